This is an optimization exercise on Yosys and OpenROAD, whose aim is small area and a short achievable clock period, not a production implementation.
At most, simulation tests tie the RTL to the original design; equivalence was not proved.
Order is by start time. A run may have started before the one above it ended, and the first run may already hold edits.
Not every run is shown, and edits may drop behaviour that the tests do not exercise.
The RTL of runs 2 to 7, 9, 16 to 20, 22, 23, 26 to 29, 35 and 36 was laid out without a check of its function.

[flow/constraint.sdc]
create_clock -name core_clock -period 11.0 [get_ports {Clock}]
set_input_delay 2.2000 -clock core_clock [delete_from_list [all_inputs] [get_ports {Clock}]]
set_output_delay 2.2000 -clock core_clock [all_outputs]
set_load 0.01 [all_outputs]
[flow/run.sh]
#!/bin/bash
# synth_recipe.tcl (not shown) runs the flow's synth.tcl, then flattens the netlist and writes it again
# the make line also repeats each setting of config.mk as NAME=value (left out here)
make -C /OpenROAD-flow-scripts/flow DESIGN_CONFIG=/design/flow/config.mk WORK_HOME=/design/flow/orfs CLKGATE_MAP_FILE= SYNTH_SCRIPT=/design/flow/synth_recipe.tcl finish
[flow/design.v]
module FIRLPF(
       input                     Clock,
       input                     Rst_n,
       input      signed  [31:0] InputData1,
       output reg signed  [31:0] OutputData    
);
parameter COEFF_00 = 13'sd5;
parameter COEFF_01 = 13'sd5;
parameter COEFF_02 = 13'sd5;
parameter COEFF_03 = 13'sd2;
parameter COEFF_04 = -13'sd2;
parameter COEFF_05 = -13'sd9;
parameter COEFF_06 = -13'sd15;
parameter COEFF_07 = -13'sd12;
parameter COEFF_08 =  13'sd10;
parameter COEFF_09 =  13'sd67;
parameter COEFF_10 =  13'sd178;
parameter COEFF_11 =  13'sd359;
parameter COEFF_12 =  13'sd621;
parameter COEFF_13 =  13'sd964;
parameter COEFF_14 =  13'sd1374;
parameter COEFF_15 =  13'sd1823;
parameter COEFF_16 =  13'sd2269;
parameter COEFF_17 =  13'sd2664;
parameter COEFF_18 =  13'sd2959;
parameter COEFF_19 =  13'sd3117;
parameter COEFF_20 =  13'sd3117;
parameter COEFF_21 =  13'sd2959;
parameter COEFF_22 =  13'sd2664;
parameter COEFF_23 =  13'sd2269;
parameter COEFF_24 =  13'sd1823;
parameter COEFF_25 =  13'sd1374;
parameter COEFF_26 =  13'sd964;
parameter COEFF_27 =  13'sd621;
parameter COEFF_28 =  13'sd359;
parameter COEFF_29 =  13'sd178;
parameter COEFF_30 =  13'sd67;
parameter COEFF_31 =  13'sd10;
parameter COEFF_32 = -13'sd12;
parameter COEFF_33 = -13'sd15;
parameter COEFF_34 = -13'sd9;
parameter COEFF_35 = -13'sd2;
parameter COEFF_36 = 13'sd2;
parameter COEFF_37 = 13'sd5;
parameter COEFF_38 = 13'sd5;
parameter COEFF_39 = 13'sd5;
wire signed[31:0] InputData;
assign InputData = InputData1;
reg [5:0]	Count;
always @(posedge Clock or negedge Rst_n)
begin
  if(Rst_n==1'b0)
    Count<=6'd0;
  else if(Count<6'd39)
    Count<=Count+6'd1;
  else
    Count<=6'd0;      
end	 
reg signed [39:0] FIRSum;
always @(posedge Clock or negedge Rst_n)
begin
  if(Rst_n==1'b0)
    FIRSum<=40'sd0;
  else 
    case(Count)
    	6'd0:FIRSum<=InputData*COEFF_00;
    	6'd1:FIRSum<=FIRSum+InputData*COEFF_01;
    	6'd2:FIRSum<=FIRSum+InputData*COEFF_02;
    	6'd3:FIRSum<=FIRSum+InputData*COEFF_03;
    	6'd4:FIRSum<=FIRSum+InputData*COEFF_04;
    	6'd5:FIRSum<=FIRSum+InputData*COEFF_05;
    	6'd6:FIRSum<=FIRSum+InputData*COEFF_06;
    	6'd7:FIRSum<=FIRSum+InputData*COEFF_07;
    	6'd8:FIRSum<=FIRSum+InputData*COEFF_08;   
    	6'd9:FIRSum<=FIRSum+InputData*COEFF_09; 
     6'd10:FIRSum<=FIRSum+InputData*COEFF_10; 
     6'd11:FIRSum<=FIRSum+InputData*COEFF_11;
     6'd12:FIRSum<=FIRSum+InputData*COEFF_12;
     6'd13:FIRSum<=FIRSum+InputData*COEFF_13;
     6'd14:FIRSum<=FIRSum+InputData*COEFF_14;
     6'd15:FIRSum<=FIRSum+InputData*COEFF_15;
     6'd16:FIRSum<=FIRSum+InputData*COEFF_16;
     6'd17:FIRSum<=FIRSum+InputData*COEFF_17;
     6'd18:FIRSum<=FIRSum+InputData*COEFF_18;   
     6'd19:FIRSum<=FIRSum+InputData*COEFF_19; 
     6'd20:FIRSum<=FIRSum+InputData*COEFF_20; 
     6'd21:FIRSum<=FIRSum+InputData*COEFF_21;
     6'd22:FIRSum<=FIRSum+InputData*COEFF_22;
     6'd23:FIRSum<=FIRSum+InputData*COEFF_23;
     6'd24:FIRSum<=FIRSum+InputData*COEFF_24;
     6'd25:FIRSum<=FIRSum+InputData*COEFF_25;
     6'd26:FIRSum<=FIRSum+InputData*COEFF_26;
     6'd27:FIRSum<=FIRSum+InputData*COEFF_27;
     6'd28:FIRSum<=FIRSum+InputData*COEFF_28;   
     6'd29:FIRSum<=FIRSum+InputData*COEFF_29; 
     6'd30:FIRSum<=FIRSum+InputData*COEFF_30; 
     6'd31:FIRSum<=FIRSum+InputData*COEFF_31;
     6'd32:FIRSum<=FIRSum+InputData*COEFF_32;
     6'd33:FIRSum<=FIRSum+InputData*COEFF_33;
     6'd34:FIRSum<=FIRSum+InputData*COEFF_34;
     6'd35:FIRSum<=FIRSum+InputData*COEFF_35;
     6'd36:FIRSum<=FIRSum+InputData*COEFF_36;
     6'd37:FIRSum<=FIRSum+InputData*COEFF_37;
     6'd38:FIRSum<=FIRSum+InputData*COEFF_38;   
     6'd39:FIRSum<=FIRSum+InputData*COEFF_39;
     default:FIRSum<=FIRSum;                	    	  	    	
    endcase	    
end	 
reg signed [24:0] FIRSum_Reg0;
reg signed [24:0] FIRSum_Reg1;
reg signed [24:0] FIRSum_Reg2;
reg signed [24:0] FIRSum_Reg3;
reg signed [24:0] FIRSum_Reg4;
reg signed [24:0] FIRSum_Reg5;
reg signed [24:0] FIRSum_Reg6;
reg signed [24:0] FIRSum_Reg7;
reg signed [27:0] FIRSum_RegSum;
always @(posedge Clock or negedge Rst_n)
begin
  if(Rst_n==1'b0)
    begin
    FIRSum_Reg0<=25'sd0;
    FIRSum_Reg1<=25'sd0;
    FIRSum_Reg2<=25'sd0;
    FIRSum_Reg3<=25'sd0;
    FIRSum_Reg4<=25'sd0;
    FIRSum_Reg5<=25'sd0;
    FIRSum_Reg6<=25'sd0;
    FIRSum_Reg7<=25'sd0;
    FIRSum_RegSum<=28'sd0;
    OutputData<=32'sd0;
    end
  else 
    case(Count)
    	6'd0:
		    begin
		    FIRSum_Reg0<=FIRSum[39:15];
		    FIRSum_Reg1<=FIRSum_Reg0;
		    FIRSum_Reg2<=FIRSum_Reg1;
		    FIRSum_Reg3<=FIRSum_Reg2;
		    FIRSum_Reg4<=FIRSum_Reg3;
		    FIRSum_Reg5<=FIRSum_Reg4;
		    FIRSum_Reg6<=FIRSum_Reg5;
		    FIRSum_Reg7<=FIRSum_Reg6;
		    OutputData<={{7{FIRSum_RegSum[27]}},FIRSum_RegSum[27:3]};
		    end
    	6'd1:FIRSum_RegSum<={{3{FIRSum_Reg0[24]}},FIRSum_Reg0};
    	6'd2:FIRSum_RegSum<=FIRSum_RegSum+{{3{FIRSum_Reg1[24]}},FIRSum_Reg1};
    	6'd3:FIRSum_RegSum<=FIRSum_RegSum+{{3{FIRSum_Reg2[24]}},FIRSum_Reg2};
    	6'd4:FIRSum_RegSum<=FIRSum_RegSum+{{3{FIRSum_Reg3[24]}},FIRSum_Reg3};
    	6'd5:FIRSum_RegSum<=FIRSum_RegSum+{{3{FIRSum_Reg4[24]}},FIRSum_Reg4};
    	6'd6:FIRSum_RegSum<=FIRSum_RegSum+{{3{FIRSum_Reg5[24]}},FIRSum_Reg5};
    	6'd7:FIRSum_RegSum<=FIRSum_RegSum+{{3{FIRSum_Reg6[24]}},FIRSum_Reg6};
    	6'd8:FIRSum_RegSum<=FIRSum_RegSum+{{3{FIRSum_Reg7[24]}},FIRSum_Reg7};
		default:FIRSum_RegSum<=FIRSum_RegSum;
    endcase
end
endmodule 
[flow/config.mk]
export PLATFORM = sky130hd
export DESIGN_NAME = FIRLPF
export DESIGN_NICKNAME = FIRLPF
export VERILOG_FILES = /design/flow/design.v
export SDC_FILE = /design/flow/constraint.sdc
export NUM_CORES = 4
export LEC_CHECK = 0
export CAP_MARGIN = 20
export CORE_MARGIN = 2
export CORE_UTILIZATION = 40
export SLEW_MARGIN = 20
==> impl_metrics.tcl, run 1 <==
set metrics [dict create \
    crit_path_end_kind "flip-flop" \
    clock-skew-final_ns 0.02295 \
    synth_seq_cells 299 \
    groute.usage.overall_pct 37.10 \
    crit_type "in2reg" \
    crit_slowest_cell "sky130_fd_sc_hd__fa_1" \
    synth_seq_area_share_pct 7.421 \
    synth.top_cells.by_area "sky130_fd_sc_hd__fa_1 (30%), sky130_fd_sc_hd__ha_1 (19%), sky130_fd_sc_hd__inv_1 (9.3%), sky130_fd_sc_hd__dfrtp_1 (7.4%), sky130_fd_sc_hd__nand2_1 (3.9%)" \
    period_minus_slack_ns 10.76 \
    via_count 92120 \
    grt_setup_unrepaired "no" \
    cts.reportedPaths.clkPinSlew_ns 0.06 \
    synthFlopType "sky130_fd_sc_hd__dfrtp_1" \
    synth_async_sr_flop_share_pct 100.0 \
    synthDominantCellAreaShare_pct 29.60 \
    drc_errors 0 \
    yosys.area.top_type "sky130_fd_sc_hd__fa_1" \
    yosysWarnings 1 \
    worst-slew-pin-transition_ns 1.254 \
    postLayoutCoreUtil_pct 44.78 \
    detail_route.iter0.violations 10650 \
    finalMaxSlewViolations 0 \
    syn_to_final_growth_pct 11.46 \
    cp_slowest_stage_delay_ns 0.51 \
    layout-drive-gt1-share_pct 8.438 \
    cts-buffers-inserted 38 \
    clock_tree.root_cell "sky130_fd_sc_hd__clkbuf_16" \
    post_synth_instance_area_um2 100800 \
    io_pins 66 \
    synth.most_common_cell "sky130_fd_sc_hd__inv_1" \
    timing.final.setup_violations 0 \
    cts_tree "built" \
    synth.distinct_cells 93 \
    netlist_instances 11660 \
    route.detailed.wl_per_inst_um 30.53 \
    cts.hold.buffers_added 0 \
    die-height_um 506.1 \
    synth_top_cells_by_count "sky130_fd_sc_hd__inv_1 (2487), sky130_fd_sc_hd__ha_1 (1536), sky130_fd_sc_hd__fa_1 (1491)" \
    clock_sink_count 299 \
    finalWirelength_mm 480.4 \
    edff_count_synth 0 \
    final_cell_area_um2 112400 \
    drt_pass1_iterations 7 \
    port_buffers 65 \
    drv.max_cap_violation_count 0 \
    place_hpwl_mm 406.4 \
    syn-num-nets 14720 \
    worst-r2r-setup-slack_ns 3.08 \
    core-area_um2 250900 \
    fp-row-count 184 \
    die_width_um 506.1 \
    nets 15410 \
    ant_nets 0 \
    via_count_of_the_first_global_routing_pass 91240 \
    hold_violations 0 \
    start_kind "input pin" \
    dpl-instance-area_um2 111000 \
    finalWeightedCongestion 1.088 \
    critPathArrivalTime_ns 11.21 \
    largest_net_degree_at_the_start_of_global_routing 139 \
    critical_path.max_fanout 6 \
    slew_headroom_pct 15.49 \
    vias_per_cell 5.855 \
    crit_required_ns 11.45 \
    run_status "finished clean" \
    fin_crit_sh_pct 97.80 \
    ctsLongestPathBuffers 3 \
    syn-mean-instance-area_um2 8.645 \
    die_area_um2 256100 \
    initial_utilization_pct 40.18 \
    clock.fmax_mhz 92.96 \
    overflow 0 \
    clock_insertion_delay_worst_skew_ns 0.58 \
    first_pass_grt_wire_length_mm 675.9 \
    min-delay-path-class "reg2reg" \
    antenna_found_initial 40 \
    cts-htree-levels 2 \
]
logic make-up after synthesis:
kind of cell / Yosys count / synth area share (%)
mux: 61 / 0.6106
compound gates: 2554 / 16.74
flops: 299 / 7.421
simple gates: 2316 / 10.50
buf+inv: 2733 / 10.22
xor+xnor: 673 / 5.846
fa+ha+maj: 3027 / 48.67
sequential cells by signal, indices dropped and copies added (netlist names):
| name | cells |
|---|---|
| FIRSum_Reg3 | 25 |
| FIRSum | 40 |
| FIRSum_Reg1 | 25 |
| FIRSum_Reg5 | 25 |
| FIRSum_RegSum | 28 |
| FIRSum_Reg7 | 25 |
| FIRSum_Reg6 | 25 |
| FIRSum_Reg2 | 25 |
| Count | 6 |
| OutputData | 25 |
| FIRSum_Reg4 | 25 |
| FIRSum_Reg0 | 25 |
cells in the final DEF (no fill, tap or decap), types with 44 or more instances in the layout:
master and instances:
sky130_fd_sc_hd__a31oi_1 84, sky130_fd_sc_hd__nand2_1 1042, sky130_fd_sc_hd__mux2i_1 57, sky130_fd_sc_hd__ha_1 1536, sky130_fd_sc_hd__nand2b_1 118, sky130_fd_sc_hd__nor2_1 432, sky130_fd_sc_hd__o21bai_1 96, sky130_fd_sc_hd__a21o_1 340
sky130_fd_sc_hd__xor2_1 280, sky130_fd_sc_hd__nand3_1 153, sky130_fd_sc_hd__a21oi_1 683, sky130_fd_sc_hd__o22ai_1 80, sky130_fd_sc_hd__xnor2_1 391, sky130_fd_sc_hd__nor2b_1 71, sky130_fd_sc_hd__a22oi_1 102, sky130_fd_sc_hd__o21ai_0 423
sky130_fd_sc_hd__inv_1 2486, sky130_fd_sc_hd__nor3_1 117, sky130_fd_sc_hd__o31ai_1 44, sky130_fd_sc_hd__and2_1 56, sky130_fd_sc_hd__o221ai_1 46, sky130_fd_sc_hd__buf_4 812, sky130_fd_sc_hd__o211ai_1 44, sky130_fd_sc_hd__fa_1 1491
sky130_fd_sc_hd__and3_1 86, sky130_fd_sc_hd__a211oi_1 83, sky130_fd_sc_hd__dfrtp_1 299, sky130_fd_sc_hd__nand4_1 59, sky130_fd_sc_hd__a221oi_1 59, sky130_fd_sc_hd__o21a_1 93
critical path: cells and delay by family:
family / cells / cell delay [ns]
fa+ha+maj: 7 / 2.82
compound gates: 17 / 4.22
xor+xnor: 1 / 0.25
buf+inv: 8 / 1.16
simple gates: 4 / 0.55
through the flow:
step | hold WS, ns | setup TNS (ns) | std cells | setup slack (ns)
floorplan | 0.4462 | 0 | 11660 | 0.7147
detailed placement | 0.4657 | -1.058 | 15650 | -0.3565
CTS | 0.4832 | 0 | 15720 | 0.2216
global route | 0.4990 | 0 | 15720 | 0.007423
finish | 0.4763 | 0 | 15730 | 0.2424
global placement | 0.4578 | -0.5856 | 15650 | -0.3258
what timing repair did:
| item | in CTS | in global routing |
|---|---|---|
| setup endpoints to repair | 0 | 8 |
| buffers inserted | 0 | 2 |
| gates resized for setup | 0 | 20 |
layer usage:
| layer | part of all wire, % | routed length [um] | track usage, % | up-vias |
|---|---|---|---|---|
| li1 | - | - | - | 39890 |
| met1 | 38 | 181400 | 46.57 | 45180 |
| met2 | 41 | 196600 | 54.03 | 5444 |
| met3 | 11 | 52420 | 9.104 | 1570 |
| met4 | 10 | 49820 | 30.23 | 32 |
| met5 | 0.040 | 194 | 0 | - |
area by class of cell:
type | count | area (um2)
fill | 25350 | 138600
multi-input combinational | 8631 | 83290
inverter | 2487 | 9339
sequential | 299 | 7482
timing repair buffer | 887 | 6812
tap | 3348 | 4189
clock buffer | 51 | 1081
clock inverter | 17 | 151.4
antenna | 13 | 32.53
final timing paths:
path / start / endpoint / depth (start not counted)
worst min register to register: OutputData[21] / OutputData[21] / 2
worst min-delay path: OutputData[21] / OutputData[21] / 2
worst max register to register: Count[4] / FIRSum[25] / 21
min in group asynchronous: Rst_n / FIRSum_Reg5[21] / 1
worst max-delay path: InputData1[13] / FIRSum[37] / 37
max in group asynchronous: Rst_n / FIRSum[5] / 2
Power of run 1 is not shown: default switching activity piles up to over one toggle a cycle in this logic, so the estimate is an artifact.
==> run 2, diff against run 1 <==
==> flow/design.v (replaced) <==
module FIRLPF(
       input                     Clock,
       input                     Rst_n,
       input      signed  [31:0] InputData1,
       output     signed  [31:0] OutputData
);
reg [5:0] Count;
always @(posedge Clock or negedge Rst_n)
  if (!Rst_n)            Count <= 6'd0;
  else if (Count < 6'd39) Count <= Count + 6'd1;
  else                   Count <= 6'd0;
wire first = (Count == 6'd0);
reg signed [12:0] coef;
always @* begin
  case (Count)
    6'd0,  6'd39: coef = 13'sd5;
    6'd1,  6'd38: coef = 13'sd5;
    6'd2,  6'd37: coef = 13'sd5;
    6'd3,  6'd36: coef = 13'sd2;
    6'd4,  6'd35: coef = -13'sd2;
    6'd5,  6'd34: coef = -13'sd9;
    6'd6,  6'd33: coef = -13'sd15;
    6'd7,  6'd32: coef = -13'sd12;
    6'd8,  6'd31: coef = 13'sd10;
    6'd9,  6'd30: coef = 13'sd67;
    6'd10, 6'd29: coef = 13'sd178;
    6'd11, 6'd28: coef = 13'sd359;
    6'd12, 6'd27: coef = 13'sd621;
    6'd13, 6'd26: coef = 13'sd964;
    6'd14, 6'd25: coef = 13'sd1374;
    6'd15, 6'd24: coef = 13'sd1823;
    6'd16, 6'd23: coef = 13'sd2269;
    6'd17, 6'd22: coef = 13'sd2664;
    6'd18, 6'd21: coef = 13'sd2959;
    default:      coef = 13'sd3117;
  endcase
end
reg  signed [39:0] S;
wire signed [39:0] prod = InputData1 * coef;
always @(posedge Clock)
  S <= (first ? 40'sd0 : S) + prod;
reg [3:0] nb;
always @(posedge Clock or negedge Rst_n)
  if (!Rst_n)                 nb <= 4'd0;
  else if (first && nb != 4'd9) nb <= nb + 4'd1;
reg [27:0] R0, R1, R2, R3, R4, R5, R6, R7, R8;
wire [27:0] newest = R3;
wire [27:0] oldest = (nb == 4'd9) ? R8 : 28'd0;
wire [27:0] ins    = (nb == 4'd0) ? 28'd0 : newest + {{3{S[39]}}, S[39:15]};
always @(posedge Clock) begin
  R0 <= first ? ins : R8;
  R1 <= R0; R2 <= R1; R3 <= R2; R4 <= R3;
  R5 <= R4; R6 <= R5; R7 <= R6; R8 <= R7;
end
wire [27:0] diff = newest - oldest;
reg [24:0] Out;
always @(posedge Clock or negedge Rst_n)
  if (!Rst_n)     Out <= 25'd0;
  else if (first) Out <= (nb == 4'd0) ? 25'd0 : diff[27:3];
assign OutputData = {{7{Out[24]}}, Out};
endmodule
==> run 2 against run 1 <==
Still clean. Area after synthesis shrank 75%. Maximum frequency grew 23%. Critical path depth shrank 12. Sequential cell count grew 28. Utilization is essentially flat. Final area shrank 75%. Wire length shrank 88%. Critical path type is now reg2reg. Critical endpoint is now S[37]. Highest routed layer unchanged.
==> impl_metrics.tcl, run 2 <==
set metrics [dict create \
    critical_path.startpoint "Count[3]" \
    via_count_of_the_first_global_routing_pass 17740 \
    synthDominantCellAreaShare_pct 30.08 \
    groute.usage.overall_pct 18.20 \
    cp_slowest_stage_delay_ns 0.86 \
    finalSetupTns_ns 0 \
    finalWirelength_mm 56.15 \
    port_buffers 65 \
    crit_slowest_cell "sky130_fd_sc_hd__dfrtp_1" \
    start_kind "flip-flop" \
    ctsLongestPathBuffers 3 \
    drt_pass1_iterations 7 \
    cts-buffers-inserted 31 \
    most-common-layout-cells "sky130_fd_sc_hd__inv_1 (457), sky130_fd_sc_hd__fa_1 (377), sky130_fd_sc_hd__dfxtp_1 (292)" \
    timing.final.setup_violations 0 \
    synth.top_cells.by_area "sky130_fd_sc_hd__fa_1 (30%), sky130_fd_sc_hd__dfxtp_1 (23%), sky130_fd_sc_hd__ha_1 (8.7%), sky130_fd_sc_hd__inv_1 (6.8%), sky130_fd_sc_hd__and2_1 (5.0%)" \
    cts_tree "built" \
    crit_type "reg2reg" \
    route.detailed.wl_per_inst_um 16.46 \
    period_minus_slack_ns 8.776 \
    holdPathStages 0 \
    die_area_um2 64730 \
    post_synth_instance_area_um2 25090 \
    flip_flop_count_of_the_largest_register_all_copies_and_words_added 40 \
    yosysWarnings 1 \
    ant_nets 0 \
    place_hpwl_mm 43.92 \
    worstReg2RegStart "Count[3]" \
    initial_utilization_pct 40.58 \
    worst-r2r-setup-slack_ns 2.22 \
    clock-skew-final_ns 0.02343 \
    layout-drive-gt1-share_pct 4.312 \
    placedCellCount 3353 \
    hold_violations 0 \
    antenna_found_initial 2 \
    io_pins 66 \
    layout_commonest_cell "sky130_fd_sc_hd__inv_1" \
    worstHoldStart "R4[11]" \
    synth_top_cells_by_count "sky130_fd_sc_hd__inv_1 (457), sky130_fd_sc_hd__fa_1 (377), sky130_fd_sc_hd__dfxtp_1 (292)" \
    clock.fmax_mhz 113.9 \
    die-height_um 254.4 \
    clock_insertion_delay_worst_skew_ns 0.57 \
    overflow 0 \
    synth.distinct_cells 67 \
    synth_async_sr_flop_share_pct 10.70 \
    run_status "finished clean" \
    netlist_instances 2543 \
    grt_setup_unrepaired "no" \
    syn_to_final_growth_pct 10.39 \
    cts_resized 0 \
    drv.max_cap_violation_count 0 \
    synth.most_common_cell "sky130_fd_sc_hd__inv_1" \
    hold_ws_ns 0.3088 \
    synth_seq_area_share_pct 26.79 \
    regMostFlops "S" \
    final.fill_count 5863 \
    syn-mean-instance-area_um2 9.865 \
    syn-num-nets 3129 \
    core-area_um2 61830 \
    first_pass_grt_wire_length_mm 93.77 \
    cts.repair_timing.setup_buffer_count 0 \
    vias_per_cell 4.836 \
    finalMaxSlewViolations 0 \
    fin_ws_ns 2.224 \
    die_width_um 254.4 \
    fp-row-count 91 \
    clock_sink_count 327 \
    crit_path_end_kind "flip-flop" \
    via_count 16500 \
    timing.hold.worst_endpoint "R5[11]" \
    largest_net_degree_at_the_start_of_global_routing 63 \
    clock_tree.root_cell "sky130_fd_sc_hd__clkbuf_16" \
    edff_count_synth 0 \
    detail_route.iter0.violations 790 \
    worst-slew-pin-transition_ns 0.9769 \
    yosys.area.top_type "sky130_fd_sc_hd__fa_1" \
    synthFlopType "sky130_fd_sc_hd__dfxtp_1" \
    rr_endpoint "S[37]" \
    finalWeightedCongestion 0.8418 \
    crit_required_ns 11.46 \
    fin_crit_sh_pct 79.79 \
    cts-htree-levels 1 \
    drc_errors 0 \
    min-delay-path-class "reg2reg" \
    synth_seq_cells 327 \
    worst-r2r-cell-count 25 \
    nets 3135 \
    cts.hold.buffers_added 0 \
    cts.reportedPaths.clkPinSlew_ns 0.06 \
    critPathMostFrequentCell "sky130_fd_sc_hd__fa_1" \
    final_cells 3412 \
    critical_path.max_fanout 26 \
    dp_worst_setup_slack_ns 2.069 \
    critPathArrivalTime_ns 9.23 \
    slew_headroom_pct 34.87 \
]
-- run 2: final cells by class --
class	instances	area, um2	area share, %
multi-input combinational	1649	16310	58.88
sequential	327	6721	24.27
inverter	457	1715	6.194
tap	837	1047	3.782
clock buffer	42	973.4	3.515
timing repair buffer	83	780.7	2.819
clock inverter	16	145.1	0.5241
antenna	1	2.502	0.009036
-- run 2: worst max path at each step --
stage	end	slack, ns	depth (start not counted)
floorplan	S[37]	3.20	24
finish	S[37]	2.22	25
global route	S[37]	1.76	25
detailed placement	S[37]	2.07	23
global placement	S[37]	2.20	23
CTS	S[37]	2.33	25
-- run 2: per-stage QoR --
step,cell area [um2],utilization [%]
detailed placement,26570,42.98
global route,27690,44.79
finish,27690,44.79
floorplan,25090,-
CTS,27690,44.79
global placement,26560,42.97
-- run 2: critical path: cells and delay by family, from the launching register on --
kind	cells	cell delay (ns)
compound gates	8	2.61
simple gates	4	0.65
flops	1	0.86
buf+inv	5	1.05
xor+xnor	1	0.12
fa+ha+maj	7	3.30
-- run 2: logic make-up after synthesis --
family / after synthesis / synth area share, %
DFF: 327 / 26.79
buffers and inverters: 567 / 8.628
muxes: 8 / 0.4688
AOI/OAI and AO/OA: 309 / 8.414
xor gates and xnor gates: 105 / 3.666
adders and majority gates: 552 / 38.81
and+or+nand+nor: 675 / 13.22
-- run 2: routing by layer --
metal | GRT usage, % | share of wire (%) | vias up
met5 | 0 | 0.021 | -
met4 | 3.697 | 1.7 | 2
met3 | 2.358 | 4.9 | 71
met2 | 29.05 | 44 | 387
met1 | 26.52 | 49 | 8190
li1 | - | - | 7850
Power of run 2 is not shown: the default activity estimate is doubtful for this run.
==> run 3, diff against run 2 <==
==> flow/design.v (replaced) <==
module FIRLPF(
       input                     Clock,
       input                     Rst_n,
       input      signed  [31:0] InputData1,
       output     signed  [31:0] OutputData
);
reg [5:0] Count;
always @(posedge Clock or negedge Rst_n)
  if (!Rst_n)             Count <= 6'd0;
  else if (Count < 6'd39) Count <= Count + 6'd1;
  else                    Count <= 6'd0;
reg [19:0] rom;
always @* begin
  case (Count)
    6'd0: rom = 20'b00000000001001000000;
    6'd1: rom = 20'b00000000001001000000;
    6'd2: rom = 20'b00000000001001000000;
    6'd3: rom = 20'b00010000000000000000;
    6'd4: rom = 20'b10010000000000000000;
    6'd5: rom = 20'b00001001000000000101;
    6'd6: rom = 20'b00000001000000000110;
    6'd7: rom = 20'b10100000101000000000;
    6'd8: rom = 20'b00010000000000000001;
    6'd9: rom = 20'b00001001001000010000;
    6'd10: rom = 20'b00010000010000001010;
    6'd11: rom = 20'b10100010010101000110;
    6'd12: rom = 20'b10010100010101000110;
    6'd13: rom = 20'b00000000001010110000;
    6'd14: rom = 20'b10010010010010101000;
    6'd15: rom = 20'b01001010000101001000;
    6'd16: rom = 20'b01000010101001101000;
    6'd17: rom = 20'b01000100010000101001;
    6'd18: rom = 20'b01001001110010000010;
    6'd19: rom = 20'b01000001101010001010;
    6'd20: rom = 20'b01000001101010001010;
    6'd21: rom = 20'b01001001110010000010;
    6'd22: rom = 20'b01000100010000101001;
    6'd23: rom = 20'b01000010101001101000;
    6'd24: rom = 20'b01001010000101001000;
    6'd25: rom = 20'b10010010010010101000;
    6'd26: rom = 20'b00000000001010110000;
    6'd27: rom = 20'b10010100010101000110;
    6'd28: rom = 20'b10100010010101000110;
    6'd29: rom = 20'b00010000010000001010;
    6'd30: rom = 20'b00001001001000010000;
    6'd31: rom = 20'b00010000000000000001;
    6'd32: rom = 20'b10100000101000000000;
    6'd33: rom = 20'b00000001000000000110;
    6'd34: rom = 20'b00001001000000000101;
    6'd35: rom = 20'b10010000000000000000;
    6'd36: rom = 20'b00010000000000000000;
    6'd37: rom = 20'b00000000001001000000;
    6'd38: rom = 20'b00000000001001000000;
    6'd39: rom = 20'b00000000001001000000;
    default: rom = 20'b0;
  endcase
end
reg [31:0] xr;
reg [19:0] ctl;
always @(posedge Clock) begin
  xr  <= InputData1;
  ctl <= rom;
end
wire [31:0] xo = {~xr[31], xr[30:0]};
wire [1:0] sel0 = ctl[1:0];
wire neg0 = ctl[2];
wire [31:0] v0 = xo ^ {32{neg0}};
wire [39:0] row0 = ({40{sel0[0]}} & {5'd0, v0, 3'd0})
                   | ({40{sel0[1]}} & {4'd0, v0, 4'd0});
wire [1:0] sel1 = ctl[4:3];
wire neg1 = ctl[5];
wire [31:0] v1 = xo ^ {32{neg1}};
wire [39:0] row1 = ({40{sel1[0]}} & {3'd0, v1, 5'd0})
                   | ({40{sel1[1]}} & {2'd0, v1, 6'd0});
wire [1:0] sel2 = ctl[7:6];
wire neg2 = ctl[8];
wire [31:0] v2 = xo ^ {32{neg2}};
wire [39:0] row2 = ({40{sel2[0]}} & {8'd0, v2})
                   | ({40{sel2[1]}} & {v2[29:0], 10'd0});
wire [1:0] sel3 = ctl[10:9];
wire neg3 = ctl[11];
wire [31:0] v3 = xo ^ {32{neg3}};
wire [39:0] row3 = ({40{sel3[0]}} & {6'd0, v3, 2'd0})
                   | ({40{sel3[1]}} & {1'd0, v3, 7'd0});
wire [2:0] sel4 = ctl[14:12];
wire neg4 = ctl[15];
wire [31:0] v4 = xo ^ {32{neg4}};
wire [39:0] row4 = ({40{sel4[0]}} & {8'd0, v4})
                   | ({40{sel4[1]}} & {v4, 8'd0})
                   | ({40{sel4[2]}} & {v4[30:0], 9'd0});
wire [2:0] sel5 = ctl[18:16];
wire neg5 = ctl[19];
wire [31:0] v5 = xo ^ {32{neg5}};
wire [39:0] row5 = ({40{sel5[0]}} & {7'd0, v5, 1'd0})
                   | ({40{sel5[1]}} & {5'd0, v5, 3'd0})
                   | ({40{sel5[2]}} & {v5[28:0], 11'd0});
wire restart = (Count == 6'd1);
localparam [39:0] K = 40'h0000000500;
reg [39:0] S;
always @(posedge Clock)
  S <= (restart ? K : S) + row0 + row1 + row2 + row3 + row4 + row5;
wire [24:0] Stop = S[39:15];
reg [3:0] nins;
always @(posedge Clock or negedge Rst_n)
  if (!Rst_n)                      nins <= 4'd0;
  else if (restart && nins != 4'd9) nins <= nins + 4'd1;
reg [27:0] R0, R1, R2, R3, R4, R5, R6, R7, R8;
wire [27:0] ins = (nins == 4'd0) ? 28'd0 : R3 + {{3{Stop[24]}}, Stop};
always @(posedge Clock) begin
  R0 <= restart ? ins : R8;
  R1 <= R0; R2 <= R1; R3 <= R2; R4 <= R3;
  R5 <= R4; R6 <= R5; R7 <= R6; R8 <= R7;
end
wire [27:0] newest = (nins == 4'd0) ? 28'd0 : R2;
wire [27:0] oldest = (nins == 4'd9) ? R7 : 28'd0;
wire [27:0] diff   = newest - oldest;
reg  [24:0] Out;
always @(posedge Clock or negedge Rst_n)
  if (!Rst_n)              Out <= 25'd0;
  else if (Count == 6'd0)  Out <= diff[27:3];
assign OutputData = {{7{Out[24]}}, Out};
endmodule
==> run 3 against run 2 <==
Still clean on timing, DRC and antenna. Die area is 8.1% lower. Count of clock-buffer cells in the layout is 11 higher. First-iteration DRC count is 76% higher. Utilization is 0.31 points higher. Maximum frequency is 27% higher.
==> impl_metrics.tcl, run 3 <==
set metrics [dict create \
    detail_route.iter0.violations 1393 \
    yosys.area.top_type "sky130_fd_sc_hd__dfxtp_1" \
    worst-r2r-cell-count 22 \
    syn-num-nets 2660 \
    finalMaxSlewViolations 0 \
    synth_top_cells_by_count "sky130_fd_sc_hd__dfxtp_1 (344), sky130_fd_sc_hd__inv_1 (219), sky130_fd_sc_hd__fa_1 (181)" \
    crit_type "reg2reg" \
    die_area_um2 59500 \
    critical_path.max_fanout 77 \
    critPathCapture "S[38]" \
    final.fill_count 5329 \
    cts_tree "built" \
    worstHoldStart "R6[27]" \
    largest_net_degree_at_the_start_of_global_routing 78 \
    layout-drive-gt1-share_pct 6.350 \
    clock_tree.root_cell "sky130_fd_sc_hd__clkbuf_16" \
    via_count_of_the_first_global_routing_pass 16650 \
    slew_headroom_pct 27.28 \
    grt_setup_unrepaired "no" \
    min-delay-path-class "reg2reg" \
    ant_nets 0 \
    fp-row-count 87 \
    netlist_instances 2335 \
    drc_errors 0 \
    critPathMostFrequentCell "sky130_fd_sc_hd__fa_1" \
    clock_insertion_delay_worst_skew_ns 0.59 \
    finalWeightedCongestion 0.9683 \
    finalWirelength_mm 58.95 \
    syn-mean-instance-area_um2 9.862 \
    crit_required_ns 11.51 \
    antenna_found_initial 0 \
    reg.largest.list "S x40, xr x32" \
    core-area_um2 56600 \
    dp_worst_setup_slack_ns 4.117 \
    syn_to_final_growth_pct 10.87 \
    first_pass_grt_wire_length_mm 94.32 \
    die_width_um 243.9 \
    clock-skew-final_ns 0.04528 \
    critical_path_depth 22 \
    antennaDiodeCount 0 \
    yosysWarnings 1 \
    most-common-layout-cells "sky130_fd_sc_hd__dfxtp_1 (337), sky130_fd_sc_hd__inv_1 (219), sky130_fd_sc_hd__fa_1 (181)" \
    cts.repair_timing.setup_buffer_count 0 \
    via_count 16710 \
    worst-slew-pin-transition_ns 1.090 \
    post_synth_instance_area_um2 23030 \
    worstReg2RegStart "Count[4]" \
    synth.most_common_cell "sky130_fd_sc_hd__dfxtp_1" \
    drv.max_cap_violation_count 0 \
    flip_flop_count_of_the_largest_register_all_copies_and_words_added 40 \
    cts_resized 0 \
    clock.fmax_mhz 144.5 \
    vias_per_cell 5.442 \
    finalSetupTns_ns 0 \
    die-height_um 243.9 \
    groute.usage.overall_pct 19.90 \
    cp_top_family "adder cells" \
    route.detailed.wl_per_inst_um 19.20 \
    synth_seq_cells 379 \
    crit_path_end_kind "flip-flop" \
    overflow 0 \
    period_minus_slack_ns 6.920 \
    run_status "finished clean" \
    fin_crit_sh_pct 62.91 \
    rr_endpoint "S[38]" \
    io_pins 66 \
    cts.reportedPaths.clkPinSlew_ns 0.06 \
    hold_violations 0 \
    critPathArrivalTime_ns 7.43 \
    cts-buffers-inserted 41 \
    synth.distinct_cells 82 \
    hold_ws_ns 0.2903 \
    ctsLongestPathBuffers 3 \
    clock_sink_count 379 \
    crit_slowest_cell "sky130_fd_sc_hd__dfrtp_1" \
    synth.top_cells.by_area "sky130_fd_sc_hd__dfxtp_1 (30%), sky130_fd_sc_hd__fa_1 (16%), sky130_fd_sc_hd__xor2_1 (6.5%), sky130_fd_sc_hd__ha_1 (6.0%), sky130_fd_sc_hd__dfrtp_1 (3.8%)" \
    initial_utilization_pct 40.68 \
    path_buf_inv 4 \
    timing.final.setup_violations 0 \
    critical_path.startpoint "Count[4]" \
    synth_async_sr_flop_share_pct 9.235 \
    postLayoutCoreUtil_pct 45.10 \
    nets 2608 \
    timing.critical_path.cells "nor2_1 -> nand3b_1 -> buf_4 -> nand2_1 -> fa_1 -> inv_1 -> fa_1 -> inv_1 -> fa_1 -> inv_1 -> ha_1 -> ha_1 -> fa_1 -> a21oi_1 -> o21a_1 -> o41ai_2 -> a31oi_1 -> nand2_1 -> nand4_1 -> nand3_1 -> o41ai_1 -> xnor2_1" \
    regMostFlops "S" \
    cts.hold.buffers_added 0 \
    cp_slowest_stage_delay_ns 0.97 \
    synthDominantCellAreaShare_pct 29.91 \
    cts-htree-levels 2 \
    place_hpwl_mm 43.44 \
    worst-r2r-setup-slack_ns 4.08 \
    synthFlopType "sky130_fd_sc_hd__dfxtp_1" \
    layout_commonest_cell "sky130_fd_sc_hd__dfxtp_1" \
    port_buffers 65 \
    edff_count_synth 0 \
    start_kind "flip-flop" \
    drt_pass1_iterations 12 \
    fin_ws_ns 4.080 \
    synth_seq_area_share_pct 33.71 \
]
run 3: how the worst min path moves through the flow:
| stage | cells past startpoint | end | slack (ns) |
|---|---|---|---|
| 2_1_floorplan | 0 | R1[0] | 0.31 |
| 3_3_place_gp | 0 | R6[24] | 0.31 |
| 3_5_place_dp | 0 | R2[15] | 0.31 |
| 4_1_cts | 0 | R7[27] | 0.29 |
| 5_1_grt | 0 | R7[27] | 0.29 |
| 6_report | 0 | R7[27] | 0.29 |
run 3: stage by stage:
step	instances	cell area, um2
after CTS	3071	25530
after detailed placement	2996	24080
after global placement	2996	24080
after global routing	3071	25530
final	3071	25530
after floorplan	2335	23030
run 3: per-layer routing:
metal  vias up  share of wire (%)  track usage (%)
met3        92                8.1            4.851
met1      8071                 47            28.55
met2       648                 43            29.76
met5         -                  0                0
li1       7901                  -                -
met4         0                2.1            5.434
run 3: logic make-up after synthesis:
logic type	synth area share, %
buffers and inverters	6.678
AND/OR/NAND/NOR	9.156
adder cells (fa/ha/maj)	21.71
XOR/XNOR	9.128
AO/OA/AOI/OAI	19.21
multiplexers	0.4021
flip-flops	33.71
run 3: area by class of cell:
cell class | count | area [um2] | share of cell area [%]
multi-input cells | 1554 | 13730 | 53.77
flip-flops and latches | 379 | 7771 | 30.44
clock buffers | 53 | 1141 | 4.470
well taps | 756 | 945.9 | 3.705
inverters | 220 | 827.0 | 3.240
repair buffers | 87 | 810.8 | 3.176
clock inverters | 22 | 306.5 | 1.201
Power of run 3 is not shown: the default activity estimate is doubtful for this run.
==> run 4, diff against run 3 <==
==> flow/design.v (replaced) <==
module FIRLPF(
       input                     Clock,
       input                     Rst_n,
       input      signed  [31:0] InputData1,
       output     signed  [31:0] OutputData
);
reg [5:0] Count;
always @(posedge Clock or negedge Rst_n)
  if (!Rst_n)             Count <= 6'd0;
  else if (Count < 6'd39) Count <= Count + 6'd1;
  else                    Count <= 6'd0;
reg [22:0] rom;
always @* begin
  case (Count)
    6'd0: rom = 23'b00000001000000100000000;
    6'd1: rom = 23'b00000001000000100000000;
    6'd2: rom = 23'b00000001000000100000000;
    6'd3: rom = 23'b00000000100000000000000;
    6'd4: rom = 23'b00000000000000000000001;
    6'd5: rom = 23'b00000010000000010000000;
    6'd6: rom = 23'b00100000000000100000000;
    6'd7: rom = 23'b00100001000000000000000;
    6'd8: rom = 23'b00000000100000000000010;
    6'd9: rom = 23'b01000001000010000000000;
    6'd10: rom = 23'b00100000100001000000100;
    6'd11: rom = 23'b01001000000011000000010;
    6'd12: rom = 23'b00100000001000010100001;
    6'd13: rom = 23'b00000001010000000000100;
    6'd14: rom = 23'b01001000010001000000001;
    6'd15: rom = 23'b00001000000100010001000;
    6'd16: rom = 23'b00000100000011001000001;
    6'd17: rom = 23'b00100010001000000101000;
    6'd18: rom = 23'b10000000010000010011000;
    6'd19: rom = 23'b00110000010000011000001;
    6'd20: rom = 23'b00110000010000011000001;
    6'd21: rom = 23'b10000000010000010011000;
    6'd22: rom = 23'b00100010001000000101000;
    6'd23: rom = 23'b00000100000011001000001;
    6'd24: rom = 23'b00001000000100010001000;
    6'd25: rom = 23'b01001000010001000000001;
    6'd26: rom = 23'b00000001010000000000100;
    6'd27: rom = 23'b00100000001000010100001;
    6'd28: rom = 23'b01001000000011000000010;
    6'd29: rom = 23'b00100000100001000000100;
    6'd30: rom = 23'b01000001000010000000000;
    6'd31: rom = 23'b00000000100000000000010;
    6'd32: rom = 23'b00100001000000000000000;
    6'd33: rom = 23'b00100000000000100000000;
    6'd34: rom = 23'b00000010000000010000000;
    6'd35: rom = 23'b00000000000000000000001;
    6'd36: rom = 23'b00000000100000000000000;
    6'd37: rom = 23'b00000001000000100000000;
    6'd38: rom = 23'b00000001000000100000000;
    6'd39: rom = 23'b00000001000000100000000;
    default: rom = 23'b0;
  endcase
end
reg [31:0] xr;
reg [22:0] ctl;
always @(posedge Clock) begin
  xr  <= InputData1;
  ctl <= rom;
end
wire [31:0] xo = {~xr[31], xr[30:0]};
wire [3:0] sel0 = ctl[3:0];
wire [2:0] sel1 = ctl[6:4];
wire [2:0] sel2 = ctl[9:7];
wire [3:0] sel3 = ctl[13:10];
wire [5:0] sel4 = ctl[19:14];
wire [2:0] sel5 = ctl[22:20];
wire [31:0] n0_0 = ~xo;
wire [31:0] n0_2 = ~xo;
wire [39:0] row0 = ({40{sel0[0]}} & {7'd0, n0_0, 1'd0})
                   | ({40{sel0[1]}} & {5'd0, xo, 3'd0})
                   | ({40{sel0[2]}} & {2'd0, n0_2, 6'd0})
                   | ({40{sel0[3]}} & {xo[28:0], 11'd0});
wire [39:0] row1 = ({40{sel1[0]}} & {4'd0, xo, 4'd0})
                   | ({40{sel1[1]}} & {1'd0, xo, 7'd0})
                   | ({40{sel1[2]}} & {xo[28:0], 11'd0});
wire [31:0] n2_0 = ~xo;
wire [39:0] row2 = ({40{sel2[0]}} & {8'd0, n2_0})
                   | ({40{sel2[1]}} & {8'd0, xo})
                   | ({40{sel2[2]}} & {xo, 8'd0});
wire [31:0] n3_0 = ~xo;
wire [31:0] n3_1 = ~xo;
wire [39:0] row3 = ({40{sel3[0]}} & {8'd0, n3_0})
                   | ({40{sel3[1]}} & {n3_1, 8'd0})
                   | ({40{sel3[2]}} & {xo[30:0], 9'd0})
                   | ({40{sel3[3]}} & {xo[29:0], 10'd0});
wire [31:0] n4_2 = ~xo;
wire [31:0] n4_3 = ~xo;
wire [39:0] row4 = ({40{sel4[0]}} & {7'd0, xo, 1'd0})
                   | ({40{sel4[1]}} & {6'd0, xo, 2'd0})
                   | ({40{sel4[2]}} & {5'd0, n4_2, 3'd0})
                   | ({40{sel4[3]}} & {3'd0, n4_3, 5'd0})
                   | ({40{sel4[4]}} & {3'd0, xo, 5'd0})
                   | ({40{sel4[5]}} & {2'd0, xo, 6'd0});
wire [31:0] n5_0 = ~xo;
wire [31:0] n5_2 = ~xo;
wire [39:0] row5 = ({40{sel5[0]}} & {4'd0, n5_0, 4'd0})
                   | ({40{sel5[1]}} & {2'd0, xo, 6'd0})
                   | ({40{sel5[2]}} & {1'd0, n5_2, 7'd0});
reg restart;
always @(posedge Clock or negedge Rst_n)
  if (!Rst_n) restart <= 1'b0;
  else        restart <= (Count == 6'd0);
localparam [39:0] K = 40'hbc00000544;
reg [39:0] Ss, Sc;
wire [39:0] ss = restart ? K : Ss;
wire [39:0] sc = restart ? 40'd0 : Sc;
wire f0s = ss[0] ^ row2[0] ^ row3[0];
wire f0c = (ss[0] & row2[0]) | (ss[0] & row3[0]) | (row2[0] & row3[0]);
wire f1s = ss[1] ^ sc[1] ^ row0[1];
wire f1c = (ss[1] & sc[1]) | (ss[1] & row0[1]) | (sc[1] & row0[1]);
wire f2s = row2[1] ^ row3[1] ^ row4[1];
wire f2c = (row2[1] & row3[1]) | (row2[1] & row4[1]) | (row3[1] & row4[1]);
wire f3s = f0c ^ f1s ^ f2s;
wire f3c = (f0c & f1s) | (f0c & f2s) | (f1s & f2s);
wire f4s = ss[2] ^ sc[2] ^ row0[2];
wire f4c = (ss[2] & sc[2]) | (ss[2] & row0[2]) | (sc[2] & row0[2]);
wire f5s = row2[2] ^ row3[2] ^ row4[2];
wire f5c = (row2[2] & row3[2]) | (row2[2] & row4[2]) | (row3[2] & row4[2]);
wire f6s = f1c ^ f2c ^ f4s;
wire f6c = (f1c & f2c) | (f1c & f4s) | (f2c & f4s);
wire f7s = f5s ^ f3c ^ f6s;
wire f7c = (f5s & f3c) | (f5s & f6s) | (f3c & f6s);
wire f8s = ss[3] ^ sc[3] ^ row0[3];
wire f8c = (ss[3] & sc[3]) | (ss[3] & row0[3]) | (sc[3] & row0[3]);
wire f9s = row2[3] ^ row3[3] ^ row4[3];
wire f9c = (row2[3] & row3[3]) | (row2[3] & row4[3]) | (row3[3] & row4[3]);
wire f10s = f4c ^ f5c ^ f8s;
wire f10c = (f4c & f5c) | (f4c & f8s) | (f5c & f8s);
wire f11s = f9s ^ f6c ^ f10s;
wire f11c = (f9s & f6c) | (f9s & f10s) | (f6c & f10s);
wire f12s = ss[4] ^ sc[4] ^ row0[4];
wire f12c = (ss[4] & sc[4]) | (ss[4] & row0[4]) | (sc[4] & row0[4]);
wire f13s = row1[4] ^ row2[4] ^ row3[4];
wire f13c = (row1[4] & row2[4]) | (row1[4] & row3[4]) | (row2[4] & row3[4]);
wire f14s = row4[4] ^ row5[4] ^ f8c;
wire f14c = (row4[4] & row5[4]) | (row4[4] & f8c) | (row5[4] & f8c);
wire f15s = f9c ^ f12s ^ f13s;
wire f15c = (f9c & f12s) | (f9c & f13s) | (f12s & f13s);
wire f16s = f10c ^ f14s ^ f15s;
wire f16c = (f10c & f14s) | (f10c & f15s) | (f14s & f15s);
wire f17s = ss[5] ^ sc[5] ^ row0[5];
wire f17c = (ss[5] & sc[5]) | (ss[5] & row0[5]) | (sc[5] & row0[5]);
wire f18s = row1[5] ^ row2[5] ^ row3[5];
wire f18c = (row1[5] & row2[5]) | (row1[5] & row3[5]) | (row2[5] & row3[5]);
wire f19s = row4[5] ^ row5[5] ^ f12c;
wire f19c = (row4[5] & row5[5]) | (row4[5] & f12c) | (row5[5] & f12c);
wire f20s = f13c ^ f17s ^ f18s;
wire f20c = (f13c & f17s) | (f13c & f18s) | (f17s & f18s);
wire f21s = f14c ^ f15c ^ f19s;
wire f21c = (f14c & f15c) | (f14c & f19s) | (f15c & f19s);
wire f22s = f20s ^ f16c ^ f21s;
wire f22c = (f20s & f16c) | (f20s & f21s) | (f16c & f21s);
wire f23s = ss[6] ^ sc[6] ^ row0[6];
wire f23c = (ss[6] & sc[6]) | (ss[6] & row0[6]) | (sc[6] & row0[6]);
wire f24s = row1[6] ^ row2[6] ^ row3[6];
wire f24c = (row1[6] & row2[6]) | (row1[6] & row3[6]) | (row2[6] & row3[6]);
wire f25s = row4[6] ^ row5[6] ^ f17c;
wire f25c = (row4[6] & row5[6]) | (row4[6] & f17c) | (row5[6] & f17c);
wire f26s = f18c ^ f23s ^ f24s;
wire f26c = (f18c & f23s) | (f18c & f24s) | (f23s & f24s);
wire f27s = f19c ^ f20c ^ f25s;
wire f27c = (f19c & f20c) | (f19c & f25s) | (f20c & f25s);
wire f28s = f26s ^ f21c ^ f27s;
wire f28c = (f26s & f21c) | (f26s & f27s) | (f21c & f27s);
wire f29s = ss[7] ^ sc[7] ^ row0[7];
wire f29c = (ss[7] & sc[7]) | (ss[7] & row0[7]) | (sc[7] & row0[7]);
wire f30s = row1[7] ^ row2[7] ^ row3[7];
wire f30c = (row1[7] & row2[7]) | (row1[7] & row3[7]) | (row2[7] & row3[7]);
wire f31s = row4[7] ^ row5[7] ^ f23c;
wire f31c = (row4[7] & row5[7]) | (row4[7] & f23c) | (row5[7] & f23c);
wire f32s = f24c ^ f29s ^ f30s;
wire f32c = (f24c & f29s) | (f24c & f30s) | (f29s & f30s);
wire f33s = f25c ^ f26c ^ f31s;
wire f33c = (f25c & f26c) | (f25c & f31s) | (f26c & f31s);
wire f34s = f32s ^ f27c ^ f33s;
wire f34c = (f32s & f27c) | (f32s & f33s) | (f27c & f33s);
wire f35s = ss[8] ^ sc[8] ^ row0[8];
wire f35c = (ss[8] & sc[8]) | (ss[8] & row0[8]) | (sc[8] & row0[8]);
wire f36s = row1[8] ^ row2[8] ^ row3[8];
wire f36c = (row1[8] & row2[8]) | (row1[8] & row3[8]) | (row2[8] & row3[8]);
wire f37s = row4[8] ^ row5[8] ^ f29c;
wire f37c = (row4[8] & row5[8]) | (row4[8] & f29c) | (row5[8] & f29c);
wire f38s = f30c ^ f35s ^ f36s;
wire f38c = (f30c & f35s) | (f30c & f36s) | (f35s & f36s);
wire f39s = f31c ^ f32c ^ f37s;
wire f39c = (f31c & f32c) | (f31c & f37s) | (f32c & f37s);
wire f40s = f38s ^ f33c ^ f39s;
wire f40c = (f38s & f33c) | (f38s & f39s) | (f33c & f39s);
wire f41s = ss[9] ^ sc[9] ^ row0[9];
wire f41c = (ss[9] & sc[9]) | (ss[9] & row0[9]) | (sc[9] & row0[9]);
wire f42s = row1[9] ^ row2[9] ^ row3[9];
wire f42c = (row1[9] & row2[9]) | (row1[9] & row3[9]) | (row2[9] & row3[9]);
wire f43s = row4[9] ^ row5[9] ^ f35c;
wire f43c = (row4[9] & row5[9]) | (row4[9] & f35c) | (row5[9] & f35c);
wire f44s = f36c ^ f41s ^ f42s;
wire f44c = (f36c & f41s) | (f36c & f42s) | (f41s & f42s);
wire f45s = f37c ^ f38c ^ f43s;
wire f45c = (f37c & f38c) | (f37c & f43s) | (f38c & f43s);
wire f46s = f44s ^ f39c ^ f45s;
wire f46c = (f44s & f39c) | (f44s & f45s) | (f39c & f45s);
wire f47s = ss[10] ^ sc[10] ^ row0[10];
wire f47c = (ss[10] & sc[10]) | (ss[10] & row0[10]) | (sc[10] & row0[10]);
wire f48s = row1[10] ^ row2[10] ^ row3[10];
wire f48c = (row1[10] & row2[10]) | (row1[10] & row3[10]) | (row2[10] & row3[10]);
wire f49s = row4[10] ^ row5[10] ^ f41c;
wire f49c = (row4[10] & row5[10]) | (row4[10] & f41c) | (row5[10] & f41c);
wire f50s = f42c ^ f47s ^ f48s;
wire f50c = (f42c & f47s) | (f42c & f48s) | (f47s & f48s);
wire f51s = f43c ^ f44c ^ f49s;
wire f51c = (f43c & f44c) | (f43c & f49s) | (f44c & f49s);
wire f52s = f50s ^ f45c ^ f51s;
wire f52c = (f50s & f45c) | (f50s & f51s) | (f45c & f51s);
wire f53s = ss[11] ^ sc[11] ^ row0[11];
wire f53c = (ss[11] & sc[11]) | (ss[11] & row0[11]) | (sc[11] & row0[11]);
wire f54s = row1[11] ^ row2[11] ^ row3[11];
wire f54c = (row1[11] & row2[11]) | (row1[11] & row3[11]) | (row2[11] & row3[11]);
wire f55s = row4[11] ^ row5[11] ^ f47c;
wire f55c = (row4[11] & row5[11]) | (row4[11] & f47c) | (row5[11] & f47c);
wire f56s = f48c ^ f53s ^ f54s;
wire f56c = (f48c & f53s) | (f48c & f54s) | (f53s & f54s);
wire f57s = f49c ^ f50c ^ f55s;
wire f57c = (f49c & f50c) | (f49c & f55s) | (f50c & f55s);
wire f58s = f56s ^ f51c ^ f57s;
wire f58c = (f56s & f51c) | (f56s & f57s) | (f51c & f57s);
wire f59s = ss[12] ^ sc[12] ^ row0[12];
wire f59c = (ss[12] & sc[12]) | (ss[12] & row0[12]) | (sc[12] & row0[12]);
wire f60s = row1[12] ^ row2[12] ^ row3[12];
wire f60c = (row1[12] & row2[12]) | (row1[12] & row3[12]) | (row2[12] & row3[12]);
wire f61s = row4[12] ^ row5[12] ^ f53c;
wire f61c = (row4[12] & row5[12]) | (row4[12] & f53c) | (row5[12] & f53c);
wire f62s = f54c ^ f59s ^ f60s;
wire f62c = (f54c & f59s) | (f54c & f60s) | (f59s & f60s);
wire f63s = f55c ^ f56c ^ f61s;
wire f63c = (f55c & f56c) | (f55c & f61s) | (f56c & f61s);
wire f64s = f62s ^ f57c ^ f63s;
wire f64c = (f62s & f57c) | (f62s & f63s) | (f57c & f63s);
wire f65s = ss[13] ^ sc[13] ^ row0[13];
wire f65c = (ss[13] & sc[13]) | (ss[13] & row0[13]) | (sc[13] & row0[13]);
wire f66s = row1[13] ^ row2[13] ^ row3[13];
wire f66c = (row1[13] & row2[13]) | (row1[13] & row3[13]) | (row2[13] & row3[13]);
wire f67s = row4[13] ^ row5[13] ^ f59c;
wire f67c = (row4[13] & row5[13]) | (row4[13] & f59c) | (row5[13] & f59c);
wire f68s = f60c ^ f65s ^ f66s;
wire f68c = (f60c & f65s) | (f60c & f66s) | (f65s & f66s);
wire f69s = f61c ^ f62c ^ f67s;
wire f69c = (f61c & f62c) | (f61c & f67s) | (f62c & f67s);
wire f70s = f68s ^ f63c ^ f69s;
wire f70c = (f68s & f63c) | (f68s & f69s) | (f63c & f69s);
wire f71s = ss[14] ^ sc[14] ^ row0[14];
wire f71c = (ss[14] & sc[14]) | (ss[14] & row0[14]) | (sc[14] & row0[14]);
wire f72s = row1[14] ^ row2[14] ^ row3[14];
wire f72c = (row1[14] & row2[14]) | (row1[14] & row3[14]) | (row2[14] & row3[14]);
wire f73s = row4[14] ^ row5[14] ^ f65c;
wire f73c = (row4[14] & row5[14]) | (row4[14] & f65c) | (row5[14] & f65c);
wire f74s = f66c ^ f71s ^ f72s;
wire f74c = (f66c & f71s) | (f66c & f72s) | (f71s & f72s);
wire f75s = f67c ^ f68c ^ f73s;
wire f75c = (f67c & f68c) | (f67c & f73s) | (f68c & f73s);
wire f76s = f74s ^ f69c ^ f75s;
wire f76c = (f74s & f69c) | (f74s & f75s) | (f69c & f75s);
wire f77s = ss[15] ^ sc[15] ^ row0[15];
wire f77c = (ss[15] & sc[15]) | (ss[15] & row0[15]) | (sc[15] & row0[15]);
wire f78s = row1[15] ^ row2[15] ^ row3[15];
wire f78c = (row1[15] & row2[15]) | (row1[15] & row3[15]) | (row2[15] & row3[15]);
wire f79s = row4[15] ^ row5[15] ^ f71c;
wire f79c = (row4[15] & row5[15]) | (row4[15] & f71c) | (row5[15] & f71c);
wire f80s = f72c ^ f77s ^ f78s;
wire f80c = (f72c & f77s) | (f72c & f78s) | (f77s & f78s);
wire f81s = f73c ^ f74c ^ f79s;
wire f81c = (f73c & f74c) | (f73c & f79s) | (f74c & f79s);
wire f82s = f80s ^ f75c ^ f81s;
wire f82c = (f80s & f75c) | (f80s & f81s) | (f75c & f81s);
wire f83s = ss[16] ^ sc[16] ^ row0[16];
wire f83c = (ss[16] & sc[16]) | (ss[16] & row0[16]) | (sc[16] & row0[16]);
wire f84s = row1[16] ^ row2[16] ^ row3[16];
wire f84c = (row1[16] & row2[16]) | (row1[16] & row3[16]) | (row2[16] & row3[16]);
wire f85s = row4[16] ^ row5[16] ^ f77c;
wire f85c = (row4[16] & row5[16]) | (row4[16] & f77c) | (row5[16] & f77c);
wire f86s = f78c ^ f83s ^ f84s;
wire f86c = (f78c & f83s) | (f78c & f84s) | (f83s & f84s);
wire f87s = f79c ^ f80c ^ f85s;
wire f87c = (f79c & f80c) | (f79c & f85s) | (f80c & f85s);
wire f88s = f86s ^ f81c ^ f87s;
wire f88c = (f86s & f81c) | (f86s & f87s) | (f81c & f87s);
wire f89s = ss[17] ^ sc[17] ^ row0[17];
wire f89c = (ss[17] & sc[17]) | (ss[17] & row0[17]) | (sc[17] & row0[17]);
wire f90s = row1[17] ^ row2[17] ^ row3[17];
wire f90c = (row1[17] & row2[17]) | (row1[17] & row3[17]) | (row2[17] & row3[17]);
wire f91s = row4[17] ^ row5[17] ^ f83c;
wire f91c = (row4[17] & row5[17]) | (row4[17] & f83c) | (row5[17] & f83c);
wire f92s = f84c ^ f89s ^ f90s;
wire f92c = (f84c & f89s) | (f84c & f90s) | (f89s & f90s);
wire f93s = f85c ^ f86c ^ f91s;
wire f93c = (f85c & f86c) | (f85c & f91s) | (f86c & f91s);
wire f94s = f92s ^ f87c ^ f93s;
wire f94c = (f92s & f87c) | (f92s & f93s) | (f87c & f93s);
wire f95s = ss[18] ^ sc[18] ^ row0[18];
wire f95c = (ss[18] & sc[18]) | (ss[18] & row0[18]) | (sc[18] & row0[18]);
wire f96s = row1[18] ^ row2[18] ^ row3[18];
wire f96c = (row1[18] & row2[18]) | (row1[18] & row3[18]) | (row2[18] & row3[18]);
wire f97s = row4[18] ^ row5[18] ^ f89c;
wire f97c = (row4[18] & row5[18]) | (row4[18] & f89c) | (row5[18] & f89c);
wire f98s = f90c ^ f95s ^ f96s;
wire f98c = (f90c & f95s) | (f90c & f96s) | (f95s & f96s);
wire f99s = f91c ^ f92c ^ f97s;
wire f99c = (f91c & f92c) | (f91c & f97s) | (f92c & f97s);
wire f100s = f98s ^ f93c ^ f99s;
wire f100c = (f98s & f93c) | (f98s & f99s) | (f93c & f99s);
wire f101s = ss[19] ^ sc[19] ^ row0[19];
wire f101c = (ss[19] & sc[19]) | (ss[19] & row0[19]) | (sc[19] & row0[19]);
wire f102s = row1[19] ^ row2[19] ^ row3[19];
wire f102c = (row1[19] & row2[19]) | (row1[19] & row3[19]) | (row2[19] & row3[19]);
wire f103s = row4[19] ^ row5[19] ^ f95c;
wire f103c = (row4[19] & row5[19]) | (row4[19] & f95c) | (row5[19] & f95c);
wire f104s = f96c ^ f101s ^ f102s;
wire f104c = (f96c & f101s) | (f96c & f102s) | (f101s & f102s);
wire f105s = f97c ^ f98c ^ f103s;
wire f105c = (f97c & f98c) | (f97c & f103s) | (f98c & f103s);
wire f106s = f104s ^ f99c ^ f105s;
wire f106c = (f104s & f99c) | (f104s & f105s) | (f99c & f105s);
wire f107s = ss[20] ^ sc[20] ^ row0[20];
wire f107c = (ss[20] & sc[20]) | (ss[20] & row0[20]) | (sc[20] & row0[20]);
wire f108s = row1[20] ^ row2[20] ^ row3[20];
wire f108c = (row1[20] & row2[20]) | (row1[20] & row3[20]) | (row2[20] & row3[20]);
wire f109s = row4[20] ^ row5[20] ^ f101c;
wire f109c = (row4[20] & row5[20]) | (row4[20] & f101c) | (row5[20] & f101c);
wire f110s = f102c ^ f107s ^ f108s;
wire f110c = (f102c & f107s) | (f102c & f108s) | (f107s & f108s);
wire f111s = f103c ^ f104c ^ f109s;
wire f111c = (f103c & f104c) | (f103c & f109s) | (f104c & f109s);
wire f112s = f110s ^ f105c ^ f111s;
wire f112c = (f110s & f105c) | (f110s & f111s) | (f105c & f111s);
wire f113s = ss[21] ^ sc[21] ^ row0[21];
wire f113c = (ss[21] & sc[21]) | (ss[21] & row0[21]) | (sc[21] & row0[21]);
wire f114s = row1[21] ^ row2[21] ^ row3[21];
wire f114c = (row1[21] & row2[21]) | (row1[21] & row3[21]) | (row2[21] & row3[21]);
wire f115s = row4[21] ^ row5[21] ^ f107c;
wire f115c = (row4[21] & row5[21]) | (row4[21] & f107c) | (row5[21] & f107c);
wire f116s = f108c ^ f113s ^ f114s;
wire f116c = (f108c & f113s) | (f108c & f114s) | (f113s & f114s);
wire f117s = f109c ^ f110c ^ f115s;
wire f117c = (f109c & f110c) | (f109c & f115s) | (f110c & f115s);
wire f118s = f116s ^ f111c ^ f117s;
wire f118c = (f116s & f111c) | (f116s & f117s) | (f111c & f117s);
wire f119s = ss[22] ^ sc[22] ^ row0[22];
wire f119c = (ss[22] & sc[22]) | (ss[22] & row0[22]) | (sc[22] & row0[22]);
wire f120s = row1[22] ^ row2[22] ^ row3[22];
wire f120c = (row1[22] & row2[22]) | (row1[22] & row3[22]) | (row2[22] & row3[22]);
wire f121s = row4[22] ^ row5[22] ^ f113c;
wire f121c = (row4[22] & row5[22]) | (row4[22] & f113c) | (row5[22] & f113c);
wire f122s = f114c ^ f119s ^ f120s;
wire f122c = (f114c & f119s) | (f114c & f120s) | (f119s & f120s);
wire f123s = f115c ^ f116c ^ f121s;
wire f123c = (f115c & f116c) | (f115c & f121s) | (f116c & f121s);
wire f124s = f122s ^ f117c ^ f123s;
wire f124c = (f122s & f117c) | (f122s & f123s) | (f117c & f123s);
wire f125s = ss[23] ^ sc[23] ^ row0[23];
wire f125c = (ss[23] & sc[23]) | (ss[23] & row0[23]) | (sc[23] & row0[23]);
wire f126s = row1[23] ^ row2[23] ^ row3[23];
wire f126c = (row1[23] & row2[23]) | (row1[23] & row3[23]) | (row2[23] & row3[23]);
wire f127s = row4[23] ^ row5[23] ^ f119c;
wire f127c = (row4[23] & row5[23]) | (row4[23] & f119c) | (row5[23] & f119c);
wire f128s = f120c ^ f125s ^ f126s;
wire f128c = (f120c & f125s) | (f120c & f126s) | (f125s & f126s);
wire f129s = f121c ^ f122c ^ f127s;
wire f129c = (f121c & f122c) | (f121c & f127s) | (f122c & f127s);
wire f130s = f128s ^ f123c ^ f129s;
wire f130c = (f128s & f123c) | (f128s & f129s) | (f123c & f129s);
wire f131s = ss[24] ^ sc[24] ^ row0[24];
wire f131c = (ss[24] & sc[24]) | (ss[24] & row0[24]) | (sc[24] & row0[24]);
wire f132s = row1[24] ^ row2[24] ^ row3[24];
wire f132c = (row1[24] & row2[24]) | (row1[24] & row3[24]) | (row2[24] & row3[24]);
wire f133s = row4[24] ^ row5[24] ^ f125c;
wire f133c = (row4[24] & row5[24]) | (row4[24] & f125c) | (row5[24] & f125c);
wire f134s = f126c ^ f131s ^ f132s;
wire f134c = (f126c & f131s) | (f126c & f132s) | (f131s & f132s);
wire f135s = f127c ^ f128c ^ f133s;
wire f135c = (f127c & f128c) | (f127c & f133s) | (f128c & f133s);
wire f136s = f134s ^ f129c ^ f135s;
wire f136c = (f134s & f129c) | (f134s & f135s) | (f129c & f135s);
wire f137s = ss[25] ^ sc[25] ^ row0[25];
wire f137c = (ss[25] & sc[25]) | (ss[25] & row0[25]) | (sc[25] & row0[25]);
wire f138s = row1[25] ^ row2[25] ^ row3[25];
wire f138c = (row1[25] & row2[25]) | (row1[25] & row3[25]) | (row2[25] & row3[25]);
wire f139s = row4[25] ^ row5[25] ^ f131c;
wire f139c = (row4[25] & row5[25]) | (row4[25] & f131c) | (row5[25] & f131c);
wire f140s = f132c ^ f137s ^ f138s;
wire f140c = (f132c & f137s) | (f132c & f138s) | (f137s & f138s);
wire f141s = f133c ^ f134c ^ f139s;
wire f141c = (f133c & f134c) | (f133c & f139s) | (f134c & f139s);
wire f142s = f140s ^ f135c ^ f141s;
wire f142c = (f140s & f135c) | (f140s & f141s) | (f135c & f141s);
wire f143s = ss[26] ^ sc[26] ^ row0[26];
wire f143c = (ss[26] & sc[26]) | (ss[26] & row0[26]) | (sc[26] & row0[26]);
wire f144s = row1[26] ^ row2[26] ^ row3[26];
wire f144c = (row1[26] & row2[26]) | (row1[26] & row3[26]) | (row2[26] & row3[26]);
wire f145s = row4[26] ^ row5[26] ^ f137c;
wire f145c = (row4[26] & row5[26]) | (row4[26] & f137c) | (row5[26] & f137c);
wire f146s = f138c ^ f143s ^ f144s;
wire f146c = (f138c & f143s) | (f138c & f144s) | (f143s & f144s);
wire f147s = f139c ^ f140c ^ f145s;
wire f147c = (f139c & f140c) | (f139c & f145s) | (f140c & f145s);
wire f148s = f146s ^ f141c ^ f147s;
wire f148c = (f146s & f141c) | (f146s & f147s) | (f141c & f147s);
wire f149s = ss[27] ^ sc[27] ^ row0[27];
wire f149c = (ss[27] & sc[27]) | (ss[27] & row0[27]) | (sc[27] & row0[27]);
wire f150s = row1[27] ^ row2[27] ^ row3[27];
wire f150c = (row1[27] & row2[27]) | (row1[27] & row3[27]) | (row2[27] & row3[27]);
wire f151s = row4[27] ^ row5[27] ^ f143c;
wire f151c = (row4[27] & row5[27]) | (row4[27] & f143c) | (row5[27] & f143c);
wire f152s = f144c ^ f149s ^ f150s;
wire f152c = (f144c & f149s) | (f144c & f150s) | (f149s & f150s);
wire f153s = f145c ^ f146c ^ f151s;
wire f153c = (f145c & f146c) | (f145c & f151s) | (f146c & f151s);
wire f154s = f152s ^ f147c ^ f153s;
wire f154c = (f152s & f147c) | (f152s & f153s) | (f147c & f153s);
wire f155s = ss[28] ^ sc[28] ^ row0[28];
wire f155c = (ss[28] & sc[28]) | (ss[28] & row0[28]) | (sc[28] & row0[28]);
wire f156s = row1[28] ^ row2[28] ^ row3[28];
wire f156c = (row1[28] & row2[28]) | (row1[28] & row3[28]) | (row2[28] & row3[28]);
wire f157s = row4[28] ^ row5[28] ^ f149c;
wire f157c = (row4[28] & row5[28]) | (row4[28] & f149c) | (row5[28] & f149c);
wire f158s = f150c ^ f155s ^ f156s;
wire f158c = (f150c & f155s) | (f150c & f156s) | (f155s & f156s);
wire f159s = f151c ^ f152c ^ f157s;
wire f159c = (f151c & f152c) | (f151c & f157s) | (f152c & f157s);
wire f160s = f158s ^ f153c ^ f159s;
wire f160c = (f158s & f153c) | (f158s & f159s) | (f153c & f159s);
wire f161s = ss[29] ^ sc[29] ^ row0[29];
wire f161c = (ss[29] & sc[29]) | (ss[29] & row0[29]) | (sc[29] & row0[29]);
wire f162s = row1[29] ^ row2[29] ^ row3[29];
wire f162c = (row1[29] & row2[29]) | (row1[29] & row3[29]) | (row2[29] & row3[29]);
wire f163s = row4[29] ^ row5[29] ^ f155c;
wire f163c = (row4[29] & row5[29]) | (row4[29] & f155c) | (row5[29] & f155c);
wire f164s = f156c ^ f161s ^ f162s;
wire f164c = (f156c & f161s) | (f156c & f162s) | (f161s & f162s);
wire f165s = f157c ^ f158c ^ f163s;
wire f165c = (f157c & f158c) | (f157c & f163s) | (f158c & f163s);
wire f166s = f164s ^ f159c ^ f165s;
wire f166c = (f164s & f159c) | (f164s & f165s) | (f159c & f165s);
wire f167s = ss[30] ^ sc[30] ^ row0[30];
wire f167c = (ss[30] & sc[30]) | (ss[30] & row0[30]) | (sc[30] & row0[30]);
wire f168s = row1[30] ^ row2[30] ^ row3[30];
wire f168c = (row1[30] & row2[30]) | (row1[30] & row3[30]) | (row2[30] & row3[30]);
wire f169s = row4[30] ^ row5[30] ^ f161c;
wire f169c = (row4[30] & row5[30]) | (row4[30] & f161c) | (row5[30] & f161c);
wire f170s = f162c ^ f167s ^ f168s;
wire f170c = (f162c & f167s) | (f162c & f168s) | (f167s & f168s);
wire f171s = f163c ^ f164c ^ f169s;
wire f171c = (f163c & f164c) | (f163c & f169s) | (f164c & f169s);
wire f172s = f170s ^ f165c ^ f171s;
wire f172c = (f170s & f165c) | (f170s & f171s) | (f165c & f171s);
wire f173s = ss[31] ^ sc[31] ^ row0[31];
wire f173c = (ss[31] & sc[31]) | (ss[31] & row0[31]) | (sc[31] & row0[31]);
wire f174s = row1[31] ^ row2[31] ^ row3[31];
wire f174c = (row1[31] & row2[31]) | (row1[31] & row3[31]) | (row2[31] & row3[31]);
wire f175s = row4[31] ^ row5[31] ^ f167c;
wire f175c = (row4[31] & row5[31]) | (row4[31] & f167c) | (row5[31] & f167c);
wire f176s = f168c ^ f173s ^ f174s;
wire f176c = (f168c & f173s) | (f168c & f174s) | (f173s & f174s);
wire f177s = f169c ^ f170c ^ f175s;
wire f177c = (f169c & f170c) | (f169c & f175s) | (f170c & f175s);
wire f178s = f176s ^ f171c ^ f177s;
wire f178c = (f176s & f171c) | (f176s & f177s) | (f171c & f177s);
wire f179s = ss[32] ^ sc[32] ^ row0[32];
wire f179c = (ss[32] & sc[32]) | (ss[32] & row0[32]) | (sc[32] & row0[32]);
wire f180s = row1[32] ^ row2[32] ^ row3[32];
wire f180c = (row1[32] & row2[32]) | (row1[32] & row3[32]) | (row2[32] & row3[32]);
wire f181s = row4[32] ^ row5[32] ^ f173c;
wire f181c = (row4[32] & row5[32]) | (row4[32] & f173c) | (row5[32] & f173c);
wire f182s = f174c ^ f179s ^ f180s;
wire f182c = (f174c & f179s) | (f174c & f180s) | (f179s & f180s);
wire f183s = f175c ^ f176c ^ f181s;
wire f183c = (f175c & f176c) | (f175c & f181s) | (f176c & f181s);
wire f184s = f182s ^ f177c ^ f183s;
wire f184c = (f182s & f177c) | (f182s & f183s) | (f177c & f183s);
wire f185s = ss[33] ^ sc[33] ^ row0[33];
wire f185c = (ss[33] & sc[33]) | (ss[33] & row0[33]) | (sc[33] & row0[33]);
wire f186s = row1[33] ^ row2[33] ^ row3[33];
wire f186c = (row1[33] & row2[33]) | (row1[33] & row3[33]) | (row2[33] & row3[33]);
wire f187s = row4[33] ^ row5[33] ^ f179c;
wire f187c = (row4[33] & row5[33]) | (row4[33] & f179c) | (row5[33] & f179c);
wire f188s = f180c ^ f185s ^ f186s;
wire f188c = (f180c & f185s) | (f180c & f186s) | (f185s & f186s);
wire f189s = f181c ^ f182c ^ f187s;
wire f189c = (f181c & f182c) | (f181c & f187s) | (f182c & f187s);
wire f190s = f188s ^ f183c ^ f189s;
wire f190c = (f188s & f183c) | (f188s & f189s) | (f183c & f189s);
wire f191s = ss[34] ^ sc[34] ^ row0[34];
wire f191c = (ss[34] & sc[34]) | (ss[34] & row0[34]) | (sc[34] & row0[34]);
wire f192s = row1[34] ^ row2[34] ^ row3[34];
wire f192c = (row1[34] & row2[34]) | (row1[34] & row3[34]) | (row2[34] & row3[34]);
wire f193s = row4[34] ^ row5[34] ^ f185c;
wire f193c = (row4[34] & row5[34]) | (row4[34] & f185c) | (row5[34] & f185c);
wire f194s = f186c ^ f191s ^ f192s;
wire f194c = (f186c & f191s) | (f186c & f192s) | (f191s & f192s);
wire f195s = f187c ^ f188c ^ f193s;
wire f195c = (f187c & f188c) | (f187c & f193s) | (f188c & f193s);
wire f196s = f194s ^ f189c ^ f195s;
wire f196c = (f194s & f189c) | (f194s & f195s) | (f189c & f195s);
wire f197s = ss[35] ^ sc[35] ^ row0[35];
wire f197c = (ss[35] & sc[35]) | (ss[35] & row0[35]) | (sc[35] & row0[35]);
wire f198s = row1[35] ^ row2[35] ^ row3[35];
wire f198c = (row1[35] & row2[35]) | (row1[35] & row3[35]) | (row2[35] & row3[35]);
wire f199s = row4[35] ^ row5[35] ^ f191c;
wire f199c = (row4[35] & row5[35]) | (row4[35] & f191c) | (row5[35] & f191c);
wire f200s = f192c ^ f197s ^ f198s;
wire f200c = (f192c & f197s) | (f192c & f198s) | (f197s & f198s);
wire f201s = f193c ^ f194c ^ f199s;
wire f201c = (f193c & f194c) | (f193c & f199s) | (f194c & f199s);
wire f202s = f200s ^ f195c ^ f201s;
wire f202c = (f200s & f195c) | (f200s & f201s) | (f195c & f201s);
wire f203s = ss[36] ^ sc[36] ^ row0[36];
wire f203c = (ss[36] & sc[36]) | (ss[36] & row0[36]) | (sc[36] & row0[36]);
wire f204s = row1[36] ^ row2[36] ^ row3[36];
wire f204c = (row1[36] & row2[36]) | (row1[36] & row3[36]) | (row2[36] & row3[36]);
wire f205s = row4[36] ^ row5[36] ^ f197c;
wire f205c = (row4[36] & row5[36]) | (row4[36] & f197c) | (row5[36] & f197c);
wire f206s = f198c ^ f203s ^ f204s;
wire f206c = (f198c & f203s) | (f198c & f204s) | (f203s & f204s);
wire f207s = f199c ^ f200c ^ f205s;
wire f207c = (f199c & f200c) | (f199c & f205s) | (f200c & f205s);
wire f208s = f206s ^ f201c ^ f207s;
wire f208c = (f206s & f201c) | (f206s & f207s) | (f201c & f207s);
wire f209s = ss[37] ^ sc[37] ^ row0[37];
wire f209c = (ss[37] & sc[37]) | (ss[37] & row0[37]) | (sc[37] & row0[37]);
wire f210s = row1[37] ^ row2[37] ^ row3[37];
wire f210c = (row1[37] & row2[37]) | (row1[37] & row3[37]) | (row2[37] & row3[37]);
wire f211s = row4[37] ^ row5[37] ^ f203c;
wire f211c = (row4[37] & row5[37]) | (row4[37] & f203c) | (row5[37] & f203c);
wire f212s = f204c ^ f209s ^ f210s;
wire f212c = (f204c & f209s) | (f204c & f210s) | (f209s & f210s);
wire f213s = f205c ^ f206c ^ f211s;
wire f213c = (f205c & f206c) | (f205c & f211s) | (f206c & f211s);
wire f214s = f212s ^ f207c ^ f213s;
wire f214c = (f212s & f207c) | (f212s & f213s) | (f207c & f213s);
wire f215s = ss[38] ^ sc[38] ^ row0[38];
wire f215c = (ss[38] & sc[38]) | (ss[38] & row0[38]) | (sc[38] & row0[38]);
wire f216s = row1[38] ^ row2[38] ^ row3[38];
wire f216c = (row1[38] & row2[38]) | (row1[38] & row3[38]) | (row2[38] & row3[38]);
wire f217s = row5[38] ^ f209c ^ f210c;
wire f217c = (row5[38] & f209c) | (row5[38] & f210c) | (f209c & f210c);
wire f218s = f215s ^ f216s ^ f211c;
wire f218c = (f215s & f216s) | (f215s & f211c) | (f216s & f211c);
wire f219s = f212c ^ f217s ^ f213c;
wire f219c = (f212c & f217s) | (f212c & f213c) | (f217s & f213c);
wire f220s = f218s ^ f214c ^ f219s;
wire f220c = (f218s & f214c) | (f218s & f219s) | (f214c & f219s);
wire f221s = ss[39] ^ sc[39] ^ row0[39];
wire f221c = (ss[39] & sc[39]) | (ss[39] & row0[39]) | (sc[39] & row0[39]);
wire f222s = row1[39] ^ row2[39] ^ row3[39];
wire f222c = (row1[39] & row2[39]) | (row1[39] & row3[39]) | (row2[39] & row3[39]);
wire f223s = f215c ^ f216c ^ f221s;
wire f223c = (f215c & f216c) | (f215c & f221s) | (f216c & f221s);
wire f224s = f222s ^ f217c ^ f223s;
wire f224c = (f222s & f217c) | (f222s & f223s) | (f217c & f223s);
wire f225s = f218c ^ f224s ^ f219c;
wire f225c = (f218c & f224s) | (f218c & f219c) | (f224s & f219c);
always @(posedge Clock) begin
  Ss <= {f220c, f220s, f208c, f202c, f196c, f190c, f184c, f178c, f172c, f166c, f160c, f154c, f148c, f142c, f136c, f130c, f124c, f118c, f112c, f106c, f100c, f94c, f88c, f82c, f76c, f70c, f64c, f58c, f52c, f46c, f40c, f34c, f28c, f22c, f22s, f11c, f7c, f7s, f3s, f0s};
  Sc <= {f225s, 1'b0, f214s, f208s, f202s, f196s, f190s, f184s, f178s, f172s, f166s, f160s, f154s, f148s, f142s, f136s, f130s, f124s, f118s, f112s, f106s, f100s, f94s, f88s, f82s, f76s, f70s, f64s, f58s, f52s, f46s, f40s, f34s, f28s, 1'b0, f16s, f11s, 1'b0, 1'b0, 1'b0};
end
wire [39:0] Ssum = Ss + Sc;
wire [24:0] Sfin = Ssum[39:15];
reg [3:0] nins;
always @(posedge Clock or negedge Rst_n)
  if (!Rst_n)                        nins <= 4'd0;
  else if (restart && nins != 4'd10) nins <= nins + 4'd1;
reg [24:0] R0, R1, R2, R3, R4, R5, R6, R7, R8;
always @(posedge Clock) begin
  R0 <= restart ? Sfin : R8;
  R1 <= R0; R2 <= R1; R3 <= R2; R4 <= R3;
  R5 <= R4; R6 <= R5; R7 <= R6; R8 <= R7;
end
reg upd;
always @(posedge Clock or negedge Rst_n)
  if (!Rst_n) upd <= 1'b0;
  else        upd <= (Count == 6'd39);
wire [24:0] add = (nins >= 4'd2)  ? R2 : 25'd0;
wire [24:0] sub = (nins == 4'd10) ? R7 : 25'd0;
reg  [27:0] U;
always @(posedge Clock or negedge Rst_n)
  if (!Rst_n)   U <= 28'd0;
  else if (upd) U <= U + {{3{add[24]}}, add} - {{3{sub[24]}}, sub};
assign OutputData = {{7{U[27]}}, U[27:3]};
endmodule
--- a/flow/config.mk
+++ b/flow/config.mk
@@ -5,6 +5,7 @@
 export SDC_FILE = /design/flow/constraint.sdc
 export NUM_CORES = 4
 export LEC_CHECK = 0
+export ABC_CLOCK_PERIOD_IN_PS = 3000
 export CAP_MARGIN = 20
 export CORE_MARGIN = 2
 export CORE_UTILIZATION = 40
==> run 4 against run 3 <==
Count of clock-buffer cells in the layout increased by 4. Hold slack improved by 0.026 ns. Utilization is 0.40 points lower. Critical path depth shrank 7. Global-route usage about the same. Final area shrank 0.89%. Sequential cell count is 14 higher. Non-clock buffer count is 1 lower. First-iteration DRC count is 51% higher. Die area decreased by 0.20%. Via count fell by 1.5%. Synthesized cell count fell by 4.1%. Largest cell class unchanged. Highest routed layer unchanged.
==> impl_metrics.tcl, run 4 <==
set metrics [dict create \
    final.fill_count 5403 \
    synthDominantCellAreaShare_pct 30.75 \
    overflow 0 \
    ff_latch_area_um2 8071 \
    synth_async_sr_flop_share_pct 10.18 \
    worst-r2r-cell-count 15 \
    layout-drive-gt1-share_pct 6.412 \
    worst-slew-pin-transition_ns 1.159 \
    drc_errors 0 \
    rr_endpoint "U[22]" \
    most-common-layout-cells "sky130_fd_sc_hd__dfxtp_1 (351), sky130_fd_sc_hd__inv_1 (277), sky130_fd_sc_hd__fa_1 (244)" \
    cts-buffers-inserted 43 \
    crit_type "reg2reg" \
    cts_resized 0 \
    port_buffers 65 \
    layout_commonest_cell "sky130_fd_sc_hd__dfxtp_1" \
    route.detailed.wl_per_inst_um 19.84 \
    netlist_instances 2240 \
    groute.usage.overall_pct 19.90 \
    grt_setup_unrepaired "no" \
    run_status "finished clean" \
    fin_crit_sh_pct 44.09 \
    synth.most_common_cell "sky130_fd_sc_hd__dfxtp_1" \
    cts.repair_timing.setup_buffer_count 0 \
    ant_nets 0 \
    cts_tree "built" \
    clock-skew-final_ns 0.02944 \
    critPathArrivalTime_ns 5.28 \
    via_count_of_the_first_global_routing_pass 16960 \
    crit_path_end_kind "flip-flop" \
    cts.hold.buffers_added 0 \
    synthFlopType "sky130_fd_sc_hd__dfxtp_1" \
    clock_insertion_delay_worst_skew_ns 0.59 \
    start_kind "flip-flop" \
    synth_seq_cells 393 \
    die-height_um 243.7 \
    clock_sink_count 393 \
    finalWirelength_mm 58.62 \
    syn-num-nets 2599 \
    clock_tree.root_cell "sky130_fd_sc_hd__clkbuf_16" \
    critical_path.startpoint "nins[0]" \
    clock.fmax_mhz 206.2 \
    synth_top_cells_by_count "sky130_fd_sc_hd__dfxtp_1 (353), sky130_fd_sc_hd__inv_1 (277), sky130_fd_sc_hd__fa_1 (244)" \
    post_synth_instance_area_um2 22980 \
    syn-mean-instance-area_um2 10.26 \
    vias_per_cell 5.572 \
    cts.reportedPaths.clkPinSlew_ns 0.06 \
    worst-r2r-setup-slack_ns 6.15 \
    finalSetupTns_ns 0 \
    drv.max_cap_violation_count 0 \
    yosys.area.top_type "sky130_fd_sc_hd__dfxtp_1" \
    drt_pass1_iterations 10 \
    period_minus_slack_ns 4.850 \
    die_area_um2 59380 \
    critical_path.max_fanout 25 \
    fp-row-count 87 \
    timing.hold.worst_endpoint "R2[11]" \
    die_width_um 243.7 \
    initial_utilization_pct 40.60 \
    reg.largest.list "Ss x40, Sc x35, xr x32" \
    ctsLongestPathBuffers 3 \
    synth_seq_area_share_pct 35.11 \
    worstReg2RegStart "nins[0]" \
    synth.distinct_cells 77 \
    flip_flop_count_of_the_largest_register_all_copies_and_words_added 40 \
    core-area_um2 56600 \
    hold_violations 0 \
    crit_required_ns 11.43 \
    antennaDiodeCount 0 \
    nets 2527 \
    via_count 16470 \
    place_hpwl_mm 40.81 \
    finalWeightedCongestion 0.8677 \
    detail_route.iter0.violations 2107 \
    timing.final.setup_violations 0 \
    largest_net_degree_at_the_start_of_global_routing 65 \
    edff_count_synth 0 \
    cts-htree-levels 2 \
    slew_headroom_pct 22.65 \
    min-delay-path-class "reg2reg" \
    combined_area_of_the_multi_input_logic_cells_um2 12980 \
    holdPathStages 0 \
    antenna_found_initial 1 \
    finalMaxSlewViolations 0 \
    worstHoldStart "R1[11]" \
    synth.top_cells.by_area "sky130_fd_sc_hd__dfxtp_1 (31%), sky130_fd_sc_hd__fa_1 (21%), sky130_fd_sc_hd__inv_1 (4.5%), sky130_fd_sc_hd__ha_1 (4.4%), sky130_fd_sc_hd__dfrtp_1 (4.4%)" \
    yosysWarnings 1 \
    regMostFlops "Ss" \
    io_pins 66 \
    first_pass_grt_wire_length_mm 94.79 \
    syn_to_final_growth_pct 10.11 \
]
## run 4: cell types whose count changed after synthesis, moves of 40 or more
| cell | delta |
|---|---|
| sky130_fd_sc_hd__a22o_1 | -92 |
| sky130_fd_sc_hd__fa_1 | +63 |
| sky130_fd_sc_hd__xor2_1 | -156 |
| sky130_fd_sc_hd__mux2i_1 | +40 |
| sky130_fd_sc_hd__inv_1 | +58 |
| sky130_fd_sc_hd__o22ai_1 | +43 |
| sky130_fd_sc_hd__a221oi_1 | +45 |
| sky130_fd_sc_hd__nand2_1 | -45 |
## run 4: metrics by stage
stage               hold WS, ns  instance area (um2)  std cells  util [%]  setup slack, ns
detailed placement       0.3121                23850       2879     42.13            6.142
global placement         0.3098                23850       2879     42.13            6.249
CTS                      0.3170                25300       2955     44.70            6.140
global route             0.3214                25300       2955     44.70            5.898
floorplan                0.3096                22980       2240         -            6.918
finish                   0.3162                25300       2955     44.70            6.150
## run 4: worst max path at each step
stage | endpoint
floorplan | U[22]
global placement | U[22]
detailed placement | U[22]
CTS | U[22]
global route | U[22]
finish | U[22]
## run 4: per-layer routing
metal | routed length [um] | global-route usage, %
met1 | 26440 | 28.57
met2 | 25180 | 29.42
met3 | 5158 | 4.076
met4 | 1848 | 7.532
met5 | 0 | 0
## run 4: layout make-up
type / count / area share (%)
Clock buffer: 57 / 4.747
Clock inverter: 19 / 1.004
Inverter: 280 / 4.154
Multi-Input combinational cell: 1364 / 51.28
Sequential cell: 393 / 31.90
Tap cell: 756 / 3.738
Timing Repair Buffer: 86 / 3.175
## run 4: logic make-up (layout without fill, tap and decap cells)
kind of cell    Yosys count  count (layout)  synth area share (%)
flops                   393             393                 35.11
mux                      78              78                 3.566
simple gates            416             416                 9.082
fa+ha+maj               325             325                 25.67
buf+inv                 483             442                 8.423
xor+xnor                 55              55                 2.096
compound gates          490             490                 16.06
## run 4: worst max-delay path: stages, from the launching register on
cell and delay (ns):
sky130_fd_sc_hd__dfrtp_1 0.41, sky130_fd_sc_hd__inv_1 0.08, sky130_fd_sc_hd__ha_1 0.21, sky130_fd_sc_hd__or4_1 0.82
sky130_fd_sc_hd__and2_1 0.36, sky130_fd_sc_hd__fa_1 0.49, sky130_fd_sc_hd__inv_1 0.09, sky130_fd_sc_hd__fa_1 0.16
sky130_fd_sc_hd__nand2b_1 0.16, sky130_fd_sc_hd__a21oi_1 0.12, sky130_fd_sc_hd__o311a_1 0.37, sky130_fd_sc_hd__or4b_1 0.58
sky130_fd_sc_hd__a31o_1 0.28, sky130_fd_sc_hd__a221oi_4 0.31, sky130_fd_sc_hd__xor2_1 0.17, sky130_fd_sc_hd__mux2i_1 0.09
Power of run 4 is not shown: the default activity estimate is doubtful for this run.
==> run 5: too many edits to list; what changed since run 4 <==
flow/design.v: 590 -> 601 lines; modules unchanged: 0
  FIRLPF: edited, 590 -> 601 lines, shown in part
==> module FIRLPF as of run 5, first 44 of 601 lines <==
module FIRLPF(
       input                     Clock,
       input                     Rst_n,
       input      signed  [31:0] InputData1,
       output     signed  [31:0] OutputData
);
reg [5:0] Count;
always @(posedge Clock or negedge Rst_n)
  if (!Rst_n)             Count <= 6'd0;
  else if (Count < 6'd39) Count <= Count + 6'd1;
  else                    Count <= 6'd0;
reg [22:0] rom;
always @* begin
  case (Count)
    6'd0: rom = 23'b00000001000000100000000;
    6'd1: rom = 23'b00000001000000100000000;
    6'd2: rom = 23'b00000001000000100000000;
    6'd3: rom = 23'b00000000100000000000000;
    6'd4: rom = 23'b00000000000000000000001;
    6'd5: rom = 23'b00000010000000010000000;
    6'd6: rom = 23'b00100000000000100000000;
    6'd7: rom = 23'b00100001000000000000000;
    6'd8: rom = 23'b00000000100000000000010;
    6'd9: rom = 23'b01000001000010000000000;
    6'd10: rom = 23'b00100000100001000000100;
    6'd11: rom = 23'b01001000000011000000010;
    6'd12: rom = 23'b00100000001000010100001;
    6'd13: rom = 23'b00000001010000000000100;
    6'd14: rom = 23'b01001000010001000000001;
    6'd15: rom = 23'b00001000000100010001000;
    6'd16: rom = 23'b00000100000011001000001;
    6'd17: rom = 23'b00100010001000000101000;
    6'd18: rom = 23'b10000000010000010011000;
    6'd19: rom = 23'b00110000010000011000001;
    6'd20: rom = 23'b00110000010000011000001;
    6'd21: rom = 23'b10000000010000010011000;
    6'd22: rom = 23'b00100010001000000101000;
    6'd23: rom = 23'b00000100000011001000001;
    6'd24: rom = 23'b00001000000100010001000;
    6'd25: rom = 23'b01001000010001000000001;
    6'd26: rom = 23'b00000001010000000000100;
    6'd27: rom = 23'b00100000001000010100001;
    6'd28: rom = 23'b01001000000011000000010;
    6'd29: rom = 23'b00100000100001000000100;
--- a/flow/config.mk
+++ b/flow/config.mk
@@ -7,6 +7,8 @@
 export LEC_CHECK = 0
 export ABC_CLOCK_PERIOD_IN_PS = 3000
 export CAP_MARGIN = 20
+export CELL_PAD_IN_SITES_DETAIL_PLACEMENT = 1
 export CORE_MARGIN = 2
-export CORE_UTILIZATION = 40
+export CORE_UTILIZATION = 30
+export PLACE_DENSITY = 0.5
 export SLEW_MARGIN = 20
==> run 5 against run 4 <==
Register-to-register slack improved by 0.64 ns. Utilization is 11 points lower. Cell count increased by 16%. Largest cell class unchanged. Still clean. Via count rose by 3.5%. Critical path type unchanged.
==> impl_metrics.tcl, run 5 <==
set metrics [dict create \
    start_kind "flip-flop" \
    cts.reportedPaths.clkPinSlew_ns 0.06 \
    reg.largest.list "Sc x40, Ss x40, xr x32" \
    worst-r2r-setup-slack_ns 6.79 \
    min-delay-path-class "reg2reg" \
    io_pins 66 \
    finalSetupTns_ns 0 \
    layout-drive-gt1-share_pct 6.653 \
    nets 2703 \
    cp_slowest_stage_delay_ns 0.85 \
    worstReg2RegStart "addv" \
    run_status "finished clean" \
    finalMaxSlewViolations 0 \
    synth.distinct_cells 70 \
    final_cells 3415 \
    drt_pass1_iterations 14 \
    synth_seq_area_share_pct 34.73 \
    combined_area_of_the_multi_input_logic_cells_um2 13240 \
    dpl-instance-area_um2 24880 \
    timing.critical_path.cells "nand2_1 -> fa_1 -> inv_1 -> ha_1 -> a2111oi_2 -> o21ai_1 -> or3b_1 -> o21ai_2 -> o41a_1 -> a21oi_2 -> o21bai_1 -> or4b_1 -> nand4_1" \
    overflow 0 \
    final.fill_count 8729 \
    ff_latch_area_um2 8229 \
    syn-mean-instance-area_um2 9.838 \
    drc_errors 0 \
    cts_resized 0 \
    synth_seq_cells 400 \
    crit_path_end_kind "flip-flop" \
    critPathArrivalTime_ns 4.73 \
    cts-buffers-inserted 46 \
    ctsLongestPathBuffers 3 \
    antennaDiodeCount 0 \
    clock.fmax_mhz 237.5 \
    crit_type "reg2reg" \
    most-common-layout-cells "sky130_fd_sc_hd__dfxtp_1 (351), sky130_fd_sc_hd__inv_1 (351), sky130_fd_sc_hd__fa_1 (244)" \
    placedCellCount 3330 \
    ant_nets 0 \
    clock_tree.root_cell "sky130_fd_sc_hd__clkbuf_16" \
    groute.usage.overall_pct 16.15 \
    clock_insertion_delay_worst_skew_ns 0.60 \
    synthFlopType "sky130_fd_sc_hd__dfxtp_1" \
    crit_required_ns 11.52 \
    fin_crit_sh_pct 38.28 \
    first_pass_grt_wire_length_mm 106.3 \
    worst-slew-pin-transition_ns 0.9884 \
    synth_top_cells_by_count "sky130_fd_sc_hd__dfxtp_1 (358), sky130_fd_sc_hd__inv_1 (351), sky130_fd_sc_hd__fa_1 (244)" \
    detail_route.iter0.violations 1329 \
    synthDominantCellAreaShare_pct 30.29 \
    final_cell_area_um2 26510 \
    finalWeightedCongestion 0.8824 \
    grt_setup_unrepaired "no" \
    port_buffers 65 \
    yosysWarnings 1 \
    syn_to_final_growth_pct 12.05 \
    cts_tree "built" \
    drv.max_cap_violation_count 0 \
    cts.hold.buffers_added 0 \
    cts.repair_timing.setup_buffer_count 0 \
    largest_net_degree_at_the_start_of_global_routing 113 \
    vias_per_cell 4.992 \
    worst-r2r-cell-count 13 \
    clock-skew-final_ns 0.02790 \
    period_minus_slack_ns 4.211 \
    via_count 17050 \
    die_width_um 284.8 \
    critical_path.startpoint "addv" \
    initial_utilization_pct 30.44 \
    crit_slowest_cell "sky130_fd_sc_hd__dfrtp_1" \
    synth.top_cells.by_area "sky130_fd_sc_hd__dfxtp_1 (30%), sky130_fd_sc_hd__fa_1 (21%), sky130_fd_sc_hd__inv_1 (5.6%), sky130_fd_sc_hd__ha_1 (4.6%), sky130_fd_sc_hd__dfrtp_1 (4.4%)" \
    die-height_um 284.8 \
    route.detailed.wl_per_inst_um 19.04 \
    post_synth_instance_area_um2 23660 \
    via_count_of_the_first_global_routing_pass 18700 \
    hold_violations 0 \
    clock_sink_count 400 \
    synth.most_common_cell "sky130_fd_sc_hd__dfxtp_1" \
    fp-row-count 102 \
    slew_headroom_pct 34.11 \
    finalWirelength_mm 65.03 \
    place_hpwl_mm 47.55 \
    die_area_um2 81130 \
    timing.final.setup_violations 0 \
    critPathCapture "U[27]" \
    critical_path.max_fanout 25 \
    yosys.area.top_type "sky130_fd_sc_hd__dfxtp_1" \
    netlist_instances 2405 \
    synth_async_sr_flop_share_pct 10.50 \
    edff_count_synth 0 \
    cts-htree-levels 2 \
    rr_endpoint "U[27]" \
    antenna_found_initial 1 \
    core-area_um2 77720 \
    syn-num-nets 2770 \
]
## run 5: cell types whose count changed in the layout (fill, tap and decap cells not counted), moves of 8 or more
cell / delta
sky130_fd_sc_hd__o21ai_1: -16
sky130_fd_sc_hd__a221o_1: +25
sky130_fd_sc_hd__mux2i_1: -8
sky130_fd_sc_hd__nor2_1: +11
sky130_fd_sc_hd__inv_1: +74
sky130_fd_sc_hd__a221oi_1: -46
sky130_fd_sc_hd__o22ai_1: -39
sky130_fd_sc_hd__o21ai_0: +58
sky130_fd_sc_hd__o211ai_1: +9
sky130_fd_sc_hd__nand4_1: +11
sky130_fd_sc_hd__a22oi_1: +11
sky130_fd_sc_hd__nand2_1: +73
## run 5: how the worst min path moves through the flow
stage | from | endpoint | slack (ns) | cells after the start
final | R6[14] | R7[14] | 0.32 | 0
after global routing | R5[12] | R6[12] | 0.32 | 0
after CTS | R5[10] | R6[10] | 0.32 | 0
after detailed placement | R0[14] | R1[14] | 0.31 | 0
after global placement | R4[8] | R5[8] | 0.31 | 0
after floorplan | R0[0] | R1[0] | 0.31 | 0
## run 5: area by class of cell
type                    count  share of cell area [%]
inverters                 356                   5.040
clock inverters            31                   1.496
well taps                1040                   4.908
clock buffers              54                   4.648
flip-flops and latches    400                   31.04
repair buffers             82                   2.931
multi-input cells        1452                   49.94
## run 5: metrics by stage
stage | hold slack [ns] | utilization, % | setup slack (ns)
final | 0.3199 | 34.11 | 6.789
after global routing | 0.3217 | 34.11 | 6.457
after detailed placement | 0.3132 | 32.01 | 6.705
after global placement | 0.3098 | 32.00 | 6.877
after CTS | 0.3220 | 34.10 | 6.722
after floorplan | 0.3096 | - | 7.271
## run 5: layer usage
layer,wire length (um),track usage (%),share of wire (%)
met1,30020,22.58,46
met3,4492,3.008,6.9
met5,0,0,0
met4,2059,5.382,3.2
met2,28470,25.07,44
## run 5: worst max-delay path: cells and delay by family (launching register included)
| family | cells | cell delay (ns) |
|---|---|---|
| AOI/OAI and AO/OA | 6 | 1.27 |
| adders and majority gates | 2 | 0.94 |
| DFF | 1 | 0.85 |
| and+or+nand+nor | 4 | 1.03 |
| buffers and inverters | 1 | 0.04 |
## run 5: kinds of logic (layout without fill, tap and decap cells)
family	count (synthesis)	after routing	share of synthesized area, %
flip-flops	400	400	34.73
AO/OA/AOI/OAI	470	470	14.61
buffers and inverters	553	523	9.312
multiplexers	72	72	3.220
AND/OR/NAND/NOR	521	521	10.74
XOR/XNOR	58	58	2.147
adder cells (fa/ha/maj)	331	331	25.24
Power of run 5 is not shown: the default activity estimate is doubtful for this run.
--- run 6: outline of the changes from run 5 ---
flow/design.v: 601 -> 603 lines; modules unchanged: 0
  FIRLPF: edited, 601 -> 595 lines, shown in part
  FIRLPF_fa: new, 4 lines
  FIRLPF_ha: new, 4 lines
==> module FIRLPF, changes in run 6, first 39 of 970 lines <==
@@ -100,481 +100,486 @@
 wire [39:0] row5 = ({40{sel5[0]}} & {4'd0, n5_0, 4'd0})
                    | ({40{sel5[1]}} & {2'd0, xo, 6'd0})
                    | ({40{sel5[2]}} & {1'd0, n5_2, 7'd0});
-reg restart;
+reg restart, restart_n, restart_s;
 always @(posedge Clock or negedge Rst_n)
   if (!Rst_n) restart <= 1'b0;
   else        restart <= (Count == 6'd0);
+always @(posedge Clock)
+  restart_n <= (Count == 6'd0);
+always @(posedge Clock or negedge Rst_n)
+  if (!Rst_n) restart_s <= 1'b1;
+  else        restart_s <= (Count == 6'd0);
 localparam [39:0] K = 40'hbc00000544;
 reg [39:0] Ss, Sc;
-wire [39:0] ss = restart ? K : Ss;
-wire [39:0] sc = restart ? 40'd0 : Sc;
-wire f0s = ss[4] ^ sc[4] ^ row0[4];
-wire f0c = (ss[4] & sc[4]) | (ss[4] & row0[4]) | (sc[4] & row0[4]);
-wire f1s = ss[5] ^ sc[5] ^ row0[5];
-wire f1c = (ss[5] & sc[5]) | (ss[5] & row0[5]) | (sc[5] & row0[5]);
-wire h2s = row1[5] ^ row2[5];
-wire h2c = row1[5] & row2[5];
-wire f3s = ss[6] ^ sc[6] ^ row0[6];
-wire f3c = (ss[6] & sc[6]) | (ss[6] & row0[6]) | (sc[6] & row0[6]);
-wire f4s = row1[6] ^ row2[6] ^ row3[6];
-wire f4c = (row1[6] & row2[6]) | (row1[6] & row3[6]) | (row2[6] & row3[6]);
-wire f5s = ss[7] ^ sc[7] ^ row0[7];
-wire f5c = (ss[7] & sc[7]) | (ss[7] & row0[7]) | (sc[7] & row0[7]);
-wire f6s = row1[7] ^ row2[7] ^ row3[7];
-wire f6c = (row1[7] & row2[7]) | (row1[7] & row3[7]) | (row2[7] & row3[7]);
-wire f7s = ss[8] ^ sc[8] ^ row0[8];
-wire f7c = (ss[8] & sc[8]) | (ss[8] & row0[8]) | (sc[8] & row0[8]);
-wire f8s = row1[8] ^ row2[8] ^ row3[8];
-wire f8c = (row1[8] & row2[8]) | (row1[8] & row3[8]) | (row2[8] & row3[8]);
-wire f9s = ss[9] ^ sc[9] ^ row0[9];
-wire f9c = (ss[9] & sc[9]) | (ss[9] & row0[9]) | (sc[9] & row0[9]);
-wire f10s = row1[9] ^ row2[9] ^ row3[9];
==> module FIRLPF_fa as of run 6 <==
module FIRLPF_fa(input a, input b, input c, output s, output co);
assign s  = a ^ b ^ c;
assign co = (a & b) | (a & c) | (b & c);
endmodule
==> module FIRLPF_ha as of run 6 <==
module FIRLPF_ha(input a, input b, output s, output co);
assign s  = a ^ b;
assign co = a & b;
endmodule
--- a/flow/config.mk
+++ b/flow/config.mk
@@ -5,10 +5,11 @@
 export SDC_FILE = /design/flow/constraint.sdc
 export NUM_CORES = 4
 export LEC_CHECK = 0
-export ABC_CLOCK_PERIOD_IN_PS = 3000
 export CAP_MARGIN = 20
 export CELL_PAD_IN_SITES_DETAIL_PLACEMENT = 1
 export CORE_MARGIN = 2
 export CORE_UTILIZATION = 30
 export PLACE_DENSITY = 0.5
 export SLEW_MARGIN = 20
+export SYNTH_HIERARCHICAL = 1
+export SYNTH_MINIMUM_KEEP_SIZE = 0
==> run 6 against run 5 <==
Final area decreased by 3.1%. Synthesized cell count decreased by 5.4%. Sequential share of layout area increased by 0.78 points. Sequential cell count decreased by 2. Clock skew decreased by 0.0091 ns. Critical path depth decreased by 7. Area after synthesis decreased by 3.5%. Utilization decreased by 0.18 points. Highest routed layer unchanged.
==> impl_metrics.tcl, run 6 <==
set metrics [dict create \
    run_status "finished clean" \
    drc_errors 0 \
    die_width_um 279.9 \
    place_hpwl_mm 46.22 \
    slew_headroom_pct 26.87 \
    cts-htree-levels 2 \
    min-delay-path-class "reg2reg" \
    cts_tree "built" \
    route.detailed.wl_per_inst_um 20.23 \
    synth.most_common_cell "sky130_fd_sc_hd__dfxtp_1" \
    clock_tree.root_cell "sky130_fd_sc_hd__clkbuf_16" \
    die_area_um2 78340 \
    yosys.area.top_type "sky130_fd_sc_hd__dfxtp_1" \
    cts.hold.buffers_added 0 \
    synthDominantCellAreaShare_pct 31.47 \
    reg.largest.list "Sc x40, Ss x40, xr x32" \
    initial_utilization_pct 30.17 \
    overflow 0 \
    worst-slew-pin-transition_ns 1.097 \
    netlist_instances 2274 \
    cts_resized 0 \
    finalWeightedCongestion 0.8944 \
    synth.top_cells.by_area "sky130_fd_sc_hd__dfxtp_1 (31%), sky130_fd_sc_hd__fa_1 (22%), sky130_fd_sc_hd__ha_1 (4.8%), sky130_fd_sc_hd__nand2_1 (4.7%), sky130_fd_sc_hd__dfrtp_1 (4.2%)" \
    cts.reportedPaths.clkPinSlew_ns 0.06 \
    via_count 16570 \
    critPathArrivalTime_ns 4.82 \
    holdPathStages 0 \
    die-height_um 279.9 \
    detail_route.iter0.violations 1362 \
    cts.repair_timing.setup_buffer_count 0 \
    syn-num-nets 2644 \
    most-common-layout-cells "sky130_fd_sc_hd__dfxtp_1 (355), sky130_fd_sc_hd__nand2_1 (288), sky130_fd_sc_hd__fa_1 (249)" \
    drt_pass1_iterations 6 \
    layout-drive-gt1-share_pct 6.147 \
    start_kind "flip-flop" \
    fp-row-count 101 \
    crit_path_end_kind "flip-flop" \
    antennaDiodeCount 0 \
    layout_commonest_cell "sky130_fd_sc_hd__dfxtp_1" \
    hold_ws_ns 0.3191 \
    synth_top_cells_by_count "sky130_fd_sc_hd__dfxtp_1 (359), sky130_fd_sc_hd__nand2_1 (288), sky130_fd_sc_hd__fa_1 (249)" \
    finalMaxSlewViolations 0 \
    hold_violations 0 \
    synth.distinct_cells 70 \
    timing.final.setup_violations 0 \
    vias_per_cell 5.140 \
    clock-skew-final_ns 0.01878 \
    synth_seq_area_share_pct 35.75 \
    critical_path.max_fanout 19 \
    syn_to_final_growth_pct 12.46 \
    finalSetupTns_ns 0 \
    finalWirelength_mm 65.20 \
    groute.usage.overall_pct 16.77 \
    grt_setup_unrepaired "no" \
    largest_net_degree_at_the_start_of_global_routing 54 \
    via_count_of_the_first_global_routing_pass 18060 \
    drv.max_cap_violation_count 0 \
    post_synth_instance_area_um2 22840 \
    port_buffers 65 \
    worst-r2r-cell-count 6 \
    clock_insertion_delay_worst_skew_ns 0.59 \
    synth_async_sr_flop_share_pct 9.799 \
    ctsLongestPathBuffers 3 \
    ant_nets 0 \
    syn-mean-instance-area_um2 10.04 \
    cts-buffers-inserted 45 \
    synthFlopType "sky130_fd_sc_hd__dfxtp_1" \
    nets 2579 \
    first_pass_grt_wire_length_mm 104.2 \
    antenna_found_initial 0 \
    io_pins 66 \
    yosysWarnings 7 \
    crit_type "reg2reg" \
    fin_crit_sh_pct 39.69 \
    clock_sink_count 398 \
    edff_count_synth 0 \
    synth_seq_cells 398 \
    period_minus_slack_ns 4.366 \
    crit_required_ns 11.46 \
    core-area_um2 75700 \
    clock.fmax_mhz 229.0 \
]
## run 6: cell type report
class	count	area, um2
repair buffers	88	818.3
clock inverters	25	411.6
clock buffers	58	1255
fillers	8381	50010
flip-flops and latches	398	8172
well taps	978	1224
multi-input cells	1508	13170
inverters	168	630.6
## run 6: worst paths after layout
check / startpoint / to / slack [ns]
min in group asynchronous: Rst_n / Count[2] / 1.70
setup / recovery: ctl[1] / Sc[33] / 6.63
hold / removal: R6[12] / R7[12] / 0.32
max in group asynchronous: Rst_n / upd / 8.76
hold reg to reg: R6[12] / R7[12] / 0.32
setup reg to reg: ctl[1] / Sc[33] / 6.63
## run 6: critical path: stages, from the launching register on
cell,delay [ns]
sky130_fd_sc_hd__dfxtp_1,0.91
sky130_fd_sc_hd__clkinv_1,0.82
sky130_fd_sc_hd__o221ai_1,0.60
sky130_fd_sc_hd__fa_1,0.52
sky130_fd_sc_hd__fa_1,0.43
sky130_fd_sc_hd__fa_1,0.53
sky130_fd_sc_hd__fa_1,0.40
## run 6: layer usage
layer	global-route usage (%)	vias up	part of all wire, %
met4	5.430	0	2.7
met2	26.70	602	45
met5	0	-	0
li1	-	7559	-
met3	3.236	129	6.5
met1	22.89	8277	46
## run 6: per-module statistics from Yosys (local to each module, per instance)
module | flops+latches | cells inside | times used
FIRLPF | 398 | 2047 | 1
FIRLPF_ha | 0 | 1 | 5
FIRLPF_fa | 0 | 1 | 222
## run 6: per-stage QoR
step / instances / worst slack, ns / cell area [um2] / utilization [%]
2_1_floorplan: 2274 / 7.757 / 22840 / -
3_3_place_gp: 3140 / 6.847 / 24010 / 31.72
3_5_place_dp: 3140 / 6.742 / 24010 / 31.72
4_1_cts: 3223 / 6.725 / 25680 / 33.92
5_1_grt: 3223 / 6.579 / 25680 / 33.93
6_report: 3223 / 6.634 / 25680 / 33.93
## run 6: kinds of logic after synthesis
| family | share of synthesized area (%) |
|---|---|
| compound gates | 16.55 |
| xor+xnor | 1.841 |
| fa+ha+maj | 26.60 |
| buf+inv | 6.580 |
| flops | 35.75 |
| mux | 2.082 |
| simple gates | 10.60 |
Power of run 6 is not shown: the default activity estimate is doubtful for this run.
==> run 7, diff against run 6 <==
==> flow/flow/run.sh (new file) <==
#!/bin/bash
# The standard layout (standard.sh), with two changes to how it is made:
# - the port buffers that global placement inserts use buf_4 instead of the
#   flow's default pick, a slow delay buffer;
# - repair_design also keeps each net's fanout at most 10 (pre_resize.tcl), so
#   high-fanout nets are buffered.
# Everything else, including synthesis, is the standard flow's. Each tool's
# full output goes to standard.log in the work folder (and the ORFS logs).
set -euo pipefail
here=$(cd "$(dirname "$0")" && pwd)
export BUFFER_PORTS_ARGS="-buffer_cell sky130_fd_sc_hd__buf_4"
export PRE_RESIZE_TCL="$here/pre_resize.tcl"
bash standard.sh > standard.log 2>&1
==> flow/flow/pre_resize.tcl (new file) <==
# Sourced by ORFS before repair_design (placement resizing step).
set_max_fanout 10 [current_design]
==> flow/standard.sh (new file) <==
#!/bin/bash
# synth_recipe.tcl (not shown) runs the flow's synth.tcl, then flattens the netlist and writes it again
# the make line also repeats each setting of config.mk as NAME=value (left out here)
make -C /OpenROAD-flow-scripts/flow DESIGN_CONFIG=/design/flow/config.mk WORK_HOME=/design/flow/orfs CLKGATE_MAP_FILE= SYNTH_SCRIPT=/design/flow/synth_recipe.tcl "${@:-finish}"
removed: flow/run.sh
==> run 7 against run 6 <==
Utilization is 2.2 points higher. Setup slack worse by 1.4 ns. Cell count grew 5.9%. Sequential share of layout area shrank 2.0 points. First-iteration DRC count increased by 21%. Critical path depth increased by 4. Via count up 8.5%. Critical path type unchanged. Largest cell class unchanged. Final area increased by 6.6%.
==> impl_metrics.tcl, run 7 <==
set metrics [dict create \
    cts_tree "built" \
    via_count_of_the_first_global_routing_pass 19490 \
    synth_top_cells_by_count "sky130_fd_sc_hd__dfxtp_1 (359), sky130_fd_sc_hd__nand2_1 (288), sky130_fd_sc_hd__fa_1 (249)" \
    crit_slowest_cell "sky130_fd_sc_hd__clkdlybuf4s50_1" \
    hold_violations 0 \
    antennaDiodeCount 0 \
    largest_net_degree_at_the_start_of_global_routing 16 \
    clock_tree.root_cell "sky130_fd_sc_hd__clkbuf_16" \
    crit_type "reg2reg" \
    synth_seq_area_share_pct 35.75 \
    core-area_um2 75700 \
    most-common-layout-cells "sky130_fd_sc_hd__dfxtp_1 (357), sky130_fd_sc_hd__nand2_1 (288), sky130_fd_sc_hd__fa_1 (249)" \
    post_synth_instance_area_um2 22840 \
    clock_sink_count 398 \
    critPathArrivalTime_ns 6.21 \
    netlist_instances 2274 \
    synth.distinct_cells 70 \
    port_buffers 65 \
    groute.usage.overall_pct 18.99 \
    cts.repair_timing.setup_buffer_count 0 \
    drv.max_cap_violation_count 0 \
    synth_seq_cells 398 \
    layout_commonest_cell "sky130_fd_sc_hd__dfxtp_1" \
    vias_per_cell 5.269 \
    synth_async_sr_flop_share_pct 9.799 \
    layout-drive-gt1-share_pct 8.217 \
    syn-num-nets 2644 \
    timing.critical_path.cells "buf_4 -> clkdlybuf4s50_1 -> clkdlybuf4s50_1 -> inv_1 -> clkdlybuf4s50_1 -> o211ai_1 -> fa_1 -> fa_1 -> fa_1 -> fa_1" \
    cts.reportedPaths.clkPinSlew_ns 0.06 \
    finalWeightedCongestion 0.8930 \
    min-delay-path-class "reg2reg" \
    yosysWarnings 7 \
    edff_count_synth 0 \
    slew_headroom_pct 40.20 \
    cts-htree-levels 2 \
    timing.final.setup_violations 0 \
    combined_area_of_the_multi_input_logic_cells_um2 13170 \
    io_pins 66 \
    ant_nets 0 \
    critPathMostFrequentCell "sky130_fd_sc_hd__fa_1" \
    drt_pass1_iterations 7 \
    place_hpwl_mm 58.38 \
    initial_utilization_pct 30.17 \
    synthFlopType "sky130_fd_sc_hd__dfxtp_1" \
    ff_latch_area_um2 8168 \
    drc_errors 0 \
    start_kind "flip-flop" \
    route.detailed.wl_per_inst_um 21.74 \
    reg.largest.list "Sc x40, Ss x40, xr x32" \
    clock-skew-final_ns 0.03145 \
    syn-mean-instance-area_um2 10.04 \
    clock_insertion_delay_worst_skew_ns 0.61 \
    worst-slew-pin-transition_ns 0.8911 \
    fin_crit_sh_pct 52.18 \
    yosys.area.top_type "sky130_fd_sc_hd__dfxtp_1" \
    detail_route.iter0.violations 1646 \
    critical_path.max_fanout 10 \
    die_width_um 279.9 \
    cts.hold.buffers_added 0 \
    cts-buffers-inserted 45 \
    final.fill_count 8419 \
    crit_required_ns 11.47 \
    nets 2768 \
    via_count 17980 \
    hold_ws_ns 0.3127 \
    synthDominantCellAreaShare_pct 31.47 \
    synth.top_cells.by_area "sky130_fd_sc_hd__dfxtp_1 (31%), sky130_fd_sc_hd__fa_1 (22%), sky130_fd_sc_hd__ha_1 (4.8%), sky130_fd_sc_hd__nand2_1 (4.7%), sky130_fd_sc_hd__dfrtp_1 (4.2%)" \
    run_status "finished clean" \
    finalSetupTns_ns 0 \
    period_minus_slack_ns 5.740 \
    antenna_found_initial 1 \
    finalMaxSlewViolations 0 \
    finalWirelength_mm 74.16 \
    fp-row-count 101 \
    overflow 0 \
    cp_slowest_stage_delay_ns 0.93 \
    cts_resized 0 \
    syn_to_final_growth_pct 19.89 \
    clock.fmax_mhz 174.2 \
    ctsLongestPathBuffers 3 \
    synth.most_common_cell "sky130_fd_sc_hd__dfxtp_1" \
    first_pass_grt_wire_length_mm 115.7 \
    die_area_um2 78340 \
    die-height_um 279.9 \
    crit_path_end_kind "flip-flop" \
    grt_setup_unrepaired "no" \
]
## run 7: cell counts after synthesis
Identical to the previous run, type by type.
## run 7: layout make-up
cell class / instances / area share, %
multi-input combinational: 1508 / 48.11
sequential: 398 / 29.83
timing repair buffer: 277 / 9.305
clock buffer: 58 / 4.625
inverter: 168 / 2.303
tap: 978 / 4.470
clock inverter: 25 / 1.353
## run 7: Yosys stat by module (local to each module, per instance)
module	cells inside	area (um2)
FIRLPF_fa	1	20.02
FIRLPF	2047	18330
FIRLPF_ha	1	12.51
## run 7: kinds of logic (layout without fill, tap and decap cells)
group	count (synthesis)	after routing	synth area share [%]
compound gates	547	547	16.55
fa+ha+maj	336	336	26.60
simple gates	530	530	10.60
buf+inv	368	528	6.580
xor+xnor	48	48	1.841
flops	398	398	35.75
mux	47	47	2.082
## run 7: final timing paths
kind                               from  endpoint  slack, ns  depth (start not counted)
worst max-delay path            ctl[10]    Sc[11]       5.26                         10
worst min-delay path             R0[11]    R1[11]       0.31                          0
worst max register to register  ctl[10]    Sc[11]       5.26                         10
worst min register to register   R0[11]    R1[11]       0.31                          0
max in group asynchronous         Rst_n     U[14]       6.42                          4
min in group asynchronous         Rst_n  Count[0]       2.12                          2
## run 7: metrics by stage
step                worst slack, ns  std cells  area (um2)  util [%]
floorplan                     7.757       2274       22840         -
global placement              6.868       3142       23870     31.53
CTS                           5.352       3412       27380     36.17
detailed placement            5.405       3329       25740     34.01
global route                  5.246       3412       27380     36.17
finish                        5.260       3412       27380     36.17
## run 7: layer usage
metal,vias up,track usage (%),part of all wire (%)
li1,7971,-,-
met1,8943,24.95,43
met2,827,29.85,44
met3,235,3.862,8.0
met4,2,9.201,5.3
met5,-,0,0.013
## run 7: worst max-delay path: cells and delay by family (launching register included)
kind | cells | cell delay, ns
DFF | 1 | 0.31
adders and majority gates | 4 | 1.91
buffers and inverters | 5 | 2.96
AOI/OAI and AO/OA | 1 | 0.41
Power of run 7 is not shown: the default activity estimate is doubtful for this run.
==> run 8: too many edits to list; what changed since run 7 <==
flow/design.v: 603 -> 595 lines; modules unchanged: 0
  FIRLPF: edited, 595 -> 595 lines, shown in part
  removed: FIRLPF_fa, FIRLPF_ha
==> module FIRLPF as of run 8, first 44 of 595 lines <==
module FIRLPF(
       input                     Clock,
       input                     Rst_n,
       input      signed  [31:0] InputData1,
       output     signed  [31:0] OutputData
);
reg [5:0] Count;
always @(posedge Clock or negedge Rst_n)
  if (!Rst_n)             Count <= 6'd0;
  else if (Count < 6'd39) Count <= Count + 6'd1;
  else                    Count <= 6'd0;
reg [22:0] rom;
always @* begin
  case (Count)
    6'd0: rom = 23'b00000001000000100000000;
    6'd1: rom = 23'b00000001000000100000000;
    6'd2: rom = 23'b00000001000000100000000;
    6'd3: rom = 23'b00000000100000000000000;
    6'd4: rom = 23'b00000000000000000000001;
    6'd5: rom = 23'b00000010000000010000000;
    6'd6: rom = 23'b00100000000000100000000;
    6'd7: rom = 23'b00100001000000000000000;
    6'd8: rom = 23'b00000000100000000000010;
    6'd9: rom = 23'b01000001000010000000000;
    6'd10: rom = 23'b00100000100001000000100;
    6'd11: rom = 23'b01001000000011000000010;
    6'd12: rom = 23'b00100000001000010100001;
    6'd13: rom = 23'b00000001010000000000100;
    6'd14: rom = 23'b01001000010001000000001;
    6'd15: rom = 23'b00001000000100010001000;
    6'd16: rom = 23'b00000100000011001000001;
    6'd17: rom = 23'b00100010001000000101000;
    6'd18: rom = 23'b10000000010000010011000;
    6'd19: rom = 23'b00110000010000011000001;
    6'd20: rom = 23'b00110000010000011000001;
    6'd21: rom = 23'b10000000010000010011000;
    6'd22: rom = 23'b00100010001000000101000;
    6'd23: rom = 23'b00000100000011001000001;
    6'd24: rom = 23'b00001000000100010001000;
    6'd25: rom = 23'b01001000010001000000001;
    6'd26: rom = 23'b00000001010000000000100;
    6'd27: rom = 23'b00100000001000010100001;
    6'd28: rom = 23'b01001000000011000000010;
    6'd29: rom = 23'b00100000100001000000100;
removed: flow/flow/run.sh
removed: flow/flow/pre_resize.tcl
removed: flow/standard.sh
==> flow/run.sh (new file) <==
#!/bin/bash
# synth_recipe.tcl (not shown) runs the flow's synth.tcl, then flattens the netlist and writes it again
# the make line also repeats each setting of config.mk as NAME=value (left out here)
make -C /OpenROAD-flow-scripts/flow DESIGN_CONFIG=/design/flow/config.mk WORK_HOME=/design/flow/orfs CLKGATE_MAP_FILE= SYNTH_SCRIPT=/design/flow/synth_recipe.tcl finish
==> flow/config.mk (replaced) <==
export PLATFORM = sky130hd
export DESIGN_NAME = FIRLPF
export DESIGN_NICKNAME = FIRLPF
export VERILOG_FILES = /design/flow/design.v
export SDC_FILE = /design/flow/constraint.sdc
export NUM_CORES = 4
export LEC_CHECK = 0
export ABC_CLOCK_PERIOD_IN_PS = 3000
export CAP_MARGIN = 20
export CELL_PAD_IN_SITES_DETAIL_PLACEMENT = 1
export CORE_MARGIN = 2
export CORE_UTILIZATION = 30
export PLACE_DENSITY = 0.5
export SLEW_MARGIN = 20
==> run 8 against run 7 <==
Still clean. Die area is 3.0% higher. Sequential share of layout area is 1.2 points higher. Critical path depth is 1 lower. Clock skew shrank 0.0082 ns. Hold slack improved by 0.0080 ns. Register-to-register slack improved by 1.7 ns. Via count fell by 3.7%. Highest routed layer is now met4.
==> impl_metrics.tcl, run 8 <==
set metrics [dict create \
    clock_sink_count 398 \
    crit_path_end_kind "flip-flop" \
    syn-mean-instance-area_um2 9.746 \
    dp_worst_setup_slack_ns 7.060 \
    cp_top_family "adder cells" \
    initial_utilization_pct 30.32 \
    clock.fmax_mhz 249.8 \
    synth_async_sr_flop_share_pct 9.799 \
    cts_tree "built" \
    cts-htree-levels 2 \
    yosys.area.top_type "sky130_fd_sc_hd__dfxtp_1" \
    route.detailed.wl_per_inst_um 20.18 \
    crit_slowest_cell "sky130_fd_sc_hd__dfxtp_1" \
    cts.repair_timing.setup_buffer_count 0 \
    post_synth_instance_area_um2 23530 \
    fin_ws_ns 6.998 \
    synth_top_cells_by_count "sky130_fd_sc_hd__inv_1 (380), sky130_fd_sc_hd__dfxtp_1 (359), sky130_fd_sc_hd__fa_1 (244)" \
    synth_xor_xnor_area_share_pct 1.973 \
    synthDominantCellAreaShare_pct 30.55 \
    post_synth_mux_area_share_pct 2.335 \
    worst-slew-pin-transition_ns 1.051 \
    syn_to_final_growth_pct 11.98 \
    layout_commonest_cell "sky130_fd_sc_hd__inv_1" \
    synth.top_cells.by_area "sky130_fd_sc_hd__dfxtp_1 (31%), sky130_fd_sc_hd__fa_1 (21%), sky130_fd_sc_hd__inv_1 (6.1%), sky130_fd_sc_hd__ha_1 (4.6%), sky130_fd_sc_hd__dfrtp_1 (4.0%)" \
    crit_required_ns 11.47 \
    timing.hold.worst_endpoint "R5[8]" \
    main_combinational_cell_family_by_area_after_synthesis "adder cells" \
    cts.hold.buffers_added 0 \
    min-delay-path-class "reg2reg" \
    holdPathStages 0 \
    antenna_found_initial 1 \
    ctsLongestPathBuffers 3 \
    via_count_of_the_first_global_routing_pass 19220 \
    detail_route.iter0.violations 1555 \
    overflow 0 \
    yosysWarnings 1 \
    finalWeightedCongestion 0.8489 \
    first_pass_grt_wire_length_mm 110.7 \
    syn-num-nets 2779 \
    die_width_um 284.0 \
    nets 2714 \
    die_area_um2 80680 \
    path_buf_inv 3 \
    worst-r2r-cell-count 9 \
    fp-row-count 102 \
    critPathMostFrequentCell "sky130_fd_sc_hd__fa_1" \
    timing.critical_path.cells "inv_1 -> nand2_1 -> o211ai_1 -> fa_1 -> inv_1 -> fa_1 -> fa_1 -> inv_1 -> fa_1" \
    synth_seq_cells 398 \
    synth.most_common_cell "sky130_fd_sc_hd__inv_1" \
    clock_insertion_delay_worst_skew_ns 0.60 \
    vias_per_cell 5.055 \
    finalSetupTns_ns 0 \
    cts_resized 0 \
    worstHoldStart "R4[8]" \
    rr_endpoint "Sc[18]" \
    edff_count_synth 0 \
    die-height_um 284.0 \
    netlist_instances 2414 \
    most-common-layout-cells "sky130_fd_sc_hd__inv_1 (380), sky130_fd_sc_hd__dfxtp_1 (356), sky130_fd_sc_hd__fa_1 (244)" \
    place_hpwl_mm 50.22 \
    drc_errors 0 \
    period_minus_slack_ns 4.002 \
    cts-buffers-inserted 46 \
    io_pins 66 \
    core-area_um2 77590 \
    reg.largest.list "Sc x40, Ss x40, xr x32" \
    run_status "finished clean" \
    drv.max_cap_violation_count 0 \
    fin_crit_sh_pct 36.39 \
    clock_tree.root_cell "sky130_fd_sc_hd__clkbuf_16" \
    finalWirelength_mm 69.14 \
    timing.final.setup_violations 0 \
    synth_compound_area_share_pct 15.31 \
    finalMaxSlewViolations 0 \
    start_kind "flip-flop" \
    slew_headroom_pct 29.94 \
    crit_type "reg2reg" \
    final.fill_count 8889 \
    largest_net_degree_at_the_start_of_global_routing 60 \
    synth-adder-area-share_pct 25.39 \
    groute.usage.overall_pct 17.14 \
    synthFlopType "sky130_fd_sc_hd__dfxtp_1" \
    worst-r2r-setup-slack_ns 7.00 \
    via_count 17320 \
    cts.reportedPaths.clkPinSlew_ns 0.06 \
    synth_seq_area_share_pct 34.70 \
    clock-skew-final_ns 0.02325 \
    cp_slowest_stage_delay_ns 0.93 \
    drt_pass1_iterations 7 \
    port_buffers 65 \
    synth_simple_gate_area_share_pct 10.44 \
    layout-drive-gt1-share_pct 5.535 \
    hold_violations 0 \
    grt_setup_unrepaired "no" \
    critical_path.max_fanout 18 \
    worstReg2RegStart "xr[9]" \
    ant_nets 0 \
    synth.distinct_cells 77 \
    critPathArrivalTime_ns 4.47 \
]
run 8: cell count changes after synthesis, moves of 16 or more:
cell and change:
sky130_fd_sc_hd__inv_1 +215, sky130_fd_sc_hd__nand2_1 -81, sky130_fd_sc_hd__nand2b_1 +64, sky130_fd_sc_hd__o21ai_0 -61, sky130_fd_sc_hd__a222oi_1 +55, sky130_fd_sc_hd__nor2b_1 -37
sky130_fd_sc_hd__o221ai_1 -34, sky130_fd_sc_hd__a221oi_1 +22, sky130_fd_sc_hd__o22ai_1 -18, sky130_fd_sc_hd__a221o_1 -16
run 8: layer usage:
layer,vias up,GRT usage [%],part of all wire (%)
li1,7865,-,-
met1,8712,23.70,46
met2,621,26.66,44
met3,120,3.746,7.2
met4,0,5.355,2.8
met5,-,0,0
run 8: worst max-delay path by stage:
stage,startpoint,to,depth (start not counted)
after global placement,xr[9],Sc[11],7
after CTS,U[27],OutputData[29],1
after global routing,ctl[0],Sc[18],8
final,xr[9],Sc[18],9
after detailed placement,ctl[0],Sc[19],8
after floorplan,xr[12],Sc[13],10
run 8: cell type report:
type	instances	area, um2	share of cell area, %
clock buffer	61	1289	4.892
sequential	398	8169	31.01
clock inverter	23	271.5	1.031
multi-input combinational	1430	13050	49.52
antenna	1	2.502	0.009498
timing repair buffer	89	825.8	3.134
inverter	384	1441	5.471
tap	1040	1301	4.939
run 8: stage by stage:
stage          area [um2]  hold WS [ns]  util, %  std cells
3_3_place_gp        24780        0.3095    31.94       3341
2_1_floorplan       23530        0.3096        -       2414
4_1_cts             26340        0.3201    33.95       3425
5_1_grt             26340        0.3287    33.95       3425
6_report            26350        0.3207    33.95       3426
3_5_place_dp        24780        0.3132    31.94       3341
run 8: cells by family (layout without fill, tap and decap cells):
group,Yosys count,count (layout)
buffers and inverters,586,557
and+or+nand+nor,502,502
AOI/OAI and AO/OA,492,492
DFF,398,398
adders and majority gates,331,331
xor gates and xnor gates,53,53
muxes,52,52
other,0,1
Power of run 8 is not shown: the default activity estimate is doubtful for this run.
==> run 9, diff against run 8 <==
==> flow/design.v: back to that of run 6 <==
==> flow/flow/run.sh (new file) <==
#!/bin/bash
# The standard layout (standard.sh), with two changes to how it is made:
# - the port buffers that global placement inserts use buf_2 instead of the
#   flow's default pick, a slow delay buffer;
# - repair_design also keeps each net's fanout at most 16, with real buffers rather than delay cells (pre_resize.tcl), so
#   high-fanout nets are buffered.
# Everything else, including synthesis, is the standard flow's. Each tool's
# full output goes to standard.log in the work folder (and the ORFS logs).
set -euo pipefail
here=$(cd "$(dirname "$0")" && pwd)
export BUFFER_PORTS_ARGS="-buffer_cell sky130_fd_sc_hd__buf_2"
export PRE_RESIZE_TCL="$here/pre_resize.tcl"
bash standard.sh > standard.log 2>&1
==> flow/flow/pre_resize.tcl (new file) <==
# Sourced by ORFS before repair_design (placement resizing step): buffer
# high-fanout nets, and do it with ordinary buffers, not delay cells.
set_dont_use [get_lib_cells {sky130_fd_sc_hd__clkdlybuf4s* sky130_fd_sc_hd__dlygate* sky130_fd_sc_hd__dlymetal* sky130_fd_sc_hd__buf_1 sky130_fd_sc_hd__clkbuf_1}]
set_max_fanout 16 [current_design]
==> flow/standard.sh (new file) <==
#!/bin/bash
# synth_recipe.tcl (not shown) runs the flow's synth.tcl, then flattens the netlist and writes it again
# the make line also repeats each setting of config.mk as NAME=value (left out here)
make -C /OpenROAD-flow-scripts/flow DESIGN_CONFIG=/design/flow/config.mk WORK_HOME=/design/flow/orfs CLKGATE_MAP_FILE= SYNTH_SCRIPT=/design/flow/synth_recipe.tcl "${@:-finish}"
--- a/flow/config.mk
+++ b/flow/config.mk
@@ -5,10 +5,11 @@
 export SDC_FILE = /design/flow/constraint.sdc
 export NUM_CORES = 4
 export LEC_CHECK = 0
-export ABC_CLOCK_PERIOD_IN_PS = 3000
 export CAP_MARGIN = 20
 export CELL_PAD_IN_SITES_DETAIL_PLACEMENT = 1
 export CORE_MARGIN = 2
 export CORE_UTILIZATION = 30
 export PLACE_DENSITY = 0.5
 export SLEW_MARGIN = 20
+export SYNTH_HIERARCHICAL = 1
+export SYNTH_MINIMUM_KEEP_SIZE = 0
removed: flow/run.sh
==> run 9 against run 8 <==
Maximum frequency down 0.51%. Sequential cell count unchanged. Area after synthesis down 2.9%. Highest routed layer unchanged.
==> impl_metrics.tcl, run 9 <==
set metrics [dict create \
    hold_violations 0 \
    most-common-layout-cells "sky130_fd_sc_hd__dfxtp_1 (357), sky130_fd_sc_hd__nand2_1 (288), sky130_fd_sc_hd__fa_1 (249)" \
    yosys.area.top_type "sky130_fd_sc_hd__dfxtp_1" \
    critPathArrivalTime_ns 4.48 \
    first_pass_grt_wire_length_mm 111.1 \
    period_minus_slack_ns 4.023 \
    synth.top_cells.by_area "sky130_fd_sc_hd__dfxtp_1 (31%), sky130_fd_sc_hd__fa_1 (22%), sky130_fd_sc_hd__ha_1 (4.8%), sky130_fd_sc_hd__nand2_1 (4.7%), sky130_fd_sc_hd__dfrtp_1 (4.2%)" \
    synth_seq_area_share_pct 35.75 \
    ant_nets 0 \
    slew_headroom_pct 39.72 \
    critical_path.max_fanout 16 \
    drv.max_cap_violation_count 0 \
    post_synth_instance_area_um2 22840 \
    initial_utilization_pct 30.17 \
    cts_resized 0 \
    synthDominantCellAreaShare_pct 31.47 \
    vias_per_cell 5.200 \
    crit_type "reg2reg" \
    nets 2676 \
    min-delay-path-class "reg2reg" \
    synth.most_common_cell "sky130_fd_sc_hd__dfxtp_1" \
    synth_top_cells_by_count "sky130_fd_sc_hd__dfxtp_1 (359), sky130_fd_sc_hd__nand2_1 (288), sky130_fd_sc_hd__fa_1 (249)" \
    clock_sink_count 398 \
    cts-htree-levels 2 \
    detail_route.iter0.violations 1582 \
    finalSetupTns_ns 0 \
    reg.largest.list "Sc x40, Ss x40, xr x32" \
    clock_tree.root_cell "sky130_fd_sc_hd__clkbuf_16" \
    run_status "finished clean" \
    syn_to_final_growth_pct 12.74 \
    clock.fmax_mhz 248.6 \
    cts.repair_timing.setup_buffer_count 0 \
    groute.usage.overall_pct 18.07 \
    worst-slew-pin-transition_ns 0.8948 \
    via_count 17250 \
    drt_pass1_iterations 6 \
    crit_path_end_kind "flip-flop" \
    cts_tree "built" \
    crit_required_ns 11.46 \
    synthFlopType "sky130_fd_sc_hd__dfxtp_1" \
    layout-drive-gt1-share_pct 12.56 \
    netlist_instances 2274 \
    ctsLongestPathBuffers 3 \
    finalMaxSlewViolations 0 \
    cts.hold.buffers_added 0 \
    synth.distinct_cells 70 \
    cts-buffers-inserted 45 \
    largest_net_degree_at_the_start_of_global_routing 17 \
    edff_count_synth 0 \
    yosysWarnings 7 \
    core-area_um2 75700 \
    synth_async_sr_flop_share_pct 9.799 \
    via_count_of_the_first_global_routing_pass 18860 \
    antenna_found_initial 1 \
    die_width_um 279.9 \
    fp-row-count 101 \
    place_hpwl_mm 53.57 \
    die_area_um2 78340 \
    io_pins 66 \
    fin_crit_sh_pct 36.57 \
    finalWirelength_mm 70.06 \
    layout_commonest_cell "sky130_fd_sc_hd__dfxtp_1" \
    die-height_um 279.9 \
    final_cells 3318 \
    port_buffers 65 \
    start_kind "flip-flop" \
    antennaDiodeCount 0 \
    cts.reportedPaths.clkPinSlew_ns 0.06 \
    route.detailed.wl_per_inst_um 21.12 \
    syn-mean-instance-area_um2 10.04 \
    overflow 0 \
    placedCellCount 3237 \
    drc_errors 0 \
    grt_setup_unrepaired "no" \
    finalWeightedCongestion 0.9053 \
    synth_seq_cells 398 \
    syn-num-nets 2644 \
    timing.final.setup_violations 0 \
    clock_insertion_delay_worst_skew_ns 0.60 \
    clock-skew-final_ns 0.03367 \
]
## run 9: cell families (layout without fill, tap and decap cells)
logic type               Yosys count  count (layout)  synth area share, %
AO/OA/AOI/OAI                    547             547                16.55
XOR/XNOR                          48              48                1.841
adder cells (fa/ha/maj)          336             336                26.60
buffers and inverters            368             434                6.580
flip-flops                       398             398                35.75
multiplexers                      47              47                2.082
AND/OR/NAND/NOR                  530             530                10.60
## run 9: metal layers
layer	global-route usage, %	wire [um]	vias up
met5	0	0	-
met4	7.788	3162	0
met3	3.870	5436	184
met2	28.22	30710	732
met1	24.12	30750	8571
li1	-	-	7765
## run 9: worst paths after layout
| check | start | end | slack [ns] | cells past startpoint |
|---|---|---|---|---|
| max | ctl[1] | Sc[20] | 6.98 | 8 |
| min | R0[7] | R1[7] | 0.32 | 0 |
| max reg2reg | ctl[1] | Sc[20] | 6.98 | 8 |
| min reg2reg | R0[7] | R1[7] | 0.32 | 0 |
| max in group asynchronous | Rst_n | upd | 7.96 | 5 |
| min in group asynchronous | Rst_n | Count[2] | 1.70 | 3 |
## run 9: stage by stage
step | utilization [%] | instance area (um2) | hold WS, ns | worst slack [ns]
detailed placement | 31.95 | 24180 | 0.3132 | 7.052
global route | 34.01 | 25740 | 0.3276 | 6.897
global placement | 31.33 | 23710 | 0.3097 | 6.878
finish | 34.01 | 25740 | 0.3216 | 6.977
CTS | 34.01 | 25740 | 0.3220 | 7.043
floorplan | - | 22840 | 0.3096 | 7.757
## run 9: final cells by class
class / count / area (um2)
fill: 8506 / 49950
clock buffer: 61 / 1329
sequential: 398 / 8168
timing repair buffer: 185 / 991.0
clock inverter: 20 / 231.5
inverter: 168 / 630.6
tap: 978 / 1224
multi-input combinational: 1508 / 13170
## run 9: modules after synthesis (local to each module, per instance)
| module | area [um2] | times used |
|---|---|---|
| FIRLPF | 18330 | 1 |
| FIRLPF_fa | 20.02 | 222 |
| FIRLPF_ha | 12.51 | 5 |
## run 9: worst max-delay path, stage by stage, from the launching register on
cell	delay (ns)
sky130_fd_sc_hd__dfxtp_1	0.86
sky130_fd_sc_hd__clkinv_1	0.41
sky130_fd_sc_hd__buf_2	0.35
sky130_fd_sc_hd__o22ai_1	0.20
sky130_fd_sc_hd__a221o_1	0.24
sky130_fd_sc_hd__fa_1	0.47
sky130_fd_sc_hd__fa_1	0.43
sky130_fd_sc_hd__fa_1	0.53
sky130_fd_sc_hd__fa_1	0.40
Power of run 9 is not shown: the default activity estimate is doubtful for this run.
==> run 10, diff against run 9 <==
==> flow/design.v (replaced) <==
module FIRLPF(
       input                     Clock,
       input                     Rst_n,
       input      signed  [31:0] InputData1,
       output     signed  [31:0] OutputData
);
reg [5:0] Count;
always @(posedge Clock or negedge Rst_n)
  if (!Rst_n)             Count <= 6'd0;
  else if (Count < 6'd39) Count <= Count + 6'd1;
  else                    Count <= 6'd0;
reg [21:0] rom;
always @* begin
  case (Count)
    6'd0: rom = 22'b0000100010000000000000;
    6'd1: rom = 22'b0000100010000000000000;
    6'd2: rom = 22'b0000100010000000000000;
    6'd3: rom = 22'b0001000000000000000000;
    6'd4: rom = 22'b0000000000100000000000;
    6'd5: rom = 22'b0000010100000000000000;
    6'd6: rom = 22'b0000100000000000000001;
    6'd7: rom = 22'b0000000010000000000001;
    6'd8: rom = 22'b0001001000000000000000;
    6'd9: rom = 22'b0000010010000100000000;
    6'd10: rom = 22'b0001000000000010100001;
    6'd11: rom = 22'b0000011000000100101000;
    6'd12: rom = 22'b0010100001010000000001;
    6'd13: rom = 22'b0100000010000010000000;
    6'd14: rom = 22'b0100000000100100101000;
    6'd15: rom = 22'b1000010000000000011000;
    6'd16: rom = 22'b1000100001000000100100;
    6'd17: rom = 22'b0010001000000101001000;
    6'd18: rom = 22'b0100010000001001000010;
    6'd19: rom = 22'b0100010000100101000001;
    6'd20: rom = 22'b0100010000100101000001;
    6'd21: rom = 22'b0100010000001001000010;
    6'd22: rom = 22'b0010001000000101001000;
    6'd23: rom = 22'b1000100001000000100100;
    6'd24: rom = 22'b1000010000000000011000;
    6'd25: rom = 22'b0100000000100100101000;
    6'd26: rom = 22'b0100000010000010000000;
    6'd27: rom = 22'b0010100001010000000001;
    6'd28: rom = 22'b0000011000000100101000;
    6'd29: rom = 22'b0001000000000010100001;
    6'd30: rom = 22'b0000010010000100000000;
    6'd31: rom = 22'b0001001000000000000000;
    6'd32: rom = 22'b0000000010000000000001;
    6'd33: rom = 22'b0000100000000000000001;
    6'd34: rom = 22'b0000010100000000000000;
    6'd35: rom = 22'b0000000000100000000000;
    6'd36: rom = 22'b0001000000000000000000;
    6'd37: rom = 22'b0000100010000000000000;
    6'd38: rom = 22'b0000100010000000000000;
    6'd39: rom = 22'b0000100010000000000000;
    default: rom = 22'b0;
  endcase
end
reg [31:0] xr;
reg [21:0] ctl;
always @(posedge Clock) begin
  xr  <= InputData1;
  ctl <= rom;
end
wire [31:0] xo = {~xr[31], xr[30:0]};
wire [3:0] sel0 = ctl[3:0];
wire [2:0] sel1 = ctl[6:4];
wire [3:0] sel2 = ctl[10:7];
wire [4:0] sel3 = ctl[15:11];
wire [2:0] sel4 = ctl[18:16];
wire [2:0] sel5 = ctl[21:19];
wire [31:0] n0_0 = ~xo;
wire [31:0] n0_2 = ~xo;
wire [39:0] row0 = ({40{sel0[0]}} & {4'd0, n0_0, 4'd0})
                   | ({40{sel0[1]}} & {4'd0, xo, 4'd0})
                   | ({40{sel0[2]}} & {3'd0, n0_2, 5'd0})
                   | ({40{sel0[3]}} & {3'd0, xo, 5'd0});
wire [31:0] n1_0 = ~xo;
wire [39:0] row1 = ({40{sel1[0]}} & {n1_0, 8'd0})
                   | ({40{sel1[1]}} & {xo, 8'd0})
                   | ({40{sel1[2]}} & {xo[28:0], 11'd0});
wire [31:0] n2_0 = ~xo;
wire [31:0] n2_2 = ~xo;
wire [39:0] row2 = ({40{sel2[0]}} & {2'd0, n2_0, 6'd0})
                   | ({40{sel2[1]}} & {2'd0, xo, 6'd0})
                   | ({40{sel2[2]}} & {1'd0, n2_2, 7'd0})
                   | ({40{sel2[3]}} & {1'd0, xo, 7'd0});
wire [31:0] n3_0 = ~xo;
wire [31:0] n3_1 = ~xo;
wire [31:0] n3_3 = ~xo;
wire [39:0] row3 = ({40{sel3[0]}} & {7'd0, n3_0, 1'd0})
                   | ({40{sel3[1]}} & {6'd0, n3_1, 2'd0})
                   | ({40{sel3[2]}} & {6'd0, xo, 2'd0})
                   | ({40{sel3[3]}} & {5'd0, n3_3, 3'd0})
                   | ({40{sel3[4]}} & {5'd0, xo, 3'd0});
wire [31:0] n4_0 = ~xo;
wire [39:0] row4 = ({40{sel4[0]}} & {8'd0, n4_0})
                   | ({40{sel4[1]}} & {8'd0, xo})
                   | ({40{sel4[2]}} & {7'd0, xo, 1'd0});
wire [39:0] row5 = ({40{sel5[0]}} & {xo[30:0], 9'd0})
                   | ({40{sel5[1]}} & {xo[29:0], 10'd0})
                   | ({40{sel5[2]}} & {xo[28:0], 11'd0});
reg restart, restart_n, restart_s;
always @(posedge Clock or negedge Rst_n)
  if (!Rst_n) restart <= 1'b0;
  else        restart <= (Count == 6'd0);
always @(posedge Clock)
  restart_n <= (Count == 6'd0);
always @(posedge Clock or negedge Rst_n)
  if (!Rst_n) restart_s <= 1'b1;
  else        restart_s <= (Count == 6'd0);
localparam [39:0] K = 40'he800000518;
reg [39:0] Ss, Sc;
wire [39:0] ss = restart_s ? K : Ss;
wire [39:0] sc = restart_n ? 40'd0 : Sc;
wire h0s, h0c;
FIRLPF_ha uh0 (.a(ss[8]), .b(sc[8]), .s(h0s), .co(h0c));
wire f1s, f1c;
FIRLPF_fa uf1 (.a(ss[9]), .b(sc[9]), .c(row0[9]), .s(f1s), .co(f1c));
wire h2s, h2c;
FIRLPF_ha uh2 (.a(row1[9]), .b(row2[9]), .s(h2s), .co(h2c));
wire f3s, f3c;
FIRLPF_fa uf3 (.a(ss[10]), .b(sc[10]), .c(row0[10]), .s(f3s), .co(f3c));
wire f4s, f4c;
FIRLPF_fa uf4 (.a(row1[10]), .b(row2[10]), .c(row3[10]), .s(f4s), .co(f4c));
wire f5s, f5c;
FIRLPF_fa uf5 (.a(ss[11]), .b(sc[11]), .c(row0[11]), .s(f5s), .co(f5c));
wire f6s, f6c;
FIRLPF_fa uf6 (.a(row1[11]), .b(row2[11]), .c(row3[11]), .s(f6s), .co(f6c));
wire f7s, f7c;
FIRLPF_fa uf7 (.a(ss[12]), .b(sc[12]), .c(row0[12]), .s(f7s), .co(f7c));
wire f8s, f8c;
FIRLPF_fa uf8 (.a(row1[12]), .b(row2[12]), .c(row3[12]), .s(f8s), .co(f8c));
wire f9s, f9c;
FIRLPF_fa uf9 (.a(ss[13]), .b(sc[13]), .c(row0[13]), .s(f9s), .co(f9c));
wire f10s, f10c;
FIRLPF_fa uf10 (.a(row1[13]), .b(row2[13]), .c(row3[13]), .s(f10s), .co(f10c));
wire f11s, f11c;
FIRLPF_fa uf11 (.a(ss[14]), .b(sc[14]), .c(row0[14]), .s(f11s), .co(f11c));
wire f12s, f12c;
FIRLPF_fa uf12 (.a(row1[14]), .b(row2[14]), .c(row3[14]), .s(f12s), .co(f12c));
wire f13s, f13c;
FIRLPF_fa uf13 (.a(ss[15]), .b(sc[15]), .c(row0[15]), .s(f13s), .co(f13c));
wire f14s, f14c;
FIRLPF_fa uf14 (.a(row1[15]), .b(row2[15]), .c(row3[15]), .s(f14s), .co(f14c));
wire f15s, f15c;
FIRLPF_fa uf15 (.a(ss[16]), .b(sc[16]), .c(row0[16]), .s(f15s), .co(f15c));
wire f16s, f16c;
FIRLPF_fa uf16 (.a(row1[16]), .b(row2[16]), .c(row3[16]), .s(f16s), .co(f16c));
wire f17s, f17c;
FIRLPF_fa uf17 (.a(ss[17]), .b(sc[17]), .c(row0[17]), .s(f17s), .co(f17c));
wire f18s, f18c;
FIRLPF_fa uf18 (.a(row1[17]), .b(row2[17]), .c(row3[17]), .s(f18s), .co(f18c));
wire f19s, f19c;
FIRLPF_fa uf19 (.a(ss[18]), .b(sc[18]), .c(row0[18]), .s(f19s), .co(f19c));
wire f20s, f20c;
FIRLPF_fa uf20 (.a(row1[18]), .b(row2[18]), .c(row3[18]), .s(f20s), .co(f20c));
wire f21s, f21c;
FIRLPF_fa uf21 (.a(ss[19]), .b(sc[19]), .c(row0[19]), .s(f21s), .co(f21c));
wire f22s, f22c;
FIRLPF_fa uf22 (.a(row1[19]), .b(row2[19]), .c(row3[19]), .s(f22s), .co(f22c));
wire f23s, f23c;
FIRLPF_fa uf23 (.a(ss[20]), .b(sc[20]), .c(row0[20]), .s(f23s), .co(f23c));
wire f24s, f24c;
FIRLPF_fa uf24 (.a(row1[20]), .b(row2[20]), .c(row3[20]), .s(f24s), .co(f24c));
wire f25s, f25c;
FIRLPF_fa uf25 (.a(ss[21]), .b(sc[21]), .c(row0[21]), .s(f25s), .co(f25c));
wire f26s, f26c;
FIRLPF_fa uf26 (.a(row1[21]), .b(row2[21]), .c(row3[21]), .s(f26s), .co(f26c));
wire f27s, f27c;
FIRLPF_fa uf27 (.a(ss[22]), .b(sc[22]), .c(row0[22]), .s(f27s), .co(f27c));
wire f28s, f28c;
FIRLPF_fa uf28 (.a(row1[22]), .b(row2[22]), .c(row3[22]), .s(f28s), .co(f28c));
wire f29s, f29c;
FIRLPF_fa uf29 (.a(ss[23]), .b(sc[23]), .c(row0[23]), .s(f29s), .co(f29c));
wire f30s, f30c;
FIRLPF_fa uf30 (.a(row1[23]), .b(row2[23]), .c(row3[23]), .s(f30s), .co(f30c));
wire f31s, f31c;
FIRLPF_fa uf31 (.a(ss[24]), .b(sc[24]), .c(row0[24]), .s(f31s), .co(f31c));
wire f32s, f32c;
FIRLPF_fa uf32 (.a(row1[24]), .b(row2[24]), .c(row3[24]), .s(f32s), .co(f32c));
wire f33s, f33c;
FIRLPF_fa uf33 (.a(ss[25]), .b(sc[25]), .c(row0[25]), .s(f33s), .co(f33c));
wire f34s, f34c;
FIRLPF_fa uf34 (.a(row1[25]), .b(row2[25]), .c(row3[25]), .s(f34s), .co(f34c));
wire f35s, f35c;
FIRLPF_fa uf35 (.a(ss[26]), .b(sc[26]), .c(row0[26]), .s(f35s), .co(f35c));
wire f36s, f36c;
FIRLPF_fa uf36 (.a(row1[26]), .b(row2[26]), .c(row3[26]), .s(f36s), .co(f36c));
wire f37s, f37c;
FIRLPF_fa uf37 (.a(ss[27]), .b(sc[27]), .c(row0[27]), .s(f37s), .co(f37c));
wire f38s, f38c;
FIRLPF_fa uf38 (.a(row1[27]), .b(row2[27]), .c(row3[27]), .s(f38s), .co(f38c));
wire f39s, f39c;
FIRLPF_fa uf39 (.a(ss[28]), .b(sc[28]), .c(row0[28]), .s(f39s), .co(f39c));
wire f40s, f40c;
FIRLPF_fa uf40 (.a(row1[28]), .b(row2[28]), .c(row3[28]), .s(f40s), .co(f40c));
wire f41s, f41c;
FIRLPF_fa uf41 (.a(ss[29]), .b(sc[29]), .c(row0[29]), .s(f41s), .co(f41c));
wire f42s, f42c;
FIRLPF_fa uf42 (.a(row1[29]), .b(row2[29]), .c(row3[29]), .s(f42s), .co(f42c));
wire f43s, f43c;
FIRLPF_fa uf43 (.a(ss[30]), .b(sc[30]), .c(row0[30]), .s(f43s), .co(f43c));
wire f44s, f44c;
FIRLPF_fa uf44 (.a(row1[30]), .b(row2[30]), .c(row3[30]), .s(f44s), .co(f44c));
wire f45s, f45c;
FIRLPF_fa uf45 (.a(ss[31]), .b(sc[31]), .c(row0[31]), .s(f45s), .co(f45c));
wire f46s, f46c;
FIRLPF_fa uf46 (.a(row1[31]), .b(row2[31]), .c(row3[31]), .s(f46s), .co(f46c));
wire f47s, f47c;
FIRLPF_fa uf47 (.a(ss[32]), .b(sc[32]), .c(row0[32]), .s(f47s), .co(f47c));
wire f48s, f48c;
FIRLPF_fa uf48 (.a(row1[32]), .b(row2[32]), .c(row3[32]), .s(f48s), .co(f48c));
wire f49s, f49c;
FIRLPF_fa uf49 (.a(ss[33]), .b(sc[33]), .c(row0[33]), .s(f49s), .co(f49c));
wire h50s, h50c;
FIRLPF_ha uh50 (.a(row1[33]), .b(row2[33]), .s(h50s), .co(h50c));
wire f51s, f51c;
FIRLPF_fa uf51 (.a(ss[34]), .b(sc[34]), .c(row0[34]), .s(f51s), .co(f51c));
wire h52s, h52c;
FIRLPF_ha uh52 (.a(row1[34]), .b(row2[34]), .s(h52s), .co(h52c));
wire f53s, f53c;
FIRLPF_fa uf53 (.a(ss[35]), .b(sc[35]), .c(row0[35]), .s(f53s), .co(f53c));
wire h54s, h54c;
FIRLPF_ha uh54 (.a(ss[36]), .b(sc[36]), .s(h54s), .co(h54c));
wire h55s, h55c;
FIRLPF_ha uh55 (.a(ss[4]), .b(sc[4]), .s(h55s), .co(h55c));
wire f56s, f56c;
FIRLPF_fa uf56 (.a(ss[5]), .b(sc[5]), .c(row0[5]), .s(f56s), .co(f56c));
wire f57s, f57c;
FIRLPF_fa uf57 (.a(ss[6]), .b(sc[6]), .c(row0[6]), .s(f57s), .co(f57c));
wire h58s, h58c;
FIRLPF_ha uh58 (.a(row2[6]), .b(row3[6]), .s(h58s), .co(h58c));
wire f59s, f59c;
FIRLPF_fa uf59 (.a(ss[7]), .b(sc[7]), .c(row0[7]), .s(f59s), .co(f59c));
wire f60s, f60c;
FIRLPF_fa uf60 (.a(row2[7]), .b(row3[7]), .c(row4[7]), .s(f60s), .co(f60c));
wire f61s, f61c;
FIRLPF_fa uf61 (.a(h0s), .b(row0[8]), .c(row1[8]), .s(f61s), .co(f61c));
wire f62s, f62c;
FIRLPF_fa uf62 (.a(row2[8]), .b(row3[8]), .c(row4[8]), .s(f62s), .co(f62c));
wire f63s, f63c;
FIRLPF_fa uf63 (.a(h0c), .b(row3[9]), .c(row4[9]), .s(f63s), .co(f63c));
wire f64s, f64c;
FIRLPF_fa uf64 (.a(row5[9]), .b(h2s), .c(f1s), .s(f64s), .co(f64c));
wire f65s, f65c;
FIRLPF_fa uf65 (.a(row4[10]), .b(row5[10]), .c(h2c), .s(f65s), .co(f65c));
wire f66s, f66c;
FIRLPF_fa uf66 (.a(f1c), .b(f3s), .c(f4s), .s(f66s), .co(f66c));
wire f67s, f67c;
FIRLPF_fa uf67 (.a(row4[11]), .b(row5[11]), .c(f3c), .s(f67s), .co(f67c));
wire f68s, f68c;
FIRLPF_fa uf68 (.a(f4c), .b(f5s), .c(f6s), .s(f68s), .co(f68c));
wire f69s, f69c;
FIRLPF_fa uf69 (.a(row4[12]), .b(row5[12]), .c(f5c), .s(f69s), .co(f69c));
wire f70s, f70c;
FIRLPF_fa uf70 (.a(f6c), .b(f7s), .c(f8s), .s(f70s), .co(f70c));
wire f71s, f71c;
FIRLPF_fa uf71 (.a(row4[13]), .b(row5[13]), .c(f7c), .s(f71s), .co(f71c));
wire f72s, f72c;
FIRLPF_fa uf72 (.a(f8c), .b(f9s), .c(f10s), .s(f72s), .co(f72c));
wire f73s, f73c;
FIRLPF_fa uf73 (.a(row4[14]), .b(row5[14]), .c(f9c), .s(f73s), .co(f73c));
wire f74s, f74c;
FIRLPF_fa uf74 (.a(f10c), .b(f11s), .c(f12s), .s(f74s), .co(f74c));
wire f75s, f75c;
FIRLPF_fa uf75 (.a(row4[15]), .b(row5[15]), .c(f11c), .s(f75s), .co(f75c));
wire f76s, f76c;
FIRLPF_fa uf76 (.a(f12c), .b(f13s), .c(f14s), .s(f76s), .co(f76c));
wire f77s, f77c;
FIRLPF_fa uf77 (.a(row4[16]), .b(row5[16]), .c(f13c), .s(f77s), .co(f77c));
wire f78s, f78c;
FIRLPF_fa uf78 (.a(f14c), .b(f15s), .c(f16s), .s(f78s), .co(f78c));
wire f79s, f79c;
FIRLPF_fa uf79 (.a(row4[17]), .b(row5[17]), .c(f15c), .s(f79s), .co(f79c));
wire f80s, f80c;
FIRLPF_fa uf80 (.a(f16c), .b(f17s), .c(f18s), .s(f80s), .co(f80c));
wire f81s, f81c;
FIRLPF_fa uf81 (.a(row4[18]), .b(row5[18]), .c(f17c), .s(f81s), .co(f81c));
wire f82s, f82c;
FIRLPF_fa uf82 (.a(f18c), .b(f19s), .c(f20s), .s(f82s), .co(f82c));
wire f83s, f83c;
FIRLPF_fa uf83 (.a(row4[19]), .b(row5[19]), .c(f19c), .s(f83s), .co(f83c));
wire f84s, f84c;
FIRLPF_fa uf84 (.a(f20c), .b(f21s), .c(f22s), .s(f84s), .co(f84c));
wire f85s, f85c;
FIRLPF_fa uf85 (.a(row4[20]), .b(row5[20]), .c(f21c), .s(f85s), .co(f85c));
wire f86s, f86c;
FIRLPF_fa uf86 (.a(f22c), .b(f23s), .c(f24s), .s(f86s), .co(f86c));
wire f87s, f87c;
FIRLPF_fa uf87 (.a(row4[21]), .b(row5[21]), .c(f23c), .s(f87s), .co(f87c));
wire f88s, f88c;
FIRLPF_fa uf88 (.a(f24c), .b(f25s), .c(f26s), .s(f88s), .co(f88c));
wire f89s, f89c;
FIRLPF_fa uf89 (.a(row4[22]), .b(row5[22]), .c(f25c), .s(f89s), .co(f89c));
wire f90s, f90c;
FIRLPF_fa uf90 (.a(f26c), .b(f27s), .c(f28s), .s(f90s), .co(f90c));
wire f91s, f91c;
FIRLPF_fa uf91 (.a(row4[23]), .b(row5[23]), .c(f27c), .s(f91s), .co(f91c));
wire f92s, f92c;
FIRLPF_fa uf92 (.a(f28c), .b(f29s), .c(f30s), .s(f92s), .co(f92c));
wire f93s, f93c;
FIRLPF_fa uf93 (.a(row4[24]), .b(row5[24]), .c(f29c), .s(f93s), .co(f93c));
wire f94s, f94c;
FIRLPF_fa uf94 (.a(f30c), .b(f31s), .c(f32s), .s(f94s), .co(f94c));
wire f95s, f95c;
FIRLPF_fa uf95 (.a(row4[25]), .b(row5[25]), .c(f31c), .s(f95s), .co(f95c));
wire f96s, f96c;
FIRLPF_fa uf96 (.a(f32c), .b(f33s), .c(f34s), .s(f96s), .co(f96c));
wire f97s, f97c;
FIRLPF_fa uf97 (.a(row4[26]), .b(row5[26]), .c(f33c), .s(f97s), .co(f97c));
wire f98s, f98c;
FIRLPF_fa uf98 (.a(f34c), .b(f35s), .c(f36s), .s(f98s), .co(f98c));
wire f99s, f99c;
FIRLPF_fa uf99 (.a(row4[27]), .b(row5[27]), .c(f35c), .s(f99s), .co(f99c));
wire f100s, f100c;
FIRLPF_fa uf100 (.a(f36c), .b(f37s), .c(f38s), .s(f100s), .co(f100c));
wire f101s, f101c;
FIRLPF_fa uf101 (.a(row4[28]), .b(row5[28]), .c(f37c), .s(f101s), .co(f101c));
wire f102s, f102c;
FIRLPF_fa uf102 (.a(f38c), .b(f39s), .c(f40s), .s(f102s), .co(f102c));
wire f103s, f103c;
FIRLPF_fa uf103 (.a(row4[29]), .b(row5[29]), .c(f39c), .s(f103s), .co(f103c));
wire f104s, f104c;
FIRLPF_fa uf104 (.a(f40c), .b(f41s), .c(f42s), .s(f104s), .co(f104c));
wire f105s, f105c;
FIRLPF_fa uf105 (.a(row4[30]), .b(row5[30]), .c(f41c), .s(f105s), .co(f105c));
wire f106s, f106c;
FIRLPF_fa uf106 (.a(f42c), .b(f43s), .c(f44s), .s(f106s), .co(f106c));
wire f107s, f107c;
FIRLPF_fa uf107 (.a(row4[31]), .b(row5[31]), .c(f43c), .s(f107s), .co(f107c));
wire f108s, f108c;
FIRLPF_fa uf108 (.a(f44c), .b(f45s), .c(f46s), .s(f108s), .co(f108c));
wire f109s, f109c;
FIRLPF_fa uf109 (.a(row4[32]), .b(row5[32]), .c(f45c), .s(f109s), .co(f109c));
wire f110s, f110c;
FIRLPF_fa uf110 (.a(f46c), .b(f47s), .c(f48s), .s(f110s), .co(f110c));
wire f111s, f111c;
FIRLPF_fa uf111 (.a(row3[33]), .b(row5[33]), .c(h50s), .s(f111s), .co(f111c));
wire f112s, f112c;
FIRLPF_fa uf112 (.a(f47c), .b(f48c), .c(f49s), .s(f112s), .co(f112c));
wire f113s, f113c;
FIRLPF_fa uf113 (.a(row3[34]), .b(row5[34]), .c(h50c), .s(f113s), .co(f113c));
wire f114s, f114c;
FIRLPF_fa uf114 (.a(h52s), .b(f49c), .c(f51s), .s(f114s), .co(f114c));
wire f115s, f115c;
FIRLPF_fa uf115 (.a(row1[35]), .b(row2[35]), .c(row5[35]), .s(f115s), .co(f115c));
wire f116s, f116c;
FIRLPF_fa uf116 (.a(h52c), .b(f51c), .c(f53s), .s(f116s), .co(f116c));
wire f117s, f117c;
FIRLPF_fa uf117 (.a(h54s), .b(row0[36]), .c(row1[36]), .s(f117s), .co(f117c));
wire f118s, f118c;
FIRLPF_fa uf118 (.a(row2[36]), .b(row5[36]), .c(f53c), .s(f118s), .co(f118c));
wire f119s, f119c;
FIRLPF_fa uf119 (.a(ss[37]), .b(sc[37]), .c(h54c), .s(f119s), .co(f119c));
wire f120s, f120c;
FIRLPF_fa uf120 (.a(row1[37]), .b(row2[37]), .c(row5[37]), .s(f120s), .co(f120c));
wire f121s, f121c;
FIRLPF_fa uf121 (.a(ss[38]), .b(sc[38]), .c(row1[38]), .s(f121s), .co(f121c));
wire h122s, h122c;
FIRLPF_ha uh122 (.a(row2[38]), .b(row5[38]), .s(h122s), .co(h122c));
wire f123s, f123c;
FIRLPF_fa uf123 (.a(ss[39]), .b(sc[39]), .c(row1[39]), .s(f123s), .co(f123c));
wire h124s, h124c;
FIRLPF_ha uh124 (.a(ss[1]), .b(sc[1]), .s(h124s), .co(h124c));
wire f125s, f125c;
FIRLPF_fa uf125 (.a(ss[2]), .b(sc[2]), .c(row3[2]), .s(f125s), .co(f125c));
wire f126s, f126c;
FIRLPF_fa uf126 (.a(ss[3]), .b(sc[3]), .c(row3[3]), .s(f126s), .co(f126c));
wire f127s, f127c;
FIRLPF_fa uf127 (.a(h55s), .b(row0[4]), .c(row3[4]), .s(f127s), .co(f127c));
wire f128s, f128c;
FIRLPF_fa uf128 (.a(h55c), .b(row3[5]), .c(row4[5]), .s(f128s), .co(f128c));
wire f129s, f129c;
FIRLPF_fa uf129 (.a(row4[6]), .b(h58s), .c(f56c), .s(f129s), .co(f129c));
wire f130s, f130c;
FIRLPF_fa uf130 (.a(h58c), .b(f57c), .c(f59s), .s(f130s), .co(f130c));
wire f131s, f131c;
FIRLPF_fa uf131 (.a(f59c), .b(f60c), .c(f61s), .s(f131s), .co(f131c));
wire f132s, f132c;
FIRLPF_fa uf132 (.a(f61c), .b(f62c), .c(f63s), .s(f132s), .co(f132c));
wire f133s, f133c;
FIRLPF_fa uf133 (.a(f63c), .b(f65s), .c(f64c), .s(f133s), .co(f133c));
wire f134s, f134c;
FIRLPF_fa uf134 (.a(f65c), .b(f66c), .c(f67s), .s(f134s), .co(f134c));
wire f135s, f135c;
FIRLPF_fa uf135 (.a(f67c), .b(f68c), .c(f69s), .s(f135s), .co(f135c));
wire f136s, f136c;
FIRLPF_fa uf136 (.a(f69c), .b(f70c), .c(f71s), .s(f136s), .co(f136c));
wire f137s, f137c;
FIRLPF_fa uf137 (.a(f71c), .b(f72c), .c(f73s), .s(f137s), .co(f137c));
wire f138s, f138c;
FIRLPF_fa uf138 (.a(f73c), .b(f74c), .c(f75s), .s(f138s), .co(f138c));
wire f139s, f139c;
FIRLPF_fa uf139 (.a(f75c), .b(f76c), .c(f77s), .s(f139s), .co(f139c));
wire f140s, f140c;
FIRLPF_fa uf140 (.a(f77c), .b(f78c), .c(f79s), .s(f140s), .co(f140c));
wire f141s, f141c;
FIRLPF_fa uf141 (.a(f79c), .b(f80c), .c(f81s), .s(f141s), .co(f141c));
wire f142s, f142c;
FIRLPF_fa uf142 (.a(f81c), .b(f82c), .c(f83s), .s(f142s), .co(f142c));
wire f143s, f143c;
FIRLPF_fa uf143 (.a(f83c), .b(f84c), .c(f85s), .s(f143s), .co(f143c));
wire f144s, f144c;
FIRLPF_fa uf144 (.a(f85c), .b(f86c), .c(f87s), .s(f144s), .co(f144c));
wire f145s, f145c;
FIRLPF_fa uf145 (.a(f87c), .b(f88c), .c(f89s), .s(f145s), .co(f145c));
wire f146s, f146c;
FIRLPF_fa uf146 (.a(f89c), .b(f90c), .c(f91s), .s(f146s), .co(f146c));
wire f147s, f147c;
FIRLPF_fa uf147 (.a(f91c), .b(f92c), .c(f93s), .s(f147s), .co(f147c));
wire f148s, f148c;
FIRLPF_fa uf148 (.a(f93c), .b(f94c), .c(f95s), .s(f148s), .co(f148c));
wire f149s, f149c;
FIRLPF_fa uf149 (.a(f95c), .b(f96c), .c(f97s), .s(f149s), .co(f149c));
wire f150s, f150c;
FIRLPF_fa uf150 (.a(f97c), .b(f98c), .c(f99s), .s(f150s), .co(f150c));
wire f151s, f151c;
FIRLPF_fa uf151 (.a(f99c), .b(f100c), .c(f101s), .s(f151s), .co(f151c));
wire f152s, f152c;
FIRLPF_fa uf152 (.a(f101c), .b(f102c), .c(f103s), .s(f152s), .co(f152c));
wire f153s, f153c;
FIRLPF_fa uf153 (.a(f103c), .b(f104c), .c(f105s), .s(f153s), .co(f153c));
wire f154s, f154c;
FIRLPF_fa uf154 (.a(f105c), .b(f106c), .c(f107s), .s(f154s), .co(f154c));
wire f155s, f155c;
FIRLPF_fa uf155 (.a(f107c), .b(f108c), .c(f109s), .s(f155s), .co(f155c));
wire f156s, f156c;
FIRLPF_fa uf156 (.a(f111s), .b(f109c), .c(f110c), .s(f156s), .co(f156c));
wire f157s, f157c;
FIRLPF_fa uf157 (.a(f113s), .b(f111c), .c(f112c), .s(f157s), .co(f157c));
wire f158s, f158c;
FIRLPF_fa uf158 (.a(f115s), .b(f113c), .c(f114c), .s(f158s), .co(f158c));
wire f159s, f159c;
FIRLPF_fa uf159 (.a(f115c), .b(f117s), .c(f116c), .s(f159s), .co(f159c));
wire f160s, f160c;
FIRLPF_fa uf160 (.a(f119s), .b(f117c), .c(f120s), .s(f160s), .co(f160c));
wire f161s, f161c;
FIRLPF_fa uf161 (.a(f119c), .b(h122s), .c(f120c), .s(f161s), .co(f161c));
wire f162s, f162c;
FIRLPF_fa uf162 (.a(row5[39]), .b(h122c), .c(f121c), .s(f162s), .co(f162c));
wire h163s, h163c;
FIRLPF_ha uh163 (.a(ss[0]), .b(sc[0]), .s(h163s), .co(h163c));
wire f164s, f164c;
FIRLPF_fa uf164 (.a(h124s), .b(row3[1]), .c(row4[1]), .s(f164s), .co(f164c));
wire f165s, f165c;
FIRLPF_fa uf165 (.a(h124c), .b(row4[2]), .c(f125s), .s(f165s), .co(f165c));
wire f166s, f166c;
FIRLPF_fa uf166 (.a(row4[3]), .b(f125c), .c(f126s), .s(f166s), .co(f166c));
wire f167s, f167c;
FIRLPF_fa uf167 (.a(row4[4]), .b(f126c), .c(f127s), .s(f167s), .co(f167c));
wire f168s, f168c;
FIRLPF_fa uf168 (.a(f127c), .b(f56s), .c(f128s), .s(f168s), .co(f168c));
wire f169s, f169c;
FIRLPF_fa uf169 (.a(f128c), .b(f57s), .c(f129s), .s(f169s), .co(f169c));
wire f170s, f170c;
FIRLPF_fa uf170 (.a(f60s), .b(f129c), .c(f130s), .s(f170s), .co(f170c));
wire f171s, f171c;
FIRLPF_fa uf171 (.a(f62s), .b(f130c), .c(f131s), .s(f171s), .co(f171c));
wire f172s, f172c;
FIRLPF_fa uf172 (.a(f131c), .b(f64s), .c(f132s), .s(f172s), .co(f172c));
wire f173s, f173c;
FIRLPF_fa uf173 (.a(f132c), .b(f66s), .c(f133s), .s(f173s), .co(f173c));
wire f174s, f174c;
FIRLPF_fa uf174 (.a(f68s), .b(f133c), .c(f134s), .s(f174s), .co(f174c));
wire f175s, f175c;
FIRLPF_fa uf175 (.a(f70s), .b(f134c), .c(f135s), .s(f175s), .co(f175c));
wire f176s, f176c;
FIRLPF_fa uf176 (.a(f72s), .b(f135c), .c(f136s), .s(f176s), .co(f176c));
wire f177s, f177c;
FIRLPF_fa uf177 (.a(f74s), .b(f136c), .c(f137s), .s(f177s), .co(f177c));
wire f178s, f178c;
FIRLPF_fa uf178 (.a(f76s), .b(f137c), .c(f138s), .s(f178s), .co(f178c));
wire f179s, f179c;
FIRLPF_fa uf179 (.a(f78s), .b(f138c), .c(f139s), .s(f179s), .co(f179c));
wire f180s, f180c;
FIRLPF_fa uf180 (.a(f80s), .b(f139c), .c(f140s), .s(f180s), .co(f180c));
wire f181s, f181c;
FIRLPF_fa uf181 (.a(f82s), .b(f140c), .c(f141s), .s(f181s), .co(f181c));
wire f182s, f182c;
FIRLPF_fa uf182 (.a(f84s), .b(f141c), .c(f142s), .s(f182s), .co(f182c));
wire f183s, f183c;
FIRLPF_fa uf183 (.a(f86s), .b(f142c), .c(f143s), .s(f183s), .co(f183c));
wire f184s, f184c;
FIRLPF_fa uf184 (.a(f88s), .b(f143c), .c(f144s), .s(f184s), .co(f184c));
wire f185s, f185c;
FIRLPF_fa uf185 (.a(f90s), .b(f144c), .c(f145s), .s(f185s), .co(f185c));
wire f186s, f186c;
FIRLPF_fa uf186 (.a(f92s), .b(f145c), .c(f146s), .s(f186s), .co(f186c));
wire f187s, f187c;
FIRLPF_fa uf187 (.a(f94s), .b(f146c), .c(f147s), .s(f187s), .co(f187c));
wire f188s, f188c;
FIRLPF_fa uf188 (.a(f96s), .b(f147c), .c(f148s), .s(f188s), .co(f188c));
wire f189s, f189c;
FIRLPF_fa uf189 (.a(f98s), .b(f148c), .c(f149s), .s(f189s), .co(f189c));
wire f190s, f190c;
FIRLPF_fa uf190 (.a(f100s), .b(f149c), .c(f150s), .s(f190s), .co(f190c));
wire f191s, f191c;
FIRLPF_fa uf191 (.a(f102s), .b(f150c), .c(f151s), .s(f191s), .co(f191c));
wire f192s, f192c;
FIRLPF_fa uf192 (.a(f104s), .b(f151c), .c(f152s), .s(f192s), .co(f192c));
wire f193s, f193c;
FIRLPF_fa uf193 (.a(f106s), .b(f152c), .c(f153s), .s(f193s), .co(f193c));
wire f194s, f194c;
FIRLPF_fa uf194 (.a(f108s), .b(f153c), .c(f154s), .s(f194s), .co(f194c));
wire f195s, f195c;
FIRLPF_fa uf195 (.a(f110s), .b(f154c), .c(f155s), .s(f195s), .co(f195c));
wire f196s, f196c;
FIRLPF_fa uf196 (.a(f112s), .b(f155c), .c(f156s), .s(f196s), .co(f196c));
wire f197s, f197c;
FIRLPF_fa uf197 (.a(f114s), .b(f156c), .c(f157s), .s(f197s), .co(f197c));
wire f198s, f198c;
FIRLPF_fa uf198 (.a(f116s), .b(f157c), .c(f158s), .s(f198s), .co(f198c));
wire f199s, f199c;
FIRLPF_fa uf199 (.a(f118s), .b(f158c), .c(f159s), .s(f199s), .co(f199c));
wire f200s, f200c;
FIRLPF_fa uf200 (.a(f118c), .b(f160s), .c(f159c), .s(f200s), .co(f200c));
wire f201s, f201c;
FIRLPF_fa uf201 (.a(f121s), .b(f160c), .c(f161s), .s(f201s), .co(f201c));
wire f202s, f202c;
FIRLPF_fa uf202 (.a(f123s), .b(f161c), .c(f162s), .s(f202s), .co(f202c));
always @(posedge Clock) begin
  Ss <= {f201c, f200c, f199c, f198c, f197c, f196c, f195c, f194c, f193c, f192c, f191c, f190c, f189c, f188c, f187c, f186c, f185c, f184c, f183c, f182c, f181c, f180c, f179c, f178c, f177c, f176c, f175c, f174c, f173c, f172c, f171c, f170c, f169c, f168c, f167c, f166c, f165c, f164c, h163c, row4[0]};
  Sc <= {f202s, f201s, f200s, f199s, f198s, f197s, f196s, f195s, f194s, f193s, f192s, f191s, f190s, f189s, f188s, f187s, f186s, f185s, f184s, f183s, f182s, f181s, f180s, f179s, f178s, f177s, f176s, f175s, f174s, f173s, f172s, f171s, f170s, f169s, f168s, f167s, f166s, f165s, f164s, h163s};
end
wire [39:0] Ssum = Ss + Sc;
wire [24:0] Sfin = Ssum[39:15];
reg [1:0] nins;
always @(posedge Clock or negedge Rst_n)
  if (!Rst_n)                       nins <= 2'd0;
  else if (restart && nins != 2'd2) nins <= nins + 2'd1;
reg [24:0] R0, R1, R2, R3, R4, R5, R6, R7, R8;
always @(posedge Clock) begin
  R0 <= restart ? (nins == 2'd0 ? 25'd0 : Sfin) : (nins == 2'd2 ? R8 : 25'd0);
  R1 <= R0; R2 <= R1; R3 <= R2; R4 <= R3;
  R5 <= R4; R6 <= R5; R7 <= R6; R8 <= R7;
end
reg upd;
always @(posedge Clock or negedge Rst_n)
  if (!Rst_n) upd <= 1'b0;
  else        upd <= (Count == 6'd39);
reg  [27:0] U;
always @(posedge Clock or negedge Rst_n)
  if (!Rst_n)   U <= 28'd0;
  else if (upd) U <= U + {{3{R2[24]}}, R2} - {{3{R7[24]}}, R7};
assign OutputData = {{7{U[27]}}, U[27:3]};
endmodule
module FIRLPF_fa(input a, input b, input c, output s, output co);
assign s  = a ^ b ^ c;
assign co = (a & b) | (a & c) | (b & c);
endmodule
module FIRLPF_ha(input a, input b, output s, output co);
assign s  = a ^ b;
assign co = a & b;
endmodule
==> flow/flow/pre_resize.tcl (replaced) <==
# Sourced by ORFS before repair_design (placement resizing step): buffer
# high-fanout nets and keep transitions short, with ordinary buffers rather
# than delay cells.
set_dont_use [get_lib_cells {sky130_fd_sc_hd__clkdlybuf4s* sky130_fd_sc_hd__dlygate* sky130_fd_sc_hd__dlymetal* sky130_fd_sc_hd__buf_1 sky130_fd_sc_hd__clkbuf_1}]
set_max_fanout 10 [current_design]
set_max_transition 0.3 [current_design]
==> run 10 against run 9 <==
Area after synthesis is 2.4% lower. Hold slack worse by 0.0028 ns. Non-clock buffer count is 409 higher. Maximum frequency is 1.2% higher. Count of clock-buffer cells in the layout is 1 higher. Global-route usage is 0.66 points higher. Critical endpoint is now R0[24]. Critical path depth is 13 higher. Setup slack better by 0.047 ns. Register-to-register slack better by 0.05 ns. Die area is 2.4% lower. Via count is 0.74% higher.
==> impl_metrics.tcl, run 10 <==
set metrics [dict create \
    run_status "finished clean" \
    cts.reportedPaths.clkPinSlew_ns 0.06 \
    port_buffers 65 \
    grt_setup_unrepaired "no" \
    clock.fmax_mhz 251.5 \
    synth.most_common_cell "sky130_fd_sc_hd__dfxtp_1" \
    synthDominantCellAreaShare_pct 32.26 \
    edff_count_synth 0 \
    final.fill_count 8059 \
    groute.usage.overall_pct 18.72 \
    cts_resized 0 \
    drv.max_cap_violation_count 0 \
    drc_errors 0 \
    critical_path.max_fanout 3 \
    final_cell_area_um2 28560 \
    synth_top_cells_by_count "sky130_fd_sc_hd__dfxtp_1 (359), sky130_fd_sc_hd__fa_1 (220), sky130_fd_sc_hd__mux2i_1 (197)" \
    crit_path_end_kind "flip-flop" \
    detail_route.iter0.violations 1032 \
    place_hpwl_mm 57.81 \
    synth_async_sr_flop_share_pct 9.799 \
    cts.repair_timing.setup_buffer_count 0 \
    netlist_instances 2057 \
    finalWeightedCongestion 0.8086 \
    synth_seq_cells 398 \
    via_count 17380 \
    reg.largest.list "Sc x40, Ss x40, xr x32" \
    yosysWarnings 7 \
    holdPathStages 0 \
    die-height_um 276.5 \
    clock-skew-final_ns 0.04305 \
    min-delay-path-class "reg2reg" \
    die_width_um 276.5 \
    most-common-layout-cells "sky130_fd_sc_hd__buf_2 (385), sky130_fd_sc_hd__dfxtp_1 (349), sky130_fd_sc_hd__fa_1 (220)" \
    first_pass_grt_wire_length_mm 112.8 \
    io_pins 66 \
    route.detailed.wl_per_inst_um 20.41 \
    critPathCapture "R0[24]" \
    synth.top_cells.by_area "sky130_fd_sc_hd__dfxtp_1 (32%), sky130_fd_sc_hd__fa_1 (20%), sky130_fd_sc_hd__mux2i_1 (8.9%), sky130_fd_sc_hd__ha_1 (5.0%), sky130_fd_sc_hd__dfrtp_1 (4.3%)" \
    fp-row-count 99 \
    cts-htree-levels 2 \
    synth.distinct_cells 77 \
    yosys.area.top_type "sky130_fd_sc_hd__dfxtp_1" \
    finalWirelength_mm 71.46 \
    slew_headroom_pct 76.61 \
    clock_tree.root_cell "sky130_fd_sc_hd__clkbuf_16" \
    nets 2846 \
    period_minus_slack_ns 3.976 \
    critPathArrivalTime_ns 4.46 \
    post_synth_instance_area_um2 22280 \
    timing.final.setup_violations 0 \
    syn_to_final_growth_pct 28.19 \
    start_kind "flip-flop" \
    worstReg2RegStart "Ss[7]" \
    drt_pass1_iterations 9 \
    cts_tree "built" \
    finalMaxSlewViolations 0 \
    layout_commonest_cell "sky130_fd_sc_hd__buf_2" \
    die_area_um2 76460 \
    cts-buffers-inserted 47 \
    layout-drive-gt1-share_pct 31.47 \
    synthFlopType "sky130_fd_sc_hd__dfxtp_1" \
    largest_net_degree_at_the_start_of_global_routing 15 \
    synth_seq_area_share_pct 36.65 \
    cts.hold.buffers_added 0 \
    clock_sink_count 398 \
    antenna_found_initial 5 \
    critical_path.startpoint "Ss[7]" \
    worst-r2r-cell-count 21 \
    ctsLongestPathBuffers 3 \
    crit_type "reg2reg" \
    worst-slew-pin-transition_ns 0.3508 \
    initial_utilization_pct 30.43 \
    rr_endpoint "R0[24]" \
    syn-mean-instance-area_um2 10.83 \
    via_count_of_the_first_global_routing_pass 19220 \
    hold_violations 0 \
    worst-r2r-setup-slack_ns 7.02 \
    vias_per_cell 4.964 \
    finalSetupTns_ns 0 \
    ant_nets 0 \
    dpl-instance-area_um2 26880 \
    clock_insertion_delay_worst_skew_ns 0.62 \
    antennaDiodeCount 0 \
    syn-num-nets 2400 \
    fin_crit_sh_pct 36.14 \
    core-area_um2 73210 \
    overflow 0 \
    crit_required_ns 11.48 \
]
## run 10: cell count changes after synthesis, moves of 29 or more
cell	change
sky130_fd_sc_hd__a221oi_1	-29
sky130_fd_sc_hd__nor2_1	-32
sky130_fd_sc_hd__nand2_1	-166
sky130_fd_sc_hd__fa_1	-29
sky130_fd_sc_hd__o21ai_0	-53
sky130_fd_sc_hd__a221o_1	-38
sky130_fd_sc_hd__mux2i_1	+154
sky130_fd_sc_hd__o221ai_1	-36
## run 10: worst max-delay path, stage by stage, from the launching register on
cell and delay (ns):
sky130_fd_sc_hd__dfxtp_1 0.34, sky130_fd_sc_hd__ha_1 0.37, sky130_fd_sc_hd__a2111oi_4 0.36, sky130_fd_sc_hd__o21a_1 0.21, sky130_fd_sc_hd__o32ai_4 0.09, sky130_fd_sc_hd__buf_2 0.14, sky130_fd_sc_hd__buf_2 0.13, sky130_fd_sc_hd__a21boi_4 0.24
sky130_fd_sc_hd__o21ai_4 0.07, sky130_fd_sc_hd__buf_4 0.16, sky130_fd_sc_hd__buf_2 0.15, sky130_fd_sc_hd__a22oi_2 0.16, sky130_fd_sc_hd__buf_2 0.15, sky130_fd_sc_hd__buf_2 0.13, sky130_fd_sc_hd__o311ai_4 0.09, sky130_fd_sc_hd__buf_2 0.14
sky130_fd_sc_hd__buf_2 0.12, sky130_fd_sc_hd__buf_2 0.13, sky130_fd_sc_hd__o31ai_4 0.22, sky130_fd_sc_hd__xnor2_2 0.10, sky130_fd_sc_hd__buf_2 0.15, sky130_fd_sc_hd__a22o_1 0.19
## run 10: metrics by stage
step	hold slack (ns)	std cells	worst slack [ns]	utilization, %
6_report	0.3188	3501	7.024	39.01
5_1_grt	0.3244	3501	6.869	39.01
4_1_cts	0.3207	3501	6.975	39.01
3_5_place_dp	0.3132	3413	7.045	36.72
3_3_place_gp	0.3097	2905	7.343	31.57
2_1_floorplan	0.3096	2057	7.721	-
## run 10: logic make-up after synthesis
family	Yosys count	synth area share [%]
compound gates	423	13.59
buf+inv	358	6.571
xor+xnor	56	2.202
flops	398	36.65
fa+ha+maj	309	24.77
simple gates	306	6.852
mux	207	9.374
## run 10: worst min path at each step
stage               startpoint      to
floorplan                R0[0]   R1[0]
global placement        R1[17]  R2[17]
detailed placement      R5[12]  R6[12]
CTS                      R6[3]   R7[3]
global route            R3[12]  R4[12]
finish                  R3[11]  R4[11]
## run 10: routing by layer
metal	routed length, um	vias up	global-route usage [%]
li1	-	7859	-
met1	30380	8769	23.90
met2	34030	578	31.42
met3	4295	173	3.312
met4	2755	0	7.356
met5	0	-	0
## run 10: modules after synthesis (local to each module, per instance)
module / flops+latches / area, um2
FIRLPF_fa: 0 / 20.02
FIRLPF: 398 / 18290
FIRLPF_ha: 0 / 12.51
## run 10: layout make-up
cell class	instances	area, um2	share of cell area, %
inverter	161	605.6	2.120
clock buffer	62	1314	4.600
tap	959	1200	4.202
multi-input combinational	1301	13100	45.86
clock inverter	26	362.8	1.271
timing repair buffer	594	3797	13.30
sequential	398	8182	28.65
Power of run 10 is not shown: the default activity estimate is doubtful for this run.
==> run 11, diff against run 10 <==
==> flow/flow/pre_resize.tcl (replaced) <==
# Sourced by ORFS before repair_design (placement resizing step): buffer
# high-fanout nets and keep transitions short, with ordinary buffers rather
# than delay cells.
set_dont_use [get_lib_cells {sky130_fd_sc_hd__clkdlybuf4s* sky130_fd_sc_hd__dlygate* sky130_fd_sc_hd__dlymetal* sky130_fd_sc_hd__buf_1 sky130_fd_sc_hd__clkbuf_1}]
set_max_fanout 16 [current_design]
set_max_transition 0.2 [current_design]
==> run 11 against run 10 <==
Still clean on timing, DRC and antenna. Hold slack lost 0.0046 ns. Clock skew decreased by 0.011 ns. Global-route usage is 0.086 points higher. Sequential share of layout area decreased by 2.5 points. Non-clock buffer count up 11. Count of clock-buffer cells in the layout grew 1. Critical path type unchanged. Highest routed layer unchanged.
==> impl_metrics.tcl, run 11 <==
set metrics [dict create \
    hold_violations 0 \
    cts-buffers-inserted 45 \
    first_pass_grt_wire_length_mm 114.6 \
    synth.distinct_cells 77 \
    synth_seq_cells 398 \
    syn_to_final_growth_pct 42.51 \
    yosys.area.top_type "sky130_fd_sc_hd__dfxtp_1" \
    synth_seq_area_share_pct 36.65 \
    synth_async_sr_flop_share_pct 9.799 \
    netlist_instances 2057 \
    drv.max_cap_violation_count 0 \
    syn-num-nets 2400 \
    clock_sink_count 398 \
    run_status "finished clean" \
    antennaDiodeCount 0 \
    critical_path.startpoint "U[4]" \
    cts.reportedPaths.clkPinSlew_ns 0.06 \
    synthFlopType "sky130_fd_sc_hd__dfxtp_1" \
    groute.usage.overall_pct 18.81 \
    layout_commonest_cell "sky130_fd_sc_hd__buf_2" \
    overflow 0 \
    critPathArrivalTime_ns 5.74 \
    period_minus_slack_ns 5.259 \
    drt_pass1_iterations 6 \
    crit_type "reg2reg" \
    route.detailed.wl_per_inst_um 20.21 \
    synth-adder-area-share_pct 24.77 \
    worst-r2r-setup-slack_ns 5.74 \
    crit_slowest_cell "sky130_fd_sc_hd__fa_1" \
    cp_slowest_stage_delay_ns 0.54 \
    start_kind "flip-flop" \
    synth_compound_area_share_pct 13.59 \
    io_pins 66 \
    critPathCapture "U[26]" \
    most-common-layout-cells "sky130_fd_sc_hd__buf_2 (336), sky130_fd_sc_hd__dfxtp_1 (317), sky130_fd_sc_hd__fa_1 (214)" \
    fp-row-count 99 \
    synth.top_cells.by_area "sky130_fd_sc_hd__dfxtp_1 (32%), sky130_fd_sc_hd__fa_1 (20%), sky130_fd_sc_hd__mux2i_1 (8.9%), sky130_fd_sc_hd__ha_1 (5.0%), sky130_fd_sc_hd__dfrtp_1 (4.3%)" \
    clock_tree.root_cell "sky130_fd_sc_hd__clkbuf_16" \
    crit_required_ns 11.48 \
    synth_xor_xnor_area_share_pct 2.202 \
    finalWirelength_mm 70.89 \
    cts_resized 0 \
    cts_tree "built" \
    synth_simple_gate_area_share_pct 6.852 \
    nets 2855 \
    clock-skew-final_ns 0.03200 \
    cts.repair_timing.setup_buffer_count 0 \
    rr_endpoint "U[26]" \
    die_area_um2 76460 \
    layout-drive-gt1-share_pct 44.06 \
    critical_path.max_fanout 3 \
    detail_route.iter0.violations 911 \
    clock.fmax_mhz 190.2 \
    reg.largest.list "Sc x40, Ss x40, xr x32" \
    place_hpwl_mm 57.15 \
    post_synth_instance_area_um2 22280 \
    port_buffers 65 \
    worst-slew-pin-transition_ns 0.5823 \
    cts-htree-levels 2 \
    finalMaxSlewViolations 0 \
    edff_count_synth 0 \
    die-height_um 276.5 \
    grt_setup_unrepaired "no" \
    main_combinational_cell_family_by_area_after_synthesis "adder cells" \
    critPathMostFrequentCell "sky130_fd_sc_hd__buf_2" \
    drc_errors 0 \
    worstReg2RegStart "U[4]" \
    die_width_um 276.5 \
    syn-mean-instance-area_um2 10.83 \
    yosysWarnings 7 \
    via_count 17210 \
    cts.hold.buffers_added 0 \
    synthDominantCellAreaShare_pct 32.26 \
    fin_crit_sh_pct 47.81 \
    synth.most_common_cell "sky130_fd_sc_hd__dfxtp_1" \
    finalSetupTns_ns 0 \
    crit_path_end_kind "flip-flop" \
    vias_per_cell 4.905 \
    worst-r2r-cell-count 32 \
    largest_net_degree_at_the_start_of_global_routing 17 \
    slew_headroom_pct 60.86 \
    ant_nets 0 \
    clock_insertion_delay_worst_skew_ns 0.62 \
    via_count_of_the_first_global_routing_pass 19870 \
    min-delay-path-class "reg2reg" \
    synth_top_cells_by_count "sky130_fd_sc_hd__dfxtp_1 (359), sky130_fd_sc_hd__fa_1 (220), sky130_fd_sc_hd__mux2i_1 (197)" \
    finalWeightedCongestion 0.8086 \
    post_synth_mux_area_share_pct 9.374 \
    initial_utilization_pct 30.43 \
    timing.final.setup_violations 0 \
    antenna_found_initial 4 \
    core-area_um2 73210 \
    ctsLongestPathBuffers 3 \
]
==> run 11: layout make-up <==
type	count	area (um2)
multi-input combinational	1301	14730
sequential	398	8314
tap	959	1200
fill	7756	41460
timing repair buffer	605	5261
clock buffer	63	1326
clock inverter	21	306.5
inverter	161	611.8
==> run 11: kinds of logic (layout without fill, tap and decap cells) <==
logic type | after synthesis | after routing
AOI/OAI and AO/OA | 423 | 423
xor gates and xnor gates | 56 | 56
adders and majority gates | 309 | 309
buffers and inverters | 358 | 850
DFF | 398 | 398
muxes | 207 | 207
and+or+nand+nor | 306 | 306
==> run 11: worst max-delay path, delay by kind of cell, from the launching register on <==
kind / cells / cell delay (ns)
adder cells (fa/ha/maj): 2 / 0.83
AO/OA/AOI/OAI: 7 / 1.01
flip-flops: 1 / 0.35
AND/OR/NAND/NOR: 3 / 0.61
buffers and inverters: 20 / 2.33
==> run 11: stage by stage <==
| stage | util, % | std cells | hold slack [ns] | setup WS [ns] | cell area (um2) |
|---|---|---|---|---|---|
| 2_1_floorplan | - | 2057 | 0.3096 | 7.721 | 22280 |
| 6_report | 43.37 | 3508 | 0.3142 | 5.741 | 31750 |
| 3_5_place_dp | 41.14 | 3424 | 0.3132 | 5.707 | 30120 |
| 4_1_cts | 43.37 | 3508 | 0.3155 | 5.713 | 31750 |
| 5_1_grt | 43.37 | 3508 | 0.3229 | 5.478 | 31750 |
| 3_3_place_gp | 31.57 | 2905 | 0.3097 | 7.343 | 23110 |
==> run 11: worst min-delay path by stage <==
stage / cells after the start / from / to / slack (ns)
floorplan: 0 / R0[0] / R1[0] / 0.31
global placement: 0 / R1[17] / R2[17] / 0.31
detailed placement: 0 / R3[15] / R4[15] / 0.31
CTS: 0 / R1[8] / R2[8] / 0.32
global route: 0 / R5[3] / R6[3] / 0.32
finish: 0 / R1[8] / R2[8] / 0.31
==> run 11: Yosys stat by module (local to each module, per instance) <==
module | area, um2 | times used
FIRLPF_ha | 12.51 | 10
FIRLPF | 18290 | 1
FIRLPF_fa | 20.02 | 193
==> run 11: per-layer routing <==
metal | GRT usage [%] | part of all wire (%) | vias up
li1 | - | - | 7872
met1 | 23.38 | 43 | 8794
met2 | 33.25 | 50 | 417
met3 | 2.586 | 4.0 | 123
met4 | 6.613 | 3.2 | 0
met5 | 0 | 0 | -
Power of run 11 is not shown: the default activity estimate is doubtful for this run.
==> run 12, diff against run 11 <==
--- a/flow/flow/run.sh
+++ b/flow/flow/run.sh
@@ -2,7 +2,7 @@
 # The standard layout (standard.sh), with two changes to how it is made:
 # - the port buffers that global placement inserts use buf_2 instead of the
 #   flow's default pick, a slow delay buffer;
-# - repair_design also keeps each net's fanout at most 16, with real buffers rather than delay cells (pre_resize.tcl), so
+# - repair_design also keeps each net's fanout at most 6, with real buffers rather than delay cells (pre_resize.tcl), so
 #   high-fanout nets are buffered.
 # Everything else, including synthesis, is the standard flow's. Each tool's
 # full output goes to standard.log in the work folder (and the ORFS logs).
==> flow/flow/pre_resize.tcl (replaced) <==
# Sourced by ORFS before repair_design (placement resizing step): buffer
# high-fanout nets, and do it with ordinary buffers, not delay cells.
set_dont_use [get_lib_cells {sky130_fd_sc_hd__clkdlybuf4s* sky130_fd_sc_hd__dlygate* sky130_fd_sc_hd__dlymetal* sky130_fd_sc_hd__buf_1 sky130_fd_sc_hd__clkbuf_1}]
set_max_fanout 6 [current_design]
--- a/flow/config.mk
+++ b/flow/config.mk
@@ -9,6 +9,8 @@
 export CELL_PAD_IN_SITES_DETAIL_PLACEMENT = 1
 export CORE_MARGIN = 2
 export CORE_UTILIZATION = 30
+export CTS_CLUSTER_DIAMETER = 60
+export CTS_CLUSTER_SIZE = 30
 export PLACE_DENSITY = 0.5
 export SLEW_MARGIN = 20
 export SYNTH_HIERARCHICAL = 1
==> run 12 against run 11 <==
Area after synthesis unchanged. Count of clock-buffer cells in the layout decreased by 27. Final area decreased by 17%. Die area unchanged. Clock skew increased by 0.023 ns. Highest routed layer unchanged. Critical path depth decreased by 18. First-iteration DRC count increased by 22%. Still clean on timing, DRC and antenna. Utilization decreased by 7.5 points. Non-clock buffer count decreased by 147. Sequential share of layout area increased by 4.9 points. Maximum frequency increased by 42%. Synthesized cell count unchanged.
==> impl_metrics.tcl, run 12 <==
set metrics [dict create \
    overflow 0 \
    cts_resized 0 \
    synthFlopType "sky130_fd_sc_hd__dfxtp_1" \
    clock.fmax_mhz 270.5 \
    start_kind "flip-flop" \
    cts_tree "built" \
    clock_insertion_delay_worst_skew_ns 0.59 \
    synth_top_cells_by_count "sky130_fd_sc_hd__dfxtp_1 (359), sky130_fd_sc_hd__fa_1 (220), sky130_fd_sc_hd__mux2i_1 (197)" \
    slew_headroom_pct 23.27 \
    drv.max_cap_violation_count 0 \
    timing.final.setup_violations 0 \
    detail_route.iter0.violations 1112 \
    yosysWarnings 7 \
    cts.hold.buffers_added 0 \
    post_synth_instance_area_um2 22280 \
    synth_async_sr_flop_share_pct 9.799 \
    clock_sink_count 398 \
    synth_seq_cells 398 \
    synth-adder-area-share_pct 24.77 \
    synth.most_common_cell "sky130_fd_sc_hd__dfxtp_1" \
    worst-slew-pin-transition_ns 1.140 \
    final.fill_count 8222 \
    critical_path.max_fanout 4 \
    edff_count_synth 0 \
    syn-mean-instance-area_um2 10.83 \
    vias_per_cell 5.007 \
    min-delay-path-class "reg2reg" \
    yosys.area.top_type "sky130_fd_sc_hd__dfxtp_1" \
    cts.repair_timing.setup_buffer_count 0 \
    worstHoldStart "R0[2]" \
    fin_crit_sh_pct 33.60 \
    layout_commonest_cell "sky130_fd_sc_hd__buf_2" \
    most-common-layout-cells "sky130_fd_sc_hd__buf_2 (437), sky130_fd_sc_hd__dfxtp_1 (355), sky130_fd_sc_hd__fa_1 (220)" \
    drt_pass1_iterations 7 \
    critical_path.startpoint "U[1]" \
    core-area_um2 73210 \
    die_width_um 276.5 \
    cp_slowest_stage_delay_ns 0.54 \
    reg.largest.list "Sc x40, Ss x40, xr x32" \
    post_synth_mux_area_share_pct 9.374 \
    finalWirelength_mm 70.03 \
    placedCellCount 3277 \
    grt_setup_unrepaired "no" \
    io_pins 66 \
    clock_tree.root_cell "sky130_fd_sc_hd__clkbuf_16" \
    nets 2698 \
    clock-skew-final_ns 0.05509 \
    finalSetupTns_ns 0 \
    first_pass_grt_wire_length_mm 110.4 \
    layout-drive-gt1-share_pct 24.27 \
    die-height_um 276.5 \
    hold_violations 0 \
    place_hpwl_mm 57.94 \
    syn_to_final_growth_pct 17.86 \
    groute.usage.overall_pct 18.43 \
    ctsLongestPathBuffers 3 \
    critPathArrivalTime_ns 4.16 \
    crit_required_ns 11.46 \
    via_count_of_the_first_global_routing_pass 18710 \
    initial_utilization_pct 30.43 \
    cts.reportedPaths.clkPinSlew_ns 0.10 \
    synth_compound_area_share_pct 13.59 \
    synth.distinct_cells 77 \
    postLayoutCoreUtil_pct 35.87 \
    run_status "finished clean" \
    route.detailed.wl_per_inst_um 20.95 \
    finalMaxSlewViolations 0 \
    worstReg2RegStart "U[1]" \
    largest_net_degree_at_the_start_of_global_routing 31 \
    period_minus_slack_ns 3.696 \
    hold_ws_ns 0.3288 \
    synth_seq_area_share_pct 36.65 \
    synthDominantCellAreaShare_pct 32.26 \
    synth_xor_xnor_area_share_pct 2.202 \
    finalWeightedCongestion 0.8086 \
    timing.critical_path.cells "inv_1 -> fa_1 -> inv_1 -> fa_1 -> a21oi_1 -> o31ai_1 -> a21oi_1 -> nand2b_1 -> o21ai_2 -> o41ai_4 -> o22ai_2 -> a221oi_2 -> nor4bb_1 -> or3_1" \
    ant_nets 0 \
    via_count 16730 \
    main_combinational_cell_family_by_area_after_synthesis "adder cells" \
    netlist_instances 2057 \
    synth_simple_gate_area_share_pct 6.852 \
    cts-htree-levels 2 \
    cts-buffers-inserted 35 \
    synth.top_cells.by_area "sky130_fd_sc_hd__dfxtp_1 (32%), sky130_fd_sc_hd__fa_1 (20%), sky130_fd_sc_hd__mux2i_1 (8.9%), sky130_fd_sc_hd__ha_1 (5.0%), sky130_fd_sc_hd__dfrtp_1 (4.3%)" \
    port_buffers 65 \
    syn-num-nets 2400 \
    antenna_found_initial 3 \
    crit_path_end_kind "flip-flop" \
    final_cells 3342 \
    die_area_um2 76460 \
    crit_type "reg2reg" \
    fp-row-count 99 \
    crit_slowest_cell "sky130_fd_sc_hd__fa_1" \
    drc_errors 0 \
]
run 12: cell types whose count changed in the layout (fill, tap and decap cells not counted), sizes merged:
cell,before,now
inv,163,174
bufinv,5,1
buf,605,458
clkbuf,63,36
diode,0,1
run 12: path summary, 6_finish.rpt:
path | end | slack (ns) | cells past startpoint
worst max register to register | U[26] | 7.30 | 14
worst min register to register | R1[2] | 0.33 | 0
max in group asynchronous | U[17] | 8.19 | 7
worst max-delay path | U[26] | 7.30 | 14
worst min-delay path | R1[2] | 0.33 | 0
min in group asynchronous | restart_s | 2.02 | 3
run 12: stage by stage:
step           area (um2)  setup slack [ns]
2_1_floorplan       22280             7.721
3_3_place_gp        23110             7.343
3_5_place_dp        24970             7.334
4_1_cts             26250             7.292
5_1_grt             26250             7.044
6_report            26260             7.304
run 12: cell families (layout without fill, tap and decap cells):
family,Yosys count,after routing
AOI/OAI and AO/OA,423,423
muxes,207,207
xor gates and xnor gates,56,56
other,0,1
DFF,398,398
adders and majority gates,309,309
buffers and inverters,358,683
and+or+nand+nor,306,306
run 12: cell type report:
class | instances | area, um2 | share of cell area [%]
antenna | 1 | 2.502 | 0.009531
clock buffer | 36 | 900.9 | 3.431
clock inverter | 28 | 379.1 | 1.444
inverter | 161 | 604.3 | 2.302
multi-input combinational | 1301 | 12650 | 48.20
sequential | 398 | 8170 | 31.12
tap | 959 | 1200 | 4.570
timing repair buffer | 458 | 2345 | 8.930
run 12: per-module statistics from Yosys (local to each module, per instance):
| module | area [um2] | cells |
|---|---|---|
| FIRLPF_fa | 20.02 | 1 |
| FIRLPF_ha | 12.51 | 1 |
| FIRLPF | 18290 | 1854 |
run 12: worst max-delay path: cells and delay by family (launching register included):
family                   cells  cell delay [ns]
adder cells (fa/ha/maj)      2             0.95
AO/OA/AOI/OAI                7             1.53
buffers and inverters        2             0.13
AND/OR/NAND/NOR              3             0.65
flip-flops                   1             0.34
run 12: routing by layer:
layer | global-route usage [%] | up-vias | wire [um]
li1 | - | 7556 | -
met1 | 23.39 | 8387 | 29760
met4 | 8.813 | 0 | 3449
met3 | 3.549 | 197 | 4447
met5 | 0 | - | 0
met2 | 30.14 | 592 | 32380
Power of run 12 is not shown: the default activity estimate is doubtful for this run.
==> run 13, diff against run 12 <==
==> flow/run.sh (new file) <==
#!/bin/bash
# synth_recipe.tcl (not shown) runs the flow's synth.tcl, then flattens the netlist and writes it again
# the make line also repeats each setting of config.mk as NAME=value (left out here)
make -C /OpenROAD-flow-scripts/flow DESIGN_CONFIG=/design/flow/config.mk WORK_HOME=/design/flow/orfs CLKGATE_MAP_FILE= SYNTH_SCRIPT=/design/flow/synth_recipe.tcl finish
--- a/flow/config.mk
+++ b/flow/config.mk
@@ -9,8 +9,6 @@
 export CELL_PAD_IN_SITES_DETAIL_PLACEMENT = 1
 export CORE_MARGIN = 2
 export CORE_UTILIZATION = 30
-export CTS_CLUSTER_DIAMETER = 60
-export CTS_CLUSTER_SIZE = 30
 export PLACE_DENSITY = 0.5
 export SLEW_MARGIN = 20
 export SYNTH_HIERARCHICAL = 1
removed: flow/flow/run.sh
removed: flow/flow/pre_resize.tcl
removed: flow/standard.sh
==> run 13 against run 12 <==
Hold slack lost 0.026 ns. Global-route usage decreased by 2.7 points. Maximum frequency fell by 3.4%. Wire length shrank 15%. Via count down 12%. Count of clock-buffer cells in the layout rose by 25. Setup slack worse by 0.13 ns. Register-to-register slack got worse by 0.08 ns. Utilization fell by 1.8 points. Clock skew shrank 0.0060 ns. Critical path depth shrank 13. Area after synthesis stayed put.
==> impl_metrics.tcl, run 13 <==
set metrics [dict create \
    run_status "finished clean" \
    finalMaxSlewViolations 0 \
    synth_simple_gate_area_share_pct 6.852 \
    synthFlopType "sky130_fd_sc_hd__dfxtp_1" \
    drt_pass1_iterations 5 \
    synthDominantCellAreaShare_pct 32.26 \
    main_combinational_cell_family_by_area_after_synthesis "adder cells" \
    layout_commonest_cell "sky130_fd_sc_hd__dfxtp_1" \
    ctsLongestPathBuffers 3 \
    die_width_um 276.5 \
    io_pins 66 \
    worst-r2r-cell-count 14 \
    syn_to_final_growth_pct 11.95 \
    cts.repair_timing.setup_buffer_count 0 \
    synth_seq_cells 398 \
    port_buffers 65 \
    via_count 14730 \
    edff_count_synth 0 \
    period_minus_slack_ns 3.828 \
    layout-drive-gt1-share_pct 7.495 \
    finalSetupTns_ns 0 \
    initial_utilization_pct 30.43 \
    clock_sink_count 398 \
    synth_compound_area_share_pct 13.59 \
    crit_slowest_cell "sky130_fd_sc_hd__clkdlybuf4s50_1" \
    worst-slew-pin-transition_ns 1.076 \
    synth_xor_xnor_area_share_pct 2.202 \
    syn-mean-instance-area_um2 10.83 \
    min-delay-path-class "reg2reg" \
    ant_nets 0 \
    synth_seq_area_share_pct 36.65 \
    die_area_um2 76460 \
    finalWirelength_mm 59.34 \
    critPathArrivalTime_ns 1.63 \
    critical_path_depth 1 \
    critPathCapture "OutputData[31]" \
    synth.distinct_cells 77 \
    antennaDiodeCount 0 \
    timing.final.setup_violations 0 \
    crit_path_end_kind "output pin" \
    start_kind "flip-flop" \
    slew_headroom_pct 28.30 \
    clock.fmax_mhz 261.2 \
    cts.reportedPaths.clkPinSlew_ns 0.06 \
    most-common-layout-cells "sky130_fd_sc_hd__dfxtp_1 (353), sky130_fd_sc_hd__fa_1 (220), sky130_fd_sc_hd__mux2i_1 (197)" \
    ff_latch_area_um2 8173 \
    combined_area_of_the_multi_input_logic_cells_um2 12650 \
    antenna_found_initial 1 \
    synth.top_cells.by_area "sky130_fd_sc_hd__dfxtp_1 (32%), sky130_fd_sc_hd__fa_1 (20%), sky130_fd_sc_hd__mux2i_1 (8.9%), sky130_fd_sc_hd__ha_1 (5.0%), sky130_fd_sc_hd__dfrtp_1 (4.3%)" \
    netlist_instances 2057 \
    path_buf_inv 1 \
    nets 2335 \
    cp_top_family "buffers and inverters" \
    yosysWarnings 7 \
    post_synth_mux_area_share_pct 9.374 \
    post_synth_instance_area_um2 22280 \
    hold_ws_ns 0.3026 \
    worstReg2RegStart "U[1]" \
    cts.hold.buffers_added 0 \
    core-area_um2 73210 \
    overflow 0 \
    crit_type "reg2out" \
    grt_setup_unrepaired "no" \
    die-height_um 276.5 \
    clock_tree.root_cell "sky130_fd_sc_hd__clkbuf_16" \
    groute.usage.overall_pct 15.73 \
    hold_violations 0 \
    synth-adder-area-share_pct 24.77 \
    route.detailed.wl_per_inst_um 19.87 \
    drv.max_cap_violation_count 0 \
    cts-htree-levels 2 \
    critical_path.startpoint "U[27]" \
    vias_per_cell 4.930 \
    timing.critical_path.cells "clkdlybuf4s50_1" \
    yosys.area.top_type "sky130_fd_sc_hd__dfxtp_1" \
    synth_async_sr_flop_share_pct 9.799 \
    first_pass_grt_wire_length_mm 95.75 \
    fp-row-count 99 \
    finalWeightedCongestion 0.8045 \
    cts-buffers-inserted 44 \
    via_count_of_the_first_global_routing_pass 16720 \
    synth.most_common_cell "sky130_fd_sc_hd__dfxtp_1" \
    cts_resized 0 \
    detail_route.iter0.violations 907 \
    critical_path.max_fanout 9 \
    final.fill_count 7944 \
    cts_tree "built" \
    worst-r2r-setup-slack_ns 7.22 \
    fin_crit_sh_pct 34.80 \
    cp_slowest_stage_delay_ns 0.59 \
    synth_top_cells_by_count "sky130_fd_sc_hd__dfxtp_1 (359), sky130_fd_sc_hd__fa_1 (220), sky130_fd_sc_hd__mux2i_1 (197)" \
    clock_insertion_delay_worst_skew_ns 0.61 \
    syn-num-nets 2400 \
    rr_endpoint "U[26]" \
    largest_net_degree_at_the_start_of_global_routing 65 \
    clock-skew-final_ns 0.04910 \
    crit_required_ns 8.80 \
    drc_errors 0 \
    place_hpwl_mm 40.71 \
    reg.largest.list "Sc x40, Ss x40, xr x32" \
]
run 13: cell counts after synthesis:
No cell type changed its count.
run 13: cells by family (layout without fill, tap and decap cells):
logic type / count (synthesis) / count (layout)
adder cells (fa/ha/maj): 309 / 309
flip-flops: 398 / 398
AO/OA/AOI/OAI: 423 / 423
XOR/XNOR: 56 / 56
buffers and inverters: 358 / 329
multiplexers: 207 / 207
AND/OR/NAND/NOR: 306 / 306
run 13: final cells by class:
| class | count | area share, % |
|---|---|---|
| Tap cell | 959 | 4.811 |
| Clock buffer | 61 | 4.997 |
| Multi-Input combinational cell | 1301 | 50.74 |
| Clock inverter | 21 | 1.038 |
| Inverter | 161 | 2.423 |
| Timing Repair Buffer | 86 | 3.221 |
| Sequential cell | 398 | 32.77 |
run 13: worst min path at each step:
stage                start     end  slack [ns]  cells after the start
finish              R1[12]  R2[12]        0.30                      0
global route        R1[12]  R2[12]        0.31                      0
CTS                 R1[12]  R2[12]        0.32                      0
detailed placement  R0[13]  R1[13]        0.31                      0
global placement    R1[21]  R2[21]        0.31                      0
floorplan            R0[0]   R1[0]        0.31                      0
run 13: layer usage:
layer  up-vias  GRT usage (%)  wire, um
met4         2          4.722      1393
met3       100          2.772      2868
met2       324          26.20     27750
met5         -              0        16
met1      7488          20.80     27310
li1       6813              -         -
run 13: modules after synthesis (local to each module, per instance):
module     times used  cell area (um2)  flops+latches  cells
FIRLPF              1            18290            398   1854
FIRLPF_ha          10            12.51              0      1
FIRLPF_fa         193            20.02              0      1
run 13: stage by stage:
step / std cells / instance area [um2] / util, % / worst slack [ns]
5_1_grt: 2987 / 24940 / 34.07 / 6.925
3_5_place_dp: 2905 / 23430 / 32.01 / 7.257
6_report: 2987 / 24940 / 34.07 / 7.172
3_3_place_gp: 2905 / 23430 / 32.01 / 7.333
2_1_floorplan: 2057 / 22280 / - / 7.721
4_1_cts: 2987 / 24940 / 34.07 / 7.108
Power of run 13 is not shown: the default activity estimate is doubtful for this run.
==> run 14, diff against run 13 <==
==> flow/flow/run.sh (new file) <==
#!/bin/bash
# The standard layout (standard.sh), with two changes to how it is made:
# - the port buffers that global placement inserts use buf_2 instead of the
#   flow's default pick, a slow delay buffer;
# - repair_design also keeps each net's fanout at most 6, with real buffers rather than delay cells (pre_resize.tcl), so
#   high-fanout nets are buffered.
# Everything else, including synthesis, is the standard flow's. Each tool's
# full output goes to standard.log in the work folder (and the ORFS logs).
set -euo pipefail
here=$(cd "$(dirname "$0")" && pwd)
export BUFFER_PORTS_ARGS="-buffer_cell sky130_fd_sc_hd__buf_2"
export PRE_RESIZE_TCL="$here/pre_resize.tcl"
bash standard.sh > standard.log 2>&1
==> flow/flow/pre_resize.tcl (new file) <==
# Sourced by ORFS before repair_design (placement resizing step): buffer
# high-fanout nets, and do it with ordinary buffers, not delay cells.
set_dont_use [get_lib_cells {sky130_fd_sc_hd__clkdlybuf4s* sky130_fd_sc_hd__dlygate* sky130_fd_sc_hd__dlymetal* sky130_fd_sc_hd__buf_1 sky130_fd_sc_hd__clkbuf_1}]
set_max_fanout 6 [current_design]
==> flow/standard.sh (new file) <==
#!/bin/bash
# synth_recipe.tcl (not shown) runs the flow's synth.tcl, then flattens the netlist and writes it again
# the make line also repeats each setting of config.mk as NAME=value (left out here)
make -C /OpenROAD-flow-scripts/flow DESIGN_CONFIG=/design/flow/config.mk WORK_HOME=/design/flow/orfs CLKGATE_MAP_FILE= SYNTH_SCRIPT=/design/flow/synth_recipe.tcl "${@:-finish}"
removed: flow/run.sh
==> run 14 against run 13 <==
Final area rose by 6.3%. Global-route usage up 2.8 points. Non-clock buffer count up 372. Via count is 14% higher. Hold slack gained 0.0053 ns. Wire length up 19%. Utilization increased by 2.1 points. Clock skew shrank 0.014 ns. Sequential share of layout area fell by 1.9 points. Count of clock-buffer cells in the layout is 8 lower.
==> impl_metrics.tcl, run 14 <==
set metrics [dict create \
    syn-mean-instance-area_um2 10.83 \
    critical_path.startpoint "U[1]" \
    fp-row-count 99 \
    port_buffers 65 \
    vias_per_cell 4.987 \
    yosys.area.top_type "sky130_fd_sc_hd__dfxtp_1" \
    ant_nets 0 \
    finalWeightedCongestion 0.8086 \
    die-height_um 276.5 \
    clock_insertion_delay_worst_skew_ns 0.60 \
    yosysWarnings 7 \
    die_width_um 276.5 \
    first_pass_grt_wire_length_mm 111.0 \
    drv.max_cap_violation_count 0 \
    cts_tree "built" \
    finalSetupTns_ns 0 \
    fin_crit_sh_pct 33.52 \
    clock_tree.root_cell "sky130_fd_sc_hd__clkbuf_16" \
    run_status "finished clean" \
    clock.fmax_mhz 271.2 \
    critical_path.max_fanout 4 \
    syn-num-nets 2400 \
    min-delay-path-class "reg2reg" \
    cts.reportedPaths.clkPinSlew_ns 0.06 \
    drt_pass1_iterations 6 \
    synthDominantCellAreaShare_pct 32.26 \
    clock_sink_count 398 \
    synth.most_common_cell "sky130_fd_sc_hd__dfxtp_1" \
    slew_headroom_pct 27.66 \
    detail_route.iter0.violations 954 \
    synth_top_cells_by_count "sky130_fd_sc_hd__dfxtp_1 (359), sky130_fd_sc_hd__fa_1 (220), sky130_fd_sc_hd__mux2i_1 (197)" \
    io_pins 66 \
    synth.distinct_cells 77 \
    groute.usage.overall_pct 18.57 \
    synthFlopType "sky130_fd_sc_hd__dfxtp_1" \
    cts.repair_timing.setup_buffer_count 0 \
    antenna_found_initial 3 \
    ctsLongestPathBuffers 3 \
    crit_type "reg2reg" \
    synth.top_cells.by_area "sky130_fd_sc_hd__dfxtp_1 (32%), sky130_fd_sc_hd__fa_1 (20%), sky130_fd_sc_hd__mux2i_1 (8.9%), sky130_fd_sc_hd__ha_1 (5.0%), sky130_fd_sc_hd__dfrtp_1 (4.3%)" \
    worstHoldStart "R1[3]" \
    crit_path_end_kind "flip-flop" \
    via_count_of_the_first_global_routing_pass 18750 \
    most-common-layout-cells "sky130_fd_sc_hd__buf_2 (437), sky130_fd_sc_hd__dfxtp_1 (355), sky130_fd_sc_hd__fa_1 (220)" \
    initial_utilization_pct 30.43 \
    finalWirelength_mm 70.83 \
    timing.final.setup_violations 0 \
    largest_net_degree_at_the_start_of_global_routing 15 \
    syn_to_final_growth_pct 18.99 \
    finalMaxSlewViolations 0 \
    worstReg2RegStart "U[1]" \
    layout-drive-gt1-share_pct 24.74 \
    core-area_um2 73210 \
    via_count 16770 \
    synth_seq_cells 398 \
    overflow 0 \
    start_kind "flip-flop" \
    hold_violations 0 \
    synth_async_sr_flop_share_pct 9.799 \
    netlist_instances 2057 \
    critPathArrivalTime_ns 4.14 \
    post_synth_instance_area_um2 22280 \
    cts.hold.buffers_added 0 \
    drc_errors 0 \
    die_area_um2 76460 \
    grt_setup_unrepaired "no" \
    final.fill_count 8197 \
    cts_resized 0 \
    reg.largest.list "Sc x40, Ss x40, xr x32" \
    edff_count_synth 0 \
    route.detailed.wl_per_inst_um 21.06 \
    synth_seq_area_share_pct 36.65 \
    crit_required_ns 11.45 \
    place_hpwl_mm 57.94 \
    clock-skew-final_ns 0.03482 \
    cts-buffers-inserted 45 \
    period_minus_slack_ns 3.687 \
    layout_commonest_cell "sky130_fd_sc_hd__buf_2" \
    worst-slew-pin-transition_ns 1.075 \
    nets 2708 \
    cts-htree-levels 2 \
]
[run 14: cell counts after synthesis]
No cell type changed its count.
[run 14: layout make-up]
cell class / count / area (um2) / area share (%)
Antenna cell: 3 / 7.507 / 0.02832
Tap cell: 959 / 1200 / 4.527
Clock inverter: 30 / 320.3 / 1.208
Clock buffer: 53 / 1206 / 4.550
Timing Repair Buffer: 458 / 2345 / 8.845
Inverter: 161 / 604.3 / 2.280
Multi-Input combinational cell: 1301 / 12650 / 47.74
Sequential cell: 398 / 8170 / 30.82
[run 14: worst max-delay path, cell delays in order (launching register included)]
cell and delay, ns:
sky130_fd_sc_hd__dfrtp_1 0.32, sky130_fd_sc_hd__inv_1 0.06, sky130_fd_sc_hd__fa_1 0.54, sky130_fd_sc_hd__inv_1 0.07, sky130_fd_sc_hd__fa_1 0.41, sky130_fd_sc_hd__a21oi_1 0.20, sky130_fd_sc_hd__o31ai_1 0.09, sky130_fd_sc_hd__a21oi_1 0.31
sky130_fd_sc_hd__nand2b_1 0.20, sky130_fd_sc_hd__o21ai_2 0.12, sky130_fd_sc_hd__o41ai_4 0.31, sky130_fd_sc_hd__o22ai_2 0.20, sky130_fd_sc_hd__a221oi_2 0.30, sky130_fd_sc_hd__nor4bb_1 0.09, sky130_fd_sc_hd__or3_1 0.36
[run 14: stage by stage]
step	setup WS [ns]	util [%]	instance area (um2)	cells	hold slack, ns
2_1_floorplan	7.721	-	22280	2057	0.3096
3_3_place_gp	7.343	31.57	23110	2905	0.3097
3_5_place_dp	7.334	34.11	24970	3277	0.3132
4_1_cts	7.301	36.20	26500	3360	0.3034
5_1_grt	7.076	36.20	26500	3360	0.3249
6_report	7.313	36.21	26510	3363	0.3078
[run 14: final timing paths]
kind | end | depth (start not counted) | slack (ns)
min in group asynchronous | restart_s | 3 | 1.96
hold reg to reg | R2[3] | 0 | 0.31
hold / removal | R2[3] | 0 | 0.31
max in group asynchronous | U[15] | 7 | 8.21
setup / recovery | U[26] | 14 | 7.31
setup reg to reg | U[26] | 14 | 7.31
[run 14: logic make-up after synthesis]
kind of cell             share of synthesized area, %
adder cells (fa/ha/maj)                         24.77
AND/OR/NAND/NOR                                 6.852
multiplexers                                    9.374
flip-flops                                      36.65
AO/OA/AOI/OAI                                   13.59
XOR/XNOR                                        2.202
buffers and inverters                           6.571
[run 14: Yosys stat by module (local to each module, per instance)]
| module | cells inside | flops+latches | times used |
|---|---|---|---|
| FIRLPF | 1854 | 398 | 1 |
| FIRLPF_fa | 1 | 0 | 193 |
| FIRLPF_ha | 1 | 0 | 10 |
[run 14: layer usage]
metal  global-route usage [%]  up-vias  share of wire [%]
met5                        0        -                  0
met4                    8.505        0                4.5
met3                    3.777      182                6.6
met2                    30.53      638                 47
met1                    23.44     8362                 42
li1                         -     7590                  -
Power of run 14 is not shown: the default activity estimate is doubtful for this run.
==> run 15, diff against run 14 <==
==> flow/flow/run.sh (replaced) <==
#!/bin/bash
# The standard layout (standard.sh) with one change to how it is made:
# the port buffers that global placement inserts use buf_2 instead of the
# flow's default pick, a slow delay buffer. Everything else, including
# synthesis, is the standard flow's. The tools' full output goes to
# standard.log in the work folder (and to the ORFS logs under orfs/logs).
set -euo pipefail
export BUFFER_PORTS_ARGS="-buffer_cell sky130_fd_sc_hd__buf_2"
bash standard.sh > standard.log 2>&1
removed: flow/flow/pre_resize.tcl
==> run 15 against run 14 <==
Cell count shrank 11%. Wire length decreased by 17%. Register-to-register slack gained 0.02 ns. Non-clock buffer count decreased by 372. Die area unchanged. Clock skew decreased by 0.012 ns. Global-route usage fell by 3.1 points. Final area shrank 6.9%. Sequential cell count stayed put. Setup slack gained 0.020 ns. Utilization is 2.5 points lower. Synthesized cell count did not move.
==> impl_metrics.tcl, run 15 <==
set metrics [dict create \
    run_status "finished clean" \
    synth.distinct_cells 77 \
    cts_tree "built" \
    cts_resized 0 \
    crit_type "reg2reg" \
    die-height_um 276.5 \
    grt_setup_unrepaired "no" \
    vias_per_cell 4.940 \
    clock_insertion_delay_worst_skew_ns 0.60 \
    worst-r2r-setup-slack_ns 7.33 \
    nets 2336 \
    critical_path.max_fanout 4 \
    reg.largest.list "Sc x40, Ss x40, xr x32" \
    edff_count_synth 0 \
    yosys.area.top_type "sky130_fd_sc_hd__dfxtp_1" \
    syn-num-nets 2400 \
    timing.final.setup_violations 0 \
    ctsLongestPathBuffers 3 \
    netlist_instances 2057 \
    first_pass_grt_wire_length_mm 94.80 \
    start_kind "flip-flop" \
    finalSetupTns_ns 0 \
    synth.most_common_cell "sky130_fd_sc_hd__dfxtp_1" \
    finalWirelength_mm 58.86 \
    min-delay-path-class "reg2reg" \
    detail_route.iter0.violations 914 \
    via_count 14760 \
    ant_nets 0 \
    finalMaxSlewViolations 0 \
    synth_seq_cells 398 \
    route.detailed.wl_per_inst_um 19.70 \
    synth_seq_area_share_pct 36.65 \
    fin_crit_sh_pct 33.34 \
    overflow 0 \
    crit_path_end_kind "flip-flop" \
    yosysWarnings 7 \
    fp-row-count 99 \
    dpl-instance-area_um2 23110 \
    synth_top_cells_by_count "sky130_fd_sc_hd__dfxtp_1 (359), sky130_fd_sc_hd__fa_1 (220), sky130_fd_sc_hd__mux2i_1 (197)" \
    groute.usage.overall_pct 15.49 \
    cts-buffers-inserted 45 \
    die_area_um2 76460 \
    critPathArrivalTime_ns 4.14 \
    period_minus_slack_ns 3.668 \
    hold_violations 0 \
    cts.repair_timing.setup_buffer_count 0 \
    place_hpwl_mm 40.59 \
    synth_async_sr_flop_share_pct 9.799 \
    drv.max_cap_violation_count 0 \
    synthFlopType "sky130_fd_sc_hd__dfxtp_1" \
    cts.hold.buffers_added 0 \
    largest_net_degree_at_the_start_of_global_routing 65 \
    post_synth_instance_area_um2 22280 \
    slew_headroom_pct 30.17 \
    synthDominantCellAreaShare_pct 32.26 \
    worst-slew-pin-transition_ns 1.047 \
    crit_required_ns 11.47 \
    antennaDiodeCount 0 \
    syn_to_final_growth_pct 10.73 \
    synth.top_cells.by_area "sky130_fd_sc_hd__dfxtp_1 (32%), sky130_fd_sc_hd__fa_1 (20%), sky130_fd_sc_hd__mux2i_1 (8.9%), sky130_fd_sc_hd__ha_1 (5.0%), sky130_fd_sc_hd__dfrtp_1 (4.3%)" \
    port_buffers 65 \
    most-common-layout-cells "sky130_fd_sc_hd__dfxtp_1 (353), sky130_fd_sc_hd__fa_1 (220), sky130_fd_sc_hd__mux2i_1 (197)" \
    clock_tree.root_cell "sky130_fd_sc_hd__clkbuf_16" \
    cts-htree-levels 2 \
    syn-mean-instance-area_um2 10.83 \
    cts.reportedPaths.clkPinSlew_ns 0.06 \
    drc_errors 0 \
    layout_commonest_cell "sky130_fd_sc_hd__dfxtp_1" \
    die_width_um 276.5 \
    layout-drive-gt1-share_pct 10.84 \
    initial_utilization_pct 30.43 \
    clock-skew-final_ns 0.02287 \
    clock_sink_count 398 \
    drt_pass1_iterations 6 \
    antenna_found_initial 1 \
    via_count_of_the_first_global_routing_pass 16430 \
    core-area_um2 73210 \
    io_pins 66 \
    final_cell_area_um2 24670 \
    clock.fmax_mhz 272.7 \
    finalWeightedCongestion 0.8086 \
]
[run 15: cell count changes in the layout (fill, tap and decap cells not counted), sizes merged]
cell	before	now
clkinv	16	14
inv	166	165
buf	458	86
clkbuf	53	56
diode	3	0
[run 15: final cells by class]
type / count / area (um2)
tap: 959 / 1200
timing repair buffer: 86 / 483.0
clock inverter: 27 / 335.3
sequential: 398 / 8173
clock buffer: 56 / 1219
inverter: 161 / 604.3
fill: 8031 / 48540
multi-input combinational: 1301 / 12650
[run 15: stage by stage]
step	setup slack, ns	utilization [%]	cells	hold slack (ns)
after global routing	7.062	33.70	2988	0.3230
final	7.332	33.70	2988	0.3220
after global placement	7.343	31.57	2905	0.3097
after CTS	7.337	33.70	2988	0.3220
after floorplan	7.721	-	2057	0.3096
after detailed placement	7.350	31.57	2905	0.3132
[run 15: logic make-up (layout without fill, tap and decap cells)]
group                      count (synthesis)  after routing  share of synthesized area, %
adders and majority gates                309            309                         24.77
AOI/OAI and AO/OA                        423            423                         13.59
buffers and inverters                    358            330                         6.571
xor gates and xnor gates                  56             56                         2.202
DFF                                      398            398                         36.65
and+or+nand+nor                          306            306                         6.852
muxes                                    207            207                         9.374
[run 15: Yosys stat by module (local to each module, per instance)]
module | times used | cells
FIRLPF | 1 | 1854
FIRLPF_ha | 10 | 1
FIRLPF_fa | 193 | 1
[run 15: critical path: stages, from the launching register on]
cell and delay, ns:
sky130_fd_sc_hd__dfrtp_1 0.32, sky130_fd_sc_hd__inv_1 0.06, sky130_fd_sc_hd__fa_1 0.53, sky130_fd_sc_hd__inv_1 0.07
sky130_fd_sc_hd__fa_1 0.41, sky130_fd_sc_hd__a21oi_1 0.20, sky130_fd_sc_hd__o31ai_1 0.09, sky130_fd_sc_hd__a21oi_1 0.34
sky130_fd_sc_hd__nand2b_1 0.20, sky130_fd_sc_hd__o21ai_2 0.11, sky130_fd_sc_hd__o41ai_4 0.29, sky130_fd_sc_hd__o22ai_2 0.19
sky130_fd_sc_hd__a221oi_2 0.30, sky130_fd_sc_hd__nor4bb_1 0.09, sky130_fd_sc_hd__or3_1 0.36
[run 15: final timing paths]
check	from	to	cells past startpoint
max	U[1]	U[26]	14
min in group asynchronous	Rst_n	U[8]	2
max in group asynchronous	Rst_n	upd	2
min reg2reg	R6[17]	R7[17]	0
min	R6[17]	R7[17]	0
max reg2reg	U[1]	U[26]	14
[run 15: routing by layer]
layer	global-route usage, %	share of wire (%)	up-vias
met5	0	0	-
met2	25.73	47	347
met4	4.554	2.2	0
met1	20.62	46	7502
met3	2.687	4.7	92
li1	-	-	6819
Power of run 15 is not shown: the default activity estimate is doubtful for this run.
## Run 16: large edit since run 15, in outline
flow/design.v: 554 -> 1148 lines; modules unchanged: 2
  FIRLPF: edited, 546 -> 1136 lines, shown in part
  FIRLPF_gp: new, 4 lines
==> module FIRLPF, changes in run 16, first 33 of 611 lines <==
@@ -522,8 +522,326 @@
   Ss <= {f201c, f200c, f199c, f198c, f197c, f196c, f195c, f194c, f193c, f192c, f191c, f190c, f189c, f188c, f187c, f186c, f185c, f184c, f183c, f182c, f181c, f180c, f179c, f178c, f177c, f176c, f175c, f174c, f173c, f172c, f171c, f170c, f169c, f168c, f167c, f166c, f165c, f164c, h163c, row4[0]};
   Sc <= {f202s, f201s, f200s, f199s, f198s, f197s, f196s, f195s, f194s, f193s, f192s, f191s, f190s, f189s, f188s, f187s, f186s, f185s, f184s, f183s, f182s, f181s, f180s, f179s, f178s, f177s, f176s, f175s, f174s, f173s, f172s, f171s, f170s, f169s, f168s, f167s, f166s, f165s, f164s, h163s};
 end
-wire [39:0] Ssum = Ss + Sc;
-wire [24:0] Sfin = Ssum[39:15];
+wire sap0, sag0;
+FIRLPF_ha usah0 (.a(Ss[0]), .b(Sc[0]), .s(sap0), .co(sag0));
+wire sap1, sag1;
+FIRLPF_ha usah1 (.a(Ss[1]), .b(Sc[1]), .s(sap1), .co(sag1));
+wire sap2, sag2;
+FIRLPF_ha usah2 (.a(Ss[2]), .b(Sc[2]), .s(sap2), .co(sag2));
+wire sap3, sag3;
+FIRLPF_ha usah3 (.a(Ss[3]), .b(Sc[3]), .s(sap3), .co(sag3));
+wire sap4, sag4;
+FIRLPF_ha usah4 (.a(Ss[4]), .b(Sc[4]), .s(sap4), .co(sag4));
+wire sap5, sag5;
+FIRLPF_ha usah5 (.a(Ss[5]), .b(Sc[5]), .s(sap5), .co(sag5));
+wire sap6, sag6;
+FIRLPF_ha usah6 (.a(Ss[6]), .b(Sc[6]), .s(sap6), .co(sag6));
+wire sap7, sag7;
+FIRLPF_ha usah7 (.a(Ss[7]), .b(Sc[7]), .s(sap7), .co(sag7));
+wire sap8, sag8;
+FIRLPF_ha usah8 (.a(Ss[8]), .b(Sc[8]), .s(sap8), .co(sag8));
+wire sap9, sag9;
+FIRLPF_ha usah9 (.a(Ss[9]), .b(Sc[9]), .s(sap9), .co(sag9));
+wire sap10, sag10;
+FIRLPF_ha usah10 (.a(Ss[10]), .b(Sc[10]), .s(sap10), .co(sag10));
+wire sap11, sag11;
+FIRLPF_ha usah11 (.a(Ss[11]), .b(Sc[11]), .s(sap11), .co(sag11));
+wire sap12, sag12;
+FIRLPF_ha usah12 (.a(Ss[12]), .b(Sc[12]), .s(sap12), .co(sag12));
+wire sap13, sag13;
==> module FIRLPF_gp as of run 16 <==
module FIRLPF_gp(input gh, input ph, input gl, input pl, output g, output p);
assign g = gh | (ph & gl);
assign p = ph & pl;
endmodule
==> run 16 against run 15 <==
First-iteration DRC count fell by 14%. Critical endpoint is now OutputData[31]. Global-route usage shrank 0.88 points. Register-to-register slack better by 0.16 ns. Wire length fell by 5.8%. Highest routed layer is now met5. Count of clock-buffer cells in the layout increased by 6. Die area decreased by 0.14%. Still clean on timing, DRC and antenna. Final area down 0.78%. Hold slack got worse by 0.0045 ns. Non-clock buffer count stayed put. Clock skew up 0.0046 ns. Synthesized cell count shrank 4.0%.
==> impl_metrics.tcl, run 16 <==
set metrics [dict create \
    run_status "finished clean" \
    post_synth_instance_area_um2 22250 \
    cts.repair_timing.setup_buffer_count 0 \
    critPathArrivalTime_ns 1.36 \
    slew_headroom_pct 29.33 \
    cts.reportedPaths.clkPinSlew_ns 0.06 \
    largest_net_degree_at_the_start_of_global_routing 56 \
    place_hpwl_mm 38.83 \
    timing.critical_path.cells "buf_2" \
    start_kind "flip-flop" \
    worst-r2r-cell-count 7 \
    most-common-layout-cells "sky130_fd_sc_hd__dfxtp_1 (353), sky130_fd_sc_hd__fa_1 (221), sky130_fd_sc_hd__mux2i_1 (189)" \
    fp-row-count 99 \
    syn-num-nets 2322 \
    cts-buffers-inserted 45 \
    combined_area_of_the_multi_input_logic_cells_um2 12850 \
    ff_latch_area_um2 8173 \
    cts-htree-levels 2 \
    worst-slew-pin-transition_ns 1.059 \
    yosysWarnings 7 \
    finalWirelength_mm 55.47 \
    initial_utilization_pct 30.39 \
    finalMaxSlewViolations 0 \
    drc_errors 0 \
    timing.hold.worst_endpoint "R7[17]" \
    finalSetupTns_ns 0 \
    cp_top_family "flip-flops" \
    worstReg2RegStart "ctl[9]" \
    crit_type "reg2out" \
    layout-drive-gt1-share_pct 10.01 \
    clock-skew-final_ns 0.02748 \
    core-area_um2 73210 \
    overflow 0 \
    cts_resized 0 \
    reg.largest.list "Sc x40, Ss x40, xr x32" \
    grt_setup_unrepaired "no" \
    route.detailed.wl_per_inst_um 19.07 \
    ant_nets 0 \
    clock_sink_count 398 \
    first_pass_grt_wire_length_mm 89.82 \
    detail_route.iter0.violations 784 \
    worstHoldStart "R6[17]" \
    cts_tree "built" \
    min-delay-path-class "reg2reg" \
    timing.final.setup_violations 0 \
    dp_worst_setup_slack_ns 7.488 \
    critical_path.max_fanout 10 \
    clock_tree.root_cell "sky130_fd_sc_hd__clkbuf_16" \
    crit_path_end_kind "output pin" \
    worst-r2r-setup-slack_ns 7.49 \
    fin_ws_ns 7.445 \
    io_pins 66 \
    cp_slowest_stage_delay_ns 0.57 \
    ctsLongestPathBuffers 3 \
    fin_crit_sh_pct 32.32 \
    via_count_of_the_first_global_routing_pass 15770 \
    die_width_um 276.3 \
    clock.fmax_mhz 281.3 \
    syn-mean-instance-area_um2 11.26 \
    netlist_instances 1975 \
    cts.hold.buffers_added 0 \
    holdPathStages 0 \
    nets 2262 \
    path_buf_inv 1 \
    groute.usage.overall_pct 14.61 \
    die_area_um2 76340 \
    syn_to_final_growth_pct 10.03 \
    port_buffers 65 \
    antenna_found_initial 4 \
    crit_required_ns 8.80 \
    finalWeightedCongestion 0.7632 \
    vias_per_cell 4.875 \
    hold_violations 0 \
    drv.max_cap_violation_count 0 \
    period_minus_slack_ns 3.555 \
    crit_slowest_cell "sky130_fd_sc_hd__dfrtp_1" \
    via_count 14180 \
    clock_insertion_delay_worst_skew_ns 0.59 \
    drt_pass1_iterations 8 \
    rr_endpoint "Sc[15]" \
    final.fill_count 7919 \
    die-height_um 276.3 \
    layout_commonest_cell "sky130_fd_sc_hd__dfxtp_1" \
]
==> run 16: worst max path at each step <==
stage	to	start	cells after the start
after CTS	OutputData[31]	U[27]	1
final	OutputData[31]	U[27]	1
after global routing	OutputData[29]	U[27]	1
after floorplan	Sc[12]	restart_s	6
after detailed placement	Sc[19]	ctl[15]	6
after global placement	Sc[20]	ctl[3]	7
==> run 16: metal layers <==
layer / track usage [%] / vias up / wire length (um)
li1: - / 6573 / -
met1: 19.63 / 7256 / 25750
met2: 24.41 / 276 / 26570
met3: 2.425 / 74 / 2217
met4: 3.685 / 2 / 919
met5: 0 / - / 11
==> run 16: final cells by class <==
type,count,share of cell area [%]
Sequential cell,398,33.39
Timing Repair Buffer,86,1.973
Tap cell,959,4.902
Clock inverter,19,0.8179
Multi-Input combinational cell,1321,52.49
Clock buffer,62,5.439
Inverter,63,0.9763
Antenna cell,1,0.01022
==> run 16: metrics by stage <==
step	util [%]	cell area (um2)	cells	hold WS (ns)
3_5_place_dp	31.34	22940	2827	0.3132
5_1_grt	33.43	24470	2908	0.3292
6_report	33.44	24480	2909	0.3175
4_1_cts	33.43	24470	2908	0.3186
2_1_floorplan	-	22250	1975	0.3096
3_3_place_gp	31.33	22940	2827	0.3102
Power of run 16 is not shown: the default activity estimate is doubtful for this run.
==> run 17, diff against run 16 <==
==> flow/flow/run.sh (replaced) <==
#!/bin/bash
# The standard layout (standard.sh) with two changes to how it is made:
# - the port buffers that global placement inserts use buf_2 instead of the
#   flow's default pick, a slow delay buffer;
# - after placement resizing (repair_design), flip-flops that drive many
#   loads get their strongest drive strength of the same cell type
#   (post_resize.tcl); detailed placement then legalizes them as usual.
# Everything else, including synthesis, is the standard flow's. The tools'
# full output goes to standard.log in the work folder (and to the ORFS logs
# under orfs/logs).
set -euo pipefail
here=$(cd "$(dirname "$0")" && pwd)
export BUFFER_PORTS_ARGS="-buffer_cell sky130_fd_sc_hd__buf_2"
export POST_RESIZE_TCL="$here/post_resize.tcl"
bash standard.sh > standard.log 2>&1
==> flow/flow/post_resize.tcl (new file) <==
# Sourced by ORFS after repair_design in the placement resizing step.
# Upsize flip-flops whose output drives more than 6 pins to the _4 drive
# strength of the same cell (same function, same type of flip-flop).
set n_up 0
foreach inst [get_cells *] {
  set master [get_property $inst ref_name]
  if {![regexp {^(sky130_fd_sc_hd__(dfxtp|dfrtp|dfstp))_[12]$} $master -> base]} { continue }
  set fo 0
  foreach pin [get_pins -of_objects $inst -filter "direction == output"] {
    set net [get_nets -of_objects $pin]
    if {$net eq ""} { continue }
    incr fo [llength [get_pins -of_objects $net -filter "direction == input"]]
  }
  if {$fo > 6} {
    replace_cell $inst ${base}_4
    incr n_up
  }
}
puts "post_resize.tcl: upsized $n_up flip-flops"
==> run 17 against run 16 <==
Wire length is 0.38% higher. Register-to-register slack hardly changed. Setup slack better by 0.051 ns. Cell count hardly changed. Highest routed layer is now met4. Die area stayed put. Largest cell class unchanged. Hold slack better by 0.0040 ns. Count of clock-buffer cells in the layout is 5 lower. Still clean on timing, DRC and antenna. Non-clock buffer count stayed put. Global-route usage is 0.14 points higher. Utilization is 0.22 points higher. Sequential cell count stayed put.
==> impl_metrics.tcl, run 17 <==
set metrics [dict create \
    start_kind "flip-flop" \
    timing.final.setup_violations 0 \
    final_cell_area_um2 24640 \
    clock_tree.root_cell "sky130_fd_sc_hd__clkbuf_16" \
    clock_insertion_delay_worst_skew_ns 0.59 \
    drv.max_cap_violation_count 0 \
    fp-row-count 99 \
    die_area_um2 76340 \
    antenna_found_initial 2 \
    most-common-layout-cells "sky130_fd_sc_hd__dfxtp_1 (318), sky130_fd_sc_hd__fa_1 (221), sky130_fd_sc_hd__mux2i_1 (189)" \
    antennaDiodeCount 0 \
    largest_net_degree_at_the_start_of_global_routing 56 \
    ctsLongestPathBuffers 3 \
    dpl-instance-area_um2 23120 \
    clock.fmax_mhz 285.4 \
    crit_required_ns 11.45 \
    cts_resized 0 \
    die-height_um 276.3 \
    finalSetupTns_ns 0 \
    die_width_um 276.3 \
    grt_setup_unrepaired "no" \
    netlist_instances 1975 \
    via_count_of_the_first_global_routing_pass 15830 \
    syn_to_final_growth_pct 10.76 \
    detail_route.iter0.violations 738 \
    ant_nets 0 \
    min-delay-path-class "reg2reg" \
    fin_crit_sh_pct 31.86 \
    nets 2261 \
    critPathArrivalTime_ns 3.95 \
    crit_type "reg2reg" \
    finalWirelength_mm 55.68 \
    post_synth_instance_area_um2 22250 \
    place_hpwl_mm 38.89 \
    slew_headroom_pct 29.94 \
    drt_pass1_iterations 5 \
    initial_utilization_pct 30.39 \
    via_count 14170 \
    route.detailed.wl_per_inst_um 19.15 \
    core-area_um2 73210 \
    yosysWarnings 7 \
    syn-mean-instance-area_um2 11.26 \
    crit_path_end_kind "flip-flop" \
    critical_path.max_fanout 31 \
    period_minus_slack_ns 3.504 \
    port_buffers 65 \
    finalWeightedCongestion 0.7632 \
    cts.reportedPaths.clkPinSlew_ns 0.07 \
    cts-buffers-inserted 44 \
    postLayoutCoreUtil_pct 33.66 \
    io_pins 66 \
    groute.usage.overall_pct 14.76 \
    drc_errors 0 \
    clock-skew-final_ns 0.02637 \
    run_status "finished clean" \
    cts.repair_timing.setup_buffer_count 0 \
    cts-htree-levels 2 \
    vias_per_cell 4.874 \
    finalMaxSlewViolations 0 \
    hold_violations 0 \
    worst-r2r-setup-slack_ns 7.50 \
    overflow 0 \
    cts_tree "built" \
    clock_sink_count 398 \
    worst-slew-pin-transition_ns 1.050 \
    reg.largest.list "Sc x40, Ss x40, xr x32" \
    layout-drive-gt1-share_pct 12.11 \
    layout_commonest_cell "sky130_fd_sc_hd__dfxtp_1" \
    cts.hold.buffers_added 0 \
    first_pass_grt_wire_length_mm 90.67 \
    syn-num-nets 2322 \
]
run 17: per-layer routing:
| metal | wire length (um) | part of all wire, % | GRT usage (%) |
|---|---|---|---|
| met1 | 25880 | 46 | 19.89 |
| met2 | 26580 | 48 | 24.78 |
| met3 | 2217 | 4.0 | 2.197 |
| met4 | 998 | 1.8 | 3.699 |
| met5 | 0 | 0 | 0 |
run 17: critical path, cell delays in order, from the launching register on:
cell,delay (ns)
sky130_fd_sc_hd__dfxtp_1,0.31
sky130_fd_sc_hd__inv_1,0.74
sky130_fd_sc_hd__o21ai_0,0.29
sky130_fd_sc_hd__fa_1,0.58
sky130_fd_sc_hd__fa_1,0.48
sky130_fd_sc_hd__fa_1,0.54
sky130_fd_sc_hd__fa_1,0.41
run 17: worst paths after layout:
kind / startpoint / endpoint / cells after the start
max reg2reg: ctl[4] / Sc[24] / 6
max: ctl[4] / Sc[24] / 6
max in group asynchronous: Rst_n / U[27] / 2
min in group asynchronous: Rst_n / Count[2] / 2
min: R6[15] / R7[15] / 0
min reg2reg: R6[15] / R7[15] / 0
run 17: layout make-up:
class | count | area, um2
inverter | 63 | 239.0
sequential | 398 | 8349
clock buffer | 57 | 1275
fill | 7933 | 48570
timing repair buffer | 86 | 483.0
multi-input combinational | 1321 | 12850
clock inverter | 24 | 244.0
tap | 959 | 1200
run 17: per-stage QoR:
stage | instances | worst slack (ns) | hold WS, ns
2_1_floorplan | 1975 | 8.141 | 0.3096
3_3_place_gp | 2827 | 7.480 | 0.3102
3_5_place_dp | 2827 | 7.556 | 0.3132
4_1_cts | 2908 | 7.462 | 0.3239
5_1_grt | 2908 | 7.352 | 0.3283
6_report | 2908 | 7.496 | 0.3215
Power of run 17 is not shown: the default activity estimate is doubtful for this run.
==> run 18, diff against run 17 <==
--- a/flow/design.v
+++ b/flow/design.v
@@ -522,86 +522,114 @@
   Ss <= {f201c, f200c, f199c, f198c, f197c, f196c, f195c, f194c, f193c, f192c, f191c, f190c, f189c, f188c, f187c, f186c, f185c, f184c, f183c, f182c, f181c, f180c, f179c, f178c, f177c, f176c, f175c, f174c, f173c, f172c, f171c, f170c, f169c, f168c, f167c, f166c, f165c, f164c, h163c, row4[0]};
   Sc <= {f202s, f201s, f200s, f199s, f198s, f197s, f196s, f195s, f194s, f193s, f192s, f191s, f190s, f189s, f188s, f187s, f186s, f185s, f184s, f183s, f182s, f181s, f180s, f179s, f178s, f177s, f176s, f175s, f174s, f173s, f172s, f171s, f170s, f169s, f168s, f167s, f166s, f165s, f164s, h163s};
 end
+wire lp0, lg0;
+FIRLPF_ha ulh0 (.a(Ss[0]), .b(Sc[0]), .s(lp0), .co(lg0));
+wire lp1, lg1;
+FIRLPF_ha ulh1 (.a(Ss[1]), .b(Sc[1]), .s(lp1), .co(lg1));
+wire lp2, lg2;
+FIRLPF_ha ulh2 (.a(Ss[2]), .b(Sc[2]), .s(lp2), .co(lg2));
+wire lp3, lg3;
+FIRLPF_ha ulh3 (.a(Ss[3]), .b(Sc[3]), .s(lp3), .co(lg3));
+wire lp4, lg4;
+FIRLPF_ha ulh4 (.a(Ss[4]), .b(Sc[4]), .s(lp4), .co(lg4));
+wire lp5, lg5;
+FIRLPF_ha ulh5 (.a(Ss[5]), .b(Sc[5]), .s(lp5), .co(lg5));
+wire lp6, lg6;
+FIRLPF_ha ulh6 (.a(Ss[6]), .b(Sc[6]), .s(lp6), .co(lg6));
+wire lp7, lg7;
+FIRLPF_ha ulh7 (.a(Ss[7]), .b(Sc[7]), .s(lp7), .co(lg7));
+wire lp8, lg8;
+FIRLPF_ha ulh8 (.a(Ss[8]), .b(Sc[8]), .s(lp8), .co(lg8));
+wire lp9, lg9;
+FIRLPF_ha ulh9 (.a(Ss[9]), .b(Sc[9]), .s(lp9), .co(lg9));
+wire lp10, lg10;
+FIRLPF_ha ulh10 (.a(Ss[10]), .b(Sc[10]), .s(lp10), .co(lg10));
+wire lp11, lg11;
+FIRLPF_ha ulh11 (.a(Ss[11]), .b(Sc[11]), .s(lp11), .co(lg11));
+wire lp12, lg12;
+FIRLPF_ha ulh12 (.a(Ss[12]), .b(Sc[12]), .s(lp12), .co(lg12));
+wire lp13, lg13;
+FIRLPF_ha ulh13 (.a(Ss[13]), .b(Sc[13]), .s(lp13), .co(lg13));
+wire lp14, lg14;
+FIRLPF_ha ulh14 (.a(Ss[14]), .b(Sc[14]), .s(lp14), .co(lg14));
+wire lt0g, lt0p;
+FIRLPF_gp ult0 (.gh(lg1), .ph(lp1), .gl(lg0), .pl(lp0), .g(lt0g), .p(lt0p));
+wire lt1g, lt1p;
+FIRLPF_gp ult1 (.gh(lg3), .ph(lp3), .gl(lg2), .pl(lp2), .g(lt1g), .p(lt1p));
+wire lt2g, lt2p;
+FIRLPF_gp ult2 (.gh(lg5), .ph(lp5), .gl(lg4), .pl(lp4), .g(lt2g), .p(lt2p));
+wire lt3g, lt3p;
+FIRLPF_gp ult3 (.gh(lg7), .ph(lp7), .gl(lg6), .pl(lp6), .g(lt3g), .p(lt3p));
+wire lt4g, lt4p;
+FIRLPF_gp ult4 (.gh(lg9), .ph(lp9), .gl(lg8), .pl(lp8), .g(lt4g), .p(lt4p));
+wire lt5g, lt5p;
+FIRLPF_gp ult5 (.gh(lg11), .ph(lp11), .gl(lg10), .pl(lp10), .g(lt5g), .p(lt5p));
+wire lt6g, lt6p;
+FIRLPF_gp ult6 (.gh(lg13), .ph(lp13), .gl(lg12), .pl(lp12), .g(lt6g), .p(lt6p));
+wire lt7g, lt7p;
+FIRLPF_gp ult7 (.gh(lt1g), .ph(lt1p), .gl(lt0g), .pl(lt0p), .g(lt7g), .p(lt7p));
+wire lt8g, lt8p;
+FIRLPF_gp ult8 (.gh(lt3g), .ph(lt3p), .gl(lt2g), .pl(lt2p), .g(lt8g), .p(lt8p));
+wire lt9g, lt9p;
+FIRLPF_gp ult9 (.gh(lt5g), .ph(lt5p), .gl(lt4g), .pl(lt4p), .g(lt9g), .p(lt9p));
+wire lt10g, lt10p;
+FIRLPF_gp ult10 (.gh(lg14), .ph(lp14), .gl(lt6g), .pl(lt6p), .g(lt10g), .p(lt10p));
+wire lt11g, lt11p;
+FIRLPF_gp ult11 (.gh(lt8g), .ph(lt8p), .gl(lt7g), .pl(lt7p), .g(lt11g), .p(lt11p));
+wire lt12g, lt12p;
+FIRLPF_gp ult12 (.gh(lt10g), .ph(lt10p), .gl(lt9g), .pl(lt9p), .g(lt12g), .p(lt12p));
+wire lt13g, lt13p;
+FIRLPF_gp ult13 (.gh(lt12g), .ph(lt12p), .gl(lt11g), .pl(lt11p), .g(lt13g), .p(lt13p));
 wire sap0, sag0;
-FIRLPF_ha usah0 (.a(Ss[0]), .b(Sc[0]), .s(sap0), .co(sag0));
+FIRLPF_ha usah0 (.a(Ss[15]), .b(Sc[15]), .s(sap0), .co(sag0));
 wire sap1, sag1;
-FIRLPF_ha usah1 (.a(Ss[1]), .b(Sc[1]), .s(sap1), .co(sag1));
+FIRLPF_ha usah1 (.a(Ss[16]), .b(Sc[16]), .s(sap1), .co(sag1));
 wire sap2, sag2;
-FIRLPF_ha usah2 (.a(Ss[2]), .b(Sc[2]), .s(sap2), .co(sag2));
+FIRLPF_ha usah2 (.a(Ss[17]), .b(Sc[17]), .s(sap2), .co(sag2));
 wire sap3, sag3;
-FIRLPF_ha usah3 (.a(Ss[3]), .b(Sc[3]), .s(sap3), .co(sag3));
+FIRLPF_ha usah3 (.a(Ss[18]), .b(Sc[18]), .s(sap3), .co(sag3));
 wire sap4, sag4;
-FIRLPF_ha usah4 (.a(Ss[4]), .b(Sc[4]), .s(sap4), .co(sag4));
+FIRLPF_ha usah4 (.a(Ss[19]), .b(Sc[19]), .s(sap4), .co(sag4));
 wire sap5, sag5;
-FIRLPF_ha usah5 (.a(Ss[5]), .b(Sc[5]), .s(sap5), .co(sag5));
+FIRLPF_ha usah5 (.a(Ss[20]), .b(Sc[20]), .s(sap5), .co(sag5));
 wire sap6, sag6;
-FIRLPF_ha usah6 (.a(Ss[6]), .b(Sc[6]), .s(sap6), .co(sag6));
+FIRLPF_ha usah6 (.a(Ss[21]), .b(Sc[21]), .s(sap6), .co(sag6));
 wire sap7, sag7;
-FIRLPF_ha usah7 (.a(Ss[7]), .b(Sc[7]), .s(sap7), .co(sag7));
+FIRLPF_ha usah7 (.a(Ss[22]), .b(Sc[22]), .s(sap7), .co(sag7));
 wire sap8, sag8;
-FIRLPF_ha usah8 (.a(Ss[8]), .b(Sc[8]), .s(sap8), .co(sag8));
+FIRLPF_ha usah8 (.a(Ss[23]), .b(Sc[23]), .s(sap8), .co(sag8));
 wire sap9, sag9;
-FIRLPF_ha usah9 (.a(Ss[9]), .b(Sc[9]), .s(sap9), .co(sag9));
+FIRLPF_ha usah9 (.a(Ss[24]), .b(Sc[24]), .s(sap9), .co(sag9));
 wire sap10, sag10;
-FIRLPF_ha usah10 (.a(Ss[10]), .b(Sc[10]), .s(sap10), .co(sag10));
+FIRLPF_ha usah10 (.a(Ss[25]), .b(Sc[25]), .s(sap10), .co(sag10));
 wire sap11, sag11;
-FIRLPF_ha usah11 (.a(Ss[11]), .b(Sc[11]), .s(sap11), .co(sag11));
+FIRLPF_ha usah11 (.a(Ss[26]), .b(Sc[26]), .s(sap11), .co(sag11));
 wire sap12, sag12;
-FIRLPF_ha usah12 (.a(Ss[12]), .b(Sc[12]), .s(sap12), .co(sag12));
+FIRLPF_ha usah12 (.a(Ss[27]), .b(Sc[27]), .s(sap12), .co(sag12));
 wire sap13, sag13;
-FIRLPF_ha usah13 (.a(Ss[13]), .b(Sc[13]), .s(sap13), .co(sag13));
+FIRLPF_ha usah13 (.a(Ss[28]), .b(Sc[28]), .s(sap13), .co(sag13));
 wire sap14, sag14;
-FIRLPF_ha usah14 (.a(Ss[14]), .b(Sc[14]), .s(sap14), .co(sag14));
+FIRLPF_ha usah14 (.a(Ss[29]), .b(Sc[29]), .s(sap14), .co(sag14));
 wire sap15, sag15;
-FIRLPF_ha usah15 (.a(Ss[15]), .b(Sc[15]), .s(sap15), .co(sag15));
+FIRLPF_ha usah15 (.a(Ss[30]), .b(Sc[30]), .s(sap15), .co(sag15));
 wire sap16, sag16;
-FIRLPF_ha usah16 (.a(Ss[16]), .b(Sc[16]), .s(sap16), .co(sag16));
+FIRLPF_ha usah16 (.a(Ss[31]), .b(Sc[31]), .s(sap16), .co(sag16));
 wire sap17, sag17;
-FIRLPF_ha usah17 (.a(Ss[17]), .b(Sc[17]), .s(sap17), .co(sag17));
+FIRLPF_ha usah17 (.a(Ss[32]), .b(Sc[32]), .s(sap17), .co(sag17));
 wire sap18, sag18;
-FIRLPF_ha usah18 (.a(Ss[18]), .b(Sc[18]), .s(sap18), .co(sag18));
+FIRLPF_ha usah18 (.a(Ss[33]), .b(Sc[33]), .s(sap18), .co(sag18));
 wire sap19, sag19;
-FIRLPF_ha usah19 (.a(Ss[19]), .b(Sc[19]), .s(sap19), .co(sag19));
+FIRLPF_ha usah19 (.a(Ss[34]), .b(Sc[34]), .s(sap19), .co(sag19));
 wire sap20, sag20;
-FIRLPF_ha usah20 (.a(Ss[20]), .b(Sc[20]), .s(sap20), .co(sag20));
+FIRLPF_ha usah20 (.a(Ss[35]), .b(Sc[35]), .s(sap20), .co(sag20));
 wire sap21, sag21;
-FIRLPF_ha usah21 (.a(Ss[21]), .b(Sc[21]), .s(sap21), .co(sag21));
+FIRLPF_ha usah21 (.a(Ss[36]), .b(Sc[36]), .s(sap21), .co(sag21));
 wire sap22, sag22;
-FIRLPF_ha usah22 (.a(Ss[22]), .b(Sc[22]), .s(sap22), .co(sag22));
+FIRLPF_ha usah22 (.a(Ss[37]), .b(Sc[37]), .s(sap22), .co(sag22));
 wire sap23, sag23;
-FIRLPF_ha usah23 (.a(Ss[23]), .b(Sc[23]), .s(sap23), .co(sag23));
+FIRLPF_ha usah23 (.a(Ss[38]), .b(Sc[38]), .s(sap23), .co(sag23));
 wire sap24, sag24;
-FIRLPF_ha usah24 (.a(Ss[24]), .b(Sc[24]), .s(sap24), .co(sag24));
-wire sap25, sag25;
-FIRLPF_ha usah25 (.a(Ss[25]), .b(Sc[25]), .s(sap25), .co(sag25));
-wire sap26, sag26;
-FIRLPF_ha usah26 (.a(Ss[26]), .b(Sc[26]), .s(sap26), .co(sag26));
-wire sap27, sag27;
-FIRLPF_ha usah27 (.a(Ss[27]), .b(Sc[27]), .s(sap27), .co(sag27));
-wire sap28, sag28;
-FIRLPF_ha usah28 (.a(Ss[28]), .b(Sc[28]), .s(sap28), .co(sag28));
-wire sap29, sag29;
-FIRLPF_ha usah29 (.a(Ss[29]), .b(Sc[29]), .s(sap29), .co(sag29));
-wire sap30, sag30;
-FIRLPF_ha usah30 (.a(Ss[30]), .b(Sc[30]), .s(sap30), .co(sag30));
-wire sap31, sag31;
-FIRLPF_ha usah31 (.a(Ss[31]), .b(Sc[31]), .s(sap31), .co(sag31));
-wire sap32, sag32;
-FIRLPF_ha usah32 (.a(Ss[32]), .b(Sc[32]), .s(sap32), .co(sag32));
-wire sap33, sag33;
-FIRLPF_ha usah33 (.a(Ss[33]), .b(Sc[33]), .s(sap33), .co(sag33));
-wire sap34, sag34;
-FIRLPF_ha usah34 (.a(Ss[34]), .b(Sc[34]), .s(sap34), .co(sag34));
-wire sap35, sag35;
-FIRLPF_ha usah35 (.a(Ss[35]), .b(Sc[35]), .s(sap35), .co(sag35));
-wire sap36, sag36;
-FIRLPF_ha usah36 (.a(Ss[36]), .b(Sc[36]), .s(sap36), .co(sag36));
-wire sap37, sag37;
-FIRLPF_ha usah37 (.a(Ss[37]), .b(Sc[37]), .s(sap37), .co(sag37));
-wire sap38, sag38;
-FIRLPF_ha usah38 (.a(Ss[38]), .b(Sc[38]), .s(sap38), .co(sag38));
-wire sap39, sag39;
-FIRLPF_ha usah39 (.a(Ss[39]), .b(Sc[39]), .s(sap39), .co(sag39));
+FIRLPF_ha usah24 (.a(Ss[39]), .b(Sc[39]), .s(sap24), .co(sag24));
 wire saG0_1g, saG0_1p;
 FIRLPF_gp usaG0_1 (.gh(sag1), .ph(sap1), .gl(sag0), .pl(sap0), .g(saG0_1g), .p(saG0_1p));
 wire saG0_3g, saG0_3p;
@@ -626,22 +654,6 @@
 FIRLPF_gp usaG0_21 (.gh(sag21), .ph(sap21), .gl(sag20), .pl(sap20), .g(saG0_21g), .p(saG0_21p));
 wire saG0_23g, saG0_23p;
 FIRLPF_gp usaG0_23 (.gh(sag23), .ph(sap23), .gl(sag22), .pl(sap22), .g(saG0_23g), .p(saG0_23p));
-wire saG0_25g, saG0_25p;
-FIRLPF_gp usaG0_25 (.gh(sag25), .ph(sap25), .gl(sag24), .pl(sap24), .g(saG0_25g), .p(saG0_25p));
-wire saG0_27g, saG0_27p;
-FIRLPF_gp usaG0_27 (.gh(sag27), .ph(sap27), .gl(sag26), .pl(sap26), .g(saG0_27g), .p(saG0_27p));
-wire saG0_29g, saG0_29p;
-FIRLPF_gp usaG0_29 (.gh(sag29), .ph(sap29), .gl(sag28), .pl(sap28), .g(saG0_29g), .p(saG0_29p));
-wire saG0_31g, saG0_31p;
-FIRLPF_gp usaG0_31 (.gh(sag31), .ph(sap31), .gl(sag30), .pl(sap30), .g(saG0_31g), .p(saG0_31p));
-wire saG0_33g, saG0_33p;
-FIRLPF_gp usaG0_33 (.gh(sag33), .ph(sap33), .gl(sag32), .pl(sap32), .g(saG0_33g), .p(saG0_33p));
-wire saG0_35g, saG0_35p;
-FIRLPF_gp usaG0_35 (.gh(sag35), .ph(sap35), .gl(sag34), .pl(sap34), .g(saG0_35g), .p(saG0_35p));
-wire saG0_37g, saG0_37p;
-FIRLPF_gp usaG0_37 (.gh(sag37), .ph(sap37), .gl(sag36), .pl(sap36), .g(saG0_37g), .p(saG0_37p));
-wire saG0_39g, saG0_39p;
-FIRLPF_gp usaG0_39 (.gh(sag39), .ph(sap39), .gl(sag38), .pl(sap38), .g(saG0_39g), .p(saG0_39p));
 wire saG1_2g, saG1_2p;
 FIRLPF_gp usaG1_2 (.gh(sag2), .ph(sap2), .gl(saG0_1g), .pl(saG0_1p), .g(saG1_2g), .p(saG1_2p));
 wire saG1_3g, saG1_3p;
@@ -666,22 +678,6 @@
 FIRLPF_gp usaG1_22 (.gh(sag22), .ph(sap22), .gl(saG0_21g), .pl(saG0_21p), .g(saG1_22g), .p(saG1_22p));
 wire saG1_23g, saG1_23p;
 FIRLPF_gp usaG1_23 (.gh(saG0_23g), .ph(saG0_23p), .gl(saG0_21g), .pl(saG0_21p), .g(saG1_23g), .p(saG1_23p));
-wire saG1_26g, saG1_26p;
-FIRLPF_gp usaG1_26 (.gh(sag26), .ph(sap26), .gl(saG0_25g), .pl(saG0_25p), .g(saG1_26g), .p(saG1_26p));
-wire saG1_27g, saG1_27p;
-FIRLPF_gp usaG1_27 (.gh(saG0_27g), .ph(saG0_27p), .gl(saG0_25g), .pl(saG0_25p), .g(saG1_27g), .p(saG1_27p));
-wire saG1_30g, saG1_30p;
-FIRLPF_gp usaG1_30 (.gh(sag30), .ph(sap30), .gl(saG0_29g), .pl(saG0_29p), .g(saG1_30g), .p(saG1_30p));
-wire saG1_31g, saG1_31p;
-FIRLPF_gp usaG1_31 (.gh(saG0_31g), .ph(saG0_31p), .gl(saG0_29g), .pl(saG0_29p), .g(saG1_31g), .p(saG1_31p));
-wire saG1_34g, saG1_34p;
-FIRLPF_gp usaG1_34 (.gh(sag34), .ph(sap34), .gl(saG0_33g), .pl(saG0_33p), .g(saG1_34g), .p(saG1_34p));
-wire saG1_35g, saG1_35p;
-FIRLPF_gp usaG1_35 (.gh(saG0_35g), .ph(saG0_35p), .gl(saG0_33g), .pl(saG0_33p), .g(saG1_35g), .p(saG1_35p));
-wire saG1_38g, saG1_38p;
-FIRLPF_gp usaG1_38 (.gh(sag38), .ph(sap38), .gl(saG0_37g), .pl(saG0_37p), .g(saG1_38g), .p(saG1_38p));
-wire saG1_39g, saG1_39p;
-FIRLPF_gp usaG1_39 (.gh(saG0_39g), .ph(saG0_39p), .gl(saG0_37g), .pl(saG0_37p), .g(saG1_39g), .p(saG1_39p));
 wire saG2_4g, saG2_4p;
 FIRLPF_gp usaG2_4 (.gh(sag4), .ph(sap4), .gl(saG1_3g), .pl(saG1_3p), .g(saG2_4g), .p(saG2_4p));
 wire saG2_5g, saG2_5p;
@@ -706,22 +702,6 @@
 FIRLPF_gp usaG2_22 (.gh(saG1_22g), .ph(saG1_22p), .gl(saG1_19g), .pl(saG1_19p), .g(saG2_22g), .p(saG2_22p));
 wire saG2_23g, saG2_23p;
 FIRLPF_gp usaG2_23 (.gh(saG1_23g), .ph(saG1_23p), .gl(saG1_19g), .pl(saG1_19p), .g(saG2_23g), .p(saG2_23p));
-wire saG2_28g, saG2_28p;
-FIRLPF_gp usaG2_28 (.gh(sag28), .ph(sap28), .gl(saG1_27g), .pl(saG1_27p), .g(saG2_28g), .p(saG2_28p));
-wire saG2_29g, saG2_29p;
-FIRLPF_gp usaG2_29 (.gh(saG0_29g), .ph(saG0_29p), .gl(saG1_27g), .pl(saG1_27p), .g(saG2_29g), .p(saG2_29p));
-wire saG2_30g, saG2_30p;
-FIRLPF_gp usaG2_30 (.gh(saG1_30g), .ph(saG1_30p), .gl(saG1_27g), .pl(saG1_27p), .g(saG2_30g), .p(saG2_30p));
-wire saG2_31g, saG2_31p;
-FIRLPF_gp usaG2_31 (.gh(saG1_31g), .ph(saG1_31p), .gl(saG1_27g), .pl(saG1_27p), .g(saG2_31g), .p(saG2_31p));
-wire saG2_36g, saG2_36p;
-FIRLPF_gp usaG2_36 (.gh(sag36), .ph(sap36), .gl(saG1_35g), .pl(saG1_35p), .g(saG2_36g), .p(saG2_36p));
-wire saG2_37g, saG2_37p;
-FIRLPF_gp usaG2_37 (.gh(saG0_37g), .ph(saG0_37p), .gl(saG1_35g), .pl(saG1_35p), .g(saG2_37g), .p(saG2_37p));
-wire saG2_38g, saG2_38p;
-FIRLPF_gp usaG2_38 (.gh(saG1_38g), .ph(saG1_38p), .gl(saG1_35g), .pl(saG1_35p), .g(saG2_38g), .p(saG2_38p));
-wire saG2_39g, saG2_39p;
-FIRLPF_gp usaG2_39 (.gh(saG1_39g), .ph(saG1_39p), .gl(saG1_35g), .pl(saG1_35p), .g(saG2_39g), .p(saG2_39p));
 wire saG3_8g, saG3_8p;
 FIRLPF_gp usaG3_8 (.gh(sag8), .ph(sap8), .gl(saG2_7g), .pl(saG2_7p), .g(saG3_8g), .p(saG3_8p));
 wire saG3_9g, saG3_9p;
@@ -740,20 +720,6 @@
 FIRLPF_gp usaG3_15 (.gh(saG2_15g), .ph(saG2_15p), .gl(saG2_7g), .pl(saG2_7p), .g(saG3_15g), .p(saG3_15p));
 wire saG3_24g, saG3_24p;
 FIRLPF_gp usaG3_24 (.gh(sag24), .ph(sap24), .gl(saG2_23g), .pl(saG2_23p), .g(saG3_24g), .p(saG3_24p));
-wire saG3_25g, saG3_25p;
-FIRLPF_gp usaG3_25 (.gh(saG0_25g), .ph(saG0_25p), .gl(saG2_23g), .pl(saG2_23p), .g(saG3_25g), .p(saG3_25p));
-wire saG3_26g, saG3_26p;
-FIRLPF_gp usaG3_26 (.gh(saG1_26g), .ph(saG1_26p), .gl(saG2_23g), .pl(saG2_23p), .g(saG3_26g), .p(saG3_26p));
-wire saG3_27g, saG3_27p;
-FIRLPF_gp usaG3_27 (.gh(saG1_27g), .ph(saG1_27p), .gl(saG2_23g), .pl(saG2_23p), .g(saG3_27g), .p(saG3_27p));
-wire saG3_28g, saG3_28p;
-FIRLPF_gp usaG3_28 (.gh(saG2_28g), .ph(saG2_28p), .gl(saG2_23g), .pl(saG2_23p), .g(saG3_28g), .p(saG3_28p));
-wire saG3_29g, saG3_29p;
-FIRLPF_gp usaG3_29 (.gh(saG2_29g), .ph(saG2_29p), .gl(saG2_23g), .pl(saG2_23p), .g(saG3_29g), .p(saG3_29p));
-wire saG3_30g, saG3_30p;
-FIRLPF_gp usaG3_30 (.gh(saG2_30g), .ph(saG2_30p), .gl(saG2_23g), .pl(saG2_23p), .g(saG3_30g), .p(saG3_30p));
-wire saG3_31g, saG3_31p;
-FIRLPF_gp usaG3_31 (.gh(saG2_31g), .ph(saG2_31p), .gl(saG2_23g), .pl(saG2_23p), .g(saG3_31g), .p(saG3_31p));
 wire saG4_16g, saG4_16p;
 FIRLPF_gp usaG4_16 (.gh(sag16), .ph(sap16), .gl(saG3_15g), .pl(saG3_15p), .g(saG4_16g), .p(saG4_16p));
 wire saG4_17g, saG4_17p;
@@ -772,76 +738,57 @@
 FIRLPF_gp usaG4_23 (.gh(saG2_23g), .ph(saG2_23p), .gl(saG3_15g), .pl(saG3_15p), .g(saG4_23g), .p(saG4_23p));
 wire saG4_24g, saG4_24p;
 FIRLPF_gp usaG4_24 (.gh(saG3_24g), .ph(saG3_24p), .gl(saG3_15g), .pl(saG3_15p), .g(saG4_24g), .p(saG4_24p));
-wire saG4_25g, saG4_25p;
-FIRLPF_gp usaG4_25 (.gh(saG3_25g), .ph(saG3_25p), .gl(saG3_15g), .pl(saG3_15p), .g(saG4_25g), .p(saG4_25p));
-wire saG4_26g, saG4_26p;
-FIRLPF_gp usaG4_26 (.gh(saG3_26g), .ph(saG3_26p), .gl(saG3_15g), .pl(saG3_15p), .g(saG4_26g), .p(saG4_26p));
-wire saG4_27g, saG4_27p;
-FIRLPF_gp usaG4_27 (.gh(saG3_27g), .ph(saG3_27p), .gl(saG3_15g), .pl(saG3_15p), .g(saG4_27g), .p(saG4_27p));
-wire saG4_28g, saG4_28p;
-FIRLPF_gp usaG4_28 (.gh(saG3_28g), .ph(saG3_28p), .gl(saG3_15g), .pl(saG3_15p), .g(saG4_28g), .p(saG4_28p));
-wire saG4_29g, saG4_29p;
-FIRLPF_gp usaG4_29 (.gh(saG3_29g), .ph(saG3_29p), .gl(saG3_15g), .pl(saG3_15p), .g(saG4_29g), .p(saG4_29p));
-wire saG4_30g, saG4_30p;
-FIRLPF_gp usaG4_30 (.gh(saG3_30g), .ph(saG3_30p), .gl(saG3_15g), .pl(saG3_15p), .g(saG4_30g), .p(saG4_30p));
-wire saG4_31g, saG4_31p;
-FIRLPF_gp usaG4_31 (.gh(saG3_31g), .ph(saG3_31p), .gl(saG3_15g), .pl(saG3_15p), .g(saG4_31g), .p(saG4_31p));
-wire saG5_32g, saG5_32p;
-FIRLPF_gp usaG5_32 (.gh(sag32), .ph(sap32), .gl(saG4_31g), .pl(saG4_31p), .g(saG5_32g), .p(saG5_32p));
-wire saG5_33g, saG5_33p;
-FIRLPF_gp usaG5_33 (.gh(saG0_33g), .ph(saG0_33p), .gl(saG4_31g), .pl(saG4_31p), .g(saG5_33g), .p(saG5_33p));
-wire saG5_34g, saG5_34p;
-FIRLPF_gp usaG5_34 (.gh(saG1_34g), .ph(saG1_34p), .gl(saG4_31g), .pl(saG4_31p), .g(saG5_34g), .p(saG5_34p));
-wire saG5_35g, saG5_35p;
-FIRLPF_gp usaG5_35 (.gh(saG1_35g), .ph(saG1_35p), .gl(saG4_31g), .pl(saG4_31p), .g(saG5_35g), .p(saG5_35p));
-wire saG5_36g, saG5_36p;
-FIRLPF_gp usaG5_36 (.gh(saG2_36g), .ph(saG2_36p), .gl(saG4_31g), .pl(saG4_31p), .g(saG5_36g), .p(saG5_36p));
-wire saG5_37g, saG5_37p;
-FIRLPF_gp usaG5_37 (.gh(saG2_37g), .ph(saG2_37p), .gl(saG4_31g), .pl(saG4_31p), .g(saG5_37g), .p(saG5_37p));
-wire saG5_38g, saG5_38p;
-FIRLPF_gp usaG5_38 (.gh(saG2_38g), .ph(saG2_38p), .gl(saG4_31g), .pl(saG4_31p), .g(saG5_38g), .p(saG5_38p));
-wire saG5_39g, saG5_39p;
-FIRLPF_gp usaG5_39 (.gh(saG2_39g), .ph(saG2_39p), .gl(saG4_31g), .pl(saG4_31p), .g(saG5_39g), .p(saG5_39p));
-wire sas1 = sap1 ^ sag0;
-wire sas2 = sap2 ^ saG0_1g;
-wire sas3 = sap3 ^ saG1_2g;
-wire sas4 = sap4 ^ saG1_3g;
-wire sas5 = sap5 ^ saG2_4g;
-wire sas6 = sap6 ^ saG2_5g;
-wire sas7 = sap7 ^ saG2_6g;
-wire sas8 = sap8 ^ saG2_7g;
-wire sas9 = sap9 ^ saG3_8g;
-wire sas10 = sap10 ^ saG3_9g;
-wire sas11 = sap11 ^ saG3_10g;
-wire sas12 = sap12 ^ saG3_11g;
-wire sas13 = sap13 ^ saG3_12g;
-wire sas14 = sap14 ^ saG3_13g;
-wire sas15 = sap15 ^ saG3_14g;
-wire sas16 = sap16 ^ saG3_15g;
-wire sas17 = sap17 ^ saG4_16g;
-wire sas18 = sap18 ^ saG4_17g;
-wire sas19 = sap19 ^ saG4_18g;
-wire sas20 = sap20 ^ saG4_19g;
-wire sas21 = sap21 ^ saG4_20g;
-wire sas22 = sap22 ^ saG4_21g;
-wire sas23 = sap23 ^ saG4_22g;
-wire sas24 = sap24 ^ saG4_23g;
-wire sas25 = sap25 ^ saG4_24g;
-wire sas26 = sap26 ^ saG4_25g;
-wire sas27 = sap27 ^ saG4_26g;
-wire sas28 = sap28 ^ saG4_27g;
-wire sas29 = sap29 ^ saG4_28g;
-wire sas30 = sap30 ^ saG4_29g;
-wire sas31 = sap31 ^ saG4_30g;
-wire sas32 = sap32 ^ saG4_31g;
-wire sas33 = sap33 ^ saG5_32g;
-wire sas34 = sap34 ^ saG5_33g;
-wire sas35 = sap35 ^ saG5_34g;
-wire sas36 = sap36 ^ saG5_35g;
-wire sas37 = sap37 ^ saG5_36g;
-wire sas38 = sap38 ^ saG5_37g;
-wire sas39 = sap39 ^ saG5_38g;
-wire [24:0] Sfin = {sas39, sas38, sas37, sas36, sas35, sas34, sas33, sas32, sas31, sas30, sas29, sas28, sas27, sas26, sas25, sas24, sas23, sas22, sas21, sas20, sas19, sas18, sas17, sas16, sas15};
+wire sac0 = sag0 | (sap0 & lt13g);
+wire sac1 = saG0_1g | (saG0_1p & lt13g);
+wire sac2 = saG1_2g | (saG1_2p & lt13g);
+wire sac3 = saG1_3g | (saG1_3p & lt13g);
+wire sac4 = saG2_4g | (saG2_4p & lt13g);
+wire sac5 = saG2_5g | (saG2_5p & lt13g);
+wire sac6 = saG2_6g | (saG2_6p & lt13g);
+wire sac7 = saG2_7g | (saG2_7p & lt13g);
+wire sac8 = saG3_8g | (saG3_8p & lt13g);
+wire sac9 = saG3_9g | (saG3_9p & lt13g);
+wire sac10 = saG3_10g | (saG3_10p & lt13g);
+wire sac11 = saG3_11g | (saG3_11p & lt13g);
+wire sac12 = saG3_12g | (saG3_12p & lt13g);
+wire sac13 = saG3_13g | (saG3_13p & lt13g);
+wire sac14 = saG3_14g | (saG3_14p & lt13g);
+wire sac15 = saG3_15g | (saG3_15p & lt13g);
+wire sac16 = saG4_16g | (saG4_16p & lt13g);
+wire sac17 = saG4_17g | (saG4_17p & lt13g);
+wire sac18 = saG4_18g | (saG4_18p & lt13g);
+wire sac19 = saG4_19g | (saG4_19p & lt13g);
+wire sac20 = saG4_20g | (saG4_20p & lt13g);
+wire sac21 = saG4_21g | (saG4_21p & lt13g);
+wire sac22 = saG4_22g | (saG4_22p & lt13g);
+wire sac23 = saG4_23g | (saG4_23p & lt13g);
+wire sac24 = saG4_24g | (saG4_24p & lt13g);
+wire sas0 = sap0 ^ lt13g;
+wire sas1 = sap1 ^ sac0;
+wire sas2 = sap2 ^ sac1;
+wire sas3 = sap3 ^ sac2;
+wire sas4 = sap4 ^ sac3;
+wire sas5 = sap5 ^ sac4;
+wire sas6 = sap6 ^ sac5;
+wire sas7 = sap7 ^ sac6;
+wire sas8 = sap8 ^ sac7;
+wire sas9 = sap9 ^ sac8;
+wire sas10 = sap10 ^ sac9;
+wire sas11 = sap11 ^ sac10;
+wire sas12 = sap12 ^ sac11;
+wire sas13 = sap13 ^ sac12;
+wire sas14 = sap14 ^ sac13;
+wire sas15 = sap15 ^ sac14;
+wire sas16 = sap16 ^ sac15;
+wire sas17 = sap17 ^ sac16;
+wire sas18 = sap18 ^ sac17;
+wire sas19 = sap19 ^ sac18;
+wire sas20 = sap20 ^ sac19;
+wire sas21 = sap21 ^ sac20;
+wire sas22 = sap22 ^ sac21;
+wire sas23 = sap23 ^ sac22;
+wire sas24 = sap24 ^ sac23;
+wire [24:0] Sfin = {sas24, sas23, sas22, sas21, sas20, sas19, sas18, sas17, sas16, sas15, sas14, sas13, sas12, sas11, sas10, sas9, sas8, sas7, sas6, sas5, sas4, sas3, sas2, sas1, sas0};
 reg [1:0] nins;
 always @(posedge Clock or negedge Rst_n)
   if (!Rst_n)                       nins <= 2'd0;
==> flow/flow/run.sh (replaced) <==
#!/bin/bash
# The standard layout (standard.sh) with two changes to how it is made:
# - the port buffers that global placement inserts use buf_2 instead of the
#   flow's default pick, a slow delay buffer;
# - after placement resizing (repair_design), cells that drive many loads
#   get a stronger drive strength of the same cell (post_resize.tcl);
#   detailed placement then legalizes them as usual.
# Everything else, including synthesis, is the standard flow's. The tools'
# full output goes to standard.log in the work folder (and to the ORFS logs
# under orfs/logs).
set -euo pipefail
here=$(cd "$(dirname "$0")" && pwd)
export BUFFER_PORTS_ARGS="-buffer_cell sky130_fd_sc_hd__buf_2"
export POST_RESIZE_TCL="$here/post_resize.tcl"
bash standard.sh > standard.log 2>&1
==> flow/flow/post_resize.tcl (replaced) <==
# Sourced by ORFS after repair_design in the placement resizing step.
# Cells whose output drives more than 6 pins get the _4 drive strength of the
# same cell, more than 3 pins the _2 one, where the library has it (same
# function; flip-flops stay the same type of flip-flop).
set n_up 0
foreach inst [get_cells *] {
  set master [get_property $inst ref_name]
  if {![regexp {^(sky130_fd_sc_hd__[a-z0-9]+)_([0-9]+)$} $master -> base drive]} { continue }
  if {[string match "*clkbuf*" $base] || [string match "*dly*" $base] || [string match "*tap*" $base]} { continue }
  set fo 0
  foreach pin [get_pins -of_objects $inst -filter "direction == output"] {
    set net [get_nets -of_objects $pin]
    if {$net eq ""} { continue }
    incr fo [llength [get_pins -of_objects $net -filter "direction == input"]]
  }
  if {$fo > 6} { set want 4 } elseif {$fo > 3} { set want 2 } else { continue }
  if {$drive >= $want} { continue }
  if {[llength [get_lib_cells -quiet ${base}_$want]] == 0} { continue }
  replace_cell $inst ${base}_$want
  incr n_up
}
puts "post_resize.tcl: upsized $n_up cells"
==> run 18 against run 17 <==
Still clean on timing, DRC and antenna. Sequential cell count stayed put. Maximum frequency is 1.8% higher. Cell count is 0.62% higher. Final area is 1.2% higher. Die area is 0.18% higher. Count of clock-buffer cells in the layout is 6 higher. Critical path type is now reg2out. Critical endpoint is now OutputData[27]. Highest routed layer unchanged.
==> impl_metrics.tcl, run 18 <==
set metrics [dict create \
    drv.max_cap_violation_count 0 \
    syn-mean-instance-area_um2 11.17 \
    netlist_instances 1995 \
    ant_nets 0 \
    most-common-layout-cells "sky130_fd_sc_hd__dfxtp_1 (316), sky130_fd_sc_hd__fa_1 (221), sky130_fd_sc_hd__mux2i_1 (188)" \
    grt_setup_unrepaired "no" \
    via_count_of_the_first_global_routing_pass 15880 \
    critical_path.max_fanout 10 \
    layout-drive-gt1-share_pct 16.68 \
    cts-buffers-inserted 44 \
    initial_utilization_pct 30.44 \
    route.detailed.wl_per_inst_um 19.03 \
    clock_sink_count 398 \
    core-area_um2 73210 \
    clock_tree.root_cell "sky130_fd_sc_hd__clkbuf_16" \
    largest_net_degree_at_the_start_of_global_routing 65 \
    finalWeightedCongestion 0.7800 \
    layout_commonest_cell "sky130_fd_sc_hd__dfxtp_1" \
    via_count 14220 \
    crit_required_ns 8.80 \
    first_pass_grt_wire_length_mm 91.58 \
    antenna_found_initial 2 \
    hold_violations 0 \
    run_status "finished clean" \
    drc_errors 0 \
    post_synth_instance_area_um2 22290 \
    clock.fmax_mhz 290.6 \
    cts_tree "built" \
    syn-num-nets 2343 \
    finalSetupTns_ns 0 \
    timing.final.setup_violations 0 \
    die_width_um 276.6 \
    place_hpwl_mm 39.04 \
    cts-htree-levels 2 \
    finalWirelength_mm 55.69 \
    cts.reportedPaths.clkPinSlew_ns 0.06 \
    worst-slew-pin-transition_ns 0.9935 \
    crit_type "reg2out" \
    hold_ws_ns 0.3201 \
    path_buf_inv 1 \
    groute.usage.overall_pct 14.79 \
    drt_pass1_iterations 6 \
    period_minus_slack_ns 3.441 \
    vias_per_cell 4.861 \
    cts_resized 0 \
    timing.critical_path.cells "buf_2" \
    io_pins 66 \
    clock-skew-final_ns 0.02174 \
    die_area_um2 76480 \
    nets 2281 \
    port_buffers 65 \
    fin_crit_sh_pct 31.28 \
    reg.largest.list "Sc x40, Ss x40, xr x32" \
    cp_slowest_stage_delay_ns 0.52 \
    finalMaxSlewViolations 0 \
    min-delay-path-class "reg2reg" \
    die-height_um 276.6 \
    slew_headroom_pct 33.16 \
    yosysWarnings 7 \
    cp_top_family "flip-flops" \
    fp-row-count 99 \
    cts.hold.buffers_added 0 \
    syn_to_final_growth_pct 11.89 \
    crit_slowest_cell "sky130_fd_sc_hd__dfrtp_4" \
    clock_insertion_delay_worst_skew_ns 0.59 \
    ctsLongestPathBuffers 3 \
    crit_path_end_kind "output pin" \
    cts.repair_timing.setup_buffer_count 0 \
    critPathArrivalTime_ns 1.24 \
    start_kind "flip-flop" \
    overflow 0 \
    detail_route.iter0.violations 812 \
]
[run 18: per-layer routing]
| layer | up-vias | part of all wire, % | track usage, % |
|---|---|---|---|
| met5 | - | 0 | 0 |
| met4 | 0 | 1.9 | 3.601 |
| met3 | 65 | 4.0 | 2.087 |
| met2 | 302 | 47 | 24.55 |
| met1 | 7214 | 47 | 20.27 |
| li1 | 6643 | - | - |
[run 18: final cells by class]
class / count / area (um2)
Sequential cell: 398 / 8349
Clock buffer: 63 / 1339
Clock inverter: 16 / 173.9
Fill cell: 7887 / 48270
Inverter: 64 / 252.7
Antenna cell: 1 / 2.502
Multi-Input combinational cell: 1339 / 13130
Timing Repair Buffer: 86 / 483.0
Tap cell: 959 / 1200
[run 18: final timing paths]
path / from / end / slack, ns / cells after the start
min in group asynchronous: Rst_n / Count[4] / 1.72 / 2
setup / recovery: U[27] / OutputData[27] / 7.56 / 1
hold / removal: R3[19] / R4[19] / 0.32 / 0
setup reg to reg: ctl[9] / Sc[27] / 7.75 / 7
max in group asynchronous: Rst_n / U[27] / 8.73 / 2
hold reg to reg: R3[19] / R4[19] / 0.32 / 0
[run 18: stage by stage]
stage	util [%]	instance area, um2	setup slack, ns	std cells
after global placement	31.41	22990	7.454	2846
after floorplan	-	22290	8.141	1995
after global routing	34.06	24930	7.498	2925
final	34.06	24930	7.559	2926
after CTS	34.06	24930	7.508	2925
after detailed placement	31.99	23420	7.741	2846
Power of run 18 is not shown: the default activity estimate is doubtful for this run.
==> run 19, diff against run 18 <==
--- a/flow/config.mk
+++ b/flow/config.mk
@@ -9,6 +9,7 @@
 export CELL_PAD_IN_SITES_DETAIL_PLACEMENT = 1
 export CORE_MARGIN = 2
 export CORE_UTILIZATION = 30
+export CTS_BUF_LIST = sky130_fd_sc_hd__clkbuf_8
 export PLACE_DENSITY = 0.5
 export SLEW_MARGIN = 20
 export SYNTH_HIERARCHICAL = 1
==> run 19 against run 18 <==
Maximum frequency decreased by 2.1%. Critical path type unchanged. Critical path depth did not move. Non-clock buffer count unchanged. First-iteration DRC count unchanged. Die area unchanged. Global-route usage grew 0.21 points. Hold slack lost 0.015 ns. Count of clock-buffer cells in the layout grew 23. Sequential share of layout area up 0.077 points.
==> impl_metrics.tcl, run 19 <==
set metrics [dict create \
    ff_latch_area_um2 8349 \
    finalMaxSlewViolations 0 \
    overflow 0 \
    reg.largest.list "Sc x40, Ss x40, xr x32" \
    dp_worst_setup_slack_ns 7.741 \
    antenna_found_initial 3 \
    drt_pass1_iterations 7 \
    final.fill_count 7918 \
    die_area_um2 76480 \
    io_pins 66 \
    vias_per_cell 4.852 \
    yosysWarnings 7 \
    cp_top_family "flip-flops" \
    netlist_instances 1995 \
    detail_route.iter0.violations 812 \
    critPathArrivalTime_ns 1.32 \
    run_status "finished clean" \
    die-height_um 276.6 \
    groute.usage.overall_pct 15.00 \
    port_buffers 65 \
    timing.critical_path.cells "buf_2" \
    cts_tree "built" \
    timing.final.setup_violations 0 \
    syn-mean-instance-area_um2 11.17 \
    clock_insertion_delay_worst_skew_ns 0.66 \
    layout-drive-gt1-share_pct 17.74 \
    finalWirelength_mm 55.98 \
    min-delay-path-class "reg2reg" \
    place_hpwl_mm 39.04 \
    grt_setup_unrepaired "no" \
    combined_area_of_the_multi_input_logic_cells_um2 13130 \
    crit_required_ns 8.80 \
    via_count_of_the_first_global_routing_pass 16120 \
    fp-row-count 99 \
    path_buf_inv 1 \
    ant_nets 0 \
    period_minus_slack_ns 3.516 \
    hold_violations 0 \
    via_count 14420 \
    first_pass_grt_wire_length_mm 92.65 \
    start_kind "flip-flop" \
    finalWeightedCongestion 0.7800 \
    nets 2307 \
    slew_headroom_pct 34.42 \
    dpl-instance-area_um2 23420 \
    layout_commonest_cell "sky130_fd_sc_hd__dfxtp_1" \
    die_width_um 276.6 \
    finalSetupTns_ns 0 \
    clock_tree.root_cell "sky130_fd_sc_hd__clkbuf_8" \
    post_synth_instance_area_um2 22290 \
    worst-slew-pin-transition_ns 0.9748 \
    crit_type "reg2out" \
    cts.reportedPaths.clkPinSlew_ns 0.05 \
    cts.hold.buffers_added 0 \
    cts-buffers-inserted 70 \
    clock_sink_count 398 \
    grt.met2_usage_pct 24.41 \
    fin_ws_ns 7.484 \
    cts-htree-levels 3 \
    crit_slowest_cell "sky130_fd_sc_hd__dfrtp_4" \
    final_cell_area_um2 24880 \
    grt_util_met1_pct 20.40 \
    core-area_um2 73210 \
    cts.repair_timing.setup_buffer_count 0 \
    groute.layer.met3.usage_pct 2.298 \
    ctsLongestPathBuffers 3 \
    crit_path_end_kind "output pin" \
    initial_utilization_pct 30.44 \
    syn_to_final_growth_pct 11.63 \
    drc_errors 0 \
    route.detailed.wl_per_inst_um 18.83 \
    most-common-layout-cells "sky130_fd_sc_hd__dfxtp_1 (316), sky130_fd_sc_hd__fa_1 (221), sky130_fd_sc_hd__mux2i_1 (188)" \
    syn-num-nets 2343 \
    gr-max-usage-layer "met2" \
    cts_resized 0 \
    cp_slowest_stage_delay_ns 0.52 \
    largest_net_degree_at_the_start_of_global_routing 65 \
    drv.max_cap_violation_count 0 \
    fin_crit_sh_pct 31.97 \
    clock.fmax_mhz 284.4 \
    critical_path.max_fanout 10 \
    clock-skew-final_ns 0.03906 \
]
-- run 19: cell count changes in the layout (fill, tap and decap cells not counted), moves of 2 or more --
cell	before	now
sky130_fd_sc_hd__clkbuf_16	49	0
sky130_fd_sc_hd__inv_16	2	0
sky130_fd_sc_hd__clkbuf_1	8	0
sky130_fd_sc_hd__inv_1	57	81
sky130_fd_sc_hd__clkbuf_8	6	86
sky130_fd_sc_hd__clkinv_2	7	5
-- run 19: path summary, 6_finish.rpt --
kind                         from              to  slack, ns  cells after the start
max                         U[27]  OutputData[27]       7.48                      1
min                         R1[0]           R2[0]       0.30                      0
max reg2reg                ctl[9]          Sc[24]       7.75                      7
min reg2reg                 R1[0]           R2[0]       0.30                      0
max in group asynchronous   Rst_n           U[27]       8.80                      2
min in group asynchronous   Rst_n        Count[4]       1.66                      2
-- run 19: cell type report --
class	instances	area share, %
repair buffers	86	1.941
flip-flops and latches	398	33.56
diodes	2	0.02012
clock buffers	86	4.758
multi-input cells	1339	52.80
clock inverters	39	1.081
well taps	959	4.823
inverters	64	1.016
-- run 19: worst register-to-register path, cell delays in order (launching register included) --
cell	delay [ns]
sky130_fd_sc_hd__dfxtp_2	0.31
sky130_fd_sc_hd__buf_4	0.60
sky130_fd_sc_hd__mux2i_1	0.22
sky130_fd_sc_hd__nand2_1	0.14
sky130_fd_sc_hd__fa_1	0.45
sky130_fd_sc_hd__fa_1	0.45
sky130_fd_sc_hd__fa_1	0.53
sky130_fd_sc_hd__fa_1	0.41
-- run 19: metal layers --
| metal | wire length (um) | vias up |
|---|---|---|
| li1 | - | 6711 |
| met1 | 25990 | 7295 |
| met2 | 26400 | 332 |
| met3 | 2433 | 86 |
| met4 | 1160 | 0 |
| met5 | 0 | - |
-- run 19: through the flow --
step	instances	hold WS, ns	util (%)
2_1_floorplan	1995	0.3096	-
3_5_place_dp	2846	0.3132	31.99
4_1_cts	2971	0.3083	33.97
6_report	2973	0.3049	33.98
5_1_grt	2972	0.3153	33.98
3_3_place_gp	2846	0.3098	31.41
Power of run 19 is not shown: the default activity estimate is doubtful for this run.
==> run 20, diff against run 19 <==
--- a/flow/design.v
+++ b/flow/design.v
@@ -803,11 +803,11 @@
 always @(posedge Clock or negedge Rst_n)
   if (!Rst_n) upd <= 1'b0;
   else        upd <= (Count == 6'd39);
-reg  [27:0] U;
-wire [27:0] Unext;
-wire [27:0] ua = U;
-wire [27:0] ub = {{3{R2[24]}}, R2};
-wire [27:0] uc = ~{{3{R7[24]}}, R7};
+reg  [29:0] U;
+wire [29:0] Unext;
+wire [29:0] ua = U;
+wire [29:0] ub = {{5{R2[24]}}, R2};
+wire [29:0] uc = ~{{5{R7[24]}}, R7};
 wire us0, uk0;
 FIRLPF_fa uu0 (.a(ua[0]), .b(ub[0]), .c(uc[0]), .s(us0), .co(uk0));
 wire us1, uk1;
@@ -864,6 +864,10 @@
 FIRLPF_fa uu26 (.a(ua[26]), .b(ub[26]), .c(uc[26]), .s(us26), .co(uk26));
 wire us27, uk27;
 FIRLPF_fa uu27 (.a(ua[27]), .b(ub[27]), .c(uc[27]), .s(us27), .co(uk27));
+wire us28, uk28;
+FIRLPF_fa uu28 (.a(ua[28]), .b(ub[28]), .c(uc[28]), .s(us28), .co(uk28));
+wire us29, uk29;
+FIRLPF_fa uu29 (.a(ua[29]), .b(ub[29]), .c(uc[29]), .s(us29), .co(uk29));
 wire uap0, uag0;
 FIRLPF_ha uuah0 (.a(us0), .b(1'b1), .s(uap0), .co(uag0));
 wire uap1, uag1;
@@ -920,6 +924,10 @@
 FIRLPF_ha uuah26 (.a(us26), .b(uk25), .s(uap26), .co(uag26));
 wire uap27, uag27;
 FIRLPF_ha uuah27 (.a(us27), .b(uk26), .s(uap27), .co(uag27));
+wire uap28, uag28;
+FIRLPF_ha uuah28 (.a(us28), .b(uk27), .s(uap28), .co(uag28));
+wire uap29, uag29;
+FIRLPF_ha uuah29 (.a(us29), .b(uk28), .s(uap29), .co(uag29));
 wire uaG0_1g, uaG0_1p;
 FIRLPF_gp uuaG0_1 (.gh(uag1), .ph(uap1), .gl(uag0), .pl(uap0), .g(uaG0_1g), .p(uaG0_1p));
 wire uaG0_3g, uaG0_3p;
@@ -948,6 +956,8 @@
 FIRLPF_gp uuaG0_25 (.gh(uag25), .ph(uap25), .gl(uag24), .pl(uap24), .g(uaG0_25g), .p(uaG0_25p));
 wire uaG0_27g, uaG0_27p;
 FIRLPF_gp uuaG0_27 (.gh(uag27), .ph(uap27), .gl(uag26), .pl(uap26), .g(uaG0_27g), .p(uaG0_27p));
+wire uaG0_29g, uaG0_29p;
+FIRLPF_gp uuaG0_29 (.gh(uag29), .ph(uap29), .gl(uag28), .pl(uap28), .g(uaG0_29g), .p(uaG0_29p));
 wire uaG1_2g, uaG1_2p;
 FIRLPF_gp uuaG1_2 (.gh(uag2), .ph(uap2), .gl(uaG0_1g), .pl(uaG0_1p), .g(uaG1_2g), .p(uaG1_2p));
 wire uaG1_3g, uaG1_3p;
@@ -1000,6 +1010,10 @@
 FIRLPF_gp uuaG2_22 (.gh(uaG1_22g), .ph(uaG1_22p), .gl(uaG1_19g), .pl(uaG1_19p), .g(uaG2_22g), .p(uaG2_22p));
 wire uaG2_23g, uaG2_23p;
 FIRLPF_gp uuaG2_23 (.gh(uaG1_23g), .ph(uaG1_23p), .gl(uaG1_19g), .pl(uaG1_19p), .g(uaG2_23g), .p(uaG2_23p));
+wire uaG2_28g, uaG2_28p;
+FIRLPF_gp uuaG2_28 (.gh(uag28), .ph(uap28), .gl(uaG1_27g), .pl(uaG1_27p), .g(uaG2_28g), .p(uaG2_28p));
+wire uaG2_29g, uaG2_29p;
+FIRLPF_gp uuaG2_29 (.gh(uaG0_29g), .ph(uaG0_29p), .gl(uaG1_27g), .pl(uaG1_27p), .g(uaG2_29g), .p(uaG2_29p));
 wire uaG3_8g, uaG3_8p;
 FIRLPF_gp uuaG3_8 (.gh(uag8), .ph(uap8), .gl(uaG2_7g), .pl(uaG2_7p), .g(uaG3_8g), .p(uaG3_8p));
 wire uaG3_9g, uaG3_9p;
@@ -1024,6 +1038,10 @@
 FIRLPF_gp uuaG3_26 (.gh(uaG1_26g), .ph(uaG1_26p), .gl(uaG2_23g), .pl(uaG2_23p), .g(uaG3_26g), .p(uaG3_26p));
 wire uaG3_27g, uaG3_27p;
 FIRLPF_gp uuaG3_27 (.gh(uaG1_27g), .ph(uaG1_27p), .gl(uaG2_23g), .pl(uaG2_23p), .g(uaG3_27g), .p(uaG3_27p));
+wire uaG3_28g, uaG3_28p;
+FIRLPF_gp uuaG3_28 (.gh(uaG2_28g), .ph(uaG2_28p), .gl(uaG2_23g), .pl(uaG2_23p), .g(uaG3_28g), .p(uaG3_28p));
+wire uaG3_29g, uaG3_29p;
+FIRLPF_gp uuaG3_29 (.gh(uaG2_29g), .ph(uaG2_29p), .gl(uaG2_23g), .pl(uaG2_23p), .g(uaG3_29g), .p(uaG3_29p));
 wire uaG4_16g, uaG4_16p;
 FIRLPF_gp uuaG4_16 (.gh(uag16), .ph(uap16), .gl(uaG3_15g), .pl(uaG3_15p), .g(uaG4_16g), .p(uaG4_16p));
 wire uaG4_17g, uaG4_17p;
@@ -1048,6 +1066,10 @@
 FIRLPF_gp uuaG4_26 (.gh(uaG3_26g), .ph(uaG3_26p), .gl(uaG3_15g), .pl(uaG3_15p), .g(uaG4_26g), .p(uaG4_26p));
 wire uaG4_27g, uaG4_27p;
 FIRLPF_gp uuaG4_27 (.gh(uaG3_27g), .ph(uaG3_27p), .gl(uaG3_15g), .pl(uaG3_15p), .g(uaG4_27g), .p(uaG4_27p));
+wire uaG4_28g, uaG4_28p;
+FIRLPF_gp uuaG4_28 (.gh(uaG3_28g), .ph(uaG3_28p), .gl(uaG3_15g), .pl(uaG3_15p), .g(uaG4_28g), .p(uaG4_28p));
+wire uaG4_29g, uaG4_29p;
+FIRLPF_gp uuaG4_29 (.gh(uaG3_29g), .ph(uaG3_29p), .gl(uaG3_15g), .pl(uaG3_15p), .g(uaG4_29g), .p(uaG4_29p));
 wire uas1 = uap1 ^ uag0;
 wire uas2 = uap2 ^ uaG0_1g;
 wire uas3 = uap3 ^ uaG1_2g;
@@ -1075,11 +1097,13 @@
 wire uas25 = uap25 ^ uaG4_24g;
 wire uas26 = uap26 ^ uaG4_25g;
 wire uas27 = uap27 ^ uaG4_26g;
-assign Unext = {uas27, uas26, uas25, uas24, uas23, uas22, uas21, uas20, uas19, uas18, uas17, uas16, uas15, uas14, uas13, uas12, uas11, uas10, uas9, uas8, uas7, uas6, uas5, uas4, uas3, uas2, uas1, uap0};
+wire uas28 = uap28 ^ uaG4_27g;
+wire uas29 = uap29 ^ uaG4_28g;
+assign Unext = {uas29, uas28, uas27, uas26, uas25, uas24, uas23, uas22, uas21, uas20, uas19, uas18, uas17, uas16, uas15, uas14, uas13, uas12, uas11, uas10, uas9, uas8, uas7, uas6, uas5, uas4, uas3, uas2, uas1, uap0};
 always @(posedge Clock or negedge Rst_n)
-  if (!Rst_n)   U <= 28'd0;
+  if (!Rst_n)   U <= 30'd0;
   else if (upd) U <= Unext;
-assign OutputData = {{7{U[27]}}, U[27:3]};
+assign OutputData = {U[29], U[29], U[28], U[28], U[28], U[27], U[27], U[27], U[26:3]};
 endmodule
 module FIRLPF_fa(input a, input b, input c, output s, output co);
 assign s  = a ^ b ^ c;
--- a/flow/config.mk
+++ b/flow/config.mk
@@ -9,7 +9,6 @@
 export CELL_PAD_IN_SITES_DETAIL_PLACEMENT = 1
 export CORE_MARGIN = 2
 export CORE_UTILIZATION = 30
-export CTS_BUF_LIST = sky130_fd_sc_hd__clkbuf_8
 export PLACE_DENSITY = 0.5
 export SLEW_MARGIN = 20
 export SYNTH_HIERARCHICAL = 1
==> run 20 against run 19 <==
Still clean on timing, DRC and antenna. Maximum frequency grew 3.3%. Global-route usage decreased by 0.23 points. Wire length increased by 0.28%. Setup slack better by 0.11 ns. Area after synthesis rose by 0.85%.
==> impl_metrics.tcl, run 20 <==
set metrics [dict create \
    run_status "finished clean" \
    detail_route.iter0.violations 861 \
    finalSetupTns_ns 0 \
    post_synth_instance_area_um2 22480 \
    worst-r2r-setup-slack_ns 7.78 \
    critPathArrivalTime_ns 1.20 \
    layout-drive-gt1-share_pct 17.01 \
    postLayoutCoreUtil_pct 34.01 \
    via_count 14470 \
    cts.reportedPaths.clkPinSlew_ns 0.06 \
    finalMaxSlewViolations 0 \
    period_minus_slack_ns 3.402 \
    port_buffers 65 \
    clock_sink_count 400 \
    cp_slowest_stage_delay_ns 0.46 \
    critPathCapture "OutputData[13]" \
    core-area_um2 74320 \
    fp-row-count 100 \
    clock-skew-final_ns 0.02980 \
    place_hpwl_mm 39.47 \
    clock_insertion_delay_worst_skew_ns 0.58 \
    critical_path.startpoint "U[16]" \
    route.detailed.wl_per_inst_um 18.95 \
    start_kind "flip-flop" \
    syn-num-nets 2368 \
    drv.max_cap_violation_count 0 \
    overflow 0 \
    antenna_found_initial 2 \
    reg.largest.list "Sc x40, Ss x40, xr x32" \
    crit_type "reg2out" \
    syn_to_final_growth_pct 12.46 \
    initial_utilization_pct 30.24 \
    finalWirelength_mm 56.14 \
    die_width_um 277.7 \
    cts.repair_timing.setup_buffer_count 0 \
    largest_net_degree_at_the_start_of_global_routing 65 \
    crit_slowest_cell "sky130_fd_sc_hd__dfrtp_1" \
    worst-slew-pin-transition_ns 0.7931 \
    critical_path.max_fanout 3 \
    critical_path_depth 1 \
    crit_path_end_kind "output pin" \
    cts-htree-levels 2 \
    most-common-layout-cells "sky130_fd_sc_hd__dfxtp_1 (317), sky130_fd_sc_hd__fa_1 (223), sky130_fd_sc_hd__mux2i_1 (189)" \
    io_pins 66 \
    crit_required_ns 8.80 \
    fin_crit_sh_pct 30.93 \
    timing.critical_path.cells "buf_2" \
    ctsLongestPathBuffers 3 \
    dp_worst_setup_slack_ns 7.799 \
    cts.hold.buffers_added 0 \
    first_pass_grt_wire_length_mm 91.69 \
    yosysWarnings 7 \
    hold_violations 0 \
    placedCellCount 2876 \
    layout_commonest_cell "sky130_fd_sc_hd__dfxtp_1" \
    cts_tree "built" \
    grt_setup_unrepaired "no" \
    die-height_um 277.7 \
    vias_per_cell 4.885 \
    drt_pass1_iterations 9 \
    final_cells 2962 \
    timing.final.setup_violations 0 \
    netlist_instances 2016 \
    worst-r2r-cell-count 7 \
    nets 2308 \
    clock_tree.root_cell "sky130_fd_sc_hd__clkbuf_16" \
    clock.fmax_mhz 293.9 \
    groute.usage.overall_pct 14.77 \
    drc_errors 0 \
    slew_headroom_pct 47.13 \
    cts_resized 0 \
    rr_endpoint "Sc[24]" \
    finalWeightedCongestion 0.7643 \
    syn-mean-instance-area_um2 11.15 \
    min-delay-path-class "reg2reg" \
    worstReg2RegStart "ctl[9]" \
    path_buf_inv 1 \
    cp_top_family "flip-flops" \
    ant_nets 0 \
    cts-buffers-inserted 47 \
    die_area_um2 77120 \
    antennaDiodeCount 0 \
    via_count_of_the_first_global_routing_pass 15930 \
    fin_ws_ns 7.598 \
]
## run 20: worst min path at each step
stage	startpoint	to	slack, ns	cells past startpoint
2_1_floorplan	R0[0]	R1[0]	0.31	0
3_5_place_dp	R0[18]	R1[18]	0.31	0
5_1_grt	R1[20]	R2[20]	0.32	0
4_1_cts	R1[20]	R2[20]	0.31	0
3_3_place_gp	R1[2]	R2[2]	0.31	0
6_report	R0[5]	R1[5]	0.30	0
## run 20: cell type report
type                            instances  area [um2]
Tap cell                              969        1212
Fill cell                            8110       49050
Clock buffer                           70        1425
Multi-Input combinational cell       1359       13340
Sequential cell                       400        8398
Inverter                               63       244.0
Timing Repair Buffer                   85       475.5
Clock inverter                         16       176.4
## run 20: metal layers
metal / track usage, % / wire length, um / up-vias
met1: 20.33 / 26290 / 7401
met3: 2.392 / 2407 / 64
met2: 24.30 / 26590 / 286
met4: 3.354 / 851 / 0
li1: - / - / 6718
met5: 0 / 0 / -
## run 20: through the flow
stage | area [um2] | hold WS (ns)
global route | 25280 | 0.3158
floorplan | 22480 | 0.3096
global placement | 23250 | 0.3097
finish | 25280 | 0.2999
CTS | 25280 | 0.3132
detailed placement | 23670 | 0.3132
Power of run 20 is not shown: the default activity estimate is doubtful for this run.
==> run 21, diff against run 20 <==
--- a/flow/design.v
+++ b/flow/design.v
@@ -803,11 +803,11 @@
 always @(posedge Clock or negedge Rst_n)
   if (!Rst_n) upd <= 1'b0;
   else        upd <= (Count == 6'd39);
-reg  [29:0] U;
-wire [29:0] Unext;
-wire [29:0] ua = U;
-wire [29:0] ub = {{5{R2[24]}}, R2};
-wire [29:0] uc = ~{{5{R7[24]}}, R7};
+reg  [27:0] U;
+wire [27:0] Unext;
+wire [27:0] ua = U;
+wire [27:0] ub = {{3{R2[24]}}, R2};
+wire [27:0] uc = ~{{3{R7[24]}}, R7};
 wire us0, uk0;
 FIRLPF_fa uu0 (.a(ua[0]), .b(ub[0]), .c(uc[0]), .s(us0), .co(uk0));
 wire us1, uk1;
@@ -864,10 +864,6 @@
 FIRLPF_fa uu26 (.a(ua[26]), .b(ub[26]), .c(uc[26]), .s(us26), .co(uk26));
 wire us27, uk27;
 FIRLPF_fa uu27 (.a(ua[27]), .b(ub[27]), .c(uc[27]), .s(us27), .co(uk27));
-wire us28, uk28;
-FIRLPF_fa uu28 (.a(ua[28]), .b(ub[28]), .c(uc[28]), .s(us28), .co(uk28));
-wire us29, uk29;
-FIRLPF_fa uu29 (.a(ua[29]), .b(ub[29]), .c(uc[29]), .s(us29), .co(uk29));
 wire uap0, uag0;
 FIRLPF_ha uuah0 (.a(us0), .b(1'b1), .s(uap0), .co(uag0));
 wire uap1, uag1;
@@ -924,10 +920,6 @@
 FIRLPF_ha uuah26 (.a(us26), .b(uk25), .s(uap26), .co(uag26));
 wire uap27, uag27;
 FIRLPF_ha uuah27 (.a(us27), .b(uk26), .s(uap27), .co(uag27));
-wire uap28, uag28;
-FIRLPF_ha uuah28 (.a(us28), .b(uk27), .s(uap28), .co(uag28));
-wire uap29, uag29;
-FIRLPF_ha uuah29 (.a(us29), .b(uk28), .s(uap29), .co(uag29));
 wire uaG0_1g, uaG0_1p;
 FIRLPF_gp uuaG0_1 (.gh(uag1), .ph(uap1), .gl(uag0), .pl(uap0), .g(uaG0_1g), .p(uaG0_1p));
 wire uaG0_3g, uaG0_3p;
@@ -956,8 +948,6 @@
 FIRLPF_gp uuaG0_25 (.gh(uag25), .ph(uap25), .gl(uag24), .pl(uap24), .g(uaG0_25g), .p(uaG0_25p));
 wire uaG0_27g, uaG0_27p;
 FIRLPF_gp uuaG0_27 (.gh(uag27), .ph(uap27), .gl(uag26), .pl(uap26), .g(uaG0_27g), .p(uaG0_27p));
-wire uaG0_29g, uaG0_29p;
-FIRLPF_gp uuaG0_29 (.gh(uag29), .ph(uap29), .gl(uag28), .pl(uap28), .g(uaG0_29g), .p(uaG0_29p));
 wire uaG1_2g, uaG1_2p;
 FIRLPF_gp uuaG1_2 (.gh(uag2), .ph(uap2), .gl(uaG0_1g), .pl(uaG0_1p), .g(uaG1_2g), .p(uaG1_2p));
 wire uaG1_3g, uaG1_3p;
@@ -1010,10 +1000,6 @@
 FIRLPF_gp uuaG2_22 (.gh(uaG1_22g), .ph(uaG1_22p), .gl(uaG1_19g), .pl(uaG1_19p), .g(uaG2_22g), .p(uaG2_22p));
 wire uaG2_23g, uaG2_23p;
 FIRLPF_gp uuaG2_23 (.gh(uaG1_23g), .ph(uaG1_23p), .gl(uaG1_19g), .pl(uaG1_19p), .g(uaG2_23g), .p(uaG2_23p));
-wire uaG2_28g, uaG2_28p;
-FIRLPF_gp uuaG2_28 (.gh(uag28), .ph(uap28), .gl(uaG1_27g), .pl(uaG1_27p), .g(uaG2_28g), .p(uaG2_28p));
-wire uaG2_29g, uaG2_29p;
-FIRLPF_gp uuaG2_29 (.gh(uaG0_29g), .ph(uaG0_29p), .gl(uaG1_27g), .pl(uaG1_27p), .g(uaG2_29g), .p(uaG2_29p));
 wire uaG3_8g, uaG3_8p;
 FIRLPF_gp uuaG3_8 (.gh(uag8), .ph(uap8), .gl(uaG2_7g), .pl(uaG2_7p), .g(uaG3_8g), .p(uaG3_8p));
 wire uaG3_9g, uaG3_9p;
@@ -1038,10 +1024,6 @@
 FIRLPF_gp uuaG3_26 (.gh(uaG1_26g), .ph(uaG1_26p), .gl(uaG2_23g), .pl(uaG2_23p), .g(uaG3_26g), .p(uaG3_26p));
 wire uaG3_27g, uaG3_27p;
 FIRLPF_gp uuaG3_27 (.gh(uaG1_27g), .ph(uaG1_27p), .gl(uaG2_23g), .pl(uaG2_23p), .g(uaG3_27g), .p(uaG3_27p));
-wire uaG3_28g, uaG3_28p;
-FIRLPF_gp uuaG3_28 (.gh(uaG2_28g), .ph(uaG2_28p), .gl(uaG2_23g), .pl(uaG2_23p), .g(uaG3_28g), .p(uaG3_28p));
-wire uaG3_29g, uaG3_29p;
-FIRLPF_gp uuaG3_29 (.gh(uaG2_29g), .ph(uaG2_29p), .gl(uaG2_23g), .pl(uaG2_23p), .g(uaG3_29g), .p(uaG3_29p));
 wire uaG4_16g, uaG4_16p;
 FIRLPF_gp uuaG4_16 (.gh(uag16), .ph(uap16), .gl(uaG3_15g), .pl(uaG3_15p), .g(uaG4_16g), .p(uaG4_16p));
 wire uaG4_17g, uaG4_17p;
@@ -1066,10 +1048,6 @@
 FIRLPF_gp uuaG4_26 (.gh(uaG3_26g), .ph(uaG3_26p), .gl(uaG3_15g), .pl(uaG3_15p), .g(uaG4_26g), .p(uaG4_26p));
 wire uaG4_27g, uaG4_27p;
 FIRLPF_gp uuaG4_27 (.gh(uaG3_27g), .ph(uaG3_27p), .gl(uaG3_15g), .pl(uaG3_15p), .g(uaG4_27g), .p(uaG4_27p));
-wire uaG4_28g, uaG4_28p;
-FIRLPF_gp uuaG4_28 (.gh(uaG3_28g), .ph(uaG3_28p), .gl(uaG3_15g), .pl(uaG3_15p), .g(uaG4_28g), .p(uaG4_28p));
-wire uaG4_29g, uaG4_29p;
-FIRLPF_gp uuaG4_29 (.gh(uaG3_29g), .ph(uaG3_29p), .gl(uaG3_15g), .pl(uaG3_15p), .g(uaG4_29g), .p(uaG4_29p));
 wire uas1 = uap1 ^ uag0;
 wire uas2 = uap2 ^ uaG0_1g;
 wire uas3 = uap3 ^ uaG1_2g;
@@ -1097,13 +1075,11 @@
 wire uas25 = uap25 ^ uaG4_24g;
 wire uas26 = uap26 ^ uaG4_25g;
 wire uas27 = uap27 ^ uaG4_26g;
-wire uas28 = uap28 ^ uaG4_27g;
-wire uas29 = uap29 ^ uaG4_28g;
-assign Unext = {uas29, uas28, uas27, uas26, uas25, uas24, uas23, uas22, uas21, uas20, uas19, uas18, uas17, uas16, uas15, uas14, uas13, uas12, uas11, uas10, uas9, uas8, uas7, uas6, uas5, uas4, uas3, uas2, uas1, uap0};
+assign Unext = {uas27, uas26, uas25, uas24, uas23, uas22, uas21, uas20, uas19, uas18, uas17, uas16, uas15, uas14, uas13, uas12, uas11, uas10, uas9, uas8, uas7, uas6, uas5, uas4, uas3, uas2, uas1, uap0};
 always @(posedge Clock or negedge Rst_n)
-  if (!Rst_n)   U <= 30'd0;
+  if (!Rst_n)   U <= 28'd0;
   else if (upd) U <= Unext;
-assign OutputData = {U[29], U[29], U[28], U[28], U[28], U[27], U[27], U[27], U[26:3]};
+assign OutputData = {U[27], U[27], U[27], U[27], U[27], U[27], U[27], U[27], U[26:3]};
 endmodule
 module FIRLPF_fa(input a, input b, input c, output s, output co);
 assign s  = a ^ b ^ c;
==> run 21 against run 20 <==
Still clean. Critical path depth stayed put. Die area is 0.83% lower. Final area is 1.4% lower. Global-route usage hardly changed. Sequential cell count is 2 lower. Critical path type unchanged. Critical endpoint is now OutputData[27].
==> impl_metrics.tcl, run 21 <==
set metrics [dict create \
    rr_endpoint "Sc[27]" \
    grt_setup_unrepaired "no" \
    timing.final.setup_violations 0 \
    via_count 14220 \
    via_count_of_the_first_global_routing_pass 15880 \
    detail_route.iter0.violations 812 \
    groute.usage.overall_pct 14.79 \
    critical_path.startpoint "U[27]" \
    antenna_found_initial 2 \
    syn-num-nets 2343 \
    overflow 0 \
    syn-mean-instance-area_um2 11.17 \
    slew_headroom_pct 33.16 \
    worst-r2r-cell-count 7 \
    drv.max_cap_violation_count 0 \
    largest_net_degree_at_the_start_of_global_routing 65 \
    cp_slowest_stage_delay_ns 0.52 \
    drt_pass1_iterations 6 \
    finalWirelength_mm 55.69 \
    critical_path.max_fanout 10 \
    layout_commonest_cell "sky130_fd_sc_hd__dfxtp_1" \
    worst-r2r-setup-slack_ns 7.75 \
    critPathCapture "OutputData[27]" \
    core-area_um2 73210 \
    worst-slew-pin-transition_ns 0.9935 \
    min-delay-path-class "reg2reg" \
    critical_path_depth 1 \
    ant_nets 0 \
    route.detailed.wl_per_inst_um 19.03 \
    timing.critical_path.cells "buf_2" \
    post_synth_instance_area_um2 22290 \
    worstReg2RegStart "ctl[9]" \
    fp-row-count 99 \
    crit_slowest_cell "sky130_fd_sc_hd__dfrtp_4" \
    fin_crit_sh_pct 31.28 \
    dpl-instance-area_um2 23420 \
    die-height_um 276.6 \
    clock.fmax_mhz 290.6 \
    first_pass_grt_wire_length_mm 91.58 \
    drc_errors 0 \
    layout-drive-gt1-share_pct 16.68 \
    crit_required_ns 8.80 \
    cts.repair_timing.setup_buffer_count 0 \
    yosysWarnings 7 \
    initial_utilization_pct 30.44 \
    path_buf_inv 1 \
    cts-buffers-inserted 44 \
    critPathArrivalTime_ns 1.24 \
    die_area_um2 76480 \
    syn_to_final_growth_pct 11.89 \
    cts_tree "built" \
    cts.reportedPaths.clkPinSlew_ns 0.06 \
    clock_insertion_delay_worst_skew_ns 0.59 \
    clock_sink_count 398 \
    cts-htree-levels 2 \
    clock_tree.root_cell "sky130_fd_sc_hd__clkbuf_16" \
    ctsLongestPathBuffers 3 \
    run_status "finished clean" \
    final_cell_area_um2 24930 \
    io_pins 66 \
    finalSetupTns_ns 0 \
    vias_per_cell 4.861 \
    port_buffers 65 \
    hold_violations 0 \
    die_width_um 276.6 \
    finalMaxSlewViolations 0 \
    nets 2281 \
    cts.hold.buffers_added 0 \
    period_minus_slack_ns 3.441 \
    cp_top_family "flip-flops" \
    most-common-layout-cells "sky130_fd_sc_hd__dfxtp_1 (316), sky130_fd_sc_hd__fa_1 (221), sky130_fd_sc_hd__mux2i_1 (188)" \
    clock-skew-final_ns 0.02174 \
    netlist_instances 1995 \
    place_hpwl_mm 39.04 \
    crit_type "reg2out" \
    reg.largest.list "Sc x40, Ss x40, xr x32" \
    final.fill_count 7887 \
    start_kind "flip-flop" \
    cts_resized 0 \
    finalWeightedCongestion 0.7800 \
    crit_path_end_kind "output pin" \
    postLayoutCoreUtil_pct 34.06 \
]
## run 21: through the flow
| stage | hold slack [ns] | setup WS (ns) | std cells |
|---|---|---|---|
| 2_1_floorplan | 0.3096 | 8.141 | 1995 |
| 3_3_place_gp | 0.3098 | 7.454 | 2846 |
| 3_5_place_dp | 0.3132 | 7.741 | 2846 |
| 4_1_cts | 0.3200 | 7.508 | 2925 |
| 5_1_grt | 0.3240 | 7.498 | 2925 |
| 6_report | 0.3201 | 7.559 | 2926 |
## run 21: area by class of cell
| class | count | area, um2 | share of cell area (%) |
|---|---|---|---|
| Tap cell | 959 | 1200 | 4.812 |
| Clock inverter | 16 | 173.9 | 0.6975 |
| Antenna cell | 1 | 2.502 | 0.01004 |
| Timing Repair Buffer | 86 | 483.0 | 1.937 |
| Sequential cell | 398 | 8349 | 33.49 |
| Multi-Input combinational cell | 1339 | 13130 | 52.67 |
| Clock buffer | 63 | 1339 | 5.369 |
| Inverter | 64 | 252.7 | 1.014 |
## run 21: metal layers
metal	track usage [%]	vias up	share of wire (%)
li1	-	6643	-
met1	20.27	7214	47
met4	3.601	0	1.9
met2	24.55	302	47
met5	0	-	0
met3	2.087	65	4.0
## run 21: worst min-delay path by stage
stage	from	end	cells after the start
floorplan	R0[0]	R1[0]	0
global placement	R3[7]	R4[7]	0
detailed placement	R0[1]	R1[1]	0
CTS	R0[2]	R1[2]	0
global route	R0[2]	R1[2]	0
finish	R3[19]	R4[19]	0
Power of run 21 is not shown: the default activity estimate is doubtful for this run.
## Run 22: large edit since run 21, in outline
flow/design.v: 1095 -> 1113 lines; modules unchanged: 3
  FIRLPF: edited, 1083 -> 1101 lines, shown in part
==> module FIRLPF as of run 22, first 33 of 1101 lines <==
module FIRLPF(
       input                     Clock,
       input                     Rst_n,
       input      signed  [31:0] InputData1,
       output     signed  [31:0] OutputData
);
reg [5:0] Count;
always @(posedge Clock or negedge Rst_n)
  if (!Rst_n)             Count <= 6'd0;
  else if (Count < 6'd39) Count <= Count + 6'd1;
  else                    Count <= 6'd0;
reg [20:0] rom;
always @* begin
  case (Count)
    6'd0: rom = 21'b100100000000000000000;
    6'd1: rom = 21'b100100000000000000000;
    6'd2: rom = 21'b100100000000000000000;
    6'd3: rom = 21'b000010000000000000000;
    6'd4: rom = 21'b000001000000000000000;
    6'd5: rom = 21'b011000000000000000000;
    6'd6: rom = 21'b100000000001000000000;
    6'd7: rom = 21'b000100000001000000000;
    6'd8: rom = 21'b000010000000000000001;
    6'd9: rom = 21'b010100000000000000100;
    6'd10: rom = 21'b000010000001100000100;
    6'd11: rom = 21'b011000010001100000000;
    6'd12: rom = 21'b010001000001100001000;
    6'd13: rom = 21'b000100000100001000000;
    6'd14: rom = 21'b000001010100000100100;
    6'd15: rom = 21'b010000100010000100000;
    6'd16: rom = 21'b010001011000000010000;
    6'd17: rom = 21'b001000100001100001000;
    6'd18: rom = 21'b010000100100010000010;
--- a/flow/flow/run.sh
+++ b/flow/flow/run.sh
@@ -3,7 +3,8 @@
 # - the port buffers that global placement inserts use buf_2 instead of the
 #   flow's default pick, a slow delay buffer;
 # - after placement resizing (repair_design), cells that drive many loads
-#   get a stronger drive strength of the same cell (post_resize.tcl);
+#   and flip-flops that feed output ports get a stronger drive strength of
+#   the same cell (post_resize.tcl);
 #   detailed placement then legalizes them as usual.
 # Everything else, including synthesis, is the standard flow's. The tools'
 # full output goes to standard.log in the work folder (and to the ORFS logs
--- a/flow/flow/post_resize.tcl
+++ b/flow/flow/post_resize.tcl
@@ -1,6 +1,7 @@
 # Sourced by ORFS after repair_design in the placement resizing step.
-# Cells whose output drives more than 6 pins get the _4 drive strength of the
-# same cell, more than 3 pins the _2 one, where the library has it (same
+# Cells whose output drives more than 6 pins, and flip-flops that drive an
+# output port's buffer, get the _4 drive strength of the same cell; cells
+# driving more than 3 pins the _2 one, where the library has it (same
 # function; flip-flops stay the same type of flip-flop).
 set n_up 0
 foreach inst [get_cells *] {
@@ -13,7 +14,18 @@
     if {$net eq ""} { continue }
     incr fo [llength [get_pins -of_objects $net -filter "direction == input"]]
   }
-  if {$fo > 6} { set want 4 } elseif {$fo > 3} { set want 2 } else { continue }
+  # flip-flops that feed an output port's buffer get the strongest drive
+  set to_port 0
+  if {[regexp {^sky130_fd_sc_hd__df} $base]} {
+    foreach pin [get_pins -of_objects $inst -filter "direction == output"] {
+      set net [get_nets -of_objects $pin]
+      if {$net eq ""} { continue }
+      foreach ld [get_pins -of_objects $net -filter "direction == input"] {
+        if {[string match "output*" [get_name [get_cells -of_objects $ld]]]} { set to_port 1 }
+      }
+    }
+  }
+  if {$fo > 6 || $to_port} { set want 4 } elseif {$fo > 3} { set want 2 } else { continue }
   if {$drive >= $want} { continue }
   if {[llength [get_lib_cells -quiet ${base}_$want]] == 0} { continue }
   replace_cell $inst ${base}_$want
==> run 22 against run 21 <==
Utilization up 0.41 points. First-iteration DRC count up 16%. Maximum frequency down 3.4%. Critical endpoint is now Sc[18]. Sequential cell count down 2. Area after synthesis down 2.1%. Die area down 2.1%. Largest cell class unchanged. Count of clock-buffer cells in the layout down 3. Cell count down 0.75%. Hold slack worse by 0.0047 ns. Global-route usage up 0.79 points. Wire length up 2.3%. Still clean.
==> impl_metrics.tcl, run 22 <==
set metrics [dict create \
    cts_resized 0 \
    critPathMostFrequentCell "sky130_fd_sc_hd__fa_1" \
    clock-skew-final_ns 0.02600 \
    syn_to_final_growth_pct 13.36 \
    slew_headroom_pct 59.08 \
    drt_pass1_iterations 5 \
    core-area_um2 71730 \
    hold_violations 0 \
    drc_errors 0 \
    cts.repair_timing.setup_buffer_count 0 \
    port_buffers 65 \
    cts-buffers-inserted 45 \
    dp_worst_setup_slack_ns 7.443 \
    place_hpwl_mm 40.70 \
    route.detailed.wl_per_inst_um 19.61 \
    first_pass_grt_wire_length_mm 92.75 \
    vias_per_cell 5.064 \
    finalMaxSlewViolations 0 \
    timing.critical_path.cells "inv_4 -> buf_4 -> o21ai_0 -> a221oi_1 -> o21ai_0 -> fa_1 -> fa_1 -> fa_1 -> fa_1" \
    cts-htree-levels 2 \
    overflow 0 \
    largest_net_degree_at_the_start_of_global_routing 56 \
    crit_slowest_cell "sky130_fd_sc_hd__fa_1" \
    most-common-layout-cells "sky130_fd_sc_hd__dfxtp_1 (320), sky130_fd_sc_hd__fa_1 (229), sky130_fd_sc_hd__a21o_1 (114)" \
    run_status "finished clean" \
    via_count 14710 \
    layout-drive-gt1-share_pct 21.24 \
    clock.fmax_mhz 280.7 \
    antennaDiodeCount 0 \
    cts.hold.buffers_added 0 \
    yosysWarnings 7 \
    post_synth_instance_area_um2 21810 \
    critical_path.max_fanout 30 \
    period_minus_slack_ns 3.562 \
    timing.final.setup_violations 0 \
    cp_slowest_stage_delay_ns 0.54 \
    crit_required_ns 11.44 \
    cts_tree "built" \
    syn-num-nets 2319 \
    initial_utilization_pct 30.41 \
    cts.reportedPaths.clkPinSlew_ns 0.06 \
    nets 2282 \
    finalWirelength_mm 56.94 \
    ctsLongestPathBuffers 3 \
    finalSetupTns_ns 0 \
    dpl-instance-area_um2 23210 \
    finalWeightedCongestion 0.8185 \
    fin_crit_sh_pct 32.38 \
    clock_sink_count 396 \
    io_pins 66 \
    start_kind "flip-flop" \
    worst-slew-pin-transition_ns 0.6138 \
    groute.usage.overall_pct 15.58 \
    die_width_um 273.7 \
    clock_tree.root_cell "sky130_fd_sc_hd__clkbuf_16" \
    die-height_um 273.7 \
    critPathArrivalTime_ns 4.00 \
    drv.max_cap_violation_count 0 \
    clock_insertion_delay_worst_skew_ns 0.59 \
    postLayoutCoreUtil_pct 34.47 \
    syn-mean-instance-area_um2 11.15 \
    reg.largest.list "Sc x40, Ss x40, xr x32" \
    via_count_of_the_first_global_routing_pass 16020 \
    detail_route.iter0.violations 940 \
    final_cell_area_um2 24730 \
    fin_ws_ns 7.438 \
    min-delay-path-class "reg2reg" \
    ant_nets 0 \
    die_area_um2 74890 \
    antenna_found_initial 1 \
    netlist_instances 1956 \
    crit_type "reg2reg" \
    grt_setup_unrepaired "no" \
    layout_commonest_cell "sky130_fd_sc_hd__dfxtp_1" \
    fp-row-count 98 \
    crit_path_end_kind "flip-flop" \
]
[run 22: critical path, delay by kind of cell, from the launching register on]
kind                       cells  cell delay, ns
AOI/OAI and AO/OA              3            0.51
buffers and inverters          2            0.60
DFF                            1            0.38
adders and majority gates      4            1.91
[run 22: final cells by class]
| class | count | area [um2] |
|---|---|---|
| Sequential cell | 396 | 8379 |
| Fill cell | 7798 | 47000 |
| Timing Repair Buffer | 83 | 460.4 |
| Multi-Input combinational cell | 1317 | 12870 |
| Clock buffer | 60 | 1284 |
| Tap cell | 950 | 1189 |
| Clock inverter | 22 | 230.2 |
| Inverter | 76 | 315.3 |
[run 22: stage by stage]
step	hold slack [ns]	cells
floorplan	0.3096	1956
global placement	0.3096	2822
detailed placement	0.3131	2822
CTS	0.3168	2904
global route	0.3276	2904
finish	0.3154	2904
[run 22: worst paths after layout]
kind | start | end | slack [ns] | depth (start not counted)
worst max-delay path | ctl[7] | Sc[18] | 7.44 | 9
worst min-delay path | R0[19] | R1[19] | 0.32 | 0
worst max register to register | ctl[7] | Sc[18] | 7.44 | 9
worst min register to register | R0[19] | R1[19] | 0.32 | 0
max in group asynchronous | Rst_n | U[4] | 8.80 | 2
min in group asynchronous | Rst_n | U[24] | 1.72 | 2
[run 22: routing by layer]
metal | part of all wire [%] | up-vias | GRT usage (%) | wire [um]
li1 | - | 6688 | - | -
met1 | 47 | 7503 | 22.08 | 26700
met2 | 45 | 425 | 24.01 | 25540
met3 | 6.1 | 90 | 2.974 | 3463
met4 | 2.2 | 0 | 4.616 | 1240
met5 | 0 | - | 0 | 0
Power of run 22 is not shown: the default activity estimate is doubtful for this run.
==> run 23, diff against run 22 <==
--- a/flow/design.v
+++ b/flow/design.v
@@ -821,11 +821,11 @@
 always @(posedge Clock or negedge Rst_n)
   if (!Rst_n) upd <= 1'b0;
   else        upd <= (Count == 6'd39);
-reg  [27:0] U;
-wire [27:0] Unext;
-wire [27:0] ua = U;
-wire [27:0] ub = {{3{R2[24]}}, R2};
-wire [27:0] uc = ~{{3{R7[24]}}, R7};
+reg  [29:0] U;
+wire [29:0] Unext;
+wire [29:0] ua = U;
+wire [29:0] ub = {{5{R2[24]}}, R2};
+wire [29:0] uc = ~{{5{R7[24]}}, R7};
 wire us0, uk0;
 FIRLPF_fa uu0 (.a(ua[0]), .b(ub[0]), .c(uc[0]), .s(us0), .co(uk0));
 wire us1, uk1;
@@ -882,6 +882,10 @@
 FIRLPF_fa uu26 (.a(ua[26]), .b(ub[26]), .c(uc[26]), .s(us26), .co(uk26));
 wire us27, uk27;
 FIRLPF_fa uu27 (.a(ua[27]), .b(ub[27]), .c(uc[27]), .s(us27), .co(uk27));
+wire us28, uk28;
+FIRLPF_fa uu28 (.a(ua[28]), .b(ub[28]), .c(uc[28]), .s(us28), .co(uk28));
+wire us29, uk29;
+FIRLPF_fa uu29 (.a(ua[29]), .b(ub[29]), .c(uc[29]), .s(us29), .co(uk29));
 wire uap0, uag0;
 FIRLPF_ha uuah0 (.a(us0), .b(1'b1), .s(uap0), .co(uag0));
 wire uap1, uag1;
@@ -938,6 +942,10 @@
 FIRLPF_ha uuah26 (.a(us26), .b(uk25), .s(uap26), .co(uag26));
 wire uap27, uag27;
 FIRLPF_ha uuah27 (.a(us27), .b(uk26), .s(uap27), .co(uag27));
+wire uap28, uag28;
+FIRLPF_ha uuah28 (.a(us28), .b(uk27), .s(uap28), .co(uag28));
+wire uap29, uag29;
+FIRLPF_ha uuah29 (.a(us29), .b(uk28), .s(uap29), .co(uag29));
 wire uaG0_1g, uaG0_1p;
 FIRLPF_gp uuaG0_1 (.gh(uag1), .ph(uap1), .gl(uag0), .pl(uap0), .g(uaG0_1g), .p(uaG0_1p));
 wire uaG0_3g, uaG0_3p;
@@ -966,6 +974,8 @@
 FIRLPF_gp uuaG0_25 (.gh(uag25), .ph(uap25), .gl(uag24), .pl(uap24), .g(uaG0_25g), .p(uaG0_25p));
 wire uaG0_27g, uaG0_27p;
 FIRLPF_gp uuaG0_27 (.gh(uag27), .ph(uap27), .gl(uag26), .pl(uap26), .g(uaG0_27g), .p(uaG0_27p));
+wire uaG0_29g, uaG0_29p;
+FIRLPF_gp uuaG0_29 (.gh(uag29), .ph(uap29), .gl(uag28), .pl(uap28), .g(uaG0_29g), .p(uaG0_29p));
 wire uaG1_2g, uaG1_2p;
 FIRLPF_gp uuaG1_2 (.gh(uag2), .ph(uap2), .gl(uaG0_1g), .pl(uaG0_1p), .g(uaG1_2g), .p(uaG1_2p));
 wire uaG1_3g, uaG1_3p;
@@ -1018,6 +1028,10 @@
 FIRLPF_gp uuaG2_22 (.gh(uaG1_22g), .ph(uaG1_22p), .gl(uaG1_19g), .pl(uaG1_19p), .g(uaG2_22g), .p(uaG2_22p));
 wire uaG2_23g, uaG2_23p;
 FIRLPF_gp uuaG2_23 (.gh(uaG1_23g), .ph(uaG1_23p), .gl(uaG1_19g), .pl(uaG1_19p), .g(uaG2_23g), .p(uaG2_23p));
+wire uaG2_28g, uaG2_28p;
+FIRLPF_gp uuaG2_28 (.gh(uag28), .ph(uap28), .gl(uaG1_27g), .pl(uaG1_27p), .g(uaG2_28g), .p(uaG2_28p));
+wire uaG2_29g, uaG2_29p;
+FIRLPF_gp uuaG2_29 (.gh(uaG0_29g), .ph(uaG0_29p), .gl(uaG1_27g), .pl(uaG1_27p), .g(uaG2_29g), .p(uaG2_29p));
 wire uaG3_8g, uaG3_8p;
 FIRLPF_gp uuaG3_8 (.gh(uag8), .ph(uap8), .gl(uaG2_7g), .pl(uaG2_7p), .g(uaG3_8g), .p(uaG3_8p));
 wire uaG3_9g, uaG3_9p;
@@ -1042,6 +1056,10 @@
 FIRLPF_gp uuaG3_26 (.gh(uaG1_26g), .ph(uaG1_26p), .gl(uaG2_23g), .pl(uaG2_23p), .g(uaG3_26g), .p(uaG3_26p));
 wire uaG3_27g, uaG3_27p;
 FIRLPF_gp uuaG3_27 (.gh(uaG1_27g), .ph(uaG1_27p), .gl(uaG2_23g), .pl(uaG2_23p), .g(uaG3_27g), .p(uaG3_27p));
+wire uaG3_28g, uaG3_28p;
+FIRLPF_gp uuaG3_28 (.gh(uaG2_28g), .ph(uaG2_28p), .gl(uaG2_23g), .pl(uaG2_23p), .g(uaG3_28g), .p(uaG3_28p));
+wire uaG3_29g, uaG3_29p;
+FIRLPF_gp uuaG3_29 (.gh(uaG2_29g), .ph(uaG2_29p), .gl(uaG2_23g), .pl(uaG2_23p), .g(uaG3_29g), .p(uaG3_29p));
 wire uaG4_16g, uaG4_16p;
 FIRLPF_gp uuaG4_16 (.gh(uag16), .ph(uap16), .gl(uaG3_15g), .pl(uaG3_15p), .g(uaG4_16g), .p(uaG4_16p));
 wire uaG4_17g, uaG4_17p;
@@ -1066,6 +1084,10 @@
 FIRLPF_gp uuaG4_26 (.gh(uaG3_26g), .ph(uaG3_26p), .gl(uaG3_15g), .pl(uaG3_15p), .g(uaG4_26g), .p(uaG4_26p));
 wire uaG4_27g, uaG4_27p;
 FIRLPF_gp uuaG4_27 (.gh(uaG3_27g), .ph(uaG3_27p), .gl(uaG3_15g), .pl(uaG3_15p), .g(uaG4_27g), .p(uaG4_27p));
+wire uaG4_28g, uaG4_28p;
+FIRLPF_gp uuaG4_28 (.gh(uaG3_28g), .ph(uaG3_28p), .gl(uaG3_15g), .pl(uaG3_15p), .g(uaG4_28g), .p(uaG4_28p));
+wire uaG4_29g, uaG4_29p;
+FIRLPF_gp uuaG4_29 (.gh(uaG3_29g), .ph(uaG3_29p), .gl(uaG3_15g), .pl(uaG3_15p), .g(uaG4_29g), .p(uaG4_29p));
 wire uas1 = uap1 ^ uag0;
 wire uas2 = uap2 ^ uaG0_1g;
 wire uas3 = uap3 ^ uaG1_2g;
@@ -1093,11 +1115,13 @@
 wire uas25 = uap25 ^ uaG4_24g;
 wire uas26 = uap26 ^ uaG4_25g;
 wire uas27 = uap27 ^ uaG4_26g;
-assign Unext = {uas27, uas26, uas25, uas24, uas23, uas22, uas21, uas20, uas19, uas18, uas17, uas16, uas15, uas14, uas13, uas12, uas11, uas10, uas9, uas8, uas7, uas6, uas5, uas4, uas3, uas2, uas1, uap0};
+wire uas28 = uap28 ^ uaG4_27g;
+wire uas29 = uap29 ^ uaG4_28g;
+assign Unext = {uas29, uas28, uas27, uas26, uas25, uas24, uas23, uas22, uas21, uas20, uas19, uas18, uas17, uas16, uas15, uas14, uas13, uas12, uas11, uas10, uas9, uas8, uas7, uas6, uas5, uas4, uas3, uas2, uas1, uap0};
 always @(posedge Clock or negedge Rst_n)
-  if (!Rst_n)   U <= 28'd0;
+  if (!Rst_n)   U <= 30'd0;
   else if (upd) U <= Unext;
-assign OutputData = {U[27], U[27], U[27], U[27], U[27], U[27], U[27], U[27], U[26:3]};
+assign OutputData = {U[29], U[29], U[28], U[28], U[28], U[27], U[27], U[27], U[26:3]};
 endmodule
 module FIRLPF_fa(input a, input b, input c, output s, output co);
 assign s  = a ^ b ^ c;
==> run 23 against run 22 <==
First-iteration DRC count is 2.4% lower. Via count up 1.4%. Sequential share of layout area is 0.12 points lower. Clock skew is 0.00071 ns lower. Utilization decreased by 0.24 points. Critical path depth is the same. Area after synthesis up 1.2%. Wire length grew 1.6%. Register-to-register slack lost 0.02 ns. Setup slack worse by 0.024 ns. Hold slack better by 0.0030 ns. Maximum frequency is 0.67% lower.
==> impl_metrics.tcl, run 23 <==
set metrics [dict create \
    cts_tree "built" \
    cts_resized 0 \
    crit_type "reg2reg" \
    hold_violations 0 \
    via_count 14910 \
    crit_path_end_kind "flip-flop" \
    antenna_found_initial 1 \
    port_buffers 65 \
    period_minus_slack_ns 3.586 \
    syn_to_final_growth_pct 13.14 \
    cts.repair_timing.setup_buffer_count 0 \
    worstReg2RegStart "ctl[12]" \
    groute.usage.overall_pct 15.55 \
    finalMaxSlewViolations 0 \
    fin_crit_sh_pct 32.60 \
    critical_path_depth 9 \
    run_status "finished clean" \
    io_pins 66 \
    antennaDiodeCount 0 \
    clock-skew-final_ns 0.02530 \
    critPathArrivalTime_ns 4.04 \
    syn-mean-instance-area_um2 11.19 \
    finalWirelength_mm 57.88 \
    cp_slowest_stage_delay_ns 0.55 \
    worst-slew-pin-transition_ns 0.6360 \
    combined_area_of_the_multi_input_logic_cells_um2 13070 \
    grt_setup_unrepaired "no" \
    layout-drive-gt1-share_pct 21.36 \
    yosysWarnings 7 \
    initial_utilization_pct 30.26 \
    crit_slowest_cell "sky130_fd_sc_hd__fa_1" \
    critPathMostFrequentCell "sky130_fd_sc_hd__fa_1" \
    ff_latch_area_um2 8436 \
    cts.reportedPaths.clkPinSlew_ns 0.06 \
    final.fill_count 7881 \
    largest_net_degree_at_the_start_of_global_routing 60 \
    die_width_um 275.3 \
    drc_errors 0 \
    drt_pass1_iterations 5 \
    netlist_instances 1973 \
    crit_required_ns 11.46 \
    timing.critical_path.cells "buf_4 -> inv_4 -> o21ai_0 -> a221oi_1 -> o21ai_0 -> fa_1 -> fa_1 -> fa_1 -> fa_1" \
    place_hpwl_mm 41.11 \
    clock.fmax_mhz 278.9 \
    layout_commonest_cell "sky130_fd_sc_hd__dfxtp_1" \
    clock_sink_count 398 \
    worst-r2r-setup-slack_ns 7.41 \
    cts-buffers-inserted 43 \
    via_count_of_the_first_global_routing_pass 16500 \
    route.detailed.wl_per_inst_um 19.79 \
    cts.hold.buffers_added 0 \
    die_area_um2 75780 \
    nets 2300 \
    most-common-layout-cells "sky130_fd_sc_hd__dfxtp_1 (321), sky130_fd_sc_hd__fa_1 (231), sky130_fd_sc_hd__a21o_1 (123)" \
    min-delay-path-class "reg2reg" \
    syn-num-nets 2340 \
    critical_path.max_fanout 41 \
    cp_top_family "adder cells" \
    overflow 0 \
    critical_path.startpoint "ctl[12]" \
    timing.final.setup_violations 0 \
    detail_route.iter0.violations 917 \
    core-area_um2 72960 \
    cts-htree-levels 2 \
    path_buf_inv 2 \
    vias_per_cell 5.097 \
    ctsLongestPathBuffers 3 \
    start_kind "flip-flop" \
    clock_tree.root_cell "sky130_fd_sc_hd__clkbuf_16" \
    reg.largest.list "Sc x40, Ss x40, xr x32" \
    fp-row-count 99 \
    post_synth_instance_area_um2 22080 \
    die-height_um 275.3 \
    finalWeightedCongestion 0.8112 \
    drv.max_cap_violation_count 0 \
    ant_nets 0 \
    holdPathStages 0 \
    worst-r2r-cell-count 9 \
    first_pass_grt_wire_length_mm 93.59 \
    finalSetupTns_ns 0 \
    rr_endpoint "Sc[22]" \
    slew_headroom_pct 57.60 \
    clock_insertion_delay_worst_skew_ns 0.58 \
    critPathCapture "Sc[22]" \
]
## run 23: final cells by class
class	instances	area share, %
Multi-Input combinational cell	1332	52.32
Sequential cell	398	33.77
Clock buffer	54	4.843
Tap cell	959	4.803
Timing Repair Buffer	82	1.813
Inverter	76	1.262
Clock inverter	24	1.192
## run 23: worst min-delay path by stage
stage | from | end | slack, ns
after floorplan | R0[0] | R1[0] | 0.31
after global placement | R1[5] | R2[5] | 0.31
after detailed placement | R0[18] | R1[18] | 0.31
after CTS | R6[19] | R7[19] | 0.32
after global routing | R5[22] | R6[22] | 0.33
final | R6[14] | R7[14] | 0.32
## run 23: per-layer routing
layer	part of all wire, %	track usage, %	up-vias
met5	0	0	-
met4	2.0	4.765	0
met3	5.9	2.793	100
met2	46	24.65	461
met1	46	21.58	7614
li1	-	-	6734
## run 23: through the flow
stage | util, % | cell area [um2] | setup WS, ns | std cells | hold WS, ns
after floorplan | - | 22080 | 7.844 | 1973 | 0.3096
after global placement | 31.45 | 22940 | 7.148 | 2847 | 0.3096
after detailed placement | 32.17 | 23470 | 7.416 | 2847 | 0.3132
after CTS | 34.24 | 24980 | 7.404 | 2925 | 0.3246
after global routing | 34.24 | 24980 | 7.210 | 2925 | 0.3262
final | 34.24 | 24980 | 7.414 | 2925 | 0.3184
Power of run 23 is not shown: the default activity estimate is doubtful for this run.
==> run 24, diff against run 23 <==
==> flow/design.v: back to that of run 21 <==
==> run 24 against run 23 <==
Still clean on timing, DRC and antenna. Count of clock-buffer cells in the layout rose by 4. Wire length fell by 2.9%. Area after synthesis rose by 0.93%. Die area rose by 0.92%. Non-clock buffer count rose by 4. Utilization barely moved. Sequential share of layout area fell by 0.13 points. Cell count rose by 0.24%. Largest cell class unchanged. Highest routed layer unchanged.
==> impl_metrics.tcl, run 24 <==
set metrics [dict create \
    run_status "finished clean" \
    syn-num-nets 2343 \
    vias_per_cell 4.906 \
    drv.max_cap_violation_count 0 \
    finalSetupTns_ns 0 \
    final_cells 2932 \
    route.detailed.wl_per_inst_um 19.17 \
    die_width_um 276.6 \
    finalWirelength_mm 56.19 \
    cts-buffers-inserted 45 \
    post_synth_instance_area_um2 22290 \
    grt_setup_unrepaired "no" \
    core-area_um2 73210 \
    worst-slew-pin-transition_ns 0.9800 \
    yosysWarnings 7 \
    period_minus_slack_ns 3.455 \
    antenna_found_initial 1 \
    die-height_um 276.6 \
    most-common-layout-cells "sky130_fd_sc_hd__dfxtp_1 (316), sky130_fd_sc_hd__fa_1 (221), sky130_fd_sc_hd__mux2i_1 (188)" \
    finalMaxSlewViolations 0 \
    crit_path_end_kind "output pin" \
    timing.final.setup_violations 0 \
    fp-row-count 99 \
    cp_top_family "flip-flops" \
    groute.usage.overall_pct 14.85 \
    clock_tree.root_cell "sky130_fd_sc_hd__clkbuf_16" \
    drt_pass1_iterations 5 \
    cp_slowest_stage_delay_ns 0.52 \
    cts.reportedPaths.clkPinSlew_ns 0.06 \
    ant_nets 0 \
    path_buf_inv 1 \
    slew_headroom_pct 34.07 \
    clock.fmax_mhz 289.4 \
    syn_to_final_growth_pct 12.58 \
    initial_utilization_pct 30.44 \
    nets 2282 \
    critPathArrivalTime_ns 1.26 \
    cts_tree "built" \
    overflow 0 \
    critical_path.max_fanout 10 \
    clock_sink_count 398 \
    placedCellCount 2846 \
    port_buffers 65 \
    final_cell_area_um2 25090 \
    clock_insertion_delay_worst_skew_ns 0.59 \
    layout_commonest_cell "sky130_fd_sc_hd__dfxtp_1" \
    netlist_instances 1995 \
    detail_route.iter0.violations 898 \
    min-delay-path-class "reg2reg" \
    largest_net_degree_at_the_start_of_global_routing 65 \
    via_count_of_the_first_global_routing_pass 15960 \
    clock-skew-final_ns 0.02187 \
    timing.critical_path.cells "buf_2" \
    io_pins 66 \
    cts.repair_timing.setup_buffer_count 0 \
    drc_errors 0 \
    layout-drive-gt1-share_pct 18.22 \
    crit_required_ns 8.80 \
    first_pass_grt_wire_length_mm 91.94 \
    fin_crit_sh_pct 31.41 \
    cts_resized 0 \
    reg.largest.list "Sc x40, Ss x40, xr x32" \
    cts.hold.buffers_added 0 \
    place_hpwl_mm 39.24 \
    ctsLongestPathBuffers 3 \
    crit_slowest_cell "sky130_fd_sc_hd__dfrtp_4" \
    finalWeightedCongestion 0.7800 \
    cts-htree-levels 2 \
    dpl-instance-area_um2 23510 \
    die_area_um2 76480 \
    syn-mean-instance-area_um2 11.17 \
    crit_type "reg2out" \
    start_kind "flip-flop" \
    hold_violations 0 \
    via_count 14380 \
]
[run 24: through the flow]
stage,hold slack [ns],worst slack [ns],util (%)
after floorplan,0.3096,8.141,-
after global placement,0.3098,7.454,31.41
after detailed placement,0.3132,7.744,32.11
after CTS,0.3212,7.508,34.26
after global routing,0.3260,7.494,34.26
final,0.3235,7.545,34.27
[run 24: cell type report]
cell class              count  area, um2
fillers                  7826      48120
multi-input cells        1339      13130
flip-flops and latches    398       8439
clock buffers              58       1287
well taps                 959       1200
repair buffers             86      483.0
clock inverters            25      284.0
inverters                  64      252.7
diodes                      3      7.507
[run 24: layer usage]
layer	GRT usage, %	vias to the layer above	wire, um
met5	0	-	0
met4	3.867	0	1132
met3	2.121	85	2269
met2	24.48	303	26550
met1	20.38	7352	26240
li1	-	6643	-
[run 24: final timing paths]
path | from | cells after the start | end | slack (ns)
setup / recovery | U[27] | 1 | OutputData[27] | 7.54
hold / removal | R0[2] | 0 | R1[2] | 0.32
setup reg to reg | ctl[9] | 7 | Sc[25] | 7.75
hold reg to reg | R0[2] | 0 | R1[2] | 0.32
max in group asynchronous | Rst_n | 2 | U[6] | 8.71
min in group asynchronous | Rst_n | 2 | Count[2] | 1.71
Power of run 24 is not shown: the default activity estimate is doubtful for this run.
==> run 25, diff against run 24 <==
--- a/flow/config.mk
+++ b/flow/config.mk
@@ -9,6 +9,8 @@
 export CELL_PAD_IN_SITES_DETAIL_PLACEMENT = 1
 export CORE_MARGIN = 2
 export CORE_UTILIZATION = 30
+export CTS_CLUSTER_DIAMETER = 60
+export CTS_CLUSTER_SIZE = 30
 export PLACE_DENSITY = 0.5
 export SLEW_MARGIN = 20
 export SYNTH_HIERARCHICAL = 1
==> run 25 against run 24 <==
Still clean on timing, DRC and antenna. Die area stayed put. First-iteration DRC count increased by 9.6%. Non-clock buffer count unchanged. Global-route usage is 0.081 points lower. Count of clock-buffer cells in the layout decreased by 19. Critical endpoint unchanged.
==> impl_metrics.tcl, run 25 <==
set metrics [dict create \
    core-area_um2 73210 \
    clock.fmax_mhz 288.6 \
    clock-skew-final_ns 0.03782 \
    most-common-layout-cells "sky130_fd_sc_hd__dfxtp_1 (316), sky130_fd_sc_hd__fa_1 (221), sky130_fd_sc_hd__mux2i_1 (188)" \
    groute.usage.overall_pct 14.77 \
    largest_net_degree_at_the_start_of_global_routing 65 \
    syn-mean-instance-area_um2 11.17 \
    dp_worst_setup_slack_ns 7.744 \
    hold_ws_ns 0.3147 \
    crit_slowest_cell "sky130_fd_sc_hd__dfrtp_4" \
    netlist_instances 1995 \
    ff_latch_area_um2 8439 \
    critPathArrivalTime_ns 1.26 \
    via_count 14330 \
    syn_to_final_growth_pct 11.56 \
    crit_required_ns 8.80 \
    grt_setup_unrepaired "no" \
    layout_commonest_cell "sky130_fd_sc_hd__dfxtp_1" \
    die-height_um 276.6 \
    final.fill_count 7862 \
    fp-row-count 99 \
    clock_sink_count 398 \
    first_pass_grt_wire_length_mm 91.25 \
    period_minus_slack_ns 3.465 \
    cts.repair_timing.setup_buffer_count 0 \
    cts_resized 0 \
    path_buf_inv 1 \
    cts.reportedPaths.clkPinSlew_ns 0.10 \
    cts-buffers-inserted 35 \
    cts.hold.buffers_added 0 \
    run_status "finished clean" \
    port_buffers 65 \
    combined_area_of_the_multi_input_logic_cells_um2 13130 \
    cts-htree-levels 2 \
    timing.critical_path.cells "buf_2" \
    finalSetupTns_ns 0 \
    timing.final.setup_violations 0 \
    clock_tree.root_cell "sky130_fd_sc_hd__clkbuf_16" \
    slew_headroom_pct 34.19 \
    io_pins 66 \
    start_kind "flip-flop" \
    detail_route.iter0.violations 984 \
    place_hpwl_mm 39.24 \
    route.detailed.wl_per_inst_um 19.16 \
    post_synth_instance_area_um2 22290 \
    drv.max_cap_violation_count 0 \
    syn-num-nets 2343 \
    min-delay-path-class "reg2reg" \
    gr-max-usage-layer "met2" \
    reg.largest.list "Sc x40, Ss x40, xr x32" \
    overflow 0 \
    worst-slew-pin-transition_ns 0.9781 \
    critical_path.max_fanout 10 \
    antenna_found_initial 1 \
    crit_type "reg2out" \
    cp_slowest_stage_delay_ns 0.53 \
    die_width_um 276.6 \
    nets 2272 \
    ant_nets 0 \
    groute.layer.met3.usage_pct 2.113 \
    yosysWarnings 7 \
    hold_violations 0 \
    ctsLongestPathBuffers 3 \
    layout-drive-gt1-share_pct 17.58 \
    grt.met2_usage_pct 24.34 \
    drc_errors 0 \
    via_count_of_the_first_global_routing_pass 15880 \
    initial_utilization_pct 30.44 \
    grt_util_met1_pct 20.31 \
    finalWeightedCongestion 0.7800 \
    fin_crit_sh_pct 31.50 \
    vias_per_cell 4.921 \
    drt_pass1_iterations 7 \
    fin_ws_ns 7.535 \
    crit_path_end_kind "output pin" \
    cp_top_family "flip-flops" \
    finalMaxSlewViolations 0 \
    cts_tree "built" \
    finalWirelength_mm 55.79 \
    clock_insertion_delay_worst_skew_ns 0.59 \
    die_area_um2 76480 \
]
-- run 25: worst paths after layout --
| check | startpoint | end | cells past startpoint | slack, ns |
|---|---|---|---|---|
| setup / recovery | U[27] | OutputData[27] | 1 | 7.54 |
| hold / removal | R6[17] | R7[17] | 0 | 0.31 |
| setup reg to reg | ctl[9] | Sc[11] | 7 | 7.73 |
| hold reg to reg | R6[17] | R7[17] | 0 | 0.31 |
| max in group asynchronous | Rst_n | U[8] | 2 | 8.72 |
| min in group asynchronous | Rst_n | Count[5] | 2 | 1.73 |
-- run 25: final cells by class --
| class | count | share of cell area, % |
|---|---|---|
| clock inverters | 25 | 1.590 |
| inverters | 64 | 1.017 |
| repair buffers | 86 | 1.943 |
| well taps | 959 | 4.826 |
| diodes | 1 | 0.01007 |
| flip-flops and latches | 398 | 33.95 |
| clock buffers | 39 | 3.840 |
| multi-input cells | 1339 | 52.83 |
-- run 25: metrics by stage --
| stage | instances | util, % | instance area [um2] |
|---|---|---|---|
| 3_3_place_gp | 2846 | 31.41 | 22990 |
| 2_1_floorplan | 1995 | - | 22290 |
| 5_1_grt | 2910 | 33.96 | 24860 |
| 3_5_place_dp | 2846 | 32.11 | 23510 |
| 4_1_cts | 2910 | 33.96 | 24860 |
| 6_report | 2911 | 33.96 | 24860 |
-- run 25: layer usage --
layer  part of all wire, %  vias to the layer above
met2                    47                      323
met3                   4.2                       69
met1                    47                     7309
li1                      -                     6625
met4                   1.8                        0
met5                     0                        -
Power of run 25 is not shown: the default activity estimate is doubtful for this run.
==> run 26, diff against run 25 <==
==> flow/design.v: back to that of run 20 <==
--- a/flow/config.mk
+++ b/flow/config.mk
@@ -9,8 +9,6 @@
 export CELL_PAD_IN_SITES_DETAIL_PLACEMENT = 1
 export CORE_MARGIN = 2
 export CORE_UTILIZATION = 30
-export CTS_CLUSTER_DIAMETER = 60
-export CTS_CLUSTER_SIZE = 30
 export PLACE_DENSITY = 0.5
 export SLEW_MARGIN = 20
 export SYNTH_HIERARCHICAL = 1
==> run 26 against run 25 <==
Highest routed layer unchanged. Wire length rose by 0.69%. Cell count rose by 1.6%. Non-clock buffer count fell by 1. Setup slack improved by 0.017 ns. Maximum frequency rose by 0.48%. Sequential cell count rose by 2. Final area rose by 2.0%. Still clean. Clock skew fell by 0.020 ns. Synthesized cell count rose by 1.1%.
==> impl_metrics.tcl, run 26 <==
set metrics [dict create \
    critical_path.startpoint "U[16]" \
    period_minus_slack_ns 3.448 \
    clock_insertion_delay_worst_skew_ns 0.58 \
    fp-row-count 100 \
    die_area_um2 77120 \
    finalWeightedCongestion 0.7643 \
    antennaDiodeCount 0 \
    cp_top_family "flip-flops" \
    combined_area_of_the_multi_input_logic_cells_um2 13340 \
    netlist_instances 2016 \
    antenna_found_initial 2 \
    clock_tree.root_cell "sky130_fd_sc_hd__clkbuf_16" \
    fin_crit_sh_pct 31.35 \
    cts.reportedPaths.clkPinSlew_ns 0.06 \
    via_count_of_the_first_global_routing_pass 16030 \
    die_width_um 277.7 \
    ctsLongestPathBuffers 3 \
    yosysWarnings 7 \
    most-common-layout-cells "sky130_fd_sc_hd__dfxtp_1 (317), sky130_fd_sc_hd__fa_1 (223), sky130_fd_sc_hd__mux2i_1 (189)" \
    die-height_um 277.7 \
    final.fill_count 8098 \
    slew_headroom_pct 47.53 \
    worst-r2r-setup-slack_ns 7.79 \
    syn-num-nets 2368 \
    finalMaxSlewViolations 0 \
    min-delay-path-class "reg2reg" \
    timing.critical_path.cells "buf_2" \
    clock_sink_count 400 \
    layout-drive-gt1-share_pct 17.89 \
    grt_setup_unrepaired "no" \
    cts-buffers-inserted 45 \
    drc_errors 0 \
    rr_endpoint "Sc[14]" \
    cts_tree "built" \
    post_synth_instance_area_um2 22480 \
    overflow 0 \
    crit_required_ns 8.80 \
    worstReg2RegStart "ctl[9]" \
    run_status "finished clean" \
    timing.final.setup_violations 0 \
    ff_latch_area_um2 8496 \
    critical_path.max_fanout 3 \
    detail_route.iter0.violations 909 \
    finalWirelength_mm 56.17 \
    worst-slew-pin-transition_ns 0.7870 \
    worst-r2r-cell-count 7 \
    start_kind "flip-flop" \
    via_count 14490 \
    finalSetupTns_ns 0 \
    crit_type "reg2out" \
    drt_pass1_iterations 7 \
    cts_resized 0 \
    critPathArrivalTime_ns 1.25 \
    clock-skew-final_ns 0.01829 \
    nets 2306 \
    crit_slowest_cell "sky130_fd_sc_hd__dfrtp_4" \
    cts.hold.buffers_added 0 \
    port_buffers 65 \
    drv.max_cap_violation_count 0 \
    cts-htree-levels 2 \
    syn_to_final_growth_pct 12.83 \
    place_hpwl_mm 39.45 \
    syn-mean-instance-area_um2 11.15 \
    groute.usage.overall_pct 14.75 \
    critical_path_depth 1 \
    vias_per_cell 4.898 \
    cts.repair_timing.setup_buffer_count 0 \
    cp_slowest_stage_delay_ns 0.52 \
    layout_commonest_cell "sky130_fd_sc_hd__dfxtp_1" \
    core-area_um2 74320 \
    ant_nets 0 \
    crit_path_end_kind "output pin" \
    initial_utilization_pct 30.24 \
    largest_net_degree_at_the_start_of_global_routing 65 \
    reg.largest.list "Sc x40, Ss x40, xr x32" \
    clock.fmax_mhz 290.0 \
    first_pass_grt_wire_length_mm 91.76 \
    critPathCapture "OutputData[13]" \
    route.detailed.wl_per_inst_um 18.98 \
    hold_violations 0 \
    path_buf_inv 1 \
    io_pins 66 \
]
run 26: cell count changes in the layout (fill, tap and decap cells not counted), sizes merged, moves of 3 or more:
cell / delta
clkbuf: +26
nor3: +3
and2: +6
bufinv: +5
a21o: +7
clkinv: +3
inv: -16
nand2: -5
o22ai: -4
run 26: routing by layer:
layer	global-route usage (%)	part of all wire, %	vias to the layer above
li1	-	-	6721
met1	20.36	47	7384
met2	23.88	47	313
met3	2.131	4.3	76
met4	4.435	2.1	0
met5	0	0	-
run 26: worst min path at each step:
| stage | startpoint | cells after the start | end | slack [ns] |
|---|---|---|---|---|
| detailed placement | R0[18] | 0 | R1[18] | 0.31 |
| finish | R1[6] | 0 | R2[6] | 0.32 |
| CTS | R1[20] | 0 | R2[20] | 0.32 |
| global route | R1[20] | 0 | R2[20] | 0.32 |
| global placement | R1[2] | 0 | R2[2] | 0.31 |
| floorplan | R0[0] | 0 | R1[0] | 0.31 |
run 26: area by class of cell:
type,count,share of cell area [%]
Clock buffer,65,5.141
Timing Repair Buffer,85,1.875
Multi-Input combinational cell,1359,52.62
Sequential cell,400,33.50
Tap cell,969,4.781
Inverter,63,0.9622
Clock inverter,18,1.115
run 26: through the flow:
stage / hold slack, ns / util (%) / instances / setup slack [ns] / area (um2)
after global routing: 0.3221 / 34.12 / 2959 / 7.504 / 25360
after floorplan: 0.3096 / - / 2016 / 8.041 / 22480
final: 0.3230 / 34.12 / 2959 / 7.552 / 25360
after global placement: 0.3097 / 31.28 / 2876 / 7.574 / 23250
after CTS: 0.3185 / 34.12 / 2959 / 7.505 / 25360
after detailed placement: 0.3132 / 31.98 / 2876 / 7.801 / 23770
Power of run 26 is not shown: the default activity estimate is doubtful for this run.
==> run 27, diff against run 26 <==
--- a/flow/config.mk
+++ b/flow/config.mk
@@ -8,8 +8,8 @@
 export CAP_MARGIN = 20
 export CELL_PAD_IN_SITES_DETAIL_PLACEMENT = 1
 export CORE_MARGIN = 2
-export CORE_UTILIZATION = 30
-export PLACE_DENSITY = 0.5
+export CORE_UTILIZATION = 45
+export PLACE_DENSITY = 0.65
 export SLEW_MARGIN = 20
 export SYNTH_HIERARCHICAL = 1
 export SYNTH_MINIMUM_KEEP_SIZE = 0
==> run 27 against run 26 <==
Cell count down 11%. Wire length rose by 3.1%. Non-clock buffer count is 5 lower. Maximum frequency is 0.37% higher. Hold slack got worse by 0.0099 ns. Final area shrank 2.0%. Setup slack better by 0.013 ns.
==> impl_metrics.tcl, run 27 <==
set metrics [dict create \
    ctsLongestPathBuffers 3 \
    hold_ws_ns 0.3131 \
    first_pass_grt_wire_length_mm 94.44 \
    clock_insertion_delay_worst_skew_ns 0.59 \
    place_hpwl_mm 39.17 \
    drc_errors 0 \
    cts.reportedPaths.clkPinSlew_ns 0.06 \
    die_width_um 227.5 \
    period_minus_slack_ns 3.435 \
    io_pins 66 \
    rr_endpoint "Sc[26]" \
    finalSetupTns_ns 0 \
    detail_route.iter0.violations 996 \
    route.detailed.wl_per_inst_um 21.91 \
    drv.max_cap_violation_count 0 \
    crit_slowest_cell "sky130_fd_sc_hd__dfrtp_4" \
    path_buf_inv 1 \
    core-area_um2 49150 \
    clock_sink_count 400 \
    timing.hold.worst_endpoint "R2[8]" \
    die-height_um 227.5 \
    port_buffers 65 \
    clock.fmax_mhz 291.1 \
    cts-buffers-inserted 42 \
    syn-mean-instance-area_um2 11.15 \
    slew_headroom_pct 50.55 \
    critical_path.max_fanout 3 \
    hold_violations 0 \
    critical_path_depth 1 \
    cts.hold.buffers_added 0 \
    cp_slowest_stage_delay_ns 0.51 \
    ant_nets 0 \
    cts.repair_timing.setup_buffer_count 0 \
    die_area_um2 51750 \
    via_count 14810 \
    grt_setup_unrepaired "no" \
    start_kind "flip-flop" \
    nets 2298 \
    cp_top_family "flip-flops" \
    run_status "finished clean" \
    worst-slew-pin-transition_ns 0.7350 \
    timing.critical_path.cells "buf_2" \
    cts-htree-levels 2 \
    critPathArrivalTime_ns 1.24 \
    crit_path_end_kind "output pin" \
    largest_net_degree_at_the_start_of_global_routing 60 \
    worst-r2r-setup-slack_ns 7.69 \
    worstHoldStart "R1[8]" \
    finalMaxSlewViolations 0 \
    antennaDiodeCount 0 \
    post_synth_instance_area_um2 22480 \
    worst-r2r-cell-count 7 \
    layout-drive-gt1-share_pct 18.03 \
    timing.final.setup_violations 0 \
    fin_crit_sh_pct 31.23 \
    syn-num-nets 2368 \
    antenna_found_initial 0 \
    overflow 0 \
    clock-skew-final_ns 0.03577 \
    yosysWarnings 7 \
    finalWirelength_mm 57.94 \
    fp-row-count 81 \
    reg.largest.list "Sc x40, Ss x40, xr x32" \
    cts_resized 0 \
    layout_commonest_cell "sky130_fd_sc_hd__dfxtp_1" \
    crit_type "reg2out" \
    clock_tree.root_cell "sky130_fd_sc_hd__clkbuf_16" \
    crit_required_ns 8.80 \
    min-delay-path-class "reg2reg" \
    via_count_of_the_first_global_routing_pass 16700 \
    initial_utilization_pct 45.72 \
    cts_tree "built" \
    netlist_instances 2016 \
    holdPathStages 0 \
    worstReg2RegStart "ctl[9]" \
    most-common-layout-cells "sky130_fd_sc_hd__dfxtp_1 (314), sky130_fd_sc_hd__fa_1 (223), sky130_fd_sc_hd__mux2i_1 (189)" \
    vias_per_cell 5.602 \
    finalWeightedCongestion 0.8393 \
    groute.usage.overall_pct 23.24 \
    critical_path.startpoint "U[18]" \
    drt_pass1_iterations 10 \
    syn_to_final_growth_pct 10.55 \
]
-- run 27: cell count changes in the layout (fill, tap and decap cells not counted), moves of 2 or more --
cell                         previous run  this run
sky130_fd_sc_hd__bufinv_16              6         4
sky130_fd_sc_hd__dfxtp_2                2         0
sky130_fd_sc_hd__dfxtp_4               40        45
sky130_fd_sc_hd__nor2b_4                0         2
sky130_fd_sc_hd__nor2b_2                4         2
sky130_fd_sc_hd__clkbuf_8               6         9
sky130_fd_sc_hd__dfxtp_1              317       314
sky130_fd_sc_hd__clkbuf_1              12         6
sky130_fd_sc_hd__buf_4                 20        15
sky130_fd_sc_hd__clkinvlp_4             0         5
sky130_fd_sc_hd__clkinv_2               4         6
sky130_fd_sc_hd__clkinv_4               3         1
sky130_fd_sc_hd__clkbuf_16             47        42
-- run 27: layer usage --
metal / up-vias / track usage [%] / routed length [um]
met5: - / 0 / 0
met4: 0 / 7.000 / 1227
met3: 85 / 3.549 / 2897
met2: 398 / 39.58 / 28650
met1: 7619 / 30.55 / 25160
li1: 6710 / - / -
-- run 27: layout make-up --
cell class	instances	area [um2]
clock buffers	57	1197
multi-input cells	1359	13350
well taps	664	830.8
flip-flops and latches	400	8512
inverters	63	246.5
fillers	5088	24310
repair buffers	80	437.9
clock inverters	21	267.8
-- run 27: worst max-delay path by stage --
stage                           to
CTS                 OutputData[15]
finish              OutputData[15]
detailed placement          Sc[26]
global placement            Sc[21]
global route        OutputData[15]
floorplan                   Sc[11]
-- run 27: metrics by stage --
step | setup WS (ns) | util, % | std cells | cell area (um2)
floorplan | 8.041 | - | 2016 | 22480
global placement | 7.511 | 46.45 | 2566 | 22830
detailed placement | 7.715 | 47.57 | 2566 | 23380
CTS | 7.533 | 50.55 | 2644 | 24850
global route | 7.530 | 50.55 | 2644 | 24850
finish | 7.565 | 50.55 | 2644 | 24850
Power of run 27 is not shown: the default activity estimate is doubtful for this run.
==> run 28: too many edits to list; what changed since run 27 <==
flow/design.v: 1119 -> 1095 lines; modules unchanged: 3
  FIRLPF: edited, 1107 -> 1083 lines, shown in part
==> module FIRLPF, changes in run 28, first 27 of 630 lines <==
@@ -9,54 +9,54 @@
   if (!Rst_n)             Count <= 6'd0;
   else if (Count < 6'd39) Count <= Count + 6'd1;
   else                    Count <= 6'd0;
-reg [21:0] rom;
+reg [20:0] rom;
 always @* begin
   case (Count)
-    6'd0: rom = 22'b0000100010000000000000;
-    6'd1: rom = 22'b0000100010000000000000;
-    6'd2: rom = 22'b0000100010000000000000;
-    6'd3: rom = 22'b0001000000000000000000;
-    6'd4: rom = 22'b0000000000100000000000;
-    6'd5: rom = 22'b0000010100000000000000;
-    6'd6: rom = 22'b0000100000000000000001;
-    6'd7: rom = 22'b0000000010000000000001;
-    6'd8: rom = 22'b0001001000000000000000;
-    6'd9: rom = 22'b0000010010000100000000;
-    6'd10: rom = 22'b0001000000000010100001;
-    6'd11: rom = 22'b0000011000000100101000;
-    6'd12: rom = 22'b0010100001010000000001;
-    6'd13: rom = 22'b0100000010000010000000;
-    6'd14: rom = 22'b0100000000100100101000;
-    6'd15: rom = 22'b1000010000000000011000;
-    6'd16: rom = 22'b1000100001000000100100;
-    6'd17: rom = 22'b0010001000000101001000;
-    6'd18: rom = 22'b0100010000001001000010;
--- a/flow/flow/run.sh
+++ b/flow/flow/run.sh
@@ -3,8 +3,7 @@
 # - the port buffers that global placement inserts use buf_2 instead of the
 #   flow's default pick, a slow delay buffer;
 # - after placement resizing (repair_design), cells that drive many loads
-#   and flip-flops that feed output ports get a stronger drive strength of
-#   the same cell (post_resize.tcl);
+#   get a stronger drive strength of the same cell (post_resize.tcl);
 #   detailed placement then legalizes them as usual.
 # Everything else, including synthesis, is the standard flow's. The tools'
 # full output goes to standard.log in the work folder (and to the ORFS logs
==> flow/flow/post_resize.tcl (replaced) <==
# Sourced by ORFS after repair_design in the placement resizing step.
# Cells whose output drives more than 6 pins get the _4 drive strength of the
# same cell, more than 3 pins the _2 one, where the library has it (same
# function; flip-flops stay the same type of flip-flop).
set n_up 0
foreach inst [get_cells *] {
  set master [get_property $inst ref_name]
  if {![regexp {^(sky130_fd_sc_hd__[a-z0-9]+)_([0-9]+)$} $master -> base drive]} { continue }
  if {[string match "*clkbuf*" $base] || [string match "*dly*" $base] || [string match "*tap*" $base]} { continue }
  set fo 0
  foreach pin [get_pins -of_objects $inst -filter "direction == output"] {
    set net [get_nets -of_objects $pin]
    if {$net eq ""} { continue }
    incr fo [llength [get_pins -of_objects $net -filter "direction == input"]]
  }
  if {$fo > 6} { set want 4 } elseif {$fo > 3} { set want 2 } else { continue }
  if {$drive >= $want} { continue }
  if {[llength [get_lib_cells -quiet ${base}_$want]] == 0} { continue }
  replace_cell $inst ${base}_$want
  incr n_up
}
puts "post_resize.tcl: upsized $n_up cells"
--- a/flow/config.mk
+++ b/flow/config.mk
@@ -8,8 +8,10 @@
 export CAP_MARGIN = 20
 export CELL_PAD_IN_SITES_DETAIL_PLACEMENT = 1
 export CORE_MARGIN = 2
-export CORE_UTILIZATION = 45
-export PLACE_DENSITY = 0.65
+export CORE_UTILIZATION = 30
+export CTS_CLUSTER_DIAMETER = 60
+export CTS_CLUSTER_SIZE = 30
+export PLACE_DENSITY = 0.5
 export SLEW_MARGIN = 20
 export SYNTH_HIERARCHICAL = 1
 export SYNTH_MINIMUM_KEEP_SIZE = 0
==> run 28 against run 27 <==
Still clean on timing, DRC and antenna. Sequential cell count fell by 3. Wire length fell by 5.2%. Hold slack improved by 0.0064 ns. Register-to-register slack improved by 0.04 ns. Maximum frequency fell by 1.4%. Cell count rose by 9.1%. Count of clock-buffer cells in the layout fell by 19. Utilization fell by 17 points. Via count fell by 3.8%. Area after synthesis fell by 2.7%. Setup slack got worse by 0.048 ns. Critical path type unchanged. Largest cell class unchanged.
==> impl_metrics.tcl, run 28 <==
set metrics [dict create \
    reg.largest.list "Sc x40, Ss x40, xr x32" \
    detail_route.iter0.violations 996 \
    clock.fmax_mhz 287.1 \
    cts-buffers-inserted 37 \
    crit_type "reg2out" \
    cts.repair_timing.setup_buffer_count 0 \
    worstReg2RegStart "ctl[1]" \
    worst-slew-pin-transition_ns 0.7079 \
    clock_tree.root_cell "sky130_fd_sc_hd__clkbuf_16" \
    syn-num-nets 2289 \
    crit_required_ns 8.80 \
    period_minus_slack_ns 3.484 \
    grt_setup_unrepaired "no" \
    route.detailed.wl_per_inst_um 19.04 \
    die_area_um2 75080 \
    cts-htree-levels 2 \
    fp-row-count 99 \
    die_width_um 274 \
    worst-r2r-setup-slack_ns 7.73 \
    first_pass_grt_wire_length_mm 90.95 \
    clock_sink_count 397 \
    worstHoldStart "R1[20]" \
    finalSetupTns_ns 0 \
    critPathArrivalTime_ns 1.28 \
    finalWirelength_mm 54.94 \
    yosysWarnings 7 \
    cts.reportedPaths.clkPinSlew_ns 0.10 \
    overflow 0 \
    post_synth_instance_area_um2 21870 \
    drc_errors 0 \
    finalMaxSlewViolations 0 \
    timing.hold.worst_endpoint "R2[20]" \
    run_status "finished clean" \
    layout_commonest_cell "sky130_fd_sc_hd__dfxtp_1" \
    most-common-layout-cells "sky130_fd_sc_hd__dfxtp_1 (317), sky130_fd_sc_hd__fa_1 (221), sky130_fd_sc_hd__mux2i_1 (128)" \
    io_pins 66 \
    hold_violations 0 \
    min-delay-path-class "reg2reg" \
    netlist_instances 1937 \
    ctsLongestPathBuffers 3 \
    start_kind "flip-flop" \
    via_count_of_the_first_global_routing_pass 16030 \
    finalWeightedCongestion 0.8026 \
    nets 2248 \
    cts.hold.buffers_added 0 \
    worst-r2r-cell-count 7 \
    largest_net_degree_at_the_start_of_global_routing 62 \
    cp_top_family "flip-flops" \
    fin_crit_sh_pct 31.67 \
    initial_utilization_pct 30.13 \
    antenna_found_initial 1 \
    crit_path_end_kind "output pin" \
    clock-skew-final_ns 0.05593 \
    syn-mean-instance-area_um2 11.29 \
    groute.usage.overall_pct 15.12 \
    place_hpwl_mm 39.80 \
    drt_pass1_iterations 10 \
    timing.critical_path.cells "buf_2" \
    via_count 14250 \
    critical_path.max_fanout 10 \
    core-area_um2 72590 \
    syn_to_final_growth_pct 12.37 \
    rr_endpoint "Sc[36]" \
    slew_headroom_pct 52.81 \
    crit_slowest_cell "sky130_fd_sc_hd__dfrtp_4" \
    cts_tree "built" \
    clock_insertion_delay_worst_skew_ns 0.60 \
    timing.final.setup_violations 0 \
    cts_resized 0 \
    cp_slowest_stage_delay_ns 0.54 \
    vias_per_cell 4.938 \
    drv.max_cap_violation_count 0 \
    path_buf_inv 1 \
    layout-drive-gt1-share_pct 16.52 \
    ant_nets 0 \
    die-height_um 274 \
    holdPathStages 0 \
    port_buffers 65 \
]
-- run 28: cell type report --
cell class / count / area (um2)
fill: 7947 / 48010
multi-input combinational: 1280 / 12760
sequential: 397 / 8324
tap: 959 / 1200
clock buffer: 38 / 950.9
clock inverter: 30 / 506.7
timing repair buffer: 83 / 460.4
inverter: 97 / 374.1
antenna: 1 / 2.502
-- run 28: worst max path at each step --
stage | from | to | slack (ns) | cells after the start
2_1_floorplan | restart_s | Sc[12] | 8.14 | 6
3_3_place_gp | restart_n | Sc[14] | 7.49 | 6
3_5_place_dp | ctl[1] | Sc[36] | 7.72 | 7
4_1_cts | U[27] | OutputData[29] | 7.45 | 1
5_1_grt | U[27] | OutputData[29] | 7.45 | 1
6_report | U[27] | OutputData[29] | 7.52 | 1
-- run 28: worst reg2reg max path, delay by kind of cell (launching register included) --
kind                     cells  cell delay [ns]
AO/OA/AOI/OAI                1             0.31
adder cells (fa/ha/maj)      4             1.82
flip-flops                   1             0.31
buffers and inverters        2             0.70
-- run 28: through the flow --
step,worst slack [ns],utilization (%),area [um2],cells,hold slack [ns]
after CTS,7.452,33.85,24570,2884,0.3211
after global placement,7.492,31.26,22690,2816,0.3097
after detailed placement,7.723,31.84,23110,2816,0.3132
after global routing,7.447,33.85,24570,2884,0.3252
after floorplan,8.141,-,21870,1937,0.3096
final,7.516,33.86,24570,2885,0.3195
-- run 28: per-layer routing --
metal  up-vias  track usage, %  routed length [um]
met1      7253           20.83               25770
met4         0           4.891                1319
met5         -               0                   0
met3        82           1.997                2274
met2       348           24.53               25580
li1       6563               -                   -
Power of run 28 is not shown: the default activity estimate is doubtful for this run.
--- run 29: outline of the changes from run 28 ---
flow/design.v: 1095 -> 830 lines; modules unchanged: 3
  FIRLPF: edited, 1083 -> 818 lines, shown in part
==> module FIRLPF as of run 29, first 44 of 818 lines <==
module FIRLPF(
       input                     Clock,
       input                     Rst_n,
       input      signed  [31:0] InputData1,
       output     signed  [31:0] OutputData
);
reg [5:0] Count;
always @(posedge Clock or negedge Rst_n)
  if (!Rst_n)             Count <= 6'd0;
  else if (Count < 6'd39) Count <= Count + 6'd1;
  else                    Count <= 6'd0;
reg [21:0] rom;
always @* begin
  case (Count)
    6'd0: rom = 22'b0000100010000000000000;
    6'd1: rom = 22'b0000100010000000000000;
    6'd2: rom = 22'b0000100010000000000000;
    6'd3: rom = 22'b0001000000000000000000;
    6'd4: rom = 22'b0000000000100000000000;
    6'd5: rom = 22'b0000010100000000000000;
    6'd6: rom = 22'b0000100000000000000001;
    6'd7: rom = 22'b0000000010000000000001;
    6'd8: rom = 22'b0001001000000000000000;
    6'd9: rom = 22'b0000010010000100000000;
    6'd10: rom = 22'b0001000000000010100001;
    6'd11: rom = 22'b0000011000000100101000;
    6'd12: rom = 22'b0010100001010000000001;
    6'd13: rom = 22'b0100000010000010000000;
    6'd14: rom = 22'b0100000000100100101000;
    6'd15: rom = 22'b1000010000000000011000;
    6'd16: rom = 22'b1000100001000000100100;
    6'd17: rom = 22'b0010001000000101001000;
    6'd18: rom = 22'b0100010000001001000010;
    6'd19: rom = 22'b0100010000100101000001;
    6'd20: rom = 22'b0100010000100101000001;
    6'd21: rom = 22'b0100010000001001000010;
    6'd22: rom = 22'b0010001000000101001000;
    6'd23: rom = 22'b1000100001000000100100;
    6'd24: rom = 22'b1000010000000000011000;
    6'd25: rom = 22'b0100000000100100101000;
    6'd26: rom = 22'b0100000010000010000000;
    6'd27: rom = 22'b0010100001010000000001;
    6'd28: rom = 22'b0000011000000100101000;
    6'd29: rom = 22'b0001000000000010100001;
==> run 29 against run 28 <==
Count of clock-buffer cells in the layout is 4 higher. Via count grew 4.9%. Final area rose by 2.7%.
==> impl_metrics.tcl, run 29 <==
set metrics [dict create \
    holdPathStages 0 \
    first_pass_grt_wire_length_mm 97.33 \
    syn-mean-instance-area_um2 10.79 \
    netlist_instances 2056 \
    cts.reportedPaths.clkPinSlew_ns 0.09 \
    worstHoldStart "R0[9]" \
    cts_tree "built" \
    rr_endpoint "Sc[22]" \
    nets 2320 \
    port_buffers 65 \
    finalMaxSlewViolations 0 \
    cp_slowest_stage_delay_ns 0.53 \
    place_hpwl_mm 42.38 \
    via_count_of_the_first_global_routing_pass 16820 \
    critical_path.max_fanout 10 \
    crit_type "reg2out" \
    cts.repair_timing.setup_buffer_count 0 \
    combined_area_of_the_multi_input_logic_cells_um2 13420 \
    placedCellCount 2894 \
    ff_latch_area_um2 8349 \
    post_synth_instance_area_um2 22180 \
    worstReg2RegStart "ctl[9]" \
    overflow 0 \
    antenna_found_initial 7 \
    layout-drive-gt1-share_pct 15.94 \
    most-common-layout-cells "sky130_fd_sc_hd__dfxtp_1 (317), sky130_fd_sc_hd__fa_1 (221), sky130_fd_sc_hd__mux2i_1 (189)" \
    syn_to_final_growth_pct 13.73 \
    die-height_um 275.9 \
    timing.critical_path.cells "buf_2" \
    hold_ws_ns 0.3150 \
    clock-skew-final_ns 0.04631 \
    cts-htree-levels 2 \
    clock.fmax_mhz 287.4 \
    cp_top_family "flip-flops" \
    slew_headroom_pct 39.86 \
    reg.largest.list "Sc x40, Ss x40, xr x32" \
    period_minus_slack_ns 3.479 \
    cts-buffers-inserted 39 \
    timing.final.setup_violations 0 \
    worst-slew-pin-transition_ns 0.8939 \
    path_buf_inv 1 \
    drc_errors 0 \
    finalWirelength_mm 61.02 \
    worst-r2r-cell-count 7 \
    vias_per_cell 5.037 \
    run_status "finished clean" \
    crit_slowest_cell "sky130_fd_sc_hd__dfrtp_4" \
    clock_sink_count 398 \
    cts_resized 0 \
    hold_violations 0 \
    yosysWarnings 7 \
    cts.hold.buffers_added 0 \
    layout_commonest_cell "sky130_fd_sc_hd__dfxtp_1" \
    die_width_um 275.9 \
    clock_tree.root_cell "sky130_fd_sc_hd__clkbuf_16" \
    min-delay-path-class "reg2reg" \
    syn-num-nets 2400 \
    clock_insertion_delay_worst_skew_ns 0.61 \
    route.detailed.wl_per_inst_um 20.57 \
    largest_net_degree_at_the_start_of_global_routing 65 \
    groute.usage.overall_pct 16.30 \
    finalWeightedCongestion 0.8008 \
    crit_path_end_kind "output pin" \
    finalSetupTns_ns 0 \
    via_count 14950 \
    worst-r2r-setup-slack_ns 7.68 \
    drt_pass1_iterations 18 \
    timing.hold.worst_endpoint "R1[9]" \
    fp-row-count 99 \
    critPathArrivalTime_ns 1.28 \
    drv.max_cap_violation_count 0 \
    grt_setup_unrepaired "no" \
    detail_route.iter0.violations 892 \
    start_kind "flip-flop" \
    io_pins 66 \
    ctsLongestPathBuffers 3 \
    final.fill_count 7970 \
    crit_required_ns 8.80 \
    initial_utilization_pct 30.35 \
    fin_crit_sh_pct 31.63 \
    final_cells 2967 \
    ant_nets 0 \
    core-area_um2 73080 \
    postLayoutCoreUtil_pct 34.52 \
    die_area_um2 76130 \
]
-- run 29: cell count changes in the layout (fill, tap and decap cells not counted), moves of 29 or more --
cell	before	now
sky130_fd_sc_hd__o211ai_1	4	34
sky130_fd_sc_hd__o21ai_0	46	89
sky130_fd_sc_hd__and2_1	83	31
sky130_fd_sc_hd__nand2_1	79	132
sky130_fd_sc_hd__ha_4	1	33
sky130_fd_sc_hd__a21o_1	116	71
sky130_fd_sc_hd__o221ai_1	30	1
sky130_fd_sc_hd__mux2i_1	128	189
sky130_fd_sc_hd__a22o_1	54	1
-- run 29: stage by stage --
stage	worst slack, ns	area [um2]
floorplan	7.920	22180
global placement	7.498	22950
detailed placement	7.695	23700
CTS	7.471	25230
global route	7.463	25230
finish	7.521	25230
-- run 29: per-layer routing --
metal  part of all wire (%)  wire length (um)  vias up  global-route usage [%]
met5                   0.11                70        -                       0
met4                    2.4              1481       12                   5.122
met2                     48             29150      353                   27.18
met1                     44             27010     7647                   21.09
li1                       -                 -     6832                       -
met3                    5.4              3305      102                   3.494
-- run 29: final cells by class --
| cell class | instances | area share, % |
|---|---|---|
| Antenna cell | 1 | 0.009919 |
| Clock buffer | 42 | 3.992 |
| Clock inverter | 30 | 2.073 |
| Inverter | 74 | 1.161 |
| Multi-Input combinational cell | 1383 | 53.18 |
| Sequential cell | 398 | 33.10 |
| Tap cell | 959 | 4.756 |
| Timing Repair Buffer | 80 | 1.736 |
-- run 29: how the worst max path moves through the flow --
stage	to	startpoint	cells after the start	slack, ns
after global routing	OutputData[29]	U[27]	1	7.46
after CTS	OutputData[25]	U[27]	1	7.47
after global placement	Sc[12]	ctl[14]	6	7.50
after detailed placement	Sc[22]	ctl[9]	7	7.69
final	OutputData[25]	U[27]	1	7.52
after floorplan	Sc[13]	xr[7]	8	7.92
Power of run 29 is not shown: the default activity estimate is doubtful for this run.
==> run 30, diff against run 29 <==
==> flow/design.v: back to that of run 21 <==
==> run 30 against run 29 <==
Die area increased by 0.46%. Hold slack got worse by 0.0088 ns. Sequential share of layout area increased by 0.72 points. Count of clock-buffer cells in the layout decreased by 5. Global-route usage decreased by 1.7 points. Sequential cell count unchanged.
==> impl_metrics.tcl, run 30 <==
set metrics [dict create \
    finalMaxSlewViolations 0 \
    path_buf_inv 1 \
    rr_endpoint "Sc[11]" \
    run_status "finished clean" \
    clock_sink_count 398 \
    finalWeightedCongestion 0.7800 \
    cts_tree "built" \
    drt_pass1_iterations 6 \
    cts-htree-levels 2 \
    crit_required_ns 8.80 \
    critPathArrivalTime_ns 1.25 \
    most-common-layout-cells "sky130_fd_sc_hd__dfxtp_1 (316), sky130_fd_sc_hd__fa_1 (221), sky130_fd_sc_hd__mux2i_1 (188)" \
    layout_commonest_cell "sky130_fd_sc_hd__dfxtp_1" \
    route.detailed.wl_per_inst_um 18.90 \
    ant_nets 0 \
    final_cell_area_um2 24690 \
    clock.fmax_mhz 290.1 \
    fp-row-count 99 \
    worstReg2RegStart "ctl[9]" \
    dpl-instance-area_um2 23420 \
    worst-slew-pin-transition_ns 0.9540 \
    clock_tree.root_cell "sky130_fd_sc_hd__clkbuf_16" \
    overflow 0 \
    cp_slowest_stage_delay_ns 0.52 \
    layout-drive-gt1-share_pct 16.37 \
    clock-skew-final_ns 0.03426 \
    cts-buffers-inserted 34 \
    grt_setup_unrepaired "no" \
    cts.reportedPaths.clkPinSlew_ns 0.08 \
    timing.final.setup_violations 0 \
    crit_slowest_cell "sky130_fd_sc_hd__dfrtp_4" \
    die_area_um2 76480 \
    cp_top_family "flip-flops" \
    ctsLongestPathBuffers 3 \
    detail_route.iter0.violations 767 \
    drv.max_cap_violation_count 0 \
    post_synth_instance_area_um2 22290 \
    place_hpwl_mm 39.04 \
    syn-num-nets 2343 \
    period_minus_slack_ns 3.447 \
    finalSetupTns_ns 0 \
    crit_type "reg2out" \
    initial_utilization_pct 30.44 \
    cts.hold.buffers_added 0 \
    cts_resized 0 \
    via_count_of_the_first_global_routing_pass 15700 \
    cts.repair_timing.setup_buffer_count 0 \
    hold_violations 0 \
    io_pins 66 \
    crit_path_end_kind "output pin" \
    antenna_found_initial 2 \
    timing.hold.worst_endpoint "R7[17]" \
    vias_per_cell 4.879 \
    first_pass_grt_wire_length_mm 90.65 \
    start_kind "flip-flop" \
    placedCellCount 2846 \
    core-area_um2 73210 \
    die_width_um 276.6 \
    syn_to_final_growth_pct 10.79 \
    syn-mean-instance-area_um2 11.17 \
    final.fill_count 7889 \
    fin_crit_sh_pct 31.34 \
    slew_headroom_pct 35.81 \
    largest_net_degree_at_the_start_of_global_routing 65 \
    timing.critical_path.cells "buf_2" \
    groute.usage.overall_pct 14.64 \
    drc_errors 0 \
    worst-r2r-setup-slack_ns 7.75 \
    port_buffers 65 \
    reg.largest.list "Sc x40, Ss x40, xr x32" \
    clock_insertion_delay_worst_skew_ns 0.58 \
    netlist_instances 1995 \
    nets 2271 \
    die-height_um 276.6 \
    worst-r2r-cell-count 7 \
    worstHoldStart "R6[17]" \
    postLayoutCoreUtil_pct 33.72 \
    final_cells 2909 \
    holdPathStages 0 \
    yosysWarnings 7 \
    via_count 14190 \
    critical_path.max_fanout 10 \
    finalWirelength_mm 54.99 \
    min-delay-path-class "reg2reg" \
]
run 30: area by class of cell:
class	count	area [um2]	area share (%)
timing repair buffer	86	483.0	1.956
antenna	1	2.502	0.01014
clock buffer	37	914.6	3.705
sequential	398	8349	33.82
inverter	64	252.7	1.024
tap	959	1200	4.860
clock inverter	25	352.8	1.429
multi-input combinational	1339	13130	53.20
run 30: routing by layer:
layer  up-vias  wire length (um)  GRT usage (%)
met5         -                 0              0
met4         0               986          3.489
met3        60              2259          2.053
met2       279             26150          24.11
li1       6633                 -              -
met1      7221             25600          20.25
run 30: worst max-delay path by stage:
stage	startpoint	depth (start not counted)	endpoint	slack, ns
global route	U[27]	1	OutputData[27]	7.49
global placement	restart_n	6	Sc[14]	7.45
CTS	U[27]	1	OutputData[27]	7.50
detailed placement	ctl[9]	7	Sc[18]	7.74
finish	U[27]	1	OutputData[27]	7.55
floorplan	restart_s	6	Sc[12]	8.14
run 30: per-stage QoR:
step	hold slack, ns	worst slack (ns)
2_1_floorplan	0.3096	8.141
3_3_place_gp	0.3098	7.454
3_5_place_dp	0.3132	7.741
4_1_cts	0.3053	7.500
5_1_grt	0.3187	7.495
6_report	0.3062	7.553
Power of run 30 is not shown: the default activity estimate is doubtful for this run.
==> run 31, diff against run 30 <==
==> flow/flow/post_resize.tcl (replaced) <==
set n_up 0
foreach inst [get_cells *] {
  set master [get_property $inst ref_name]
  if {![regexp {^(sky130_fd_sc_hd__[a-z0-9]+)_([0-9]+)$} $master -> base drive]} { continue }
  if {[string match "*clkbuf*" $base] || [string match "*dly*" $base] || [string match "*tap*" $base]} { continue }
  set fo 0
  foreach pin [get_pins -of_objects $inst -filter "direction == output"] {
    set net [get_nets -of_objects $pin]
    if {$net eq ""} { continue }
    incr fo [llength [get_pins -of_objects $net -filter "direction == input"]]
  }
  if {$fo > 8} { set want 4 } elseif {$fo > 4} { set want 2 } else { continue }
  if {$drive >= $want} { continue }
  if {[llength [get_lib_cells -quiet ${base}_$want]] == 0} { continue }
  replace_cell $inst ${base}_$want
  incr n_up
}
puts "post_resize.tcl: upsized $n_up cells"
==> run 31 against run 30 <==
Critical path depth is the same. Via count is 0.42% higher. Wire length rose by 0.67%. Non-clock buffer count unchanged. Register-to-register slack lost 0.02 ns. Critical endpoint unchanged. Largest cell class unchanged.
==> impl_metrics.tcl, run 31 <==
set metrics [dict create \
    drv.max_cap_violation_count 0 \
    layout_commonest_cell "sky130_fd_sc_hd__dfxtp_1" \
    largest_net_degree_at_the_start_of_global_routing 65 \
    netlist_instances 1995 \
    worst-r2r-cell-count 7 \
    clock_insertion_delay_worst_skew_ns 0.60 \
    critical_path.max_fanout 10 \
    worst-r2r-setup-slack_ns 7.73 \
    grt_setup_unrepaired "no" \
    die_width_um 276.6 \
    die-height_um 276.6 \
    cts-htree-levels 2 \
    timing.critical_path.cells "buf_2" \
    drc_errors 0 \
    io_pins 66 \
    groute.usage.overall_pct 14.73 \
    start_kind "flip-flop" \
    via_count_of_the_first_global_routing_pass 15830 \
    most-common-layout-cells "sky130_fd_sc_hd__dfxtp_1 (316), sky130_fd_sc_hd__fa_1 (221), sky130_fd_sc_hd__mux2i_1 (188)" \
    cts_resized 0 \
    crit_path_end_kind "output pin" \
    first_pass_grt_wire_length_mm 91.16 \
    run_status "finished clean" \
    ant_nets 0 \
    clock-skew-final_ns 0.04354 \
    clock.fmax_mhz 288.8 \
    syn_to_final_growth_pct 11.17 \
    period_minus_slack_ns 3.463 \
    clock_sink_count 398 \
    worst-slew-pin-transition_ns 0.9439 \
    clock_tree.root_cell "sky130_fd_sc_hd__clkbuf_16" \
    ctsLongestPathBuffers 3 \
    crit_slowest_cell "sky130_fd_sc_hd__dfrtp_4" \
    layout-drive-gt1-share_pct 14.43 \
    cts_tree "built" \
    path_buf_inv 1 \
    port_buffers 65 \
    crit_required_ns 8.80 \
    die_area_um2 76480 \
    finalWeightedCongestion 0.7800 \
    yosysWarnings 7 \
    post_synth_instance_area_um2 22290 \
    fp-row-count 99 \
    cts.repair_timing.setup_buffer_count 0 \
    timing.final.setup_violations 0 \
    finalSetupTns_ns 0 \
    nets 2274 \
    initial_utilization_pct 30.44 \
    finalMaxSlewViolations 0 \
    reg.largest.list "Sc x40, Ss x40, xr x32" \
    syn-num-nets 2343 \
    cp_slowest_stage_delay_ns 0.53 \
    final.fill_count 7868 \
    critical_path_depth 1 \
    drt_pass1_iterations 6 \
    slew_headroom_pct 36.49 \
    core-area_um2 73210 \
    cts.hold.buffers_added 0 \
    vias_per_cell 4.893 \
    antenna_found_initial 4 \
    holdPathStages 0 \
    fin_crit_sh_pct 31.48 \
    hold_violations 0 \
    cts.reportedPaths.clkPinSlew_ns 0.11 \
    finalWirelength_mm 55.36 \
    cts-buffers-inserted 37 \
    cp_top_family "flip-flops" \
    via_count 14250 \
    syn-mean-instance-area_um2 11.17 \
    critPathArrivalTime_ns 1.26 \
    overflow 0 \
    route.detailed.wl_per_inst_um 19.00 \
    min-delay-path-class "reg2reg" \
    detail_route.iter0.violations 811 \
    place_hpwl_mm 39.20 \
    crit_type "reg2out" \
    antennaDiodeCount 0 \
]
run 31: cell type report:
cell class / instances / area [um2] / share of cell area, %
multi-input combinational: 1339 / 13050 / 52.66
sequential: 398 / 8347 / 33.69
tap: 959 / 1200 / 4.843
clock buffer: 38 / 950.9 / 3.838
clock inverter: 29 / 500.5 / 2.020
timing repair buffer: 86 / 483.0 / 1.949
inverter: 64 / 247.7 / 1.000
run 31: stage by stage:
step                      area (um2)  util [%]  setup slack [ns]  hold slack [ns]  std cells
final                          24780     33.84             7.537           0.3073       2913
after global placement         22990     31.41             7.454           0.3098       2846
after CTS                      24780     33.84             7.491           0.3081       2913
after global routing           24780     33.84             7.483           0.3120       2913
after floorplan                22290         -             8.141           0.3096       1995
after detailed placement       23320     31.86             7.721           0.3132       2846
run 31: path summary, 6_finish.rpt:
check / from / to
max: U[27] / OutputData[27]
min: R0[1] / R1[1]
max reg2reg: ctl[9] / Sc[25]
min reg2reg: R0[1] / R1[1]
max in group asynchronous: Rst_n / U[27]
min in group asynchronous: Rst_n / Count[5]
run 31: layer usage:
layer / track usage (%) / share of wire, % / up-vias
li1: - / - / 6631
met1: 20.19 / 47 / 7281
met2: 24.31 / 48 / 270
met3: 2.163 / 3.8 / 69
met4: 3.755 / 1.9 / 2
met5: 0 / 0.018 / -
run 31: worst register-to-register path: stages, from the launching register on:
cell and delay [ns]:
sky130_fd_sc_hd__dfxtp_2 0.32, sky130_fd_sc_hd__buf_4 0.63, sky130_fd_sc_hd__mux2i_1 0.19, sky130_fd_sc_hd__nand2_1 0.15
sky130_fd_sc_hd__fa_1 0.46, sky130_fd_sc_hd__fa_1 0.44, sky130_fd_sc_hd__fa_1 0.55, sky130_fd_sc_hd__fa_1 0.42
Power of run 31 is not shown: the default activity estimate is doubtful for this run.
==> run 32, diff against run 31 <==
==> flow/flow/post_resize.tcl (replaced) <==
# Sourced by ORFS after repair_design in the placement resizing step.
# Cells whose output drives more than 6 pins get the _4 drive strength of the
# same cell, more than 3 pins the _2 one, where the library has it (same
# function; flip-flops stay the same type of flip-flop). Adder cells are
# left alone.
set n_up 0
foreach inst [get_cells *] {
  set master [get_property $inst ref_name]
  if {![regexp {^(sky130_fd_sc_hd__[a-z0-9]+)_([0-9]+)$} $master -> base drive]} { continue }
  if {[string match "*clkbuf*" $base] || [string match "*dly*" $base] || [string match "*tap*" $base]} { continue }
  # the adders' cells (half adders and prefix cells) are left as they are
  if {[regexp {__(ha|fa|a21o)$} $base]} { continue }
  set fo 0
  foreach pin [get_pins -of_objects $inst -filter "direction == output"] {
    set net [get_nets -of_objects $pin]
    if {$net eq ""} { continue }
    incr fo [llength [get_pins -of_objects $net -filter "direction == input"]]
  }
  if {$fo > 6} { set want 4 } elseif {$fo > 3} { set want 2 } else { continue }
  if {$drive >= $want} { continue }
  if {[llength [get_lib_cells -quiet ${base}_$want]] == 0} { continue }
  replace_cell $inst ${base}_$want
  incr n_up
}
puts "post_resize.tcl: upsized $n_up cells"
==> run 32 against run 31 <==
Largest cell class unchanged. Clock skew is 0.0026 ns lower. Wire length is 0.55% lower. Still clean on timing, DRC and antenna. Hold slack is essentially flat. Area after synthesis unchanged. Critical path type unchanged. Cell count decreased by 0.10%.
==> impl_metrics.tcl, run 32 <==
set metrics [dict create \
    finalMaxSlewViolations 0 \
    drc_errors 0 \
    vias_per_cell 4.900 \
    crit_required_ns 8.80 \
    hold_violations 0 \
    drt_pass1_iterations 9 \
    syn_to_final_growth_pct 10.02 \
    overflow 0 \
    cts-buffers-inserted 35 \
    run_status "finished clean" \
    groute.usage.overall_pct 14.60 \
    antenna_found_initial 2 \
    antennaDiodeCount 0 \
    clock_insertion_delay_worst_skew_ns 0.58 \
    cp_slowest_stage_delay_ns 0.52 \
    netlist_instances 1995 \
    place_hpwl_mm 38.86 \
    grt_setup_unrepaired "no" \
    largest_net_degree_at_the_start_of_global_routing 65 \
    cts.repair_timing.setup_buffer_count 0 \
    layout_commonest_cell "sky130_fd_sc_hd__dfxtp_1" \
    min-delay-path-class "reg2reg" \
    most-common-layout-cells "sky130_fd_sc_hd__dfxtp_1 (316), sky130_fd_sc_hd__fa_1 (221), sky130_fd_sc_hd__mux2i_1 (188)" \
    drv.max_cap_violation_count 0 \
    cts.hold.buffers_added 0 \
    period_minus_slack_ns 3.450 \
    fp-row-count 99 \
    clock.fmax_mhz 289.8 \
    yosysWarnings 7 \
    finalWirelength_mm 55.05 \
    clock_sink_count 398 \
    first_pass_grt_wire_length_mm 90.12 \
    slew_headroom_pct 25.18 \
    final.fill_count 7887 \
    cp_top_family "flip-flops" \
    finalSetupTns_ns 0 \
    core-area_um2 73210 \
    syn-num-nets 2343 \
    post_synth_instance_area_um2 22290 \
    cts_resized 0 \
    critical_path.max_fanout 10 \
    die_width_um 276.6 \
    holdPathStages 0 \
    fin_crit_sh_pct 31.37 \
    crit_path_end_kind "output pin" \
    via_count 14260 \
    postLayoutCoreUtil_pct 33.49 \
    via_count_of_the_first_global_routing_pass 15660 \
    nets 2272 \
    critical_path_depth 1 \
    finalWeightedCongestion 0.7800 \
    worst-slew-pin-transition_ns 1.122 \
    start_kind "flip-flop" \
    path_buf_inv 1 \
    ant_nets 0 \
    clock-skew-final_ns 0.04089 \
    critPathArrivalTime_ns 1.25 \
    cts_tree "built" \
    ctsLongestPathBuffers 3 \
    detail_route.iter0.violations 905 \
    timing.final.setup_violations 0 \
    clock_tree.root_cell "sky130_fd_sc_hd__clkbuf_16" \
    crit_type "reg2out" \
    cts-htree-levels 2 \
    die_area_um2 76480 \
    die-height_um 276.6 \
    initial_utilization_pct 30.44 \
    syn-mean-instance-area_um2 11.17 \
    reg.largest.list "Sc x40, Ss x40, xr x32" \
    io_pins 66 \
    cts.reportedPaths.clkPinSlew_ns 0.09 \
    layout-drive-gt1-share_pct 12.97 \
    worst-r2r-cell-count 7 \
    crit_slowest_cell "sky130_fd_sc_hd__dfrtp_4" \
    port_buffers 65 \
    timing.critical_path.cells "buf_2" \
    route.detailed.wl_per_inst_um 18.92 \
]
-- run 32: worst register-to-register path: stages (launching register included) --
cell and delay (ns):
sky130_fd_sc_hd__dfxtp_2 0.32, sky130_fd_sc_hd__buf_4 0.62, sky130_fd_sc_hd__mux2i_1 0.19, sky130_fd_sc_hd__nand2_1 0.13, sky130_fd_sc_hd__fa_1 0.45, sky130_fd_sc_hd__fa_1 0.45, sky130_fd_sc_hd__fa_1 0.55, sky130_fd_sc_hd__fa_1 0.42
-- run 32: routing by layer --
layer,up-vias,track usage (%),wire length (um)
li1,6630,-,-
met1,7288,19.91,25610
met2,262,24.23,26150
met3,78,2.146,2174
met4,0,3.699,1120
met5,-,0,0
-- run 32: area by class of cell --
class | instances | area (um2) | area share (%)
clock inverters | 23 | 319.1 | 1.301
repair buffers | 86 | 483.0 | 1.970
inverters | 64 | 252.7 | 1.031
well taps | 959 | 1200 | 4.894
flip-flops and latches | 398 | 8349 | 34.05
clock buffers | 41 | 960.9 | 3.919
multi-input cells | 1339 | 12950 | 52.83
-- run 32: path summary, 6_finish.rpt --
path / end / slack (ns) / from
setup / recovery: OutputData[27] / 7.55 / U[27]
min in group asynchronous: nins[0] / 1.75 / Rst_n
hold reg to reg: R6[18] / 0.31 / R5[18]
setup reg to reg: Sc[11] / 7.75 / ctl[9]
max in group asynchronous: U[27] / 8.73 / Rst_n
hold / removal: R6[18] / 0.31 / R5[18]
-- run 32: stage by stage --
| step | setup WS (ns) | hold WS [ns] | instances | cell area, um2 |
|---|---|---|---|---|
| after CTS | 7.494 | 0.3117 | 2910 | 24520 |
| final | 7.550 | 0.3073 | 2910 | 24520 |
| after detailed placement | 7.741 | 0.3132 | 2846 | 23240 |
| after global placement | 7.454 | 0.3098 | 2846 | 22990 |
| after global routing | 7.490 | 0.3260 | 2910 | 24520 |
| after floorplan | 8.141 | 0.3096 | 1995 | 22290 |
Power of run 32 is not shown: the default activity estimate is doubtful for this run.
==> run 33, diff against run 32 <==
--- a/flow/flow/run.sh
+++ b/flow/flow/run.sh
@@ -3,7 +3,8 @@
 # - the port buffers that global placement inserts use buf_2 instead of the
 #   flow's default pick, a slow delay buffer;
 # - after placement resizing (repair_design), cells that drive many loads
-#   get a stronger drive strength of the same cell (post_resize.tcl);
+#   get a stronger drive strength of the same cell, adder cells excepted
+#   (post_resize.tcl);
 #   detailed placement then legalizes them as usual.
 # Everything else, including synthesis, is the standard flow's. The tools'
 # full output goes to standard.log in the work folder (and to the ORFS logs
==> run 33 against run 32 <==
Still clean on timing, DRC and antenna. Die area is the same. Final area is the same. Sequential cell count is the same. Sequential share of layout area is the same. Critical path type unchanged. Largest cell class unchanged.
==> impl_metrics.tcl, run 33 <==
set metrics [dict create \
    run_status "finished clean" \
    period_minus_slack_ns 3.450 \
    overflow 0 \
    first_pass_grt_wire_length_mm 90.12 \
    antennaDiodeCount 0 \
    nets 2272 \
    syn-mean-instance-area_um2 11.17 \
    fin_crit_sh_pct 31.37 \
    drc_errors 0 \
    cp_slowest_stage_delay_ns 0.52 \
    cp_top_family "flip-flops" \
    critPathArrivalTime_ns 1.25 \
    drt_pass1_iterations 9 \
    min-delay-path-class "reg2reg" \
    finalSetupTns_ns 0 \
    crit_type "reg2out" \
    cts_tree "built" \
    largest_net_degree_at_the_start_of_global_routing 65 \
    port_buffers 65 \
    antenna_found_initial 2 \
    clock_sink_count 398 \
    syn-num-nets 2343 \
    die_width_um 276.6 \
    groute.usage.overall_pct 14.60 \
    reg.largest.list "Sc x40, Ss x40, xr x32" \
    crit_slowest_cell "sky130_fd_sc_hd__dfrtp_4" \
    via_count_of_the_first_global_routing_pass 15660 \
    detail_route.iter0.violations 905 \
    yosysWarnings 7 \
    cts.reportedPaths.clkPinSlew_ns 0.09 \
    hold_violations 0 \
    initial_utilization_pct 30.44 \
    drv.max_cap_violation_count 0 \
    vias_per_cell 4.900 \
    core-area_um2 73210 \
    io_pins 66 \
    layout-drive-gt1-share_pct 12.97 \
    crit_required_ns 8.80 \
    clock_insertion_delay_worst_skew_ns 0.58 \
    finalWirelength_mm 55.05 \
    slew_headroom_pct 25.18 \
    cts_resized 0 \
    wl_met2_mm 26.15 \
    detailroute.wirelength.met3_mm 2.174 \
    finalMaxSlewViolations 0 \
    crit_path_end_kind "output pin" \
    finalWeightedCongestion 0.7800 \
    post_synth_instance_area_um2 22290 \
    netlist_instances 1995 \
    die-height_um 276.6 \
    critical_path.max_fanout 10 \
    worst-slew-pin-transition_ns 1.122 \
    layout_commonest_cell "sky130_fd_sc_hd__dfxtp_1" \
    timing.final.setup_violations 0 \
    die_area_um2 76480 \
    timing.critical_path.cells "buf_2" \
    wl_met1_mm 25.61 \
    fp-row-count 99 \
    most-common-layout-cells "sky130_fd_sc_hd__dfxtp_1 (316), sky130_fd_sc_hd__fa_1 (221), sky130_fd_sc_hd__mux2i_1 (188)" \
    place_hpwl_mm 38.86 \
    grt_setup_unrepaired "no" \
    ctsLongestPathBuffers 3 \
    cts.hold.buffers_added 0 \
    path_buf_inv 1 \
    start_kind "flip-flop" \
    clock-skew-final_ns 0.04089 \
    cts-buffers-inserted 35 \
    cts-htree-levels 2 \
    via_count 14260 \
    cts.repair_timing.setup_buffer_count 0 \
    clock_tree.root_cell "sky130_fd_sc_hd__clkbuf_16" \
    syn_to_final_growth_pct 10.02 \
    ant_nets 0 \
    maxUsedRoutingLayer "met4" \
    final.fill_count 7887 \
    route.detailed.wl_per_inst_um 18.92 \
    clock.fmax_mhz 289.8 \
]
==> run 33: area by class of cell <==
cell class / count / area (um2) / share of cell area [%]
Clock inverter: 23 / 319.1 / 1.301
Clock buffer: 41 / 960.9 / 3.919
Tap cell: 959 / 1200 / 4.894
Timing Repair Buffer: 86 / 483.0 / 1.970
Multi-Input combinational cell: 1339 / 12950 / 52.83
Sequential cell: 398 / 8349 / 34.05
Inverter: 64 / 252.7 / 1.031
==> run 33: per-layer routing <==
layer | vias up | global-route usage, %
met3 | 78 | 2.146
met5 | - | 0
met2 | 262 | 24.23
met1 | 7288 | 19.91
met4 | 0 | 3.699
li1 | 6630 | -
==> run 33: worst paths after layout <==
path                       slack (ns)   start              to  depth (start not counted)
setup / recovery                 7.55   U[27]  OutputData[27]                          1
hold / removal                   0.31  R5[18]          R6[18]                          0
setup reg to reg                 7.75  ctl[9]          Sc[11]                          7
hold reg to reg                  0.31  R5[18]          R6[18]                          0
max in group asynchronous        8.73   Rst_n           U[27]                          2
min in group asynchronous        1.75   Rst_n         nins[0]                          2
==> run 33: per-stage QoR <==
| stage | instance area [um2] | utilization (%) | hold slack (ns) | instances | setup WS [ns] |
|---|---|---|---|---|---|
| floorplan | 22290 | - | 0.3096 | 1995 | 8.141 |
| global placement | 22990 | 31.41 | 0.3098 | 2846 | 7.454 |
| detailed placement | 23240 | 31.74 | 0.3132 | 2846 | 7.741 |
| CTS | 24520 | 33.49 | 0.3117 | 2910 | 7.494 |
| global route | 24520 | 33.49 | 0.3260 | 2910 | 7.490 |
| finish | 24520 | 33.49 | 0.3073 | 2910 | 7.550 |
Power of run 33 is not shown: the default activity estimate is doubtful for this run.
## Run 34: large edit since run 33, in outline
flow/design.v: 1095 -> 1115 lines; modules unchanged: 3
  FIRLPF: edited, 1083 -> 1103 lines, shown in part
==> module FIRLPF as of run 34, first 45 of 1103 lines <==
module FIRLPF(
       input                     Clock,
       input                     Rst_n,
       input      signed  [31:0] InputData1,
       output     signed  [31:0] OutputData
);
reg [5:0] Count;
always @(posedge Clock or negedge Rst_n)
  if (!Rst_n)             Count <= 6'd0;
  else if (Count < 6'd39) Count <= Count + 6'd1;
  else                    Count <= 6'd0;
reg [20:0] rom;
always @* begin
  case (Count)
    6'd0: rom = 21'b000000000100000100000;
    6'd1: rom = 21'b000000000100000100000;
    6'd2: rom = 21'b000000000100000100000;
    6'd3: rom = 21'b000000000000000000010;
    6'd4: rom = 21'b000000001000000000000;
    6'd5: rom = 21'b000000000000001000001;
    6'd6: rom = 21'b000000100100000000000;
    6'd7: rom = 21'b000000100000000100000;
    6'd8: rom = 21'b000000010000000000010;
    6'd9: rom = 21'b000000000100100000010;
    6'd10: rom = 21'b001000100000000010010;
    6'd11: rom = 21'b001000010010000001001;
    6'd12: rom = 21'b010000101010000000001;
    6'd13: rom = 21'b100000000000000110000;
    6'd14: rom = 21'b010001001001000001000;
    6'd15: rom = 21'b000110000000010000001;
    6'd16: rom = 21'b001010001000000001001;
    6'd17: rom = 21'b010010010010000001000;
    6'd18: rom = 21'b100010000001000000101;
    6'd19: rom = 21'b100010001000010000101;
    6'd20: rom = 21'b100010001000010000101;
    6'd21: rom = 21'b100010000001000000101;
    6'd22: rom = 21'b010010010010000001000;
    6'd23: rom = 21'b001010001000000001001;
    6'd24: rom = 21'b000110000000010000001;
    6'd25: rom = 21'b010001001001000001000;
    6'd26: rom = 21'b100000000000000110000;
    6'd27: rom = 21'b010000101010000000001;
    6'd28: rom = 21'b001000010010000001001;
    6'd29: rom = 21'b001000100000000010010;
    6'd30: rom = 21'b000000000100100000010;
==> run 34 against run 33 <==
Hold slack improved by 0.013 ns. Critical path depth unchanged. Via count increased by 2.4%. Sequential cell count unchanged. Critical endpoint is now OutputData[25]. Largest cell class unchanged. Highest routed layer is now met5.
==> impl_metrics.tcl, run 34 <==
set metrics [dict create \
    run_status "finished clean" \
    cts_resized 0 \
    layout_commonest_cell "sky130_fd_sc_hd__dfxtp_1" \
    worst-slew-pin-transition_ns 1.070 \
    crit_type "reg2out" \
    path_buf_inv 1 \
    ctsLongestPathBuffers 3 \
    timing.final.setup_violations 0 \
    vias_per_cell 4.936 \
    crit_required_ns 8.80 \
    ant_nets 0 \
    finalWeightedCongestion 0.7826 \
    yosysWarnings 7 \
    critical_path.max_fanout 10 \
    route.detailed.wl_per_inst_um 18.57 \
    groute.usage.overall_pct 15.03 \
    groute.layer.met3.usage_pct 2.435 \
    port_buffers 65 \
    largest_net_degree_at_the_start_of_global_routing 56 \
    cts.repair_timing.setup_buffer_count 0 \
    fin_crit_sh_pct 31.54 \
    cts-htree-levels 2 \
    initial_utilization_pct 30.15 \
    cts-buffers-inserted 36 \
    detail_route.iter0.violations 695 \
    start_kind "flip-flop" \
    first_pass_grt_wire_length_mm 91.02 \
    syn-num-nets 2404 \
    place_hpwl_mm 39.21 \
    drt_pass1_iterations 5 \
    die_area_um2 75140 \
    via_count_of_the_first_global_routing_pass 16180 \
    core-area_um2 72590 \
    critPathArrivalTime_ns 1.27 \
    die-height_um 274.1 \
    antennaDiodeCount 0 \
    post_synth_instance_area_um2 21890 \
    grt.met2_usage_pct 25.44 \
    timing.critical_path.cells "buf_2" \
    syn-mean-instance-area_um2 10.71 \
    cp_slowest_stage_delay_ns 0.54 \
    grt_setup_unrepaired "no" \
    crit_path_end_kind "output pin" \
    slew_headroom_pct 28.67 \
    most-common-layout-cells "sky130_fd_sc_hd__dfxtp_1 (320), sky130_fd_sc_hd__fa_1 (232), sky130_fd_sc_hd__nand2_1 (172)" \
    period_minus_slack_ns 3.469 \
    die_width_um 274.1 \
    finalMaxSlewViolations 0 \
    via_count 14610 \
    cts.hold.buffers_added 0 \
    antenna_found_initial 1 \
    finalSetupTns_ns 0 \
    io_pins 66 \
    cts_tree "built" \
    nets 2334 \
    drc_errors 0 \
    clock_tree.root_cell "sky130_fd_sc_hd__clkbuf_16" \
    finalWirelength_mm 54.94 \
    crit_slowest_cell "sky130_fd_sc_hd__dfrtp_4" \
    overflow 0 \
    clock_insertion_delay_worst_skew_ns 0.57 \
    reg.largest.list "Sc x40, Ss x40, xr x32" \
    drv.max_cap_violation_count 0 \
    syn_to_final_growth_pct 10.71 \
    final.fill_count 8019 \
    layout-drive-gt1-share_pct 12.25 \
    netlist_instances 2043 \
    clock_sink_count 398 \
    fp-row-count 99 \
    cts.reportedPaths.clkPinSlew_ns 0.09 \
    clock.fmax_mhz 288.3 \
    hold_violations 0 \
    cp_top_family "flip-flops" \
    min-delay-path-class "reg2reg" \
    clock-skew-final_ns 0.02873 \
    gr-max-usage-layer "met2" \
    grt_util_met1_pct 19.90 \
]
## run 34: layer usage
metal | wire length, um | vias to the layer above
li1 | - | 6814
met1 | 25030 | 7433
met2 | 26680 | 285
met3 | 2144 | 72
met4 | 1062 | 2
met5 | 13 | -
## run 34: cell type report
cell class,count,area [um2],share of cell area [%]
sequential,398,8339,34.41
clock buffer,36,900.9,3.718
inverter,48,197.7,0.8158
multi-input combinational,1407,12660,52.23
clock inverter,29,485.5,2.003
timing repair buffer,82,452.9,1.869
tap,959,1200,4.952
## run 34: metrics by stage
stage	hold WS, ns	instances	util [%]	setup slack [ns]	area (um2)
after floorplan	0.3096	2043	-	8.075	21890
after global placement	0.3096	2894	31.16	7.337	22620
after detailed placement	0.3132	2894	31.47	7.705	22850
after CTS	0.3246	2959	33.38	7.468	24230
after global routing	0.3202	2959	33.38	7.455	24230
final	0.3206	2959	33.38	7.531	24230
## run 34: final timing paths
path,start,to,slack (ns),depth (start not counted)
worst max-delay path,U[27],OutputData[25],7.53,1
worst min-delay path,R0[16],R1[16],0.32,0
worst max register to register,xr[20],Sc[29],7.68,7
worst min register to register,R0[16],R1[16],0.32,0
max in group asynchronous,Rst_n,Count[5],8.80,2
min in group asynchronous,Rst_n,U[27],1.71,2
Power of run 34 is not shown: the default activity estimate is doubtful for this run.
==> run 35, diff against run 34 <==
--- a/flow/design.v
+++ b/flow/design.v
@@ -823,11 +823,11 @@
 always @(posedge Clock or negedge Rst_n)
   if (!Rst_n) upd <= 1'b0;
   else        upd <= (Count == 6'd39);
-reg  [27:0] U;
-wire [27:0] Unext;
-wire [27:0] ua = U;
-wire [27:0] ub = {{3{R2[24]}}, R2};
-wire [27:0] uc = ~{{3{R7[24]}}, R7};
+reg  [29:0] U;
+wire [29:0] Unext;
+wire [29:0] ua = U;
+wire [29:0] ub = {{5{R2[24]}}, R2};
+wire [29:0] uc = ~{{5{R7[24]}}, R7};
 wire us0, uk0;
 FIRLPF_fa uu0 (.a(ua[0]), .b(ub[0]), .c(uc[0]), .s(us0), .co(uk0));
 wire us1, uk1;
@@ -884,6 +884,10 @@
 FIRLPF_fa uu26 (.a(ua[26]), .b(ub[26]), .c(uc[26]), .s(us26), .co(uk26));
 wire us27, uk27;
 FIRLPF_fa uu27 (.a(ua[27]), .b(ub[27]), .c(uc[27]), .s(us27), .co(uk27));
+wire us28, uk28;
+FIRLPF_fa uu28 (.a(ua[28]), .b(ub[28]), .c(uc[28]), .s(us28), .co(uk28));
+wire us29, uk29;
+FIRLPF_fa uu29 (.a(ua[29]), .b(ub[29]), .c(uc[29]), .s(us29), .co(uk29));
 wire uap0, uag0;
 FIRLPF_ha uuah0 (.a(us0), .b(1'b1), .s(uap0), .co(uag0));
 wire uap1, uag1;
@@ -940,6 +944,10 @@
 FIRLPF_ha uuah26 (.a(us26), .b(uk25), .s(uap26), .co(uag26));
 wire uap27, uag27;
 FIRLPF_ha uuah27 (.a(us27), .b(uk26), .s(uap27), .co(uag27));
+wire uap28, uag28;
+FIRLPF_ha uuah28 (.a(us28), .b(uk27), .s(uap28), .co(uag28));
+wire uap29, uag29;
+FIRLPF_ha uuah29 (.a(us29), .b(uk28), .s(uap29), .co(uag29));
 wire uaG0_1g, uaG0_1p;
 FIRLPF_gp uuaG0_1 (.gh(uag1), .ph(uap1), .gl(uag0), .pl(uap0), .g(uaG0_1g), .p(uaG0_1p));
 wire uaG0_3g, uaG0_3p;
@@ -968,6 +976,8 @@
 FIRLPF_gp uuaG0_25 (.gh(uag25), .ph(uap25), .gl(uag24), .pl(uap24), .g(uaG0_25g), .p(uaG0_25p));
 wire uaG0_27g, uaG0_27p;
 FIRLPF_gp uuaG0_27 (.gh(uag27), .ph(uap27), .gl(uag26), .pl(uap26), .g(uaG0_27g), .p(uaG0_27p));
+wire uaG0_29g, uaG0_29p;
+FIRLPF_gp uuaG0_29 (.gh(uag29), .ph(uap29), .gl(uag28), .pl(uap28), .g(uaG0_29g), .p(uaG0_29p));
 wire uaG1_2g, uaG1_2p;
 FIRLPF_gp uuaG1_2 (.gh(uag2), .ph(uap2), .gl(uaG0_1g), .pl(uaG0_1p), .g(uaG1_2g), .p(uaG1_2p));
 wire uaG1_3g, uaG1_3p;
@@ -1020,6 +1030,10 @@
 FIRLPF_gp uuaG2_22 (.gh(uaG1_22g), .ph(uaG1_22p), .gl(uaG1_19g), .pl(uaG1_19p), .g(uaG2_22g), .p(uaG2_22p));
 wire uaG2_23g, uaG2_23p;
 FIRLPF_gp uuaG2_23 (.gh(uaG1_23g), .ph(uaG1_23p), .gl(uaG1_19g), .pl(uaG1_19p), .g(uaG2_23g), .p(uaG2_23p));
+wire uaG2_28g, uaG2_28p;
+FIRLPF_gp uuaG2_28 (.gh(uag28), .ph(uap28), .gl(uaG1_27g), .pl(uaG1_27p), .g(uaG2_28g), .p(uaG2_28p));
+wire uaG2_29g, uaG2_29p;
+FIRLPF_gp uuaG2_29 (.gh(uaG0_29g), .ph(uaG0_29p), .gl(uaG1_27g), .pl(uaG1_27p), .g(uaG2_29g), .p(uaG2_29p));
 wire uaG3_8g, uaG3_8p;
 FIRLPF_gp uuaG3_8 (.gh(uag8), .ph(uap8), .gl(uaG2_7g), .pl(uaG2_7p), .g(uaG3_8g), .p(uaG3_8p));
 wire uaG3_9g, uaG3_9p;
@@ -1044,6 +1058,10 @@
 FIRLPF_gp uuaG3_26 (.gh(uaG1_26g), .ph(uaG1_26p), .gl(uaG2_23g), .pl(uaG2_23p), .g(uaG3_26g), .p(uaG3_26p));
 wire uaG3_27g, uaG3_27p;
 FIRLPF_gp uuaG3_27 (.gh(uaG1_27g), .ph(uaG1_27p), .gl(uaG2_23g), .pl(uaG2_23p), .g(uaG3_27g), .p(uaG3_27p));
+wire uaG3_28g, uaG3_28p;
+FIRLPF_gp uuaG3_28 (.gh(uaG2_28g), .ph(uaG2_28p), .gl(uaG2_23g), .pl(uaG2_23p), .g(uaG3_28g), .p(uaG3_28p));
+wire uaG3_29g, uaG3_29p;
+FIRLPF_gp uuaG3_29 (.gh(uaG2_29g), .ph(uaG2_29p), .gl(uaG2_23g), .pl(uaG2_23p), .g(uaG3_29g), .p(uaG3_29p));
 wire uaG4_16g, uaG4_16p;
 FIRLPF_gp uuaG4_16 (.gh(uag16), .ph(uap16), .gl(uaG3_15g), .pl(uaG3_15p), .g(uaG4_16g), .p(uaG4_16p));
 wire uaG4_17g, uaG4_17p;
@@ -1068,6 +1086,10 @@
 FIRLPF_gp uuaG4_26 (.gh(uaG3_26g), .ph(uaG3_26p), .gl(uaG3_15g), .pl(uaG3_15p), .g(uaG4_26g), .p(uaG4_26p));
 wire uaG4_27g, uaG4_27p;
 FIRLPF_gp uuaG4_27 (.gh(uaG3_27g), .ph(uaG3_27p), .gl(uaG3_15g), .pl(uaG3_15p), .g(uaG4_27g), .p(uaG4_27p));
+wire uaG4_28g, uaG4_28p;
+FIRLPF_gp uuaG4_28 (.gh(uaG3_28g), .ph(uaG3_28p), .gl(uaG3_15g), .pl(uaG3_15p), .g(uaG4_28g), .p(uaG4_28p));
+wire uaG4_29g, uaG4_29p;
+FIRLPF_gp uuaG4_29 (.gh(uaG3_29g), .ph(uaG3_29p), .gl(uaG3_15g), .pl(uaG3_15p), .g(uaG4_29g), .p(uaG4_29p));
 wire uas1 = uap1 ^ uag0;
 wire uas2 = uap2 ^ uaG0_1g;
 wire uas3 = uap3 ^ uaG1_2g;
@@ -1095,11 +1117,13 @@
 wire uas25 = uap25 ^ uaG4_24g;
 wire uas26 = uap26 ^ uaG4_25g;
 wire uas27 = uap27 ^ uaG4_26g;
-assign Unext = {uas27, uas26, uas25, uas24, uas23, uas22, uas21, uas20, uas19, uas18, uas17, uas16, uas15, uas14, uas13, uas12, uas11, uas10, uas9, uas8, uas7, uas6, uas5, uas4, uas3, uas2, uas1, uap0};
+wire uas28 = uap28 ^ uaG4_27g;
+wire uas29 = uap29 ^ uaG4_28g;
+assign Unext = {uas29, uas28, uas27, uas26, uas25, uas24, uas23, uas22, uas21, uas20, uas19, uas18, uas17, uas16, uas15, uas14, uas13, uas12, uas11, uas10, uas9, uas8, uas7, uas6, uas5, uas4, uas3, uas2, uas1, uap0};
 always @(posedge Clock or negedge Rst_n)
-  if (!Rst_n)   U <= 28'd0;
+  if (!Rst_n)   U <= 30'd0;
   else if (upd) U <= Unext;
-assign OutputData = {U[27], U[27], U[27], U[27], U[27], U[27], U[27], U[27], U[26:3]};
+assign OutputData = {U[29], U[29], U[28], U[28], U[28], U[27], U[27], U[27], U[26:3]};
 endmodule
 module FIRLPF_fa(input a, input b, input c, output s, output co);
 assign s  = a ^ b ^ c;
==> run 35 against run 34 <==
Final area increased by 1.6%. Count of clock-buffer cells in the layout increased by 5. Die area increased by 1.5%. Hold slack worse by 0.012 ns. Synthesized cell count shrank 0.29%. Maximum frequency is 1.2% higher. Cell count up 0.10%.
==> impl_metrics.tcl, run 35 <==
set metrics [dict create \
    timing.final.setup_violations 0 \
    worstReg2RegStart "ctl[9]" \
    clock_tree.root_cell "sky130_fd_sc_hd__clkbuf_16" \
    crit_required_ns 8.80 \
    critPathArrivalTime_ns 1.23 \
    path_buf_inv 1 \
    ant_nets 0 \
    min-delay-path-class "reg2reg" \
    worst-r2r-setup-slack_ns 7.58 \
    dpl-instance-area_um2 23210 \
    slew_headroom_pct 55.78 \
    finalMaxSlewViolations 0 \
    finalSetupTns_ns 0 \
    placedCellCount 2894 \
    detail_route.iter0.violations 865 \
    syn-num-nets 2402 \
    yosysWarnings 7 \
    io_pins 66 \
    crit_slowest_cell "sky130_fd_sc_hd__dfrtp_1" \
    finalWirelength_mm 60.91 \
    critical_path_depth 1 \
    cts.hold.buffers_added 0 \
    cts-buffers-inserted 37 \
    groute.usage.overall_pct 16.11 \
    place_hpwl_mm 41.51 \
    cts_tree "built" \
    reg.largest.list "Sc x40, Ss x40, xr x32" \
    drv.max_cap_violation_count 0 \
    finalWeightedCongestion 0.8111 \
    ctsLongestPathBuffers 3 \
    crit_path_end_kind "output pin" \
    cp_top_family "flip-flops" \
    start_kind "flip-flop" \
    fp-row-count 99 \
    run_status "finished clean" \
    layout-drive-gt1-share_pct 13.33 \
    core-area_um2 73080 \
    most-common-layout-cells "sky130_fd_sc_hd__dfxtp_1 (324), sky130_fd_sc_hd__fa_1 (234), sky130_fd_sc_hd__a21o_1 (133)" \
    clock-skew-final_ns 0.05571 \
    fin_crit_sh_pct 31.16 \
    die-height_um 276.1 \
    period_minus_slack_ns 3.427 \
    drt_pass1_iterations 5 \
    crit_type "reg2out" \
    first_pass_grt_wire_length_mm 98.33 \
    hold_ws_ns 0.3089 \
    clock_sink_count 400 \
    cts-htree-levels 2 \
    clock.fmax_mhz 291.8 \
    die_area_um2 76250 \
    overflow 0 \
    cts.reportedPaths.clkPinSlew_ns 0.10 \
    antennaDiodeCount 0 \
    cp_slowest_stage_delay_ns 0.46 \
    via_count_of_the_first_global_routing_pass 16900 \
    nets 2339 \
    grt_setup_unrepaired "no" \
    die_width_um 276.1 \
    worst-slew-pin-transition_ns 0.6632 \
    route.detailed.wl_per_inst_um 20.56 \
    critical_path.max_fanout 3 \
    post_synth_instance_area_um2 22220 \
    vias_per_cell 5.138 \
    rr_endpoint "Sc[10]" \
    hold_violations 0 \
    syn-mean-instance-area_um2 10.91 \
    cts_resized 0 \
    clock_insertion_delay_worst_skew_ns 0.60 \
    port_buffers 65 \
    worst-r2r-cell-count 8 \
    timing.critical_path.cells "buf_2" \
    via_count 15220 \
    final_cells 2962 \
    critPathCapture "OutputData[14]" \
    syn_to_final_growth_pct 10.87 \
    cts.repair_timing.setup_buffer_count 0 \
    antenna_found_initial 0 \
    layout_commonest_cell "sky130_fd_sc_hd__dfxtp_1" \
    critical_path.startpoint "U[17]" \
    final_cell_area_um2 24630 \
    netlist_instances 2037 \
    drc_errors 0 \
    initial_utilization_pct 30.40 \
    largest_net_degree_at_the_start_of_global_routing 60 \
]
==> run 35: cell types whose count changed in the layout (fill, tap and decap cells not counted), moves of 12 or more <==
| cell | before | now |
|---|---|---|
| sky130_fd_sc_hd__a221oi_1 | 25 | 7 |
| sky130_fd_sc_hd__nand2_1 | 172 | 121 |
| sky130_fd_sc_hd__mux2i_1 | 29 | 17 |
| sky130_fd_sc_hd__a2bb2oi_1 | 0 | 12 |
| sky130_fd_sc_hd__o21ai_0 | 125 | 88 |
| sky130_fd_sc_hd__a22oi_1 | 90 | 112 |
==> run 35: stage by stage <==
| stage | util (%) | setup WS, ns |
|---|---|---|
| after global routing | 33.70 | 7.439 |
| after floorplan | - | 8.066 |
| after CTS | 33.70 | 7.521 |
| after detailed placement | 31.76 | 7.641 |
| after global placement | 31.46 | 7.410 |
| final | 33.70 | 7.573 |
==> run 35: worst min-delay path by stage <==
stage | from | end | slack (ns) | cells after the start
after floorplan | R0[0] | R1[0] | 0.31 | 0
after global placement | R1[8] | R2[8] | 0.31 | 0
after detailed placement | R5[24] | R6[24] | 0.31 | 0
after CTS | R1[13] | R2[13] | 0.31 | 0
after global routing | R1[13] | R2[13] | 0.32 | 0
final | R1[13] | R2[13] | 0.31 | 0
==> run 35: area by class of cell <==
cell class	instances	area, um2
fill	8056	48450
multi-input combinational	1396	12930
sequential	400	8374
tap	959	1200
clock buffer	41	972.2
timing repair buffer	88	498.0
clock inverter	27	449.2
inverter	51	203.9
==> run 35: metal layers <==
| layer | up-vias | track usage (%) | share of wire (%) |
|---|---|---|---|
| li1 | 6857 | - | - |
| met1 | 7806 | 21.38 | 45 |
| met2 | 480 | 26.82 | 48 |
| met3 | 77 | 2.949 | 5.8 |
| met4 | 0 | 4.568 | 1.8 |
| met5 | - | 0 | 0 |
Power of run 35 is not shown: the default activity estimate is doubtful for this run.
==> run 36, diff against run 35 <==
==> flow/design.v: back to that of run 28 <==
==> run 36 against run 35 <==
Utilization shrank 0.17 points. Synthesized cell count fell by 4.9%. Area after synthesis decreased by 1.6%. Die area fell by 1.5%. Setup slack lost 0.053 ns. Sequential share of layout area is 0.20 points higher. Maximum frequency decreased by 1.5%. Hold slack worse by 0.023 ns. Final area down 1.2%. Still clean on timing, DRC and antenna. Count of clock-buffer cells in the layout increased by 2. Non-clock buffer count decreased by 5. Critical path depth is the same.
==> impl_metrics.tcl, run 36 <==
set metrics [dict create \
    run_status "finished clean" \
    largest_net_degree_at_the_start_of_global_routing 62 \
    cp_top_family "flip-flops" \
    overflow 0 \
    clock_sink_count 397 \
    min-delay-path-class "reg2reg" \
    io_pins 66 \
    final.fill_count 7974 \
    via_count 14260 \
    crit_path_end_kind "output pin" \
    most-common-layout-cells "sky130_fd_sc_hd__dfxtp_1 (317), sky130_fd_sc_hd__fa_1 (221), sky130_fd_sc_hd__mux2i_1 (128)" \
    critPathArrivalTime_ns 1.28 \
    finalWeightedCongestion 0.8026 \
    grt_setup_unrepaired "no" \
    layout_commonest_cell "sky130_fd_sc_hd__dfxtp_1" \
    cts-htree-levels 2 \
    syn-num-nets 2289 \
    clock-skew-final_ns 0.04196 \
    start_kind "flip-flop" \
    clock_insertion_delay_worst_skew_ns 0.59 \
    hold_violations 0 \
    period_minus_slack_ns 3.480 \
    cts.repair_timing.setup_buffer_count 0 \
    worstReg2RegStart "ctl[1]" \
    drt_pass1_iterations 10 \
    ctsLongestPathBuffers 3 \
    first_pass_grt_wire_length_mm 90.82 \
    drc_errors 0 \
    slew_headroom_pct 50.74 \
    crit_slowest_cell "sky130_fd_sc_hd__dfrtp_4" \
    core-area_um2 72590 \
    cts_resized 0 \
    crit_required_ns 8.80 \
    fp-row-count 99 \
    detail_route.iter0.violations 952 \
    timing.final.setup_violations 0 \
    port_buffers 65 \
    crit_type "reg2out" \
    path_buf_inv 1 \
    fin_crit_sh_pct 31.64 \
    ant_nets 0 \
    vias_per_cell 4.941 \
    initial_utilization_pct 30.13 \
    critical_path.startpoint "U[27]" \
    die_width_um 274 \
    critical_path.max_fanout 10 \
    clock.fmax_mhz 287.4 \
    worst-slew-pin-transition_ns 0.7388 \
    cts-buffers-inserted 38 \
    groute.usage.overall_pct 15.11 \
    clock_tree.root_cell "sky130_fd_sc_hd__clkbuf_16" \
    nets 2249 \
    yosysWarnings 7 \
    die_area_um2 75080 \
    reg.largest.list "Sc x40, Ss x40, xr x32" \
    route.detailed.wl_per_inst_um 19.00 \
    syn-mean-instance-area_um2 11.29 \
    via_count_of_the_first_global_routing_pass 15880 \
    post_synth_instance_area_um2 21870 \
    place_hpwl_mm 39.71 \
    timing.critical_path.cells "buf_2" \
    finalMaxSlewViolations 0 \
    finalWirelength_mm 54.84 \
    antenna_found_initial 3 \
    cts.reportedPaths.clkPinSlew_ns 0.09 \
    worstHoldStart "R1[1]" \
    die-height_um 274 \
    cp_slowest_stage_delay_ns 0.54 \
    cts.hold.buffers_added 0 \
    cts_tree "built" \
    antennaDiodeCount 0 \
    finalSetupTns_ns 0 \
    layout-drive-gt1-share_pct 13.18 \
    drv.max_cap_violation_count 0 \
    syn_to_final_growth_pct 11.31 \
    netlist_instances 1937 \
]
==> run 36: area by class of cell <==
class | count | area [um2] | area share [%]
multi-input cells | 1280 | 12570 | 51.65
flip-flops and latches | 397 | 8324 | 34.20
well taps | 959 | 1200 | 4.929
clock buffers | 43 | 1011 | 4.153
repair buffers | 83 | 460.4 | 1.891
clock inverters | 27 | 401.6 | 1.650
inverters | 97 | 374.1 | 1.537
==> run 36: final timing paths <==
| check | end | slack (ns) | depth (start not counted) |
|---|---|---|---|
| worst max-delay path | OutputData[30] | 7.52 | 1 |
| min in group asynchronous | U[18] | 1.72 | 2 |
| worst min-delay path | R2[1] | 0.29 | 0 |
| worst min register to register | R2[1] | 0.29 | 0 |
| max in group asynchronous | U[27] | 8.78 | 2 |
| worst max register to register | Sc[36] | 7.70 | 7 |
==> run 36: routing by layer <==
metal  wire length [um]  GRT usage (%)  vias to the layer above
met2              25380          24.53                      319
met3               2338          2.207                       80
li1                   -              -                     6571
met1              25730          20.84                     7289
met5                  0              0                        -
met4               1395          4.391                        0
==> run 36: worst reg2reg max path, cell delays in order (launching register included) <==
cell	delay, ns
sky130_fd_sc_hd__dfxtp_2	0.32
sky130_fd_sc_hd__buf_4	0.55
sky130_fd_sc_hd__inv_2	0.16
sky130_fd_sc_hd__o211ai_1	0.32
sky130_fd_sc_hd__fa_1	0.50
sky130_fd_sc_hd__fa_1	0.42
sky130_fd_sc_hd__fa_1	0.51
sky130_fd_sc_hd__fa_1	0.40
==> run 36: per-stage QoR <==
step | worst slack (ns) | cell area [um2] | std cells | hold slack (ns) | util (%)
after floorplan | 8.141 | 21870 | 1937 | 0.3096 | -
after global routing | 7.462 | 24340 | 2886 | 0.2986 | 33.54
after global placement | 7.492 | 22690 | 2816 | 0.3097 | 31.26
after detailed placement | 7.712 | 22930 | 2816 | 0.3132 | 31.59
after CTS | 7.469 | 24340 | 2886 | 0.2847 | 33.54
final | 7.520 | 24340 | 2886 | 0.2858 | 33.54
Power of run 36 is not shown: the default activity estimate is doubtful for this run.

## separate check: timing with driven ports
No port has a modelled driver above. Below, the same layouts with a new extraction and two added sets of constraints.
Step 1 sets driving cells, clkbuf_16 on the clock port and buf_2 on the other inputs (assumed; they add their load-dependent delay and slew).
Step 2 also shifts input and output timing later by t, the mid clock arrival at the registers, as if the neighbouring blocks saw the same clock.
Three values: ideal, step 1, step 2; two values: the first two.
run	shift t [ns]	slack for setup (ns)	worst setup path at the end
run 1	0.627	0.242 / 0.240 / -0.387	input to register
run 2	0.617	2.224 / 2.224 / 2.020	input to register
run 3	0.624	4.080 / 4.080 / 4.080	register to register
run 4	0.627	6.150 / 6.150 / 6.150	register to register
run 5	0.648	6.789 / 6.789 / 6.789	register to register
run 6	0.637	6.634 / 6.634 / 6.634	register to register
run 7	0.652	5.260 / 5.260 / 5.260	register to register
run 8	0.653	6.998 / 6.998 / 6.998	register to register
run 9	0.639	6.977 / 6.977 / 6.977	register to register
run 10	0.661	7.024 / 7.024 / 7.024	register to register
run 11	0.667	5.741 / 5.741 / 5.741	register to register
run 12	0.625	7.304 / 7.304 / 7.304	register to register
run 13	0.652	7.172 / 7.110 / 7.224	register to register
run 14	0.642	7.313 / 7.313 / 7.313	register to register
run 15	0.647	7.332 / 7.332 / 7.332	register to register
run 16	0.641	7.445 / 7.381 / 7.488	register to register
run 17	0.642	7.496 / 7.455 / 7.496	register to register
run 18	0.637	7.559 / 7.499 / 7.753	register to register
run 19	0.696	7.484 / 7.432 / 7.751	register to register
run 20	0.627	7.598 / 7.538 / 7.778	register to register
run 21	0.637	7.559 / 7.499 / 7.753	register to register
run 22	0.633	7.438 / 7.438 / 7.438	register to register
run 23	0.627	7.414 / 7.414 / 7.414	register to register
run 24	0.639	7.545 / 7.490 / 7.751	register to register
run 25	0.629	7.535 / 7.475 / 7.727	register to register
run 26	0.637	7.552 / 7.491 / 7.793	register to register
run 27	0.630	7.565 / 7.507 / 7.693	register to register
run 28	0.623	7.516 / 7.462 / 7.734	register to register
run 29	0.654	7.521 / 7.457 / 7.680	register to register
run 30	0.620	7.553 / 7.492 / 7.753	register to register
run 31	0.630	7.537 / 7.483 / 7.726	register to register
run 32	0.623	7.550 / 7.489 / 7.746	register to register
run 33	0.623	7.550 / 7.489 / 7.746	register to register
run 34	0.616	7.531 / 7.474 / 7.684	register to register
run 35	0.635	7.573 / 7.512 / 7.584	register to register
run 36	0.619	7.520 / 7.467 / 7.704	register to register
Met with ideal ports but missed after step 2: setup timing in run 1. The setup slack of run 1, which loses most, moves by -0.002 ns with the drivers and by -0.629 ns with both steps.
